This design comes from an exercise in tuning for small area, a short achievable clock period and few clock cycles per item on the open sky130 flow, not from production work.
At most, simulation tests tie the RTL to the original design; equivalence was not proved.
Order is by start time. A run may have started before the one above it ended, and the first run may already hold edits.
Some runs may be left out. An edit can pass the tests and still lose a function that they never use.
No functional check of the RTL was part of runs 3 to 18, 20, 22, 23, 25, 26, 28 and 42 to 44.
Power and IR drop assume default switching activity.

`flow/design.v`:
```
module conv_single(input[8:0] kernel, input[8:0] window, output act_sign);
reg[8:0] conv_out;
reg[3:0] num_ones;
integer i;
always@(*) begin
	conv_out = kernel ~^ window;
	num_ones = 4'b0;
	for(i = 0; i < 9; i = i + 1)
		num_ones = num_ones + conv_out[i];
end
assign act_sign = (num_ones > 4'd4) ? 1'b1: 1'b0; 
endmodule
module pipelined_conv(
	input[15:0] input_row,
	input [8:0] weights,
	input[15:0] dim,
	input clk,
	output[13:0] conv_out);
reg[15:0] R1, R2, R3;
wire[15:0] sign_acts;
always @(posedge clk) begin
	R1 <= input_row;
	R2 <= R1;
	R3 <= R2;
end
conv_single u0(.kernel(weights), .window({R1[2:0], R2[2:0], R3[2:0]}), .act_sign(sign_acts[0]));
conv_single u1(.kernel(weights), .window({R1[3:1], R2[3:1], R3[3:1]}), .act_sign(sign_acts[1]));
conv_single u2(.kernel(weights), .window({R1[4:2], R2[4:2], R3[4:2]}), .act_sign(sign_acts[2]));
conv_single u3(.kernel(weights), .window({R1[5:3], R2[5:3], R3[5:3]}), .act_sign(sign_acts[3]));
conv_single u4(.kernel(weights), .window({R1[6:4], R2[6:4], R3[6:4]}), .act_sign(sign_acts[4]));
conv_single u5(.kernel(weights), .window({R1[7:5], R2[7:5], R3[7:5]}), .act_sign(sign_acts[5]));
conv_single u6(.kernel(weights), .window({R1[8:6], R2[8:6], R3[8:6]}), .act_sign(sign_acts[6]));
conv_single u7(.kernel(weights), .window({R1[9:7], R2[9:7], R3[9:7]}), .act_sign(sign_acts[7]));
conv_single u8(.kernel(weights), .window({R1[10:8], R2[10:8], R3[10:8]}), .act_sign(sign_acts[8]));
conv_single u9(.kernel(weights), .window({R1[11:9], R2[11:9], R3[11:9]}), .act_sign(sign_acts[9]));
conv_single u10(.kernel(weights), .window({R1[12:10], R2[12:10], R3[12:10]}), .act_sign(sign_acts[10]));
conv_single u11(.kernel(weights), .window({R1[13:11], R2[13:11], R3[13:11]}), .act_sign(sign_acts[11]));
conv_single u12(.kernel(weights), .window({R1[14:12], R2[14:12], R3[14:12]}), .act_sign(sign_acts[12]));
conv_single u13(.kernel(weights), .window({R1[15:13], R2[15:13], R3[15:13]}), .act_sign(sign_acts[13]));
assign conv_out = (dim == 16'd10) ?  {6'b0, sign_acts[7:0]} : ((dim == 16'd12) ? {4'b0, sign_acts[9:0]} : sign_acts);
endmodule
module controller(input reset_b,
		  input clk,
		  input dut_run,
		  input[15:0] input_mdr,
		  output reg busy, output_write_en,
		  output reg[11:0] weight_mar, input_mar, output_mar,
		  output reg[15:0] dim
		 );
reg[2:0] current_state;
reg[2:0] next_state;
reg[3:0] conv_count;
reg conv_count_in;
parameter Size10x10 = 2'b00;
parameter Size12x12 = 2'b01;
parameter Size16x16 = 2'b10;
reg[15:0] dim_in;
reg[15:0] input_mar_in;
reg[15:0] output_mar_in;
reg reset_conv_count;
parameter [2:0]
	RESTING = 3'b000,
	SU1 = 3'b001,
	SU2 = 3'b010,
	SU3 = 3'b011,
	SU4 = 3'b100,
	CONV_RUNNING = 3'b101;
always@(posedge clk)
	if(current_state == SU1) dim <= input_mdr;
always@(posedge clk or negedge reset_b)
	if(!reset_b) current_state <= RESTING;
	else current_state <= next_state;
always@(posedge clk or negedge reset_b)
	if(!reset_b) input_mar <= 12'h0;
	else input_mar <= input_mar_in;
always@(posedge clk or negedge reset_b)
	if(!reset_b) conv_count <= 4'b0;
	else conv_count <= reset_conv_count ? 4'b0 : conv_count + conv_count_in;
always@(posedge clk or negedge reset_b)
	if(!reset_b) output_mar <= 12'b0;
	else output_mar <= output_mar_in;
always@(current_state or dut_run or conv_count)
begin
busy = 1'b1;
output_write_en = 1'b0;
output_mar_in = 0;
input_mar_in = 0;
conv_count_in = 0;
reset_conv_count = 0;
weight_mar = 12'h01;
case(current_state)
RESTING:
	begin
	input_mar_in = 0;
	reset_conv_count = 1;
	busy = 1'b0;
	if(dut_run) begin
		next_state = SU1;
		input_mar_in = 2;
	end
	else next_state = RESTING;
	end
SU1:
	begin
	input_mar_in = input_mar+1;
	output_mar_in = output_mar;
	if(input_mdr == 16'h00) next_state = RESTING;
	else next_state = SU2;
	end
SU2: begin
	input_mar_in = input_mar+1;
	output_mar_in = output_mar;
	next_state = SU3;
    end
SU3: begin
	input_mar_in = input_mar+1;
	output_mar_in = output_mar;
	next_state = SU4;
    end
SU4: begin
	input_mar_in = input_mar+1;
	output_mar_in = output_mar;
	next_state = CONV_RUNNING;
    end
CONV_RUNNING: begin
	input_mar_in = input_mar+1;
	output_mar_in = output_mar+1;
	output_write_en = 1;
	if(conv_count < dim - 3) begin
		conv_count_in = 1;
		next_state = CONV_RUNNING;
	end
	else begin
		reset_conv_count = 1;
		conv_count_in = 0;
		next_state = SU1;
	end
    end
default: next_state = RESTING;
endcase
end
endmodule
module top_without_mem(input dut_run, reset_b, clk,
		       output dut_busy,
		       input[15:0] sram_dut_read_data, wmem_dut_read_data,
		       output[15:0] dut_sram_write_data, 
		       output[11:0] dut_sram_write_address, dut_sram_read_address,
		       output[11:0] dut_wmem_read_address, output dut_sram_write_enable
			);
wire[15:0] dim;
wire[13:0] conv_out;
controller u1(.reset_b(reset_b), .clk(clk), .dut_run(dut_run),
		.input_mdr(sram_dut_read_data), .busy(dut_busy),
		.weight_mar(dut_wmem_read_address),
		.input_mar(dut_sram_read_address),
		.output_mar(dut_sram_write_address),
		.dim(dim),
		.output_write_en(dut_sram_write_enable));
pipelined_conv u2(.input_row(sram_dut_read_data), .weights(wmem_dut_read_data[8:0]),
		 .dim(dim), .clk(clk), .conv_out(conv_out));
assign dut_sram_write_data = {2'b0, conv_out};
endmodule
```
`flow/run.sh`:
```
#!/bin/bash
# synth_recipe.tcl (not shown) runs the flow's synth.tcl, then flattens the netlist and writes it again
# the make line also repeats each setting of config.mk as NAME=value (left out here)
make -C /OpenROAD-flow-scripts/flow DESIGN_CONFIG=/design/flow/config.mk WORK_HOME=/design/flow/orfs CLKGATE_MAP_FILE= SYNTH_SCRIPT=/design/flow/synth_recipe.tcl finish
```
`flow/config.mk`:
```
export PLATFORM = sky130hd
export DESIGN_NAME = top_without_mem
export DESIGN_NICKNAME = top_without_mem
export VERILOG_FILES = /design/flow/design.v
export SDC_FILE = /design/flow/constraint.sdc
export NUM_CORES = 4
export LEC_CHECK = 0
export CAP_MARGIN = 20
export CORE_MARGIN = 2
export CORE_UTILIZATION = 40
export SLEW_MARGIN = 20
```
`flow/constraint.sdc`:
```
create_clock -name core_clock -period 6.5 [get_ports {clk}]
set_input_delay 1.3000 -clock core_clock [delete_from_list [all_inputs] [get_ports {clk}]]
set_output_delay 1.3000 -clock core_clock [all_outputs]
set_load 0.01 [all_outputs]
```
==> summary.txt, run 1 <==
Power and ir drop
  – Sw Ratio: 0.379
  – Proportion of power drawn by flip-flops and latches: 0.266
  – Internal power consumption: approximately 1.5 mW
  – Maximum ir drop on the vdd rail: 0.172 mV
  – Proportion of power drawn by combinational gates: 0.515
  – Final total power: about 2.4 mW
  – Areal power density over the cells: a little under 300 nW/um2
  – Leakage power: 3.63 nW
  – Clock network fraction of total power: 0.219
  – Net switching power figure: approximately 0.9 mW

Hold path
  – Class of the tightest hold or removal check: flop to flop

Layout
  – Post-Layout Cell Count: ~970
  – Filler cell count in the final layout: 1,580
  – Antenna fix cells: 0
  – Area overhead of the layout relative to synthesis: 19.6%
  – Most common cell after layout, fill and taps aside: xor2_1
  – Commonest cells after routing, fill and taps aside: xor2_1, inv_1, fa_1
  – Fraction of final layout cells sized beyond drive strength 1: 0.113
  – Nets@finish: a little under 900

Routing
  – Via count: around 4,700
  – Count of nets left with antenna violations after detail routing: 0
  – Overall routed net length: around 15 mm
  – Vias per Instance: slightly below 5
  – Number of detailed-routing iterations run before antenna repair: 4
  – Number of DRC violations after detailed-routing iteration 0: about 140
  – DRC violation count after routing: 0
  – Wire per inst: approximately 15 um

Global route
  – Antenna violations before repair: 0
  – Largest net degree at the start of global routing: 32
  – Gr ovfl total: 0
  – First-pass GRT wire length: roughly 25 mm
  – Total global routing track utilization: 0.172
  – Via count of the first global-routing pass: 5,029

Clocking
  – Total number of H-tree levels: 3
  – Clock input transition at the sequential cells of the worst setup and hold paths: roughly 0.06 ns
  – Num CTS Buffers: 9
  – CTS Hold Buffers Added: 0
  – Clock root cell: clkbuf_16
  – Sinks on Clock Net: 95
  – Clock tree from TritonCTS: done
  – Source-to-sink clock delay at the later pin of the worst-skew pair: approximately 0.34 ns
  – Maximum buffer depth of the clock tree: 2

Yosys
  – Post-synthesis register bit count: 95
  – Synth cell types: 42
  – Avg Inst Size Synth: 10.4 um2
  – Share of synthesized area occupied by flip-flops and latches: 0.318
  – EDFF count, synth: 16
  – Cell count after synthesis: between 600 and 700
  – Post-synthesis instance area: 6980 um2
  – YS warnings: 5
  – Share of flip-flops with an asynchronous set or reset after synthesis: 0.326
  – Prevailing post-synth register cell: dfxtp_1

Timing
  – Final critical-path share of the clock period: 0.979
  – Worst clock skew: roughly 0.0042 ns
  – Shortest clock period the worst path allows after layout: about 6.4 ns
  – Worst rel slew slack: 0.372
  – Pin slew with the least headroom to its limit: slightly above 0.9 ns
  – Aggregate negative setup slack: 0 ns
  – Achievable Freq: 157 MHz
  – Max Transition Viols Final: 0
  – Count of final setup violators: 0
  – Final hold viol count: 0

Critical path
  – Type of element launching the critical path: primary input
  – Worst Setup End Kind: output pin
  – Arrival time reported for the critical path endpoint: a little over 5 ns
  – Max FO, Critical Path: 4
  – Type of the worst setup path: primary input to output pin
  – Critical path data required time: roughly 5.2 ns

Floorplanning
  – Die Area: 18,500 um2
  – Total number of placement rows: between 40 and 50
  – Starting Density: 0.406
  – Top-level port count: 89
  – Die outline height: approximately 140 um
  – Die boundary width: around 140 um
  – Core area: about 17,000 um2

Run status
  – Outcome: timing/DRC/antenna clean

Place
  – Post-placement cell count: ~950
  – Sum of net half-perimeters after detailed placement: approximately 11 mm
  – # port buffers: 67
  – Routability-driven placement congestion ratio: 0.808

Job
  – Number of maximum-capacitance violations: 0
## sequential cells by signal (all words and copies together) (netlist names)
signal	count
u1.dim	16
u2.R1	16
u2.R2	16
u2.R3	16
u1.input_mar	12
u1.output_mar	12
u1.conv_count	4
u1.current_state	3
## per-stage QoR
| step | instance area (um2) | hold WS, ns | util | worst slack [ns] |
|---|---|---|---|---|
| after floorplan | 7030 | 0.349 | - | 0.00356 |
| after global placement | 7940 | 0.353 | 0.462 | -0.555 |
| after detailed placement | 7940 | 0.359 | 0.462 | -0.624 |
| after CTS | 8290 | 0.368 | 0.483 | 0.0213 |
| after global routing | 8350 | 0.373 | 0.486 | -0.0192 |
| final | 8350 | 0.366 | 0.486 | 0.136 |
## area by class of cell
class / instances / area, um2 / area share
Inverter: 74 / 278 / 0.0333
Tap cell: 225 / 282 / 0.0337
Timing Repair Buffer: 93 / 866 / 0.104
Sequential cell: 95 / 2220 / 0.266
Clock inverter: 7 / 70.1 / 0.00839
Multi-Input combinational cell: 466 / 4410 / 0.528
Clock buffer: 9 / 225 / 0.0270
## layer usage
layer | up-vias | wire, um | part of all wire | global-route usage
met4 | 0 | 191 | 0.013 | 0.0388
met1 | 2315 | 6600 | 0.44 | 0.226
li1 | 2260 | - | - | -
met5 | - | 0 | 0 | 0
met3 | 19 | 787 | 0.053 | 0.0395
met2 | 118 | 7310 | 0.49 | 0.291
## worst max-delay path, cell delays in order
cell           delay, ns
dlygate4sd2_1       0.27
buf_4               0.17
xnor2_2             0.15
fa_1                0.49
inv_1               0.06
fa_1                0.50
fa_1                0.54
inv_1               0.06
fa_2                0.39
fa_1                0.51
nor2_2              0.05
o21ai_0             0.14
a21oi_1             0.10
nor2_2              0.17
buf_2               0.16
## power groups by stage
stage / clock network, mW / registers [mW] / logic (mW)
after global placement: 0 / 0.651 / 1.21
after CTS: 0.543 / 0.639 / 1.23
after detailed placement: 0 / 0.651 / 1.29
final: 0.526 / 0.640 / 1.24
after floorplan: 0 / 0.645 / 0.943
after global routing: 0.576 / 0.642 / 1.44
## cells in the mapped netlist (all sizes together), types with 7 or more instances
cell,n,share of area
nand3,7,0.0050
ha,38,0.068
xor2,90,0.11
xnor2,51,0.064
nand2,26,0.014
fa,70,0.20
buf,29,0.030
o21ai,42,0.030
dfrtp,31,0.11
a21oi,34,0.024
inv,74,0.040
a21o,8,0.0086
edfxtp,16,0.069
nor4,8,0.0072
dfxtp,48,0.14
clkbuf,18,0.0097
nand4,9,0.0081
nor2,24,0.013
## cell families (layout without fill, tap and decap cells)
logic type,Yosys count,in the layout,synth area share
XOR/XNOR,141,141,0.177
AO/OA/AOI/OAI,102,102,0.0824
AND/OR/NAND/NOR,101,101,0.0740
buffers and inverters,121,183,0.0792
other,2,14,0.00108
adder cells (fa/ha/maj),108,108,0.269
flip-flops,95,95,0.318
## what timing repair did
| action | CTS | global route |
|---|---|---|
| pin swaps | 14 | 10 |
| setup endpoints to repair | 14 | 14 |
| resized for setup | 59 | 32 |
| setup buffers | 1 | 1 |
| hold endpoints to repair | 0 | 0 |
## path summary, 6_finish.rpt
check	start	endpoint	slack, ns	cells past startpoint
min	u2.R1[15]$_DFF_P_	u2.R2[15]$_DFF_P_	0.37	0
max reg2reg	u1.dim[0]$_DFFE_PN_	u1.conv_count[2]$_DFF_PN0_	3.42	12
max	wmem_dut_read_data[3]	dut_sram_write_data[12]	0.14	15
min in group asynchronous	reset_b	u1.input_mar[10]$_DFF_PN0_	1.35	2
max in group asynchronous	reset_b	u1.input_mar[1]$_DFF_PN0_	4.86	2
min reg2reg	u2.R1[15]$_DFF_P_	u2.R2[15]$_DFF_P_	0.37	0
Testbench counts, summed over its fixed seeds: cycles 45,676, items 33,100.
==> inputs of run 2 (changes only) <==
==> flow/design.v (replaced) <==
module conv_single(input [8:0] kernel, input [8:0] window, output act_sign);
wire [8:0] m = kernel ~^ window;
wire [2:0] early = m[0] + m[1] + m[2] + m[3] + m[4] + m[5];
wire [1:0] late = m[6] + m[7] + m[8];
assign act_sign = (early + late) > 4'd4;
endmodule
module pipelined_conv(
	input clk,
	input [15:0] input_row,
	input [8:0] weights_in,
	input m12, m16,		 
	output reg [13:0] conv_out);
reg [15:0] R1, R2;
reg [8:0] K;
wire [13:0] sign_acts;
always @(posedge clk) begin
	R1 <= input_row;
	R2 <= R1;
	K <= weights_in;
end
genvar k;
generate
	for (k = 0; k < 14; k = k + 1) begin : g_conv
		conv_single u(.kernel(K),
			.window({input_row[k+2:k], R1[k+2:k], R2[k+2:k]}),
			.act_sign(sign_acts[k]));
	end
endgenerate
always @(posedge clk)
	conv_out <= {sign_acts[13:10] & {4{m16}}, sign_acts[9:8] & {2{m12}}, sign_acts[7:0]};
endmodule
module controller(input reset_b,
		  input clk,
		  input dut_run,
		  input [15:0] input_mdr,
		  output reg busy,
		  output reg output_write_en,
		  output reg [11:0] input_mar,
		  output reg [11:0] output_mar,
		  output reg m12, m16
		 );
localparam [1:0] ROW = 2'd0, DIMA = 2'd1, DIMD = 2'd2, DONE = 2'd3;
reg [1:0] st;
reg [3:0] c;		 
reg v;			 
wire idle = !busy;
wire is_row = busy && st == ROW;
wire is_dimd = busy && st == DIMD;
wire zero = input_mdr == 16'd0;
wire last = c[3] & c[0] & (!m12 | c[1] & (!m16 | c[2]));
always @(posedge clk or negedge reset_b)
	if (!reset_b) begin
		busy <= 1'b0;
		st <= ROW;
		v <= 1'b0;
		output_write_en <= 1'b0;
	end else begin
		v <= is_row && (c[3] | c[2] | c[1]);
		output_write_en <= v;
		if (idle) begin
			busy <= dut_run;
			st <= zero ? DONE : ROW;
		end else case (st)
			ROW: if (last) st <= DIMA;
			DIMA: st <= DIMD;
			DIMD: begin
				st <= ROW;
				if (zero) busy <= 1'b0;
			end
			DONE: busy <= 1'b0;
		endcase
	end
always @(posedge clk) begin
	if (idle) input_mar <= {10'd0, dut_run, 1'b0};
	else input_mar <= input_mar + {10'd0, is_row & last, !(is_row & last)};
	if (idle) output_mar <= 12'd0;
	else if (output_write_en) output_mar <= output_mar + 12'd1;
	c <= (is_row | is_dimd) ? c + 4'd1 : 4'd0;
	if (idle | is_dimd) begin
		m16 <= input_mdr[4];
		m12 <= input_mdr[4] | input_mdr[2];
	end
end
endmodule
module top_without_mem(input dut_run, reset_b, clk,
		       output dut_busy,
		       input[15:0] sram_dut_read_data, wmem_dut_read_data,
		       output[15:0] dut_sram_write_data,
		       output[11:0] dut_sram_write_address, dut_sram_read_address,
		       output[11:0] dut_wmem_read_address, output dut_sram_write_enable
			);
wire m12, m16;
wire [13:0] conv_out;
controller u1(.reset_b(reset_b), .clk(clk), .dut_run(dut_run),
		.input_mdr(sram_dut_read_data), .busy(dut_busy),
		.output_write_en(dut_sram_write_enable),
		.input_mar(dut_sram_read_address),
		.output_mar(dut_sram_write_address),
		.m12(m12), .m16(m16));
pipelined_conv u2(.clk(clk), .input_row(sram_dut_read_data),
		.weights_in(wmem_dut_read_data[8:0]),
		.m12(m12), .m16(m16), .conv_out(conv_out));
assign dut_wmem_read_address = 12'd1;
assign dut_sram_write_data = {2'b0, conv_out};
endmodule
==> summary.txt, run 2 <==
Run status
  – Outcome: timing/DRC/antenna clean

Place
  – # port buffers: 67
  – Sum of net half-perimeters after detailed placement: 9.93 mm
  – Routability-driven placement congestion ratio: between 0.7 and 0.8

Floorplanning
  – Die Area: approximately 17,000 um2
  – Die boundary width: 131 um
  – Die outline height: ~130 um
  – Total number of placement rows: 46
  – Starting Density: 0.408
  – Top-level port count: 89
  – Core area: ~16,000 um2

Timing
  – Final critical-path share of the clock period: 0.677
  – Pin slew with the least headroom to its limit: ~1.1 ns
  – Hold slack: 0.361 ns
  – Final hold viol count: 0
  – Achievable Freq: roughly 230 MHz
  – Unrepaired setup endpoints after global routing: no
  – Max Transition Viols Final: 0
  – Worst clock skew: between 0.007 and 0.008 ns
  – Aggregate negative setup slack: 0 ns
  – Count of final setup violators: 0
  – Shortest clock period the worst path allows after layout: 4.40 ns
  – Worst rel slew slack: 0.255

Clocking
  – Setup Fix Bufs, Post-CTS: 0
  – Sinks on Clock Net: 90
  – Clock input transition at the sequential cells of the worst setup and hold paths: around 0.070 ns
  – Clock tree from TritonCTS: done
  – Total number of H-tree levels: 3
  – Clock root cell: clkbuf_16
  – Num CTS Buffers: 9
  – Source-to-sink clock delay at the later pin of the worst-skew pair: 0.35 ns
  – CTS Hold Buffers Added: 0
  – Maximum buffer depth of the clock tree: 2
  – Post-CTS sizing: 0

Power and ir drop
  – Net switching power figure: around 1 mW
  – Maximum ir drop on the vdd rail: roughly 0.24 mV
  – Areal power density over the cells: between 300 and 400 nW/um2
  – Leakage power: between 3 and 4 nW
  – Sw Ratio: 0.388
  – Proportion of power drawn by combinational gates: 0.517
  – Clock network fraction of total power: 0.196
  – Proportion of power drawn by flip-flops and latches: 0.287
  – Internal power consumption: about 1.6 mW

Global route
  – Antenna violations before repair: 0
  – Largest net degree at the start of global routing: 39
  – Total global routing track utilization: 0.162
  – First-pass GRT wire length: roughly 22 mm
  – Via count of the first global-routing pass: 4,625
  – Gr ovfl total: 0

Layout
  – Final core utilization: 0.476
  – Nets@finish: between 800 and 900
  – Antenna fix cells: 0
  – Commonest cells after routing, fill and taps aside: xor2_1, dfxtp_1, inv_1
  – Area overhead of the layout relative to synthesis: 16.5%
  – Registers with the most flip-flops: u2.R1: 16 flops, u2.R2: 16 flops, u2.conv_out: 14 flops
  – Most common cell after layout, fill and taps aside: xor2_1
  – Fraction of final layout cells sized beyond drive strength 1: 0.0308
  – Filler cell count in the final layout: between 1,000 and 1,500

Yosys
  – Share of synthesized area occupied by flip-flops and latches: 0.286
  – Main combinational cell family by area after synthesis: adder cells
  – Synth cell types: 42
  – Leading post-synthesis cells by instance count: xor2_1, dfxtp_1, inv_1
  – XOR/XNOR Fraction of Synth Area: 0.196
  – Prevailing post-synth register cell: dfxtp_1
  – Adder and majority cell fraction of the synthesized area: 0.290
  – EDFF count, synth: 2
  – Fraction of synthesized cell area taken by the top area cell type: 0.257
  – Post-synthesis register bit count: 90
  – YS warnings: 2
  – Post-synthesis instance area: roughly 6500 um2
  – Post-synthesis share of cell area spent on and, or, nand and nor gates: 0.0735
  – Share of flip-flops with an asynchronous set or reset after synthesis: 0.0556
  – Synthesized-area fraction occupied by ao, oa, aoi and oai cells: 0.0703
  – Most common cell in the netlist: xor2_1
  – Largest area contributor in the netlist: dfxtp_1
  – Cell count after synthesis: 623
  – Multiplexer area fraction after synthesis: 0.00968
  – Main area contributors after synthesis: dfxtp_1, fa_1, xor2_1
  – Avg Inst Size Synth: 10.4 um2

Critical path
  – Worst Setup End Kind: flop
  – Type of element launching the critical path: primary input
  – Critical path data required time: between 6 and 7 ns
  – Arrival time reported for the critical path endpoint: ~4.7 ns
  – Max FO, Critical Path: 7
  – Type of the worst setup path: primary input to flop
  – Worst setup slack for register-to-register paths: 2.22 ns

Routing
  – Number of DRC violations after detailed-routing iteration 0: 157
  – DRC violation count after routing: 0
  – Number of detailed-routing iterations run before antenna repair: 6
  – Wire per inst: between 10 and 15 um
  – Overall routed net length: about 13 mm
  – Vias per Instance: about 4.7
  – Via count: between 4,000 and 5,000
  – Count of nets left with antenna violations after detail routing: 0

Job
  – Number of maximum-capacitance violations: 0

Hold path
  – Class of the tightest hold or removal check: flop to flop
## run 2: power by group through the flow
stage / sequential, mW / combinational [mW] / clock (mW)
after floorplan: 0.741 / 0.959 / 0
after global placement: 0.745 / 1.24 / 0
after detailed placement: 0.747 / 1.32 / 0
after global routing: 0.746 / 1.54 / 0.539
after CTS: 0.735 / 1.34 / 0.523
final: 0.734 / 1.32 / 0.501
## run 2: cell families (layout without fill, tap and decap cells)
| kind of cell | Yosys count | in the layout |
|---|---|---|
| buffers and inverters | 109 | 156 |
| adder cells (fa/ha/maj) | 107 | 107 |
| AO/OA/AOI/OAI | 78 | 78 |
| other | 2 | 14 |
| AND/OR/NAND/NOR | 86 | 86 |
| multiplexers | 6 | 6 |
| flip-flops | 90 | 90 |
| XOR/XNOR | 145 | 145 |
## run 2: final timing paths
path | startpoint | cells after the start | to
max | sram_dut_read_data[4] | 11 | u2.conv_out[2]$_DFF_P_
min | u1.v$_DFF_PN0_ | 0 | u1.output_write_en$_DFF_PN0_
max reg2reg | u2.K[1]$_DFF_P_ | 12 | u2.conv_out[1]$_DFF_P_
min reg2reg | u1.v$_DFF_PN0_ | 0 | u1.output_write_en$_DFF_PN0_
max in group asynchronous | reset_b | 1 | u1.output_write_en$_DFF_PN0_
min in group asynchronous | reset_b | 1 | u1.busy$_DFF_PN0_
## run 2: area by class of cell
| class | instances | area, um2 | area share |
|---|---|---|---|
| Clock inverter | 5 | 37.5 | 0.00498 |
| Inverter | 72 | 270 | 0.0359 |
| Multi-Input combinational cell | 436 | 4190 | 0.556 |
| Timing Repair Buffer | 68 | 678 | 0.0900 |
| Sequential cell | 90 | 1850 | 0.245 |
| Clock buffer | 11 | 243 | 0.0322 |
| Tap cell | 216 | 270 | 0.0359 |
## run 2: worst max-delay path, stage by stage
cell,delay (ns)
clkdlybuf4s50_1,0.72
xor2_1,0.26
fa_1,0.48
fa_1,0.55
inv_1,0.06
fa_1,0.46
fa_1,0.52
nor2_1,0.05
o21ai_0,0.13
nand2_1,0.06
o21ai_0,0.08
## run 2: routing by layer
layer	vias up	wire, um	track usage
li1	2052	-	-
met2	59	6650	0.289
met1	2065	6040	0.203
met4	0	122	0.0374
met5	-	0	0
met3	11	384	0.0320
## run 2: metrics by stage
stage	instance area [um2]	std cells	total power, mW	setup slack, ns
2_1_floorplan	6510	635	1.70	2.61
3_3_place_gp	7250	882	1.99	1.79
3_5_place_dp	7250	882	2.07	1.72
4_1_cts	7530	898	2.60	2.10
5_1_grt	7530	898	2.82	1.98
6_report	7530	898	2.55	2.10
Testbench counts for the RTL of run 2, summed over its fixed seeds: cycles 42,580, items 33,100.
==> inputs of run 3 (changes only) <==
--- a/flow/design.v
+++ b/flow/design.v
@@ -2,5 +2,14 @@
 wire [8:0] m = kernel ~^ window;
-wire [2:0] early = m[0] + m[1] + m[2] + m[3] + m[4] + m[5];
-wire [1:0] late = m[6] + m[7] + m[8];
-assign act_sign = (early + late) > 4'd4;
+wire sa = m[0] ^ m[1] ^ m[2];
+wire ca = (m[0] & m[1]) | (m[0] & m[2]) | (m[1] & m[2]);
+wire sb = m[3] ^ m[4] ^ m[5];
+wire cb = (m[3] & m[4]) | (m[3] & m[5]) | (m[4] & m[5]);
+wire e5 = ca & cb & (sa | sb);
+wire e4 = (ca & cb) | ((ca | cb) & sa & sb);
+wire e3 = (ca & cb) | ((ca | cb) & (sa | sb));
+wire e2 = ca | cb | (sa & sb);
+wire l1 = m[6] | m[7] | m[8];
+wire l2 = (m[6] & m[7]) | (m[6] & m[8]) | (m[7] & m[8]);
+wire l3 = m[6] & m[7] & m[8];
+assign act_sign = e5 | (e4 & l1) | (e3 & l2) | (e2 & l3);
 endmodule
--- a/flow/config.mk
+++ b/flow/config.mk
@@ -10,2 +10,3 @@
 export CORE_UTILIZATION = 40
+export SETUP_SLACK_MARGIN = 0
 export SLEW_MARGIN = 20
==> summary.txt, run 3 <==
Layout
  – Commonest cells after routing, fill and taps aside: xnor2_1, dfxtp_1, clkdlybuf4s50_1
  – Registers with the most flip-flops: u2.R1: 16 flops, u2.R2: 16 flops, u2.conv_out: 14 flops
  – Seq. cell area: 1850 um2
  – Fraction of final layout cells sized beyond drive strength 1: 0.0395
  – Antenna fix cells: 0
  – Nets@finish: 751
  – Multi-input combinational cell area: 3870 um2
  – Area overhead of the layout relative to synthesis: 18.4%
  – Most common cell after layout, fill and taps aside: xnor2_1
  – Filler cell count in the final layout: 1,377

Yosys
  – Avg Inst Size Synth: 9.47 um2
  – Largest area contributor in the netlist: dfxtp_1
  – Post-synthesis instance area: 5900 um2
  – EDFF count, synth: 2
  – Share of synthesized area occupied by flip-flops and latches: 0.313
  – YS warnings: 2
  – Main area contributors after synthesis: dfxtp_1, xnor2_1, fa_1
  – Most common cell in the netlist: xnor2_1
  – Share of flip-flops with an asynchronous set or reset after synthesis: 0.0556
  – Synth cell types: 55
  – Cell count after synthesis: 623
  – Post-synthesis register bit count: 90
  – Fraction of synthesized cell area taken by the top area cell type: 0.282
  – Leading post-synthesis cells by instance count: xnor2_1, dfxtp_1, xor2_1
  – Prevailing post-synth register cell: dfxtp_1

Clocking
  – Setup Fix Bufs, Post-CTS: 0
  – Clock root cell: clkbuf_16
  – Total number of H-tree levels: 3
  – CTS Hold Buffers Added: 0
  – Clock tree from TritonCTS: done
  – Clock input transition at the sequential cells of the worst setup and hold paths: ~0.060 ns
  – Num CTS Buffers: 9
  – Sinks on Clock Net: 90
  – Maximum buffer depth of the clock tree: 2
  – Post-CTS sizing: 0
  – Source-to-sink clock delay at the later pin of the worst-skew pair: 0.35 ns

Timing
  – Final hold viol count: 0
  – Aggregate negative setup slack: 0 ns
  – Pin slew with the least headroom to its limit: 1.13 ns
  – Shortest clock period the worst path allows after layout: roughly 3.3 ns
  – Worst clock skew: between 0.003 and 0.004 ns
  – Worst setup slack after layout: 3.25 ns
  – Unrepaired setup endpoints after global routing: no
  – Count of final setup violators: 0
  – Worst rel slew slack: 0.248
  – Achievable Freq: 307 MHz
  – Final critical-path share of the clock period: 0.500
  – Max Transition Viols Final: 0

Place
  – Worst slack after detailed placement: about 3.1 ns
  – Routability-driven placement congestion ratio: just under 0.8
  – Sum of net half-perimeters after detailed placement: 9.73 mm
  – # port buffers: 67

Routing
  – DRC violation count after routing: 0
  – Wire per inst: roughly 16 um
  – Number of detailed-routing iterations run before antenna repair: 4
  – Vias per Instance: around 5.3
  – Number of DRC violations after detailed-routing iteration 0: approximately 270
  – Overall routed net length: 13.5 mm
  – Via count: roughly 4,600
  – Count of nets left with antenna violations after detail routing: 0

Global route
  – Largest net degree at the start of global routing: 35
  – Antenna violations before repair: 0
  – Gr ovfl total: 0
  – First-pass GRT wire length: 22.8 mm
  – Total global routing track utilization: 0.178
  – Via count of the first global-routing pass: ~4,700

Critical path
  – CP peak stage delay: ~0.9 ns
  – Critical path data required time: 5.20 ns
  – Crit path buf inv count: 1
  – Worst Setup End Kind: output pin
  – Worst path slowest cell: dfrtp_1
  – Type of the worst setup path: flop to output pin
  – Type of element launching the critical path: flop
  – Arrival time reported for the critical path endpoint: between 1.5 and 2 ns
  – Max FO, Critical Path: 34
  – Critical path, cell by cell: clkdlybuf4s50_1
  – Delay-heaviest family, CP: flip-flops

Hold path
  – Class of the tightest hold or removal check: flop to flop

Power and ir drop
  – Internal power consumption: around 1.4 mW
  – Net switching power figure: 0.727 mW
  – Clock network fraction of total power: 0.268
  – Proportion of power drawn by flip-flops and latches: 0.351
  – Maximum ir drop on the vdd rail: about 0.22 mV
  – Areal power density over the cells: roughly 310 nW/um2
  – Proportion of power drawn by combinational gates: 0.382
  – Leakage power: ~2.7 nW
  – Sw Ratio: 0.335

Floorplanning
  – Core area: ~14,000 um2
  – Top-level port count: 89
  – Total number of placement rows: 44
  – Starting Density: 0.408
  – Die boundary width: 125 um
  – Die Area: between 15,000 and 20,000 um2
  – Die outline height: between 100 and 150 um

Job
  – Number of maximum-capacitance violations: 0

Run status
  – Outcome: timing/DRC/antenna clean
-- run 3: power groups by stage --
stage / logic (mW) / registers (mW) / clock network [mW]
detailed placement: 0.821 / 0.773 / 0
global placement: 0.786 / 0.770 / 0
CTS: 0.826 / 0.763 / 0.598
global route: 0.917 / 0.779 / 0.622
floorplan: 0.569 / 0.758 / 0
finish: 0.827 / 0.760 / 0.580
-- run 3: per-layer routing --
metal  routed length, um  track usage
met1                5720        0.210
met2                6710        0.308
met3                 812       0.0513
met4                 297       0.0654
met5                   0            0
-- run 3: logic make-up (layout without fill, tap and decap cells) --
family	Yosys count	after routing	share of synthesized area
XOR/XNOR	148	148	0.222
AND/OR/NAND/NOR	165	165	0.142
multiplexers	4	4	0.00721
flip-flops	90	90	0.313
other	2	14	0.00127
adder cells (fa/ha/maj)	47	47	0.133
AO/OA/AOI/OAI	125	125	0.142
buffers and inverters	42	91	0.0384
-- run 3: through the flow --
stage / power [mW] / area (um2) / utilization / instances / hold slack (ns)
after floorplan: 1.33 / 5950 / - / 635 / 0.331
after global placement: 1.56 / 6650 / 0.460 / 852 / 0.344
after detailed placement: 1.59 / 6650 / 0.460 / 852 / 0.343
after CTS: 2.19 / 6980 / 0.482 / 868 / 0.360
after global routing: 2.32 / 6980 / 0.482 / 868 / 0.374
final: 2.17 / 6980 / 0.482 / 868 / 0.360
-- run 3: worst paths after layout --
| check | start | endpoint | slack (ns) | cells after the start |
|---|---|---|---|---|
| max in group asynchronous | reset_b | u1.busy$_DFF_PN0_ | 5.15 | 1 |
| min in group asynchronous | reset_b | u1.v$_DFF_PN0_ | 1.16 | 1 |
| max reg2reg | u2.K[3]$_DFF_P_ | u2.conv_out[2]$_DFF_P_ | 3.71 | 5 |
| min reg2reg | u1.v$_DFF_PN0_ | u1.output_write_en$_DFF_PN0_ | 0.36 | 0 |
| max | u1.busy$_DFF_PN0_ | dut_busy | 3.25 | 1 |
| min | u1.v$_DFF_PN0_ | u1.output_write_en$_DFF_PN0_ | 0.36 | 0 |
-- run 3: final cells by class --
type	instances	area share
multi-input cells	503	0.554
flip-flops and latches	90	0.264
repair buffers	68	0.0971
clock buffers	12	0.0367
well taps	184	0.0330
clock inverters	4	0.0106
inverters	7	0.00376
==> inputs of run 4 (changes only) <==
--- a/flow/config.mk
+++ b/flow/config.mk
@@ -10,3 +10,3 @@
 export CORE_UTILIZATION = 40
-export SETUP_SLACK_MARGIN = 0
+export SETUP_SLACK_MARGIN = 4
 export SLEW_MARGIN = 20
==> summary.txt, run 4 <==
Run status
  – Outcome: timing/DRC/antenna clean

Yosys
  – Main area contributors after synthesis: dfxtp_1, xnor2_1, fa_1
  – Post-synthesis instance area: 5900 um2
  – Share of synthesized area occupied by flip-flops and latches: 0.313
  – XOR/XNOR Fraction of Synth Area: 0.222
  – Adder and majority cell fraction of the synthesized area: 0.133
  – Most common cell in the netlist: xnor2_1
  – Post-synthesis share of cell area spent on and, or, nand and nor gates: 0.142
  – Largest area contributor in the netlist: dfxtp_1
  – Main combinational cell family by area after synthesis: XOR/XNOR gates
  – Prevailing post-synth register cell: dfxtp_1
  – Synth cell types: 55
  – Cell count after synthesis: between 600 and 700
  – Share of flip-flops with an asynchronous set or reset after synthesis: 0.0556
  – Post-synthesis register bit count: 90
  – Multiplexer area fraction after synthesis: 0.00721
  – EDFF count, synth: 2
  – Avg Inst Size Synth: 9.47 um2
  – Synthesized-area fraction occupied by ao, oa, aoi and oai cells: 0.142
  – YS warnings: 2
  – Fraction of synthesized cell area taken by the top area cell type: 0.282
  – Leading post-synthesis cells by instance count: xnor2_1, dfxtp_1, xor2_1

Routing
  – Number of DRC violations after detailed-routing iteration 0: between 200 and 250
  – Via count: 4,625
  – Wire per inst: roughly 16 um
  – Number of detailed-routing iterations run before antenna repair: 5
  – Vias per Instance: around 5.3
  – Count of nets left with antenna violations after detail routing: 0
  – Overall routed net length: approximately 14 mm
  – DRC violation count after routing: 0

Place
  – Cell area reported after detailed placement: roughly 6700 um2
  – # port buffers: 67
  – Sum of net half-perimeters after detailed placement: around 9.5 mm
  – Worst slack after detailed placement: 3.07 ns
  – Routability-driven placement congestion ratio: between 0.8 and 0.9
  – Post-placement cell count: about 850

Critical path
  – Max FO, Critical Path: 5
  – Type of the worst setup path: primary input to flop
  – Worst setup slack for register-to-register paths: between 4 and 5 ns
  – Arrival time reported for the critical path endpoint: 2.70 ns
  – Worst Setup End Kind: flop
  – Type of element launching the critical path: primary input
  – Critical path data required time: approximately 6.7 ns

Timing
  – Worst rel slew slack: 0.270
  – Aggregate negative setup slack: 0 ns
  – Worst clock skew: approximately 0.0067 ns
  – Hold slack: 0.363 ns
  – Achievable Freq: about 410 MHz
  – Worst setup slack after layout: 4.04 ns
  – Final critical-path share of the clock period: 0.378
  – Unrepaired setup endpoints after global routing: yes
  – Max Transition Viols Final: 0
  – Final hold viol count: 0
  – Pin slew with the least headroom to its limit: around 1.1 ns
  – Count of final setup violators: 0
  – Shortest clock period the worst path allows after layout: 2.46 ns

Floorplanning
  – Top-level port count: about 90
  – Die Area: ~16,000 um2
  – Die boundary width: ~130 um
  – Core area: 14,500 um2
  – Total number of placement rows: 44
  – Starting Density: 0.408
  – Die outline height: between 100 and 150 um

Clocking
  – Sinks on Clock Net: 90
  – Clock input transition at the sequential cells of the worst setup and hold paths: approximately 0.070 ns
  – Num CTS Buffers: 9
  – Clock root cell: clkbuf_16
  – Total number of H-tree levels: 3
  – Clock tree from TritonCTS: done
  – Maximum buffer depth of the clock tree: 2
  – Source-to-sink clock delay at the later pin of the worst-skew pair: 0.35 ns

Power and ir drop
  – Leakage power: 2.94 nW
  – Final total power: around 2.2 mW
  – Areal power density over the cells: ~300 nW/um2
  – Maximum ir drop on the vdd rail: approximately 0.19 mV

Global route
  – Largest net degree at the start of global routing: 18
  – Via count of the first global-routing pass: roughly 4,700
  – Antenna violations before repair: 0
  – First-pass GRT wire length: 22.7 mm
  – Total global routing track utilization: 0.177
  – Gr ovfl total: 0

Layout
  – Commonest cells after routing, fill and taps aside: xnor2_1, dfxtp_1, xor2_1
  – Final core utilization: 0.494
  – Registers with the most flip-flops: u2.R1: 16 flops, u2.R2: 16 flops, u2.conv_out: 14 flops
  – Antenna fix cells: 0
  – Fraction of final layout cells sized beyond drive strength 1: 0.0813
  – Area overhead of the layout relative to synthesis: 21.2%
  – Post-Layout Cell Count: between 800 and 900
  – Filler cell count in the final layout: 1,340
  – Final design instance area without fill: 7150 um2
  – Nets@finish: between 700 and 800
  – Most common cell after layout, fill and taps aside: xnor2_1

Hold path
  – Class of the tightest hold or removal check: flop to flop

Job
  – Number of maximum-capacitance violations: 0
## run 4: cell count changes in the layout (fill, tap and decap cells not counted), sizes merged
cell / previous run / this run
clkdlybuf4s50: 67 / 11
dlygate4sd2: 0 / 41
dlymetal6s2s: 0 / 10
buf: 1 / 7
clkbuf: 12 / 16
clkinv: 2 / 0
clkdlybuf4s15: 0 / 1
clkinvlp: 0 / 1
## run 4: per-layer routing
layer / share of wire / global-route usage / up-vias
li1: - / - / 2248
met1: 0.44 / 0.215 / 2227
met2: 0.49 / 0.302 / 125
met3: 0.051 / 0.0449 / 25
met4: 0.023 / 0.0686 / 0
met5: 0 / 0 / -
## run 4: power breakdown
part           total [mW]  internal, mW  switching [mW]
Combinational       0.835         0.407           0.428
Sequential          0.738         0.654          0.0833
Clock               0.608         0.382           0.226
Total                2.18          1.44           0.738
## run 4: cells by family after synthesis
logic type,after synthesis
fa+ha+maj,47
flops,90
simple gates,165
xor+xnor,148
mux,4
compound gates,125
other cells,2
buf+inv,42
## run 4: worst max-delay path, cell delays in order
cell and delay, ns:
clkbuf_4 0.18, xor2_2 0.20, nand2_1 0.11, maj3_2 0.32, maj3_2 0.30, a221o_1 0.28
## run 4: final cells by class
cell class	count	area [um2]	area share
multi-input combinational	503	4000	0.559
tap	184	230	0.0322
inverter	7	26.3	0.00367
clock inverter	3	67.6	0.00944
timing repair buffer	73	679	0.0950
sequential	90	1870	0.262
clock buffer	13	282	0.0393
## run 4: worst paths after layout
path / startpoint / to / cells after the start
worst min-delay path: u1.v$_DFF_PN0_ / u1.output_write_en$_DFF_PN0_ / 0
min in group asynchronous: reset_b / u1.st[1]$_DFFE_PN0P_ / 1
worst min register to register: u1.v$_DFF_PN0_ / u1.output_write_en$_DFF_PN0_ / 0
max in group asynchronous: reset_b / u1.busy$_DFF_PN0_ / 1
worst max register to register: u2.K[2]$_DFF_P_ / u2.conv_out[2]$_DFF_P_ / 5
worst max-delay path: sram_dut_read_data[6] / u2.conv_out[4]$_DFF_P_ / 6
## run 4: what timing repair did
item,in CTS,in global routing
buffers inserted,4,0
pin swaps,0,0
endpoints found under the hold margin,0,0
endpoints found under the setup margin,54,16
hold buffers,0,0
gates resized for setup,79,22
==> inputs of run 5 (changes only) <==
--- a/flow/config.mk
+++ b/flow/config.mk
@@ -10,3 +10,3 @@
 export CORE_UTILIZATION = 40
-export SETUP_SLACK_MARGIN = 4
+export SETUP_SLACK_MARGIN = 4.6
 export SLEW_MARGIN = 20
==> summary.txt, run 5 <==
Routing
  – Overall routed net length: 16.7 mm
  – Number of detailed-routing iterations run before antenna repair: 5
  – Number of DRC violations after detailed-routing iteration 0: 200
  – Via count: 5,190
  – Vias per Instance: 5.34
  – DRC violation count after routing: 0
  – Count of nets left with antenna violations after detail routing: 0
  – Wire per inst: ~17 um

Floorplanning
  – Die Area: approximately 16,000 um2
  – Total number of placement rows: 44
  – Top-level port count: 89
  – Die boundary width: about 130 um
  – Die outline height: 125 um
  – Starting Density: 0.408
  – Core area: ~14,000 um2

Hold path
  – Endpoint of the worst hold path: u1.output_write_en$_DFF_PN0_
  – Class of the tightest hold or removal check: flop to flop
  – Worst Hold Launch: u1.v$_DFF_PN0_
  – Hold Crit Depth: 0

Place
  – Routability-driven placement congestion ratio: about 0.78
  – Worst slack after detailed placement: 3.02 ns
  – # port buffers: between 60 and 70
  – Cell area reported after detailed placement: between 7000 and 8000 um2
  – Sum of net half-perimeters after detailed placement: around 10 mm

Yosys
  – EDFF count, synth: 2
  – Post-synthesis instance area: ~5900 um2
  – Multiplexer area fraction after synthesis: 0.00721
  – XOR/XNOR Fraction of Synth Area: 0.222
  – Share of synthesized area occupied by flip-flops and latches: 0.313
  – Post-synthesis share of cell area spent on and, or, nand and nor gates: 0.142
  – Main combinational cell family by area after synthesis: XOR/XNOR gates
  – Synthesized-area fraction occupied by ao, oa, aoi and oai cells: 0.142
  – Adder and majority cell fraction of the synthesized area: 0.133
  – Largest area contributor in the netlist: dfxtp_1
  – YS warnings: 2
  – Cell count after synthesis: between 600 and 700
  – Avg Inst Size Synth: roughly 9.5 um2
  – Prevailing post-synth register cell: dfxtp_1
  – Post-synthesis register bit count: 90
  – Main area contributors after synthesis: dfxtp_1, xnor2_1, fa_1
  – Most common cell in the netlist: xnor2_1
  – Fraction of synthesized cell area taken by the top area cell type: 0.282
  – Leading post-synthesis cells by instance count: xnor2_1, dfxtp_1, xor2_1
  – Synth cell types: 55
  – Share of flip-flops with an asynchronous set or reset after synthesis: 0.0556

Critical path
  – Max FO, Critical Path: 4
  – Worst Setup End Kind: flop
  – Type of the worst setup path: primary input to flop
  – FF-to-FF path depth: 6
  – Arrival time reported for the critical path endpoint: about 2.5 ns
  – Critical path data required time: roughly 6.7 ns
  – Startpoint of the lowest-slack register-to-register path: u2.K[3]$_DFF_P_
  – Worst setup slack for register-to-register paths: about 4.3 ns
  – Type of element launching the critical path: primary input
  – Worst R2R End: u2.conv_out[4]$_DFF_P_

Global route
  – Via count of the first global-routing pass: approximately 5,500
  – Total global routing track utilization: 0.216
  – Gr ovfl total: 0
  – Largest net degree at the start of global routing: 18
  – First-pass GRT wire length: 27.5 mm
  – Antenna violations before repair: 0

Layout
  – Commonest cells after routing, fill and taps aside: buf_4, buf_6, dfxtp_1
  – Nets@finish: about 860
  – Area overhead of the layout relative to synthesis: 58.9%
  – Filler cell count in the final layout: approximately 1,100
  – Final core utilization: 0.647
  – Final design instance area without fill: ~9400 um2
  – Fraction of final layout cells sized beyond drive strength 1: 0.477
  – Antenna fix cells: 0
  – Most common cell after layout, fill and taps aside: buf_4
  – Registers with the most flip-flops: u2.R1: 16 flops, u2.R2: 16 flops, u2.conv_out: 14 flops

Timing
  – Count of final setup violators: 0
  – Pin slew with the least headroom to its limit: ~0.70 ns
  – Worst clock skew: around 0.0074 ns
  – Final critical-path share of the clock period: 0.352
  – Worst rel slew slack: 0.532
  – Worst setup slack after layout: ~4.2 ns
  – Aggregate negative setup slack: 0 ns
  – Max Transition Viols Final: 0
  – Final hold viol count: 0
  – Achievable Freq: between 400 and 500 MHz
  – Hold slack: about 0.36 ns
  – Unrepaired setup endpoints after global routing: yes
  – Shortest clock period the worst path allows after layout: around 2.3 ns

Clocking
  – Maximum buffer depth of the clock tree: 2
  – Total number of H-tree levels: 3
  – CTS Hold Buffers Added: 0
  – Num CTS Buffers: 9
  – Clock root cell: clkbuf_16
  – Clock tree from TritonCTS: done
  – Source-to-sink clock delay at the later pin of the worst-skew pair: approximately 0.35 ns
  – Sinks on Clock Net: 90
  – Clock input transition at the sequential cells of the worst setup and hold paths: 0.07 ns

Power and ir drop
  – Areal power density over the cells: between 200 and 300 nW/um2
  – Maximum ir drop on the vdd rail: approximately 0.21 mV
  – Leakage power: roughly 3.8 nW

Run status
  – Outcome: timing/DRC/antenna clean

Job
  – Number of maximum-capacitance violations: 0
==> run 5: cell counts after synthesis <==
Identical to the previous run, type by type.
==> run 5: cell families after synthesis <==
family                     Yosys count
DFF                                 90
and+or+nand+nor                    165
other                                2
buffers and inverters               42
xor gates and xnor gates           148
muxes                                4
adders and majority gates           47
AOI/OAI and AO/OA                  125
==> run 5: where the power goes <==
group          leakage, nW  internal, mW  switching [mW]
Sequential           0.786         0.667          0.0778
Combinational         2.87         0.638           0.579
Clock                0.159         0.347           0.226
==> run 5: through the flow <==
step,power (mW),std cells
final,2.53,972
after global routing,2.69,972
after CTS,2.45,958
after detailed placement,1.68,856
after global placement,1.64,856
after floorplan,1.40,635
==> run 5: worst max path at each step <==
| stage | from | end | slack [ns] | depth (start not counted) |
|---|---|---|---|---|
| after global placement | sram_dut_read_data[3] | u2.conv_out[2]$_DFF_P_ | 3.03 | 6 |
| after floorplan | sram_dut_read_data[5] | u2.conv_out[4]$_DFF_P_ | 3.97 | 5 |
| after CTS | u1.busy$_DFF_PN0_ | dut_busy | 4.23 | 1 |
| final | sram_dut_read_data[3] | u2.conv_out[2]$_DFF_P_ | 4.21 | 6 |
| after global routing | sram_dut_read_data[3] | u2.conv_out[2]$_DFF_P_ | 4.18 | 6 |
| after detailed placement | sram_dut_read_data[3] | u2.conv_out[2]$_DFF_P_ | 3.02 | 6 |
==> run 5: cell type report <==
cell class	count	area (um2)	area share
Sequential cell	90	1930	0.206
Multi-Input combinational cell	503	5160	0.551
Inverter	7	28.8	0.00307
Timing Repair Buffer	172	1700	0.181
Clock buffer	11	243	0.0259
Clock inverter	5	78.8	0.00841
Tap cell	184	230	0.0246
==> run 5: layer usage <==
metal,routed length (um),global-route usage,vias up
li1,-,-,2465
met1,7050,0.264,2544
met2,8620,0.379,149
met3,693,0.0462,32
met4,337,0.0699,0
met5,0,0,-
==> run 5: what timing repair did <==
action | 4_1_cts | 5_1_grt
buffers inserted | 86 | 13
gates resized for setup | 404 | 66
setup endpoints to repair | 78 | 68
pin swaps | 72 | 53
gates cloned | 0 | 1
==> run 5: worst max-delay path, stage by stage <==
cell     delay (ns)
buf_12         0.10
xor2_4         0.15
nand2_2        0.07
maj3_2         0.30
maj3_2         0.31
a221o_1        0.29
==> inputs of run 6 (changes only) <==
--- a/flow/config.mk
+++ b/flow/config.mk
@@ -10,3 +10,3 @@
 export CORE_UTILIZATION = 40
-export SETUP_SLACK_MARGIN = 4.6
+export SETUP_SLACK_MARGIN = 4.3
 export SLEW_MARGIN = 20
==> summary.txt, run 6 <==
Run status
  – Outcome: timing/DRC/antenna clean

Yosys
  – YS warnings: 2
  – EDFF count, synth: 2
  – Post-synthesis instance area: around 5900 um2
  – Avg Inst Size Synth: around 9.5 um2
  – Share of synthesized area occupied by flip-flops and latches: 0.313
  – Main area contributors after synthesis: dfxtp_1, xnor2_1, fa_1
  – Leading post-synthesis cells by instance count: xnor2_1, dfxtp_1, xor2_1
  – Synth cell types: 55
  – Prevailing post-synth register cell: dfxtp_1
  – Post-synthesis register bit count: 90
  – Fraction of synthesized cell area taken by the top area cell type: 0.282
  – Largest area contributor in the netlist: dfxtp_1
  – Most common cell in the netlist: xnor2_1
  – Cell count after synthesis: between 600 and 700
  – Share of flip-flops with an asynchronous set or reset after synthesis: 0.0556

Power and ir drop
  – Clock group power: between 0.5 and 0.6 mW
  – Maximum ir drop on the vdd rail: between 0.15 and 0.2 mV
  – Internal power consumption: approximately 1.4 mW
  – Leading power group: combinational logic
  – Proportion of power drawn by combinational gates: 0.420
  – Final total power: between 2 and 2.5 mW
  – Sequential power: just over 0.7 mW
  – Clock network fraction of total power: 0.254
  – Net switching power figure: between 0.7 and 0.8 mW
  – Sw Ratio: 0.356
  – Areal power density over the cells: 289 nW/um2
  – Proportion of power drawn by flip-flops and latches: 0.325
  – Leakage power: between 3 and 4 nW
  – Power drawn by the combinational cells: 0.939 mW

Timing
  – Final critical-path share of the clock period: 0.354
  – Max Transition Viols Final: 0
  – Final hold viol count: 0
  – Worst clock skew: between 0.007 and 0.008 ns
  – Shortest clock period the worst path allows after layout: 2.30 ns
  – Unrepaired setup endpoints after global routing: yes
  – Aggregate negative setup slack: 0 ns
  – Achievable Freq: roughly 430 MHz
  – Count of final setup violators: 0

Routing
  – Via count: ~5,000
  – DRC violation count after routing: 0
  – Number of DRC violations after detailed-routing iteration 0: 287
  – Overall routed net length: 15.2 mm
  – Wire per inst: roughly 16 um
  – Count of nets left with antenna violations after detail routing: 0
  – Vias per Instance: about 5.3
  – Number of detailed-routing iterations run before antenna repair: 4

Clocking
  – Clock input transition at the sequential cells of the worst setup and hold paths: approximately 0.070 ns
  – Maximum buffer depth of the clock tree: 2
  – Clock tree from TritonCTS: done
  – Clock root cell: clkbuf_16
  – Total number of H-tree levels: 3
  – Num CTS Buffers: 9
  – Source-to-sink clock delay at the later pin of the worst-skew pair: approximately 0.35 ns
  – Sinks on Clock Net: 90
  – CTS Hold Buffers Added: 0

Hold path
  – Class of the tightest hold or removal check: flop to flop

Place
  – Routability-driven placement congestion ratio: roughly 0.77
  – Sum of net half-perimeters after detailed placement: between 9 and 10 mm
  – # port buffers: 67

Floorplanning
  – Total number of placement rows: 44
  – Top-level port count: 89
  – Core area: 14,500 um2
  – Die boundary width: ~130 um
  – Die Area: 15,700 um2
  – Starting Density: 0.408
  – Die outline height: approximately 130 um

Critical path
  – Type of element launching the critical path: primary input
  – Worst setup path startpoint: sram_dut_read_data[5]
  – Worst R2R End: u2.conv_out[2]$_DFF_P_
  – Critical path data required time: ~6.7 ns
  – FF-to-FF path depth: 5
  – Type of the worst setup path: primary input to flop
  – Worst Setup End Kind: flop
  – Crit path capture: u2.conv_out[4]$_DFF_P_
  – Arrival time reported for the critical path endpoint: around 2.5 ns
  – Max FO, Critical Path: 4
  – Worst setup slack for register-to-register paths: 4.26 ns
  – Startpoint of the lowest-slack register-to-register path: u2.K[3]$_DFF_P_

Global route
  – Largest net degree at the start of global routing: 18
  – Total global routing track utilization: 0.194
  – First-pass GRT wire length: 24.7 mm
  – Via count of the first global-routing pass: about 5,000
  – Gr ovfl total: 0
  – Antenna violations before repair: 0

Layout
  – Area overhead of the layout relative to synthesis: 30.8%
  – Nets@finish: ~800
  – Registers with the most flip-flops: u2.R1: 16 flops, u2.R2: 16 flops, u2.conv_out: 14 flops
  – Antenna fix cells: 0
  – Commonest cells after routing, fill and taps aside: xnor2_1, buf_4, dfxtp_1
  – Most common cell after layout, fill and taps aside: xnor2_1
  – Fraction of final layout cells sized beyond drive strength 1: 0.304

Job
  – Number of maximum-capacitance violations: 0
-- run 6: worst max-delay path, stage by stage --
cell     delay (ns)
buf_12         0.10
xor2_2         0.16
nand2_1        0.10
maj3_2         0.30
maj3_2         0.29
a221o_1        0.29
-- run 6: how the worst min path moves through the flow --
stage | slack, ns | depth (start not counted) | endpoint | from
floorplan | 0.33 | 0 | u1.output_write_en$_DFF_PN0_ | u1.v$_DFF_PN0_
global placement | 0.34 | 0 | u1.output_write_en$_DFF_PN0_ | u1.v$_DFF_PN0_
detailed placement | 0.34 | 0 | u1.output_write_en$_DFF_PN0_ | u1.v$_DFF_PN0_
CTS | 0.36 | 0 | u2.R2[0]$_DFF_P_ | u2.R1[0]$_DFF_P_
global route | 0.38 | 0 | u2.R2[15]$_DFF_P_ | u2.R1[15]$_DFF_P_
finish | 0.37 | 0 | u2.R2[15]$_DFF_P_ | u2.R1[15]$_DFF_P_
-- run 6: cell families after synthesis --
| group | Yosys count | share of synthesized area |
|---|---|---|
| and+or+nand+nor | 165 | 0.142 |
| xor gates and xnor gates | 148 | 0.222 |
| AOI/OAI and AO/OA | 125 | 0.142 |
| DFF | 90 | 0.313 |
| adders and majority gates | 47 | 0.133 |
| buffers and inverters | 42 | 0.0384 |
| muxes | 4 | 0.00721 |
| other | 2 | 0.00127 |
-- run 6: layout make-up --
cell class                      count  area (um2)
Fill cell                        1288        6760
Multi-Input combinational cell    503        4170
Sequential cell                    90        1920
Timing Repair Buffer              137        1050
Clock buffer                       10         239
Tap cell                          184         230
Clock inverter                      6        78.8
Inverter                            7        26.3
-- run 6: timing repair --
action	in CTS	in global routing
gates cloned	0	0
endpoints found under the hold margin	0	0
pin swaps	18	24
buffers inserted	52	15
setup endpoints to repair	69	31
resized for setup	299	54
-- run 6: per-layer routing --
layer | up-vias | global-route usage | share of wire
li1 | 2382 | - | -
met1 | 2404 | 0.216 | 0.41
met2 | 126 | 0.355 | 0.53
met3 | 28 | 0.0454 | 0.045
met4 | 0 | 0.0817 | 0.022
met5 | - | 0 | 0
-- run 6: stage by stage --
| stage | hold slack (ns) | setup slack, ns | cell area (um2) | utilization | std cells |
|---|---|---|---|---|---|
| 2_1_floorplan | 0.331 | 3.97 | 6080 | - | 635 |
| 3_3_place_gp | 0.337 | 2.97 | 6750 | 0.466 | 854 |
| 3_5_place_dp | 0.341 | 2.99 | 6750 | 0.466 | 854 |
| 4_1_cts | 0.365 | 4.22 | 7510 | 0.518 | 922 |
| 5_1_grt | 0.377 | 4.17 | 7720 | 0.533 | 937 |
| 6_report | 0.367 | 4.20 | 7720 | 0.533 | 937 |
==> inputs of run 7 (changes only) <==
--- a/flow/design.v
+++ b/flow/design.v
@@ -21,3 +21,3 @@
 	output reg [13:0] conv_out);
-reg [15:0] R1, R2;
+reg [15:0] R1, R2, R3;
 reg [8:0] K;
@@ -27,2 +27,3 @@
 	R2 <= R1;
+	R3 <= R2;
 	K <= weights_in;
@@ -33,3 +34,3 @@
 		conv_single u(.kernel(K),
-			.window({input_row[k+2:k], R1[k+2:k], R2[k+2:k]}),
+			.window({R1[k+2:k], R2[k+2:k], R3[k+2:k]}),
 			.act_sign(sign_acts[k]));
@@ -53,3 +54,3 @@
 reg [3:0] c;		 
-reg v;			 
+reg v0, v;		 
 wire idle = !busy;
@@ -63,2 +64,3 @@
 		st <= ROW;
+		v0 <= 1'b0;
 		v <= 1'b0;
@@ -66,3 +68,4 @@
 	end else begin
-		v <= is_row && (c[3] | c[2] | c[1]);
+		v0 <= is_row && (c[3] | c[2] | c[1]);
+		v <= v0;
 		output_write_en <= v;
@@ -75,4 +78,3 @@
 			DIMD: begin
-				st <= ROW;
-				if (zero) busy <= 1'b0;
+				st <= zero ? DONE : ROW;
 			end
--- a/flow/config.mk
+++ b/flow/config.mk
@@ -10,3 +10,3 @@
 export CORE_UTILIZATION = 40
-export SETUP_SLACK_MARGIN = 4.3
+export SETUP_SLACK_MARGIN = 4.0
 export SLEW_MARGIN = 20
==> summary.txt, run 7 <==
Timing
  – Pin slew with the least headroom to its limit: between 0.7 and 0.8 ns
  – Count of final setup violators: 0
  – Shortest clock period the worst path allows after layout: approximately 2.5 ns
  – Max Transition Viols Final: 0
  – Aggregate negative setup slack: 0 ns
  – Unrepaired setup endpoints after global routing: yes
  – Worst clock skew: around 0.0086 ns
  – Final critical-path share of the clock period: 0.379
  – Final hold viol count: 0
  – Worst rel slew slack: 0.502
  – Achievable Freq: 405 MHz

Power and ir drop
  – Leakage power: roughly 3.1 nW
  – Internal power consumption: 1.51 mW
  – Sw Ratio: 0.341
  – Proportion of power drawn by combinational gates: 0.363
  – Proportion of power drawn by flip-flops and latches: 0.377
  – Areal power density over the cells: 301 nW/um2
  – Clock network fraction of total power: 0.260
  – Maximum ir drop on the vdd rail: approximately 0.27 mV
  – Net switching power figure: slightly below 0.8 mW

Yosys
  – Share of flip-flops with an asynchronous set or reset after synthesis: 0.0561
  – Main area contributors after synthesis: dfxtp_1, xnor2_1, xor2_1
  – Prevailing post-synth register cell: dfxtp_1
  – EDFF count, synth: 2
  – Share of synthesized area occupied by flip-flops and latches: 0.358
  – YS warnings: 2
  – Fraction of synthesized cell area taken by the top area cell type: 0.323
  – Post-synthesis register bit count: around 110
  – Largest area contributor in the netlist: dfxtp_1
  – Avg Inst Size Synth: between 10 and 15 um2
  – Cell count after synthesis: between 600 and 700
  – Synth cell types: 53
  – Leading post-synthesis cells by instance count: dfxtp_1, xnor2_1, xor2_1
  – Most common cell in the netlist: dfxtp_1
  – Post-synthesis instance area: just over 6000 um2

Clocking
  – CTS Hold Buffers Added: 0
  – Sinks on Clock Net: around 110
  – Clock root cell: clkbuf_16
  – Num CTS Buffers: 9
  – Clock input transition at the sequential cells of the worst setup and hold paths: roughly 0.080 ns
  – Total number of H-tree levels: 3
  – Maximum buffer depth of the clock tree: 2
  – Source-to-sink clock delay at the later pin of the worst-skew pair: around 0.36 ns
  – Clock tree from TritonCTS: done

Layout
  – Registers with the most flip-flops: u2.R1: 16 flops, u2.R2: 16 flops, u2.R3: 16 flops
  – Most common cell after layout, fill and taps aside: dfxtp_1
  – Nets@finish: 758
  – Filler cell count in the final layout: ~1,400
  – Fraction of final layout cells sized beyond drive strength 1: 0.165
  – Antenna fix cells: 0
  – Area overhead of the layout relative to synthesis: 24.2%
  – Commonest cells after routing, fill and taps aside: dfxtp_1, xnor2_1, xor2_1
  – Final design instance area without fill: 7610 um2
  – Post-Layout Cell Count: ~880

Place
  – Routability-driven placement congestion ratio: about 0.75
  – Post-placement cell count: around 840
  – Sum of net half-perimeters after detailed placement: approximately 10 mm
  – # port buffers: between 60 and 70
  – Cell area reported after detailed placement: between 6000 and 7000 um2

Floorplanning
  – Starting Density: 0.406
  – Top-level port count: 89
  – Die Area: between 15,000 and 20,000 um2
  – Total number of placement rows: 45
  – Core area: 15,100 um2
  – Die outline height: around 130 um
  – Die boundary width: about 130 um

Run status
  – Outcome: timing/DRC/antenna clean

Critical path
  – Critical path data required time: 6.80 ns
  – Arrival time reported for the critical path endpoint: approximately 2.8 ns
  – Max FO, Critical Path: 7
  – Worst Setup End Kind: flop
  – Type of the worst setup path: flop to flop
  – Type of element launching the critical path: flop
  – Worst setup slack for register-to-register paths: between 4 and 5 ns

Routing
  – Overall routed net length: approximately 14 mm
  – Number of DRC violations after detailed-routing iteration 0: 167
  – Number of detailed-routing iterations run before antenna repair: 4
  – Count of nets left with antenna violations after detail routing: 0
  – Vias per Instance: approximately 5.1
  – DRC violation count after routing: 0
  – Via count: 4,520
  – Wire per inst: between 15 and 20 um

Global route
  – First-pass GRT wire length: 22.2 mm
  – Largest net degree at the start of global routing: 25
  – Total global routing track utilization: 0.173
  – Gr ovfl total: 0
  – Antenna violations before repair: 0
  – Via count of the first global-routing pass: ~4,600

Job
  – Number of maximum-capacitance violations: 0

Hold path
  – Class of the tightest hold or removal check: flop to flop
==> run 7: per-layer routing <==
metal  vias up  GRT usage  share of wire
li1       2167          -              -
met1      2213      0.203           0.43
met2       113      0.290           0.49
met3        27     0.0534          0.059
met4         0     0.0789          0.026
met5         -          0              0
==> run 7: worst max-delay path: stages, from the launching register on <==
cell	delay [ns]
dfxtp_4	0.46
xor2_1	0.22
fa_1	0.46
or2_1	0.25
maj3_1	0.36
maj3_1	0.36
a21oi_1	0.15
o21a_1	0.14
==> run 7: final cells by class <==
type	instances	area, um2	area share
clock inverters	6	78.8	0.0104
multi-input cells	459	3930	0.516
repair buffers	89	810	0.106
well taps	188	235	0.0309
clock buffers	10	250	0.0329
flip-flops and latches	107	2240	0.294
inverters	20	75.1	0.00986
==> run 7: power by group through the flow <==
stage | logic (mW) | clock network, mW | registers, mW
floorplan | 0.556 | 0 | 0.872
global placement | 0.756 | 0 | 0.888
detailed placement | 0.795 | 0 | 0.893
CTS | 0.790 | 0.617 | 0.863
global route | 0.921 | 0.640 | 0.878
finish | 0.830 | 0.596 | 0.863
==> run 7: stage by stage <==
step | hold slack (ns) | utilization | power [mW] | setup WS, ns
floorplan | 0.331 | - | 1.43 | 4.00
global placement | 0.344 | 0.453 | 1.64 | 3.31
detailed placement | 0.343 | 0.453 | 1.69 | 3.29
CTS | 0.356 | 0.485 | 2.27 | 3.98
global route | 0.364 | 0.504 | 2.44 | 3.95
finish | 0.354 | 0.504 | 2.29 | 4.03
==> run 7: path summary, 6_finish.rpt <==
check	start	endpoint	cells past startpoint
max in group asynchronous	reset_b	u1.busy$_DFF_PN0_	1
worst max-delay path	u2.K[0]$_DFF_P_	u2.conv_out[11]$_DFF_P_	7
worst min-delay path	u1.v0$_DFF_PN0_	u1.v$_DFF_PN0_	0
worst max register to register	u2.K[0]$_DFF_P_	u2.conv_out[11]$_DFF_P_	7
worst min register to register	u1.v0$_DFF_PN0_	u1.v$_DFF_PN0_	0
min in group asynchronous	reset_b	u1.v$_DFF_PN0_	1
==> run 7: timing repair <==
action                                  4_1_cts  5_1_grt
endpoints found under the setup margin       54       13
pin swaps                                     2       22
gates resized for setup                      68       45
buffers inserted                             15        7
==> run 7: logic make-up after synthesis <==
family                   after synthesis  share of synthesized area
XOR/XNOR                             147                      0.211
AND/OR/NAND/NOR                      132                      0.102
flip-flops                           107                      0.358
AO/OA/AOI/OAI                         94                      0.102
adder cells (fa/ha/maj)               68                      0.164
buffers and inverters                 57                     0.0543
multiplexers                           4                    0.00694
other                                  2                    0.00123
==> inputs of run 8 (changes only) <==
--- a/flow/config.mk
+++ b/flow/config.mk
@@ -10,3 +10,3 @@
 export CORE_UTILIZATION = 40
-export SETUP_SLACK_MARGIN = 4.0
+export SETUP_SLACK_MARGIN = 4.3
 export SLEW_MARGIN = 20
==> summary.txt, run 8 <==
Run status
  – Outcome: timing/DRC/antenna clean

Timing
  – Final hold viol count: 0
  – Pin slew with the least headroom to its limit: 0.758 ns
  – Shortest clock period the worst path allows after layout: between 2 and 2.5 ns
  – Unrepaired setup endpoints after global routing: yes
  – Final critical-path share of the clock period: 0.364
  – Max Transition Viols Final: 0
  – Achievable Freq: approximately 420 MHz
  – Count of final setup violators: 0
  – Worst clock skew: roughly 0.007 ns
  – Worst rel slew slack: 0.494
  – Aggregate negative setup slack: 0 ns

Floorplanning
  – Core area: 15,100 um2
  – Starting Density: 0.406
  – Die Area: roughly 16,000 um2
  – Top-level port count: between 80 and 90
  – Die boundary width: 128 um
  – Die outline height: between 100 and 150 um
  – Total number of placement rows: 45

Place
  – Sum of net half-perimeters after detailed placement: between 9 and 10 mm
  – Routability-driven placement congestion ratio: slightly below 0.8
  – Cell area reported after detailed placement: 7070 um2
  – # port buffers: 67

Yosys
  – Prevailing post-synth register cell: dfxtp_1
  – EDFF count, synth: 2
  – Share of synthesized area occupied by flip-flops and latches: 0.358
  – Cell count after synthesis: ~600
  – YS warnings: 2
  – Multiplexer area fraction after synthesis: 0.00694
  – Main combinational cell family by area after synthesis: XOR/XNOR gates
  – Post-synthesis share of cell area spent on and, or, nand and nor gates: 0.102
  – Synth cell types: 53
  – Leading post-synthesis cells by instance count: dfxtp_1, xnor2_1, xor2_1
  – Post-synthesis instance area: between 6000 and 7000 um2
  – Main area contributors after synthesis: dfxtp_1, xnor2_1, xor2_1
  – XOR/XNOR Fraction of Synth Area: 0.211
  – Synthesized-area fraction occupied by ao, oa, aoi and oai cells: 0.102
  – Adder and majority cell fraction of the synthesized area: 0.164
  – Share of flip-flops with an asynchronous set or reset after synthesis: 0.0561
  – Most common cell in the netlist: dfxtp_1
  – Fraction of synthesized cell area taken by the top area cell type: 0.323
  – Largest area contributor in the netlist: dfxtp_1
  – Avg Inst Size Synth: between 10 and 15 um2
  – Post-synthesis register bit count: ~110

Critical path
  – Worst setup path startpoint: u2.K[4]$_DFF_P_
  – Arrival time reported for the critical path endpoint: between 2 and 3 ns
  – Critical path data required time: 6.80 ns
  – Max FO, Critical Path: 6
  – Worst Setup End Kind: flop
  – Type of the worst setup path: flop to flop
  – Type of element launching the critical path: flop
  – Startpoint of the lowest-slack register-to-register path: u2.K[4]$_DFF_P_

Routing
  – Overall routed net length: around 14 mm
  – Vias per Instance: between 5 and 6
  – Number of DRC violations after detailed-routing iteration 0: 163
  – Count of nets left with antenna violations after detail routing: 0
  – DRC violation count after routing: 0
  – Number of detailed-routing iterations run before antenna repair: 4
  – Wire per inst: between 15 and 20 um
  – Via count: around 4,700

Layout
  – Fraction of final layout cells sized beyond drive strength 1: 0.387
  – Most common cell after layout, fill and taps aside: dfxtp_1
  – Registers with the most flip-flops: u2.R1: 16 flops, u2.R2: 16 flops, u2.R3: 16 flops
  – Final core utilization: 0.551
  – Filler cell count in the final layout: ~1,300
  – Commonest cells after routing, fill and taps aside: dfxtp_1, buf_4, xnor2_1
  – Final design instance area without fill: a little over 8000 um2
  – Nets@finish: ~800
  – Multi-input combinational cell area: approximately 4300 um2
  – Area overhead of the layout relative to synthesis: 35.6%
  – Seq. cell area: approximately 2300 um2

Clocking
  – Maximum buffer depth of the clock tree: 2
  – Clock tree from TritonCTS: done
  – Total number of H-tree levels: 3
  – Num CTS Buffers: 9
  – Sinks on Clock Net: between 100 and 150
  – Clock input transition at the sequential cells of the worst setup and hold paths: about 0.07 ns
  – Source-to-sink clock delay at the later pin of the worst-skew pair: 0.36 ns
  – Clock root cell: clkbuf_16

Global route
  – Largest net degree at the start of global routing: 25
  – Total global routing track utilization: 0.181
  – Antenna violations before repair: 1
  – Via count of the first global-routing pass: 4,760
  – Gr ovfl total: 0
  – First-pass GRT wire length: about 23 mm

Power and ir drop
  – Areal power density over the cells: between 200 and 300 nW/um2
  – Maximum ir drop on the vdd rail: 0.202 mV
  – Leakage power: between 3 and 4 nW

Job
  – Number of maximum-capacitance violations: 0

Hold path
  – Worst Hold Launch: u1.v$_DFF_PN0_
  – Class of the tightest hold or removal check: flop to flop
run 8: cell counts after synthesis:
Identical to the previous run, type by type.
run 8: kinds of logic (layout without fill, tap and decap cells):
logic type      Yosys count  count (layout)
buf+inv                  57             171
compound gates           94              94
fa+ha+maj                68              68
other cells               2              15
mux                       4               4
simple gates            132             132
flops                   107             107
xor+xnor                147             147
run 8: layer usage:
| metal | global-route usage | routed length, um | vias to the layer above |
|---|---|---|---|
| met4 | 0.0595 | 325 | 0 |
| met5 | 0 | 0 | - |
| li1 | - | - | 2265 |
| met3 | 0.0580 | 785 | 24 |
| met1 | 0.214 | 5900 | 2260 |
| met2 | 0.313 | 7160 | 107 |
run 8: per-stage QoR:
stage               total power [mW]  hold WS [ns]  worst slack [ns]  cells
global route                    2.52         0.371              4.03    926
global placement                1.67         0.343              3.28    842
floorplan                       1.46         0.331              4.16    623
finish                          2.35         0.363              4.13    926
CTS                             2.34         0.362              4.15    911
detailed placement              1.71         0.336              3.29    842
run 8: layout make-up:
| cell class | instances | area share |
|---|---|---|
| diodes | 1 | 0.000301 |
| clock buffers | 9 | 0.0271 |
| clock inverters | 7 | 0.00602 |
| inverters | 20 | 0.00904 |
| multi-input cells | 459 | 0.522 |
| flip-flops and latches | 107 | 0.274 |
| well taps | 188 | 0.0283 |
| repair buffers | 135 | 0.133 |
run 8: final timing paths:
path	to	slack (ns)	depth (start not counted)
worst max register to register	u2.conv_out[12]$_DFF_P_	4.13	9
max in group asynchronous	u1.busy$_DFF_PN0_	5.12	1
worst max-delay path	u2.conv_out[12]$_DFF_P_	4.13	9
worst min register to register	u1.output_write_en$_DFF_PN0_	0.36	0
min in group asynchronous	u1.v$_DFF_PN0_	1.17	1
worst min-delay path	u1.output_write_en$_DFF_PN0_	0.36	0
run 8: worst max-delay path: stages (launching register included):
cell and delay (ns):
dfxtp_2 0.33, buf_12 0.14, buf_4 0.14, xor2_2 0.14
fa_1 0.46, or2_1 0.27, maj3_2 0.31, maj3_2 0.30
a21oi_2 0.11, o21a_1 0.12
run 8: what timing repair did:
item	CTS	global route
cloned	0	0
pin swaps	63	31
buffers inserted	53	14
hold buffers	0	0
resized for setup	294	40
setup endpoints to repair	63	36
run 8: where the power goes:
part	internal, mW	switching, mW	total [mW]	leakage (nW)
registers	0.770	0.0924	0.863	0.933
clock network	0.263	0.258	0.521	0.136
logic	0.506	0.463	0.970	2.40
==> inputs of run 9 (changes only) <==
--- a/flow/design.v
+++ b/flow/design.v
@@ -2,14 +2,16 @@
 wire [8:0] m = kernel ~^ window;
-wire sa = m[0] ^ m[1] ^ m[2];
-wire ca = (m[0] & m[1]) | (m[0] & m[2]) | (m[1] & m[2]);
-wire sb = m[3] ^ m[4] ^ m[5];
-wire cb = (m[3] & m[4]) | (m[3] & m[5]) | (m[4] & m[5]);
-wire e5 = ca & cb & (sa | sb);
-wire e4 = (ca & cb) | ((ca | cb) & sa & sb);
-wire e3 = (ca & cb) | ((ca | cb) & (sa | sb));
-wire e2 = ca | cb | (sa & sb);
-wire l1 = m[6] | m[7] | m[8];
-wire l2 = (m[6] & m[7]) | (m[6] & m[8]) | (m[7] & m[8]);
-wire l3 = m[6] & m[7] & m[8];
-assign act_sign = e5 | (e4 & l1) | (e3 & l2) | (e2 & l3);
+wire a1 = m[0] | m[1] | m[2];
+wire a2 = (m[0] & m[1]) | (m[0] & m[2]) | (m[1] & m[2]);
+wire a3 = m[0] & m[1] & m[2];
+wire b1 = m[3] | m[4] | m[5];
+wire b2 = (m[3] & m[4]) | (m[3] & m[5]) | (m[4] & m[5]);
+wire b3 = m[3] & m[4] & m[5];
+wire c1 = m[6] | m[7] | m[8];
+wire c2 = (m[6] & m[7]) | (m[6] & m[8]) | (m[7] & m[8]);
+wire c3 = m[6] & m[7] & m[8];
+wire t2 = a2 | b2 | (a1 & b1);
+wire t3 = a3 | b3 | (a2 & b1) | (a1 & b2);
+wire t4 = (a3 & b1) | (a2 & b2) | (a1 & b3);
+wire t5 = (a3 & b2) | (a2 & b3);
+assign act_sign = t5 | (t4 & c1) | (t3 & c2) | (t2 & c3);
 endmodule
@@ -21,3 +23,3 @@
 	output reg [13:0] conv_out);
-reg [15:0] R1, R2, R3;
+reg [15:0] R1, R2;
 reg [8:0] K;
@@ -27,3 +29,2 @@
 	R2 <= R1;
-	R3 <= R2;
 	K <= weights_in;
@@ -34,3 +35,3 @@
 		conv_single u(.kernel(K),
-			.window({R1[k+2:k], R2[k+2:k], R3[k+2:k]}),
+			.window({input_row[k+2:k], R1[k+2:k], R2[k+2:k]}),
 			.act_sign(sign_acts[k]));
@@ -54,3 +55,3 @@
 reg [3:0] c;		 
-reg v0, v;		 
+reg v;			 
 wire idle = !busy;
@@ -64,3 +65,2 @@
 		st <= ROW;
-		v0 <= 1'b0;
 		v <= 1'b0;
@@ -68,4 +68,3 @@
 	end else begin
-		v0 <= is_row && (c[3] | c[2] | c[1]);
-		v <= v0;
+		v <= is_row && (c[3] | c[2] | c[1]);
 		output_write_en <= v;
@@ -78,3 +77,4 @@
 			DIMD: begin
-				st <= zero ? DONE : ROW;
+				st <= ROW;
+				if (zero) busy <= 1'b0;
 			end
==> summary.txt, run 9 <==
Clocking
  – Total number of H-tree levels: 3
  – Source-to-sink clock delay at the later pin of the worst-skew pair: 0.36 ns
  – Num CTS Buffers: 9
  – Clock root cell: clkbuf_16
  – Clock input transition at the sequential cells of the worst setup and hold paths: ~0.08 ns
  – Clock tree from TritonCTS: done
  – Maximum buffer depth of the clock tree: 2
  – Sinks on Clock Net: 90

Yosys
  – YS warnings: 2
  – Prevailing post-synth register cell: dfxtp_1
  – EDFF count, synth: 2
  – Leading post-synthesis cells by instance count: xnor2_1, xor2_1, dfxtp_1
  – Share of synthesized area occupied by flip-flops and latches: 0.301
  – Synth cell types: 52
  – Cell count after synthesis: ~710
  – Avg Inst Size Synth: ~8.7 um2
  – Post-synthesis register bit count: 90
  – Largest area contributor in the netlist: dfxtp_1
  – Main area contributors after synthesis: dfxtp_1, xnor2_1, xor2_1
  – Post-synthesis instance area: about 6100 um2
  – Most common cell in the netlist: xnor2_1
  – Share of flip-flops with an asynchronous set or reset after synthesis: 0.0556
  – Fraction of synthesized cell area taken by the top area cell type: 0.271

Critical path
  – Delay-heaviest family, CP: flip-flops
  – Critical path data required time: 5.20 ns
  – Arrival time reported for the critical path endpoint: 0.98 ns
  – Max FO, Critical Path: 2
  – Worst path slowest cell: dfrtp_4
  – Worst Setup End Kind: output pin
  – Type of the worst setup path: flop to output pin
  – Type of element launching the critical path: flop
  – CP peak stage delay: ~0.49 ns
  – Worst setup slack for register-to-register paths: approximately 4.3 ns
  – Critical path, cell by cell: buf_6
  – Crit path buf inv count: 1

Timing
  – Pin slew with the least headroom to its limit: around 0.53 ns
  – Worst rel slew slack: 0.644
  – Aggregate negative setup slack: 0 ns
  – Count of final setup violators: 0
  – Worst clock skew: between 0.015 and 0.02 ns
  – Max Transition Viols Final: 0
  – Unrepaired setup endpoints after global routing: yes
  – Achievable Freq: 439 MHz
  – Shortest clock period the worst path allows after layout: 2.28 ns
  – Final critical-path share of the clock period: 0.350
  – Final hold viol count: 0

Global route
  – Gr ovfl total: 0
  – Largest net degree at the start of global routing: 21
  – Total global routing track utilization: 0.190
  – Via count of the first global-routing pass: about 5,300
  – First-pass GRT wire length: ~25 mm
  – Antenna violations before repair: 0

Layout
  – Antenna fix cells: 0
  – Registers with the most flip-flops: u2.R1: 16 flops, u2.R2: 16 flops, u2.conv_out: 14 flops
  – Nets@finish: 843
  – Fraction of final layout cells sized beyond drive strength 1: 0.266
  – Most common cell after layout, fill and taps aside: xor2_1
  – Commonest cells after routing, fill and taps aside: xor2_1, xnor2_1, nor2_1
  – Area overhead of the layout relative to synthesis: 26.1%

Routing
  – Count of nets left with antenna violations after detail routing: 0
  – Overall routed net length: roughly 16 mm
  – DRC violation count after routing: 0
  – Number of detailed-routing iterations run before antenna repair: 5
  – Vias per Instance: roughly 5.4
  – Wire per inst: 16.0 um
  – Number of DRC violations after detailed-routing iteration 0: 278
  – Via count: 5,375

Place
  – Sum of net half-perimeters after detailed placement: between 10 and 15 mm
  – # port buffers: 67
  – Routability-driven placement congestion ratio: approximately 0.85

Floorplanning
  – Total number of placement rows: between 40 and 50
  – Starting Density: 0.407
  – Die boundary width: about 130 um
  – Core area: between 15,000 and 20,000 um2
  – Die outline height: ~130 um
  – Die Area: around 16,000 um2
  – Top-level port count: slightly below 90

Power and ir drop
  – Maximum ir drop on the vdd rail: roughly 0.19 mV
  – Leakage power: 3.11 nW
  – Final total power: approximately 2 mW
  – Areal power density over the cells: around 260 nW/um2

Run status
  – Outcome: timing/DRC/antenna clean

Job
  – Number of maximum-capacitance violations: 0

Hold path
  – Class of the tightest hold or removal check: flop to flop
==> run 9: changes by cell type in the layout (fill, tap and decap cells not counted), sizes merged, moves of 14 or more <==
cell,delta
xnor2,+14
nand2,+22
o21ai,+25
fa,-28
and2,+23
dfxtp,-16
nor2,+17
xor2,+22
==> run 9: kinds of logic after synthesis <==
kind of cell / synth area share
multiplexers: 0.0104
adder cells (fa/ha/maj): 0.0511
other: 0.00122
buffers and inverters: 0.0585
flip-flops: 0.301
AO/OA/AOI/OAI: 0.156
XOR/XNOR: 0.261
AND/OR/NAND/NOR: 0.161
==> run 9: per-stage QoR <==
stage               setup WS, ns  hold slack [ns]  utilization  instances  area [um2]
floorplan                   4.22            0.326            -        719        6350
global route                4.20            0.383        0.513        992        7740
CTS                         4.20            0.369        0.491        975        7400
global placement            3.28            0.338        0.463        936        6980
detailed placement          3.27            0.347        0.463        936        6980
finish                      4.22            0.362        0.513        992        7740
==> run 9: final cells by class <==
| class | count | area, um2 |
|---|---|---|
| fill | 1378 | 7340 |
| clock buffer | 10 | 250 |
| multi-input combinational | 577 | 4280 |
| timing repair buffer | 116 | 981 |
| clock inverter | 6 | 57.6 |
| inverter | 5 | 18.8 |
| sequential | 90 | 1920 |
| tap | 188 | 235 |
==> run 9: where the power goes <==
group / internal [mW] / leakage, nW / total, mW / switching [mW]
clock: 0.293 / 0.153 / 0.547 / 0.254
sequential: 0.644 / 0.784 / 0.706 / 0.0618
combinational: 0.359 / 2.17 / 0.754 / 0.395
==> run 9: final timing paths <==
check | endpoint | cells after the start | start
hold / removal | u1.output_write_en$_DFF_PN0_ | 0 | u1.v$_DFF_PN0_
setup / recovery | dut_busy | 1 | u1.busy$_DFF_PN0_
hold reg to reg | u1.output_write_en$_DFF_PN0_ | 0 | u1.v$_DFF_PN0_
setup reg to reg | u2.conv_out[9]$_DFF_P_ | 7 | u2.K[0]$_DFF_P_
max in group asynchronous | u1.busy$_DFF_PN0_ | 1 | reset_b
min in group asynchronous | u1.v$_DFF_PN0_ | 1 | reset_b
==> run 9: repair_timing <==
item / 4_1_cts / 5_1_grt
pin swaps: 7 / 19
gates cloned: 0 / 6
hold buffers: 0 / 0
resized for setup: 284 / 59
endpoints found under the setup margin: 67 / 29
buffers inserted: 23 / 11
==> run 9: metal layers <==
metal | track usage | part of all wire | vias up
met4 | 0.0866 | 0.027 | 0
met2 | 0.321 | 0.48 | 160
met5 | 0 | 0 | -
met3 | 0.0371 | 0.044 | 29
met1 | 0.235 | 0.45 | 2557
li1 | - | - | 2629
==> inputs of run 10 (changes only) <==
--- a/flow/config.mk
+++ b/flow/config.mk
@@ -10,3 +10,3 @@
 export CORE_UTILIZATION = 40
-export SETUP_SLACK_MARGIN = 4.3
+export SETUP_SLACK_MARGIN = 4.0
 export SLEW_MARGIN = 20
==> summary.txt, run 10 <==
Run status
  – Outcome: timing/DRC/antenna clean

Yosys
  – Share of flip-flops with an asynchronous set or reset after synthesis: 0.0556
  – Synth cell types: 52
  – Main area contributors after synthesis: dfxtp_1, xnor2_1, xor2_1
  – Avg Inst Size Synth: 8.69 um2
  – YS warnings: 2
  – Most common cell in the netlist: xnor2_1
  – Fraction of synthesized cell area taken by the top area cell type: 0.271
  – Leading post-synthesis cells by instance count: xnor2_1, xor2_1, dfxtp_1
  – Post-synthesis register bit count: 90
  – Post-synthesis instance area: 6140 um2
  – Prevailing post-synth register cell: dfxtp_1
  – Largest area contributor in the netlist: dfxtp_1
  – EDFF count, synth: 2
  – Cell count after synthesis: ~710
  – Share of synthesized area occupied by flip-flops and latches: 0.301

Power and ir drop
  – Maximum ir drop on the vdd rail: approximately 0.16 mV
  – Areal power density over the cells: 275 nW/um2
  – Leakage power: roughly 2.9 nW

Critical path
  – Worst setup path startpoint: sram_dut_read_data[1]
  – Type of element launching the critical path: primary input
  – Crit path buf inv count: 1
  – Arrival time reported for the critical path endpoint: 2.63 ns
  – Delay-heaviest family, CP: compound AO/OA/AOI/OAI gates
  – Worst Setup End Kind: flop
  – Max FO, Critical Path: 4
  – CP peak stage delay: approximately 0.31 ns
  – Critical path, cell by cell: dlygate4sd2_1 -> xor2_1 -> and2_1 -> o21ai_0 -> a221oi_1 -> o311ai_1
  – Worst path slowest cell: dlygate4sd2_1
  – Critical path data required time: around 6.7 ns
  – Type of the worst setup path: primary input to flop
  – Startpoint of the lowest-slack register-to-register path: u2.K[0]$_DFF_P_

Layout
  – Nets@finish: 807
  – Registers with the most flip-flops: u2.R1: 16 flops, u2.R2: 16 flops, u2.conv_out: 14 flops
  – Final core utilization: 0.474
  – Most common cell after layout, fill and taps aside: xnor2_1
  – Fraction of final layout cells sized beyond drive strength 1: 0.0820
  – Commonest cells after routing, fill and taps aside: xnor2_1, xor2_1, dfxtp_1
  – Final design instance area without fill: roughly 7200 um2
  – Area overhead of the layout relative to synthesis: 16.5%
  – Antenna fix cells: 0

Routing
  – Number of DRC violations after detailed-routing iteration 0: around 190
  – DRC violation count after routing: 0
  – Overall routed net length: 14.8 mm
  – Vias per Instance: 5.46
  – Wire per inst: around 15 um
  – Count of nets left with antenna violations after detail routing: 0
  – Number of detailed-routing iterations run before antenna repair: 4
  – Via count: approximately 5,200

Floorplanning
  – Top-level port count: 89
  – Starting Density: 0.407
  – Total number of placement rows: 45
  – Die Area: around 16,000 um2
  – Die outline height: 128 um
  – Die boundary width: around 130 um
  – Core area: 15,100 um2

Timing
  – Worst rel slew slack: 0.229
  – Hold slack: roughly 0.36 ns
  – Final hold viol count: 0
  – Count of final setup violators: 0
  – Aggregate negative setup slack: 0 ns
  – Pin slew with the least headroom to its limit: about 1.2 ns
  – Achievable Freq: 414 MHz
  – Max Transition Viols Final: 0
  – Shortest clock period the worst path allows after layout: roughly 2.4 ns
  – Unrepaired setup endpoints after global routing: yes
  – Worst clock skew: between 0.008 and 0.009 ns
  – Final critical-path share of the clock period: 0.371

Place
  – # port buffers: 67
  – Routability-driven placement congestion ratio: between 0.7 and 0.8
  – Cell area reported after detailed placement: between 6000 and 7000 um2
  – Sum of net half-perimeters after detailed placement: roughly 10 mm

Clocking
  – Sinks on Clock Net: 90
  – Maximum buffer depth of the clock tree: 2
  – Clock tree from TritonCTS: done
  – Clock input transition at the sequential cells of the worst setup and hold paths: around 0.07 ns
  – Total number of H-tree levels: 3
  – Num CTS Buffers: 9
  – Clock root cell: clkbuf_16
  – Source-to-sink clock delay at the later pin of the worst-skew pair: 0.36 ns

Hold path
  – Worst Hold Launch: u1.v$_DFF_PN0_
  – Class of the tightest hold or removal check: flop to flop

Global route
  – Largest net degree at the start of global routing: 21
  – Antenna violations before repair: 0
  – Gr ovfl total: 0
  – First-pass GRT wire length: about 24 mm
  – Via count of the first global-routing pass: 5,067
  – Total global routing track utilization: 0.187

Job
  – Number of maximum-capacitance violations: 0
[run 10: logic make-up after synthesis]
logic type	count (synthesis)	synth area share
XOR/XNOR	183	0.261
multiplexers	6	0.0104
flip-flops	90	0.301
AO/OA/AOI/OAI	138	0.156
other	2	0.00122
adder cells (fa/ha/maj)	27	0.0511
AND/OR/NAND/NOR	209	0.161
buffers and inverters	52	0.0585
[run 10: worst paths after layout]
check                                               end  slack [ns]  cells past startpoint
min in group asynchronous                u1.v$_DFF_PN0_        1.15                      1
hold reg to reg            u1.output_write_en$_DFF_PN0_        0.36                      0
setup / recovery                 u2.conv_out[0]$_DFF_P_        4.09                      6
hold / removal             u1.output_write_en$_DFF_PN0_        0.36                      0
max in group asynchronous             u1.busy$_DFF_PN0_        5.14                      1
setup reg to reg                 u2.conv_out[9]$_DFF_P_        4.19                      7
[run 10: worst register-to-register path: stages, from the launching register on]
cell       delay, ns
dfxtp_1         0.31
buf_4           0.35
xnor2_1         0.14
maj3_1          0.43
a222oi_1        0.43
a22oi_1         0.15
a2bb2oi_1       0.14
o31a_1          0.25
[run 10: through the flow]
| stage | setup WS (ns) | total power, mW | std cells |
|---|---|---|---|
| floorplan | 4.17 | 1.18 | 719 |
| global placement | 3.29 | 1.36 | 933 |
| detailed placement | 3.30 | 1.39 | 933 |
| CTS | 3.87 | 1.98 | 953 |
| global route | 3.96 | 2.09 | 956 |
| finish | 4.09 | 1.97 | 956 |
[run 10: what timing repair did]
action | CTS | global route
gates resized for setup | 66 | 19
pin swaps | 2 | 0
setup buffers | 4 | 2
hold buffers | 0 | 0
endpoints found under the setup margin | 55 | 13
gates cloned | 0 | 0
[run 10: layout make-up]
class,count,area (um2)
Clock buffer,9,225
Clock inverter,7,110
Fill cell,1412,7940
Inverter,5,18.8
Multi-Input combinational cell,577,4010
Sequential cell,90,1860
Tap cell,188,235
Timing Repair Buffer,80,697
[run 10: metal layers]
layer / up-vias / GRT usage / wire length, um
met3: 41 / 0.0380 / 646
met2: 142 / 0.320 / 7060
met1: 2474 / 0.226 / 6600
met4: 0 / 0.0814 / 441
met5: - / 0 / 0
li1: 2565 / - / -
[run 10: report_power, final]
part / internal, mW / switching [mW]
logic: 0.307 / 0.350
clock network: 0.346 / 0.250
registers: 0.642 / 0.0749
==> inputs of run 11 (changes only) <==
--- a/flow/design.v
+++ b/flow/design.v
@@ -2,16 +2,13 @@
 wire [8:0] m = kernel ~^ window;
-wire a1 = m[0] | m[1] | m[2];
-wire a2 = (m[0] & m[1]) | (m[0] & m[2]) | (m[1] & m[2]);
-wire a3 = m[0] & m[1] & m[2];
-wire b1 = m[3] | m[4] | m[5];
-wire b2 = (m[3] & m[4]) | (m[3] & m[5]) | (m[4] & m[5]);
-wire b3 = m[3] & m[4] & m[5];
-wire c1 = m[6] | m[7] | m[8];
-wire c2 = (m[6] & m[7]) | (m[6] & m[8]) | (m[7] & m[8]);
-wire c3 = m[6] & m[7] & m[8];
-wire t2 = a2 | b2 | (a1 & b1);
-wire t3 = a3 | b3 | (a2 & b1) | (a1 & b2);
-wire t4 = (a3 & b1) | (a2 & b2) | (a1 & b3);
-wire t5 = (a3 & b2) | (a2 & b3);
-assign act_sign = t5 | (t4 & c1) | (t3 & c2) | (t2 & c3);
+wire s1 = m[0] ^ m[1] ^ m[2];
+wire c1 = (m[0] & m[1]) | (m[0] & m[2]) | (m[1] & m[2]);
+wire s2 = m[3] ^ m[4] ^ m[5];
+wire c2 = (m[3] & m[4]) | (m[3] & m[5]) | (m[4] & m[5]);
+wire s3 = m[6] ^ m[7] ^ m[8];
+wire c3 = (m[6] & m[7]) | (m[6] & m[8]) | (m[7] & m[8]);
+wire u = s1 ^ s2 ^ s3;
+wire w = (s1 & s2) | (s1 & s3) | (s2 & s3);
+wire p = c1 ^ c2 ^ c3;
+wire q = (c1 & c2) | (c1 & c3) | (c2 & c3);
+assign act_sign = (q & (p | w | u)) | (u & p & w);
 endmodule
==> summary.txt, run 11 <==
Place
  – Sum of net half-perimeters after detailed placement: ~9 mm
  – Worst slack after detailed placement: around 2.8 ns
  – Cell area reported after detailed placement: between 6000 and 7000 um2
  – # port buffers: 67
  – Routability-driven placement congestion ratio: 0.767
  – Post-placement cell count: about 760

Layout
  – Area overhead of the layout relative to synthesis: 23.7%
  – Final core utilization: 0.504
  – Registers with the most flip-flops: u2.R1: 16 flops, u2.R2: 16 flops, u2.conv_out: 14 flops
  – Antenna fix cells: 0
  – Commonest cells after routing, fill and taps aside: xor2_1, fa_1, dfxtp_1
  – Post-Layout Cell Count: just under 800
  – Final design instance area without fill: about 7300 um2
  – Filler cell count in the final layout: roughly 1,300
  – Nets@finish: 709
  – Fraction of final layout cells sized beyond drive strength 1: 0.173

Floorplanning
  – Die outline height: between 100 and 150 um
  – Core area: roughly 14,000 um2
  – Starting Density: 0.408
  – Total number of placement rows: 44
  – Die boundary width: around 130 um
  – Top-level port count: 89
  – Die Area: approximately 16,000 um2

Global route
  – Largest net degree at the start of global routing: 38
  – Via count of the first global-routing pass: 4,124
  – Gr ovfl total: 0
  – Total global routing track utilization: 0.165
  – First-pass GRT wire length: 20.6 mm
  – Antenna violations before repair: 0

Critical path
  – Worst R2R End: u2.conv_out[9]$_DFF_P_
  – Max FO, Critical Path: 3
  – Worst Setup End Kind: flop
  – Type of the worst setup path: primary input to flop
  – Type of element launching the critical path: primary input
  – Startpoint of the lowest-slack register-to-register path: u2.K[6]$_DFF_P_
  – Arrival time reported for the critical path endpoint: between 2 and 3 ns
  – Worst setup slack for register-to-register paths: roughly 4.0 ns
  – FF-to-FF path depth: 6
  – Critical path data required time: 6.74 ns

Clocking
  – Source-to-sink clock delay at the later pin of the worst-skew pair: 0.35 ns
  – Total number of H-tree levels: 3
  – Clock input transition at the sequential cells of the worst setup and hold paths: approximately 0.08 ns
  – Sinks on Clock Net: 90
  – Clock tree from TritonCTS: done
  – Clock root cell: clkbuf_16
  – Maximum buffer depth of the clock tree: 2
  – Num CTS Buffers: 9

Yosys
  – EDFF count, synth: 2
  – YS warnings: 2
  – Post-synthesis register bit count: 90
  – Synth cell types: slightly above 40
  – Fraction of synthesized cell area taken by the top area cell type: 0.281
  – Prevailing post-synth register cell: dfxtp_1
  – Avg Inst Size Synth: ~11 um2
  – Share of synthesized area occupied by flip-flops and latches: 0.313
  – Leading post-synthesis cells by instance count: xor2_1, dfxtp_1, fa_1
  – Largest area contributor in the netlist: dfxtp_1
  – Cell count after synthesis: around 540
  – Post-synthesis instance area: about 6000 um2
  – Share of flip-flops with an asynchronous set or reset after synthesis: 0.0556
  – Most common cell in the netlist: xor2_1
  – Main area contributors after synthesis: dfxtp_1, fa_1, xor2_1

Hold path
  – Endpoint of the worst hold path: u1.output_write_en$_DFF_PN0_
  – Class of the tightest hold or removal check: flop to flop
  – Worst Hold Launch: u1.v$_DFF_PN0_
  – Hold Crit Depth: 0

Timing
  – Max Transition Viols Final: 0
  – Unrepaired setup endpoints after global routing: yes
  – Achievable Freq: between 300 and 400 MHz
  – Final hold viol count: 0
  – Aggregate negative setup slack: 0 ns
  – Final critical-path share of the clock period: 0.412
  – Worst rel slew slack: 0.487
  – Worst clock skew: around 0.010 ns
  – Pin slew with the least headroom to its limit: 0.769 ns
  – Count of final setup violators: 0
  – Worst setup slack after layout: about 3.8 ns
  – Shortest clock period the worst path allows after layout: approximately 2.7 ns

Job
  – Number of maximum-capacitance violations: 0

Routing
  – Count of nets left with antenna violations after detail routing: 0
  – Via count: between 3,000 and 4,000
  – Number of DRC violations after detailed-routing iteration 0: approximately 110
  – Overall routed net length: approximately 12 mm
  – Wire per inst: ~15 um
  – Vias per Instance: approximately 4.7
  – DRC violation count after routing: 0
  – Number of detailed-routing iterations run before antenna repair: 4

Power and ir drop
  – Maximum ir drop on the vdd rail: between 0.15 and 0.2 mV
  – Areal power density over the cells: between 200 and 300 nW/um2
  – Leakage power: 3.19 nW

Run status
  – Outcome: timing/DRC/antenna clean
## run 11: cell types whose count changed after synthesis, moves of 20 or more
cell	before	now
nand2_1	44	13
fa_1	1	71
nand3_1	30	5
o21ai_0	31	11
inv_1	5	37
nor2_1	61	12
xnor2_1	92	50
## run 11: critical path, stage by stage
cell and delay, ns:
buf_12 0.11, buf_12 0.12, xor2_2 0.17, fa_2 0.41
fa_1 0.52, o21ai_0 0.09, a21oi_1 0.15, nor2_1 0.05
## run 11: final cells by class
type	count	area (um2)	share of cell area
multi-input combinational	381	3990	0.546
sequential	90	1880	0.257
clock inverter	7	71.3	0.00976
clock buffer	9	225	0.0308
inverter	39	146	0.0200
timing repair buffer	74	764	0.105
tap	184	230	0.0315
## run 11: report_power, final
group | total (mW) | internal, mW | switching [mW]
clock network | 0.522 | 0.270 | 0.251
logic | 0.896 | 0.442 | 0.454
registers | 0.742 | 0.654 | 0.0878
## run 11: metal layers
layer / vias up / track usage / routed length, um
met5: - / 0 / 0
met4: 0 / 0.0614 / 212
met3: 14 / 0.0359 / 545
met1: 1880 / 0.209 / 5380
li1: 1753 / - / -
met2: 72 / 0.276 / 5990
## run 11: cell families (layout without fill, tap and decap cells)
group           Yosys count  after routing  share of synthesized area
mux                       5              5                    0.00890
fa+ha+maj                79             79                      0.258
compound gates           58             58                     0.0623
other cells               2             14                    0.00127
buf+inv                  76            129                     0.0606
flops                    90             90                      0.313
xor+xnor                146            146                      0.216
simple gates             79             79                     0.0803
## run 11: worst max path at each step
stage                                      start                       to  slack (ns)  cells after the start
after floorplan           sram_dut_read_data[11]   u2.conv_out[9]$_DFF_P_        3.64                      6
after global placement    sram_dut_read_data[10]   u2.conv_out[9]$_DFF_P_        2.89                      7
after detailed placement  sram_dut_read_data[10]   u2.conv_out[9]$_DFF_P_        2.82                      7
after CTS                 sram_dut_read_data[13]  u2.conv_out[13]$_DFF_P_        3.81                      7
after global routing      sram_dut_read_data[14]  u2.conv_out[13]$_DFF_P_        3.76                      7
final                     sram_dut_read_data[13]  u2.conv_out[12]$_DFF_P_        3.82                      8
## run 11: through the flow
step,hold WS [ns],total power [mW]
2_1_floorplan,0.331,1.35
3_3_place_gp,0.344,1.59
3_5_place_dp,0.342,1.63
4_1_cts,0.362,2.16
5_1_grt,0.365,2.33
6_report,0.360,2.16
## run 11: timing repair
item | 4_1_cts | 5_1_grt
endpoints found under the setup margin | 49 | 19
setup buffers | 5 | 1
resized for setup | 181 | 27
endpoints found under the hold margin | 0 | 0
pin swaps | 42 | 24
hold buffers | 0 | 0
==> inputs of run 12 (changes only) <==
--- a/flow/design.v
+++ b/flow/design.v
@@ -20,3 +20,3 @@
 	output reg [13:0] conv_out);
-reg [15:0] R1, R2;
+reg [15:0] R1, R2, R3;
 reg [8:0] K;
@@ -26,2 +26,3 @@
 	R2 <= R1;
+	R3 <= R2;
 	K <= weights_in;
@@ -32,3 +33,3 @@
 		conv_single u(.kernel(K),
-			.window({input_row[k+2:k], R1[k+2:k], R2[k+2:k]}),
+			.window({R1[k+2:k], R2[k+2:k], R3[k+2:k]}),
 			.act_sign(sign_acts[k]));
@@ -52,3 +53,3 @@
 reg [3:0] c;		 
-reg v;			 
+reg v0, v;		 
 wire idle = !busy;
@@ -62,2 +63,3 @@
 		st <= ROW;
+		v0 <= 1'b0;
 		v <= 1'b0;
@@ -65,3 +67,4 @@
 	end else begin
-		v <= is_row && (c[3] | c[2] | c[1]);
+		v0 <= is_row && (c[3] | c[2] | c[1]);
+		v <= v0;
 		output_write_en <= v;
@@ -74,4 +77,3 @@
 			DIMD: begin
-				st <= ROW;
-				if (zero) busy <= 1'b0;
+				st <= zero ? DONE : ROW;
 			end
--- a/flow/config.mk
+++ b/flow/config.mk
@@ -10,3 +10,3 @@
 export CORE_UTILIZATION = 40
-export SETUP_SLACK_MARGIN = 4.0
+export SETUP_SLACK_MARGIN = 4.2
 export SLEW_MARGIN = 20
==> summary.txt, run 12 <==
Run status
  – Outcome: timing/DRC/antenna clean

Floorplanning
  – Core area: 15,200 um2
  – Die outline height: between 100 and 150 um
  – Die boundary width: about 130 um
  – Top-level port count: 89
  – Die Area: around 17,000 um2
  – Total number of placement rows: 45
  – Starting Density: 0.409

Layout
  – Fraction of final layout cells sized beyond drive strength 1: 0.208
  – Area overhead of the layout relative to synthesis: 26.1%
  – Registers with the most flip-flops: u2.R1: 16 flops, u2.R2: 16 flops, u2.R3: 16 flops
  – Filler cell count in the final layout: ~1,400
  – Nets@finish: about 760
  – Most common cell after layout, fill and taps aside: xor2_1
  – Commonest cells after routing, fill and taps aside: xor2_1, fa_1, dfxtp_1
  – Post-Layout Cell Count: around 840
  – Final design instance area without fill: roughly 7800 um2

Timing
  – Unrepaired setup endpoints after global routing: yes
  – Max Transition Viols Final: 0
  – Final hold viol count: 0
  – Count of final setup violators: 0
  – Shortest clock period the worst path allows after layout: around 2.3 ns
  – Worst clock skew: 0.00714 ns
  – Final critical-path share of the clock period: 0.352
  – Aggregate negative setup slack: 0 ns
  – Achievable Freq: 437 MHz

Yosys
  – Post-synthesis instance area: 6210 um2
  – Prevailing post-synth register cell: dfxtp_1
  – Avg Inst Size Synth: roughly 11 um2
  – Leading post-synthesis cells by instance count: dfxtp_1, xor2_1, fa_1
  – Share of synthesized area occupied by flip-flops and latches: 0.353
  – Main area contributors after synthesis: dfxtp_1, fa_1, xor2_1
  – Fraction of synthesized cell area taken by the top area cell type: 0.319
  – YS warnings: 2
  – Share of flip-flops with an asynchronous set or reset after synthesis: 0.0561
  – Cell count after synthesis: around 550
  – Post-synthesis register bit count: 107
  – Synth cell types: 39
  – EDFF count, synth: 2
  – Largest area contributor in the netlist: dfxtp_1
  – Most common cell in the netlist: dfxtp_1

Routing
  – Overall routed net length: roughly 13 mm
  – Via count: approximately 3,900
  – Number of detailed-routing iterations run before antenna repair: 4
  – Count of nets left with antenna violations after detail routing: 0
  – Vias per Instance: between 4 and 5
  – DRC violation count after routing: 0
  – Number of DRC violations after detailed-routing iteration 0: approximately 100
  – Wire per inst: roughly 15 um

Job
  – Number of maximum-capacitance violations: 0

Critical path
  – Worst Setup End Kind: output pin
  – Delay-heaviest family, CP: flip-flops
  – Critical path data required time: between 5 and 6 ns
  – Type of element launching the critical path: flop
  – Worst path slowest cell: dfrtp_4
  – Arrival time reported for the critical path endpoint: between 0.9 and 1 ns
  – Critical path, cell by cell: clkbuf_2
  – Crit path buf inv count: 1
  – Worst R2R End: u2.conv_out[1]$_DFF_P_
  – Max FO, Critical Path: 3
  – FF-to-FF path depth: 8
  – Startpoint of the lowest-slack register-to-register path: u2.K[0]$_DFF_P_
  – Type of the worst setup path: flop to output pin
  – CP peak stage delay: 0.49 ns
  – Worst setup slack for register-to-register paths: 4.24 ns

Clocking
  – Clock input transition at the sequential cells of the worst setup and hold paths: ~0.080 ns
  – Clock root cell: clkbuf_16
  – CTS Hold Buffers Added: 0
  – Sinks on Clock Net: between 100 and 150
  – Maximum buffer depth of the clock tree: 2
  – Source-to-sink clock delay at the later pin of the worst-skew pair: around 0.36 ns
  – Clock tree from TritonCTS: done
  – Num CTS Buffers: 9
  – Total number of H-tree levels: 3

Power and ir drop
  – Areal power density over the cells: about 300 nW/um2
  – Leakage power: between 3 and 4 nW
  – Maximum ir drop on the vdd rail: about 0.22 mV

Hold path
  – Class of the tightest hold or removal check: flop to flop
  – Hold Crit Depth: 0
  – Worst Hold Launch: u1.v$_DFF_PN0_
  – Endpoint of the worst hold path: u1.output_write_en$_DFF_PN0_

Global route
  – Via count of the first global-routing pass: around 4,000
  – First-pass GRT wire length: 20.7 mm
  – Antenna violations before repair: 1
  – Total global routing track utilization: 0.163
  – Gr ovfl total: 0
  – Largest net degree at the start of global routing: 21

Place
  – Cell area reported after detailed placement: 6960 um2
  – Routability-driven placement congestion ratio: around 0.74
  – Sum of net half-perimeters after detailed placement: a little under 9 mm
  – Post-placement cell count: between 700 and 800
  – # port buffers: 67
run 12: cell types whose count changed after synthesis, sizes merged, moves of 3 or more:
cell and change:
dfxtp +16, nand2 -3, nand4 +6, nor3 -4
nor4 -3, xnor2 +3, xor2 -3
run 12: metal layers:
metal  wire, um  up-vias  track usage
met2       6610       82        0.278
met1       5590     1937        0.207
li1           -     1896            -
met3        599        7       0.0478
met4         90        0       0.0345
met5          0        -            0
run 12: stage by stage:
| stage | power, mW | utilization | setup WS (ns) | hold slack, ns |
|---|---|---|---|---|
| 2_1_floorplan | 1.51 | - | 4.21 | 0.331 |
| 3_3_place_gp | 1.76 | 0.458 | 3.37 | 0.338 |
| 3_5_place_dp | 1.81 | 0.458 | 3.37 | 0.337 |
| 4_1_cts | 2.37 | 0.486 | 3.98 | 0.356 |
| 5_1_grt | 2.61 | 0.515 | 4.16 | 0.371 |
| 6_report | 2.41 | 0.515 | 4.21 | 0.354 |
run 12: cell families after synthesis:
| kind of cell | after synthesis | share of synthesized area |
|---|---|---|
| compound gates | 60 | 0.0616 |
| xor+xnor | 146 | 0.206 |
| fa+ha+maj | 79 | 0.245 |
| buf+inv | 75 | 0.0560 |
| flops | 107 | 0.353 |
| mux | 4 | 0.00685 |
| other cells | 2 | 0.00121 |
| simple gates | 78 | 0.0705 |
run 12: power by group:
part	total [mW]	leakage (nW)	internal [mW]	switching, mW
registers	0.869	0.934	0.780	0.0895
clock network	0.564	0.151	0.284	0.280
logic	0.982	2.27	0.498	0.484
run 12: cell type report:
class / count / area, um2 / share of cell area
Multi-Input combinational cell: 381 / 3820 / 0.488
Inverter: 38 / 143 / 0.0182
Tap cell: 188 / 235 / 0.0300
Clock inverter: 6 / 62.6 / 0.00799
Antenna cell: 1 / 2.50 / 0.000319
Timing Repair Buffer: 111 / 1050 / 0.134
Sequential cell: 107 / 2280 / 0.291
Clock buffer: 10 / 239 / 0.0305
run 12: worst max path at each step:
| stage | startpoint | end | slack (ns) | depth (start not counted) |
|---|---|---|---|---|
| finish | u1.busy$_DFF_PN0_ | dut_busy | 4.21 | 1 |
| global route | u2.K[4]$_DFF_P_ | u2.conv_out[5]$_DFF_P_ | 4.16 | 6 |
| CTS | u1.busy$_DFF_PN0_ | dut_busy | 3.98 | 1 |
| detailed placement | sram_dut_read_data[13] | u1.st[0]$_DFFE_PN0P_ | 3.37 | 5 |
| global placement | sram_dut_read_data[13] | u1.st[0]$_DFFE_PN0P_ | 3.37 | 5 |
| floorplan | u2.K[1]$_DFF_P_ | u2.conv_out[8]$_DFF_P_ | 4.21 | 8 |
run 12: what timing repair did:
item / 4_1_cts / 5_1_grt
pin swaps: 5 / 7
resized for setup: 147 / 34
buffers inserted: 3 / 41
setup endpoints to repair: 62 / 36
hold endpoints to repair: 0 / 0
==> inputs of run 13 (changes only) <==
--- a/flow/design.v
+++ b/flow/design.v
@@ -6,9 +6,10 @@
 wire c2 = (m[3] & m[4]) | (m[3] & m[5]) | (m[4] & m[5]);
-wire s3 = m[6] ^ m[7] ^ m[8];
-wire c3 = (m[6] & m[7]) | (m[6] & m[8]) | (m[7] & m[8]);
-wire u = s1 ^ s2 ^ s3;
-wire w = (s1 & s2) | (s1 & s3) | (s2 & s3);
-wire p = c1 ^ c2 ^ c3;
-wire q = (c1 & c2) | (c1 & c3) | (c2 & c3);
-assign act_sign = (q & (p | w | u)) | (u & p & w);
+wire x = s1 ^ s2;
+wire y = s1 & s2;
+wire p = y ^ c1 ^ c2;
+wire q = (y & c1) | (y & c2) | (c1 & c2);
+wire l1 = m[6] | m[7] | m[8];
+wire l2 = (m[6] & m[7]) | (m[6] & m[8]) | (m[7] & m[8]);
+wire l3 = m[6] & m[7] & m[8];
+assign act_sign = (q & (p | x)) | (q & l1) | (p & x & l2) | (p & l3);
 endmodule
@@ -20,3 +21,3 @@
 	output reg [13:0] conv_out);
-reg [15:0] R1, R2, R3;
+reg [15:0] R1, R2;
 reg [8:0] K;
@@ -26,3 +27,2 @@
 	R2 <= R1;
-	R3 <= R2;
 	K <= weights_in;
@@ -33,3 +33,3 @@
 		conv_single u(.kernel(K),
-			.window({R1[k+2:k], R2[k+2:k], R3[k+2:k]}),
+			.window({input_row[k+2:k], R1[k+2:k], R2[k+2:k]}),
 			.act_sign(sign_acts[k]));
@@ -53,3 +53,3 @@
 reg [3:0] c;		 
-reg v0, v;		 
+reg v;			 
 wire idle = !busy;
@@ -63,3 +63,2 @@
 		st <= ROW;
-		v0 <= 1'b0;
 		v <= 1'b0;
@@ -67,4 +66,3 @@
 	end else begin
-		v0 <= is_row && (c[3] | c[2] | c[1]);
-		v <= v0;
+		v <= is_row && (c[3] | c[2] | c[1]);
 		output_write_en <= v;
@@ -77,3 +75,4 @@
 			DIMD: begin
-				st <= zero ? DONE : ROW;
+				st <= ROW;
+				if (zero) busy <= 1'b0;
 			end
--- a/flow/config.mk
+++ b/flow/config.mk
@@ -10,3 +10,3 @@
 export CORE_UTILIZATION = 40
-export SETUP_SLACK_MARGIN = 4.2
+export SETUP_SLACK_MARGIN = 4.0
 export SLEW_MARGIN = 20
==> summary.txt, run 13 <==
Layout
  – Fraction of final layout cells sized beyond drive strength 1: 0.173
  – Area overhead of the layout relative to synthesis: 28.5%
  – Commonest cells after routing, fill and taps aside: xnor2_1, xor2_1, dfxtp_1
  – Nets@finish: between 700 and 800
  – Registers with the most flip-flops: u2.R1: 16 flops, u2.R2: 16 flops, u2.conv_out: 14 flops

Routing
  – Top layer in use: met4
  – DRC violation count after routing: 0
  – Met2 Wirelength: 6.26 mm
  – Number of DRC violations after detailed-routing iteration 0: about 120
  – Met1 WL: between 5 and 6 mm
  – Wire per inst: ~16 um
  – Number of detailed-routing iterations run before antenna repair: 4
  – Via count: roughly 4,000
  – Vias per Instance: roughly 5.0
  – Routed met3 length: roughly 620 um
  – Count of nets left with antenna violations after detail routing: 0
  – Overall routed net length: approximately 13 mm

Yosys
  – Prevailing post-synth register cell: dfxtp_1
  – Main area contributors after synthesis: dfxtp_1, fa_1, xnor2_1
  – Largest area contributor in the netlist: dfxtp_1
  – EDFF count, synth: 2
  – YS warnings: 2
  – Post-synthesis instance area: 5730 um2
  – Cell count after synthesis: 550
  – Share of flip-flops with an asynchronous set or reset after synthesis: 0.0556
  – Share of synthesized area occupied by flip-flops and latches: 0.322
  – Post-synthesis register bit count: 90
  – Fraction of synthesized cell area taken by the top area cell type: 0.290
  – Leading post-synthesis cells by instance count: dfxtp_1, xnor2_1, xor2_1
  – Synth cell types: between 40 and 50
  – Most common cell in the netlist: dfxtp_1
  – Avg Inst Size Synth: approximately 10 um2

Timing
  – Worst clock skew: between 0.009 and 0.01 ns
  – Aggregate negative setup slack: 0 ns
  – Worst setup slack after layout: between 3 and 4 ns
  – Final hold viol count: 0
  – Max Transition Viols Final: 0
  – Achievable Freq: just under 400 MHz
  – Unrepaired setup endpoints after global routing: yes
  – Shortest clock period the worst path allows after layout: roughly 2.5 ns
  – Hold slack: approximately 0.36 ns
  – Count of final setup violators: 0
  – Final critical-path share of the clock period: 0.392
  – Worst rel slew slack: 0.248
  – Pin slew with the least headroom to its limit: 1.13 ns

Floorplanning
  – Die outline height: roughly 120 um
  – Die boundary width: 124 um
  – Core area: approximately 14,000 um2
  – Die Area: roughly 15,000 um2
  – Total number of placement rows: 43
  – Starting Density: 0.411
  – Top-level port count: between 80 and 90

Run status
  – Outcome: timing/DRC/antenna clean

Clocking
  – Sinks on Clock Net: 90
  – Total number of H-tree levels: 3
  – Clock input transition at the sequential cells of the worst setup and hold paths: approximately 0.06 ns
  – Clock tree from TritonCTS: done
  – Clock root cell: clkbuf_16
  – Source-to-sink clock delay at the later pin of the worst-skew pair: 0.35 ns
  – CTS Hold Buffers Added: 0
  – Maximum buffer depth of the clock tree: 2
  – Num CTS Buffers: 9

Critical path
  – Critical path data required time: between 6 and 7 ns
  – Most frequent cell on the critical path: fa_1
  – FF-to-FF path depth: 8
  – Worst Setup End Kind: flop
  – Startpoint of the lowest-slack register-to-register path: u2.K[3]$_DFF_P_
  – CP peak stage delay: 0.55 ns
  – Worst R2R End: u2.conv_out[6]$_DFF_P_
  – Type of the worst setup path: flop to flop
  – Critical path, cell by cell: buf_12 -> xor2_1 -> fa_1 -> inv_1 -> ha_1 -> fa_1 -> o41ai_2 -> o21ai_1
  – Worst setup slack for register-to-register paths: a little under 4 ns
  – Max FO, Critical Path: 3
  – Arrival time reported for the critical path endpoint: ~2.8 ns
  – Worst path slowest cell: fa_1
  – Type of element launching the critical path: flop

Global route
  – Via count of the first global-routing pass: between 4,000 and 5,000
  – Largest net degree at the start of global routing: 39
  – Gr ovfl total: 0
  – Antenna violations before repair: 1
  – Total global routing track utilization: 0.184
  – First-pass GRT wire length: approximately 22 mm

Place
  – Worst slack after detailed placement: ~3.4 ns
  – Routability-driven placement congestion ratio: about 0.83
  – Sum of net half-perimeters after detailed placement: slightly below 9 mm
  – # port buffers: between 60 and 70

Hold path
  – Class of the tightest hold or removal check: flop to flop
  – Worst Hold Launch: u2.R1[15]$_DFF_P_
  – Endpoint of the worst hold path: u2.R2[15]$_DFF_P_
  – Hold Crit Depth: 0

Power and ir drop
  – Leakage power: around 3.3 nW
  – Final total power: about 2.2 mW
  – Maximum ir drop on the vdd rail: ~0.22 mV
  – Areal power density over the cells: between 200 and 300 nW/um2

Job
  – Number of maximum-capacitance violations: 0
-- run 13: repair_timing --
item,4_1_cts,5_1_grt
setup endpoints to repair,48,33
buffers inserted,16,14
pin swaps,3,27
gates cloned,0,0
gates resized for setup,80,40
-- run 13: area by class of cell --
cell class / count / area (um2)
antenna: 1 / 2.50
clock buffer: 10 / 239
sequential: 90 / 1880
inverter: 39 / 149
timing repair buffer: 98 / 1000
multi-input combinational: 397 / 3800
fill: 1245 / 6570
tap: 180 / 225
clock inverter: 6 / 66.3
-- run 13: through the flow --
step            util  cell area, um2  cells
2_1_floorplan      -            5820    562
6_report       0.528            7360    821
5_1_grt        0.528            7360    821
4_1_cts        0.507            7060    806
3_3_place_gp   0.464            6470    774
3_5_place_dp   0.464            6470    774
-- run 13: routing by layer --
metal | vias to the layer above | global-route usage
met5 | - | 0
met4 | 0 | 0.0845
met3 | 28 | 0.0403
met2 | 101 | 0.295
met1 | 1998 | 0.235
li1 | 1960 | -
-- run 13: kinds of logic after synthesis --
logic type	count (synthesis)	share of synthesized area
other	2	0.00131
XOR/XNOR	147	0.227
buffers and inverters	75	0.0644
flip-flops	90	0.322
multiplexers	6	0.0109
AO/OA/AOI/OAI	62	0.0736
AND/OR/NAND/NOR	97	0.0915
adder cells (fa/ha/maj)	71	0.209
-- run 13: power breakdown --
group	switching [mW]	internal [mW]
Clock	0.229	0.308
Combinational	0.464	0.454
Sequential	0.0746	0.652
Total	0.767	1.41
-- run 13: how the worst max path moves through the flow --
stage                          from                      to
floorplan           u2.K[3]$_DFF_P_  u2.conv_out[0]$_DFF_P_
global placement    u2.K[3]$_DFF_P_  u2.conv_out[7]$_DFF_P_
detailed placement  u2.K[3]$_DFF_P_  u2.conv_out[7]$_DFF_P_
CTS                 u2.K[5]$_DFF_P_  u2.conv_out[7]$_DFF_P_
global route        u2.K[3]$_DFF_P_  u2.conv_out[6]$_DFF_P_
finish              u2.K[3]$_DFF_P_  u2.conv_out[6]$_DFF_P_
-- run 13: worst max-delay path, delay by kind of cell, from the launching register on --
family / cells / cell delay (ns)
buffers and inverters: 2 / 0.17
XOR/XNOR: 1 / 0.17
flip-flops: 1 / 0.36
AO/OA/AOI/OAI: 2 / 0.44
adder cells (fa/ha/maj): 3 / 1.28
==> inputs of run 14 (changes only) <==
--- a/flow/config.mk
+++ b/flow/config.mk
@@ -10,3 +10,3 @@
 export CORE_UTILIZATION = 40
-export SETUP_SLACK_MARGIN = 4.0
+export SETUP_SLACK_MARGIN = 4.25
 export SLEW_MARGIN = 20
==> summary.txt, run 14 <==
Timing
  – Worst clock skew: 0.00788 ns
  – Final critical-path share of the clock period: 0.376
  – Worst setup slack after layout: ~4.1 ns
  – Shortest clock period the worst path allows after layout: roughly 2.4 ns
  – Final hold viol count: 0
  – Max Transition Viols Final: 0
  – Pin slew with the least headroom to its limit: 1.10 ns
  – Worst rel slew slack: 0.265
  – Unrepaired setup endpoints after global routing: yes
  – Hold slack: around 0.36 ns
  – Achievable Freq: 409 MHz
  – Aggregate negative setup slack: 0 ns
  – Count of final setup violators: 0

Yosys
  – Post-synthesis instance area: roughly 5700 um2
  – Main area contributors after synthesis: dfxtp_1, fa_1, xnor2_1
  – Cell count after synthesis: 550
  – Most common cell in the netlist: dfxtp_1
  – Leading post-synthesis cells by instance count: dfxtp_1, xnor2_1, xor2_1
  – Prevailing post-synth register cell: dfxtp_1
  – Post-synthesis register bit count: 90
  – Avg Inst Size Synth: roughly 10 um2
  – Share of synthesized area occupied by flip-flops and latches: 0.322
  – Largest area contributor in the netlist: dfxtp_1
  – Share of flip-flops with an asynchronous set or reset after synthesis: 0.0556
  – Synth cell types: 48
  – EDFF count, synth: 2
  – YS warnings: 2
  – Fraction of synthesized cell area taken by the top area cell type: 0.290

Place
  – # port buffers: 67
  – Worst slack after detailed placement: around 3.4 ns
  – Sum of net half-perimeters after detailed placement: roughly 8.9 mm
  – Routability-driven placement congestion ratio: approximately 0.81

Routing
  – Wire per inst: 16.0 um
  – Number of DRC violations after detailed-routing iteration 0: about 100
  – Number of detailed-routing iterations run before antenna repair: 4
  – DRC violation count after routing: 0
  – Vias per Instance: 4.93
  – Count of nets left with antenna violations after detail routing: 0
  – Overall routed net length: 13.3 mm
  – Via count: slightly above 4,000

Floorplanning
  – Core area: between 10,000 and 15,000 um2
  – Top-level port count: 89
  – Die boundary width: 124 um
  – Die Area: approximately 15,000 um2
  – Die outline height: between 100 and 150 um
  – Starting Density: 0.411
  – Total number of placement rows: 43

Critical path
  – Max FO, Critical Path: 10
  – Critical path data required time: about 6.7 ns
  – Arrival time reported for the critical path endpoint: 2.66 ns
  – Type of the worst setup path: flop to flop
  – Critical path, cell by cell: buf_12 -> xor2_2 -> fa_1 -> inv_1 -> ha_2 -> fa_1 -> o41ai_2 -> o21ai_1
  – Worst path slowest cell: fa_1
  – Type of element launching the critical path: flop
  – Crit path buf inv count: 2
  – Delay-heaviest family, CP: adder cells
  – CP peak stage delay: roughly 0.55 ns
  – Most frequent cell on the critical path: fa_1
  – Worst Setup End Kind: flop

Layout
  – Nets@finish: about 750
  – Antenna fix cells: 0
  – Fraction of final layout cells sized beyond drive strength 1: 0.335
  – Area overhead of the layout relative to synthesis: 33.6%
  – Final core utilization: 0.549
  – Registers with the most flip-flops: u2.R1: 16 flops, u2.R2: 16 flops, u2.conv_out: 14 flops
  – Multi-input combinational cell area: about 4100 um2
  – Commonest cells after routing, fill and taps aside: xnor2_1, dfxtp_1, xor2_1
  – Filler cell count in the final layout: between 1,000 and 1,500
  – Most common cell after layout, fill and taps aside: xnor2_1
  – Seq. cell area: a little under 2000 um2

Global route
  – Largest net degree at the start of global routing: 39
  – First-pass GRT wire length: ~22 mm
  – Total global routing track utilization: 0.189
  – Gr ovfl total: 0
  – Via count of the first global-routing pass: 4,386
  – Antenna violations before repair: 0

Clocking
  – Source-to-sink clock delay at the later pin of the worst-skew pair: 0.36 ns
  – Clock input transition at the sequential cells of the worst setup and hold paths: around 0.07 ns
  – Clock tree from TritonCTS: done
  – Maximum buffer depth of the clock tree: 2
  – Sinks on Clock Net: 90
  – Num CTS Buffers: 9
  – Clock root cell: clkbuf_16
  – Total number of H-tree levels: 3

Power and ir drop
  – Proportion of power drawn by flip-flops and latches: 0.328
  – Leakage power: 3.18 nW
  – Internal power consumption: between 1 and 1.5 mW
  – Clock network fraction of total power: 0.251
  – Proportion of power drawn by combinational gates: 0.421
  – Maximum ir drop on the vdd rail: between 0.1 and 0.15 mV
  – Areal power density over the cells: just under 300 nW/um2
  – Net switching power figure: about 0.8 mW
  – Sw Ratio: 0.356

Hold path
  – Class of the tightest hold or removal check: flop to flop

Job
  – Number of maximum-capacitance violations: 0

Run status
  – Outcome: timing/DRC/antenna clean
-- run 14: path summary, 6_finish.rpt --
path | start | cells past startpoint | end | slack, ns
worst max register to register | u2.K[3]$_DFF_P_ | 8 | u2.conv_out[7]$_DFF_P_ | 4.05
min in group asynchronous | reset_b | 1 | u1.output_write_en$_DFF_PN0_ | 1.16
worst min-delay path | u1.v$_DFF_PN0_ | 0 | u1.output_write_en$_DFF_PN0_ | 0.36
worst min register to register | u1.v$_DFF_PN0_ | 0 | u1.output_write_en$_DFF_PN0_ | 0.36
worst max-delay path | u2.K[3]$_DFF_P_ | 8 | u2.conv_out[7]$_DFF_P_ | 4.05
max in group asynchronous | reset_b | 1 | u1.output_write_en$_DFF_PN0_ | 5.13
-- run 14: metal layers --
metal | up-vias | track usage | routed length (um)
li1 | 1976 | - | -
met5 | - | 0 | 0
met3 | 18 | 0.0426 | 555
met4 | 0 | 0.0824 | 270
met2 | 85 | 0.323 | 6780
met1 | 2036 | 0.227 | 5710
-- run 14: cell type report --
| type | count | area share |
|---|---|---|
| multi-input combinational | 397 | 0.532 |
| sequential | 90 | 0.251 |
| timing repair buffer | 112 | 0.127 |
| clock buffer | 10 | 0.0312 |
| tap | 180 | 0.0294 |
| inverter | 39 | 0.0195 |
| clock inverter | 6 | 0.00932 |
-- run 14: metrics by stage --
stage	total power, mW	instance area, um2	cells
after global placement	1.57	6740	775
final	2.22	7650	834
after global routing	2.39	7650	834
after detailed placement	1.59	6740	775
after CTS	2.20	7510	820
after floorplan	1.33	6190	562
-- run 14: power groups by stage --
stage                     clock [mW]  combinational, mW  sequential, mW
after floorplan                    0              0.578           0.750
after global placement             0              0.816           0.751
final                          0.557              0.936           0.728
after CTS                      0.571              0.897           0.728
after global routing           0.598               1.05           0.739
after detailed placement           0              0.838           0.754
-- run 14: kinds of logic after synthesis --
| logic type | share of synthesized area |
|---|---|
| compound gates | 0.0736 |
| xor+xnor | 0.227 |
| fa+ha+maj | 0.209 |
| buf+inv | 0.0644 |
| flops | 0.322 |
| mux | 0.0109 |
| other cells | 0.00131 |
| simple gates | 0.0915 |
-- run 14: repair_timing --
item                       in CTS  in global routing
gates resized for setup       202                 69
hold buffers                    0                  0
buffers inserted               29                 14
setup endpoints to repair      66                 46
pin swaps                       4                  6
==> inputs of run 15 (changes only) <==
--- a/flow/design.v
+++ b/flow/design.v
@@ -2,14 +2,16 @@
 wire [8:0] m = kernel ~^ window;
-wire s1 = m[0] ^ m[1] ^ m[2];
-wire c1 = (m[0] & m[1]) | (m[0] & m[2]) | (m[1] & m[2]);
-wire s2 = m[3] ^ m[4] ^ m[5];
-wire c2 = (m[3] & m[4]) | (m[3] & m[5]) | (m[4] & m[5]);
-wire x = s1 ^ s2;
-wire y = s1 & s2;
-wire p = y ^ c1 ^ c2;
-wire q = (y & c1) | (y & c2) | (c1 & c2);
-wire l1 = m[6] | m[7] | m[8];
-wire l2 = (m[6] & m[7]) | (m[6] & m[8]) | (m[7] & m[8]);
-wire l3 = m[6] & m[7] & m[8];
-assign act_sign = (q & (p | x)) | (q & l1) | (p & x & l2) | (p & l3);
+wire a1 = m[0] | m[1] | m[2];
+wire a2 = (m[0] & m[1]) | (m[0] & m[2]) | (m[1] & m[2]);
+wire a3 = m[0] & m[1] & m[2];
+wire b1 = m[3] | m[4] | m[5];
+wire b2 = (m[3] & m[4]) | (m[3] & m[5]) | (m[4] & m[5]);
+wire b3 = m[3] & m[4] & m[5];
+wire c1 = m[6] | m[7] | m[8];
+wire c2 = (m[6] & m[7]) | (m[6] & m[8]) | (m[7] & m[8]);
+wire c3 = m[6] & m[7] & m[8];
+wire t2 = a2 | b2 | (a1 & b1);
+wire t3 = a3 | b3 | (a2 & b1) | (a1 & b2);
+wire t4 = (a3 & b1) | (a2 & b2) | (a1 & b3);
+wire t5 = (a3 & b2) | (a2 & b3);
+assign act_sign = t5 | (t4 & c1) | (t3 & c2) | (t2 & c3);
 endmodule
--- a/flow/config.mk
+++ b/flow/config.mk
@@ -9,4 +9,4 @@
 export CORE_MARGIN = 2
-export CORE_UTILIZATION = 40
-export SETUP_SLACK_MARGIN = 4.25
+export CORE_UTILIZATION = 60
+export SETUP_SLACK_MARGIN = 4.2
 export SLEW_MARGIN = 20
==> summary.txt, run 15 <==
Run status
  – Outcome: timing/DRC/antenna clean

Floorplanning
  – Die outline height: between 100 and 150 um
  – Starting Density: 0.623
  – Die boundary width: 105 um
  – Top-level port count: 89
  – Core area: 9860 um2
  – Die Area: roughly 11,000 um2
  – Total number of placement rows: 36

Critical path
  – Arrival time reported for the critical path endpoint: 0.97 ns
  – Delay-heaviest family, CP: flip-flops
  – Type of the worst setup path: flop to output pin
  – Worst path slowest cell: dfxtp_2
  – CP peak stage delay: between 0.3 and 0.4 ns
  – Crit path buf inv count: 1
  – Critical path, cell by cell: clkdlybuf4s15_1
  – Max FO, Critical Path: 5
  – Critical path data required time: between 5 and 6 ns
  – Type of element launching the critical path: flop
  – Worst Setup End Kind: output pin

Clocking
  – Clock root cell: clkbuf_8
  – Num CTS Buffers: 9
  – Total number of H-tree levels: 3
  – Source-to-sink clock delay at the later pin of the worst-skew pair: about 0.36 ns
  – Clock tree from TritonCTS: done
  – Clock input transition at the sequential cells of the worst setup and hold paths: 0.10 ns
  – Maximum buffer depth of the clock tree: 2
  – Sinks on Clock Net: 90

Yosys
  – Post-synthesis register bit count: 90
  – Leading post-synthesis cells by instance count: xnor2_1, xor2_1, dfxtp_1
  – Share of flip-flops with an asynchronous set or reset after synthesis: 0.0556
  – Synthesized-area fraction occupied by ao, oa, aoi and oai cells: 0.156
  – XOR/XNOR Fraction of Synth Area: 0.261
  – Main area contributors after synthesis: dfxtp_1, xnor2_1, xor2_1
  – YS warnings: 2
  – EDFF count, synth: 2
  – Cell count after synthesis: just over 700
  – Prevailing post-synth register cell: dfxtp_1
  – Post-synthesis share of cell area spent on and, or, nand and nor gates: 0.161
  – Post-synthesis instance area: roughly 6100 um2
  – Fraction of synthesized cell area taken by the top area cell type: 0.271
  – Adder and majority cell fraction of the synthesized area: 0.0511
  – Largest area contributor in the netlist: dfxtp_1
  – Most common cell in the netlist: xnor2_1
  – Multiplexer area fraction after synthesis: 0.0104
  – Share of synthesized area occupied by flip-flops and latches: 0.301
  – Main combinational cell family by area after synthesis: XOR/XNOR gates
  – Synth cell types: 52
  – Avg Inst Size Synth: a little under 9 um2

Power and ir drop
  – Final total power: about 1.8 mW
  – Leakage power: about 2.8 nW
  – Maximum ir drop on the vdd rail: between 0.2 and 0.25 mV
  – Areal power density over the cells: 252 nW/um2

Layout
  – Nets@finish: about 820
  – Multi-input combinational cell area: 4070 um2
  – Registers with the most flip-flops: u2.R1: 16 flops, u2.R2: 16 flops, u2.conv_out: 14 flops
  – Seq. cell area: 1900 um2
  – Fraction of final layout cells sized beyond drive strength 1: 0.165
  – Area overhead of the layout relative to synthesis: 15.7%
  – Commonest cells after routing, fill and taps aside: xnor2_1, xor2_1, dfxtp_1
  – Antenna fix cells: 0
  – Most common cell after layout, fill and taps aside: xnor2_1
  – Filler cell count in the final layout: around 770

Timing
  – Shortest clock period the worst path allows after layout: 2.27 ns
  – Final hold viol count: 0
  – Final critical-path share of the clock period: 0.350
  – Worst rel slew slack: 0.571
  – Max Transition Viols Final: 0
  – Achievable Freq: between 400 and 500 MHz
  – Worst clock skew: ~0.014 ns
  – Aggregate negative setup slack: 0 ns
  – Count of final setup violators: 0
  – Pin slew with the least headroom to its limit: around 0.64 ns
  – Unrepaired setup endpoints after global routing: yes

Place
  – Sum of net half-perimeters after detailed placement: 9.82 mm
  – Routability-driven placement congestion ratio: 0.843
  – # port buffers: between 60 and 70

Global route
  – Gr ovfl total: 0
  – Largest net degree at the start of global routing: 21
  – Antenna violations before repair: 0
  – Total global routing track utilization: 0.262
  – Via count of the first global-routing pass: around 5,000
  – First-pass GRT wire length: ~23 mm

Routing
  – Overall routed net length: roughly 14 mm
  – Number of DRC violations after detailed-routing iteration 0: slightly below 300
  – Count of nets left with antenna violations after detail routing: 0
  – DRC violation count after routing: 0
  – Number of detailed-routing iterations run before antenna repair: 5
  – Vias per Instance: 5.72
  – Via count: between 5,000 and 6,000
  – Wire per inst: about 16 um

Hold path
  – Class of the tightest hold or removal check: flop to flop

Job
  – Number of maximum-capacitance violations: 0
==> run 15: metal layers <==
layer	global-route usage	routed length [um]	vias up
met4	0.103	360	0
met5	0	0	-
met2	0.458	6910	140
li1	-	-	2574
met3	0.0331	671	32
met1	0.327	6180	2456
==> run 15: worst register-to-register path: stages, from the launching register on <==
cell and delay [ns]:
dfxtp_1 0.34, buf_6 0.25, xnor2_1 0.13, maj3_2 0.34
a222oi_1 0.44, a22oi_1 0.17, a2bb2oi_1 0.15, o31a_1 0.25
==> run 15: path summary, 6_finish.rpt <==
check	startpoint	to	slack, ns	cells after the start
max	u1.output_mar[5]$_SDFFE_PN0P_	dut_sram_write_address[5]	4.23	1
min	u2.R1[0]$_DFF_P_	u2.R2[0]$_DFF_P_	0.36	0
max reg2reg	u2.K[5]$_DFF_P_	u2.conv_out[13]$_DFF_P_	4.32	7
min reg2reg	u2.R1[0]$_DFF_P_	u2.R2[0]$_DFF_P_	0.36	0
max in group asynchronous	reset_b	u1.busy$_DFF_PN0_	5.14	1
min in group asynchronous	reset_b	u1.st[1]$_DFFE_PN0P_	1.15	1
==> run 15: area by class of cell <==
cell class / instances / share of cell area
Timing Repair Buffer: 88 / 0.106
Clock buffer: 9 / 0.0174
Clock inverter: 7 / 0.0104
Multi-Input combinational cell: 577 / 0.572
Sequential cell: 90 / 0.268
Inverter: 5 / 0.00264
Tap cell: 133 / 0.0234
==> run 15: stage by stage <==
step | utilization | instance area [um2] | worst slack (ns) | cells | hold WS (ns)
2_1_floorplan | - | 6190 | 4.21 | 719 | 0.326
5_1_grt | 0.721 | 7110 | 4.13 | 909 | 0.366
3_3_place_gp | 0.683 | 6730 | 3.43 | 878 | 0.336
4_1_cts | 0.711 | 7010 | 4.05 | 902 | 0.359
3_5_place_dp | 0.683 | 6730 | 3.38 | 878 | 0.355
6_report | 0.721 | 7110 | 4.23 | 909 | 0.361
==> run 15: power breakdown <==
| group | total [mW] | switching, mW | internal (mW) | leakage, nW |
|---|---|---|---|---|
| combinational | 0.680 | 0.358 | 0.322 | 1.87 |
| clock | 0.392 | 0.211 | 0.181 | 0.106 |
| sequential | 0.715 | 0.0711 | 0.644 | 0.783 |
| total | 1.79 | 0.640 | 1.15 | 2.76 |
==> run 15: cell families after synthesis <==
family,Yosys count
AOI/OAI and AO/OA,138
xor gates and xnor gates,183
adders and majority gates,27
buffers and inverters,52
DFF,90
muxes,6
other,2
and+or+nand+nor,209
==> run 15: what timing repair did <==
| action | 4_1_cts | 5_1_grt |
|---|---|---|
| hold buffers | 0 | 0 |
| pin swaps | 8 | 18 |
| cloned | 0 | 0 |
| setup endpoints to repair | 66 | 44 |
| resized for setup | 152 | 62 |
| buffers inserted | 8 | 7 |
==> inputs of run 16 (changes only) <==
--- a/flow/config.mk
+++ b/flow/config.mk
@@ -10,2 +10,3 @@
 export CORE_UTILIZATION = 60
+export CTS_BUF_LIST = sky130_fd_sc_hd__clkbuf_8
 export SETUP_SLACK_MARGIN = 4.2
==> summary.txt, run 16 <==
Place
  – # port buffers: 67
  – Cell area reported after detailed placement: slightly below 7000 um2
  – Sum of net half-perimeters after detailed placement: 9.82 mm
  – Post-placement cell count: about 880
  – Routability-driven placement congestion ratio: ~0.84

Global route
  – Largest net degree at the start of global routing: 21
  – First-pass GRT wire length: approximately 23 mm
  – Total global routing track utilization: 0.262
  – Antenna violations before repair: 0
  – Gr ovfl total: 0
  – Via count of the first global-routing pass: approximately 5,000

Critical path
  – FF-to-FF path depth: 7
  – Max FO, Critical Path: 5
  – Arrival time reported for the critical path endpoint: ~0.97 ns
  – Instance count on the critical path: 1
  – Crit path buf inv count: 1
  – Critical path, cell by cell: clkdlybuf4s15_1
  – Worst path slowest cell: dfxtp_2
  – Worst Setup End Kind: output pin
  – Delay-heaviest family, CP: flip-flops
  – Critical path data required time: ~5.2 ns
  – Type of the worst setup path: flop to output pin
  – Type of element launching the critical path: flop
  – CP peak stage delay: roughly 0.37 ns

Yosys
  – Fraction of synthesized cell area taken by the top area cell type: 0.271
  – EDFF count, synth: 2
  – Main area contributors after synthesis: dfxtp_1, xnor2_1, xor2_1
  – Post-synthesis instance area: just over 6000 um2
  – Synth cell types: 52
  – Share of flip-flops with an asynchronous set or reset after synthesis: 0.0556
  – Share of synthesized area occupied by flip-flops and latches: 0.301
  – Prevailing post-synth register cell: dfxtp_1
  – YS warnings: 2
  – Most common cell in the netlist: xnor2_1
  – Avg Inst Size Synth: between 8 and 9 um2
  – Cell count after synthesis: 707
  – Post-synthesis register bit count: 90
  – Largest area contributor in the netlist: dfxtp_1
  – Leading post-synthesis cells by instance count: xnor2_1, xor2_1, dfxtp_1

Timing
  – Pin slew with the least headroom to its limit: 0.643 ns
  – Worst rel slew slack: 0.571
  – Achievable Freq: 440 MHz
  – Aggregate negative setup slack: 0 ns
  – Final hold viol count: 0
  – Final critical-path share of the clock period: 0.350
  – Worst clock skew: 0.0139 ns
  – Count of final setup violators: 0
  – Hold slack: about 0.36 ns
  – Max Transition Viols Final: 0
  – Unrepaired setup endpoints after global routing: yes
  – Shortest clock period the worst path allows after layout: about 2.3 ns

Layout
  – Fraction of final layout cells sized beyond drive strength 1: 0.165
  – Filler cell count in the final layout: 765
  – Area overhead of the layout relative to synthesis: 15.7%
  – Nets@finish: 815
  – Commonest cells after routing, fill and taps aside: xnor2_1, xor2_1, dfxtp_1
  – Post-Layout Cell Count: 909
  – Antenna fix cells: 0
  – Registers with the most flip-flops: u2.R1: 16 flops, u2.R2: 16 flops, u2.conv_out: 14 flops
  – Most common cell after layout, fill and taps aside: xnor2_1
  – Final design instance area without fill: 7110 um2

Hold path
  – Hold Crit Depth: 0
  – Class of the tightest hold or removal check: flop to flop

Run status
  – Outcome: timing/DRC/antenna clean

Job
  – Number of maximum-capacitance violations: 0

Routing
  – Number of detailed-routing iterations run before antenna repair: 5
  – DRC violation count after routing: 0
  – Top layer in use: met4
  – Routed met3 length: around 670 um
  – Number of DRC violations after detailed-routing iteration 0: ~290
  – Wire per inst: 15.5 um
  – Met1 WL: between 6 and 7 mm
  – Via count: roughly 5,200
  – Met2 Wirelength: a little under 7 mm
  – Overall routed net length: 14.1 mm
  – Count of nets left with antenna violations after detail routing: 0
  – Vias per Instance: 5.72

Clocking
  – Clock root cell: clkbuf_8
  – Total number of H-tree levels: 3
  – Clock tree from TritonCTS: done
  – Clock input transition at the sequential cells of the worst setup and hold paths: 0.10 ns
  – CTS Hold Buffers Added: 0
  – Source-to-sink clock delay at the later pin of the worst-skew pair: 0.36 ns
  – Sinks on Clock Net: 90
  – Num CTS Buffers: 9
  – Maximum buffer depth of the clock tree: 2

Power and ir drop
  – Maximum ir drop on the vdd rail: approximately 0.21 mV
  – Final total power: 1.79 mW
  – Areal power density over the cells: about 250 nW/um2
  – Sw Ratio: 0.358
  – Clock network fraction of total power: 0.219
  – Internal power consumption: 1.15 mW
  – Net switching power figure: between 0.6 and 0.7 mW
  – Proportion of power drawn by flip-flops and latches: 0.400
  – Leakage power: around 2.8 nW
  – Proportion of power drawn by combinational gates: 0.380

Floorplanning
  – Total number of placement rows: 36
  – Starting Density: 0.623
  – Die outline height: roughly 110 um
  – Core area: 9860 um2
  – Die Area: between 10,000 and 15,000 um2
  – Top-level port count: 89
  – Die boundary width: about 110 um
[run 16: worst paths after layout]
path	endpoint	from	slack, ns
worst max-delay path	dut_sram_write_address[5]	u1.output_mar[5]$_SDFFE_PN0P_	4.23
worst min-delay path	u2.R2[0]$_DFF_P_	u2.R1[0]$_DFF_P_	0.36
worst max register to register	u2.conv_out[13]$_DFF_P_	u2.K[5]$_DFF_P_	4.32
worst min register to register	u2.R2[0]$_DFF_P_	u2.R1[0]$_DFF_P_	0.36
max in group asynchronous	u1.busy$_DFF_PN0_	reset_b	5.14
min in group asynchronous	u1.st[1]$_DFFE_PN0P_	reset_b	1.15
[run 16: final cells by class]
type | instances | area [um2] | area share
timing repair buffer | 88 | 754 | 0.106
clock inverter | 7 | 73.8 | 0.0104
clock buffer | 9 | 124 | 0.0174
tap | 133 | 166 | 0.0234
multi-input combinational | 577 | 4070 | 0.572
sequential | 90 | 1900 | 0.268
inverter | 5 | 18.8 | 0.00264
[run 16: metrics by stage]
step / utilization / worst slack (ns)
final: 0.721 / 4.23
after global routing: 0.721 / 4.13
after CTS: 0.711 / 4.05
after detailed placement: 0.683 / 3.38
after global placement: 0.683 / 3.43
after floorplan: - / 4.21
[run 16: logic make-up (layout without fill, tap and decap cells)]
| kind of cell | Yosys count | in the layout | synth area share |
|---|---|---|---|
| AOI/OAI and AO/OA | 138 | 138 | 0.156 |
| xor gates and xnor gates | 183 | 183 | 0.261 |
| adders and majority gates | 27 | 27 | 0.0511 |
| buffers and inverters | 52 | 109 | 0.0585 |
| DFF | 90 | 90 | 0.301 |
| muxes | 6 | 6 | 0.0104 |
| other | 2 | 14 | 0.00122 |
| and+or+nand+nor | 209 | 209 | 0.161 |
[run 16: timing repair]
item,4_1_cts,5_1_grt
gates cloned,0,0
resized for setup,152,62
pin swaps,8,18
setup endpoints to repair,66,44
buffers inserted,8,7
[run 16: power by group through the flow]
stage / Combinational, mW / Clock [mW] / Sequential, mW
detailed placement: 0.630 / 0 / 0.754
CTS: 0.661 / 0.399 / 0.714
floorplan: 0.460 / 0 / 0.724
global placement: 0.609 / 0 / 0.752
global route: 0.757 / 0.420 / 0.724
finish: 0.680 / 0.392 / 0.715
[run 16: layer usage]
layer  up-vias  global-route usage
met5         -                   0
met4         0               0.103
met3        32              0.0331
met2       140               0.458
met1      2456               0.327
li1       2574                   -
==> inputs of run 17 (changes only) <==
==> flow/flow/run.sh (new file) <==
#!/bin/bash
# The standard layout, with plain buffers (not delay cells) on the ports.
set -euo pipefail
export BUFFER_PORTS_ARGS="-buffer_cell sky130_fd_sc_hd__buf_2"
bash standard.sh > standard.log 2>&1
==> flow/standard.sh (new file) <==
#!/bin/bash
# synth_recipe.tcl (not shown) runs the flow's synth.tcl, then flattens the netlist and writes it again
# the make line also repeats each setting of config.mk as NAME=value (left out here)
make -C /OpenROAD-flow-scripts/flow DESIGN_CONFIG=/design/flow/config.mk WORK_HOME=/design/flow/orfs CLKGATE_MAP_FILE= SYNTH_SCRIPT=/design/flow/synth_recipe.tcl "${@:-finish}"
--- a/flow/config.mk
+++ b/flow/config.mk
@@ -10,3 +10,2 @@
 export CORE_UTILIZATION = 60
-export CTS_BUF_LIST = sky130_fd_sc_hd__clkbuf_8
 export SETUP_SLACK_MARGIN = 4.2
removed: flow/run.sh
==> summary.txt, run 17 <==
Run status
  – Outcome: timing/DRC/antenna clean

Yosys
  – Cell count after synthesis: around 700
  – Multiplexer area fraction after synthesis: 0.0104
  – Share of flip-flops with an asynchronous set or reset after synthesis: 0.0556
  – XOR/XNOR Fraction of Synth Area: 0.261
  – Adder and majority cell fraction of the synthesized area: 0.0511
  – Prevailing post-synth register cell: dfxtp_1
  – Post-synthesis share of cell area spent on and, or, nand and nor gates: 0.161
  – Fraction of synthesized cell area taken by the top area cell type: 0.271
  – Main combinational cell family by area after synthesis: XOR/XNOR gates
  – Avg Inst Size Synth: ~8.7 um2
  – EDFF count, synth: 2
  – Synth cell types: 52
  – Main area contributors after synthesis: dfxtp_1, xnor2_1, xor2_1
  – YS warnings: 2
  – Post-synthesis instance area: a little over 6000 um2
  – Share of synthesized area occupied by flip-flops and latches: 0.301
  – Post-synthesis register bit count: 90
  – Largest area contributor in the netlist: dfxtp_1
  – Leading post-synthesis cells by instance count: xnor2_1, xor2_1, dfxtp_1
  – Synthesized-area fraction occupied by ao, oa, aoi and oai cells: 0.156
  – Most common cell in the netlist: xnor2_1

Power and ir drop
  – Maximum ir drop on the vdd rail: 0.235 mV
  – Final total power: between 1.5 and 2 mW
  – Leakage power: between 2 and 3 nW
  – Areal power density over the cells: around 260 nW/um2

Layout
  – Most common cell after layout, fill and taps aside: xnor2_1
  – Nets@finish: 805
  – Filler cell count in the final layout: between 800 and 900
  – Fraction of final layout cells sized beyond drive strength 1: 0.159
  – Commonest cells after routing, fill and taps aside: xnor2_1, xor2_1, dfxtp_1
  – Registers with the most flip-flops: u2.R1: 16 flops, u2.R2: 16 flops, u2.conv_out: 14 flops
  – Antenna fix cells: 0
  – Area overhead of the layout relative to synthesis: 9.05%

Floorplanning
  – Die outline height: between 100 and 150 um
  – Core area: roughly 10000 um2
  – Die boundary width: around 110 um
  – Total number of placement rows: 36
  – Die Area: 11,100 um2
  – Starting Density: 0.623
  – Top-level port count: a little under 90

Place
  – # port buffers: 67
  – Routability-driven placement congestion ratio: 0.808
  – Sum of net half-perimeters after detailed placement: slightly below 10 mm

Routing
  – Number of DRC violations after detailed-routing iteration 0: 291
  – Via count: just over 5,000
  – Wire per inst: between 15 and 20 um
  – Vias per Instance: 5.67
  – Count of nets left with antenna violations after detail routing: 0
  – Number of detailed-routing iterations run before antenna repair: 6
  – Overall routed net length: about 14 mm
  – DRC violation count after routing: 0

Clocking
  – Num CTS Buffers: 9
  – Clock tree from TritonCTS: done
  – Sinks on Clock Net: 90
  – Total number of H-tree levels: 3
  – Source-to-sink clock delay at the later pin of the worst-skew pair: 0.38 ns
  – Clock input transition at the sequential cells of the worst setup and hold paths: 0.10 ns
  – Clock root cell: clkbuf_8
  – Maximum buffer depth of the clock tree: 2

Timing
  – Final hold viol count: 0
  – Aggregate negative setup slack: 0 ns
  – Unrepaired setup endpoints after global routing: yes
  – Final critical-path share of the clock period: 0.353
  – Worst rel slew slack: 0.603
  – Shortest clock period the worst path allows after layout: between 2 and 2.5 ns
  – Pin slew with the least headroom to its limit: 0.595 ns
  – Hold slack: 0.358 ns
  – Worst clock skew: ~0.013 ns
  – Achievable Freq: between 400 and 500 MHz
  – Count of final setup violators: 0
  – Max Transition Viols Final: 0

Critical path
  – Type of element launching the critical path: flop
  – Crit path buf inv count: 1
  – CP peak stage delay: between 0.4 and 0.5 ns
  – Arrival time reported for the critical path endpoint: 0.99 ns
  – Startpoint of the lowest-slack register-to-register path: u2.K[2]$_DFF_P_
  – Delay-heaviest family, CP: flip-flops
  – Critical path, cell by cell: buf_6
  – Type of the worst setup path: flop to output pin
  – Worst Setup End Kind: output pin
  – Max FO, Critical Path: 2
  – Worst R2R End: u2.conv_out[11]$_DFF_P_
  – Critical path data required time: 5.20 ns
  – Worst path slowest cell: dfrtp_4
  – FF-to-FF path depth: 7
  – Worst setup slack for register-to-register paths: roughly 4.3 ns

Hold path
  – Worst Hold Launch: u1.v$_DFF_PN0_
  – Hold Crit Depth: 0
  – Endpoint of the worst hold path: u1.output_write_en$_DFF_PN0_
  – Class of the tightest hold or removal check: flop to flop

Job
  – Number of maximum-capacitance violations: 0

Global route
  – First-pass GRT wire length: 23.2 mm
  – Antenna violations before repair: 0
  – Via count of the first global-routing pass: between 4,000 and 5,000
  – Total global routing track utilization: 0.263
  – Gr ovfl total: 0
  – Largest net degree at the start of global routing: 21
==> run 17: cell counts after synthesis <==
No cell type changed its count.
==> run 17: power breakdown <==
group,internal (mW),switching [mW]
logic,0.291,0.346
registers,0.643,0.0764
clock network,0.170,0.226
==> run 17: through the flow <==
step | setup WS [ns] | cell area [um2] | utilization | std cells
2_1_floorplan | 4.21 | 6190 | - | 719
3_3_place_gp | 3.90 | 6400 | 0.649 | 878
3_5_place_dp | 3.87 | 6400 | 0.649 | 878
4_1_cts | 4.17 | 6640 | 0.673 | 898
5_1_grt | 4.09 | 6700 | 0.679 | 899
6_report | 4.21 | 6700 | 0.679 | 899
==> run 17: repair_timing <==
| action | 4_1_cts | 5_1_grt |
|---|---|---|
| gates resized for setup | 7 | 16 |
| pin swaps | 0 | 2 |
| hold buffers | 0 | 0 |
| setup endpoints to repair | 14 | 18 |
| buffers inserted | 4 | 1 |
==> run 17: worst max-delay path by stage <==
stage                                     start                endpoint  slack (ns)  cells past startpoint
after CTS                     u1.busy$_DFF_PN0_                dut_busy        4.17                      1
final                         u1.busy$_DFF_PN0_                dut_busy        4.21                      1
after detailed placement  sram_dut_read_data[7]       u1.busy$_DFF_PN0_        3.87                      6
after global placement    sram_dut_read_data[5]       u1.busy$_DFF_PN0_        3.90                      6
after floorplan           sram_dut_read_data[2]       u1.busy$_DFF_PN0_        4.21                      6
after global routing      sram_dut_read_data[7]  u2.conv_out[6]$_DFF_P_        4.09                      7
==> run 17: area by class of cell <==
cell class,instances,area [um2],area share
timing repair buffer,78,458,0.0684
clock buffer,10,149,0.0222
clock inverter,6,52.6,0.00785
tap,133,166,0.0249
multi-input combinational,577,3990,0.596
inverter,5,18.8,0.00280
sequential,90,1860,0.278
==> run 17: kinds of logic after synthesis <==
kind of cell / after synthesis
other cells: 2
flops: 90
fa+ha+maj: 27
mux: 6
xor+xnor: 183
simple gates: 209
compound gates: 138
buf+inv: 52
==> run 17: metal layers <==
metal,track usage,part of all wire,vias up
met3,0.0393,0.046,16
met1,0.335,0.45,2384
met2,0.454,0.49,143
li1,-,-,2551
met5,0,0,-
met4,0.0857,0.014,0
==> inputs of run 18 (changes only) <==
==> flow/run.sh (new file) <==
#!/bin/bash
# synth_recipe.tcl (not shown) runs the flow's synth.tcl, then flattens the netlist and writes it again
# the make line also repeats each setting of config.mk as NAME=value (left out here)
make -C /OpenROAD-flow-scripts/flow DESIGN_CONFIG=/design/flow/config.mk WORK_HOME=/design/flow/orfs CLKGATE_MAP_FILE= SYNTH_SCRIPT=/design/flow/synth_recipe.tcl finish
--- a/flow/config.mk
+++ b/flow/config.mk
@@ -9,3 +9,3 @@
 export CORE_MARGIN = 2
-export CORE_UTILIZATION = 60
+export CORE_UTILIZATION = 75
 export SETUP_SLACK_MARGIN = 4.2
removed: flow/flow/run.sh
removed: flow/standard.sh
==> summary.txt, run 18 <==
Timing
  – Shortest clock period the worst path allows after layout: roughly 2.3 ns
  – Pin slew with the least headroom to its limit: just under 0.7 ns
  – Count of final setup violators: 0
  – Achievable Freq: roughly 430 MHz
  – Max Transition Viols Final: 0
  – Final hold viol count: 0
  – Worst clock skew: about 0.018 ns
  – Final critical-path share of the clock period: 0.355
  – Unrepaired setup endpoints after global routing: yes
  – Aggregate negative setup slack: 0 ns
  – Worst rel slew slack: 0.542

Routing
  – DRC violation count after routing: 0
  – Number of DRC violations after detailed-routing iteration 0: about 290
  – Vias per Instance: 6.29
  – Via count: ~5,500
  – Overall routed net length: roughly 16 mm
  – Wire per inst: 17.9 um
  – Number of detailed-routing iterations run before antenna repair: 6
  – Count of nets left with antenna violations after detail routing: 0

Critical path
  – Arrival time reported for the critical path endpoint: about 2.5 ns
  – Worst setup slack for register-to-register paths: around 4.3 ns
  – Delay-heaviest family, CP: compound AO/OA/AOI/OAI gates
  – Critical path data required time: 6.73 ns
  – Worst Setup End Kind: flop
  – Critical path, cell by cell: buf_2 -> xnor2_1 -> nor2_1 -> and2_1 -> o21ai_0 -> a221oi_1 -> o311ai_1
  – Startpoint of the lowest-slack register-to-register path: u2.K[4]$_DFF_P_
  – Crit path buf inv count: 1
  – Type of the worst setup path: primary input to flop
  – CP peak stage delay: between 0.3 and 0.4 ns
  – Worst R2R End: u2.conv_out[12]$_DFF_P_
  – Worst path slowest cell: a221oi_1
  – FF-to-FF path depth: 6
  – Max FO, Critical Path: 5
  – Type of element launching the critical path: primary input

Clocking
  – Clock input transition at the sequential cells of the worst setup and hold paths: ~0.10 ns
  – Source-to-sink clock delay at the later pin of the worst-skew pair: about 0.36 ns
  – Sinks on Clock Net: 90
  – Total number of H-tree levels: 3
  – Maximum buffer depth of the clock tree: 2
  – CTS Hold Buffers Added: 0
  – Clock root cell: clkbuf_8
  – Post-CTS sizing: 150
  – Clock tree from TritonCTS: done
  – Num CTS Buffers: 9
  – Setup Fix Bufs, Post-CTS: 9

Global route
  – Largest net degree at the start of global routing: 21
  – Antenna violations before repair: 0
  – Via count of the first global-routing pass: between 5,000 and 6,000
  – First-pass GRT wire length: around 24 mm
  – Gr ovfl total: 0
  – Total global routing track utilization: 0.343

Yosys
  – EDFF count, synth: 2
  – Share of flip-flops with an asynchronous set or reset after synthesis: 0.0556
  – Post-synthesis instance area: between 6000 and 7000 um2
  – Avg Inst Size Synth: slightly below 9 um2
  – YS warnings: 2
  – Cell count after synthesis: 707
  – Main area contributors after synthesis: dfxtp_1, xnor2_1, xor2_1
  – Leading post-synthesis cells by instance count: xnor2_1, xor2_1, dfxtp_1
  – Largest area contributor in the netlist: dfxtp_1
  – Synth cell types: 52
  – Share of synthesized area occupied by flip-flops and latches: 0.301
  – Fraction of synthesized cell area taken by the top area cell type: 0.271
  – Prevailing post-synth register cell: dfxtp_1
  – Most common cell in the netlist: xnor2_1
  – Post-synthesis register bit count: 90

Floorplanning
  – Die Area: between 8000 and 9000 um2
  – Die boundary width: 94.5 um
  – Core area: 8090 um2
  – Top-level port count: about 90
  – Die outline height: roughly 94 um
  – Starting Density: 0.759
  – Total number of placement rows: 33

Place
  – Sum of net half-perimeters after detailed placement: 10.1 mm
  – Routability-driven placement congestion ratio: approximately 0.84
  – # port buffers: between 60 and 70

Job
  – Number of maximum-capacitance violations: 0

Layout
  – Registers with the most flip-flops: u2.R1: 16 flops, u2.R2: 16 flops, u2.conv_out: 14 flops
  – Nets@finish: around 800
  – Fraction of final layout cells sized beyond drive strength 1: 0.163
  – Antenna fix cells: 0
  – Area overhead of the layout relative to synthesis: 14.9%
  – Commonest cells after routing, fill and taps aside: xnor2_1, xor2_1, nor2_1
  – Final core utilization: 0.872
  – Most common cell after layout, fill and taps aside: xnor2_1

Power and ir drop
  – Maximum ir drop on the vdd rail: ~0.22 mV
  – Areal power density over the cells: roughly 260 nW/um2
  – Leakage power: around 2.8 nW

Hold path
  – Class of the tightest hold or removal check: flop to flop
  – Hold Crit Depth: 0
  – Worst Hold Launch: u1.v$_DFF_PN0_
  – Endpoint of the worst hold path: u1.output_write_en$_DFF_PN0_

Run status
  – Outcome: timing/DRC/antenna clean
-- run 18: changes by cell type in the layout (fill, tap and decap cells not counted), moves of 4 or more --
cell / delta
buf_2: -57
buf_4: +9
clkbuf_2: +19
clkdlybuf4s15_1: +7
clkdlybuf4s15_2: +4
clkdlybuf4s50_1: +11
dfxtp_1: -18
dfxtp_2: +11
dfxtp_4: +7
dlygate4sd2_1: +16
xnor2_1: -4
xnor2_2: +4
xor2_1: -4
-- run 18: area by class of cell --
class                           count  area, um2
Timing Repair Buffer               86        682
Fill cell                         419       1030
Sequential cell                    90       1900
Inverter                            5       18.8
Clock inverter                      4       55.1
Tap cell                          105        131
Clock buffer                       12        166
Multi-Input combinational cell    577       4100
-- run 18: logic make-up (layout without fill, tap and decap cells) --
kind of cell / after synthesis / after routing / share of synthesized area
XOR/XNOR: 183 / 183 / 0.261
AND/OR/NAND/NOR: 209 / 209 / 0.161
buffers and inverters: 52 / 107 / 0.0585
AO/OA/AOI/OAI: 138 / 138 / 0.156
other: 2 / 14 / 0.00122
flip-flops: 90 / 90 / 0.301
multiplexers: 6 / 6 / 0.0104
adder cells (fa/ha/maj): 27 / 27 / 0.0511
-- run 18: worst max-delay path by stage --
stage,start,end,slack [ns],depth (start not counted)
after floorplan,sram_dut_read_data[2],u1.busy$_DFF_PN0_,4.21,6
final,sram_dut_read_data[9],u2.conv_out[7]$_DFF_P_,4.19,7
after global placement,sram_dut_read_data[5],u1.busy$_DFF_PN0_,3.38,6
after global routing,sram_dut_read_data[8],u2.conv_out[7]$_DFF_P_,4.07,7
after CTS,u1.busy$_DFF_PN0_,dut_busy,4.06,1
after detailed placement,sram_dut_read_data[5],u1.busy$_DFF_PN0_,3.39,6
-- run 18: routing by layer --
| metal | vias to the layer above | part of all wire | global-route usage |
|---|---|---|---|
| li1 | 2568 | - | - |
| met1 | 2659 | 0.39 | 0.390 |
| met2 | 242 | 0.51 | 0.623 |
| met3 | 61 | 0.069 | 0.0567 |
| met4 | 0 | 0.035 | 0.163 |
| met5 | - | 0 | 0 |
-- run 18: stage by stage --
| step | hold WS (ns) | setup WS [ns] | cell area [um2] | total power, mW | cells |
|---|---|---|---|---|---|
| floorplan | 0.326 | 4.21 | 6190 | 1.18 | 719 |
| global placement | 0.337 | 3.38 | 6670 | 1.35 | 846 |
| detailed placement | 0.338 | 3.39 | 6670 | 1.38 | 846 |
| CTS | 0.358 | 4.06 | 7010 | 1.80 | 871 |
| global route | 0.363 | 4.07 | 7060 | 1.94 | 879 |
| finish | 0.363 | 4.19 | 7060 | 1.84 | 879 |
-- run 18: where the power goes --
part | internal, mW | switching [mW] | total, mW
clock network | 0.214 | 0.207 | 0.421
logic | 0.316 | 0.369 | 0.686
registers | 0.644 | 0.0861 | 0.730
total | 1.17 | 0.662 | 1.84
==> inputs of run 19 (changes only) <==
--- a/flow/design.v
+++ b/flow/design.v
@@ -59,3 +59,3 @@
 wire is_dimd = busy && st == DIMD;
-wire zero = input_mdr == 16'd0;
+wire zero = !(input_mdr[3] | input_mdr[4]);
 wire last = c[3] & c[0] & (!m12 | c[1] & (!m16 | c[2]));
==> flow/flow/run.sh (new file) <==
#!/bin/bash
# The standard layout, with plain buffers (not delay cells) on the ports.
set -euo pipefail
export BUFFER_PORTS_ARGS="-buffer_cell sky130_fd_sc_hd__buf_2"
bash standard.sh > standard.log 2>&1
==> flow/standard.sh (new file) <==
#!/bin/bash
# synth_recipe.tcl (not shown) runs the flow's synth.tcl, then flattens the netlist and writes it again
# the make line also repeats each setting of config.mk as NAME=value (left out here)
make -C /OpenROAD-flow-scripts/flow DESIGN_CONFIG=/design/flow/config.mk WORK_HOME=/design/flow/orfs CLKGATE_MAP_FILE= SYNTH_SCRIPT=/design/flow/synth_recipe.tcl "${@:-finish}"
--- a/flow/config.mk
+++ b/flow/config.mk
@@ -9,3 +9,3 @@
 export CORE_MARGIN = 2
-export CORE_UTILIZATION = 75
+export CORE_UTILIZATION = 60
 export SETUP_SLACK_MARGIN = 4.2
removed: flow/run.sh
==> summary.txt, run 19 <==
Run status
  – Outcome: timing/DRC/antenna clean

Timing
  – Worst clock skew: between 0.01 and 0.015 ns
  – Final critical-path share of the clock period: 0.362
  – Achievable Freq: 425 MHz
  – Shortest clock period the worst path allows after layout: approximately 2.4 ns
  – Unrepaired setup endpoints after global routing: yes
  – Worst rel slew slack: 0.596
  – Pin slew with the least headroom to its limit: roughly 0.61 ns
  – Max Transition Viols Final: 0
  – Final hold viol count: 0
  – Aggregate negative setup slack: 0 ns
  – Count of final setup violators: 0

Critical path
  – Worst path slowest cell: dfrtp_2
  – Critical path, cell by cell: buf_12 -> buf_6
  – Arrival time reported for the critical path endpoint: ~1.1 ns
  – Type of the worst setup path: flop to output pin
  – Worst setup slack for register-to-register paths: around 4.3 ns
  – Worst Setup End Kind: output pin
  – Type of element launching the critical path: flop
  – Delay-heaviest family, CP: flip-flops
  – Critical path data required time: around 5.2 ns
  – Crit path buf inv count: 2
  – CP peak stage delay: ~0.44 ns
  – Max FO, Critical Path: 2

Floorplanning
  – Core area: 9860 um2
  – Top-level port count: a little under 90
  – Die outline height: roughly 110 um
  – Die Area: 11,000 um2
  – Starting Density: 0.622
  – Die boundary width: roughly 110 um
  – Total number of placement rows: 36

Power and ir drop
  – Areal power density over the cells: ~260 nW/um2
  – Leakage power: 2.74 nW
  – Maximum ir drop on the vdd rail: 0.277 mV

Global route
  – First-pass GRT wire length: between 20 and 25 mm
  – Via count of the first global-routing pass: just under 5,000
  – Antenna violations before repair: 0
  – Gr ovfl total: 0
  – Largest net degree at the start of global routing: 21
  – Total global routing track utilization: 0.253

Yosys
  – Synthesized-area fraction occupied by ao, oa, aoi and oai cells: 0.155
  – Share of flip-flops with an asynchronous set or reset after synthesis: 0.0556
  – XOR/XNOR Fraction of Synth Area: 0.260
  – Leading post-synthesis cells by instance count: xnor2_1, xor2_1, dfxtp_1
  – Most common cell in the netlist: xnor2_1
  – Post-synthesis share of cell area spent on and, or, nand and nor gates: 0.165
  – Main combinational cell family by area after synthesis: XOR/XNOR gates
  – Prevailing post-synth register cell: dfxtp_1
  – Share of synthesized area occupied by flip-flops and latches: 0.301
  – Adder and majority cell fraction of the synthesized area: 0.0530
  – Post-synthesis register bit count: 90
  – Largest area contributor in the netlist: dfxtp_1
  – Multiplexer area fraction after synthesis: 0.00673
  – Synth cell types: 51
  – Fraction of synthesized cell area taken by the top area cell type: 0.271
  – YS warnings: 2
  – EDFF count, synth: 2
  – Avg Inst Size Synth: approximately 8.6 um2
  – Cell count after synthesis: approximately 720
  – Post-synthesis instance area: 6130 um2
  – Main area contributors after synthesis: dfxtp_1, xnor2_1, xor2_1

Clocking
  – CTS Hold Buffers Added: 0
  – Source-to-sink clock delay at the later pin of the worst-skew pair: 0.37 ns
  – Total number of H-tree levels: 3
  – Clock input transition at the sequential cells of the worst setup and hold paths: ~0.1 ns
  – Clock root cell: clkbuf_8
  – Num CTS Buffers: 9
  – Maximum buffer depth of the clock tree: 2
  – Sinks on Clock Net: 90
  – Clock tree from TritonCTS: done

Layout
  – Post-Layout Cell Count: 908
  – Most common cell after layout, fill and taps aside: xnor2_1
  – Commonest cells after routing, fill and taps aside: xnor2_1, xor2_1, dfxtp_1
  – Fraction of final layout cells sized beyond drive strength 1: 0.168
  – Registers with the most flip-flops: u2.R1: 16 flops, u2.R2: 16 flops, u2.conv_out: 14 flops
  – Area overhead of the layout relative to synthesis: 10.5%
  – Antenna fix cells: 0
  – Nets@finish: 814

Routing
  – Vias per Instance: about 5.7
  – Number of detailed-routing iterations run before antenna repair: 5
  – Number of DRC violations after detailed-routing iteration 0: 273
  – Overall routed net length: between 10 and 15 mm
  – Count of nets left with antenna violations after detail routing: 0
  – DRC violation count after routing: 0
  – Wire per inst: around 15 um
  – Via count: a little over 5,000

Place
  – Routability-driven placement congestion ratio: 0.852
  – # port buffers: between 60 and 70
  – Sum of net half-perimeters after detailed placement: ~9.5 mm
  – Post-placement cell count: between 800 and 900

Hold path
  – Class of the tightest hold or removal check: flop to flop

Job
  – Number of maximum-capacitance violations: 0
run 19: cell types whose count changed in the layout (fill, tap and decap cells not counted), sizes merged, moves of 11 or more:
cell / delta
buf: +50
clkbuf: -21
clkdlybuf4s50: -11
dlygate4sd2: -16
clkdlybuf4s15: -11
run 19: final cells by class:
| type | count | area (um2) |
|---|---|---|
| inverters | 8 | 30.0 |
| clock buffers | 11 | 153 |
| multi-input cells | 582 | 4000 |
| repair buffers | 79 | 488 |
| clock inverters | 5 | 65.1 |
| fillers | 810 | 3080 |
| well taps | 133 | 166 |
| flip-flops and latches | 90 | 1880 |
run 19: worst paths after layout:
check	startpoint	endpoint	cells past startpoint
setup / recovery	u1.busy$_DFF_PN0_	dut_busy	2
hold / removal	u1.v$_DFF_PN0_	u1.output_write_en$_DFF_PN0_	0
setup reg to reg	u2.K[3]$_DFF_P_	u2.conv_out[11]$_DFF_P_	7
hold reg to reg	u1.v$_DFF_PN0_	u1.output_write_en$_DFF_PN0_	0
max in group asynchronous	reset_b	u1.output_write_en$_DFF_PN0_	1
min in group asynchronous	reset_b	u1.v$_DFF_PN0_	1
run 19: stage by stage:
stage / utilization / power, mW / setup slack (ns) / hold WS (ns) / area, um2
final: 0.687 / 1.78 / 4.15 / 0.360 / 6780
after global routing: 0.687 / 1.91 / 4.10 / 0.376 / 6780
after CTS: 0.682 / 1.79 / 4.13 / 0.361 / 6730
after detailed placement: 0.649 / 1.30 / 3.74 / 0.339 / 6400
after global placement: 0.649 / 1.27 / 3.80 / 0.336 / 6400
after floorplan: - / 1.16 / 4.14 / 0.326 / 6200
run 19: power by group:
part | switching [mW] | internal, mW
clock | 0.216 | 0.207
combinational | 0.342 | 0.311
sequential | 0.0724 | 0.636
total | 0.630 | 1.15
run 19: what timing repair did:
action / in CTS / in global routing
setup buffers: 5 / 2
gates cloned: 1 / 0
resized for setup: 16 / 15
pin swaps: 0 / 1
endpoints found under the setup margin: 21 / 26
run 19: worst reg2reg max path: cells and delay by family, from the launching register on:
kind / cells / cell delay, ns
adder cells (fa/ha/maj): 1 / 0.36
buffers and inverters: 1 / 0.27
flip-flops: 1 / 0.34
AO/OA/AOI/OAI: 4 / 0.99
XOR/XNOR: 1 / 0.14
run 19: cell families (layout without fill, tap and decap cells):
| group | count (synthesis) | in the layout |
|---|---|---|
| and+or+nand+nor | 215 | 215 |
| DFF | 90 | 90 |
| muxes | 4 | 4 |
| adders and majority gates | 28 | 28 |
| xor gates and xnor gates | 182 | 182 |
| other | 2 | 14 |
| AOI/OAI and AO/OA | 139 | 139 |
| buffers and inverters | 55 | 103 |
run 19: routing by layer:
layer,wire length [um],share of wire,global-route usage
met3,620,0.046,0.0605
met4,208,0.015,0.0619
met2,6700,0.49,0.438
met5,0,0,0
met1,6070,0.45,0.315
Testbench counts for the RTL of run 19, summed over its fixed seeds: cycles 42,580, items 33,100.
==> inputs of run 20 (changes only) <==
--- a/flow/design.v
+++ b/flow/design.v
@@ -2,16 +2,14 @@
 wire [8:0] m = kernel ~^ window;
-wire a1 = m[0] | m[1] | m[2];
-wire a2 = (m[0] & m[1]) | (m[0] & m[2]) | (m[1] & m[2]);
-wire a3 = m[0] & m[1] & m[2];
-wire b1 = m[3] | m[4] | m[5];
-wire b2 = (m[3] & m[4]) | (m[3] & m[5]) | (m[4] & m[5]);
-wire b3 = m[3] & m[4] & m[5];
-wire c1 = m[6] | m[7] | m[8];
-wire c2 = (m[6] & m[7]) | (m[6] & m[8]) | (m[7] & m[8]);
-wire c3 = m[6] & m[7] & m[8];
-wire t2 = a2 | b2 | (a1 & b1);
-wire t3 = a3 | b3 | (a2 & b1) | (a1 & b2);
-wire t4 = (a3 & b1) | (a2 & b2) | (a1 & b3);
-wire t5 = (a3 & b2) | (a2 & b3);
-assign act_sign = t5 | (t4 & c1) | (t3 & c2) | (t2 & c3);
+wire sa = m[0] ^ m[1] ^ m[2];
+wire ca = (m[0] & m[1]) | (m[0] & m[2]) | (m[1] & m[2]);
+wire sb = m[3] ^ m[4] ^ m[5];
+wire cb = (m[3] & m[4]) | (m[3] & m[5]) | (m[4] & m[5]);
+wire e5 = ca & cb & (sa | sb);
+wire e4 = (ca & cb) | ((ca | cb) & sa & sb);
+wire e3 = (ca & cb) | ((ca | cb) & (sa | sb));
+wire e2 = ca | cb | (sa & sb);
+wire l1 = m[6] | m[7] | m[8];
+wire l2 = (m[6] & m[7]) | (m[6] & m[8]) | (m[7] & m[8]);
+wire l3 = m[6] & m[7] & m[8];
+assign act_sign = e5 | (e4 & l1) | (e3 & l2) | (e2 & l3);
 endmodule
==> flow/flow/run.sh (replaced) <==
#!/bin/bash
# The standard layout, with plain buffers (not delay cells) on the ports.
set -euo pipefail
export BUFFER_PORTS_ARGS="-buffer_cell sky130_fd_sc_hd__buf_1"
bash standard.sh > standard.log 2>&1
--- a/flow/config.mk
+++ b/flow/config.mk
@@ -10,3 +10,3 @@
 export CORE_UTILIZATION = 60
-export SETUP_SLACK_MARGIN = 4.2
+export SETUP_SLACK_MARGIN = 4.3
 export SLEW_MARGIN = 20
==> summary.txt, run 20 <==
Critical path
  – Delay-heaviest family, CP: flip-flops
  – CP peak stage delay: between 0.4 and 0.5 ns
  – Type of element launching the critical path: flop
  – Arrival time reported for the critical path endpoint: around 0.90 ns
  – Max FO, Critical Path: 2
  – Worst path slowest cell: dfrtp_2
  – Worst Setup End Kind: output pin
  – Type of the worst setup path: flop to output pin
  – Crit path buf inv count: 1
  – Critical path data required time: around 5.2 ns
  – Critical path, cell by cell: buf_6

Power and ir drop
  – Net switching power figure: 0.811 mW
  – Sw Ratio: 0.393
  – Final total power: a little over 2 mW
  – Leakage power: between 2 and 3 nW
  – Maximum ir drop on the vdd rail: just over 0.2 mV
  – Leading power group: combinational logic
  – Proportion of power drawn by combinational gates: 0.477
  – Areal power density over the cells: between 200 and 300 nW/um2
  – Clock group power: between 0.3 and 0.4 mW
  – Proportion of power drawn by flip-flops and latches: 0.346
  – Power drawn by the combinational cells: around 0.99 mW
  – Clock network fraction of total power: 0.177
  – Internal power consumption: between 1 and 1.5 mW
  – Sequential power: just over 0.7 mW

Clocking
  – Sinks on Clock Net: 90
  – Source-to-sink clock delay at the later pin of the worst-skew pair: between 0.3 and 0.4 ns
  – Num CTS Buffers: 9
  – Maximum buffer depth of the clock tree: 2
  – Clock input transition at the sequential cells of the worst setup and hold paths: approximately 0.09 ns
  – Total number of H-tree levels: 3
  – Clock tree from TritonCTS: done
  – Clock root cell: clkbuf_8

Timing
  – Final critical-path share of the clock period: 0.339
  – Pin slew with the least headroom to its limit: ~0.8 ns
  – Max Transition Viols Final: 0
  – Aggregate negative setup slack: 0 ns
  – Unrepaired setup endpoints after global routing: yes
  – Final hold viol count: 0
  – Worst rel slew slack: 0.475
  – Achievable Freq: 454 MHz
  – Count of final setup violators: 0
  – Worst clock skew: between 0.01 and 0.015 ns
  – Shortest clock period the worst path allows after layout: ~2.2 ns

Yosys
  – Leading post-synthesis cells by instance count: dfxtp_1, xor2_1, xnor2_1
  – Fraction of synthesized cell area taken by the top area cell type: 0.284
  – Cell count after synthesis: between 600 and 700
  – Largest area contributor in the netlist: dfxtp_1
  – EDFF count, synth: 2
  – Prevailing post-synth register cell: dfxtp_1
  – Post-synthesis register bit count: 90
  – Post-synthesis instance area: slightly below 6000 um2
  – Share of flip-flops with an asynchronous set or reset after synthesis: 0.0556
  – Share of synthesized area occupied by flip-flops and latches: 0.315
  – Synth cell types: 58
  – YS warnings: 2
  – Avg Inst Size Synth: 9.36 um2
  – Main area contributors after synthesis: dfxtp_1, xor2_1, xnor2_1
  – Most common cell in the netlist: dfxtp_1

Floorplanning
  – Starting Density: 0.608
  – Die outline height: between 100 and 150 um
  – Core area: between 9000 and 10,000 um2
  – Top-level port count: 89
  – Die Area: 10,600 um2
  – Die boundary width: between 100 and 150 um
  – Total number of placement rows: 36

Global route
  – Largest net degree at the start of global routing: 26
  – Gr ovfl total: 0
  – Total global routing track utilization: 0.242
  – Via count of the first global-routing pass: 4,229
  – Antenna violations before repair: 0
  – First-pass GRT wire length: 20.0 mm

Routing
  – Count of nets left with antenna violations after detail routing: 0
  – Via count: about 5,000
  – DRC violation count after routing: 0
  – Number of detailed-routing iterations run before antenna repair: 5
  – Wire per inst: 16.0 um
  – Number of DRC violations after detailed-routing iteration 0: approximately 210
  – Overall routed net length: ~14 mm
  – Vias per Instance: approximately 5.6

Layout
  – Fraction of final layout cells sized beyond drive strength 1: 0.295
  – Most common cell after layout, fill and taps aside: xor2_1
  – Area overhead of the layout relative to synthesis: 27.0%
  – Registers with the most flip-flops: u2.R1: 16 flops, u2.R2: 16 flops, u2.conv_out: 14 flops
  – Antenna fix cells: 0
  – Commonest cells after routing, fill and taps aside: xor2_1, dfxtp_1, xnor2_1
  – Nets@finish: ~810

Job
  – Number of maximum-capacitance violations: 0

Hold path
  – Class of the tightest hold or removal check: flop to flop

Run status
  – Outcome: timing/DRC/antenna clean

Place
  – # port buffers: between 60 and 70
  – Sum of net half-perimeters after detailed placement: 8.87 mm
  – Routability-driven placement congestion ratio: between 0.8 and 0.9
==> run 20: cell types whose count changed in the layout (fill, tap and decap cells not counted), sizes merged, moves of 12 or more <==
| cell | before | now |
|---|---|---|
| buf | 78 | 109 |
| fa | 1 | 29 |
| xnor2 | 96 | 71 |
| nor2 | 62 | 40 |
| a21oi | 9 | 30 |
| and2 | 23 | 7 |
| maj3 | 19 | 4 |
| o21ai | 36 | 23 |
| xor2 | 86 | 74 |
==> run 20: cell type report <==
cell class              count  area [um2]
inverters                  12        45.0
clock inverters             7        58.8
multi-input cells         499        4250
well taps                 133         166
flip-flops and latches     90        1920
clock buffers               9         124
repair buffers            122         872
fillers                   656        2200
==> run 20: worst paths after layout <==
| kind | start | endpoint | slack [ns] | cells past startpoint |
|---|---|---|---|---|
| max in group asynchronous | reset_b | u1.busy$_DFF_PN0_ | 5.47 | 1 |
| min in group asynchronous | reset_b | u1.st[1]$_DFFE_PN0P_ | 0.78 | 1 |
| worst min register to register | u1.v$_DFF_PN0_ | u1.output_write_en$_DFF_PN0_ | 0.36 | 0 |
| worst min-delay path | u1.v$_DFF_PN0_ | u1.output_write_en$_DFF_PN0_ | 0.36 | 0 |
| worst max register to register | u2.K[0]$_DFF_P_ | u2.conv_out[3]$_DFF_P_ | 4.32 | 8 |
| worst max-delay path | u1.busy$_DFF_PN0_ | dut_busy | 4.30 | 1 |
==> run 20: cell families after synthesis <==
group / count (synthesis) / share of synthesized area
compound gates: 133 / 0.151
xor+xnor: 145 / 0.218
fa+ha+maj: 41 / 0.123
buf+inv: 49 / 0.0506
flops: 90 / 0.315
mux: 3 / 0.00555
other cells: 2 / 0.00128
simple gates: 163 / 0.135
==> run 20: repair_timing <==
action | CTS | global route
resized for setup | 65 | 108
setup endpoints to repair | 44 | 41
hold buffers | 0 | 0
pin swaps | 4 | 66
cloned | 0 | 2
setup buffers | 15 | 36
==> run 20: worst register-to-register path, stage by stage (launching register included) <==
cell	delay, ns
dfxtp_4	0.40
buf_12	0.16
xnor2_2	0.15
fa_2	0.66
a31oi_4	0.11
o31ai_2	0.22
nand2_1	0.08
a22o_1	0.24
o21ai_2	0.08
==> run 20: metal layers <==
metal | share of wire | global-route usage
met1 | 0.45 | 0.334
met2 | 0.50 | 0.397
met3 | 0.042 | 0.0373
met4 | 0.013 | 0.0688
met5 | 0 | 0
==> run 20: metrics by stage <==
stage               setup slack (ns)  hold WS, ns  utilization  cells  cell area (um2)
floorplan                       4.21        0.331            -    638             6000
global placement                3.83        0.342        0.637    803             6140
detailed placement              3.72        0.338        0.637    803             6140
CTS                             4.25        0.366        0.686    834             6620
global route                    4.23        0.370        0.772    872             7440
finish                          4.30        0.363        0.772    872             7440
==> inputs of run 21 (changes only) <==
--- a/flow/design.v
+++ b/flow/design.v
@@ -2,14 +2,16 @@
 wire [8:0] m = kernel ~^ window;
-wire sa = m[0] ^ m[1] ^ m[2];
-wire ca = (m[0] & m[1]) | (m[0] & m[2]) | (m[1] & m[2]);
-wire sb = m[3] ^ m[4] ^ m[5];
-wire cb = (m[3] & m[4]) | (m[3] & m[5]) | (m[4] & m[5]);
-wire e5 = ca & cb & (sa | sb);
-wire e4 = (ca & cb) | ((ca | cb) & sa & sb);
-wire e3 = (ca & cb) | ((ca | cb) & (sa | sb));
-wire e2 = ca | cb | (sa & sb);
-wire l1 = m[6] | m[7] | m[8];
-wire l2 = (m[6] & m[7]) | (m[6] & m[8]) | (m[7] & m[8]);
-wire l3 = m[6] & m[7] & m[8];
-assign act_sign = e5 | (e4 & l1) | (e3 & l2) | (e2 & l3);
+wire a1 = m[0] | m[1] | m[2];
+wire a2 = (m[0] & m[1]) | (m[0] & m[2]) | (m[1] & m[2]);
+wire a3 = m[0] & m[1] & m[2];
+wire b1 = m[3] | m[4] | m[5];
+wire b2 = (m[3] & m[4]) | (m[3] & m[5]) | (m[4] & m[5]);
+wire b3 = m[3] & m[4] & m[5];
+wire c1 = m[6] | m[7] | m[8];
+wire c2 = (m[6] & m[7]) | (m[6] & m[8]) | (m[7] & m[8]);
+wire c3 = m[6] & m[7] & m[8];
+wire t2 = a2 | b2 | (a1 & b1);
+wire t3 = a3 | b3 | (a2 & b1) | (a1 & b2);
+wire t4 = (a3 & b1) | (a2 & b2) | (a1 & b3);
+wire t5 = (a3 & b2) | (a2 & b3);
+assign act_sign = t5 | (t4 & c1) | (t3 & c2) | (t2 & c3);
 endmodule
==> summary.txt, run 21 <==
Timing
  – Final hold viol count: 0
  – Pin slew with the least headroom to its limit: 0.684 ns
  – Unrepaired setup endpoints after global routing: yes
  – Count of final setup violators: 0
  – Final critical-path share of the clock period: 0.355
  – Worst clock skew: 0.0151 ns
  – Max Transition Viols Final: 0
  – Achievable Freq: approximately 430 MHz
  – Worst rel slew slack: 0.544
  – Aggregate negative setup slack: 0 ns
  – Shortest clock period the worst path allows after layout: roughly 2.3 ns

Layout
  – Antenna fix cells: 0
  – Registers with the most flip-flops: u2.R1: 16 flops, u2.R2: 16 flops, u2.conv_out: 14 flops
  – Post-Layout Cell Count: just over 900
  – Nets@finish: 840
  – Fraction of final layout cells sized beyond drive strength 1: 0.200
  – Most common cell after layout, fill and taps aside: xnor2_1
  – Area overhead of the layout relative to synthesis: 17.3%
  – Commonest cells after routing, fill and taps aside: xnor2_1, xor2_1, nor2_1

Critical path
  – Type of the worst setup path: flop to output pin
  – Critical path, cell by cell: buf_6
  – Crit path buf inv count: 1
  – FF-to-FF path depth: 7
  – Worst Setup End Kind: output pin
  – Instance count on the critical path: 1
  – Max FO, Critical Path: 2
  – Arrival time reported for the critical path endpoint: ~1.0 ns
  – CP peak stage delay: roughly 0.5 ns
  – Worst path slowest cell: dfrtp_4
  – Type of element launching the critical path: flop
  – Delay-heaviest family, CP: flip-flops
  – Critical path data required time: approximately 5.2 ns

Clocking
  – Total number of H-tree levels: 3
  – Clock root cell: clkbuf_8
  – Clock tree from TritonCTS: done
  – Num CTS Buffers: 9
  – Source-to-sink clock delay at the later pin of the worst-skew pair: around 0.37 ns
  – Clock input transition at the sequential cells of the worst setup and hold paths: around 0.10 ns
  – Sinks on Clock Net: 90
  – CTS Hold Buffers Added: 0
  – Maximum buffer depth of the clock tree: 2

Yosys
  – Main area contributors after synthesis: dfxtp_1, xnor2_1, xor2_1
  – Avg Inst Size Synth: about 8.6 um2
  – Leading post-synthesis cells by instance count: xnor2_1, xor2_1, dfxtp_1
  – Share of synthesized area occupied by flip-flops and latches: 0.301
  – Main combinational cell family by area after synthesis: XOR/XNOR gates
  – Multiplexer area fraction after synthesis: 0.00673
  – Synthesized-area fraction occupied by ao, oa, aoi and oai cells: 0.155
  – Fraction of synthesized cell area taken by the top area cell type: 0.271
  – Share of flip-flops with an asynchronous set or reset after synthesis: 0.0556
  – Cell count after synthesis: 715
  – Prevailing post-synth register cell: dfxtp_1
  – Most common cell in the netlist: xnor2_1
  – Post-synthesis instance area: roughly 6100 um2
  – Largest area contributor in the netlist: dfxtp_1
  – EDFF count, synth: 2
  – XOR/XNOR Fraction of Synth Area: 0.260
  – Synth cell types: 51
  – Adder and majority cell fraction of the synthesized area: 0.0530
  – Post-synthesis register bit count: 90
  – YS warnings: 2
  – Post-synthesis share of cell area spent on and, or, nand and nor gates: 0.165

Floorplanning
  – Die outline height: 105 um
  – Top-level port count: just under 90
  – Starting Density: 0.622
  – Die Area: roughly 11,000 um2
  – Total number of placement rows: 36
  – Core area: a little under 10,000 um2
  – Die boundary width: 105 um

Hold path
  – Class of the tightest hold or removal check: flop to flop
  – Hold Crit Depth: 0

Run status
  – Outcome: timing/DRC/antenna clean

Routing
  – Top layer in use: met4
  – Met2 Wirelength: between 7 and 8 mm
  – Vias per Instance: ~5.6
  – Number of detailed-routing iterations run before antenna repair: 7
  – Number of DRC violations after detailed-routing iteration 0: roughly 290
  – DRC violation count after routing: 0
  – Wire per inst: between 15 and 20 um
  – Routed met3 length: 587 um
  – Overall routed net length: around 15 mm
  – Count of nets left with antenna violations after detail routing: 0
  – Via count: roughly 5,300
  – Met1 WL: roughly 6.5 mm

Global route
  – Largest net degree at the start of global routing: 21
  – First-pass GRT wire length: between 20 and 25 mm
  – Total global routing track utilization: 0.254
  – Antenna violations before repair: 0
  – Gr ovfl total: 0
  – Via count of the first global-routing pass: 4,981

Job
  – Number of maximum-capacitance violations: 0

Power and ir drop
  – Maximum ir drop on the vdd rail: 0.163 mV
  – Areal power density over the cells: approximately 250 nW/um2
  – Leakage power: approximately 2.8 nW

Place
  – Routability-driven placement congestion ratio: just over 0.8
  – Sum of net half-perimeters after detailed placement: between 9 and 10 mm
  – Post-placement cell count: between 800 and 900
  – # port buffers: 67
run 21: cell types whose count changed after synthesis, sizes merged, moves of 13 or more:
| cell | previous run | this run |
|---|---|---|
| fa | 29 | 1 |
| xnor2 | 71 | 96 |
| nor2 | 40 | 62 |
| a21oi | 30 | 9 |
| and2 | 7 | 23 |
| maj3 | 4 | 19 |
| o21ai | 23 | 36 |
run 21: repair_timing:
action,CTS,global route
setup buffers,10,18
gates resized for setup,68,48
pin swaps,0,10
cloned,0,4
setup endpoints to repair,50,33
run 21: metal layers:
| layer | global-route usage | vias up |
|---|---|---|
| li1 | - | 2618 |
| met4 | 0.114 | 0 |
| met3 | 0.0362 | 24 |
| met1 | 0.318 | 2497 |
| met5 | 0 | - |
| met2 | 0.434 | 135 |
run 21: final timing paths:
check,start,to,slack (ns)
worst max-delay path,u1.busy$_DFF_PN0_,dut_busy,4.19
worst min-delay path,u1.v$_DFF_PN0_,u1.output_write_en$_DFF_PN0_,0.35
worst max register to register,u2.K[0]$_DFF_P_,u2.conv_out[9]$_DFF_P_,4.35
worst min register to register,u1.v$_DFF_PN0_,u1.output_write_en$_DFF_PN0_,0.35
max in group asynchronous,reset_b,u1.output_write_en$_DFF_PN0_,5.47
min in group asynchronous,reset_b,u1.busy$_DFF_PN0_,0.77
run 21: stage by stage:
| step | area (um2) | utilization | setup slack [ns] | hold slack, ns | total power [mW] |
|---|---|---|---|---|---|
| after global routing | 7200 | 0.730 | 4.16 | 0.366 | 1.88 |
| final | 7200 | 0.730 | 4.19 | 0.353 | 1.76 |
| after CTS | 6780 | 0.687 | 4.18 | 0.356 | 1.72 |
| after floorplan | 6270 | - | 4.14 | 0.326 | 1.17 |
| after detailed placement | 6380 | 0.647 | 3.73 | 0.337 | 1.29 |
| after global placement | 6380 | 0.647 | 3.81 | 0.334 | 1.27 |
run 21: logic make-up (layout without fill, tap and decap cells):
group,count (synthesis),count (layout)
multiplexers,4,4
AO/OA/AOI/OAI,139,139
AND/OR/NAND/NOR,215,215
XOR/XNOR,182,182
flip-flops,90,90
buffers and inverters,55,129
other,2,14
adder cells (fa/ha/maj),28,28
run 21: layout make-up:
type / count / area [um2]
multi-input cells: 582 / 4120
fillers: 773 / 2670
flip-flops and latches: 90 / 1920
repair buffers: 105 / 772
well taps: 133 / 166
clock buffers: 10 / 149
clock inverters: 6 / 47.5
inverters: 8 / 30.0
run 21: report_power, final:
| group | switching [mW] | internal [mW] |
|---|---|---|
| Combinational | 0.369 | 0.314 |
| Sequential | 0.0663 | 0.637 |
| Clock | 0.214 | 0.164 |
| Total | 0.649 | 1.12 |
Testbench counts for the RTL of run 21, summed over its fixed seeds: cycles 42,580, items 33,100.
==> inputs of run 22 (changes only) <==
--- a/flow/design.v
+++ b/flow/design.v
@@ -2,16 +2,14 @@
 wire [8:0] m = kernel ~^ window;
-wire a1 = m[0] | m[1] | m[2];
-wire a2 = (m[0] & m[1]) | (m[0] & m[2]) | (m[1] & m[2]);
-wire a3 = m[0] & m[1] & m[2];
-wire b1 = m[3] | m[4] | m[5];
-wire b2 = (m[3] & m[4]) | (m[3] & m[5]) | (m[4] & m[5]);
-wire b3 = m[3] & m[4] & m[5];
-wire c1 = m[6] | m[7] | m[8];
-wire c2 = (m[6] & m[7]) | (m[6] & m[8]) | (m[7] & m[8]);
-wire c3 = m[6] & m[7] & m[8];
-wire t2 = a2 | b2 | (a1 & b1);
-wire t3 = a3 | b3 | (a2 & b1) | (a1 & b2);
-wire t4 = (a3 & b1) | (a2 & b2) | (a1 & b3);
-wire t5 = (a3 & b2) | (a2 & b3);
-assign act_sign = t5 | (t4 & c1) | (t3 & c2) | (t2 & c3);
+wire sa = m[0] ^ m[1] ^ m[2];
+wire ca = (m[0] & m[1]) | (m[0] & m[2]) | (m[1] & m[2]);
+wire sb = m[3] ^ m[4] ^ m[5];
+wire cb = (m[3] & m[4]) | (m[3] & m[5]) | (m[4] & m[5]);
+wire e5 = ca & cb & (sa | sb);
+wire e4 = (ca & cb) | ((ca | cb) & sa & sb);
+wire e3 = (ca & cb) | ((ca | cb) & (sa | sb));
+wire e2 = ca | cb | (sa & sb);
+wire l1 = m[6] | m[7] | m[8];
+wire l2 = (m[6] & m[7]) | (m[6] & m[8]) | (m[7] & m[8]);
+wire l3 = m[6] & m[7] & m[8];
+assign act_sign = e5 | (e4 & l1) | (e3 & l2) | (e2 & l3);
 endmodule
--- a/flow/config.mk
+++ b/flow/config.mk
@@ -10,3 +10,3 @@
 export CORE_UTILIZATION = 60
-export SETUP_SLACK_MARGIN = 4.3
+export SETUP_SLACK_MARGIN = 4.2
 export SLEW_MARGIN = 20
==> summary.txt, run 22 <==
Run status
  – Outcome: timing/DRC/antenna clean

Critical path
  – Max FO, Critical Path: 8
  – Most frequent cell on the critical path: buf_4
  – Arrival time reported for the critical path endpoint: around 2.6 ns
  – Type of element launching the critical path: flop
  – Critical path data required time: 6.76 ns
  – Worst path slowest cell: fa_2
  – Delay-heaviest family, CP: compound AO/OA/AOI/OAI gates
  – Critical path, cell by cell: buf_4 -> buf_4 -> xnor2_1 -> fa_2 -> a21oi_1 -> o221ai_1 -> a21boi_0 -> o311ai_0
  – Worst Setup End Kind: flop
  – Crit path buf inv count: 2
  – Type of the worst setup path: flop to flop
  – CP peak stage delay: about 0.58 ns

Timing
  – Worst setup slack after layout: between 4 and 5 ns
  – Count of final setup violators: 0
  – Achievable Freq: around 430 MHz
  – Max Transition Viols Final: 0
  – Shortest clock period the worst path allows after layout: 2.31 ns
  – Worst rel slew slack: 0.497
  – Worst clock skew: approximately 0.013 ns
  – Aggregate negative setup slack: 0 ns
  – Pin slew with the least headroom to its limit: 0.753 ns
  – Final hold viol count: 0
  – Unrepaired setup endpoints after global routing: yes
  – Final critical-path share of the clock period: 0.356

Yosys
  – Multiplexer area fraction after synthesis: 0.00555
  – Leading post-synthesis cells by instance count: dfxtp_1, xor2_1, xnor2_1
  – Cell count after synthesis: approximately 630
  – Largest area contributor in the netlist: dfxtp_1
  – EDFF count, synth: 2
  – Fraction of synthesized cell area taken by the top area cell type: 0.284
  – Post-synthesis share of cell area spent on and, or, nand and nor gates: 0.135
  – Post-synthesis register bit count: 90
  – Prevailing post-synth register cell: dfxtp_1
  – Avg Inst Size Synth: between 9 and 10 um2
  – Main combinational cell family by area after synthesis: XOR/XNOR gates
  – Synthesized-area fraction occupied by ao, oa, aoi and oai cells: 0.151
  – Most common cell in the netlist: dfxtp_1
  – XOR/XNOR Fraction of Synth Area: 0.218
  – Share of synthesized area occupied by flip-flops and latches: 0.315
  – Post-synthesis instance area: between 5000 and 6000 um2
  – YS warnings: 2
  – Share of flip-flops with an asynchronous set or reset after synthesis: 0.0556
  – Synth cell types: 58
  – Adder and majority cell fraction of the synthesized area: 0.123
  – Main area contributors after synthesis: dfxtp_1, xor2_1, xnor2_1

Clocking
  – Clock tree from TritonCTS: done
  – Total number of H-tree levels: 3
  – Sinks on Clock Net: 90
  – Maximum buffer depth of the clock tree: 2
  – Num CTS Buffers: 9
  – Clock input transition at the sequential cells of the worst setup and hold paths: 0.10 ns
  – Source-to-sink clock delay at the later pin of the worst-skew pair: between 0.3 and 0.4 ns
  – Clock root cell: clkbuf_8

Routing
  – Number of detailed-routing iterations run before antenna repair: 4
  – Vias per Instance: between 5 and 6
  – Count of nets left with antenna violations after detail routing: 0
  – Number of DRC violations after detailed-routing iteration 0: approximately 160
  – DRC violation count after routing: 0
  – Overall routed net length: ~13 mm
  – Via count: between 4,000 and 5,000
  – Wire per inst: 15.2 um

Global route
  – Via count of the first global-routing pass: between 4,000 and 5,000
  – Antenna violations before repair: 0
  – Largest net degree at the start of global routing: 26
  – Total global routing track utilization: 0.242
  – First-pass GRT wire length: slightly below 20 mm
  – Gr ovfl total: 0

Layout
  – Nets@finish: 793
  – Seq. cell area: roughly 1900 um2
  – Area overhead of the layout relative to synthesis: 17.3%
  – Filler cell count in the final layout: about 740
  – Most common cell after layout, fill and taps aside: xor2_1
  – Commonest cells after routing, fill and taps aside: xor2_1, xnor2_1, dfxtp_1
  – Registers with the most flip-flops: u2.R1: 16 flops, u2.R2: 16 flops, u2.conv_out: 14 flops
  – Fraction of final layout cells sized beyond drive strength 1: 0.178
  – Final design instance area without fill: between 6000 and 7000 um2
  – Multi-input combinational cell area: around 3900 um2
  – Antenna fix cells: 0

Hold path
  – Class of the tightest hold or removal check: flop to flop

Power and ir drop
  – Areal power density over the cells: approximately 290 nW/um2
  – Leakage power: 2.66 nW
  – Final total power: roughly 2.0 mW
  – Maximum ir drop on the vdd rail: about 0.22 mV

Floorplanning
  – Starting Density: 0.608
  – Die Area: around 11,000 um2
  – Core area: approximately 9600 um2
  – Total number of placement rows: 36
  – Die outline height: between 100 and 150 um
  – Die boundary width: around 100 um
  – Top-level port count: 89

Place
  – Worst slack after detailed placement: between 3 and 4 ns
  – # port buffers: 67
  – Sum of net half-perimeters after detailed placement: 8.89 mm
  – Routability-driven placement congestion ratio: about 0.75
  – Cell area reported after detailed placement: ~6100 um2

Job
  – Number of maximum-capacitance violations: 0
==> run 22: cell types whose count changed after synthesis, sizes merged, moves of 15 or more <==
cell   before  now
a21oi       9   30
and2       23    7
fa          1   29
maj3       19    4
nor2       62   40
xnor2      96   71
==> run 22: logic make-up (layout without fill, tap and decap cells) <==
| logic type | count (synthesis) | count (layout) |
|---|---|---|
| AOI/OAI and AO/OA | 133 | 133 |
| muxes | 3 | 3 |
| adders and majority gates | 41 | 41 |
| and+or+nand+nor | 163 | 163 |
| buffers and inverters | 49 | 137 |
| xor gates and xnor gates | 145 | 145 |
| DFF | 90 | 90 |
| other | 2 | 14 |
==> run 22: worst paths after layout <==
| kind | cells after the start | slack [ns] | start | end |
|---|---|---|---|---|
| worst max-delay path | 8 | 4.19 | u2.K[2]$_DFF_P_ | u2.conv_out[5]$_DFF_P_ |
| worst min-delay path | 0 | 0.37 | u2.R1[15]$_DFF_P_ | u2.R2[15]$_DFF_P_ |
| worst max register to register | 8 | 4.19 | u2.K[2]$_DFF_P_ | u2.conv_out[5]$_DFF_P_ |
| worst min register to register | 0 | 0.37 | u2.R1[15]$_DFF_P_ | u2.R2[15]$_DFF_P_ |
| max in group asynchronous | 1 | 5.51 | reset_b | u1.busy$_DFF_PN0_ |
| min in group asynchronous | 1 | 0.75 | reset_b | u1.v$_DFF_PN0_ |
==> run 22: per-stage QoR <==
step	util	std cells	hold slack [ns]
after global placement	0.631	801	0.346
final	0.713	859	0.367
after global routing	0.713	859	0.383
after CTS	0.657	819	0.369
after floorplan	-	638	0.331
after detailed placement	0.631	801	0.341
==> run 22: power by group <==
group / internal [mW] / total [mW] / switching, mW / leakage [nW]
Combinational: 0.382 / 0.844 / 0.462 / 1.78
Clock: 0.183 / 0.404 / 0.222 / 0.0979
Sequential: 0.648 / 0.724 / 0.0754 / 0.778
Total: 1.21 / 1.97 / 0.759 / 2.66
==> run 22: repair_timing <==
action / in CTS / in global routing
setup buffers: 2 / 40
setup endpoints to repair: 20 / 28
gates cloned: 0 / 0
pin swaps: 1 / 15
resized for setup: 18 / 56
hold buffers: 0 / 0
==> run 22: layer usage <==
layer / GRT usage / vias to the layer above / share of wire
met4: 0.0789 / 0 / 0.018
met2: 0.398 / 124 / 0.50
met1: 0.310 / 2272 / 0.44
li1: - / 2337 / -
met3: 0.0685 / 20 / 0.049
met5: 0 / - / 0
==> run 22: area by class of cell <==
type,count,share of cell area
inverter,12,0.00655
timing repair buffer,109,0.0910
clock inverter,6,0.0106
tap,133,0.0242
clock buffer,10,0.0186
multi-input combinational,499,0.574
sequential,90,0.275
==> inputs of run 23 (changes only) <==
--- a/flow/config.mk
+++ b/flow/config.mk
@@ -10,3 +10,3 @@
 export CORE_UTILIZATION = 60
-export SETUP_SLACK_MARGIN = 4.2
+export SETUP_SLACK_MARGIN = 4.1
 export SLEW_MARGIN = 20
==> summary.txt, run 23 <==
Critical path
  – Max FO, Critical Path: 4
  – Startpoint of the lowest-slack register-to-register path: u2.K[3]$_DFF_P_
  – Arrival time reported for the critical path endpoint: around 2.6 ns
  – Type of the worst setup path: primary input to flop
  – Worst Setup End Kind: flop
  – FF-to-FF path depth: 9
  – Worst setup slack for register-to-register paths: ~4.2 ns
  – Critical path data required time: a little under 7 ns
  – Worst R2R End: u2.conv_out[9]$_DFF_P_
  – Type of element launching the critical path: primary input

Clocking
  – Clock input transition at the sequential cells of the worst setup and hold paths: approximately 0.090 ns
  – Clock root cell: clkbuf_8
  – Maximum buffer depth of the clock tree: 2
  – Sinks on Clock Net: 90
  – Source-to-sink clock delay at the later pin of the worst-skew pair: roughly 0.37 ns
  – Clock tree from TritonCTS: done
  – CTS Hold Buffers Added: 0
  – Num CTS Buffers: 9
  – Total number of H-tree levels: 3

Place
  – Sum of net half-perimeters after detailed placement: about 8.7 mm
  – Routability-driven placement congestion ratio: roughly 0.80
  – # port buffers: between 60 and 70
  – Cell area reported after detailed placement: a little over 6000 um2
  – Worst slack after detailed placement: between 3 and 4 ns

Yosys
  – Fraction of synthesized cell area taken by the top area cell type: 0.284
  – EDFF count, synth: 2
  – Synth cell types: 58
  – Prevailing post-synth register cell: dfxtp_1
  – Share of synthesized area occupied by flip-flops and latches: 0.315
  – Cell count after synthesis: roughly 630
  – Avg Inst Size Synth: roughly 9.4 um2
  – YS warnings: 2
  – Largest area contributor in the netlist: dfxtp_1
  – Most common cell in the netlist: dfxtp_1
  – Leading post-synthesis cells by instance count: dfxtp_1, xor2_1, xnor2_1
  – Post-synthesis instance area: 5860 um2
  – Share of flip-flops with an asynchronous set or reset after synthesis: 0.0556
  – Post-synthesis register bit count: 90
  – Main area contributors after synthesis: dfxtp_1, xor2_1, xnor2_1

Routing
  – Number of DRC violations after detailed-routing iteration 0: ~150
  – Vias per Instance: ~5.6
  – Count of nets left with antenna violations after detail routing: 0
  – Overall routed net length: 12.3 mm
  – Via count: roughly 4,700
  – DRC violation count after routing: 0
  – Number of detailed-routing iterations run before antenna repair: 4
  – Wire per inst: about 15 um

Timing
  – Unrepaired setup endpoints after global routing: yes
  – Max Transition Viols Final: 0
  – Count of final setup violators: 0
  – Worst clock skew: around 0.011 ns
  – Achievable Freq: 426 MHz
  – Worst rel slew slack: 0.275
  – Shortest clock period the worst path allows after layout: approximately 2.3 ns
  – Final hold viol count: 0
  – Worst setup slack after layout: 4.15 ns
  – Final critical-path share of the clock period: 0.361
  – Pin slew with the least headroom to its limit: 1.09 ns
  – Aggregate negative setup slack: 0 ns

Hold path
  – Worst Hold Launch: u2.R1[15]$_DFF_P_
  – Class of the tightest hold or removal check: flop to flop
  – Endpoint of the worst hold path: u2.R2[15]$_DFF_P_
  – Hold Crit Depth: 0

Floorplanning
  – Core area: ~9600 um2
  – Total number of placement rows: 36
  – Starting Density: 0.608
  – Top-level port count: 89
  – Die outline height: around 100 um
  – Die boundary width: 103 um
  – Die Area: 10,600 um2

Power and ir drop
  – Net switching power figure: just over 0.7 mW
  – Proportion of power drawn by flip-flops and latches: 0.389
  – Maximum ir drop on the vdd rail: 0.208 mV
  – Sw Ratio: 0.386
  – Clock network fraction of total power: 0.193
  – Internal power consumption: around 1.1 mW
  – Leakage power: approximately 2.5 nW
  – Areal power density over the cells: 287 nW/um2
  – Proportion of power drawn by combinational gates: 0.417

Layout
  – Registers with the most flip-flops: u2.R1: 16 flops, u2.R2: 16 flops, u2.conv_out: 14 flops
  – Nets@finish: about 770
  – Area overhead of the layout relative to synthesis: 10.7%
  – Commonest cells after routing, fill and taps aside: dfxtp_1, xor2_1, xnor2_1
  – Most common cell after layout, fill and taps aside: dfxtp_1
  – Antenna fix cells: 0
  – Final design instance area without fill: around 6500 um2
  – Fraction of final layout cells sized beyond drive strength 1: 0.0783

Global route
  – Largest net degree at the start of global routing: 26
  – Antenna violations before repair: 0
  – Gr ovfl total: 0
  – Highest-utilization routing layer at the global route stage: met2
  – Met2 track utilization from global routing: 0.409
  – First-pass GRT wire length: roughly 19 mm
  – Via count of the first global-routing pass: ~4,200
  – Met3 usage: 0.0637
  – Met1 GRT Util: 0.297
  – Total global routing track utilization: 0.237

Run status
  – Outcome: timing/DRC/antenna clean

Job
  – Number of maximum-capacitance violations: 0
==> run 23: cell counts after synthesis <==
Identical to the previous run, type by type.
==> run 23: worst max-delay path by stage <==
stage / startpoint / to / slack [ns] / depth (start not counted)
floorplan: sram_dut_read_data[4] / u2.conv_out[4]$_DFF_P_ / 4.11 / 6
global placement: sram_dut_read_data[6] / u2.conv_out[6]$_DFF_P_ / 3.81 / 6
detailed placement: sram_dut_read_data[4] / u2.conv_out[4]$_DFF_P_ / 3.74 / 6
CTS: u1.m16$_DFFE_PP_ / u1.input_mar[8]$_SDFF_PN0_ / 4.11 / 9
global route: sram_dut_read_data[6] / u2.conv_out[6]$_DFF_P_ / 4.06 / 6
finish: sram_dut_read_data[6] / u2.conv_out[4]$_DFF_P_ / 4.15 / 6
==> run 23: repair_timing <==
item,CTS,global route
resized for setup,11,11
setup buffers,0,18
setup endpoints to repair,19,14
pin swaps,0,2
==> run 23: layer usage <==
metal / vias up / routed length, um
met4: 0 / 174
met5: - / 0
met2: 113 / 6150
met3: 12 / 508
li1: 2297 / -
met1: 2259 / 5490
==> run 23: area by class of cell <==
cell class	instances	area [um2]
inverters	12	45.0
fillers	828	3150
clock inverters	5	36.3
repair buffers	85	438
well taps	133	166
multi-input cells	499	3790
clock buffers	11	141
flip-flops and latches	90	1870
==> run 23: per-stage QoR <==
stage               hold WS [ns]  power (mW)  std cells   util
floorplan                  0.331        1.31        638      -
global placement           0.340        1.44        801  0.631
CTS                        0.373        1.84        817  0.651
global route               0.386        2.00        835  0.673
detailed placement         0.336        1.47        801  0.631
finish                     0.371        1.86        835  0.673
==> run 23: kinds of logic (layout without fill, tap and decap cells) <==
family | count (synthesis) | in the layout | synth area share
other cells | 2 | 14 | 0.00128
flops | 90 | 90 | 0.315
fa+ha+maj | 41 | 41 | 0.123
xor+xnor | 145 | 145 | 0.218
simple gates | 163 | 163 | 0.135
mux | 3 | 3 | 0.00555
buf+inv | 49 | 113 | 0.0506
compound gates | 133 | 133 | 0.151
==> run 23: worst max-delay path: stages <==
cell      delay (ns)
buf_1           0.26
xor2_1          0.28
nand2_1         0.13
maj3_1          0.36
a21oi_1         0.11
o311ai_0        0.14
==> run 23: power groups by stage <==
stage / clock (mW) / combinational (mW) / sequential [mW]
after floorplan: 0 / 0.573 / 0.737
after global placement: 0 / 0.697 / 0.745
after detailed placement: 0 / 0.723 / 0.748
after CTS: 0.374 / 0.729 / 0.737
after global routing: 0.393 / 0.870 / 0.737
final: 0.360 / 0.777 / 0.725
==> inputs of run 24 (changes only) <==
--- a/flow/design.v
+++ b/flow/design.v
@@ -2,14 +2,16 @@
 wire [8:0] m = kernel ~^ window;
-wire sa = m[0] ^ m[1] ^ m[2];
-wire ca = (m[0] & m[1]) | (m[0] & m[2]) | (m[1] & m[2]);
-wire sb = m[3] ^ m[4] ^ m[5];
-wire cb = (m[3] & m[4]) | (m[3] & m[5]) | (m[4] & m[5]);
-wire e5 = ca & cb & (sa | sb);
-wire e4 = (ca & cb) | ((ca | cb) & sa & sb);
-wire e3 = (ca & cb) | ((ca | cb) & (sa | sb));
-wire e2 = ca | cb | (sa & sb);
-wire l1 = m[6] | m[7] | m[8];
-wire l2 = (m[6] & m[7]) | (m[6] & m[8]) | (m[7] & m[8]);
-wire l3 = m[6] & m[7] & m[8];
-assign act_sign = e5 | (e4 & l1) | (e3 & l2) | (e2 & l3);
+wire a1 = m[0] | m[1] | m[2];
+wire a2 = (m[0] & m[1]) | (m[0] & m[2]) | (m[1] & m[2]);
+wire a3 = m[0] & m[1] & m[2];
+wire b1 = m[3] | m[4] | m[5];
+wire b2 = (m[3] & m[4]) | (m[3] & m[5]) | (m[4] & m[5]);
+wire b3 = m[3] & m[4] & m[5];
+wire c1 = m[6] | m[7] | m[8];
+wire c2 = (m[6] & m[7]) | (m[6] & m[8]) | (m[7] & m[8]);
+wire c3 = m[6] & m[7] & m[8];
+wire t2 = a2 | b2 | (a1 & b1);
+wire t3 = a3 | b3 | (a2 & b1) | (a1 & b2);
+wire t4 = (a3 & b1) | (a2 & b2) | (a1 & b3);
+wire t5 = (a3 & b2) | (a2 & b3);
+assign act_sign = t5 | (t4 & c1) | (t3 & c2) | (t2 & c3);
 endmodule
--- a/flow/config.mk
+++ b/flow/config.mk
@@ -10,3 +10,3 @@
 export CORE_UTILIZATION = 60
-export SETUP_SLACK_MARGIN = 4.1
+export SETUP_SLACK_MARGIN = 4.2
 export SLEW_MARGIN = 20
==> summary.txt, run 24 <==
Timing
  – Achievable Freq: about 430 MHz
  – Worst clock skew: between 0.015 and 0.02 ns
  – Unrepaired setup endpoints after global routing: yes
  – Shortest clock period the worst path allows after layout: 2.33 ns
  – Final critical-path share of the clock period: 0.358
  – Hold slack: 0.359 ns
  – Worst setup slack after layout: between 4 and 5 ns
  – Count of final setup violators: 0
  – Final hold viol count: 0
  – Worst rel slew slack: 0.609
  – Aggregate negative setup slack: 0 ns
  – Max Transition Viols Final: 0
  – Pin slew with the least headroom to its limit: ~0.59 ns

Routing
  – Count of nets left with antenna violations after detail routing: 0
  – Via count: approximately 5,100
  – DRC violation count after routing: 0
  – Number of detailed-routing iterations run before antenna repair: 5
  – Number of DRC violations after detailed-routing iteration 0: 232
  – Overall routed net length: between 10 and 15 mm
  – Vias per Instance: 5.65
  – Wire per inst: 14.8 um

Floorplanning
  – Die boundary width: between 100 and 150 um
  – Top-level port count: 89
  – Die outline height: 105 um
  – Starting Density: 0.622
  – Total number of placement rows: 36
  – Core area: around 9900 um2
  – Die Area: between 10,000 and 15,000 um2

Critical path
  – Worst R2R End: u1.input_mar[10]$_SDFF_PN0_
  – Type of element launching the critical path: flop
  – Startpoint of the lowest-slack register-to-register path: u1.st[0]$_DFFE_PN0P_
  – Worst path slowest cell: dfrtp_4
  – Critical path, cell by cell: buf_6
  – Worst setup slack for register-to-register paths: around 4.4 ns
  – CP peak stage delay: between 0.5 and 0.6 ns
  – FF-to-FF path depth: 10
  – Crit path buf inv count: 1
  – Delay-heaviest family, CP: flip-flops
  – Max FO, Critical Path: 2
  – Critical path data required time: 5.20 ns
  – Worst Setup End Kind: output pin
  – Type of the worst setup path: flop to output pin
  – Arrival time reported for the critical path endpoint: around 1 ns

Yosys
  – Post-synthesis instance area: 6130 um2
  – Prevailing post-synth register cell: dfxtp_1
  – Synth cell types: a little over 50
  – Share of flip-flops with an asynchronous set or reset after synthesis: 0.0556
  – Post-synthesis register bit count: 90
  – Avg Inst Size Synth: about 8.6 um2
  – YS warnings: 2
  – Leading post-synthesis cells by instance count: xnor2_1, xor2_1, dfxtp_1
  – Cell count after synthesis: roughly 720
  – Most common cell in the netlist: xnor2_1
  – Largest area contributor in the netlist: dfxtp_1
  – Main area contributors after synthesis: dfxtp_1, xnor2_1, xor2_1
  – Fraction of synthesized cell area taken by the top area cell type: 0.271
  – Share of synthesized area occupied by flip-flops and latches: 0.301
  – EDFF count, synth: 2

Global route
  – Via count of the first global-routing pass: roughly 4,900
  – Antenna violations before repair: 0
  – First-pass GRT wire length: 22.3 mm
  – Largest net degree at the start of global routing: 21
  – Total global routing track utilization: 0.248
  – Gr ovfl total: 0

Power and ir drop
  – Maximum ir drop on the vdd rail: between 0.2 and 0.25 mV
  – Final total power: between 1.5 and 2 mW
  – Leakage power: around 2.5 nW
  – Areal power density over the cells: between 200 and 300 nW/um2

Layout
  – Registers with the most flip-flops: u2.R1: 16 flops, u2.R2: 16 flops, u2.conv_out: 14 flops
  – Fraction of final layout cells sized beyond drive strength 1: 0.0931
  – Post-Layout Cell Count: roughly 900
  – Final core utilization: 0.673
  – Antenna fix cells: 0
  – Commonest cells after routing, fill and taps aside: xnor2_1, xor2_1, dfxtp_1
  – Nets@finish: approximately 810
  – Area overhead of the layout relative to synthesis: 8.20%
  – Most common cell after layout, fill and taps aside: xnor2_1
  – Final design instance area without fill: between 6000 and 7000 um2
  – Filler cell count in the final layout: approximately 860

Clocking
  – Clock tree from TritonCTS: done
  – Source-to-sink clock delay at the later pin of the worst-skew pair: about 0.4 ns
  – CTS Hold Buffers Added: 0
  – Maximum buffer depth of the clock tree: 2
  – Num CTS Buffers: 9
  – Total number of H-tree levels: 3
  – Clock input transition at the sequential cells of the worst setup and hold paths: approximately 0.10 ns
  – Clock root cell: clkbuf_8
  – Sinks on Clock Net: 90

Place
  – Routability-driven placement congestion ratio: ~0.82
  – Sum of net half-perimeters after detailed placement: ~9.4 mm
  – Worst slack after detailed placement: around 3.7 ns
  – # port buffers: between 60 and 70
  – Post-placement cell count: roughly 900
  – Cell area reported after detailed placement: 6310 um2

Hold path
  – Class of the tightest hold or removal check: flop to flop
  – Worst Hold Launch: u1.v$_DFF_PN0_
  – Endpoint of the worst hold path: u1.output_write_en$_DFF_PN0_
  – Hold Crit Depth: 0

Run status
  – Outcome: timing/DRC/antenna clean

Job
  – Number of maximum-capacitance violations: 0
## run 24: what timing repair did
action	CTS	global route
hold endpoints to repair	0	0
setup endpoints to repair	26	27
gates resized for setup	15	25
buffers inserted	5	2
pin swaps	0	1
## run 24: worst max-delay path by stage
stage | slack [ns] | from | depth (start not counted) | endpoint
2_1_floorplan | 4.14 | sram_dut_read_data[4] | 7 | u2.conv_out[2]$_DFF_P_
3_3_place_gp | 3.73 | sram_dut_read_data[4] | 7 | u2.conv_out[2]$_DFF_P_
3_5_place_dp | 3.71 | sram_dut_read_data[4] | 7 | u2.conv_out[2]$_DFF_P_
4_1_cts | 4.16 | u1.busy$_DFF_PN0_ | 1 | dut_busy
5_1_grt | 4.13 | sram_dut_read_data[7] | 6 | u2.conv_out[7]$_DFF_P_
6_report | 4.17 | u1.busy$_DFF_PN0_ | 1 | dut_busy
## run 24: worst register-to-register path, cell delays in order (launching register included)
cell	delay, ns
dfrtp_1	0.39
inv_1	0.10
ha_2	0.23
nand3_2	0.10
ha_1	0.17
inv_1	0.06
fa_1	0.42
nor2b_4	0.18
nand4_1	0.13
xnor2_1	0.13
and2_1	0.14
## run 24: routing by layer
| layer | GRT usage | share of wire | vias up |
|---|---|---|---|
| li1 | - | - | 2575 |
| met1 | 0.303 | 0.45 | 2409 |
| met2 | 0.428 | 0.49 | 112 |
| met3 | 0.0636 | 0.045 | 23 |
| met4 | 0.0790 | 0.019 | 0 |
| met5 | 0 | 0 | - |
## run 24: cell families after synthesis
family	synth area share
AOI/OAI and AO/OA	0.155
xor gates and xnor gates	0.260
adders and majority gates	0.0530
buffers and inverters	0.0581
DFF	0.301
muxes	0.00673
other	0.00122
and+or+nand+nor	0.165
## run 24: power breakdown
part,switching (mW),internal (mW)
sequential,0.0764,0.637
combinational,0.337,0.270
clock,0.229,0.158
total,0.642,1.07
## run 24: area by class of cell
type                            count  area (um2)  share of cell area
Multi-Input combinational cell    582        4010               0.604
Sequential cell                    90        1880               0.284
Timing Repair Buffer               77         359              0.0541
Tap cell                          133         166              0.0251
Clock buffer                       10         138              0.0207
Clock inverter                      6        56.3             0.00848
Inverter                            8        30.0             0.00452
Testbench counts for the RTL of run 24, summed over its fixed seeds: cycles 42,580, items 33,100.
==> inputs of run 25 (changes only) <==
--- a/flow/design.v
+++ b/flow/design.v
@@ -2,16 +2,14 @@
 wire [8:0] m = kernel ~^ window;
-wire a1 = m[0] | m[1] | m[2];
-wire a2 = (m[0] & m[1]) | (m[0] & m[2]) | (m[1] & m[2]);
-wire a3 = m[0] & m[1] & m[2];
-wire b1 = m[3] | m[4] | m[5];
-wire b2 = (m[3] & m[4]) | (m[3] & m[5]) | (m[4] & m[5]);
-wire b3 = m[3] & m[4] & m[5];
-wire c1 = m[6] | m[7] | m[8];
-wire c2 = (m[6] & m[7]) | (m[6] & m[8]) | (m[7] & m[8]);
-wire c3 = m[6] & m[7] & m[8];
-wire t2 = a2 | b2 | (a1 & b1);
-wire t3 = a3 | b3 | (a2 & b1) | (a1 & b2);
-wire t4 = (a3 & b1) | (a2 & b2) | (a1 & b3);
-wire t5 = (a3 & b2) | (a2 & b3);
-assign act_sign = t5 | (t4 & c1) | (t3 & c2) | (t2 & c3);
+wire sa = m[0] ^ m[1] ^ m[2];
+wire ca = (m[0] & m[1]) | (m[0] & m[2]) | (m[1] & m[2]);
+wire sb = m[3] ^ m[4] ^ m[5];
+wire cb = (m[3] & m[4]) | (m[3] & m[5]) | (m[4] & m[5]);
+wire e5 = ca & cb & (sa | sb);
+wire e4 = (ca & cb) | ((ca | cb) & sa & sb);
+wire e3 = (ca & cb) | ((ca | cb) & (sa | sb));
+wire e2 = ca | cb | (sa & sb);
+wire l1 = m[6] | m[7] | m[8];
+wire l2 = (m[6] & m[7]) | (m[6] & m[8]) | (m[7] & m[8]);
+wire l3 = m[6] & m[7] & m[8];
+assign act_sign = e5 | (e4 & l1) | (e3 & l2) | (e2 & l3);
 endmodule
==> flow/flow/run.sh (replaced) <==
#!/bin/bash
# The standard layout, with two changes: ABC maps the logic with an area-oriented script
# (flow/abc.script, through flow/synth.tcl), and the ports get plain buffers, not delay cells.
set -euo pipefail
W=$(pwd)
export BUFFER_PORTS_ARGS="-buffer_cell sky130_fd_sc_hd__buf_1"
export FLOW_ABC_SCRIPT="$W/flow/abc.script"
bash standard.sh SYNTH_SCRIPT="$W/flow/synth.tcl" finish > standard.log 2>&1
==> flow/flow/abc.script (new file) <==
&get -n
&st
&dch
&nf -a
&put
topo
stime -c
==> flow/flow/synth.tcl (new file) <==
# synth_recipe.tcl (the standard synthesis script), except that ABC maps the logic with
# flow/abc.script instead of ORFS's abc_speed.script. Registers are mapped before ABC runs,
# so they are the standard synthesis's.
proc synth {args} { yosys synth -nofsm -noshare {*}$args }
proc abc {args} {
  set i [lsearch $args -script]
  if {$i >= 0} { set args [lreplace $args [expr {$i+1}] [expr {$i+1}] $::env(FLOW_ABC_SCRIPT)] }
  yosys abc {*}$args
}
source $::env(SCRIPTS_DIR)/synth.tcl
# left out here: clear keep_hierarchy, flatten, clean up, hide names made inside functions, write 1_2_yosys.v
==> summary.txt, run 25 <==
Routing
  – Overall routed net length: ~11 mm
  – Number of DRC violations after detailed-routing iteration 0: approximately 100
  – Count of nets left with antenna violations after detail routing: 0
  – Number of detailed-routing iterations run before antenna repair: 4
  – Wire per inst: around 14 um
  – Vias per Instance: roughly 5.4
  – DRC violation count after routing: 0
  – Via count: a little over 4,000

Yosys
  – Fraction of synthesized cell area taken by the top area cell type: 0.315
  – Main area contributors after synthesis: dfxtp_1, xnor2_1, fa_1
  – Share of flip-flops with an asynchronous set or reset after synthesis: 0.0556
  – Synth cell types: 35
  – Avg Inst Size Synth: between 9 and 10 um2
  – Most common cell in the netlist: dfxtp_1
  – Share of synthesized area occupied by flip-flops and latches: 0.350
  – Leading post-synthesis cells by instance count: dfxtp_1, xnor2_1, nor2_1
  – EDFF count, synth: 2
  – Prevailing post-synth register cell: dfxtp_1
  – Largest area contributor in the netlist: dfxtp_1
  – Post-synthesis instance area: approximately 5300 um2
  – Cell count after synthesis: approximately 570
  – Post-synthesis register bit count: 90
  – YS warnings: 2

Hold path
  – Endpoint of the worst hold path: u1.output_write_en$_DFF_PN0_
  – Class of the tightest hold or removal check: flop to flop
  – Hold Crit Depth: 0
  – Worst Hold Launch: u1.v$_DFF_PN0_

Critical path
  – Critical path data required time: between 5 and 6 ns
  – Crit path buf inv count: 1
  – Worst path slowest cell: dfrtp_4
  – Delay-heaviest family, CP: flip-flops
  – Type of element launching the critical path: flop
  – Arrival time reported for the critical path endpoint: 0.99 ns
  – Max FO, Critical Path: 2
  – Worst R2R End: u1.input_mar[10]$_SDFF_PN0_
  – FF-to-FF path depth: 10
  – Type of the worst setup path: flop to output pin
  – Critical path, cell by cell: buf_6
  – Worst Setup End Kind: output pin
  – Worst setup slack for register-to-register paths: ~4.3 ns
  – CP peak stage delay: between 0.5 and 0.6 ns
  – Startpoint of the lowest-slack register-to-register path: u1.st[0]$_DFFE_PN0P_

Job
  – Number of maximum-capacitance violations: 0

Clocking
  – Clock root cell: clkbuf_8
  – CTS Hold Buffers Added: 0
  – Clock input transition at the sequential cells of the worst setup and hold paths: around 0.09 ns
  – Sinks on Clock Net: 90
  – Num CTS Buffers: 9
  – Clock tree from TritonCTS: done
  – Maximum buffer depth of the clock tree: 2
  – Source-to-sink clock delay at the later pin of the worst-skew pair: ~0.36 ns
  – Total number of H-tree levels: 3

Power and ir drop
  – Final total power: 1.79 mW
  – Areal power density over the cells: 301 nW/um2
  – Leakage power: around 2.2 nW
  – Maximum ir drop on the vdd rail: approximately 0.25 mV

Layout
  – Multi-input combinational cell area: ~3400 um2
  – Antenna fix cells: 0
  – Registers with the most flip-flops: u2.R1: 16 flops, u2.R2: 16 flops, u2.conv_out: 14 flops
  – Filler cell count in the final layout: between 700 and 800
  – Final core utilization: 0.687
  – Most common cell after layout, fill and taps aside: xnor2_1
  – Fraction of final layout cells sized beyond drive strength 1: 0.0669
  – Commonest cells after routing, fill and taps aside: xnor2_1, dfxtp_1, nor2_1
  – Seq. cell area: 1870 um2
  – Area overhead of the layout relative to synthesis: 12.4%
  – Nets@finish: around 730
  – Post-Layout Cell Count: 766

Floorplanning
  – Die outline height: slightly below 100 um
  – Top-level port count: between 80 and 90
  – Core area: approximately 8600 um2
  – Total number of placement rows: 34
  – Die boundary width: around 98 um
  – Die Area: roughly 9600 um2
  – Starting Density: 0.611

Timing
  – Unrepaired setup endpoints after global routing: yes
  – Max Transition Viols Final: 0
  – Count of final setup violators: 0
  – Hold slack: 0.366 ns
  – Shortest clock period the worst path allows after layout: 2.29 ns
  – Aggregate negative setup slack: 0 ns
  – Final hold viol count: 0
  – Final critical-path share of the clock period: 0.352
  – Achievable Freq: around 440 MHz
  – Worst clock skew: approximately 0.016 ns
  – Pin slew with the least headroom to its limit: 1.09 ns
  – Worst rel slew slack: 0.270

Global route
  – First-pass GRT wire length: 18.4 mm
  – Via count of the first global-routing pass: roughly 4,000
  – Gr ovfl total: 0
  – Largest net degree at the start of global routing: 17
  – Total global routing track utilization: 0.238
  – Antenna violations before repair: 0

Place
  – Post-placement cell count: roughly 750
  – # port buffers: 67
  – Routability-driven placement congestion ratio: slightly above 0.8
  – Sum of net half-perimeters after detailed placement: 7.68 mm

Run status
  – Outcome: timing/DRC/antenna clean
==> run 25: cell count changes after synthesis, moves of 10 or more <==
cell / delta
and2_1: -23
fa_1: +28
xor2_1: -23
nor3_1: -10
or3_1: -11
a21oi_1: +20
buf_2: -15
o22ai_1: -18
nand3_1: -14
o21ai_0: +12
nand2_1: +11
maj3_2: -12
xnor2_1: -23
a22oi_1: -12
==> run 25: metal layers <==
metal	share of wire	GRT usage
met5	0	0
met4	0.014	0.0812
met1	0.45	0.311
met3	0.045	0.0301
met2	0.49	0.411
==> run 25: repair_timing <==
action	4_1_cts	5_1_grt
endpoints found under the setup margin	18	12
gates resized for setup	14	16
setup buffers	3	1
pin swaps	1	1
==> run 25: how the worst max path moves through the flow <==
stage,end,startpoint,cells past startpoint
after global routing,u1.input_mar[10]$_SDFF_PN0_,u1.st[0]$_DFFE_PN0P_,10
after floorplan,u1.input_mar[10]$_SDFF_PN0_,u1.st[0]$_DFFE_PN0P_,10
after global placement,u2.conv_out[4]$_DFF_P_,sram_dut_read_data[4],5
after detailed placement,u2.conv_out[4]$_DFF_P_,sram_dut_read_data[4],5
final,dut_busy,u1.busy$_DFF_PN0_,1
after CTS,dut_busy,u1.busy$_DFF_PN0_,1
==> run 25: stage by stage <==
step	area (um2)	setup slack (ns)
final	5930	4.21
after global routing	5930	4.17
after CTS	5890	4.19
after detailed placement	5600	3.96
after global placement	5600	3.99
after floorplan	5320	4.30
==> run 25: kinds of logic after synthesis <==
logic type               after synthesis  share of synthesized area
buffers and inverters                 23                     0.0263
AO/OA/AOI/OAI                        110                      0.125
adder cells (fa/ha/maj)               37                      0.129
XOR/XNOR                             136                      0.226
multiplexers                           2                    0.00379
AND/OR/NAND/NOR                      173                      0.138
other                                  2                    0.00142
flip-flops                            90                      0.350
==> run 25: power by group <==
group	internal [mW]	leakage, nW	switching, mW
sequential	0.645	0.774	0.0824
combinational	0.264	1.33	0.354
clock	0.228	0.121	0.211
==> run 25: final cells by class <==
cell class / instances / area share
clock inverters: 5 / 0.0103
flip-flops and latches: 90 / 0.315
multi-input cells: 472 / 0.568
inverters: 9 / 0.00611
well taps: 108 / 0.0228
repair buffers: 71 / 0.0487
clock buffers: 11 / 0.0293
==> inputs of run 26 (changes only) <==
--- a/flow/config.mk
+++ b/flow/config.mk
@@ -10,3 +10,3 @@
 export CORE_UTILIZATION = 60
-export SETUP_SLACK_MARGIN = 4.2
+export SETUP_SLACK_MARGIN = 4.3
 export SLEW_MARGIN = 20
==> summary.txt, run 26 <==
Clocking
  – CTS Hold Buffers Added: 0
  – Clock tree from TritonCTS: done
  – Clock root cell: clkbuf_8
  – Source-to-sink clock delay at the later pin of the worst-skew pair: 0.36 ns
  – Total number of H-tree levels: 3
  – Num CTS Buffers: 9
  – Maximum buffer depth of the clock tree: 2
  – Clock input transition at the sequential cells of the worst setup and hold paths: ~0.09 ns
  – Sinks on Clock Net: 90

Yosys
  – Largest area contributor in the netlist: dfxtp_1
  – Leading post-synthesis cells by instance count: dfxtp_1, xnor2_1, nor2_1
  – Share of flip-flops with an asynchronous set or reset after synthesis: 0.0556
  – Fraction of synthesized cell area taken by the top area cell type: 0.315
  – Synth cell types: 35
  – Prevailing post-synth register cell: dfxtp_1
  – Main area contributors after synthesis: dfxtp_1, xnor2_1, fa_1
  – Avg Inst Size Synth: around 9.2 um2
  – EDFF count, synth: 2
  – Post-synthesis instance area: 5280 um2
  – YS warnings: 2
  – Share of synthesized area occupied by flip-flops and latches: 0.350
  – Most common cell in the netlist: dfxtp_1
  – Cell count after synthesis: 573
  – Post-synthesis register bit count: 90

Global route
  – Gr ovfl total: 0
  – Antenna violations before repair: 0
  – Largest net degree at the start of global routing: 17
  – Via count of the first global-routing pass: roughly 4,100
  – First-pass GRT wire length: 18.7 mm
  – Total global routing track utilization: 0.241

Timing
  – Pin slew with the least headroom to its limit: about 1.1 ns
  – Unrepaired setup endpoints after global routing: yes
  – Count of final setup violators: 0
  – Hold slack: between 0.3 and 0.4 ns
  – Worst rel slew slack: 0.280
  – Shortest clock period the worst path allows after layout: 2.28 ns
  – Worst clock skew: between 0.01 and 0.015 ns
  – Achievable Freq: between 400 and 500 MHz
  – Max Transition Viols Final: 0
  – Worst setup slack after layout: between 4 and 5 ns
  – Final hold viol count: 0
  – Aggregate negative setup slack: 0 ns
  – Final critical-path share of the clock period: 0.351

Critical path
  – CP peak stage delay: a little over 0.5 ns
  – Instance count on the critical path: 1
  – FF-to-FF path depth: 9
  – Worst Setup End Kind: output pin
  – Worst path slowest cell: dfrtp_4
  – Critical path, cell by cell: buf_6
  – Crit path buf inv count: 1
  – Arrival time reported for the critical path endpoint: about 0.98 ns
  – Worst setup path startpoint: u1.busy$_DFF_PN0_
  – Type of the worst setup path: flop to output pin
  – Delay-heaviest family, CP: flip-flops
  – Type of element launching the critical path: flop
  – Critical path data required time: approximately 5.2 ns
  – Max FO, Critical Path: 2
  – Startpoint of the lowest-slack register-to-register path: u1.busy$_DFF_PN0_

Routing
  – Wire per inst: 14.4 um
  – Via count: approximately 4,200
  – Vias per Instance: 5.39
  – DRC violation count after routing: 0
  – Number of detailed-routing iterations run before antenna repair: 5
  – Number of DRC violations after detailed-routing iteration 0: 109
  – Count of nets left with antenna violations after detail routing: 0
  – Overall routed net length: 11.3 mm

Layout
  – Most common cell after layout, fill and taps aside: xnor2_1
  – Registers with the most flip-flops: u2.R1: 16 flops, u2.R2: 16 flops, u2.conv_out: 14 flops
  – Nets@finish: about 740
  – Commonest cells after routing, fill and taps aside: xnor2_1, nor2_1, xor2_1
  – Post-Layout Cell Count: 780
  – Final core utilization: 0.711
  – Filler cell count in the final layout: just under 700
  – Final design instance area without fill: roughly 6100 um2
  – Antenna fix cells: 0
  – Fraction of final layout cells sized beyond drive strength 1: 0.158
  – Area overhead of the layout relative to synthesis: 16.3%

Hold path
  – Worst Hold Launch: u1.v$_DFF_PN0_
  – Class of the tightest hold or removal check: flop to flop
  – Hold Crit Depth: 0

Power and ir drop
  – Internal power consumption: 1.15 mW
  – Proportion of power drawn by flip-flops and latches: 0.404
  – Leakage power: 2.44 nW
  – Proportion of power drawn by combinational gates: 0.352
  – Net switching power figure: 0.655 mW
  – Sw Ratio: 0.363
  – Maximum ir drop on the vdd rail: between 0.2 and 0.25 mV
  – Final total power: 1.80 mW
  – Areal power density over the cells: 294 nW/um2
  – Clock network fraction of total power: 0.244

Floorplanning
  – Core area: approximately 8600 um2
  – Top-level port count: 89
  – Die Area: about 9600 um2
  – Die boundary width: between 90 and 100 um
  – Total number of placement rows: 34
  – Starting Density: 0.611
  – Die outline height: approximately 98 um

Place
  – Cell area reported after detailed placement: 5600 um2
  – Worst slack after detailed placement: between 3 and 4 ns
  – Post-placement cell count: ~750
  – # port buffers: between 60 and 70
  – Sum of net half-perimeters after detailed placement: 7.68 mm
  – Routability-driven placement congestion ratio: 0.805

Run status
  – Outcome: timing/DRC/antenna clean

Job
  – Number of maximum-capacitance violations: 0
run 26: cells by family (layout without fill, tap and decap cells):
family,after synthesis,in the layout,share of synthesized area
xor gates and xnor gates,136,136,0.226
other,2,14,0.00142
DFF,90,90,0.350
muxes,2,2,0.00379
AOI/OAI and AO/OA,110,110,0.125
buffers and inverters,23,110,0.0263
and+or+nand+nor,173,173,0.138
adders and majority gates,37,37,0.129
run 26: worst paths after layout:
path | endpoint | slack [ns]
max in group asynchronous | u1.busy$_DFF_PN0_ | 5.50
min | u1.output_write_en$_DFF_PN0_ | 0.37
max | dut_busy | 4.22
min reg2reg | u1.output_write_en$_DFF_PN0_ | 0.37
max reg2reg | u1.input_mar[10]$_SDFF_PN0_ | 4.38
min in group asynchronous | u1.st[0]$_DFFE_PN0P_ | 0.78
run 26: power groups by stage:
stage / registers [mW] / clock network, mW / logic, mW
floorplan: 0.754 / 0 / 0.413
detailed placement: 0.751 / 0 / 0.565
finish: 0.728 / 0.440 / 0.635
CTS: 0.727 / 0.449 / 0.610
global route: 0.738 / 0.467 / 0.720
global placement: 0.750 / 0 / 0.543
run 26: final cells by class:
cell class                      instances  area, um2  share of cell area
Inverter                                9       36.3             0.00591
Multi-Input combinational cell        472       3380               0.551
Clock buffer                           11        174              0.0283
Tap cell                              108        135              0.0220
Clock inverter                          5       61.3             0.00999
Sequential cell                        90       1920               0.313
Timing Repair Buffer                   85        427              0.0695
run 26: timing repair:
| item | in CTS | in global routing |
|---|---|---|
| setup buffers | 6 | 12 |
| endpoints found under the setup margin | 44 | 39 |
| resized for setup | 51 | 42 |
| pin swaps | 2 | 5 |
run 26: per-layer routing:
layer  wire length [um]  up-vias  track usage
li1                   -     2094            -
met1               5030     1992        0.315
met2               5500       98        0.415
met3                509       22       0.0301
met4                207        0       0.0855
met5                  0        -            0
==> inputs of run 27 (changes only) <==
--- a/flow/design.v
+++ b/flow/design.v
@@ -44,3 +44,3 @@
 		  input [15:0] input_mdr,
-		  output reg busy,
+		  output reg busy_out,
 		  output reg output_write_en,
@@ -51,2 +51,3 @@
 localparam [1:0] ROW = 2'd0, DIMA = 2'd1, DIMD = 2'd2, DONE = 2'd3;
+reg busy;		 
 reg [1:0] st;
@@ -59,2 +60,3 @@
 wire last = c[3] & c[0] & (!m12 | c[1] & (!m16 | c[2]));
+wire done = st[1] & (st[0] | zero);
 always @(posedge clk or negedge reset_b)
@@ -62,3 +64,3 @@
 		busy <= 1'b0;
-		st <= ROW;
+		busy_out <= 1'b0;
 		v <= 1'b0;
@@ -68,16 +70,16 @@
 		output_write_en <= v;
-		if (idle) begin
+		busy_out <= busy ? !done : dut_run;
+		if (idle)
 			busy <= dut_run;
-			st <= zero ? DONE : ROW;
-		end else case (st)
-			ROW: if (last) st <= DIMA;
-			DIMA: st <= DIMD;
-			DIMD: begin
-				st <= ROW;
-				if (zero) busy <= 1'b0;
-			end
-			DONE: busy <= 1'b0;
-		endcase
+		else if (st == DONE || (st == DIMD && zero))
+			busy <= 1'b0;
 	end
 always @(posedge clk) begin
+	if (idle) st <= zero ? DONE : ROW;
+	else case (st)
+		ROW: if (last) st <= DIMA;
+		DIMA: st <= DIMD;
+		DIMD: st <= ROW;
+		DONE: st <= ROW;
+	endcase
 	if (idle) input_mar <= {10'd0, dut_run, 1'b0};
@@ -103,3 +105,3 @@
 controller u1(.reset_b(reset_b), .clk(clk), .dut_run(dut_run),
-		.input_mdr(sram_dut_read_data), .busy(dut_busy),
+		.input_mdr(sram_dut_read_data), .busy_out(dut_busy),
 		.output_write_en(dut_sram_write_enable),
--- a/flow/config.mk
+++ b/flow/config.mk
@@ -10,3 +10,3 @@
 export CORE_UTILIZATION = 60
-export SETUP_SLACK_MARGIN = 4.3
+export SETUP_SLACK_MARGIN = 4.2
 export SLEW_MARGIN = 20
==> summary.txt, run 27 <==
Yosys
  – Post-synthesis register bit count: 91
  – Cell count after synthesis: 546
  – Most common cell in the netlist: dfxtp_1
  – Avg Inst Size Synth: 9.68 um2
  – Leading post-synthesis cells by instance count: dfxtp_1, xnor2_1, xor2_1
  – Share of synthesized area occupied by flip-flops and latches: 0.356
  – Main area contributors after synthesis: dfxtp_1, xnor2_1, fa_1
  – Share of flip-flops with an asynchronous set or reset after synthesis: 0.0440
  – Synth cell types: 36
  – Prevailing post-synth register cell: dfxtp_1
  – EDFF count, synth: 4
  – Largest area contributor in the netlist: dfxtp_1
  – Post-synthesis instance area: about 5300 um2
  – Fraction of synthesized cell area taken by the top area cell type: 0.314
  – YS warnings: 2

Clocking
  – Num CTS Buffers: 9
  – Clock input transition at the sequential cells of the worst setup and hold paths: about 0.1 ns
  – Maximum buffer depth of the clock tree: 2
  – Sinks on Clock Net: a little over 90
  – Clock root cell: clkbuf_8
  – Total number of H-tree levels: 3
  – Source-to-sink clock delay at the later pin of the worst-skew pair: 0.36 ns
  – Clock tree from TritonCTS: done

Power and ir drop
  – Final total power: ~1.8 mW
  – Maximum ir drop on the vdd rail: 0.169 mV
  – Areal power density over the cells: 299 nW/um2
  – Leakage power: 2.07 nW

Layout
  – Registers with the most flip-flops: u2.R1: 16 flops, u2.R2: 16 flops, u2.conv_out: 14 flops
  – Final design instance area without fill: between 5000 and 6000 um2
  – Antenna fix cells: 0
  – Area overhead of the layout relative to synthesis: 12.0%
  – Nets@finish: between 600 and 700
  – Commonest cells after routing, fill and taps aside: xnor2_1, buf_1, dfxtp_1
  – Fraction of final layout cells sized beyond drive strength 1: 0.0806
  – Most common cell after layout, fill and taps aside: xnor2_1
  – Filler cell count in the final layout: 723

Hold path
  – Class of the tightest hold or removal check: flop to flop

Global route
  – Antenna violations before repair: 0
  – First-pass GRT wire length: roughly 19 mm
  – Total global routing track utilization: 0.240
  – Largest net degree at the start of global routing: 21
  – Via count of the first global-routing pass: 4,062
  – Gr ovfl total: 0

Floorplanning
  – Core area: about 8600 um2
  – Starting Density: 0.612
  – Die Area: 9570 um2
  – Die boundary width: 97.8 um
  – Die outline height: just under 100 um
  – Top-level port count: just under 90
  – Total number of placement rows: 34

Critical path
  – Critical path data required time: about 5.2 ns
  – Arrival time reported for the critical path endpoint: between 0.9 and 1 ns
  – Crit path buf inv count: 1
  – Type of the worst setup path: flop to output pin
  – Worst Setup End Kind: output pin
  – CP peak stage delay: about 0.40 ns
  – Type of element launching the critical path: flop
  – Max FO, Critical Path: 5
  – Critical path, cell by cell: buf_1
  – Delay-heaviest family, CP: flip-flops
  – Worst path slowest cell: dfxtp_1

Place
  – Routability-driven placement congestion ratio: between 0.7 and 0.8
  – Worst slack after detailed placement: around 4.0 ns
  – # port buffers: 67
  – Cell area reported after detailed placement: 5610 um2
  – Sum of net half-perimeters after detailed placement: a little under 8 mm

Timing
  – Worst rel slew slack: 0.287
  – Unrepaired setup endpoints after global routing: no
  – Max Transition Viols Final: 0
  – Pin slew with the least headroom to its limit: around 1.1 ns
  – Achievable Freq: about 450 MHz
  – Shortest clock period the worst path allows after layout: ~2.2 ns
  – Worst clock skew: 0.0106 ns
  – Count of final setup violators: 0
  – Aggregate negative setup slack: 0 ns
  – Final critical-path share of the clock period: 0.344
  – Worst setup slack after layout: between 4 and 5 ns
  – Final hold viol count: 0

Routing
  – Overall routed net length: roughly 11 mm
  – Top layer in use: met4
  – Wire per inst: 14.6 um
  – Met2 Wirelength: around 5.2 mm
  – Vias per Instance: approximately 5.6
  – Number of detailed-routing iterations run before antenna repair: 4
  – DRC violation count after routing: 0
  – Via count: ~4,100
  – Routed met3 length: ~470 um
  – Number of DRC violations after detailed-routing iteration 0: 116
  – Count of nets left with antenna violations after detail routing: 0
  – Met1 WL: 4.98 mm

Run status
  – Outcome: timing/DRC/antenna clean

Job
  – Number of maximum-capacitance violations: 0
[run 27: cell types whose count changed after synthesis, moves of 7 or more]
cell / change
a21oi_1: -16
nand2_1: -12
o211ai_1: +12
nor2_1: -26
xnor2_1: +8
xor2_1: -7
o21ai_0: -8
[run 27: cell families (layout without fill, tap and decap cells)]
family / after synthesis / after routing / share of synthesized area
AO/OA/AOI/OAI: 112 / 112 / 0.138
AND/OR/NAND/NOR: 142 / 142 / 0.120
buffers and inverters: 23 / 98 / 0.0263
XOR/XNOR: 137 / 137 / 0.227
flip-flops: 91 / 91 / 0.356
adder cells (fa/ha/maj): 39 / 39 / 0.131
other: 2 / 14 / 0.00142
[run 27: timing repair]
item | 4_1_cts | 5_1_grt
pin swaps | 0 | 8
resized for setup | 11 | 21
endpoints found under the setup margin | 13 | 25
buffers inserted | 1 | 5
hold buffers | 0 | 0
[run 27: layout make-up]
type	count	area [um2]	share of cell area
inverter	9	36.3	0.00613
tap	108	135	0.0228
sequential	91	1900	0.322
clock inverter	7	76.3	0.0129
multi-input combinational	444	3340	0.565
clock buffer	9	124	0.0209
timing repair buffer	73	297	0.0501
[run 27: layer usage]
layer	global-route usage	vias up
met2	0.396	97
met3	0.0501	19
met5	0	-
met1	0.313	1966
met4	0.0887	0
li1	-	2048
[run 27: path summary, 6_finish.rpt]
kind                                                     end                  startpoint  cells past startpoint  slack, ns
worst max-delay path                dut_sram_read_address[2]  u1.input_mar[2]$_SDFF_PN0_                      1       4.26
worst min-delay path            u1.output_write_en$_DFF_PN0_              u1.v$_DFF_PN0_                      0       0.36
worst max register to register    u1.input_mar[8]$_SDFF_PN0_            u1.m16$_DFFE_PP_                     10       4.33
worst min register to register  u1.output_write_en$_DFF_PN0_              u1.v$_DFF_PN0_                      0       0.36
max in group asynchronous       u1.output_write_en$_DFF_PN0_                     reset_b                      1       5.57
min in group asynchronous              u1.busy_out$_DFF_PN0_                     reset_b                      1       0.74
[run 27: power by group]
group / internal, mW / total (mW) / switching, mW
Sequential: 0.668 / 0.757 / 0.0897
Combinational: 0.268 / 0.623 / 0.355
Clock: 0.180 / 0.391 / 0.211
Total: 1.12 / 1.77 / 0.656
[run 27: stage by stage]
| step | std cells | hold WS, ns | util |
|---|---|---|---|
| 2_1_floorplan | 558 | 0.331 | - |
| 3_3_place_gp | 719 | 0.339 | 0.650 |
| 3_5_place_dp | 719 | 0.350 | 0.650 |
| 4_1_cts | 736 | 0.363 | 0.675 |
| 5_1_grt | 741 | 0.371 | 0.685 |
| 6_report | 741 | 0.363 | 0.685 |
Testbench counts for the RTL of run 27, summed over its fixed seeds: cycles 42,580, items 33,100.
==> inputs of run 28 (changes only) <==
--- a/flow/design.v
+++ b/flow/design.v
@@ -6,6 +6,3 @@
 wire cb = (m[3] & m[4]) | (m[3] & m[5]) | (m[4] & m[5]);
-wire e5 = ca & cb & (sa | sb);
-wire e4 = (ca & cb) | ((ca | cb) & sa & sb);
-wire e3 = (ca & cb) | ((ca | cb) & (sa | sb));
-wire e2 = ca | cb | (sa & sb);
+wire c2 = ca & cb, c1 = ca | cb, s2 = sa & sb, s1 = sa | sb;
 wire l1 = m[6] | m[7] | m[8];
@@ -13,3 +10,3 @@
 wire l3 = m[6] & m[7] & m[8];
-assign act_sign = e5 | (e4 & l1) | (e3 & l2) | (e2 & l3);
+assign act_sign = (c2 & (s1 | l1)) | (c1 & ((s2 & l1) | (s1 & l2) | l3)) | (s2 & l3);
 endmodule
==> summary.txt, run 28 <==
Timing
  – Count of final setup violators: 0
  – Worst rel slew slack: 0.333
  – Worst clock skew: ~0.011 ns
  – Aggregate negative setup slack: 0 ns
  – Hold slack: roughly 0.36 ns
  – Achievable Freq: about 440 MHz
  – Final hold viol count: 0
  – Pin slew with the least headroom to its limit: between 0.9 and 1 ns
  – Unrepaired setup endpoints after global routing: yes
  – Max Transition Viols Final: 0
  – Final critical-path share of the clock period: 0.351
  – Shortest clock period the worst path allows after layout: ~2.3 ns
  – Worst setup slack after layout: roughly 4.2 ns

Routing
  – Count of nets left with antenna violations after detail routing: 0
  – Wire per inst: about 15 um
  – DRC violation count after routing: 0
  – Vias per Instance: roughly 5.5
  – Number of DRC violations after detailed-routing iteration 0: between 100 and 150
  – Number of detailed-routing iterations run before antenna repair: 4
  – Via count: approximately 4,100
  – Overall routed net length: 11.2 mm

Yosys
  – Adder and majority cell fraction of the synthesized area: 0.132
  – Main combinational cell family by area after synthesis: XOR/XNOR gates
  – Share of synthesized area occupied by flip-flops and latches: 0.360
  – Multiplexer area fraction after synthesis: 0
  – Leading post-synthesis cells by instance count: dfxtp_1, xnor2_1, xor2_1
  – Avg Inst Size Synth: about 9.6 um2
  – Most common cell in the netlist: dfxtp_1
  – XOR/XNOR Fraction of Synth Area: 0.228
  – Post-synthesis share of cell area spent on and, or, nand and nor gates: 0.139
  – Synthesized-area fraction occupied by ao, oa, aoi and oai cells: 0.114
  – Post-synthesis register bit count: 91
  – Prevailing post-synth register cell: dfxtp_1
  – Post-synthesis instance area: roughly 5200 um2
  – EDFF count, synth: 4
  – Fraction of synthesized cell area taken by the top area cell type: 0.318
  – Synth cell types: 37
  – Cell count after synthesis: around 540
  – Main area contributors after synthesis: dfxtp_1, xnor2_1, fa_1
  – Share of flip-flops with an asynchronous set or reset after synthesis: 0.0440
  – Largest area contributor in the netlist: dfxtp_1
  – YS warnings: 2

Floorplanning
  – Die outline height: 97.3 um
  – Top-level port count: slightly below 90
  – Starting Density: 0.608
  – Total number of placement rows: 34
  – Die Area: between 9000 and 10,000 um2
  – Die boundary width: roughly 97 um
  – Core area: 8590 um2

Layout
  – Multi-input combinational cell area: between 3000 and 4000 um2
  – Registers with the most flip-flops: u2.R1: 16 flops, u2.R2: 16 flops, u2.conv_out: 14 flops
  – Seq. cell area: 1910 um2
  – Filler cell count in the final layout: between 700 and 800
  – Final design instance area without fill: between 5000 and 6000 um2
  – Final core utilization: 0.687
  – Post-Layout Cell Count: ~740
  – Area overhead of the layout relative to synthesis: 13.1%
  – Most common cell after layout, fill and taps aside: xnor2_1
  – Antenna fix cells: 0
  – Fraction of final layout cells sized beyond drive strength 1: 0.0998
  – Nets@finish: between 600 and 700
  – Commonest cells after routing, fill and taps aside: xnor2_1, dfxtp_1, xor2_1

Place
  – Cell area reported after detailed placement: 5560 um2
  – Worst slack after detailed placement: 3.73 ns
  – Post-placement cell count: between 700 and 800
  – Sum of net half-perimeters after detailed placement: 7.83 mm
  – Routability-driven placement congestion ratio: ~0.8
  – # port buffers: 67

Hold path
  – Class of the tightest hold or removal check: flop to flop

Critical path
  – Crit path buf inv count: 1
  – Worst Setup End Kind: output pin
  – Delay-heaviest family, CP: flip-flops
  – Max FO, Critical Path: 4
  – Type of element launching the critical path: flop
  – Arrival time reported for the critical path endpoint: approximately 0.98 ns
  – Type of the worst setup path: flop to output pin
  – Critical path data required time: ~5.2 ns
  – CP peak stage delay: 0.44 ns
  – Worst setup slack for register-to-register paths: between 4 and 5 ns
  – Worst path slowest cell: dfxtp_1
  – Critical path, cell by cell: buf_1

Global route
  – Met2 track utilization from global routing: 0.417
  – Largest net degree at the start of global routing: 25
  – Met1 GRT Util: 0.320
  – Antenna violations before repair: 0
  – Met3 usage: 0.0475
  – First-pass GRT wire length: 18.8 mm
  – Via count of the first global-routing pass: 4,013
  – Gr ovfl total: 0
  – Total global routing track utilization: 0.245
  – Highest-utilization routing layer at the global route stage: met2

Clocking
  – Clock input transition at the sequential cells of the worst setup and hold paths: around 0.1 ns
  – Maximum buffer depth of the clock tree: 2
  – Total number of H-tree levels: 3
  – Sinks on Clock Net: 91
  – Num CTS Buffers: 9
  – Source-to-sink clock delay at the later pin of the worst-skew pair: 0.37 ns
  – Clock tree from TritonCTS: done
  – Clock root cell: clkbuf_8

Power and ir drop
  – Leakage power: 2.21 nW
  – Areal power density over the cells: 293 nW/um2
  – Final total power: ~1.7 mW
  – Maximum ir drop on the vdd rail: 0.246 mV

Run status
  – Outcome: timing/DRC/antenna clean

Job
  – Number of maximum-capacitance violations: 0
run 28: cell count changes in the layout (fill, tap and decap cells not counted), moves of 8 or more:
cell / before / now
o21ai_0: 34 / 8
o211ai_1: 22 / 5
o2111ai_1: 8 / 0
a21oi_1: 12 / 44
xnor2_1: 81 / 70
xor2_1: 56 / 66
and3_1: 3 / 12
nor3_1: 7 / 25
run 28: path summary, 6_finish.rpt:
path	start	cells after the start	end
min reg2reg	u1.v$_DFF_PN0_	0	u1.output_write_en$_DFF_PN0_
min in group asynchronous	reset_b	1	u1.busy_out$_DFF_PN0_
max	u1.input_mar[5]$_SDFF_PN0_	1	dut_sram_read_address[5]
max reg2reg	u1.busy$_DFF_PN0_	10	u1.input_mar[8]$_SDFF_PN0_
max in group asynchronous	reset_b	1	u1.busy$_DFF_PN0_
min	u1.v$_DFF_PN0_	0	u1.output_write_en$_DFF_PN0_
run 28: cell families after synthesis:
logic type               Yosys count
buffers and inverters             21
other                              2
XOR/XNOR                         136
flip-flops                        91
adder cells (fa/ha/maj)           39
AND/OR/NAND/NOR                  157
AO/OA/AOI/OAI                     98
run 28: area by class of cell:
| class | count | area share |
|---|---|---|
| timing repair buffer | 73 | 0.0511 |
| multi-input combinational | 444 | 0.563 |
| tap | 108 | 0.0229 |
| clock inverter | 6 | 0.00869 |
| inverter | 7 | 0.00466 |
| sequential | 91 | 0.324 |
| clock buffer | 10 | 0.0252 |
run 28: report_power, final:
group	total (mW)	internal (mW)	switching, mW	leakage [nW]
clock network	0.392	0.169	0.222	0.105
logic	0.588	0.249	0.340	1.32
registers	0.750	0.663	0.0867	0.783
run 28: worst reg2reg max path, cell delays in order, from the launching register on:
cell,delay (ns)
dfrtp_2,0.45
nand2_2,0.12
nor2_2,0.06
nand2_1,0.09
ha_2,0.19
inv_2,0.04
fa_2,0.34
and3b_2,0.27
nand3_4,0.10
or3_1,0.32
a21oi_1,0.12
run 28: metal layers:
metal / share of wire / vias up
met5: 0 / -
met4: 0.012 / 0
met3: 0.048 / 10
met2: 0.50 / 104
met1: 0.44 / 1971
li1: - / 2010
run 28: repair_timing:
item	in CTS	in global routing
setup endpoints to repair	17	19
hold buffers	0	0
gates resized for setup	12	31
setup buffers	3	3
cloned	0	0
pin swaps	1	9
==> inputs of run 29 (changes only) <==
--- a/flow/design.v
+++ b/flow/design.v
@@ -41,3 +41,3 @@
 		  input [15:0] input_mdr,
-		  output reg busy_out,
+		  output reg busy,
 		  output reg output_write_en,
@@ -48,3 +48,2 @@
 localparam [1:0] ROW = 2'd0, DIMA = 2'd1, DIMD = 2'd2, DONE = 2'd3;
-reg busy;		 
 reg [1:0] st;
@@ -57,3 +56,2 @@
 wire last = c[3] & c[0] & (!m12 | c[1] & (!m16 | c[2]));
-wire done = st[1] & (st[0] | zero);
 always @(posedge clk or negedge reset_b)
@@ -61,3 +59,3 @@
 		busy <= 1'b0;
-		busy_out <= 1'b0;
+		st <= ROW;
 		v <= 1'b0;
@@ -67,16 +65,16 @@
 		output_write_en <= v;
-		busy_out <= busy ? !done : dut_run;
-		if (idle)
+		if (idle) begin
 			busy <= dut_run;
-		else if (st == DONE || (st == DIMD && zero))
-			busy <= 1'b0;
+			st <= zero ? DONE : ROW;
+		end else case (st)
+			ROW: if (last) st <= DIMA;
+			DIMA: st <= DIMD;
+			DIMD: begin
+				st <= ROW;
+				if (zero) busy <= 1'b0;
+			end
+			DONE: busy <= 1'b0;
+		endcase
 	end
 always @(posedge clk) begin
-	if (idle) st <= zero ? DONE : ROW;
-	else case (st)
-		ROW: if (last) st <= DIMA;
-		DIMA: st <= DIMD;
-		DIMD: st <= ROW;
-		DONE: st <= ROW;
-	endcase
 	if (idle) input_mar <= {10'd0, dut_run, 1'b0};
@@ -102,3 +100,3 @@
 controller u1(.reset_b(reset_b), .clk(clk), .dut_run(dut_run),
-		.input_mdr(sram_dut_read_data), .busy_out(dut_busy),
+		.input_mdr(sram_dut_read_data), .busy(dut_busy),
 		.output_write_en(dut_sram_write_enable),
==> summary.txt, run 29 <==
Run status
  – Outcome: timing/DRC/antenna clean

Critical path
  – Worst Setup End Kind: output pin
  – Delay-heaviest family, CP: flip-flops
  – Type of element launching the critical path: flop
  – Critical path data required time: around 5.2 ns
  – CP peak stage delay: 0.44 ns
  – FF-to-FF path depth: 6
  – Crit path buf inv count: 1
  – Type of the worst setup path: flop to output pin
  – Worst path slowest cell: dfxtp_1
  – Critical path, cell by cell: buf_1
  – Arrival time reported for the critical path endpoint: between 0.9 and 1 ns
  – Max FO, Critical Path: 5
  – Instance count on the critical path: 1

Routing
  – Via count: between 4,000 and 5,000
  – Routed met3 length: between 400 and 500 um
  – Number of DRC violations after detailed-routing iteration 0: around 130
  – Vias per Instance: approximately 5.5
  – Count of nets left with antenna violations after detail routing: 0
  – Met2 Wirelength: roughly 5.5 mm
  – Wire per inst: between 10 and 15 um
  – Top layer in use: met4
  – DRC violation count after routing: 0
  – Number of detailed-routing iterations run before antenna repair: 4
  – Met1 WL: just under 5 mm
  – Overall routed net length: roughly 11 mm

Timing
  – Aggregate negative setup slack: 0 ns
  – Worst setup slack after layout: roughly 4.2 ns
  – Shortest clock period the worst path allows after layout: approximately 2.3 ns
  – Pin slew with the least headroom to its limit: about 1.0 ns
  – Final hold viol count: 0
  – Unrepaired setup endpoints after global routing: no
  – Final critical-path share of the clock period: 0.348
  – Worst clock skew: 0.0104 ns
  – Achievable Freq: 442 MHz
  – Max Transition Viols Final: 0
  – Count of final setup violators: 0
  – Worst rel slew slack: 0.304

Power and ir drop
  – Final total power: roughly 1.7 mW
  – Leakage power: about 2.2 nW
  – Maximum ir drop on the vdd rail: about 0.25 mV
  – Areal power density over the cells: 289 nW/um2

Hold path
  – Class of the tightest hold or removal check: flop to flop
  – Hold Crit Depth: 0

Job
  – Number of maximum-capacitance violations: 0

Yosys
  – Fraction of synthesized cell area taken by the top area cell type: 0.317
  – Share of synthesized area occupied by flip-flops and latches: 0.352
  – Synth cell types: 39
  – YS warnings: 2
  – Leading post-synthesis cells by instance count: dfxtp_1, xnor2_1, xor2_1
  – Post-synthesis instance area: approximately 5200 um2
  – Largest area contributor in the netlist: dfxtp_1
  – Cell count after synthesis: around 550
  – Share of flip-flops with an asynchronous set or reset after synthesis: 0.0556
  – Prevailing post-synth register cell: dfxtp_1
  – EDFF count, synth: 2
  – Post-synthesis register bit count: 90
  – Avg Inst Size Synth: ~9.6 um2
  – Most common cell in the netlist: dfxtp_1
  – Main area contributors after synthesis: dfxtp_1, xnor2_1, xor2_1

Place
  – Sum of net half-perimeters after detailed placement: around 8 mm
  – Routability-driven placement congestion ratio: 0.832
  – # port buffers: 67
  – Worst slack after detailed placement: 3.78 ns

Floorplanning
  – Starting Density: 0.611
  – Core area: ~8600 um2
  – Die Area: between 9000 and 10,000 um2
  – Total number of placement rows: 34
  – Top-level port count: between 80 and 90
  – Die boundary width: between 90 and 100 um
  – Die outline height: between 90 and 100 um

Clocking
  – Total number of H-tree levels: 3
  – Maximum buffer depth of the clock tree: 2
  – Num CTS Buffers: 9
  – Sinks on Clock Net: 90
  – CTS Hold Buffers Added: 0
  – Clock input transition at the sequential cells of the worst setup and hold paths: ~0.09 ns
  – Source-to-sink clock delay at the later pin of the worst-skew pair: about 0.35 ns
  – Clock tree from TritonCTS: done
  – Clock root cell: clkbuf_8

Layout
  – Registers with the most flip-flops: u2.R1: 16 flops, u2.R2: 16 flops, u2.conv_out: 14 flops
  – Final core utilization: 0.683
  – Nets@finish: around 700
  – Most common cell after layout, fill and taps aside: dfxtp_1
  – Fraction of final layout cells sized beyond drive strength 1: 0.0791
  – Area overhead of the layout relative to synthesis: 11.9%
  – Antenna fix cells: 0
  – Commonest cells after routing, fill and taps aside: dfxtp_1, xnor2_1, xor2_1

Global route
  – Via count of the first global-routing pass: just over 4,000
  – Largest net degree at the start of global routing: 20
  – Total global routing track utilization: 0.239
  – First-pass GRT wire length: approximately 19 mm
  – Antenna violations before repair: 0
  – Gr ovfl total: 0
run 29: cell types whose count changed after synthesis, sizes merged, moves of 2 or more:
cell and change:
and3 -4, nor2b +2, nand2 -5, nand3 +6
mux2i +2, or3 -2, ha +4, edfxtp -2
clkinv +3, and2 -2
run 29: area by class of cell:
type | instances | area (um2)
Multi-Input combinational cell | 445 | 3370
Tap cell | 108 | 135
Sequential cell | 90 | 1860
Inverter | 10 | 40.0
Clock inverter | 5 | 36.3
Fill cell | 732 | 2720
Clock buffer | 11 | 141
Timing Repair Buffer | 71 | 288
run 29: metal layers:
| metal | vias to the layer above | GRT usage |
|---|---|---|
| li1 | 2017 | - |
| met1 | 1949 | 0.309 |
| met2 | 99 | 0.407 |
| met3 | 17 | 0.0417 |
| met4 | 0 | 0.0748 |
| met5 | - | 0 |
run 29: path summary, 6_finish.rpt:
path / startpoint / to / slack, ns
max: u1.input_mar[6]$_SDFF_PN0_ / dut_sram_read_address[6] / 4.24
min: u1.v$_DFF_PN0_ / u1.output_write_en$_DFF_PN0_ / 0.37
max reg2reg: u2.K[0]$_DFF_P_ / u2.conv_out[6]$_DFF_P_ / 4.31
min reg2reg: u1.v$_DFF_PN0_ / u1.output_write_en$_DFF_PN0_ / 0.37
max in group asynchronous: reset_b / u1.busy$_DFF_PN0_ / 5.48
min in group asynchronous: reset_b / u1.st[1]$_DFFE_PN0P_ / 0.79
run 29: cells by family after synthesis:
kind of cell,Yosys count,share of synthesized area
XOR/XNOR,137,0.229
AO/OA/AOI/OAI,99,0.114
adder cells (fa/ha/maj),43,0.141
multiplexers,2,0.00382
buffers and inverters,24,0.0272
flip-flops,90,0.352
AND/OR/NAND/NOR,150,0.131
other,2,0.00143
run 29: report_power, final:
| part | switching, mW | total [mW] | internal [mW] |
|---|---|---|---|
| clock | 0.205 | 0.357 | 0.153 |
| combinational | 0.357 | 0.618 | 0.261 |
| sequential | 0.0798 | 0.723 | 0.643 |
run 29: metrics by stage:
step | area, um2 | std cells | hold slack [ns]
2_1_floorplan | 5290 | 559 | 0.331
3_3_place_gp | 5570 | 720 | 0.344
3_5_place_dp | 5570 | 720 | 0.336
4_1_cts | 5810 | 739 | 0.374
5_1_grt | 5870 | 740 | 0.376
6_report | 5870 | 740 | 0.370
run 29: repair_timing:
| action | in CTS | in global routing |
|---|---|---|
| setup endpoints to repair | 22 | 17 |
| gates resized for setup | 15 | 21 |
| pin swaps | 1 | 3 |
| gates cloned | 0 | 0 |
| setup buffers | 3 | 1 |
Testbench counts for the RTL of run 29, summed over its fixed seeds: cycles 42,580, items 33,100.
==> inputs of run 30 (changes only) <==
--- a/flow/design.v
+++ b/flow/design.v
@@ -6,3 +6,6 @@
 wire cb = (m[3] & m[4]) | (m[3] & m[5]) | (m[4] & m[5]);
-wire c2 = ca & cb, c1 = ca | cb, s2 = sa & sb, s1 = sa | sb;
+wire e5 = ca & cb & (sa | sb);
+wire e4 = (ca & cb) | ((ca | cb) & sa & sb);
+wire e3 = (ca & cb) | ((ca | cb) & (sa | sb));
+wire e2 = ca | cb | (sa & sb);
 wire l1 = m[6] | m[7] | m[8];
@@ -10,3 +13,3 @@
 wire l3 = m[6] & m[7] & m[8];
-assign act_sign = (c2 & (s1 | l1)) | (c1 & ((s2 & l1) | (s1 & l2) | l3)) | (s2 & l3);
+assign act_sign = e5 | (e4 & l1) | (e3 & l2) | (e2 & l3);
 endmodule
@@ -41,3 +44,3 @@
 		  input [15:0] input_mdr,
-		  output reg busy,
+		  output reg busy_out,
 		  output reg output_write_en,
@@ -48,2 +51,3 @@
 localparam [1:0] ROW = 2'd0, DIMA = 2'd1, DIMD = 2'd2, DONE = 2'd3;
+reg busy;		 
 reg [1:0] st;
@@ -56,2 +60,3 @@
 wire last = c[3] & c[0] & (!m12 | c[1] & (!m16 | c[2]));
+wire done = st[1] & (st[0] | zero);
 always @(posedge clk or negedge reset_b)
@@ -59,3 +64,3 @@
 		busy <= 1'b0;
-		st <= ROW;
+		busy_out <= 1'b0;
 		v <= 1'b0;
@@ -65,16 +70,16 @@
 		output_write_en <= v;
-		if (idle) begin
+		busy_out <= busy ? !done : dut_run;
+		if (idle)
 			busy <= dut_run;
-			st <= zero ? DONE : ROW;
-		end else case (st)
-			ROW: if (last) st <= DIMA;
-			DIMA: st <= DIMD;
-			DIMD: begin
-				st <= ROW;
-				if (zero) busy <= 1'b0;
-			end
-			DONE: busy <= 1'b0;
-		endcase
+		else if (st == DONE || (st == DIMD && zero))
+			busy <= 1'b0;
 	end
 always @(posedge clk) begin
+	if (idle) st <= zero ? DONE : ROW;
+	else case (st)
+		ROW: if (last) st <= DIMA;
+		DIMA: st <= DIMD;
+		DIMD: st <= ROW;
+		DONE: st <= ROW;
+	endcase
 	if (idle) input_mar <= {10'd0, dut_run, 1'b0};
@@ -100,3 +105,3 @@
 controller u1(.reset_b(reset_b), .clk(clk), .dut_run(dut_run),
-		.input_mdr(sram_dut_read_data), .busy(dut_busy),
+		.input_mdr(sram_dut_read_data), .busy_out(dut_busy),
 		.output_write_en(dut_sram_write_enable),
--- a/flow/config.mk
+++ b/flow/config.mk
@@ -10,3 +10,4 @@
 export CORE_UTILIZATION = 60
-export SETUP_SLACK_MARGIN = 4.2
+export CTS_BUF_LIST = sky130_fd_sc_hd__clkbuf_16
+export SETUP_SLACK_MARGIN = 4.25
 export SLEW_MARGIN = 20
==> summary.txt, run 30 <==
Hold path
  – Hold Crit Depth: 0
  – Class of the tightest hold or removal check: flop to flop
  – Endpoint of the worst hold path: u1.output_write_en$_DFF_PN0_
  – Worst Hold Launch: u1.v$_DFF_PN0_

Floorplanning
  – Die Area: around 9600 um2
  – Core area: between 8000 and 9000 um2
  – Die outline height: 97.8 um
  – Top-level port count: 89
  – Die boundary width: 97.8 um
  – Starting Density: 0.612
  – Total number of placement rows: 34

Timing
  – Count of final setup violators: 0
  – Unrepaired setup endpoints after global routing: no
  – Final critical-path share of the clock period: 0.339
  – Worst rel slew slack: 0.293
  – Shortest clock period the worst path allows after layout: 2.21 ns
  – Aggregate negative setup slack: 0 ns
  – Worst clock skew: a little over 0.007 ns
  – Pin slew with the least headroom to its limit: between 1 and 1.5 ns
  – Achievable Freq: about 450 MHz
  – Max Transition Viols Final: 0
  – Final hold viol count: 0

Critical path
  – Worst Setup End Kind: output pin
  – Critical path data required time: 5.20 ns
  – Arrival time reported for the critical path endpoint: slightly above 0.9 ns
  – Worst setup slack for register-to-register paths: around 4.4 ns
  – Delay-heaviest family, CP: flip-flops
  – FF-to-FF path depth: 9
  – Type of element launching the critical path: flop
  – Crit path buf inv count: 1
  – Max FO, Critical Path: 5
  – Startpoint of the lowest-slack register-to-register path: u1.m16$_DFFE_PP_
  – Worst path slowest cell: dfxtp_1
  – Worst R2R End: u1.input_mar[8]$_SDFF_PN0_
  – CP peak stage delay: slightly below 0.4 ns
  – Type of the worst setup path: flop to output pin
  – Critical path, cell by cell: buf_1

Place
  – Sum of net half-perimeters after detailed placement: 7.78 mm
  – # port buffers: 67
  – Routability-driven placement congestion ratio: between 0.7 and 0.8

Yosys
  – Post-synthesis register bit count: between 90 and 100
  – Fraction of synthesized cell area taken by the top area cell type: 0.314
  – Avg Inst Size Synth: around 9.7 um2
  – Main area contributors after synthesis: dfxtp_1, xnor2_1, fa_1
  – Synth cell types: 36
  – Share of synthesized area occupied by flip-flops and latches: 0.356
  – Most common cell in the netlist: dfxtp_1
  – Share of flip-flops with an asynchronous set or reset after synthesis: 0.0440
  – Prevailing post-synth register cell: dfxtp_1
  – Leading post-synthesis cells by instance count: dfxtp_1, xnor2_1, xor2_1
  – Largest area contributor in the netlist: dfxtp_1
  – EDFF count, synth: 4
  – YS warnings: 2
  – Post-synthesis instance area: 5280 um2
  – Cell count after synthesis: around 550

Layout
  – Final core utilization: 0.699
  – Commonest cells after routing, fill and taps aside: xnor2_1, buf_1, dfxtp_1
  – Filler cell count in the final layout: between 700 and 800
  – Nets@finish: around 700
  – Most common cell after layout, fill and taps aside: xnor2_1
  – Antenna fix cells: 0
  – Area overhead of the layout relative to synthesis: 14.3%
  – Registers with the most flip-flops: u2.R1: 16 flops, u2.R2: 16 flops, u2.conv_out: 14 flops
  – Fraction of final layout cells sized beyond drive strength 1: 0.0820

Clocking
  – Maximum buffer depth of the clock tree: 2
  – Total number of H-tree levels: 3
  – Source-to-sink clock delay at the later pin of the worst-skew pair: approximately 0.34 ns
  – CTS Hold Buffers Added: 0
  – Clock root cell: clkbuf_16
  – Num CTS Buffers: 9
  – Sinks on Clock Net: between 90 and 100
  – Clock input transition at the sequential cells of the worst setup and hold paths: about 0.07 ns
  – Clock tree from TritonCTS: done

Global route
  – Total global routing track utilization: 0.242
  – Gr ovfl total: 0
  – Via count of the first global-routing pass: a little over 4,000
  – Antenna violations before repair: 0
  – Largest net degree at the start of global routing: 21
  – First-pass GRT wire length: 19.0 mm

Routing
  – DRC violation count after routing: 0
  – Vias per Instance: about 5.6
  – Number of detailed-routing iterations run before antenna repair: 4
  – Via count: 4,169
  – Wire per inst: between 10 and 15 um
  – Number of DRC violations after detailed-routing iteration 0: between 100 and 150
  – Overall routed net length: 10.9 mm
  – Count of nets left with antenna violations after detail routing: 0

Power and ir drop
  – Leakage power: approximately 2.1 nW
  – Areal power density over the cells: roughly 320 nW/um2
  – Maximum ir drop on the vdd rail: about 0.17 mV

Job
  – Number of maximum-capacitance violations: 0

Run status
  – Outcome: timing/DRC/antenna clean
-- run 30: cell count changes in the layout (fill, tap and decap cells not counted), sizes merged, moves of 11 or more --
cell | previous run | this run
o21ai | 9 | 35
o211ai | 6 | 22
a21oi | 46 | 13
xor2 | 67 | 56
xnor2 | 70 | 81
nor3 | 26 | 8
-- run 30: kinds of logic (layout without fill, tap and decap cells) --
kind of cell,count (synthesis),after routing,share of synthesized area
other cells,2,14,0.00142
compound gates,112,112,0.138
simple gates,142,142,0.120
flops,91,91,0.356
buf+inv,23,99,0.0263
xor+xnor,137,137,0.227
fa+ha+maj,39,39,0.131
-- run 30: power by group --
part,internal (mW),switching (mW)
combinational,0.268,0.362
sequential,0.669,0.0887
clock,0.300,0.228
total,1.24,0.679
-- run 30: final cells by class --
class                   instances  area (um2)  area share
inverters                       9        36.3     0.00601
well taps                     108         135      0.0224
clock buffers                   9         225      0.0373
clock inverters                 7        76.3      0.0126
flip-flops and latches         91        1900       0.315
repair buffers                 74         308      0.0510
multi-input cells             444        3350       0.555
-- run 30: worst max path at each step --
stage	start	end	cells after the start
after floorplan	u1.m16$_DFFE_PP_	u1.input_mar[8]$_SDFF_PN0_	10
after global placement	u1.m16$_DFFE_PP_	u1.input_mar[8]$_SDFF_PN0_	10
after detailed placement	u1.m16$_DFFE_PP_	u1.input_mar[8]$_SDFF_PN0_	10
after CTS	u1.m16$_DFFE_PP_	u1.input_mar[8]$_SDFF_PN0_	10
after global routing	u1.m16$_DFFE_PP_	u1.input_mar[10]$_SDFF_PN0_	10
final	u1.input_mar[2]$_SDFF_PN0_	dut_sram_read_address[2]	1
-- run 30: layer usage --
metal / vias up / part of all wire / track usage
met5: - / 0 / 0
li1: 2056 / - / -
met4: 0 / 0.022 / 0.104
met2: 106 / 0.48 / 0.405
met1: 1987 / 0.45 / 0.313
met3: 20 / 0.046 / 0.0394
-- run 30: per-stage QoR --
| stage | instance area (um2) | hold slack, ns | total power [mW] | std cells | setup slack (ns) |
|---|---|---|---|---|---|
| after floorplan | 5330 | 0.331 | 1.19 | 558 | 4.31 |
| after global placement | 5610 | 0.339 | 1.32 | 719 | 4.04 |
| after detailed placement | 5610 | 0.350 | 1.34 | 719 | 4.01 |
| after CTS | 5950 | 0.358 | 1.89 | 738 | 4.23 |
| after global routing | 6040 | 0.367 | 2.05 | 742 | 4.24 |
| final | 6040 | 0.354 | 1.91 | 742 | 4.29 |
-- run 30: timing repair --
action                                  4_1_cts  5_1_grt
buffers inserted                              3        4
resized for setup                            15       19
endpoints found under the setup margin       22        9
pin swaps                                     0        9
Testbench counts for the RTL of run 30, summed over its fixed seeds: cycles 42,580, items 33,100.
==> inputs of run 31 (changes only) <==
--- a/flow/config.mk
+++ b/flow/config.mk
@@ -10,4 +10,3 @@
 export CORE_UTILIZATION = 60
-export CTS_BUF_LIST = sky130_fd_sc_hd__clkbuf_16
-export SETUP_SLACK_MARGIN = 4.25
+export SETUP_SLACK_MARGIN = 4.3
 export SLEW_MARGIN = 20
==> summary.txt, run 31 <==
Run status
  – Outcome: timing/DRC/antenna clean

Clocking
  – Num CTS Buffers: 9
  – Clock input transition at the sequential cells of the worst setup and hold paths: 0.10 ns
  – Maximum buffer depth of the clock tree: 2
  – Total number of H-tree levels: 3
  – Clock root cell: clkbuf_8
  – Source-to-sink clock delay at the later pin of the worst-skew pair: between 0.3 and 0.4 ns
  – Clock tree from TritonCTS: done
  – Sinks on Clock Net: 91
  – CTS Hold Buffers Added: 0

Layout
  – Most common cell after layout, fill and taps aside: xnor2_1
  – Fraction of final layout cells sized beyond drive strength 1: 0.159
  – Area overhead of the layout relative to synthesis: 16.0%
  – Antenna fix cells: 0
  – Final design instance area without fill: just over 6000 um2
  – Registers with the most flip-flops: u2.R1: 16 flops, u2.R2: 16 flops, u2.conv_out: 14 flops
  – Nets@finish: 712
  – Commonest cells after routing, fill and taps aside: xnor2_1, xor2_1, dfxtp_1
  – Filler cell count in the final layout: between 600 and 700

Place
  – # port buffers: 67
  – Sum of net half-perimeters after detailed placement: about 8 mm
  – Worst slack after detailed placement: ~4 ns
  – Routability-driven placement congestion ratio: around 0.80
  – Cell area reported after detailed placement: around 5600 um2

Yosys
  – Largest area contributor in the netlist: dfxtp_1
  – YS warnings: 2
  – Share of synthesized area occupied by flip-flops and latches: 0.356
  – Cell count after synthesis: roughly 550
  – Most common cell in the netlist: dfxtp_1
  – EDFF count, synth: 4
  – Main area contributors after synthesis: dfxtp_1, xnor2_1, fa_1
  – Avg Inst Size Synth: just under 10 um2
  – Share of flip-flops with an asynchronous set or reset after synthesis: 0.0440
  – Leading post-synthesis cells by instance count: dfxtp_1, xnor2_1, xor2_1
  – Post-synthesis register bit count: about 90
  – Synth cell types: 36
  – Post-synthesis instance area: 5280 um2
  – Fraction of synthesized cell area taken by the top area cell type: 0.314
  – Prevailing post-synth register cell: dfxtp_1

Critical path
  – Arrival time reported for the critical path endpoint: between 0.9 and 1 ns
  – Worst path slowest cell: dfrtp_2
  – Type of the worst setup path: flop to output pin
  – Critical path data required time: ~5.2 ns
  – Max FO, Critical Path: 2
  – Worst Setup End Kind: output pin
  – Type of element launching the critical path: flop
  – Critical path, cell by cell: clkbuf_2
  – CP peak stage delay: 0.42 ns
  – Crit path buf inv count: 1
  – Delay-heaviest family, CP: flip-flops

Power and ir drop
  – Proportion of power drawn by combinational gates: 0.368
  – Areal power density over the cells: between 200 and 300 nW/um2
  – Final total power: 1.81 mW
  – Proportion of power drawn by flip-flops and latches: 0.415
  – Leakage power: 2.26 nW
  – Maximum ir drop on the vdd rail: ~0.17 mV
  – Net switching power figure: 0.666 mW
  – Clock network fraction of total power: 0.217
  – Sw Ratio: 0.368
  – Internal power consumption: between 1 and 1.5 mW

Hold path
  – Class of the tightest hold or removal check: flop to flop

Global route
  – Total global routing track utilization: 0.243
  – Largest net degree at the start of global routing: 21
  – Antenna violations before repair: 0
  – Gr ovfl total: 0
  – Via count of the first global-routing pass: a little over 4,000
  – First-pass GRT wire length: between 15 and 20 mm

Timing
  – Shortest clock period the worst path allows after layout: around 2.2 ns
  – Count of final setup violators: 0
  – Final critical-path share of the clock period: 0.341
  – Final hold viol count: 0
  – Unrepaired setup endpoints after global routing: yes
  – Achievable Freq: 451 MHz
  – Aggregate negative setup slack: 0 ns
  – Worst clock skew: a little over 0.01 ns
  – Worst setup slack after layout: roughly 4.3 ns
  – Worst rel slew slack: 0.282
  – Max Transition Viols Final: 0
  – Pin slew with the least headroom to its limit: 1.08 ns

Floorplanning
  – Total number of placement rows: 34
  – Die Area: 9570 um2
  – Die boundary width: roughly 98 um
  – Die outline height: about 98 um
  – Core area: ~8600 um2
  – Starting Density: 0.612
  – Top-level port count: 89

Routing
  – DRC violation count after routing: 0
  – Overall routed net length: about 11 mm
  – Number of DRC violations after detailed-routing iteration 0: 120
  – Count of nets left with antenna violations after detail routing: 0
  – Vias per Instance: about 5.6
  – Wire per inst: between 10 and 15 um
  – Via count: roughly 4,200
  – Number of detailed-routing iterations run before antenna repair: 4

Job
  – Number of maximum-capacitance violations: 0
[run 31: changes by cell type in the layout (fill, tap and decap cells not counted), sizes merged]
cell / change
buf: +6
clkbuf: +9
clkinv: +1
inv: -1
[run 31: cell type report]
type	instances	area [um2]	share of cell area
Clock buffer	9	124	0.0202
Clock inverter	7	76.3	0.0125
Inverter	9	35.0	0.00572
Multi-Input combinational cell	444	3330	0.544
Sequential cell	91	1950	0.319
Tap cell	108	135	0.0220
Timing Repair Buffer	89	473	0.0772
[run 31: metrics by stage]
step	util	cells	hold WS [ns]
floorplan	-	558	0.331
global placement	0.650	719	0.339
detailed placement	0.650	719	0.350
CTS	0.686	740	0.363
global route	0.710	757	0.376
finish	0.710	757	0.358
[run 31: power by group through the flow]
stage / clock network [mW] / registers (mW) / logic [mW]
after detailed placement: 0 / 0.770 / 0.574
after global routing: 0.426 / 0.762 / 0.756
after floorplan: 0 / 0.779 / 0.411
after CTS: 0.403 / 0.752 / 0.611
after global placement: 0 / 0.770 / 0.552
final: 0.393 / 0.750 / 0.665
[run 31: path summary, 6_finish.rpt]
path                                         startpoint                      endpoint  slack [ns]  depth (start not counted)
setup / recovery           u1.output_write_en$_DFF_PN0_         dut_sram_write_enable        4.28                          1
hold / removal                           u1.v$_DFF_PN0_  u1.output_write_en$_DFF_PN0_        0.36                          0
setup reg to reg                      u1.busy$_DFF_PN0_    u1.input_mar[8]$_SDFF_PN0_        4.36                          9
hold reg to reg                          u1.v$_DFF_PN0_  u1.output_write_en$_DFF_PN0_        0.36                          0
max in group asynchronous                       reset_b             u1.busy$_DFF_PN0_        5.55                          1
min in group asynchronous                       reset_b  u1.output_write_en$_DFF_PN0_        0.75                          1
[run 31: worst register-to-register path: stages, from the launching register on]
cell      delay [ns]
dfrtp_2         0.43
nand2_2         0.13
nor2_4          0.06
nand2_2         0.08
ha_2            0.18
clkinv_1        0.07
fa_2            0.35
nand3b_1        0.23
or3_1           0.39
a21oi_1         0.14
[run 31: cells by family (layout without fill, tap and decap cells)]
group,count (synthesis),count (layout),share of synthesized area
compound gates,112,112,0.138
xor+xnor,137,137,0.227
fa+ha+maj,39,39,0.131
buf+inv,23,114,0.0263
flops,91,91,0.356
other cells,2,14,0.00142
simple gates,142,142,0.120
[run 31: what timing repair did]
action / in CTS / in global routing
endpoints found under the setup margin: 42 / 27
pin swaps: 1 / 6
hold endpoints to repair: 0 / 0
buffers inserted: 5 / 17
gates resized for setup: 51 / 34
[run 31: per-layer routing]
layer	routed length, um	GRT usage	share of wire
met5	0	0	0
met1	4880	0.314	0.44
met2	5460	0.406	0.49
met4	199	0.0887	0.018
met3	584	0.0501	0.052
==> inputs of run 32 (changes only) <==
--- a/flow/config.mk
+++ b/flow/config.mk
@@ -9,4 +9,4 @@
 export CORE_MARGIN = 2
-export CORE_UTILIZATION = 60
-export SETUP_SLACK_MARGIN = 4.3
+export CORE_UTILIZATION = 70
+export SETUP_SLACK_MARGIN = 4.2
 export SLEW_MARGIN = 20
==> summary.txt, run 32 <==
Floorplanning
  – Top-level port count: between 80 and 90
  – Total number of placement rows: 31
  – Starting Density: 0.725
  – Die boundary width: between 90 and 100 um
  – Die Area: 8260 um2
  – Die outline height: between 90 and 100 um
  – Core area: 7290 um2

Routing
  – Vias per Instance: ~5.8
  – DRC violation count after routing: 0
  – Number of DRC violations after detailed-routing iteration 0: 173
  – Overall routed net length: roughly 12 mm
  – Via count: between 4,000 and 5,000
  – Number of detailed-routing iterations run before antenna repair: 4
  – Count of nets left with antenna violations after detail routing: 0
  – Wire per inst: about 16 um

Yosys
  – Cell count after synthesis: 546
  – Synth cell types: 36
  – Prevailing post-synth register cell: dfxtp_1
  – Main area contributors after synthesis: dfxtp_1, xnor2_1, fa_1
  – EDFF count, synth: 4
  – Fraction of synthesized cell area taken by the top area cell type: 0.314
  – Share of flip-flops with an asynchronous set or reset after synthesis: 0.0440
  – YS warnings: 2
  – Share of synthesized area occupied by flip-flops and latches: 0.356
  – Most common cell in the netlist: dfxtp_1
  – Post-synthesis register bit count: 91
  – Leading post-synthesis cells by instance count: dfxtp_1, xnor2_1, xor2_1
  – Avg Inst Size Synth: 9.68 um2
  – Post-synthesis instance area: about 5300 um2
  – Largest area contributor in the netlist: dfxtp_1

Global route
  – First-pass GRT wire length: 19.4 mm
  – Largest net degree at the start of global routing: 21
  – Via count of the first global-routing pass: ~4,200
  – Met3 usage: 0.0518
  – Total global routing track utilization: 0.289
  – Met2 track utilization from global routing: 0.502
  – Highest-utilization routing layer at the global route stage: met2
  – Gr ovfl total: 0
  – Antenna violations before repair: 0
  – Met1 GRT Util: 0.371

Clocking
  – Sinks on Clock Net: 91
  – Clock input transition at the sequential cells of the worst setup and hold paths: roughly 0.10 ns
  – Total number of H-tree levels: 3
  – Source-to-sink clock delay at the later pin of the worst-skew pair: about 0.37 ns
  – Clock root cell: clkbuf_8
  – Clock tree from TritonCTS: done
  – CTS Hold Buffers Added: 0
  – Maximum buffer depth of the clock tree: 2
  – Num CTS Buffers: 9

Layout
  – Commonest cells after routing, fill and taps aside: xnor2_1, buf_1, dfxtp_1
  – Nets@finish: between 600 and 700
  – Fraction of final layout cells sized beyond drive strength 1: 0.0833
  – Area overhead of the layout relative to synthesis: 12.4%
  – Post-Layout Cell Count: approximately 740
  – Antenna fix cells: 0
  – Final design instance area without fill: 5940 um2
  – Final core utilization: 0.814
  – Registers with the most flip-flops: u2.R1: 16 flops, u2.R2: 16 flops, u2.conv_out: 14 flops
  – Most common cell after layout, fill and taps aside: xnor2_1

Critical path
  – CP peak stage delay: 0.42 ns
  – Worst setup slack for register-to-register paths: approximately 4.3 ns
  – Startpoint of the lowest-slack register-to-register path: u1.st[1]$_DFFE_PP_
  – Max FO, Critical Path: 5
  – Critical path, cell by cell: buf_1
  – Type of the worst setup path: flop to output pin
  – Crit path buf inv count: 1
  – Type of element launching the critical path: flop
  – Worst path slowest cell: dfxtp_1
  – Worst setup path startpoint: u1.input_mar[6]$_SDFF_PN0_
  – Delay-heaviest family, CP: flip-flops
  – Arrival time reported for the critical path endpoint: about 0.97 ns
  – FF-to-FF path depth: 9
  – Worst R2R End: u1.input_mar[8]$_SDFF_PN0_
  – Worst Setup End Kind: output pin
  – Critical path data required time: 5.20 ns

Timing
  – Aggregate negative setup slack: 0 ns
  – Max Transition Viols Final: 0
  – Count of final setup violators: 0
  – Worst clock skew: 0.0118 ns
  – Final hold viol count: 0
  – Worst setup slack after layout: approximately 4.2 ns
  – Achievable Freq: 441 MHz
  – Hold slack: ~0.37 ns
  – Worst rel slew slack: 0.299
  – Final critical-path share of the clock period: 0.349
  – Shortest clock period the worst path allows after layout: between 2 and 2.5 ns
  – Pin slew with the least headroom to its limit: 1.05 ns
  – Unrepaired setup endpoints after global routing: yes

Job
  – Number of maximum-capacitance violations: 0

Power and ir drop
  – Areal power density over the cells: between 200 and 300 nW/um2
  – Final total power: about 1.8 mW
  – Maximum ir drop on the vdd rail: 0.234 mV
  – Leakage power: around 2.1 nW

Place
  – Routability-driven placement congestion ratio: ~0.85
  – Cell area reported after detailed placement: 5600 um2
  – Sum of net half-perimeters after detailed placement: 8.09 mm
  – Worst slack after detailed placement: roughly 4.0 ns
  – Post-placement cell count: between 700 and 800
  – # port buffers: 67

Hold path
  – Endpoint of the worst hold path: u2.R2[0]$_DFF_P_
  – Class of the tightest hold or removal check: flop to flop
  – Worst Hold Launch: u2.R1[0]$_DFF_P_
  – Hold Crit Depth: 0

Run status
  – Outcome: timing/DRC/antenna clean
[run 32: metal layers]
layer,vias up,part of all wire
li1,2063,-
met1,2038,0.41
met2,138,0.51
met3,9,0.068
met4,0,0.0087
met5,-,0
[run 32: layout make-up]
type	instances	area, um2
multi-input combinational	444	3360
sequential	91	1910
fill	481	1360
timing repair buffer	76	319
clock buffer	9	124
tap	99	124
clock inverter	7	67.6
inverter	9	36.3
[run 32: kinds of logic after synthesis]
group	share of synthesized area
simple gates	0.120
other cells	0.00142
xor+xnor	0.227
fa+ha+maj	0.131
compound gates	0.138
flops	0.356
buf+inv	0.0263
[run 32: what timing repair did]
action,CTS,global route
gates resized for setup,12,22
setup buffers,4,5
endpoints found under the setup margin,18,25
endpoints found under the hold margin,0,0
pin swaps,0,3
[run 32: report_power, final]
part | switching (mW) | internal (mW)
logic | 0.374 | 0.267
registers | 0.0946 | 0.668
clock network | 0.227 | 0.150
[run 32: worst max-delay path by stage]
stage,endpoint,cells past startpoint,slack [ns]
finish,dut_sram_read_address[6],1,4.23
global route,u1.input_mar[8]$_SDFF_PN0_,9,4.19
CTS,u1.input_mar[8]$_SDFF_PN0_,10,4.19
detailed placement,u1.input_mar[8]$_SDFF_PN0_,10,3.96
global placement,u1.input_mar[8]$_SDFF_PN0_,10,4.08
floorplan,u1.input_mar[8]$_SDFF_PN0_,10,4.31
==> inputs of run 33 (changes only) <==
--- a/flow/flow/run.sh
+++ b/flow/flow/run.sh
@@ -5,3 +5,3 @@
 W=$(pwd)
-export BUFFER_PORTS_ARGS="-buffer_cell sky130_fd_sc_hd__buf_1"
+export BUFFER_PORTS_ARGS="-buffer_cell sky130_fd_sc_hd__buf_2"
 export FLOW_ABC_SCRIPT="$W/flow/abc.script"
--- a/flow/config.mk
+++ b/flow/config.mk
@@ -9,3 +9,3 @@
 export CORE_MARGIN = 2
-export CORE_UTILIZATION = 70
+export CORE_UTILIZATION = 60
 export SETUP_SLACK_MARGIN = 4.2
==> summary.txt, run 33 <==
Place
  – Sum of net half-perimeters after detailed placement: between 7 and 8 mm
  – # port buffers: 67
  – Cell area reported after detailed placement: roughly 5700 um2
  – Routability-driven placement congestion ratio: 0.790

Yosys
  – Main area contributors after synthesis: dfxtp_1, xnor2_1, fa_1
  – Share of flip-flops with an asynchronous set or reset after synthesis: 0.0440
  – EDFF count, synth: 4
  – Share of synthesized area occupied by flip-flops and latches: 0.356
  – Prevailing post-synth register cell: dfxtp_1
  – Fraction of synthesized cell area taken by the top area cell type: 0.314
  – Post-synthesis register bit count: 91
  – Avg Inst Size Synth: between 9 and 10 um2
  – YS warnings: 2
  – Leading post-synthesis cells by instance count: dfxtp_1, xnor2_1, xor2_1
  – Most common cell in the netlist: dfxtp_1
  – Cell count after synthesis: around 550
  – Synth cell types: 36
  – Post-synthesis instance area: around 5300 um2
  – Largest area contributor in the netlist: dfxtp_1

Clocking
  – Sinks on Clock Net: 91
  – Source-to-sink clock delay at the later pin of the worst-skew pair: about 0.35 ns
  – Num CTS Buffers: 9
  – Clock root cell: clkbuf_8
  – Clock input transition at the sequential cells of the worst setup and hold paths: ~0.10 ns
  – Total number of H-tree levels: 3
  – Clock tree from TritonCTS: done
  – Maximum buffer depth of the clock tree: 2

Critical path
  – Worst path slowest cell: dfxtp_1
  – Crit path buf inv count: 1
  – CP peak stage delay: 0.42 ns
  – Worst setup slack for register-to-register paths: 4.34 ns
  – Max FO, Critical Path: 5
  – FF-to-FF path depth: 10
  – Type of element launching the critical path: flop
  – Critical path, cell by cell: buf_2
  – Startpoint of the lowest-slack register-to-register path: u1.m16$_DFFE_PP_
  – Worst Setup End Kind: output pin
  – Arrival time reported for the critical path endpoint: 0.93 ns
  – Type of the worst setup path: flop to output pin
  – Delay-heaviest family, CP: flip-flops
  – Worst R2R End: u1.input_mar[8]$_SDFF_PN0_
  – Critical path data required time: 5.20 ns

Hold path
  – Class of the tightest hold or removal check: flop to flop
  – Hold Crit Depth: 0
  – Endpoint of the worst hold path: u1.output_write_en$_DFF_PN0_
  – Worst Hold Launch: u1.v$_DFF_PN0_

Timing
  – Max Transition Viols Final: 0
  – Achievable Freq: approximately 450 MHz
  – Hold slack: 0.364 ns
  – Count of final setup violators: 0
  – Pin slew with the least headroom to its limit: roughly 1.1 ns
  – Final critical-path share of the clock period: 0.343
  – Shortest clock period the worst path allows after layout: between 2 and 2.5 ns
  – Final hold viol count: 0
  – Aggregate negative setup slack: 0 ns
  – Worst clock skew: 0.00727 ns
  – Worst rel slew slack: 0.292
  – Unrepaired setup endpoints after global routing: yes

Floorplanning
  – Die boundary width: a little under 100 um
  – Total number of placement rows: 34
  – Top-level port count: 89
  – Die outline height: between 90 and 100 um
  – Die Area: around 9600 um2
  – Starting Density: 0.612
  – Core area: 8640 um2

Routing
  – Via count: 4,155
  – Number of DRC violations after detailed-routing iteration 0: between 100 and 150
  – Overall routed net length: around 11 mm
  – Number of detailed-routing iterations run before antenna repair: 5
  – Count of nets left with antenna violations after detail routing: 0
  – Wire per inst: approximately 15 um
  – DRC violation count after routing: 0
  – Vias per Instance: between 5 and 6

Power and ir drop
  – Final total power: 1.78 mW
  – Leakage power: around 2.3 nW
  – Areal power density over the cells: roughly 300 nW/um2
  – Maximum ir drop on the vdd rail: about 0.17 mV

Layout
  – Commonest cells after routing, fill and taps aside: xnor2_1, dfxtp_1, buf_2
  – Filler cell count in the final layout: between 600 and 700
  – Fraction of final layout cells sized beyond drive strength 1: 0.181
  – Seq. cell area: between 1500 and 2000 um2
  – Most common cell after layout, fill and taps aside: xnor2_1
  – Final core utilization: 0.696
  – Multi-input combinational cell area: ~3300 um2
  – Registers with the most flip-flops: u2.R1: 16 flops, u2.R2: 16 flops, u2.conv_out: 14 flops
  – Antenna fix cells: 0
  – Final design instance area without fill: approximately 6000 um2
  – Nets@finish: between 600 and 700
  – Area overhead of the layout relative to synthesis: 13.7%

Global route
  – Via count of the first global-routing pass: between 4,000 and 5,000
  – Total global routing track utilization: 0.237
  – Antenna violations before repair: 0
  – First-pass GRT wire length: between 15 and 20 mm
  – Gr ovfl total: 0
  – Largest net degree at the start of global routing: 21

Job
  – Number of maximum-capacitance violations: 0

Run status
  – Outcome: timing/DRC/antenna clean
## run 33: what timing repair did
item                       CTS  global route
resized for setup            8            20
setup endpoints to repair   13            23
pin swaps                    0             9
buffers inserted             3             5
hold buffers                 0             0
## run 33: routing by layer
layer	share of wire	GRT usage	wire length, um
met1	0.46	0.314	5040
met2	0.49	0.407	5300
met3	0.043	0.0408	461
met4	0.0038	0.0524	41
met5	0	0	0
## run 33: report_power, final
group,internal (mW),total (mW),switching (mW)
clock network,0.169,0.390,0.220
registers,0.667,0.753,0.0865
logic,0.279,0.638,0.359
total,1.12,1.78,0.665
## run 33: stage by stage
step	worst slack, ns	std cells
floorplan	4.31	558
global placement	4.04	719
detailed placement	4.01	719
CTS	4.16	738
global route	4.17	743
finish	4.27	743
## run 33: how the worst max path moves through the flow
stage | from | endpoint | slack (ns) | depth (start not counted)
2_1_floorplan | u1.m16$_DFFE_PP_ | u1.input_mar[8]$_SDFF_PN0_ | 4.31 | 10
5_1_grt | u1.m16$_DFFE_PP_ | u1.input_mar[10]$_SDFF_PN0_ | 4.17 | 11
4_1_cts | u1.m16$_DFFE_PP_ | u1.input_mar[8]$_SDFF_PN0_ | 4.16 | 10
6_report | u1.output_mar[0]$_SDFFE_PN0P_ | dut_sram_write_address[0] | 4.27 | 1
3_3_place_gp | u1.m16$_DFFE_PP_ | u1.input_mar[8]$_SDFF_PN0_ | 4.04 | 10
3_5_place_dp | u1.busy$_DFF_PN0_ | u1.input_mar[8]$_SDFF_PN0_ | 4.01 | 9
## run 33: layout make-up
| cell class | instances | area share |
|---|---|---|
| Sequential cell | 91 | 0.316 |
| Clock buffer | 10 | 0.0248 |
| Tap cell | 108 | 0.0225 |
| Clock inverter | 6 | 0.00854 |
| Multi-Input combinational cell | 444 | 0.556 |
| Inverter | 9 | 0.00604 |
| Timing Repair Buffer | 75 | 0.0658 |
## run 33: logic make-up after synthesis
logic type	after synthesis	synth area share
buf+inv	23	0.0263
other cells	2	0.00142
xor+xnor	137	0.227
flops	91	0.356
compound gates	112	0.138
fa+ha+maj	39	0.131
simple gates	142	0.120
==> inputs of run 34 (changes only) <==
--- a/flow/flow/run.sh
+++ b/flow/flow/run.sh
@@ -5,3 +5,3 @@
 W=$(pwd)
-export BUFFER_PORTS_ARGS="-buffer_cell sky130_fd_sc_hd__buf_2"
+export BUFFER_PORTS_ARGS="-buffer_cell sky130_fd_sc_hd__buf_1"
 export FLOW_ABC_SCRIPT="$W/flow/abc.script"
--- a/flow/config.mk
+++ b/flow/config.mk
@@ -10,2 +10,4 @@
 export CORE_UTILIZATION = 60
+export CTS_CLUSTER_DIAMETER = 80
+export CTS_CLUSTER_SIZE = 40
 export SETUP_SLACK_MARGIN = 4.2
==> summary.txt, run 34 <==
Clocking
  – Clock root cell: clkbuf_8
  – CTS Hold Buffers Added: 0
  – Source-to-sink clock delay at the later pin of the worst-skew pair: ~0.36 ns
  – Clock input transition at the sequential cells of the worst setup and hold paths: approximately 0.10 ns
  – Total number of H-tree levels: 3
  – Sinks on Clock Net: 91
  – Num CTS Buffers: 9
  – Maximum buffer depth of the clock tree: 2
  – Clock tree from TritonCTS: done

Timing
  – Achievable Freq: 447 MHz
  – Pin slew with the least headroom to its limit: about 1.1 ns
  – Aggregate negative setup slack: 0 ns
  – Count of final setup violators: 0
  – Unrepaired setup endpoints after global routing: no
  – Worst clock skew: 0.0106 ns
  – Shortest clock period the worst path allows after layout: approximately 2.2 ns
  – Worst rel slew slack: 0.287
  – Max Transition Viols Final: 0
  – Final hold viol count: 0
  – Final critical-path share of the clock period: 0.344

Yosys
  – Share of synthesized area occupied by flip-flops and latches: 0.356
  – Main area contributors after synthesis: dfxtp_1, xnor2_1, fa_1
  – Leading post-synthesis cells by instance count: dfxtp_1, xnor2_1, xor2_1
  – Post-synthesis instance area: 5280 um2
  – YS warnings: 2
  – Prevailing post-synth register cell: dfxtp_1
  – Post-synthesis register bit count: between 90 and 100
  – Largest area contributor in the netlist: dfxtp_1
  – Synth cell types: 36
  – Most common cell in the netlist: dfxtp_1
  – EDFF count, synth: 4
  – Share of flip-flops with an asynchronous set or reset after synthesis: 0.0440
  – Avg Inst Size Synth: slightly below 10 um2
  – Fraction of synthesized cell area taken by the top area cell type: 0.314
  – Cell count after synthesis: 546

Hold path
  – Class of the tightest hold or removal check: flop to flop
  – Worst Hold Launch: u1.v$_DFF_PN0_
  – Hold Crit Depth: 0
  – Endpoint of the worst hold path: u1.output_write_en$_DFF_PN0_

Global route
  – Total global routing track utilization: 0.240
  – Gr ovfl total: 0
  – First-pass GRT wire length: between 15 and 20 mm
  – Largest net degree at the start of global routing: 21
  – Via count of the first global-routing pass: ~4,100
  – Antenna violations before repair: 0

Routing
  – DRC violation count after routing: 0
  – Count of nets left with antenna violations after detail routing: 0
  – Via count: roughly 4,100
  – Overall routed net length: 10.8 mm
  – Vias per Instance: 5.57
  – Number of DRC violations after detailed-routing iteration 0: about 120
  – Wire per inst: roughly 15 um
  – Number of detailed-routing iterations run before antenna repair: 4

Power and ir drop
  – Leakage power: 2.07 nW
  – Maximum ir drop on the vdd rail: between 0.15 and 0.2 mV
  – Final total power: 1.77 mW
  – Areal power density over the cells: 299 nW/um2

Critical path
  – Crit path buf inv count: 1
  – Worst R2R End: u1.input_mar[8]$_SDFF_PN0_
  – Max FO, Critical Path: 5
  – Worst setup slack for register-to-register paths: 4.33 ns
  – Worst path slowest cell: dfxtp_1
  – Delay-heaviest family, CP: flip-flops
  – CP peak stage delay: approximately 0.4 ns
  – Critical path, cell by cell: buf_1
  – Critical path data required time: 5.20 ns
  – Type of element launching the critical path: flop
  – FF-to-FF path depth: 10
  – Worst Setup End Kind: output pin
  – Startpoint of the lowest-slack register-to-register path: u1.m16$_DFFE_PP_
  – Type of the worst setup path: flop to output pin
  – Arrival time reported for the critical path endpoint: around 0.94 ns

Place
  – Routability-driven placement congestion ratio: 0.796
  – Sum of net half-perimeters after detailed placement: ~7.8 mm
  – # port buffers: 67
  – Post-placement cell count: ~720

Floorplanning
  – Die Area: 9570 um2
  – Starting Density: 0.612
  – Die outline height: about 98 um
  – Die boundary width: about 98 um
  – Top-level port count: 89
  – Core area: 8640 um2
  – Total number of placement rows: 34

Layout
  – Fraction of final layout cells sized beyond drive strength 1: 0.0806
  – Most common cell after layout, fill and taps aside: xnor2_1
  – Registers with the most flip-flops: u2.R1: 16 flops, u2.R2: 16 flops, u2.conv_out: 14 flops
  – Area overhead of the layout relative to synthesis: 12.0%
  – Nets@finish: between 600 and 700
  – Post-Layout Cell Count: around 740
  – Commonest cells after routing, fill and taps aside: xnor2_1, buf_1, dfxtp_1
  – Antenna fix cells: 0
  – Filler cell count in the final layout: 723

Job
  – Number of maximum-capacitance violations: 0

Run status
  – Outcome: timing/DRC/antenna clean
## run 34: cell types whose count changed in the layout (fill, tap and decap cells not counted), moves of 2 or more
cell and delta:
buf_1 +67, buf_2 -67, dfxtp_1 -4, dfxtp_2 +4, inv_6 -4, buf_4 -2
clkinv_4 +2, nand2_2 +2
## run 34: timing repair
item	in CTS	in global routing
pin swaps	0	8
gates resized for setup	11	21
setup endpoints to repair	13	25
setup buffers	1	5
## run 34: cell families after synthesis
logic type / count (synthesis) / share of synthesized area
simple gates: 142 / 0.120
xor+xnor: 137 / 0.227
compound gates: 112 / 0.138
flops: 91 / 0.356
fa+ha+maj: 39 / 0.131
buf+inv: 23 / 0.0263
other cells: 2 / 0.00142
## run 34: stage by stage
step / setup slack (ns) / utilization / hold slack (ns) / instance area [um2]
2_1_floorplan: 4.31 / - / 0.331 / 5330
3_3_place_gp: 4.04 / 0.650 / 0.339 / 5610
3_5_place_dp: 4.01 / 0.650 / 0.350 / 5610
4_1_cts: 4.17 / 0.675 / 0.363 / 5830
6_report: 4.26 / 0.685 / 0.363 / 5920
5_1_grt: 4.21 / 0.685 / 0.371 / 5920
## run 34: worst max path at each step
stage | startpoint | to | depth (start not counted)
4_1_cts | u1.busy$_DFF_PN0_ | u1.input_mar[8]$_SDFF_PN0_ | 9
3_5_place_dp | u1.m16$_DFFE_PP_ | u1.input_mar[8]$_SDFF_PN0_ | 10
2_1_floorplan | u1.m16$_DFFE_PP_ | u1.input_mar[8]$_SDFF_PN0_ | 10
3_3_place_gp | u1.m16$_DFFE_PP_ | u1.input_mar[8]$_SDFF_PN0_ | 10
6_report | u1.input_mar[2]$_SDFF_PN0_ | dut_sram_read_address[2] | 1
5_1_grt | u1.input_mar[6]$_SDFF_PN0_ | dut_sram_read_address[6] | 1
## run 34: final cells by class
type	instances	area, um2	share of cell area
inverter	9	36.3	0.00613
clock buffer	9	124	0.0209
sequential	91	1900	0.322
timing repair buffer	73	297	0.0501
tap	108	135	0.0228
multi-input combinational	444	3340	0.565
clock inverter	7	76.3	0.0129
## run 34: power by group
group          switching [mW]  internal (mW)  total (mW)
combinational           0.355          0.268       0.623
sequential             0.0897          0.668       0.757
clock                   0.211          0.180       0.391
## run 34: per-layer routing
layer  global-route usage  part of all wire  vias up
li1                     -                 -     2048
met1                0.313              0.46     1966
met2                0.396              0.48       97
met3               0.0501             0.043       19
met4               0.0887             0.019        0
met5                    0                 0        -
==> inputs of run 35 (changes only) <==
--- a/flow/config.mk
+++ b/flow/config.mk
@@ -10,4 +10,3 @@
 export CORE_UTILIZATION = 60
-export CTS_CLUSTER_DIAMETER = 80
-export CTS_CLUSTER_SIZE = 40
+export PLACE_DENSITY = 0.8
 export SETUP_SLACK_MARGIN = 4.2
==> summary.txt, run 35 <==
Timing
  – Aggregate negative setup slack: 0 ns
  – Max Transition Viols Final: 0
  – Pin slew with the least headroom to its limit: about 1.1 ns
  – Final critical-path share of the clock period: 0.345
  – Unrepaired setup endpoints after global routing: no
  – Achievable Freq: 446 MHz
  – Shortest clock period the worst path allows after layout: 2.24 ns
  – Count of final setup violators: 0
  – Worst clock skew: 0.00690 ns
  – Final hold viol count: 0
  – Worst rel slew slack: 0.286

Routing
  – Wire per inst: 15.5 um
  – Number of detailed-routing iterations run before antenna repair: 4
  – Vias per Instance: about 5.7
  – DRC violation count after routing: 0
  – Met1 WL: between 4 and 5 mm
  – Overall routed net length: ~11 mm
  – Number of DRC violations after detailed-routing iteration 0: about 190
  – Met2 Wirelength: ~5.7 mm
  – Routed met3 length: 493 um
  – Top layer in use: met4
  – Via count: approximately 4,200
  – Count of nets left with antenna violations after detail routing: 0

Yosys
  – Leading post-synthesis cells by instance count: dfxtp_1, xnor2_1, xor2_1
  – Post-synthesis instance area: between 5000 and 6000 um2
  – Share of synthesized area occupied by flip-flops and latches: 0.356
  – Synth cell types: 36
  – Share of flip-flops with an asynchronous set or reset after synthesis: 0.0440
  – Post-synthesis register bit count: between 90 and 100
  – EDFF count, synth: 4
  – Most common cell in the netlist: dfxtp_1
  – YS warnings: 2
  – Largest area contributor in the netlist: dfxtp_1
  – Avg Inst Size Synth: around 9.7 um2
  – Cell count after synthesis: between 500 and 600
  – Fraction of synthesized cell area taken by the top area cell type: 0.314
  – Main area contributors after synthesis: dfxtp_1, xnor2_1, fa_1
  – Prevailing post-synth register cell: dfxtp_1

Run status
  – Outcome: timing/DRC/antenna clean

Critical path
  – Delay-heaviest family, CP: flip-flops
  – Instance count on the critical path: 1
  – Type of element launching the critical path: flop
  – Max FO, Critical Path: 5
  – Worst setup slack for register-to-register paths: ~4.3 ns
  – Crit path buf inv count: 1
  – FF-to-FF path depth: 9
  – Arrival time reported for the critical path endpoint: roughly 0.94 ns
  – Worst R2R End: u1.input_mar[8]$_SDFF_PN0_
  – Startpoint of the lowest-slack register-to-register path: u1.m16$_DFFE_PP_
  – Critical path, cell by cell: buf_1
  – Type of the worst setup path: flop to output pin
  – Worst path slowest cell: dfxtp_1
  – CP peak stage delay: between 0.4 and 0.5 ns
  – Critical path data required time: ~5.2 ns
  – Worst Setup End Kind: output pin

Hold path
  – Endpoint of the worst hold path: u2.R2[15]$_DFF_P_
  – Hold Crit Depth: 0
  – Worst Hold Launch: u2.R1[15]$_DFF_P_
  – Class of the tightest hold or removal check: flop to flop

Clocking
  – Num CTS Buffers: 9
  – Clock tree from TritonCTS: done
  – CTS Hold Buffers Added: 0
  – Total number of H-tree levels: 3
  – Source-to-sink clock delay at the later pin of the worst-skew pair: about 0.36 ns
  – Maximum buffer depth of the clock tree: 2
  – Sinks on Clock Net: 91
  – Clock root cell: clkbuf_8
  – Clock input transition at the sequential cells of the worst setup and hold paths: ~0.090 ns

Power and ir drop
  – Proportion of power drawn by flip-flops and latches: 0.436
  – Sw Ratio: 0.384
  – Proportion of power drawn by combinational gates: 0.358
  – Maximum ir drop on the vdd rail: between 0.15 and 0.2 mV
  – Clock network fraction of total power: 0.206
  – Internal power consumption: 1.07 mW
  – Areal power density over the cells: 295 nW/um2
  – Leakage power: between 2 and 2.5 nW
  – Net switching power figure: between 0.6 and 0.7 mW

Layout
  – Most common cell after layout, fill and taps aside: xnor2_1
  – Final core utilization: 0.681
  – Commonest cells after routing, fill and taps aside: xnor2_1, buf_1, dfxtp_1
  – Registers with the most flip-flops: u2.R1: 16 flops, u2.R2: 16 flops, u2.conv_out: 14 flops
  – Area overhead of the layout relative to synthesis: 11.2%
  – Nets@finish: just under 700
  – Fraction of final layout cells sized beyond drive strength 1: 0.0774
  – Antenna fix cells: 0

Floorplanning
  – Starting Density: 0.612
  – Die boundary width: 97.8 um
  – Total number of placement rows: 34
  – Top-level port count: 89
  – Die Area: 9570 um2
  – Die outline height: roughly 98 um
  – Core area: ~8600 um2

Global route
  – Via count of the first global-routing pass: slightly above 4,000
  – Total global routing track utilization: 0.247
  – Antenna violations before repair: 0
  – Gr ovfl total: 0
  – First-pass GRT wire length: around 19 mm
  – Largest net degree at the start of global routing: 21

Place
  – Routability-driven placement congestion ratio: 0.801
  – # port buffers: 67
  – Sum of net half-perimeters after detailed placement: about 8.2 mm

Job
  – Number of maximum-capacitance violations: 0
-- run 35: changes by cell type in the layout (fill, tap and decap cells not counted), sizes merged --
cell | before | now
clkinvlp | 2 | 0
clkinv | 9 | 12
bufinv | 1 | 0
-- run 35: layout make-up --
class	count	area [um2]
Timing Repair Buffer	73	297
Clock inverter	7	52.6
Sequential cell	91	1910
Tap cell	108	135
Fill cell	693	2760
Multi-Input combinational cell	444	3330
Clock buffer	9	124
Inverter	9	36.3
-- run 35: repair_timing --
action,CTS,global route
endpoints found under the setup margin,11,30
pin swaps,1,6
setup buffers,4,2
gates resized for setup,10,19
-- run 35: worst max-delay path by stage --
stage / from / end / slack, ns
2_1_floorplan: u1.m16$_DFFE_PP_ / u1.input_mar[8]$_SDFF_PN0_ / 4.31
3_3_place_gp: u1.m16$_DFFE_PP_ / u1.input_mar[8]$_SDFF_PN0_ / 4.08
3_5_place_dp: u1.m16$_DFFE_PP_ / u1.input_mar[8]$_SDFF_PN0_ / 3.95
4_1_cts: u1.m16$_DFFE_PP_ / u1.input_mar[8]$_SDFF_PN0_ / 4.20
5_1_grt: u1.m16$_DFFE_PP_ / u1.input_mar[8]$_SDFF_PN0_ / 4.19
6_report: u1.input_mar[6]$_SDFF_PN0_ / dut_sram_read_address[6] / 4.26
-- run 35: power groups by stage --
stage | Combinational [mW] | Sequential [mW] | Clock, mW
after global routing | 0.698 | 0.770 | 0.385
final | 0.621 | 0.756 | 0.357
after floorplan | 0.411 | 0.779 | 0
after detailed placement | 0.580 | 0.772 | 0
after global placement | 0.549 | 0.768 | 0
after CTS | 0.606 | 0.750 | 0.364
-- run 35: layer usage --
metal,vias up,global-route usage
li1,2061,-
met1,1997,0.308
met2,104,0.417
met3,31,0.0608
met4,0,0.0940
met5,-,0
-- run 35: metrics by stage --
step	setup WS [ns]	power (mW)	hold slack (ns)	cells	cell area (um2)
3_3_place_gp	4.08	1.32	0.344	719	5610
6_report	4.26	1.73	0.371	741	5880
5_1_grt	4.19	1.85	0.378	741	5880
2_1_floorplan	4.31	1.19	0.331	558	5330
3_5_place_dp	3.95	1.35	0.341	719	5610
4_1_cts	4.20	1.72	0.373	739	5830
-- run 35: logic make-up (layout without fill, tap and decap cells) --
| kind of cell | count (synthesis) | count (layout) | synth area share |
|---|---|---|---|
| fa+ha+maj | 39 | 39 | 0.131 |
| compound gates | 112 | 112 | 0.138 |
| simple gates | 142 | 142 | 0.120 |
| flops | 91 | 91 | 0.356 |
| xor+xnor | 137 | 137 | 0.227 |
| other cells | 2 | 14 | 0.00142 |
| buf+inv | 23 | 98 | 0.0263 |
==> inputs of run 36 (changes only) <==
--- a/flow/config.mk
+++ b/flow/config.mk
@@ -10,3 +10,3 @@
 export CORE_UTILIZATION = 60
-export PLACE_DENSITY = 0.8
+export PLACE_DENSITY = 0.9
 export SETUP_SLACK_MARGIN = 4.2
==> summary.txt, run 36 <==
Yosys
  – Share of synthesized area occupied by flip-flops and latches: 0.356
  – Main area contributors after synthesis: dfxtp_1, xnor2_1, fa_1
  – Leading post-synthesis cells by instance count: dfxtp_1, xnor2_1, xor2_1
  – Post-synthesis register bit count: 91
  – Share of flip-flops with an asynchronous set or reset after synthesis: 0.0440
  – Fraction of synthesized cell area taken by the top area cell type: 0.314
  – Prevailing post-synth register cell: dfxtp_1
  – EDFF count, synth: 4
  – Synth cell types: 36
  – Largest area contributor in the netlist: dfxtp_1
  – Most common cell in the netlist: dfxtp_1
  – Avg Inst Size Synth: between 9 and 10 um2
  – Cell count after synthesis: about 550
  – Post-synthesis instance area: 5280 um2
  – YS warnings: 2

Timing
  – Unrepaired setup endpoints after global routing: no
  – Achievable Freq: between 400 and 500 MHz
  – Worst setup slack after layout: around 4.2 ns
  – Final critical-path share of the clock period: 0.346
  – Count of final setup violators: 0
  – Max Transition Viols Final: 0
  – Hold slack: 0.373 ns
  – Shortest clock period the worst path allows after layout: between 2 and 2.5 ns
  – Worst clock skew: approximately 0.017 ns
  – Aggregate negative setup slack: 0 ns
  – Worst rel slew slack: 0.292
  – Pin slew with the least headroom to its limit: ~1.1 ns
  – Final hold viol count: 0

Critical path
  – Critical path, cell by cell: buf_1
  – Arrival time reported for the critical path endpoint: roughly 0.95 ns
  – Worst setup slack for register-to-register paths: ~4.3 ns
  – Crit path buf inv count: 1
  – Delay-heaviest family, CP: flip-flops
  – Worst Setup End Kind: output pin
  – FF-to-FF path depth: 9
  – Max FO, Critical Path: 5
  – Critical path data required time: approximately 5.2 ns
  – Type of element launching the critical path: flop
  – Worst path slowest cell: dfxtp_1
  – Startpoint of the lowest-slack register-to-register path: u1.m16$_DFFE_PP_
  – CP peak stage delay: between 0.4 and 0.5 ns
  – Type of the worst setup path: flop to output pin
  – Worst R2R End: u1.input_mar[8]$_SDFF_PN0_

Hold path
  – Endpoint of the worst hold path: u2.R2[15]$_DFF_P_
  – Hold Crit Depth: 0
  – Class of the tightest hold or removal check: flop to flop
  – Worst Hold Launch: u2.R1[15]$_DFF_P_

Floorplanning
  – Die outline height: 97.8 um
  – Starting Density: 0.612
  – Core area: about 8600 um2
  – Die boundary width: between 90 and 100 um
  – Total number of placement rows: 34
  – Top-level port count: 89
  – Die Area: approximately 9600 um2

Global route
  – First-pass GRT wire length: ~20 mm
  – Via count of the first global-routing pass: 4,324
  – Total global routing track utilization: 0.261
  – Largest net degree at the start of global routing: 21
  – Gr ovfl total: 0
  – Antenna violations before repair: 0

Routing
  – Count of nets left with antenna violations after detail routing: 0
  – Wire per inst: roughly 17 um
  – Overall routed net length: ~12 mm
  – Via count: approximately 4,400
  – Number of detailed-routing iterations run before antenna repair: 5
  – Number of DRC violations after detailed-routing iteration 0: roughly 230
  – DRC violation count after routing: 0
  – Vias per Instance: 5.91

Layout
  – Antenna fix cells: 0
  – Multi-input combinational cell area: 3340 um2
  – Post-Layout Cell Count: 741
  – Commonest cells after routing, fill and taps aside: xnor2_1, buf_1, dfxtp_1
  – Most common cell after layout, fill and taps aside: xnor2_1
  – Nets@finish: a little under 700
  – Area overhead of the layout relative to synthesis: 12.5%
  – Seq. cell area: between 1500 and 2000 um2
  – Fraction of final layout cells sized beyond drive strength 1: 0.0821
  – Registers with the most flip-flops: u2.R1: 16 flops, u2.R2: 16 flops, u2.conv_out: 14 flops
  – Filler cell count in the final layout: 608

Clocking
  – Clock root cell: clkbuf_8
  – Num CTS Buffers: 9
  – Clock tree from TritonCTS: done
  – Total number of H-tree levels: 3
  – Sinks on Clock Net: just over 90
  – Clock input transition at the sequential cells of the worst setup and hold paths: 0.10 ns
  – Maximum buffer depth of the clock tree: 2
  – Source-to-sink clock delay at the later pin of the worst-skew pair: between 0.3 and 0.4 ns

Place
  – Worst slack after detailed placement: a little over 4 ns
  – # port buffers: 67
  – Sum of net half-perimeters after detailed placement: about 8.4 mm
  – Post-placement cell count: 719
  – Routability-driven placement congestion ratio: between 0.8 and 0.9

Run status
  – Outcome: timing/DRC/antenna clean

Power and ir drop
  – Maximum ir drop on the vdd rail: 0.197 mV
  – Leakage power: around 2.1 nW
  – Final total power: approximately 1.8 mW
  – Areal power density over the cells: about 310 nW/um2

Job
  – Number of maximum-capacitance violations: 0
-- run 36: report_power, final --
part,internal (mW),switching [mW]
Clock,0.216,0.215
Combinational,0.265,0.381
Sequential,0.668,0.0939
Total,1.15,0.690
-- run 36: cell type report --
class,instances,area share
multi-input combinational,444,0.562
tap,108,0.0227
clock buffer,11,0.0274
inverter,9,0.00610
clock inverter,5,0.0109
timing repair buffer,73,0.0499
sequential,91,0.321
-- run 36: kinds of logic (layout without fill, tap and decap cells) --
logic type	after synthesis	count (layout)	share of synthesized area
other cells	2	14	0.00142
fa+ha+maj	39	39	0.131
compound gates	112	112	0.138
buf+inv	23	98	0.0263
simple gates	142	142	0.120
flops	91	91	0.356
xor+xnor	137	137	0.227
-- run 36: worst max-delay path by stage --
stage,end,slack (ns),startpoint,cells after the start
6_report,dut_sram_read_address[2],4.25,u1.input_mar[2]$_SDFF_PN0_,1
5_1_grt,u1.input_mar[8]$_SDFF_PN0_,4.17,u1.m16$_DFFE_PP_,9
4_1_cts,u1.input_mar[8]$_SDFF_PN0_,4.15,u1.m16$_DFFE_PP_,10
3_5_place_dp,u1.input_mar[8]$_SDFF_PN0_,4.04,u1.m16$_DFFE_PP_,10
3_3_place_gp,u1.input_mar[8]$_SDFF_PN0_,4.09,u1.m16$_DFFE_PP_,10
2_1_floorplan,u1.input_mar[8]$_SDFF_PN0_,4.31,u1.m16$_DFFE_PP_,10
-- run 36: per-layer routing --
layer | up-vias | routed length (um) | track usage
li1 | 2060 | - | -
met1 | 2133 | 5120 | 0.317
met2 | 156 | 6300 | 0.442
met3 | 34 | 663 | 0.0494
met4 | 0 | 370 | 0.138
met5 | - | 0 | 0
-- run 36: metrics by stage --
stage,util,instance area [um2]
after CTS,0.679,5870
after floorplan,-,5330
after global placement,0.650,5610
final,0.688,5950
after detailed placement,0.650,5610
after global routing,0.688,5950
-- run 36: what timing repair did --
action                     4_1_cts  5_1_grt
resized for setup               10       23
setup endpoints to repair       17       28
pin swaps                        0        4
hold buffers                     0        0
buffers inserted                 2        4
==> inputs of run 37 (changes only) <==
--- a/flow/design.v
+++ b/flow/design.v
@@ -55,2 +55,3 @@
 reg v;			 
+reg last;		 
 wire idle = !busy;
@@ -59,3 +60,4 @@
 wire zero = !(input_mdr[3] | input_mdr[4]);
-wire last = c[3] & c[0] & (!m12 | c[1] & (!m16 | c[2]));
+wire next_last = c[3] & !c[0] & (!m12 | c[1] & (!m16 | c[2]));
+wire skip = is_row & last;
 wire done = st[1] & (st[0] | zero);
@@ -85,3 +87,6 @@
 	if (idle) input_mar <= {10'd0, dut_run, 1'b0};
-	else input_mar <= input_mar + {10'd0, is_row & last, !(is_row & last)};
+	else begin
+		input_mar[0] <= input_mar[0] ^ !skip;
+		input_mar[11:1] <= input_mar[11:1] + (input_mar[0] | skip);
+	end
 	if (idle) output_mar <= 12'd0;
@@ -89,2 +94,3 @@
 	c <= (is_row | is_dimd) ? c + 4'd1 : 4'd0;
+	last <= is_row & next_last;
 	if (idle | is_dimd) begin
--- a/flow/config.mk
+++ b/flow/config.mk
@@ -10,3 +10,3 @@
 export CORE_UTILIZATION = 60
-export PLACE_DENSITY = 0.9
+export PLACE_DENSITY = 0.8
 export SETUP_SLACK_MARGIN = 4.2
==> summary.txt, run 37 <==
Critical path
  – Startpoint of the lowest-slack register-to-register path: u1.st[0]$_DFFE_PP_
  – FF-to-FF path depth: 11
  – Max FO, Critical Path: 5
  – CP peak stage delay: about 0.43 ns
  – Arrival time reported for the critical path endpoint: approximately 0.95 ns
  – Critical path data required time: ~5.2 ns
  – Crit path buf inv count: 1
  – Worst setup slack for register-to-register paths: approximately 4.4 ns
  – Type of element launching the critical path: flop
  – Type of the worst setup path: flop to output pin
  – Critical path, cell by cell: buf_1
  – Worst R2R End: u1.input_mar[7]$_SDFF_PN0_
  – Worst path slowest cell: dfxtp_1
  – Delay-heaviest family, CP: flip-flops
  – Worst Setup End Kind: output pin

Layout
  – Filler cell count in the final layout: 693
  – Final design instance area without fill: 5810 um2
  – Nets@finish: 710
  – Post-Layout Cell Count: about 750
  – Multi-input combinational cell area: around 3300 um2
  – Antenna fix cells: 0
  – Commonest cells after routing, fill and taps aside: xnor2_1, nor2_1, dfxtp_1
  – Most common cell after layout, fill and taps aside: xnor2_1
  – Seq. cell area: between 1500 and 2000 um2
  – Fraction of final layout cells sized beyond drive strength 1: 0.0480
  – Area overhead of the layout relative to synthesis: 10.8%
  – Registers with the most flip-flops: u2.R1: 16 flops, u2.R2: 16 flops, u2.conv_out: 14 flops

Hold path
  – Endpoint of the worst hold path: u2.R2[15]$_DFF_P_
  – Worst Hold Launch: u2.R1[15]$_DFF_P_
  – Class of the tightest hold or removal check: flop to flop
  – Hold Crit Depth: 0

Clocking
  – CTS Hold Buffers Added: 0
  – Clock root cell: clkbuf_8
  – Maximum buffer depth of the clock tree: 2
  – Sinks on Clock Net: between 90 and 100
  – Clock input transition at the sequential cells of the worst setup and hold paths: about 0.10 ns
  – Source-to-sink clock delay at the later pin of the worst-skew pair: 0.35 ns
  – Clock tree from TritonCTS: done
  – Num CTS Buffers: 9
  – Total number of H-tree levels: 3

Floorplanning
  – Starting Density: 0.610
  – Top-level port count: 89
  – Die boundary width: between 90 and 100 um
  – Total number of placement rows: 34
  – Core area: between 8000 and 9000 um2
  – Die Area: ~9500 um2
  – Die outline height: between 90 and 100 um

Routing
  – Number of DRC violations after detailed-routing iteration 0: 116
  – Overall routed net length: roughly 11 mm
  – Count of nets left with antenna violations after detail routing: 0
  – Number of detailed-routing iterations run before antenna repair: 4
  – Vias per Instance: about 5.5
  – Wire per inst: between 10 and 15 um
  – DRC violation count after routing: 0
  – Via count: approximately 4,100

Global route
  – Largest net degree at the start of global routing: 25
  – Gr ovfl total: 0
  – Via count of the first global-routing pass: about 4,200
  – Antenna violations before repair: 0
  – First-pass GRT wire length: 18.4 mm
  – Total global routing track utilization: 0.234

Yosys
  – Main area contributors after synthesis: dfxtp_1, xnor2_1, fa_1
  – Post-synthesis register bit count: slightly above 90
  – Largest area contributor in the netlist: dfxtp_1
  – Share of synthesized area occupied by flip-flops and latches: 0.363
  – Prevailing post-synth register cell: dfxtp_1
  – YS warnings: 2
  – EDFF count, synth: 4
  – Post-synthesis instance area: around 5200 um2
  – Share of flip-flops with an asynchronous set or reset after synthesis: 0.0435
  – Synth cell types: 33
  – Avg Inst Size Synth: 9.29 um2
  – Fraction of synthesized cell area taken by the top area cell type: 0.321
  – Cell count after synthesis: between 500 and 600
  – Leading post-synthesis cells by instance count: dfxtp_1, xnor2_1, nor2_1
  – Most common cell in the netlist: dfxtp_1

Run status
  – Outcome: timing/DRC/antenna clean

Timing
  – Achievable Freq: roughly 440 MHz
  – Final hold viol count: 0
  – Worst clock skew: 0.0121 ns
  – Max Transition Viols Final: 0
  – Count of final setup violators: 0
  – Unrepaired setup endpoints after global routing: no
  – Pin slew with the least headroom to its limit: 1.02 ns
  – Worst rel slew slack: 0.317
  – Aggregate negative setup slack: 0 ns
  – Final critical-path share of the clock period: 0.346
  – Shortest clock period the worst path allows after layout: 2.25 ns

Power and ir drop
  – Leakage power: 2.17 nW
  – Maximum ir drop on the vdd rail: 0.186 mV
  – Areal power density over the cells: around 300 nW/um2

Place
  – Routability-driven placement congestion ratio: around 0.8
  – Post-placement cell count: ~740
  – # port buffers: between 60 and 70
  – Cell area reported after detailed placement: ~5600 um2
  – Sum of net half-perimeters after detailed placement: a little under 8 mm

Job
  – Number of maximum-capacitance violations: 0
-- run 37: cell count changes after synthesis, sizes merged, moves of 4 or more --
cell | previous run | this run
o22ai | 6 | 0
nor2 | 43 | 77
a41oi | 6 | 0
xor2 | 56 | 63
o311ai | 6 | 0
o211ai | 22 | 8
o31a | 1 | 7
o31ai | 0 | 6
nand2 | 49 | 68
a31oi | 7 | 3
maj3 | 6 | 0
nor3 | 8 | 4
-- run 37: how the worst max path moves through the flow --
stage                                            to                     startpoint  slack (ns)  cells after the start
after floorplan             u2.conv_out[12]$_DFF_P_                u2.K[3]$_DFF_P_        4.41                      6
after global placement      u2.conv_out[12]$_DFF_P_                u2.K[3]$_DFF_P_        4.13                      6
after detailed placement    u2.conv_out[13]$_DFF_P_                u2.K[3]$_DFF_P_        4.09                      6
after CTS                  dut_sram_read_address[9]     u1.input_mar[9]$_SDFF_PN0_        4.20                      1
after global routing      dut_sram_write_address[5]  u1.output_mar[5]$_SDFFE_PN0P_        4.20                      1
final                     dut_sram_write_address[5]  u1.output_mar[5]$_SDFFE_PN0P_        4.25                      1
-- run 37: power breakdown --
| group | switching [mW] | leakage, nW | total, mW | internal (mW) |
|---|---|---|---|---|
| combinational | 0.327 | 1.27 | 0.566 | 0.239 |
| sequential | 0.0912 | 0.787 | 0.761 | 0.669 |
| clock | 0.193 | 0.103 | 0.374 | 0.181 |
-- run 37: kinds of logic after synthesis --
kind of cell / count (synthesis) / share of synthesized area
simple gates: 180 / 0.141
other cells: 2 / 0.00143
buf+inv: 21 / 0.0251
fa+ha+maj: 33 / 0.119
compound gates: 95 / 0.116
xor+xnor: 141 / 0.236
flops: 92 / 0.363
-- run 37: layer usage --
layer	GRT usage	vias to the layer above	part of all wire
li1	-	2035	-
met1	0.291	1961	0.43
met2	0.420	120	0.50
met3	0.0324	12	0.061
met4	0.0780	0	0.015
met5	0	-	0
-- run 37: repair_timing --
| item | 4_1_cts | 5_1_grt |
|---|---|---|
| endpoints found under the setup margin | 10 | 24 |
| resized for setup | 7 | 8 |
| setup buffers | 0 | 2 |
-- run 37: layout make-up --
class,instances,area share
timing repair buffer,69,0.0459
inverter,7,0.00453
tap,108,0.0233
sequential,92,0.330
multi-input combinational,463,0.562
clock inverter,3,0.00323
clock buffer,12,0.0304
-- run 37: metrics by stage --
step	util	worst slack (ns)	total power, mW	hold WS [ns]
2_1_floorplan	-	4.41	1.17	0.331
3_5_place_dp	0.648	4.09	1.32	0.355
6_report	0.676	4.25	1.70	0.368
5_1_grt	0.676	4.20	1.83	0.385
4_1_cts	0.672	4.20	1.70	0.368
3_3_place_gp	0.648	4.13	1.29	0.336
Testbench counts for the RTL of run 37, summed over its fixed seeds: cycles 42,580, items 33,100.
==> inputs of run 38 (changes only) <==
--- a/flow/config.mk
+++ b/flow/config.mk
@@ -11,3 +11,3 @@
 export PLACE_DENSITY = 0.8
-export SETUP_SLACK_MARGIN = 4.2
+export SETUP_SLACK_MARGIN = 4.3
 export SLEW_MARGIN = 20
==> summary.txt, run 38 <==
Routing
  – Count of nets left with antenna violations after detail routing: 0
  – DRC violation count after routing: 0
  – Vias per Instance: ~5.5
  – Number of DRC violations after detailed-routing iteration 0: 111
  – Overall routed net length: approximately 11 mm
  – Wire per inst: between 10 and 15 um
  – Number of detailed-routing iterations run before antenna repair: 4
  – Via count: approximately 4,100

Clocking
  – Num CTS Buffers: 9
  – Total number of H-tree levels: 3
  – Clock root cell: clkbuf_8
  – Sinks on Clock Net: 92
  – CTS Hold Buffers Added: 0
  – Clock input transition at the sequential cells of the worst setup and hold paths: 0.09 ns
  – Maximum buffer depth of the clock tree: 2
  – Source-to-sink clock delay at the later pin of the worst-skew pair: around 0.36 ns
  – Clock tree from TritonCTS: done

Timing
  – Unrepaired setup endpoints after global routing: yes
  – Final hold viol count: 0
  – Worst rel slew slack: 0.322
  – Max Transition Viols Final: 0
  – Pin slew with the least headroom to its limit: 1.02 ns
  – Final critical-path share of the clock period: 0.337
  – Worst clock skew: between 0.01 and 0.015 ns
  – Shortest clock period the worst path allows after layout: approximately 2.2 ns
  – Achievable Freq: 456 MHz
  – Count of final setup violators: 0
  – Aggregate negative setup slack: 0 ns

Global route
  – First-pass GRT wire length: ~19 mm
  – Via count of the first global-routing pass: 4,207
  – Total global routing track utilization: 0.237
  – Largest net degree at the start of global routing: 25
  – Antenna violations before repair: 0
  – Gr ovfl total: 0

Yosys
  – Main combinational cell family by area after synthesis: XOR/XNOR gates
  – Prevailing post-synth register cell: dfxtp_1
  – Avg Inst Size Synth: roughly 9.3 um2
  – Leading post-synthesis cells by instance count: dfxtp_1, xnor2_1, nor2_1
  – Adder and majority cell fraction of the synthesized area: 0.119
  – Post-synthesis instance area: about 5200 um2
  – Share of synthesized area occupied by flip-flops and latches: 0.363
  – Post-synthesis share of cell area spent on and, or, nand and nor gates: 0.141
  – Most common cell in the netlist: dfxtp_1
  – Post-synthesis register bit count: 92
  – Main area contributors after synthesis: dfxtp_1, xnor2_1, fa_1
  – Largest area contributor in the netlist: dfxtp_1
  – Multiplexer area fraction after synthesis: 0
  – YS warnings: 2
  – Fraction of synthesized cell area taken by the top area cell type: 0.321
  – EDFF count, synth: 4
  – Cell count after synthesis: 564
  – XOR/XNOR Fraction of Synth Area: 0.236
  – Synth cell types: 33
  – Synthesized-area fraction occupied by ao, oa, aoi and oai cells: 0.116
  – Share of flip-flops with an asynchronous set or reset after synthesis: 0.0435

Hold path
  – Hold Crit Depth: 0
  – Class of the tightest hold or removal check: flop to flop
  – Worst Hold Launch: u2.R1[15]$_DFF_P_
  – Endpoint of the worst hold path: u2.R2[15]$_DFF_P_

Layout
  – Registers with the most flip-flops: u2.R1: 16 flops, u2.R2: 16 flops, u2.conv_out: 14 flops
  – Antenna fix cells: 0
  – Filler cell count in the final layout: around 680
  – Fraction of final layout cells sized beyond drive strength 1: 0.111
  – Nets@finish: 711
  – Post-Layout Cell Count: 755
  – Most common cell after layout, fill and taps aside: xnor2_1
  – Commonest cells after routing, fill and taps aside: xnor2_1, nor2_1, nand2_1
  – Area overhead of the layout relative to synthesis: 12.7%

Job
  – Number of maximum-capacitance violations: 0

Floorplanning
  – Die outline height: 97.5 um
  – Core area: 8590 um2
  – Die Area: roughly 9500 um2
  – Top-level port count: slightly below 90
  – Starting Density: 0.610
  – Die boundary width: just under 100 um
  – Total number of placement rows: 34

Run status
  – Outcome: timing/DRC/antenna clean

Power and ir drop
  – Sw Ratio: 0.361
  – Proportion of power drawn by flip-flops and latches: 0.445
  – Maximum ir drop on the vdd rail: between 0.15 and 0.2 mV
  – Proportion of power drawn by combinational gates: 0.334
  – Net switching power figure: between 0.6 and 0.7 mW
  – Areal power density over the cells: between 200 and 300 nW/um2
  – Leakage power: ~2.3 nW
  – Clock network fraction of total power: 0.220
  – Internal power consumption: around 1.1 mW

Critical path
  – Worst Setup End Kind: output pin
  – Crit path buf inv count: 1
  – CP peak stage delay: between 0.4 and 0.5 ns
  – Delay-heaviest family, CP: flip-flops
  – Critical path, cell by cell: buf_1
  – Worst R2R End: u1.input_mar[11]$_SDFF_PN0_
  – FF-to-FF path depth: 11
  – Worst path slowest cell: dfrtp_2
  – Max FO, Critical Path: 2
  – Critical path data required time: around 5.2 ns
  – Type of the worst setup path: flop to output pin
  – Type of element launching the critical path: flop
  – Startpoint of the lowest-slack register-to-register path: u1.st[0]$_DFFE_PP_
  – Worst setup slack for register-to-register paths: 4.43 ns
  – Instance count on the critical path: 1
  – Arrival time reported for the critical path endpoint: slightly below 0.9 ns

Place
  – Post-placement cell count: around 740
  – Routability-driven placement congestion ratio: 0.819
  – # port buffers: 67
  – Sum of net half-perimeters after detailed placement: 7.78 mm
==> run 38: cell type report <==
type	instances	area [um2]	share of cell area
multi-input cells	463	3280	0.555
well taps	108	135	0.0229
flip-flops and latches	92	1970	0.334
repair buffers	70	300	0.0508
clock inverters	3	18.8	0.00318
clock buffers	12	176	0.0299
inverters	7	26.3	0.00445
==> run 38: how the worst max path moves through the flow <==
stage	startpoint	to	slack [ns]
2_1_floorplan	u2.K[3]$_DFF_P_	u2.conv_out[12]$_DFF_P_	4.41
3_3_place_gp	u2.K[3]$_DFF_P_	u2.conv_out[12]$_DFF_P_	4.13
3_5_place_dp	u2.K[3]$_DFF_P_	u2.conv_out[13]$_DFF_P_	4.09
4_1_cts	u1.output_write_en$_DFF_PN0_	dut_sram_write_enable	4.30
5_1_grt	u1.output_write_en$_DFF_PN0_	dut_sram_write_enable	4.27
6_report	u1.output_write_en$_DFF_PN0_	dut_sram_write_enable	4.31
==> run 38: metal layers <==
metal  vias to the layer above  wire (um)  share of wire  GRT usage
met5                         -          0              0          0
met4                         0        163          0.015     0.0769
met3                        12        561          0.052     0.0324
met2                       117       5430           0.51      0.421
met1                      1971       4560           0.43      0.298
li1                       2046          -              -          -
==> run 38: cells by family after synthesis <==
group / after synthesis
AOI/OAI and AO/OA: 95
and+or+nand+nor: 180
adders and majority gates: 33
xor gates and xnor gates: 141
buffers and inverters: 21
other: 2
DFF: 92
==> run 38: power groups by stage <==
stage                     Sequential, mW  Clock [mW]  Combinational [mW]
after floorplan                    0.779           0               0.394
after global placement             0.767           0               0.520
after detailed placement           0.772           0               0.550
after CTS                          0.758       0.385               0.565
after global routing               0.772       0.407               0.654
final                              0.759       0.376               0.570
==> run 38: what timing repair did <==
| item | 4_1_cts | 5_1_grt |
|---|---|---|
| resized for setup | 45 | 25 |
| endpoints found under the hold margin | 0 | 0 |
| pin swaps | 0 | 1 |
| setup buffers | 1 | 2 |
| endpoints found under the setup margin | 39 | 27 |
==> run 38: through the flow <==
stage	hold slack [ns]	utilization	worst slack, ns	power [mW]	instance area [um2]
after floorplan	0.331	-	4.41	1.17	5290
after global placement	0.336	0.648	4.13	1.29	5570
after detailed placement	0.355	0.648	4.09	1.32	5570
after CTS	0.368	0.679	4.30	1.71	5840
after global routing	0.385	0.688	4.27	1.83	5910
final	0.368	0.688	4.31	1.71	5910
==> inputs of run 39 (changes only) <==
--- a/flow/config.mk
+++ b/flow/config.mk
@@ -11,3 +11,3 @@
 export PLACE_DENSITY = 0.8
-export SETUP_SLACK_MARGIN = 4.3
+export SETUP_SLACK_MARGIN = 4.35
 export SLEW_MARGIN = 20
==> summary.txt, run 39 <==
Job
  – Number of maximum-capacitance violations: 0

Yosys
  – Avg Inst Size Synth: approximately 9.3 um2
  – Post-synthesis register bit count: 92
  – Leading post-synthesis cells by instance count: dfxtp_1, xnor2_1, nor2_1
  – Prevailing post-synth register cell: dfxtp_1
  – Most common cell in the netlist: dfxtp_1
  – YS warnings: 2
  – Largest area contributor in the netlist: dfxtp_1
  – Share of flip-flops with an asynchronous set or reset after synthesis: 0.0435
  – Share of synthesized area occupied by flip-flops and latches: 0.363
  – Synth cell types: 33
  – Fraction of synthesized cell area taken by the top area cell type: 0.321
  – Post-synthesis instance area: 5240 um2
  – Cell count after synthesis: 564
  – Main area contributors after synthesis: dfxtp_1, xnor2_1, fa_1
  – EDFF count, synth: 4

Timing
  – Unrepaired setup endpoints after global routing: yes
  – Max Transition Viols Final: 0
  – Pin slew with the least headroom to its limit: between 1 and 1.5 ns
  – Worst clock skew: between 0.008 and 0.009 ns
  – Worst rel slew slack: 0.319
  – Final critical-path share of the clock period: 0.337
  – Shortest clock period the worst path allows after layout: roughly 2.2 ns
  – Hold slack: around 0.37 ns
  – Final hold viol count: 0
  – Count of final setup violators: 0
  – Achievable Freq: around 460 MHz
  – Aggregate negative setup slack: 0 ns
  – Worst setup slack after layout: 4.31 ns

Critical path
  – Worst setup slack for register-to-register paths: roughly 4.5 ns
  – Delay-heaviest family, CP: flip-flops
  – Arrival time reported for the critical path endpoint: roughly 0.89 ns
  – FF-to-FF path depth: 11
  – Crit path buf inv count: 1
  – Type of element launching the critical path: flop
  – Worst Setup End Kind: output pin
  – Worst R2R End: u1.input_mar[7]$_SDFF_PN0_
  – CP peak stage delay: about 0.42 ns
  – Startpoint of the lowest-slack register-to-register path: u1.st[0]$_DFFE_PP_
  – Worst path slowest cell: dfrtp_2
  – Critical path data required time: between 5 and 6 ns
  – Critical path, cell by cell: buf_1
  – Max FO, Critical Path: 2
  – Type of the worst setup path: flop to output pin

Global route
  – First-pass GRT wire length: around 19 mm
  – Largest net degree at the start of global routing: 25
  – Total global routing track utilization: 0.244
  – Gr ovfl total: 0
  – Antenna violations before repair: 0
  – Via count of the first global-routing pass: roughly 4,400

Clocking
  – Maximum buffer depth of the clock tree: 2
  – Num CTS Buffers: 9
  – Sinks on Clock Net: 92
  – Clock input transition at the sequential cells of the worst setup and hold paths: 0.09 ns
  – Source-to-sink clock delay at the later pin of the worst-skew pair: between 0.3 and 0.4 ns
  – Clock tree from TritonCTS: done
  – CTS Hold Buffers Added: 0
  – Total number of H-tree levels: 3
  – Clock root cell: clkbuf_8

Power and ir drop
  – Areal power density over the cells: between 200 and 300 nW/um2
  – Leakage power: 2.43 nW
  – Final total power: 1.76 mW
  – Maximum ir drop on the vdd rail: a little under 0.2 mV

Routing
  – Wire per inst: 14.5 um
  – Count of nets left with antenna violations after detail routing: 0
  – Number of detailed-routing iterations run before antenna repair: 4
  – Overall routed net length: around 11 mm
  – Number of DRC violations after detailed-routing iteration 0: around 110
  – DRC violation count after routing: 0
  – Via count: 4,283
  – Vias per Instance: 5.51

Place
  – # port buffers: 67
  – Worst slack after detailed placement: 4.09 ns
  – Post-placement cell count: roughly 740
  – Sum of net half-perimeters after detailed placement: between 7 and 8 mm
  – Routability-driven placement congestion ratio: 0.819

Layout
  – Filler cell count in the final layout: about 640
  – Post-Layout Cell Count: between 700 and 800
  – Registers with the most flip-flops: u2.R1: 16 flops, u2.R2: 16 flops, u2.conv_out: 14 flops
  – Fraction of final layout cells sized beyond drive strength 1: 0.161
  – Nets@finish: 733
  – Multi-input combinational cell area: between 3000 and 4000 um2
  – Antenna fix cells: 0
  – Area overhead of the layout relative to synthesis: 17.0%
  – Commonest cells after routing, fill and taps aside: xnor2_1, nor2_1, nand2_1
  – Most common cell after layout, fill and taps aside: xnor2_1
  – Seq. cell area: around 2000 um2

Floorplanning
  – Die Area: between 9000 and 10,000 um2
  – Core area: 8590 um2
  – Total number of placement rows: 34
  – Top-level port count: 89
  – Die outline height: 97.5 um
  – Die boundary width: 97.5 um
  – Starting Density: 0.610

Hold path
  – Worst Hold Launch: u2.R1[15]$_DFF_P_
  – Endpoint of the worst hold path: u2.R2[15]$_DFF_P_
  – Class of the tightest hold or removal check: flop to flop
  – Hold Crit Depth: 0

Run status
  – Outcome: timing/DRC/antenna clean
==> run 39: how the worst max path moves through the flow <==
| stage | from | to | cells after the start |
|---|---|---|---|
| after detailed placement | u2.K[3]$_DFF_P_ | u2.conv_out[13]$_DFF_P_ | 6 |
| after global placement | u2.K[3]$_DFF_P_ | u2.conv_out[12]$_DFF_P_ | 6 |
| final | u1.output_write_en$_DFF_PN0_ | dut_sram_write_enable | 1 |
| after floorplan | u2.K[3]$_DFF_P_ | u2.conv_out[12]$_DFF_P_ | 6 |
| after CTS | u1.output_write_en$_DFF_PN0_ | dut_sram_write_enable | 1 |
| after global routing | u1.output_write_en$_DFF_PN0_ | dut_sram_write_enable | 1 |
==> run 39: stage by stage <==
step | util | instance area [um2]
6_report | 0.714 | 6130
5_1_grt | 0.714 | 6130
4_1_cts | 0.702 | 6030
2_1_floorplan | - | 5290
3_5_place_dp | 0.648 | 5570
3_3_place_gp | 0.648 | 5570
==> run 39: layer usage <==
| metal | wire length [um] | GRT usage |
|---|---|---|
| met1 | 4640 | 0.301 |
| met3 | 599 | 0.0324 |
| met2 | 5860 | 0.441 |
| met5 | 0 | 0 |
| met4 | 129 | 0.0801 |
==> run 39: cells by family after synthesis <==
logic type / Yosys count / synth area share
xor gates and xnor gates: 141 / 0.236
and+or+nand+nor: 180 / 0.141
other: 2 / 0.00143
adders and majority gates: 33 / 0.119
buffers and inverters: 21 / 0.0251
DFF: 92 / 0.363
AOI/OAI and AO/OA: 95 / 0.116
==> run 39: area by class of cell <==
type	instances	share of cell area
Timing Repair Buffer	92	0.0853
Sequential cell	92	0.322
Clock buffer	12	0.0288
Tap cell	108	0.0220
Clock inverter	3	0.00306
Multi-Input combinational cell	463	0.535
Inverter	7	0.00428
==> run 39: power by group <==
| part | internal, mW | switching [mW] |
|---|---|---|
| Clock | 0.181 | 0.198 |
| Combinational | 0.275 | 0.348 |
| Sequential | 0.669 | 0.0850 |
| Total | 1.12 | 0.631 |
==> run 39: repair_timing <==
action	in CTS	in global routing
gates resized for setup	71	19
buffers inserted	19	6
setup endpoints to repair	48	27
pin swaps	1	1
==> inputs of run 40 (changes only) <==
--- a/flow/config.mk
+++ b/flow/config.mk
@@ -11,3 +11,3 @@
 export PLACE_DENSITY = 0.8
-export SETUP_SLACK_MARGIN = 4.35
+export SETUP_SLACK_MARGIN = 4.25
 export SLEW_MARGIN = 20
==> summary.txt, run 40 <==
Yosys
  – Post-synthesis instance area: 5240 um2
  – YS warnings: 2
  – Synth cell types: 33
  – Leading post-synthesis cells by instance count: dfxtp_1, xnor2_1, nor2_1
  – Most common cell in the netlist: dfxtp_1
  – Share of flip-flops with an asynchronous set or reset after synthesis: 0.0435
  – Fraction of synthesized cell area taken by the top area cell type: 0.321
  – Largest area contributor in the netlist: dfxtp_1
  – Post-synthesis register bit count: 92
  – Avg Inst Size Synth: 9.29 um2
  – Share of synthesized area occupied by flip-flops and latches: 0.363
  – Prevailing post-synth register cell: dfxtp_1
  – EDFF count, synth: 4
  – Cell count after synthesis: between 500 and 600
  – Main area contributors after synthesis: dfxtp_1, xnor2_1, fa_1

Global route
  – Gr ovfl total: 0
  – Via count of the first global-routing pass: around 4,200
  – Antenna violations before repair: 0
  – Largest net degree at the start of global routing: 25
  – Total global routing track utilization: 0.237
  – First-pass GRT wire length: roughly 19 mm

Place
  – # port buffers: 67
  – Cell area reported after detailed placement: 5570 um2
  – Sum of net half-perimeters after detailed placement: about 7.8 mm
  – Routability-driven placement congestion ratio: a little over 0.8

Power and ir drop
  – Net switching power figure: around 0.6 mW
  – Proportion of power drawn by combinational gates: 0.332
  – Proportion of power drawn by flip-flops and latches: 0.447
  – Sw Ratio: 0.361
  – Maximum ir drop on the vdd rail: about 0.19 mV
  – Leakage power: around 2.2 nW
  – Clock network fraction of total power: 0.221
  – Internal power consumption: ~1.1 mW
  – Areal power density over the cells: around 300 nW/um2

Floorplanning
  – Starting Density: 0.610
  – Die outline height: between 90 and 100 um
  – Total number of placement rows: 34
  – Core area: about 8600 um2
  – Die boundary width: around 97 um
  – Top-level port count: 89
  – Die Area: approximately 9500 um2

Hold path
  – Class of the tightest hold or removal check: flop to flop

Clocking
  – Num CTS Buffers: 9
  – Total number of H-tree levels: 3
  – Maximum buffer depth of the clock tree: 2
  – Clock root cell: clkbuf_8
  – CTS Hold Buffers Added: 0
  – Source-to-sink clock delay at the later pin of the worst-skew pair: around 0.36 ns
  – Sinks on Clock Net: just over 90
  – Clock input transition at the sequential cells of the worst setup and hold paths: around 0.090 ns
  – Clock tree from TritonCTS: done

Layout
  – Final design instance area without fill: ~5800 um2
  – Seq. cell area: between 1500 and 2000 um2
  – Most common cell after layout, fill and taps aside: xnor2_1
  – Antenna fix cells: 0
  – Fraction of final layout cells sized beyond drive strength 1: 0.0682
  – Registers with the most flip-flops: u2.R1: 16 flops, u2.R2: 16 flops, u2.conv_out: 14 flops
  – Commonest cells after routing, fill and taps aside: xnor2_1, nor2_1, nand2_1
  – Multi-input combinational cell area: around 3300 um2
  – Filler cell count in the final layout: around 690
  – Area overhead of the layout relative to synthesis: 11.1%
  – Nets@finish: 709

Timing
  – Unrepaired setup endpoints after global routing: no
  – Max Transition Viols Final: 0
  – Final critical-path share of the clock period: 0.340
  – Pin slew with the least headroom to its limit: approximately 1.0 ns
  – Worst rel slew slack: 0.299
  – Final hold viol count: 0
  – Aggregate negative setup slack: 0 ns
  – Worst clock skew: about 0.012 ns
  – Count of final setup violators: 0
  – Shortest clock period the worst path allows after layout: between 2 and 2.5 ns
  – Achievable Freq: around 450 MHz

Critical path
  – Type of element launching the critical path: flop
  – Delay-heaviest family, CP: flip-flops
  – CP peak stage delay: about 0.4 ns
  – Crit path buf inv count: 1
  – Type of the worst setup path: flop to output pin
  – Critical path data required time: 5.20 ns
  – Critical path, cell by cell: buf_1
  – Arrival time reported for the critical path endpoint: around 0.9 ns
  – Worst path slowest cell: dfxtp_1
  – Worst Setup End Kind: output pin
  – Max FO, Critical Path: 5

Routing
  – Count of nets left with antenna violations after detail routing: 0
  – DRC violation count after routing: 0
  – Vias per Instance: about 5.5
  – Wire per inst: around 14 um
  – Number of DRC violations after detailed-routing iteration 0: around 120
  – Overall routed net length: around 11 mm
  – Number of detailed-routing iterations run before antenna repair: 4
  – Via count: 4,126

Job
  – Number of maximum-capacitance violations: 0

Run status
  – Outcome: timing/DRC/antenna clean
[run 40: logic make-up (layout without fill, tap and decap cells)]
kind of cell	Yosys count	in the layout	synth area share
XOR/XNOR	141	141	0.236
adder cells (fa/ha/maj)	33	33	0.119
AO/OA/AOI/OAI	95	95	0.116
flip-flops	92	92	0.363
AND/OR/NAND/NOR	180	180	0.141
buffers and inverters	21	90	0.0251
other	2	14	0.00143
[run 40: worst paths after layout]
path	startpoint	to	slack, ns	depth (start not counted)
max	u1.output_mar[1]$_SDFFE_PN0P_	dut_sram_write_address[1]	4.29	1
min	u2.R1[15]$_DFF_P_	u2.R2[15]$_DFF_P_	0.37	0
max reg2reg	u1.st[0]$_DFFE_PP_	u1.input_mar[10]$_SDFF_PN0_	4.39	10
min reg2reg	u2.R1[15]$_DFF_P_	u2.R2[15]$_DFF_P_	0.37	0
max in group asynchronous	reset_b	u1.output_write_en$_DFF_PN0_	5.55	1
min in group asynchronous	reset_b	u1.busy_out$_DFF_PN0_	0.76	1
[run 40: layout make-up]
type	count	share of cell area
Clock inverter	3	0.00322
Sequential cell	92	0.332
Clock buffer	12	0.0303
Timing Repair Buffer	68	0.0447
Inverter	7	0.00451
Tap cell	108	0.0232
Multi-Input combinational cell	463	0.562
[run 40: routing by layer]
layer	up-vias	GRT usage	wire, um
met3	14	0.0324	528
met1	1969	0.298	4640
met4	0	0.0769	182
li1	2037	-	-
met5	-	0	0
met2	106	0.421	5350
[run 40: metrics by stage]
step                      cells  setup slack (ns)   util  power [mW]  hold slack, ns
after detailed placement    737              4.09  0.648        1.32           0.355
final                       753              4.29  0.677        1.70           0.368
after global routing        753              4.25  0.677        1.83           0.385
after CTS                   753              4.25  0.675        1.71           0.368
after global placement      737              4.13  0.648        1.29           0.336
after floorplan             576              4.41      -        1.17           0.331
[run 40: power groups by stage]
| stage | clock, mW | combinational [mW] | sequential, mW |
|---|---|---|---|
| after detailed placement | 0 | 0.550 | 0.772 |
| after CTS | 0.385 | 0.564 | 0.758 |
| after floorplan | 0 | 0.394 | 0.779 |
| after global routing | 0.407 | 0.649 | 0.773 |
| after global placement | 0 | 0.520 | 0.767 |
| final | 0.377 | 0.566 | 0.761 |
[run 40: repair_timing]
| item | in CTS | in global routing |
|---|---|---|
| pin swaps | 0 | 0 |
| endpoints found under the setup margin | 30 | 12 |
| buffers inserted | 1 | 0 |
| resized for setup | 20 | 10 |
==> inputs of run 41 (changes only) <==
--- a/flow/config.mk
+++ b/flow/config.mk
@@ -9,3 +9,3 @@
 export CORE_MARGIN = 2
-export CORE_UTILIZATION = 60
+export CORE_UTILIZATION = 55
 export PLACE_DENSITY = 0.8
==> summary.txt, run 41 <==
Timing
  – Shortest clock period the worst path allows after layout: around 2.2 ns
  – Unrepaired setup endpoints after global routing: yes
  – Worst rel slew slack: 0.314
  – Final hold viol count: 0
  – Aggregate negative setup slack: 0 ns
  – Count of final setup violators: 0
  – Max Transition Viols Final: 0
  – Pin slew with the least headroom to its limit: 1.03 ns
  – Hold slack: ~0.36 ns
  – Achievable Freq: 449 MHz
  – Worst clock skew: roughly 0.011 ns
  – Final critical-path share of the clock period: 0.342

Yosys
  – Cell count after synthesis: roughly 560
  – Post-synthesis instance area: 5240 um2
  – Avg Inst Size Synth: ~9.3 um2
  – Most common cell in the netlist: dfxtp_1
  – Leading post-synthesis cells by instance count: dfxtp_1, xnor2_1, nor2_1
  – Share of synthesized area occupied by flip-flops and latches: 0.363
  – Share of flip-flops with an asynchronous set or reset after synthesis: 0.0435
  – Main area contributors after synthesis: dfxtp_1, xnor2_1, fa_1
  – Prevailing post-synth register cell: dfxtp_1
  – YS warnings: 2
  – Post-synthesis register bit count: between 90 and 100
  – Fraction of synthesized cell area taken by the top area cell type: 0.321
  – Synth cell types: 33
  – EDFF count, synth: 4
  – Largest area contributor in the netlist: dfxtp_1

Clocking
  – Clock tree from TritonCTS: done
  – Clock root cell: clkbuf_8
  – Total number of H-tree levels: 3
  – CTS Hold Buffers Added: 0
  – Maximum buffer depth of the clock tree: 2
  – Clock input transition at the sequential cells of the worst setup and hold paths: around 0.090 ns
  – Sinks on Clock Net: between 90 and 100
  – Source-to-sink clock delay at the later pin of the worst-skew pair: around 0.37 ns
  – Num CTS Buffers: 9

Critical path
  – Worst Setup End Kind: output pin
  – Startpoint of the lowest-slack register-to-register path: u2.K[0]$_DFF_P_
  – Type of the worst setup path: flop to output pin
  – Critical path, cell by cell: buf_1
  – Critical path data required time: roughly 5.2 ns
  – Worst R2R End: u2.conv_out[13]$_DFF_P_
  – Worst path slowest cell: dfxtp_1
  – Max FO, Critical Path: 3
  – Crit path buf inv count: 1
  – Type of element launching the critical path: flop
  – Worst setup slack for register-to-register paths: between 4 and 5 ns
  – CP peak stage delay: ~0.4 ns
  – Delay-heaviest family, CP: flip-flops
  – FF-to-FF path depth: 6
  – Arrival time reported for the critical path endpoint: just over 0.9 ns

Hold path
  – Hold Crit Depth: 0
  – Class of the tightest hold or removal check: flop to flop
  – Endpoint of the worst hold path: u1.output_write_en$_DFF_PN0_
  – Worst Hold Launch: u1.v$_DFF_PN0_

Floorplanning
  – Total number of placement rows: 35
  – Die boundary width: approximately 100 um
  – Die Area: 10,300 um2
  – Core area: approximately 9200 um2
  – Starting Density: 0.567
  – Die outline height: 102 um
  – Top-level port count: 89

Power and ir drop
  – Leakage power: between 2 and 2.5 nW
  – Maximum ir drop on the vdd rail: ~0.21 mV
  – Internal power consumption: 1.14 mW
  – Areal power density over the cells: ~300 nW/um2
  – Sw Ratio: 0.358
  – Proportion of power drawn by flip-flops and latches: 0.430
  – Final total power: 1.77 mW
  – Net switching power figure: 0.634 mW
  – Clock network fraction of total power: 0.243
  – Proportion of power drawn by combinational gates: 0.327

Layout
  – Commonest cells after routing, fill and taps aside: xnor2_1, nor2_1, nand2_1
  – Nets@finish: around 710
  – Most common cell after layout, fill and taps aside: xnor2_1
  – Final core utilization: 0.640
  – Filler cell count in the final layout: between 700 and 800
  – Antenna fix cells: 0
  – Fraction of final layout cells sized beyond drive strength 1: 0.0977
  – Area overhead of the layout relative to synthesis: 12.9%
  – Post-Layout Cell Count: a little under 800
  – Registers with the most flip-flops: u2.R1: 16 flops, u2.R2: 16 flops, u2.conv_out: 14 flops

Run status
  – Outcome: timing/DRC/antenna clean

Place
  – # port buffers: 67
  – Post-placement cell count: ~760
  – Sum of net half-perimeters after detailed placement: 7.95 mm
  – Routability-driven placement congestion ratio: roughly 0.85

Global route
  – Gr ovfl total: 0
  – First-pass GRT wire length: between 15 and 20 mm
  – Largest net degree at the start of global routing: 25
  – Antenna violations before repair: 0
  – Via count of the first global-routing pass: 4,234
  – Total global routing track utilization: 0.231

Routing
  – Overall routed net length: ~11 mm
  – Wire per inst: approximately 15 um
  – Vias per Instance: roughly 5.4
  – Number of DRC violations after detailed-routing iteration 0: 120
  – Via count: ~4,200
  – DRC violation count after routing: 0
  – Count of nets left with antenna violations after detail routing: 0
  – Number of detailed-routing iterations run before antenna repair: 5

Job
  – Number of maximum-capacitance violations: 0
-- run 41: cell types whose count changed in the layout (fill, tap and decap cells not counted), sizes merged --
| cell | before | now |
|---|---|---|
| buf | 67 | 50 |
| bufinv | 0 | 2 |
| clkbuf | 13 | 28 |
| clkinv | 10 | 8 |
| inv | 0 | 2 |
-- run 41: logic make-up after synthesis --
family | after synthesis | synth area share
and+or+nand+nor | 180 | 0.141
xor gates and xnor gates | 141 | 0.236
AOI/OAI and AO/OA | 95 | 0.116
DFF | 92 | 0.363
adders and majority gates | 33 | 0.119
buffers and inverters | 21 | 0.0251
other | 2 | 0.00143
-- run 41: how the worst max path moves through the flow --
stage | start | to | slack, ns | cells past startpoint
2_1_floorplan | u2.K[3]$_DFF_P_ | u2.conv_out[12]$_DFF_P_ | 4.41 | 6
3_3_place_gp | u2.K[3]$_DFF_P_ | u2.conv_out[13]$_DFF_P_ | 4.13 | 6
3_5_place_dp | u2.K[3]$_DFF_P_ | u2.conv_out[13]$_DFF_P_ | 4.02 | 6
4_1_cts | u1.input_mar[9]$_SDFF_PN0_ | dut_sram_read_address[9] | 4.26 | 1
5_1_grt | u1.output_write_en$_DFF_PN0_ | dut_sram_write_enable | 4.24 | 1
6_report | u1.output_mar[10]$_SDFFE_PN0P_ | dut_sram_write_address[10] | 4.27 | 1
-- run 41: layout make-up --
cell class,instances,area [um2],area share
sequential,92,1950,0.330
clock buffer,10,138,0.0233
multi-input combinational,463,3270,0.552
inverter,7,26.3,0.00444
clock inverter,5,83.8,0.0142
timing repair buffer,68,289,0.0488
tap,129,161,0.0273
-- run 41: layer usage --
| metal | up-vias | GRT usage | wire [um] |
|---|---|---|---|
| met3 | 33 | 0.0545 | 540 |
| met1 | 1983 | 0.269 | 4890 |
| li1 | 2036 | - | - |
| met2 | 134 | 0.412 | 5550 |
| met5 | - | 0 | 0 |
| met4 | 0 | 0.0852 | 265 |
-- run 41: per-stage QoR --
step           area [um2]  worst slack, ns
4_1_cts              5860             4.26
2_1_floorplan        5290             4.41
5_1_grt              5920             4.24
3_3_place_gp         5590             4.13
6_report             5920             4.27
3_5_place_dp         5590             4.02
-- run 41: timing repair --
action	in CTS	in global routing
buffers inserted	1	0
gates resized for setup	25	32
setup endpoints to repair	35	28
-- run 41: power by group through the flow --
stage	Clock (mW)	Combinational [mW]	Sequential, mW
floorplan	0	0.394	0.779
detailed placement	0	0.553	0.771
global placement	0	0.522	0.767
CTS	0.439	0.565	0.759
global route	0.469	0.660	0.774
finish	0.431	0.578	0.762
==> inputs of run 42 (changes only) <==
--- a/flow/design.v
+++ b/flow/design.v
@@ -54,3 +54,2 @@
 reg [3:0] c;		 
-reg v;			 
 reg last;		 
@@ -62,2 +61,3 @@
 wire skip = is_row & last;
+wire v = busy & (st == ROW ? c[3] | c[2] | (c[1] & c[0]) : st == DIMA);
 wire done = st[1] & (st[0] | zero);
@@ -67,6 +67,4 @@
 		busy_out <= 1'b0;
-		v <= 1'b0;
 		output_write_en <= 1'b0;
 	end else begin
-		v <= is_row && (c[3] | c[2] | c[1]);
 		output_write_en <= v;
--- a/flow/config.mk
+++ b/flow/config.mk
@@ -9,3 +9,3 @@
 export CORE_MARGIN = 2
-export CORE_UTILIZATION = 55
+export CORE_UTILIZATION = 60
 export PLACE_DENSITY = 0.8
==> summary.txt, run 42 <==
Critical path
  – Max FO, Critical Path: 2
  – Worst Setup End Kind: output pin
  – Worst path slowest cell: dfxtp_1
  – Type of element launching the critical path: flop
  – Arrival time reported for the critical path endpoint: 0.92 ns
  – CP peak stage delay: roughly 0.4 ns
  – Type of the worst setup path: flop to output pin
  – Critical path, cell by cell: buf_1
  – Crit path buf inv count: 1
  – Delay-heaviest family, CP: flip-flops
  – Critical path data required time: ~5.2 ns

Yosys
  – Share of synthesized area occupied by flip-flops and latches: 0.361
  – Prevailing post-synth register cell: dfxtp_1
  – Post-synthesis instance area: between 5000 and 6000 um2
  – Main area contributors after synthesis: dfxtp_1, xnor2_1, fa_1
  – Most common cell in the netlist: dfxtp_1
  – Cell count after synthesis: 560
  – YS warnings: 2
  – EDFF count, synth: 4
  – Avg Inst Size Synth: about 9.3 um2
  – Largest area contributor in the netlist: dfxtp_1
  – Fraction of synthesized cell area taken by the top area cell type: 0.323
  – Share of flip-flops with an asynchronous set or reset after synthesis: 0.0330
  – Leading post-synthesis cells by instance count: dfxtp_1, xnor2_1, nor2_1
  – Post-synthesis register bit count: 91
  – Synth cell types: 33

Timing
  – Shortest clock period the worst path allows after layout: ~2.2 ns
  – Final hold viol count: 0
  – Aggregate negative setup slack: 0 ns
  – Pin slew with the least headroom to its limit: roughly 1.0 ns
  – Worst clock skew: around 0.009 ns
  – Worst rel slew slack: 0.321
  – Max Transition Viols Final: 0
  – Achievable Freq: around 450 MHz
  – Unrepaired setup endpoints after global routing: yes
  – Count of final setup violators: 0
  – Final critical-path share of the clock period: 0.342

Power and ir drop
  – Leakage power: ~2.2 nW
  – Areal power density over the cells: slightly above 300 nW/um2
  – Final total power: about 1.8 mW
  – Maximum ir drop on the vdd rail: ~0.19 mV

Job
  – Number of maximum-capacitance violations: 0

Floorplanning
  – Starting Density: 0.627
  – Top-level port count: between 80 and 90
  – Total number of placement rows: 33
  – Die boundary width: about 97 um
  – Core area: 8300 um2
  – Die outline height: 97.1 um
  – Die Area: between 9000 and 10,000 um2

Global route
  – Total global routing track utilization: 0.247
  – Antenna violations before repair: 0
  – Largest net degree at the start of global routing: 21
  – Via count of the first global-routing pass: between 4,000 and 5,000
  – Gr ovfl total: 0
  – First-pass GRT wire length: between 15 and 20 mm

Layout
  – Most common cell after layout, fill and taps aside: xnor2_1
  – Area overhead of the layout relative to synthesis: 12.5%
  – Commonest cells after routing, fill and taps aside: xnor2_1, nor2_1, nand2_1, buf_1
  – Multi-input combinational cell area: between 3000 and 4000 um2
  – Filler cell count in the final layout: around 660
  – Seq. cell area: approximately 1900 um2
  – Registers with the most flip-flops: u2.R1: 16 flops, u2.R2: 16 flops, u2.conv_out: 14 flops
  – Antenna fix cells: 0
  – Fraction of final layout cells sized beyond drive strength 1: 0.0731
  – Post-Layout Cell Count: 748
  – Nets@finish: slightly above 700

Place
  – # port buffers: between 60 and 70
  – Sum of net half-perimeters after detailed placement: 8.13 mm
  – Routability-driven placement congestion ratio: approximately 0.85
  – Post-placement cell count: 730

Routing
  – Wire per inst: between 10 and 15 um
  – Count of nets left with antenna violations after detail routing: 0
  – Via count: between 4,000 and 5,000
  – Overall routed net length: between 10 and 15 mm
  – Vias per Instance: around 5.6
  – DRC violation count after routing: 0
  – Number of detailed-routing iterations run before antenna repair: 4
  – Number of DRC violations after detailed-routing iteration 0: 168

Clocking
  – Num CTS Buffers: 9
  – Clock root cell: clkbuf_8
  – Total number of H-tree levels: 3
  – Clock input transition at the sequential cells of the worst setup and hold paths: 0.08 ns
  – Source-to-sink clock delay at the later pin of the worst-skew pair: 0.36 ns
  – Sinks on Clock Net: between 90 and 100
  – CTS Hold Buffers Added: 0
  – Clock tree from TritonCTS: done
  – Maximum buffer depth of the clock tree: 2

Hold path
  – Class of the tightest hold or removal check: flop to flop

Run status
  – Outcome: timing/DRC/antenna clean
## run 42: area by class of cell
cell class,count,area share
multi-input combinational,461,0.559
sequential,91,0.327
timing repair buffer,69,0.0462
clock buffer,12,0.0248
tap,105,0.0224
clock inverter,4,0.0169
inverter,6,0.00385
## run 42: what timing repair did
item	in CTS	in global routing
resized for setup	21	15
buffers inserted	2	0
cloned	0	0
endpoints found under the setup margin	28	13
pin swaps	0	1
## run 42: report_power, final
| group | internal [mW] | switching [mW] |
|---|---|---|
| Combinational | 0.243 | 0.346 |
| Clock | 0.267 | 0.196 |
| Sequential | 0.666 | 0.0911 |
| Total | 1.18 | 0.633 |
## run 42: final timing paths
check | start | endpoint | slack (ns) | cells past startpoint
min in group asynchronous | reset_b | u1.busy_out$_DFF_PN0_ | 0.74 | 1
worst max register to register | u2.K[3]$_DFF_P_ | u2.conv_out[9]$_DFF_P_ | 4.38 | 6
worst max-delay path | u1.input_mar[1]$_DFF_P_ | dut_sram_read_address[1] | 4.28 | 1
worst min register to register | u2.R1[15]$_DFF_P_ | u2.R2[15]$_DFF_P_ | 0.37 | 0
max in group asynchronous | reset_b | u1.output_write_en$_DFF_PN0_ | 5.58 | 1
worst min-delay path | u2.R1[15]$_DFF_P_ | u2.R2[15]$_DFF_P_ | 0.37 | 0
## run 42: through the flow
stage	setup slack, ns	util	hold WS [ns]	area [um2]
floorplan	4.41	-	0.349	5250
global placement	4.08	0.666	0.356	5530
detailed placement	3.99	0.666	0.366	5530
CTS	4.21	0.700	0.374	5810
global route	4.25	0.705	0.382	5850
finish	4.28	0.705	0.374	5850
## run 42: kinds of logic after synthesis
kind of cell | after synthesis | share of synthesized area
fa+ha+maj | 33 | 0.120
other cells | 2 | 0.00144
buf+inv | 20 | 0.0245
xor+xnor | 137 | 0.231
simple gates | 179 | 0.147
compound gates | 98 | 0.116
flops | 91 | 0.361
## run 42: routing by layer
layer | vias up | global-route usage | share of wire
met5 | - | 0 | 0
met4 | 0 | 0.0856 | 0.020
met3 | 22 | 0.0568 | 0.067
met2 | 130 | 0.438 | 0.50
met1 | 1996 | 0.296 | 0.41
li1 | 2036 | - | -
==> inputs of run 43 (changes only) <==
--- a/flow/design.v
+++ b/flow/design.v
@@ -22,3 +22,2 @@
 reg [15:0] R1, R2;
-reg [8:0] K;
 wire [13:0] sign_acts;
@@ -27,3 +26,2 @@
 	R2 <= R1;
-	K <= weights_in;
 end
@@ -32,3 +30,3 @@
 	for (k = 0; k < 14; k = k + 1) begin : g_conv
-		conv_single u(.kernel(K),
+		conv_single u(.kernel(weights_in),
 			.window({input_row[k+2:k], R1[k+2:k], R2[k+2:k]}),
==> summary.txt, run 43 <==
Timing
  – Aggregate negative setup slack: 0 ns
  – Pin slew with the least headroom to its limit: approximately 0.64 ns
  – Shortest clock period the worst path allows after layout: between 2 and 3 ns
  – Final hold viol count: 0
  – Worst setup slack after layout: ~3.8 ns
  – Final critical-path share of the clock period: 0.416
  – Count of final setup violators: 0
  – Unrepaired setup endpoints after global routing: yes
  – Achievable Freq: 370 MHz
  – Max Transition Viols Final: 0
  – Worst clock skew: around 0.014 ns
  – Worst rel slew slack: 0.571
  – Hold slack: 0.401 ns

Yosys
  – Main combinational cell family by area after synthesis: XOR/XNOR gates
  – Post-synthesis instance area: 5020 um2
  – Share of flip-flops with an asynchronous set or reset after synthesis: 0.0366
  – Leading post-synthesis cells by instance count: dfxtp_1, xnor2_1, nor2_1
  – Post-synthesis register bit count: roughly 80
  – EDFF count, synth: 4
  – Synthesized-area fraction occupied by ao, oa, aoi and oai cells: 0.124
  – Adder and majority cell fraction of the synthesized area: 0.124
  – Synth cell types: 31
  – Main area contributors after synthesis: dfxtp_1, xnor2_1, fa_1
  – Share of synthesized area occupied by flip-flops and latches: 0.338
  – Avg Inst Size Synth: between 9 and 10 um2
  – XOR/XNOR Fraction of Synth Area: 0.239
  – Post-synthesis share of cell area spent on and, or, nand and nor gates: 0.148
  – Cell count after synthesis: roughly 560
  – Fraction of synthesized cell area taken by the top area cell type: 0.299
  – Multiplexer area fraction after synthesis: 0
  – YS warnings: 2
  – Largest area contributor in the netlist: dfxtp_1
  – Prevailing post-synth register cell: dfxtp_1

Routing
  – Via count: 4,491
  – Count of nets left with antenna violations after detail routing: 0
  – Number of detailed-routing iterations run before antenna repair: 5
  – Number of DRC violations after detailed-routing iteration 0: 248
  – Vias per Instance: 5.81
  – Wire per inst: approximately 19 um
  – Overall routed net length: 14.3 mm
  – DRC violation count after routing: 0

Global route
  – Via count of the first global-routing pass: ~4,400
  – Antenna violations before repair: 0
  – Gr ovfl total: 0
  – Met3 usage: 0.0530
  – Met1 GRT Util: 0.349
  – Largest net degree at the start of global routing: 22
  – Highest-utilization routing layer at the global route stage: met2
  – Total global routing track utilization: 0.306
  – First-pass GRT wire length: ~21 mm
  – Met2 track utilization from global routing: 0.541

Clocking
  – Source-to-sink clock delay at the later pin of the worst-skew pair: around 0.36 ns
  – CTS Hold Buffers Added: 0
  – Maximum buffer depth of the clock tree: 2
  – Sinks on Clock Net: between 80 and 90
  – Clock root cell: clkbuf_8
  – Clock input transition at the sequential cells of the worst setup and hold paths: about 0.090 ns
  – Num CTS Buffers: 9
  – Total number of H-tree levels: 3
  – Clock tree from TritonCTS: done

Place
  – Sum of net half-perimeters after detailed placement: about 8.0 mm
  – # port buffers: 67
  – Worst slack after detailed placement: 2.94 ns
  – Routability-driven placement congestion ratio: 0.786

Run status
  – Outcome: timing/DRC/antenna clean

Critical path
  – CP peak stage delay: roughly 0.55 ns
  – Arrival time reported for the critical path endpoint: between 2 and 3 ns
  – Max FO, Critical Path: 6
  – Critical path data required time: slightly below 7 ns
  – Worst Setup End Kind: flop
  – Type of element launching the critical path: primary input
  – Type of the worst setup path: primary input to flop
  – Crit path buf inv count: 2
  – Critical path, cell by cell: buf_12 -> buf_16 -> xor2_2 -> fa_1 -> nor2_1 -> o21ai_1 -> a21oi_1 -> o31a_1
  – Worst path slowest cell: fa_1
  – Delay-heaviest family, CP: compound AO/OA/AOI/OAI gates

Layout
  – Commonest cells after routing, fill and taps aside: nand2_1, dfxtp_1, buf_1
  – Most common cell after layout, fill and taps aside: nand2_1
  – Antenna fix cells: 0
  – Nets@finish: between 700 and 800
  – Fraction of final layout cells sized beyond drive strength 1: 0.220
  – Area overhead of the layout relative to synthesis: 32.6%
  – Final core utilization: 0.815
  – Registers with the most flip-flops: u2.R1: 16 flops, u2.R2: 16 flops, u2.conv_out: 14 flops

Floorplanning
  – Die boundary width: between 90 and 100 um
  – Die outline height: 95.5 um
  – Core area: a little over 8000 um2
  – Starting Density: 0.614
  – Total number of placement rows: 33
  – Die Area: 9120 um2
  – Top-level port count: 89

Hold path
  – Class of the tightest hold or removal check: flop to flop

Power and ir drop
  – Proportion of power drawn by flip-flops and latches: 0.386
  – Sw Ratio: 0.400
  – Areal power density over the cells: approximately 270 nW/um2
  – Proportion of power drawn by combinational gates: 0.416
  – Clock network fraction of total power: 0.198
  – Leakage power: approximately 2.6 nW
  – Final total power: roughly 1.8 mW
  – Net switching power figure: around 0.71 mW
  – Internal power consumption: 1.07 mW
  – Maximum ir drop on the vdd rail: 0.239 mV

Job
  – Number of maximum-capacitance violations: 0
==> run 43: cells by family (layout without fill, tap and decap cells) <==
family / Yosys count / in the layout
AO/OA/AOI/OAI: 102 / 102
XOR/XNOR: 137 / 137
adder cells (fa/ha/maj): 33 / 33
buffers and inverters: 20 / 121
flip-flops: 82 / 82
other: 2 / 14
AND/OR/NAND/NOR: 179 / 179
==> run 43: worst reg2reg max path: stages, from the launching register on <==
cell      delay, ns
edfxtp_1       0.38
clkinv_1       0.11
nand2_4        0.08
nor2_1         0.09
nand2_1        0.07
ha_1           0.18
clkinv_1       0.05
ha_1           0.18
ha_2           0.21
nand3_2        0.11
or3_1          0.37
a21oi_1        0.16
==> run 43: what timing repair did <==
action	4_1_cts	5_1_grt
resized for setup	73	26
endpoints found under the setup margin	27	24
buffers inserted	19	5
cloned	2	1
pin swaps	37	21
==> run 43: area by class of cell <==
type / count / area [um2]
flip-flops and latches: 82 / 1720
multi-input cells: 465 / 3900
repair buffers: 99 / 719
well taps: 105 / 131
fillers: 495 / 1510
clock inverters: 6 / 47.5
inverters: 6 / 22.5
clock buffers: 10 / 128
==> run 43: stage by stage <==
stage	instance area [um2]	cells
final	6660	773
after detailed placement	5870	730
after global routing	6660	773
after global placement	5870	730
after CTS	6520	767
after floorplan	5550	567
==> run 43: power groups by stage <==
stage	sequential (mW)	combinational, mW	clock [mW]
2_1_floorplan	0.707	0.424	0
3_5_place_dp	0.694	0.612	0
3_3_place_gp	0.690	0.583	0
6_report	0.688	0.741	0.354
4_1_cts	0.682	0.677	0.352
5_1_grt	0.700	0.822	0.375
==> run 43: per-layer routing <==
metal	up-vias	wire length [um]
met5	-	0
met3	62	935
li1	2079	-
met1	2155	5250
met2	195	7300
met4	0	811
==> run 43: worst paths after layout <==
kind	cells past startpoint	slack [ns]	end	startpoint
max reg2reg	11	4.44	u1.input_mar[7]$_SDFF_PN0_	u1.st[1]$_DFFE_PP_
min in group asynchronous	1	0.74	u1.busy_out$_DFF_PN0_	reset_b
min	0	0.40	u2.R2[15]$_DFF_P_	u2.R1[15]$_DFF_P_
max in group asynchronous	1	5.60	u1.output_write_en$_DFF_PN0_	reset_b
max	8	3.80	u2.conv_out[13]$_DFF_P_	wmem_dut_read_data[1]
min reg2reg	0	0.40	u2.R2[15]$_DFF_P_	u2.R1[15]$_DFF_P_
==> inputs of run 44 (changes only) <==
--- a/flow/config.mk
+++ b/flow/config.mk
@@ -11,3 +11,3 @@
 export PLACE_DENSITY = 0.8
-export SETUP_SLACK_MARGIN = 4.25
+export SETUP_SLACK_MARGIN = 4.15
 export SLEW_MARGIN = 20
==> summary.txt, run 44 <==
Yosys
  – Prevailing post-synth register cell: dfxtp_1
  – Main area contributors after synthesis: dfxtp_1, xnor2_1, fa_1
  – Largest area contributor in the netlist: dfxtp_1
  – Post-synthesis register bit count: a little over 80
  – Synthesized-area fraction occupied by ao, oa, aoi and oai cells: 0.124
  – Cell count after synthesis: roughly 560
  – Adder and majority cell fraction of the synthesized area: 0.124
  – Multiplexer area fraction after synthesis: 0
  – Share of flip-flops with an asynchronous set or reset after synthesis: 0.0366
  – Main combinational cell family by area after synthesis: XOR/XNOR gates
  – Post-synthesis instance area: ~5000 um2
  – Leading post-synthesis cells by instance count: dfxtp_1, xnor2_1, nor2_1
  – XOR/XNOR Fraction of Synth Area: 0.239
  – Post-synthesis share of cell area spent on and, or, nand and nor gates: 0.148
  – Share of synthesized area occupied by flip-flops and latches: 0.338
  – YS warnings: 2
  – Avg Inst Size Synth: a little over 9 um2
  – Synth cell types: 31
  – Fraction of synthesized cell area taken by the top area cell type: 0.299
  – EDFF count, synth: 4

Floorplanning
  – Core area: 8180 um2
  – Total number of placement rows: 33
  – Die outline height: 95.5 um
  – Top-level port count: 89
  – Starting Density: 0.614
  – Die boundary width: ~96 um
  – Die Area: about 9000 um2

Routing
  – Via count: between 4,000 and 5,000
  – Vias per Instance: ~5.7
  – Count of nets left with antenna violations after detail routing: 0
  – Number of DRC violations after detailed-routing iteration 0: approximately 170
  – Met1 WL: just over 5 mm
  – Wire per inst: roughly 18 um
  – Met2 Wirelength: between 7 and 8 mm
  – DRC violation count after routing: 0
  – Overall routed net length: about 14 mm
  – Routed met3 length: about 710 um
  – Top layer in use: met4
  – Number of detailed-routing iterations run before antenna repair: 5

Critical path
  – Type of the worst setup path: primary input to flop
  – Startpoint of the lowest-slack register-to-register path: u1.st[1]$_DFFE_PP_
  – Worst R2R End: u1.input_mar[11]$_SDFF_PN0_
  – Worst setup path startpoint: wmem_dut_read_data[5]
  – Crit path capture: u2.conv_out[13]$_DFF_P_
  – Worst Setup End Kind: flop
  – Worst setup slack for register-to-register paths: roughly 4.4 ns
  – Critical path data required time: 6.79 ns
  – Max FO, Critical Path: 5
  – Arrival time reported for the critical path endpoint: about 3 ns
  – FF-to-FF path depth: 12
  – Type of element launching the critical path: primary input

Global route
  – Total global routing track utilization: 0.303
  – Via count of the first global-routing pass: ~4,400
  – Largest net degree at the start of global routing: 22
  – Gr ovfl total: 0
  – Antenna violations before repair: 0
  – First-pass GRT wire length: 20.7 mm

Timing
  – Aggregate negative setup slack: 0 ns
  – Unrepaired setup endpoints after global routing: yes
  – Worst rel slew slack: 0.605
  – Achievable Freq: 369 MHz
  – Worst clock skew: around 0.011 ns
  – Max Transition Viols Final: 0
  – Hold slack: 0.415 ns
  – Final hold viol count: 0
  – Shortest clock period the worst path allows after layout: between 2 and 3 ns
  – Count of final setup violators: 0
  – Final critical-path share of the clock period: 0.417
  – Pin slew with the least headroom to its limit: 0.593 ns

Clocking
  – Num CTS Buffers: 9
  – Clock root cell: clkbuf_8
  – Clock tree from TritonCTS: done
  – Maximum buffer depth of the clock tree: 2
  – Clock input transition at the sequential cells of the worst setup and hold paths: around 0.09 ns
  – CTS Hold Buffers Added: 0
  – Source-to-sink clock delay at the later pin of the worst-skew pair: between 0.3 and 0.4 ns
  – Total number of H-tree levels: 3
  – Sinks on Clock Net: 82

Run status
  – Outcome: timing/DRC/antenna clean

Layout
  – Nets@finish: just over 700
  – Final core utilization: 0.806
  – Commonest cells after routing, fill and taps aside: dfxtp_1, nand2_1, buf_1
  – Antenna fix cells: 0
  – Final design instance area without fill: 6590 um2
  – Area overhead of the layout relative to synthesis: 31.1%
  – Filler cell count in the final layout: slightly above 500
  – Registers with the most flip-flops: u2.R1: 16 flops, u2.R2: 16 flops, u2.conv_out: 14 flops
  – Most common cell after layout, fill and taps aside: dfxtp_1
  – Fraction of final layout cells sized beyond drive strength 1: 0.185
  – Post-Layout Cell Count: slightly below 800

Place
  – Post-placement cell count: 730
  – # port buffers: 67
  – Sum of net half-perimeters after detailed placement: 8.04 mm
  – Cell area reported after detailed placement: roughly 6000 um2
  – Routability-driven placement congestion ratio: about 0.79

Power and ir drop
  – Areal power density over the cells: about 270 nW/um2
  – Leakage power: between 2 and 3 nW
  – Maximum ir drop on the vdd rail: 0.232 mV

Hold path
  – Worst Hold Launch: u2.R1[15]$_DFF_P_
  – Class of the tightest hold or removal check: flop to flop

Job
  – Number of maximum-capacitance violations: 0
run 44: cell counts after synthesis:
Identical to the previous run, type by type.
run 44: stage by stage:
stage	worst slack, ns	power, mW
after floorplan	3.89	1.13
after detailed placement	2.94	1.31
after global placement	3.00	1.27
after CTS	3.94	1.71
final	3.79	1.75
after global routing	3.76	1.87
run 44: metal layers:
layer  track usage  vias up
met3        0.0530       52
met4         0.173        0
met5             0        -
li1              -     2062
met2         0.534      170
met1         0.347     2094
run 44: logic make-up (layout without fill, tap and decap cells):
kind of cell             count (synthesis)  after routing
adder cells (fa/ha/maj)                 33             33
flip-flops                              82             82
AND/OR/NAND/NOR                        179            179
other                                    2             14
XOR/XNOR                               137            137
AO/OA/AOI/OAI                          102            102
buffers and inverters                   20            117
run 44: worst max-delay path: stages:
cell     delay (ns)
buf_12         0.11
buf_16         0.14
xor2_2         0.23
fa_1           0.47
nor2_1         0.18
nor2_1         0.07
o31ai_1        0.32
o31a_1         0.18
run 44: repair_timing:
action / in CTS / in global routing
cloned: 2 / 0
endpoints found under the hold margin: 0 / 0
pin swaps: 36 / 16
setup buffers: 18 / 3
setup endpoints to repair: 17 / 17
gates resized for setup: 64 / 14
run 44: layout make-up:
class	count	area, um2	area share
Clock buffer	10	128	0.0194
Inverter	6	22.5	0.00342
Multi-Input combinational cell	465	3880	0.589
Tap cell	105	131	0.0199
Clock inverter	6	47.5	0.00722
Timing Repair Buffer	95	682	0.104
Sequential cell	82	1700	0.258
run 44: report_power, final:
| part | internal [mW] | switching [mW] |
|---|---|---|
| logic | 0.313 | 0.406 |
| registers | 0.605 | 0.0820 |
| clock network | 0.143 | 0.205 |
| total | 1.06 | 0.693 |
run 44: worst min path at each step:
stage                         to  slack (ns)  cells past startpoint
6_report       u2.R2[15]$_DFF_P_        0.41                      0
5_1_grt        u2.R2[14]$_DFF_P_        0.43                      0
4_1_cts        u2.R2[15]$_DFF_P_        0.39                      0
3_5_place_dp   u2.R2[15]$_DFF_P_        0.36                      0
3_3_place_gp   u2.R2[15]$_DFF_P_        0.36                      0
2_1_floorplan  u2.R2[15]$_DFF_P_        0.35                      0
==> inputs of run 45 (changes only) <==
--- a/flow/design.v
+++ b/flow/design.v
@@ -22,2 +22,3 @@
 reg [15:0] R1, R2;
+reg [5:0] K;	 
 wire [13:0] sign_acts;
@@ -26,2 +27,3 @@
 	R2 <= R1;
+	K <= weights_in[5:0];
 end
@@ -30,3 +32,3 @@
 	for (k = 0; k < 14; k = k + 1) begin : g_conv
-		conv_single u(.kernel(weights_in),
+		conv_single u(.kernel({weights_in[8:6], K}),
 			.window({input_row[k+2:k], R1[k+2:k], R2[k+2:k]}),
--- a/flow/config.mk
+++ b/flow/config.mk
@@ -11,3 +11,3 @@
 export PLACE_DENSITY = 0.8
-export SETUP_SLACK_MARGIN = 4.15
+export SETUP_SLACK_MARGIN = 4.25
 export SLEW_MARGIN = 20
==> summary.txt, run 45 <==
Clocking
  – Clock root cell: clkbuf_8
  – Num CTS Buffers: 9
  – Maximum buffer depth of the clock tree: 2
  – Source-to-sink clock delay at the later pin of the worst-skew pair: ~0.36 ns
  – Clock tree from TritonCTS: done
  – Total number of H-tree levels: 3
  – Clock input transition at the sequential cells of the worst setup and hold paths: 0.09 ns
  – Sinks on Clock Net: between 80 and 90

Place
  – Routability-driven placement congestion ratio: 0.817
  – Sum of net half-perimeters after detailed placement: 7.69 mm
  – # port buffers: 67

Routing
  – Wire per inst: approximately 14 um
  – Number of detailed-routing iterations run before antenna repair: 4
  – Count of nets left with antenna violations after detail routing: 0
  – Number of DRC violations after detailed-routing iteration 0: around 130
  – Overall routed net length: roughly 11 mm
  – Via count: around 4,200
  – Vias per Instance: 5.50
  – DRC violation count after routing: 0

Hold path
  – Class of the tightest hold or removal check: flop to flop
  – Worst Hold Launch: u2.R1[15]$_DFF_P_

Critical path
  – Max FO, Critical Path: 5
  – Critical path data required time: between 5 and 6 ns
  – Arrival time reported for the critical path endpoint: slightly above 0.9 ns
  – Critical path, cell by cell: buf_1
  – Delay-heaviest family, CP: flip-flops
  – Startpoint of the lowest-slack register-to-register path: u2.K[0]$_DFF_P_
  – Worst Setup End Kind: output pin
  – Type of the worst setup path: flop to output pin
  – Crit path buf inv count: 1
  – Type of element launching the critical path: flop
  – Worst path slowest cell: dfxtp_1
  – Worst setup path startpoint: u1.output_mar[9]$_SDFFE_PN0P_
  – CP peak stage delay: between 0.3 and 0.4 ns

Power and ir drop
  – Net switching power figure: roughly 0.63 mW
  – Clock network fraction of total power: 0.204
  – Areal power density over the cells: ~290 nW/um2
  – Sw Ratio: 0.378
  – Leakage power: between 2 and 2.5 nW
  – Proportion of power drawn by combinational gates: 0.360
  – Proportion of power drawn by flip-flops and latches: 0.436
  – Maximum ir drop on the vdd rail: between 0.15 and 0.2 mV
  – Internal power consumption: 1.03 mW

Yosys
  – Post-synthesis instance area: around 5200 um2
  – EDFF count, synth: 4
  – Cell count after synthesis: 565
  – Leading post-synthesis cells by instance count: dfxtp_1, nand2_1, xnor2_1
  – Fraction of synthesized cell area taken by the top area cell type: 0.314
  – Share of synthesized area occupied by flip-flops and latches: 0.351
  – Most common cell in the netlist: dfxtp_1
  – YS warnings: 2
  – Post-synthesis register bit count: a little under 90
  – Prevailing post-synth register cell: dfxtp_1
  – Avg Inst Size Synth: a little over 9 um2
  – Largest area contributor in the netlist: dfxtp_1
  – Share of flip-flops with an asynchronous set or reset after synthesis: 0.0341
  – Main area contributors after synthesis: dfxtp_1, xnor2_1, fa_1
  – Synth cell types: 35

Layout
  – Nets@finish: a little over 700
  – Filler cell count in the final layout: between 600 and 700
  – Final core utilization: 0.693
  – Commonest cells after routing, fill and taps aside: xnor2_1, nand2_1, buf_1
  – Area overhead of the layout relative to synthesis: 11.3%
  – Fraction of final layout cells sized beyond drive strength 1: 0.0675
  – Seq. cell area: 1850 um2
  – Antenna fix cells: 0
  – Multi-input combinational cell area: approximately 3300 um2
  – Registers with the most flip-flops: u2.R1: 16 flops, u2.R2: 16 flops, u2.conv_out: 14 flops

Floorplanning
  – Die outline height: around 97 um
  – Total number of placement rows: 33
  – Core area: ~8300 um2
  – Top-level port count: ~90
  – Starting Density: 0.623
  – Die boundary width: 96.8 um
  – Die Area: between 9000 and 10,000 um2

Global route
  – Via count of the first global-routing pass: slightly above 4,000
  – Largest net degree at the start of global routing: 17
  – Antenna violations before repair: 0
  – First-pass GRT wire length: 18.3 mm
  – Total global routing track utilization: 0.237
  – Gr ovfl total: 0

Timing
  – Hold slack: between 0.3 and 0.4 ns
  – Achievable Freq: 452 MHz
  – Count of final setup violators: 0
  – Unrepaired setup endpoints after global routing: no
  – Max Transition Viols Final: 0
  – Shortest clock period the worst path allows after layout: approximately 2.2 ns
  – Final hold viol count: 0
  – Worst clock skew: between 0.01 and 0.015 ns
  – Final critical-path share of the clock period: 0.340
  – Aggregate negative setup slack: 0 ns

Job
  – Number of maximum-capacitance violations: 0

Run status
  – Outcome: timing/DRC/antenna clean
run 45: changes by cell type after synthesis, sizes merged, moves of 4 or more:
cell    change
nor3        -4
dfxtp       +6
xor2        -4
a21boi      +4
nor2        -8
xnor2       -6
run 45: final timing paths:
| kind | to | slack [ns] | cells after the start |
|---|---|---|---|
| min in group asynchronous | u1.busy_out$_DFF_PN0_ | 0.73 | 1 |
| setup / recovery | dut_sram_write_address[9] | 4.29 | 1 |
| max in group asynchronous | u1.busy$_DFF_PN0_ | 5.59 | 1 |
| hold reg to reg | u2.R2[15]$_DFF_P_ | 0.37 | 0 |
| setup reg to reg | u2.conv_out[11]$_DFF_P_ | 4.39 | 6 |
| hold / removal | u2.R2[15]$_DFF_P_ | 0.37 | 0 |
run 45: cell families (layout without fill, tap and decap cells):
| group | count (synthesis) | after routing | synth area share |
|---|---|---|---|
| adder cells (fa/ha/maj) | 33 | 33 | 0.121 |
| AO/OA/AOI/OAI | 115 | 115 | 0.136 |
| flip-flops | 88 | 88 | 0.351 |
| AND/OR/NAND/NOR | 179 | 179 | 0.150 |
| other | 2 | 14 | 0.00145 |
| XOR/XNOR | 127 | 127 | 0.215 |
| buffers and inverters | 21 | 96 | 0.0254 |
run 45: stage by stage:
step	worst slack, ns	power (mW)	cell area, um2	std cells
after global routing	4.25	1.79	5750	757
after detailed placement	3.80	1.30	5510	737
after floorplan	4.29	1.15	5210	577
after CTS	4.25	1.65	5710	755
final	4.29	1.66	5750	757
after global placement	3.51	1.27	5510	737
run 45: final cells by class:
cell class	count	area share
clock inverter	7	0.00849
multi-input combinational	468	0.569
timing repair buffer	73	0.0522
tap	105	0.0228
sequential	88	0.322
clock buffer	9	0.0215
inverter	7	0.00457
run 45: per-layer routing:
| metal | global-route usage | routed length [um] |
|---|---|---|
| met1 | 0.307 | 4670 |
| met2 | 0.398 | 5330 |
| met3 | 0.0376 | 600 |
| met4 | 0.0899 | 160 |
| met5 | 0 | 0 |
run 45: power groups by stage:
stage          logic, mW  registers, mW  clock network, mW
5_1_grt            0.684          0.736              0.366
2_1_floorplan      0.391          0.756                  0
3_5_place_dp       0.552          0.751                  0
4_1_cts            0.578          0.731              0.343
6_report           0.598          0.724              0.339
3_3_place_gp       0.520          0.747                  0
run 45: repair_timing:
| item | 4_1_cts | 5_1_grt |
|---|---|---|
| endpoints found under the setup margin | 29 | 14 |
| hold buffers | 0 | 0 |
| buffers inserted | 2 | 2 |
| resized for setup | 14 | 12 |
| gates cloned | 0 | 0 |
| pin swaps | 0 | 0 |
Testbench counts for the RTL of run 45, summed over its fixed seeds: cycles 42,580, items 33,100.
==> inputs of run 46 (changes only) <==
--- a/flow/config.mk
+++ b/flow/config.mk
@@ -11,3 +11,3 @@
 export PLACE_DENSITY = 0.8
-export SETUP_SLACK_MARGIN = 4.25
+export SETUP_SLACK_MARGIN = 4.3
 export SLEW_MARGIN = 20
==> summary.txt, run 46 <==
Yosys
  – Post-synthesis register bit count: slightly below 90
  – EDFF count, synth: 4
  – Post-synthesis instance area: around 5200 um2
  – Leading post-synthesis cells by instance count: dfxtp_1, nand2_1, xnor2_1
  – Avg Inst Size Synth: 9.15 um2
  – Cell count after synthesis: approximately 570
  – Largest area contributor in the netlist: dfxtp_1
  – Share of flip-flops with an asynchronous set or reset after synthesis: 0.0341
  – Synth cell types: 35
  – Prevailing post-synth register cell: dfxtp_1
  – Fraction of synthesized cell area taken by the top area cell type: 0.314
  – Share of synthesized area occupied by flip-flops and latches: 0.351
  – Most common cell in the netlist: dfxtp_1
  – Main area contributors after synthesis: dfxtp_1, xnor2_1, fa_1
  – YS warnings: 2

Routing
  – Number of DRC violations after detailed-routing iteration 0: about 130
  – Wire per inst: 14.0 um
  – Vias per Instance: 5.48
  – Number of detailed-routing iterations run before antenna repair: 5
  – Overall routed net length: 10.7 mm
  – Count of nets left with antenna violations after detail routing: 0
  – Via count: about 4,200
  – DRC violation count after routing: 0

Timing
  – Worst rel slew slack: 0.667
  – Aggregate negative setup slack: 0 ns
  – Final critical-path share of the clock period: 0.340
  – Final hold viol count: 0
  – Pin slew with the least headroom to its limit: between 0.5 and 0.6 ns
  – Unrepaired setup endpoints after global routing: yes
  – Max Transition Viols Final: 0
  – Count of final setup violators: 0
  – Hold slack: ~0.37 ns
  – Shortest clock period the worst path allows after layout: 2.21 ns
  – Achievable Freq: approximately 450 MHz
  – Worst clock skew: approximately 0.0075 ns

Critical path
  – Type of the worst setup path: flop to output pin
  – Max FO, Critical Path: 2
  – Worst path slowest cell: dfrtp_2
  – Type of element launching the critical path: flop
  – Critical path, cell by cell: clkbuf_2
  – CP peak stage delay: 0.42 ns
  – Critical path data required time: 5.20 ns
  – Delay-heaviest family, CP: flip-flops
  – Arrival time reported for the critical path endpoint: around 0.9 ns
  – Worst Setup End Kind: output pin
  – Crit path buf inv count: 1

Global route
  – Via count of the first global-routing pass: between 4,000 and 5,000
  – Largest net degree at the start of global routing: 16
  – Total global routing track utilization: 0.239
  – First-pass GRT wire length: around 19 mm
  – Antenna violations before repair: 0
  – Gr ovfl total: 0

Layout
  – Commonest cells after routing, fill and taps aside: xnor2_1, nand2_1, nor2_1
  – Antenna fix cells: 0
  – Seq. cell area: approximately 1900 um2
  – Nets@finish: between 700 and 800
  – Fraction of final layout cells sized beyond drive strength 1: 0.133
  – Filler cell count in the final layout: approximately 700
  – Multi-input combinational cell area: 3270 um2
  – Area overhead of the layout relative to synthesis: 14.1%
  – Registers with the most flip-flops: u2.R1: 16 flops, u2.R2: 16 flops, u2.conv_out: 14 flops

Clocking
  – CTS Hold Buffers Added: 0
  – Maximum buffer depth of the clock tree: 2
  – Num CTS Buffers: 9
  – Clock input transition at the sequential cells of the worst setup and hold paths: around 0.090 ns
  – Total number of H-tree levels: 3
  – Clock root cell: clkbuf_8
  – Sinks on Clock Net: just under 90
  – Source-to-sink clock delay at the later pin of the worst-skew pair: approximately 0.36 ns
  – Clock tree from TritonCTS: done

Hold path
  – Class of the tightest hold or removal check: flop to flop

Floorplanning
  – Die boundary width: slightly below 100 um
  – Top-level port count: 89
  – Die Area: approximately 9400 um2
  – Total number of placement rows: 33
  – Die outline height: 96.8 um
  – Core area: around 8300 um2
  – Starting Density: 0.623

Power and ir drop
  – Maximum ir drop on the vdd rail: between 0.15 and 0.2 mV
  – Leakage power: around 2.3 nW
  – Areal power density over the cells: around 290 nW/um2

Place
  – # port buffers: 67
  – Routability-driven placement congestion ratio: about 0.8
  – Sum of net half-perimeters after detailed placement: roughly 7.6 mm

Run status
  – Outcome: timing/DRC/antenna clean

Job
  – Number of maximum-capacitance violations: 0
[run 46: cell counts after synthesis]
No cell type changed its count.
[run 46: path summary, 6_finish.rpt]
path                                               from                       to  slack (ns)  cells after the start
hold / removal                        u2.R1[15]$_DFF_P_        u2.R2[15]$_DFF_P_        0.37                      0
max in group asynchronous                       reset_b        u1.busy$_DFF_PN0_        5.60                      1
setup / recovery           u1.output_write_en$_DFF_PN0_    dut_sram_write_enable        4.29                      1
min in group asynchronous                       reset_b    u1.busy_out$_DFF_PN0_        0.72                      1
hold reg to reg                       u2.R1[15]$_DFF_P_        u2.R2[15]$_DFF_P_        0.37                      0
setup reg to reg                        u2.K[4]$_DFF_P_  u2.conv_out[13]$_DFF_P_        4.41                      6
[run 46: timing repair]
item	CTS	global route
gates resized for setup	50	19
setup buffers	3	9
endpoints found under the setup margin	40	26
[run 46: logic make-up (layout without fill, tap and decap cells)]
kind of cell             after synthesis  count (layout)  share of synthesized area
AND/OR/NAND/NOR                      179             179                      0.150
XOR/XNOR                             127             127                      0.215
AO/OA/AOI/OAI                        115             115                      0.136
flip-flops                            88              88                      0.351
adder cells (fa/ha/maj)               33              33                      0.121
buffers and inverters                 21             104                     0.0254
other                                  2              14                    0.00145
[run 46: area by class of cell]
class / count / area share
Inverter: 7 / 0.00446
Multi-Input combinational cell: 468 / 0.555
Clock inverter: 5 / 0.00637
Clock buffer: 11 / 0.0257
Timing Repair Buffer: 81 / 0.0671
Sequential cell: 88 / 0.319
Tap cell: 105 / 0.0223
[run 46: where the power goes]
part / switching (mW) / internal (mW) / leakage, nW
Combinational: 0.356 / 0.259 / 1.45
Clock: 0.206 / 0.162 / 0.0968
Sequential: 0.0717 / 0.647 / 0.760
Total: 0.634 / 1.07 / 2.30
[run 46: per-stage QoR]
step	total power [mW]	area, um2	worst slack [ns]	std cells	util
finish	1.70	5900	4.29	765	0.710
global route	1.83	5900	4.24	765	0.710
CTS	1.70	5790	4.27	756	0.697
detailed placement	1.30	5510	3.99	737	0.664
global placement	1.27	5510	3.51	737	0.664
floorplan	1.15	5220	4.41	577	-
[run 46: per-layer routing]
layer  part of all wire  vias to the layer above  GRT usage
met5                  0                        -          0
met2               0.49                      106      0.419
met4              0.020                        0     0.0834
li1                   -                     2083          -
met1               0.45                     1981      0.295
met3              0.038                       20     0.0426
==> inputs of run 47 (changes only) <==
--- a/flow/flow/run.sh
+++ b/flow/flow/run.sh
@@ -6,2 +6,3 @@
 export BUFFER_PORTS_ARGS="-buffer_cell sky130_fd_sc_hd__buf_1"
+export CTS_ARGS="-sink_clustering_enable -repair_clock_nets -dont_use_dummy_load -root_buf sky130_fd_sc_hd__clkbuf_16"
 export FLOW_ABC_SCRIPT="$W/flow/abc.script"
--- a/flow/config.mk
+++ b/flow/config.mk
@@ -11,3 +11,3 @@
 export PLACE_DENSITY = 0.8
-export SETUP_SLACK_MARGIN = 4.3
+export SETUP_SLACK_MARGIN = 4.25
 export SLEW_MARGIN = 20
==> summary.txt, run 47 <==
Global route
  – Total global routing track utilization: 0.234
  – Via count of the first global-routing pass: a little over 4,000
  – First-pass GRT wire length: 18.2 mm
  – Largest net degree at the start of global routing: 16
  – Gr ovfl total: 0
  – Antenna violations before repair: 0

Routing
  – Number of DRC violations after detailed-routing iteration 0: around 140
  – Vias per Instance: about 5.6
  – DRC violation count after routing: 0
  – Number of detailed-routing iterations run before antenna repair: 4
  – Overall routed net length: roughly 11 mm
  – Wire per inst: between 10 and 15 um
  – Count of nets left with antenna violations after detail routing: 0
  – Via count: 4,216

Floorplanning
  – Die Area: ~9400 um2
  – Top-level port count: approximately 90
  – Die boundary width: slightly below 100 um
  – Core area: roughly 8300 um2
  – Die outline height: a little under 100 um
  – Starting Density: 0.623
  – Total number of placement rows: 33

Layout
  – Most common cell after layout, fill and taps aside: dfxtp_1
  – Area overhead of the layout relative to synthesis: 11.9%
  – Registers with the most flip-flops: u2.R1: 16 flops, u2.R2: 16 flops, u2.conv_out: 14 flops
  – Commonest cells after routing, fill and taps aside: dfxtp_1, xnor2_1, nand2_1
  – Nets@finish: between 700 and 800
  – Antenna fix cells: 0
  – Fraction of final layout cells sized beyond drive strength 1: 0.0450

Timing
  – Unrepaired setup endpoints after global routing: no
  – Worst setup slack after layout: between 4 and 5 ns
  – Final critical-path share of the clock period: 0.341
  – Shortest clock period the worst path allows after layout: 2.21 ns
  – Achievable Freq: between 400 and 500 MHz
  – Count of final setup violators: 0
  – Max Transition Viols Final: 0
  – Worst clock skew: around 0.012 ns
  – Final hold viol count: 0
  – Aggregate negative setup slack: 0 ns

Hold path
  – Class of the tightest hold or removal check: flop to flop

Critical path
  – Critical path, cell by cell: buf_1
  – Crit path buf inv count: 1
  – Max FO, Critical Path: 6
  – Type of the worst setup path: flop to output pin
  – Critical path data required time: 5.20 ns
  – Delay-heaviest family, CP: flip-flops
  – Worst path slowest cell: dfxtp_1
  – Type of element launching the critical path: flop
  – Worst Setup End Kind: output pin
  – Arrival time reported for the critical path endpoint: 0.91 ns
  – CP peak stage delay: a little over 0.4 ns

Yosys
  – YS warnings: 2
  – Synth cell types: 35
  – Prevailing post-synth register cell: dfxtp_1
  – Leading post-synthesis cells by instance count: dfxtp_1, nand2_1, xnor2_1
  – Post-synthesis instance area: roughly 5200 um2
  – Most common cell in the netlist: dfxtp_1
  – Main area contributors after synthesis: dfxtp_1, xnor2_1, fa_1
  – Cell count after synthesis: ~570
  – Fraction of synthesized cell area taken by the top area cell type: 0.314
  – Post-synthesis register bit count: 88
  – Largest area contributor in the netlist: dfxtp_1
  – EDFF count, synth: 4
  – Share of flip-flops with an asynchronous set or reset after synthesis: 0.0341
  – Avg Inst Size Synth: roughly 9.1 um2
  – Share of synthesized area occupied by flip-flops and latches: 0.351

Place
  – # port buffers: 67
  – Sum of net half-perimeters after detailed placement: 7.69 mm
  – Worst slack after detailed placement: 3.80 ns
  – Routability-driven placement congestion ratio: slightly above 0.8

Power and ir drop
  – Final total power: 1.74 mW
  – Sw Ratio: 0.349
  – Clock network fraction of total power: 0.244
  – Net switching power figure: 0.609 mW
  – Proportion of power drawn by combinational gates: 0.342
  – Proportion of power drawn by flip-flops and latches: 0.414
  – Maximum ir drop on the vdd rail: 0.158 mV
  – Internal power consumption: roughly 1.1 mW
  – Areal power density over the cells: between 300 and 400 nW/um2
  – Leakage power: between 2 and 2.5 nW

Clocking
  – Total number of H-tree levels: 3
  – Clock input transition at the sequential cells of the worst setup and hold paths: roughly 0.060 ns
  – CTS Hold Buffers Added: 0
  – Maximum buffer depth of the clock tree: 2
  – Clock tree from TritonCTS: done
  – Num CTS Buffers: 9
  – Clock root cell: clkbuf_16
  – Sinks on Clock Net: slightly below 90
  – Source-to-sink clock delay at the later pin of the worst-skew pair: approximately 0.33 ns

Run status
  – Outcome: timing/DRC/antenna clean

Job
  – Number of maximum-capacitance violations: 0
==> run 47: area by class of cell <==
| class | count | area (um2) |
|---|---|---|
| sequential | 88 | 1840 |
| tap | 105 | 131 |
| timing repair buffer | 72 | 293 |
| multi-input combinational | 468 | 3270 |
| clock buffer | 9 | 225 |
| fill | 650 | 2510 |
| inverter | 7 | 26.3 |
==> run 47: cells by family (layout without fill, tap and decap cells) <==
kind of cell | Yosys count | count (layout) | synth area share
and+or+nand+nor | 179 | 179 | 0.150
AOI/OAI and AO/OA | 115 | 115 | 0.136
DFF | 88 | 88 | 0.351
xor gates and xnor gates | 127 | 127 | 0.215
buffers and inverters | 21 | 88 | 0.0254
other | 2 | 14 | 0.00145
adders and majority gates | 33 | 33 | 0.121
==> run 47: path summary, 6_finish.rpt <==
kind,to,cells past startpoint,slack [ns],startpoint
setup / recovery,dut_sram_write_address[2],1,4.29,u1.output_mar[2]$_SDFFE_PN0P_
hold / removal,u2.R2[15]$_DFF_P_,0,0.37,u2.R1[15]$_DFF_P_
setup reg to reg,u2.conv_out[11]$_DFF_P_,6,4.39,u2.K[0]$_DFF_P_
hold reg to reg,u2.R2[15]$_DFF_P_,0,0.37,u2.R1[15]$_DFF_P_
max in group asynchronous,u1.busy$_DFF_PN0_,1,5.57,reset_b
min in group asynchronous,u1.busy_out$_DFF_PN0_,1,0.76,reset_b
==> run 47: per-layer routing <==
metal | up-vias | global-route usage | wire length [um]
met2 | 139 | 0.389 | 5250
met5 | - | 0 | 0
met3 | 22 | 0.0318 | 514
met4 | 0 | 0.0975 | 239
li1 | 2056 | - | -
met1 | 1999 | 0.309 | 4770
==> run 47: power by group through the flow <==
stage	Clock (mW)	Sequential [mW]	Combinational, mW
after floorplan	0	0.756	0.391
after global placement	0	0.747	0.520
after detailed placement	0	0.751	0.552
after CTS	0.435	0.721	0.592
after global routing	0.451	0.734	0.683
final	0.426	0.722	0.597
==> run 47: metrics by stage <==
step / hold slack [ns] / utilization / instance area (um2) / std cells
global route: 0.378 / 0.697 / 5790 / 749
floorplan: 0.349 / - / 5210 / 577
detailed placement: 0.361 / 0.664 / 5510 / 737
finish: 0.368 / 0.697 / 5790 / 749
CTS: 0.370 / 0.695 / 5770 / 749
global placement: 0.355 / 0.664 / 5510 / 737
==> run 47: what timing repair did <==
item / in CTS / in global routing
endpoints found under the setup margin: 24 / 12
resized for setup: 9 / 9
setup buffers: 3 / 0
==> inputs of run 48 (changes only) <==
--- a/flow/flow/run.sh
+++ b/flow/flow/run.sh
@@ -6,3 +6,3 @@
 export BUFFER_PORTS_ARGS="-buffer_cell sky130_fd_sc_hd__buf_1"
-export CTS_ARGS="-sink_clustering_enable -repair_clock_nets -dont_use_dummy_load -root_buf sky130_fd_sc_hd__clkbuf_16"
+export CTS_ARGS="-sink_clustering_enable -repair_clock_nets -dont_use_dummy_load"
 export FLOW_ABC_SCRIPT="$W/flow/abc.script"
==> summary.txt, run 48 <==
Run status
  – Outcome: timing/DRC/antenna clean

Critical path
  – Critical path data required time: approximately 5.2 ns
  – Worst path slowest cell: dfxtp_1
  – Max FO, Critical Path: 6
  – Worst Setup End Kind: output pin
  – Type of element launching the critical path: flop
  – FF-to-FF path depth: 6
  – Instance count on the critical path: 1
  – Delay-heaviest family, CP: flip-flops
  – Type of the worst setup path: flop to output pin
  – Arrival time reported for the critical path endpoint: 0.92 ns
  – CP peak stage delay: around 0.41 ns
  – Critical path, cell by cell: buf_1
  – Crit path buf inv count: 1

Global route
  – Gr ovfl total: 0
  – Total global routing track utilization: 0.234
  – Via count of the first global-routing pass: 4,074
  – Largest net degree at the start of global routing: 16
  – First-pass GRT wire length: about 18 mm
  – Antenna violations before repair: 0

Yosys
  – Share of flip-flops with an asynchronous set or reset after synthesis: 0.0341
  – Fraction of synthesized cell area taken by the top area cell type: 0.314
  – Main area contributors after synthesis: dfxtp_1, xnor2_1, fa_1
  – Post-synthesis register bit count: 88
  – Leading post-synthesis cells by instance count: dfxtp_1, nand2_1, xnor2_1
  – Prevailing post-synth register cell: dfxtp_1
  – Post-synthesis instance area: approximately 5200 um2
  – Share of synthesized area occupied by flip-flops and latches: 0.351
  – Avg Inst Size Synth: 9.15 um2
  – Largest area contributor in the netlist: dfxtp_1
  – Synth cell types: 35
  – YS warnings: 2
  – Most common cell in the netlist: dfxtp_1
  – Cell count after synthesis: roughly 570
  – EDFF count, synth: 4

Clocking
  – Clock input transition at the sequential cells of the worst setup and hold paths: 0.07 ns
  – Source-to-sink clock delay at the later pin of the worst-skew pair: approximately 0.35 ns
  – Clock root cell: clkbuf_8
  – Sinks on Clock Net: slightly below 90
  – CTS Hold Buffers Added: 0
  – Num CTS Buffers: 9
  – Maximum buffer depth of the clock tree: 2
  – Clock tree from TritonCTS: done
  – Total number of H-tree levels: 3

Routing
  – Top layer in use: met4
  – Number of DRC violations after detailed-routing iteration 0: 123
  – Met2 Wirelength: about 5.3 mm
  – Number of detailed-routing iterations run before antenna repair: 4
  – DRC violation count after routing: 0
  – Met1 WL: a little under 5 mm
  – Wire per inst: about 14 um
  – Routed met3 length: approximately 460 um
  – Via count: 4,155
  – Overall routed net length: about 11 mm
  – Count of nets left with antenna violations after detail routing: 0
  – Vias per Instance: roughly 5.5

Timing
  – Max Transition Viols Final: 0
  – Final hold viol count: 0
  – Aggregate negative setup slack: 0 ns
  – Hold slack: about 0.37 ns
  – Final critical-path share of the clock period: 0.342
  – Shortest clock period the worst path allows after layout: 2.22 ns
  – Worst setup slack after layout: about 4.3 ns
  – Worst clock skew: between 0.02 and 0.025 ns
  – Achievable Freq: approximately 450 MHz
  – Unrepaired setup endpoints after global routing: yes
  – Count of final setup violators: 0

Floorplanning
  – Core area: 8300 um2
  – Die outline height: between 90 and 100 um
  – Top-level port count: 89
  – Die Area: about 9400 um2
  – Die boundary width: between 90 and 100 um
  – Starting Density: 0.623
  – Total number of placement rows: 33

Power and ir drop
  – Leakage power: 2.11 nW
  – Sw Ratio: 0.369
  – Clock network fraction of total power: 0.180
  – Maximum ir drop on the vdd rail: 0.151 mV
  – Proportion of power drawn by combinational gates: 0.371
  – Areal power density over the cells: roughly 280 nW/um2
  – Internal power consumption: about 1.0 mW
  – Final total power: roughly 1.6 mW
  – Net switching power figure: around 0.59 mW
  – Proportion of power drawn by flip-flops and latches: 0.449

Place
  – Routability-driven placement congestion ratio: roughly 0.82
  – Sum of net half-perimeters after detailed placement: between 7 and 8 mm
  – Cell area reported after detailed placement: approximately 5500 um2
  – Worst slack after detailed placement: 3.80 ns
  – Post-placement cell count: ~740
  – # port buffers: between 60 and 70

Layout
  – Filler cell count in the final layout: approximately 670
  – Area overhead of the layout relative to synthesis: 10.0%
  – Post-Layout Cell Count: between 700 and 800
  – Nets@finish: 714
  – Antenna fix cells: 0
  – Commonest cells after routing, fill and taps aside: xnor2_1, nand2_1, dfxtp_1
  – Multi-input combinational cell area: between 3000 and 4000 um2
  – Final core utilization: 0.685
  – Final design instance area without fill: around 5700 um2
  – Registers with the most flip-flops: u2.R1: 16 flops, u2.R2: 16 flops, u2.conv_out: 14 flops
  – Seq. cell area: 1840 um2
  – Fraction of final layout cells sized beyond drive strength 1: 0.0497

Job
  – Number of maximum-capacitance violations: 0

Hold path
  – Class of the tightest hold or removal check: flop to flop
  – Hold Crit Depth: 0
==> run 48: cell count changes in the layout (fill, tap and decap cells not counted) <==
cell	change
dfxtp_1	-3
clkbuf_16	-9
clkbuf_8	+9
dfxtp_2	+3
==> run 48: power groups by stage <==
stage	logic, mW	registers (mW)	clock network [mW]
after floorplan	0.391	0.756	0
after global placement	0.520	0.747	0
after detailed placement	0.552	0.751	0
after CTS	0.593	0.720	0.298
after global routing	0.683	0.733	0.315
final	0.597	0.722	0.290
==> run 48: per-layer routing <==
layer	up-vias	global-route usage
li1	2056	-
met1	1965	0.302
met2	115	0.397
met3	19	0.0361
met4	0	0.0888
met5	-	0
==> run 48: kinds of logic (layout without fill, tap and decap cells) <==
logic type / after synthesis / in the layout / share of synthesized area
compound gates: 115 / 115 / 0.136
flops: 88 / 88 / 0.351
fa+ha+maj: 33 / 33 / 0.121
simple gates: 179 / 179 / 0.150
buf+inv: 21 / 88 / 0.0254
xor+xnor: 127 / 127 / 0.215
other cells: 2 / 14 / 0.00145
==> run 48: final cells by class <==
cell class	count	area share
Multi-Input combinational cell	468	0.575
Clock buffer	9	0.0218
Timing Repair Buffer	72	0.0515
Inverter	7	0.00462
Sequential cell	88	0.324
Tap cell	105	0.0231
==> run 48: final timing paths <==
check / endpoint / from / slack [ns]
max in group asynchronous: u1.busy$_DFF_PN0_ / reset_b / 5.59
worst min-delay path: u2.R2[0]$_DFF_P_ / u2.R1[0]$_DFF_P_ / 0.37
worst min register to register: u2.R2[0]$_DFF_P_ / u2.R1[0]$_DFF_P_ / 0.37
worst max-delay path: dut_sram_read_address[7] / u1.input_mar[7]$_SDFF_PN0_ / 4.28
min in group asynchronous: u1.busy$_DFF_PN0_ / reset_b / 0.74
worst max register to register: u2.conv_out[11]$_DFF_P_ / u2.K[0]$_DFF_P_ / 4.40
==> run 48: timing repair <==
action | CTS | global route
resized for setup | 11 | 10
setup buffers | 3 | 0
hold endpoints to repair | 0 | 0
setup endpoints to repair | 26 | 13
pin swaps | 0 | 0

## separate check: timing with driven ports
How much do the figures lean on ideal ports? The routed layouts below were timed once more, with nothing changed but the port constraints.
Step 1: set_driving_cell puts a clkbuf_16 on clk and a buf_2 on each other input, an assumption about the parent block.
Step 2 times the ports against the registers' clock, not the clock port: input delays grow and output delays shrink by t, the midpoint of the rising clock arrivals with the driver on.
a / b / c = ideal / step 1 / step 2; a / b = the first two.
run	t (ns)	slack for setup (ns)	worst setup path after step 2	clock arrival spread, ns	worst register clock-pin slew, ns
run 1	0.374	0.136 / 0.116 / 0.116	input to output	0.007 / 0.007	0.07 / 0.07
run 2	0.383	2.098 / 2.109 / 1.726	input to register	0.008 / 0.007	0.07 / 0.07
run 3	0.386	3.247 / 3.207 / 3.087	input to register	0.004 / 0.004	0.06 / 0.06
run 4	0.385	4.041 / 4.053 / 3.668	input to register	0.008 / 0.008	0.07 / 0.07
run 5	0.388	4.213 / 4.188 / 3.801	input to register	0.009 / 0.009	0.07 / 0.07
run 6	0.390	4.198 / 4.175 / 3.786	input to register	0.007 / 0.007	0.07 / 0.07
run 7	0.397	4.033 / 4.010 / 3.662	input to register	0.010 / 0.010	0.08 / 0.08
run 8	0.395	4.133 / 4.133 / 3.989	input to register	0.007 / 0.007	0.07 / 0.07
run 9	0.399	4.223 / 4.182 / 3.940	input to register	0.015 / 0.015	0.08 / 0.08
run 10	0.397	4.086 / 4.097 / 3.703	input to register	0.010 / 0.011	0.08 / 0.08
run 11	0.392	3.822 / 3.806 / 3.415	input to register	0.015 / 0.015	0.08 / 0.08
run 12	0.394	4.213 / 4.173 / 3.873	input to register	0.008 / 0.007	0.08 / 0.08
run 13	0.386	3.951 / 3.951 / 3.739	input to register	0.010 / 0.010	0.07 / 0.07
run 14	0.392	4.053 / 4.053 / 3.836	input to register	0.009 / 0.009	0.07 / 0.07
run 15	0.390	4.225 / 4.190 / 3.868	input to register	0.014 / 0.015	0.10 / 0.10
run 16	0.390	4.225 / 4.190 / 3.868	input to register	0.014 / 0.015	0.10 / 0.10
run 17	0.408	4.208 / 4.173 / 3.831	input to register	0.013 / 0.013	0.10 / 0.10
run 18	0.387	4.193 / 4.184 / 3.810	input to register	0.019 / 0.018	0.10 / 0.10
run 19	0.404	4.146 / 4.110 / 3.904	input to register	0.011 / 0.011	0.10 / 0.10
run 20	0.387	4.295 / 4.262 / 3.946	input to register	0.013 / 0.014	0.10 / 0.10
run 21	0.395	4.194 / 4.158 / 3.958	input to register	0.015 / 0.015	0.10 / 0.10
run 22	0.411	4.189 / 4.189 / 3.831	input to register	0.013 / 0.013	0.10 / 0.10
run 23	0.397	4.155 / 4.149 / 3.764	input to register	0.011 / 0.011	0.09 / 0.09
run 24	0.412	4.171 / 4.136 / 3.905	input to register	0.017 / 0.017	0.10 / 0.10
run 25	0.385	4.209 / 4.176 / 3.936	input to register	0.017 / 0.017	0.10 / 0.10
run 26	0.385	4.217 / 4.182 / 3.994	input to register	0.016 / 0.016	0.10 / 0.10
run 27	0.393	4.262 / 4.228 / 4.024	input to register	0.012 / 0.011	0.10 / 0.10
run 28	0.395	4.222 / 4.188 / 3.907	input to register	0.011 / 0.011	0.10 / 0.10
run 29	0.381	4.236 / 4.202 / 3.925	input to register	0.011 / 0.011	0.09 / 0.09
run 30	0.377	4.295 / 4.257 / 4.043	input to register	0.007 / 0.008	0.07 / 0.07
run 31	0.396	4.284 / 4.250 / 4.023	input to register	0.010 / 0.011	0.10 / 0.10
run 32	0.401	4.232 / 4.198 / 4.052	input to register	0.013 / 0.012	0.10 / 0.10
run 33	0.381	4.268 / 4.239 / 4.145	input to register	0.008 / 0.007	0.10 / 0.10
run 34	0.393	4.262 / 4.228 / 4.024	input to register	0.012 / 0.011	0.10 / 0.10
run 35	0.393	4.259 / 4.225 / 4.075	input to register	0.007 / 0.007	0.09 / 0.09
run 36	0.393	4.249 / 4.215 / 3.993	input to register	0.018 / 0.018	0.10 / 0.10
run 37	0.382	4.249 / 4.214 / 4.085	input to register	0.013 / 0.013	0.10 / 0.10
run 38	0.385	4.309 / 4.274 / 4.075	input to register	0.013 / 0.013	0.09 / 0.09
run 39	0.387	4.307 / 4.271 / 4.083	input to register	0.010 / 0.009	0.09 / 0.09
run 40	0.387	4.288 / 4.253 / 4.084	input to register	0.013 / 0.013	0.09 / 0.09
run 41	0.395	4.274 / 4.241 / 4.040	input to register	0.012 / 0.012	0.09 / 0.09
run 42	0.385	4.279 / 4.245 / 4.075	input to register	0.010 / 0.010	0.09 / 0.09
run 43	0.387	3.799 / 3.776 / 3.389	input to register	0.015 / 0.016	0.10 / 0.10
run 44	0.384	3.787 / 3.766 / 3.382	input to register	0.016 / 0.015	0.10 / 0.10
run 45	0.389	4.287 / 4.252 / 4.013	input to register	0.010 / 0.010	0.09 / 0.09
run 46	0.394	4.292 / 4.258 / 4.006	input to register	0.009 / 0.009	0.09 / 0.09
run 47	0.366	4.287 / 4.249 / 3.993	input to register	0.012 / 0.012	0.06 / 0.06
run 48	0.373	4.280 / 4.246 / 3.988	input to register	0.022 / 0.023	0.09 / 0.09
After both steps setup and hold are still met in every run listed.
